What follows belongs to an exercise in optimizing a design on an open flow for small area and a short achievable clock period; a production flow would make more cautious choices. RTL that was checked went through simulation tests only; none was proved equivalent to the original. Order is by start time. A run may have started before the one above it ended, and the first run may already hold edits. The series may have gaps, and a smaller design here may also do less where the tests do not look. No functional check of the RTL was part of runs 4 to 8, 11, 18, 21 to 23, 25 and 31. Power is estimated from default activity; no workload was simulated.

### flow/design.v
module alu_top(CLK, OP1, OP2, OPRN, OUT, ZERO);
	input CLK;
	input [31:0] OP1;
	input [31:0] OP2;
	input [5:0] OPRN;
	output [31:0] OUT;
	output ZERO;
	reg [31:0] op1_q, op2_q;
	reg [5:0] oprn_q;
	reg [31:0] out_q;
	reg zero_q;
	wire [31:0] alu_out;
	wire alu_zero;
	ALU alu_inst(alu_out, alu_zero, op1_q, op2_q, oprn_q);
	always @(posedge CLK) begin
		op1_q <= OP1;
		op2_q <= OP2;
		oprn_q <= OPRN;
		out_q <= alu_out;
		zero_q <= alu_zero;
	end
	assign OUT = out_q;
	assign ZERO = zero_q;
endmodule

`timescale 1ns/10ps
module mux(result, operand1, operand2, control);
	input operand1, operand2, control;
	output result;
	wire notwire, and1wire, and2wire;
	not not1(notwire, control);
	and and1(and1wire, operand1, notwire);
	and and2(and2wire, operand2, control);
	or or1(result, and1wire, and2wire);
endmodule
module mux26_2x1(result, operand1, operand2, control);
	input [25:0] operand1, operand2;
	input control;
	output [25:0] result;
	genvar i; generate
		for (i=0; i<26; i=i+1)begin : mux5_2x1_gen_loop
			mux m(result[i], operand1[i], operand2[i], control);
		end
	endgenerate
endmodule
module mux5_2x1(result, operand1, operand2, control);
	input [4:0] operand1, operand2;
	input control;
	output [4:0] result;
	genvar i; generate
		for (i=0; i<5; i=i+1)begin : mux5_2x1_gen_loop
			mux m(result[i], operand1[i], operand2[i], control);
		end
	endgenerate
endmodule
module mux32_2x1(result, operand1, operand2, control);
	input [31:0] operand1, operand2;
	input control;
	output [31:0] result;
	genvar i; generate
		for (i=0; i<32; i=i+1)begin : mux_gen_loop
			mux m(result[i], operand1[i], operand2[i], control);
		end
	endgenerate
endmodule
module mux64_2x1(result, operand1, operand2, control);
	input [63:0] operand1, operand2;
	input control;
	output [63:0] result;
	genvar i;
	generate
		for (i=0; i<64; i=i+1)
		begin : mux_gen_loop
			mux m(result[i], operand1[i], operand2[i], control);
		end
	endgenerate
endmodule
module mux32_4x1(result, operand1, operand2, operand3, operand4, control);
	input [31:0] operand1, operand2, operand3, operand4;
	input [1:0] control;
	output [31:0] result;
	wire [31:0] mux1Wire, mux2Wire;
	mux32_2x1 m1(.result(mux1Wire), .operand1(operand1), .operand2(operand2), .control(control[0]));
	mux32_2x1 m2(.result(mux2Wire), .operand1(operand3), .operand2(operand4), .control(control[0]));
	mux32_2x1 m3(.result(result), .operand1(mux1Wire), .operand2(mux2Wire), .control(control[1]));
endmodule
module mux32_8x1(result, operand1, operand2, operand3, operand4, 
	operand5, operand6, operand7, operand8, control);
	input [31:0] operand1, operand2, operand3, operand4, operand5, operand6, operand7, operand8;
	input [2:0] control;
	output [31:0] result;
	wire [31:0] mux1Wire, mux2Wire;
	mux32_4x1 m1(mux1Wire, operand1, operand2, operand3, operand4, control[1:0]);
	mux32_4x1 m2(mux2Wire, operand5, operand6, operand7, operand8, control[1:0]);
	mux32_2x1 m3(result, mux1Wire, mux2Wire, control[2]);
endmodule
module mux32_16x1(result, operand1, operand2, operand3, operand4, 
	operand5, operand6, operand7, operand8,
	operand9, operand10, operand11, operand12, 
	operand13, operand14, operand15, operand16, control);
	input [31:0] operand1, operand2, operand3, operand4, 
	operand5, operand6, operand7, operand8, 
	operand9, operand10, operand11, operand12, 
	operand13, operand14, operand15, operand16;
	input [3:0] control;
	output [31:0] result;
	wire [31:0] mux1Wire, mux2Wire;
	mux32_8x1 m1(.result(mux1Wire), .operand1(operand1), .operand2(operand2), .operand3(operand3), 
		.operand4(operand4), .operand5(operand5), .operand6(operand6), .operand7(operand7), 
		.operand8(operand8), .control(control[2:0]));
	mux32_8x1 m2(.result(mux2Wire), .operand1(operand9), .operand2(operand10), .operand3(operand11), 
		.operand4(operand12), .operand5(operand13), .operand6(operand14), .operand7(operand15), 
		.operand8(operand16), .control(control[2:0]));
	mux32_2x1 m3(.result(result), .operand1(mux1Wire), .operand2(mux2Wire), .control(control[3]));
endmodule
module mux32_32x1(result, d0, d1, d2, d3, d4, d5, d6, d7, d8, d9, d10, d11, d12, d13, d14, d15, 
	d16, d17, d18, d19, d20, d21, d22, d23, d24, d25, d26, d27, d28, d29, d30, d31, control);
	input [31:0] d0, d1, d2, d3, d4, d5, d6, d7, d8, d9, d10, d11, d12, d13, d14, d15, 
	d16, d17, d18, d19, d20, d21, d22, d23, d24, d25, d26, d27, d28, d29, d30, d31;
	input [4:0] control;
	output [31:0] result;
	wire [31:0] mux1Wire, mux2Wire;
	mux32_16x1 m1(mux1Wire, d0, d1, d2, d3, d4, d5, d6, d7, 
		d8, d9, d10, d11, d12, d13, d14, d15, control[3:0]);
	mux32_16x1 m2(mux2Wire, d16, d17, d18, d19, d20, d21, d22, d23, 
		d24, d25, d26, d27, d28, d29, d30, d31, control[3:0]);
	mux32_2x1 m3(result, mux1Wire, mux2Wire, control[4]);
endmodule
module twosComplement(result, operand);
	input [31:0] operand;
	output [31:0] result;
	wire [31:0] notwire;
	wire notNeeded;
	wire add = 1'b0;
	wire [31:0] uno = 32'b1;
	genvar i;
	for (i=0; i<32; i=i+1) begin : logic_loop
		not not1(notwire[i], operand[i]);
	end
	rc_add_sub_32 rc(result, notNeeded, notwire, uno, add);
endmodule
module twosComplement64(result, operand);
	input [63:0] operand;
	output [63:0] result;
	wire [63:0] notwire;
	wire notNeeded;
	wire add = 1'b0;
	wire [63:0] uno = 64'b1;
	genvar i;
	for (i=0; i<64; i=i+1) begin : logic_loop
		not not1(notwire[i], operand[i]);
	end
	rc_add_sub_64 rc(result, notNeeded, notwire, uno, add);
endmodule
module buf32(result, operand);
	input [31:0] operand;
	output [31:0] result;
	genvar i;
	for (i=0; i<32; i=i+1) begin : logic_loop
		buf nb(result[i], operand[i]);
	end
endmodule
module lineDecoder2to4(d, b);
	input [1:0] b;
	output [3:0] d;
	wire [1:0] bundle;
	not n0(bundle[0], b[0]);
	not n1(bundle[1], b[1]);
	and a0(d[0], bundle[0], bundle[1]);
	and a1(d[1], bundle[1], b[0]);
	and a2(d[2], b[1], bundle[0]);
	and a3(d[3], b[1], b[0]);
endmodule
module lineDecoder3to8(d, b);
	input [2:0] b;
	output [7:0] d;
	wire [4:0] bundle;
	lineDecoder2to4 l(bundle[3:0], b[1:0]);
	not n0(bundle[4], b[2]);
	genvar i;
	for (i=0; i<4; i=i+1) begin : logic_loop
		and a1(d[i], bundle[i], bundle[4]);
		and a2(d[i+4], bundle[i], b[2]);
	end
endmodule
module lineDecoder4to16(d, b);
	input [3:0] b;
	output [15:0] d;
	wire [8:0] bundle;
	lineDecoder3to8 l(bundle[7:0], b[2:0]);
	not n0(bundle[8], b[3]);
	genvar i;
	for (i=0; i<8; i=i+1) begin : logic_loop
		and a1(d[i], bundle[i], bundle[8]);
		and a2(d[i+8], bundle[i], b[3]);
	end
endmodule
module lineDecoder5to32(d, b);
	input [4:0] b;
	output [31:0] d;
	wire [16:0] bundle;
	lineDecoder4to16 l(bundle[15:0], b[3:0]);
	not n0(bundle[16], b[4]);
	genvar i;
	for (i=0; i<16; i=i+1) begin : logic_loop
		and a1(d[i], bundle[i], bundle[16]);
		and a2(d[i+16], bundle[i], b[4]);
	end
endmodule
module nor32(result, operand1, operand2);
	input [31:0] operand1, operand2;
	output [31:0] result;
	genvar i;
	generate
		for (i=0; i<32; i=i+1)
		begin : nor32_loop
			nor nor1(result[i], operand1[i], operand2[i]);
		end
	endgenerate
endmodule
module and32(result, operand1, operand2);
	input [31:0] operand1, operand2;
	output [31:0] result;
	genvar i;
	generate
		for (i=0; i<32; i=i+1)
		begin : and32_loop
			and a1(result[i], operand1[i], operand2[i]);
		end
	endgenerate
endmodule
module inv32(result, operand);
	input [31:0] operand;
	output [31:0] result;
	genvar i;
	generate
		for (i=0; i<32; i=i+1)
		begin : inv32_loop
			not not1(result[i], operand[i]);
		end
	endgenerate
endmodule
module or31x1(result, operand);
	input [31:0] operand;
	wire [29:0] orWire; 
	output result;
	or o0(orWire[0], operand[0], operand[1]);
	or o1(orWire[1], orWire[0], operand[2]);
	or o2(orWire[2], orWire[1], operand[3]);
	or o3(orWire[3], orWire[2], operand[4]);
	or o4(orWire[4], orWire[3], operand[5]);
	or o5(orWire[5], orWire[4], operand[6]);
	or o6(orWire[6], orWire[5], operand[7]);
	or o7(orWire[7], orWire[6], operand[8]);
	or o8(orWire[8], orWire[7], operand[9]);
	or o9(orWire[9], orWire[8], operand[10]);
	or o10(orWire[10], orWire[9], operand[11]);
	or o11(orWire[11], orWire[10], operand[12]);
	or o12(orWire[12], orWire[11], operand[13]);
	or o13(orWire[13], orWire[12], operand[14]);
	or o14(orWire[14], orWire[13], operand[15]);
	or o15(orWire[15], orWire[14], operand[16]);
	or o16(orWire[16], orWire[15], operand[17]);
	or o17(orWire[17], orWire[16], operand[18]);
	or o18(orWire[18], orWire[17], operand[19]);
	or o19(orWire[19], orWire[18], operand[20]);
	or o20(orWire[20], orWire[19], operand[21]);
	or o21(orWire[21], orWire[20], operand[22]);
	or o22(orWire[22], orWire[21], operand[23]);
	or o23(orWire[23], orWire[22], operand[24]);
	or o24(orWire[24], orWire[23], operand[25]);
	or o25(orWire[25], orWire[24], operand[26]);
	or o26(orWire[26], orWire[25], operand[27]);
	or o27(orWire[27], orWire[26], operand[28]);
	or o28(orWire[28], orWire[27], operand[29]);
	or o29(orWire[29], orWire[28], operand[30]);
	or o30(result, orWire[29], operand[31]);
endmodule
module or32(result, operand1, operand2);
	input [31:0] operand1, operand2;
	output [31:0] result;
	wire [31:0] norWire;
	nor32 n1(norWire, operand1, operand2);
	inv32 i1(result, norWire);
endmodule
module rc_add_sub_32(result, carryOut, operand1, operand2, subtractNotAdd);
	input [31:0] operand1, operand2;
	input subtractNotAdd;
	output [31:0] result;
	output carryOut;
	wire [31:0] xorProduct;
	wire [31:0] wireNext;
	genvar i;
	generate
		for (i=0; i<32; i=i+1) begin : rc_add_sub_32_loop
			xor xor_inst(xorProduct[i], subtractNotAdd, operand2[i]);
			if(i!=0 && i!=31) begin
				full_adder fa(result[i], wireNext[i],
					operand1[i], xorProduct[i], wireNext[i-1]);
			end else if(i==0) begin
				full_adder fa(result[i], wireNext[i],
					operand1[i], xorProduct[i], subtractNotAdd);
			end else if(i==31) begin
				full_adder fa(result[i], carryOut,
					operand1[i], xorProduct[i], wireNext[i-1]);
			end
		end
	endgenerate
endmodule
module rc_add_sub_64(r, c, o, p, sNa);
	input [63:0] o, p;
	input sNa;
	output [63:0] r;
	output c;
	wire [63:0] xorProduct, wireNext;
	genvar i;
	generate
		for (i=0; i<64; i=i+1) begin : rc_add_sub_64_loop
			xor xor_inst(xorProduct[i], sNa, p[i]);
			if(i!=0 && i!=63) begin
				full_adder fa(r[i], wireNext[i], o[i], xorProduct[i], wireNext[i-1]);
			end else if(i==0) begin
				full_adder fa(r[i], wireNext[i], o[i], xorProduct[i], sNa);
			end else if(i==63) begin
				full_adder fa(r[i], c, o[i], xorProduct[i], wireNext[i-1]);
			end
		end
	endgenerate
endmodule
module full_adder(s, co, o, p, ci);
	input o, p, ci;
	output s, co;
	wire HA1sum, HA1carry, HA2carry;
	half_adder h1(HA1sum, HA1carry, o, p);
	half_adder h2(s, HA2carry, HA1sum, ci);
	or orI(co, HA1carry, HA2carry);
endmodule
module half_adder(s, c, o, p);
	input o, p;
	output s, c;
	xor i(s, o, p);
	and j(c, o, p);
endmodule
`timescale 1ns/10ps
module barrel_shifter(result, operand, shift, leftNotRight);
	input [31:0] operand;
	input [31:0] shift;
	input leftNotRight;
	output [31:0] result;
	wire [31:0] shiftOut0, shiftOut1, muxOut;
	wire orResult;
	right_shifter rs(.result(shiftOut0), .operand(operand), .shift(shift[4:0]));
	left_shifter ls(.result(shiftOut1), .operand(operand), .shift(shift[4:0]));
	mux32_2x1 m(.result(muxOut), .operand1(shiftOut0), 
		.operand2(shiftOut1), .control(leftNotRight));
	or31x1 or1(orResult, {5'b0,{shift[31:5]}});
	mux32_2x1 m1(.result(result), .operand1(muxOut), 
		.operand2(0), .control(orResult));
endmodule
module left_shifter(result, operand, shift);
	input [31:0] operand;
	input [4:0] shift;
	output [31:0] result;
	wire mOut [3:0][31:0];
	genvar i, m, j, k;
	generate
		for (i=0; i<=31; i=i+1)
		begin : input_mux_gen_loop_
			if(i>0) begin
				mux m1(.result(mOut[0][i]), .operand1(operand[i]), .operand2(operand[i-1]), .control(shift[0]));
			end else begin
				mux m2(.result(mOut[0][i]), .operand1(operand[i]), .operand2(1'b0), .control(shift[0]));
			end
		end
		for (m=0; m<3; m=m+1)
		begin : inner_col_mux_gen_loop_
			for (k=0; k<=31; k=k+1)
			begin : inner_mux_gen_loop_
				if(k>=2**(m+1)) begin
					mux m3(.result(mOut[m+1][k]), .operand1(mOut[m][k]), .operand2(mOut[m][k-2**(m+1)]), .control(shift[m+1]));
				end else begin
					mux m4(.result(mOut[m+1][k]), .operand1(mOut[m][k]), .operand2(1'b0), .control(shift[m+1]));
				end
			end
		end
		for (j=0; j<=31; j=j+1)
		begin : result_mux_gen_loop_
			if(j>=16) begin
				mux m5(.result(result[j]), .operand1(mOut[3][j]), .operand2(mOut[3][j-16]), .control(shift[4]));
			end else begin
				mux m6(.result(result[j]), .operand1(mOut[3][j]), .operand2(1'b0), .control(shift[4]));
			end
		end
	endgenerate
endmodule
module right_shifter(result, operand, shift);
	input [31:0] operand;
	input [4:0] shift;
	output [31:0] result;
	wire mOut [3:0][31:0];
	genvar i, m, j, k;
	generate
		for (i=0; i<=31; i=i+1)
		begin : input_mux_gen_loop_
			if(i<31) begin
				mux m1(.result(mOut[0][i]), .operand1(operand[i]), .operand2(operand[i+1]), .control(shift[0]));
			end else begin
				mux m2(.result(mOut[0][i]), .operand1(operand[i]), .operand2(1'b0), .control(shift[0]));
			end
		end
		for (m=0; m<3; m=m+1)
		begin : inner_col_mux_gen_loop_
			for (k=0; k<=31; k=k+1)
			begin : inner_mux_gen_loop_
				if(k<32-2**(m+1)) begin
					mux m3(.result(mOut[m+1][k]), .operand1(mOut[m][k]), .operand2(mOut[m][k+2**(m+1)]), .control(shift[m+1]));
				end else begin
					mux m4(.result(mOut[m+1][k]), .operand1(mOut[m][k]), .operand2(1'b0), .control(shift[m+1]));
				end
			end
		end
		for (j=0; j<=31; j=j+1)
		begin : result_mux_gen_loop_
			if(j<16) begin
				mux m5(.result(result[j]), .operand1(mOut[3][j]), .operand2(mOut[3][j+16]), .control(shift[4]));
			end else begin
				mux m6(.result(result[j]), .operand1(mOut[3][j]), .operand2(1'b0), .control(shift[4]));
			end
		end
	endgenerate
endmodule
module mult_32Bit_Unsigned(resultHigh, resultLow, multiplicand, multiplier);
	input [31:0] multiplicand, multiplier;
	output [31:0] resultHigh, resultLow;
	wire cOut [31:0];
	wire [31:0] op2Wire [31:0];
	and32 an(op2Wire[0], multiplicand, {32{multiplier[0]}});
	buf b2(cOut[0], 1'b0);
	buf b(resultLow[0], op2Wire[0][0]);
	genvar j;
	generate
		for (j=1; j<32; j=j+1) begin : loop_
			wire [31:0] op1Wire;
			and32 an(op1Wire, multiplicand, {32{multiplier[j]}});
			rc_add_sub_32 ad(op2Wire[j], cOut[j], op1Wire, {cOut[j-1],{op2Wire[j-1][31:1]}}, 1'b0);
			buf b(resultLow[j], op2Wire[j][0]);
		end
	endgenerate
	buf32 b4(resultHigh, {cOut[31],{op2Wire[31][31:1]}});
endmodule
module mult(resultHigh, resultLow, multiplicand, multiplier);
	input [31:0] multiplicand, multiplier;
	output [31:0] resultHigh, resultLow;
	wire [31:0] bundle [3:0];
	wire [63:0] unsignedWire, twosOutm, muxOut;
	wire xorGate;
	xor o(xorGate, multiplicand[31], multiplier[31]);
	twosComplement t1(bundle[0], multiplicand);
	mux32_2x1 m1(bundle[1], multiplicand, bundle[0], multiplicand[31]);
	twosComplement t2(bundle[2], multiplier);
	mux32_2x1 m2(bundle[3], multiplier, bundle[2], multiplier[31]);
	mult_32Bit_Unsigned mul(unsignedWire[63:32], unsignedWire[31:0], bundle[1], bundle[3]);
	twosComplement64 t3(twosOutm, unsignedWire);
	mux64_2x1 m3(muxOut, unsignedWire, twosOutm, xorGate);
	buf32 b1(resultLow, muxOut[31:0]);
	buf32 b2(resultHigh, muxOut[63:32]);
endmodule
`timescale 1ns/10ps
module ALU(OUT, ZERO, OP1, OP2, OPRN);
	input [(32 -1):0] OP1;  
	input [(32 -1):0] OP2;  
	input [(6 -1):0] OPRN;  
	output [(32 -1):0] OUT;  
	output ZERO;
	wire [31:0] addSubWire;
	wire [31:0] shftWire;
	wire [31:0] mulWire;
	wire [31:0] andWire;
	wire [31:0] orWire;
	wire [31:0] norWire;
	wire [31:0] nullWire;
	wire carryWire;
	wire nonZero;
	wire [31:0] muxWire;
	wire lnr;
	wire andADDWire;
	wire orADDWire;
	and andADD(andADDWire, OPRN[0], OPRN[3]);
	rc_add_sub_32 addSub(.result(addSubWire), .carryOut(carryWire), .operand1(OP1), .operand2(OP2), .subtractNotAdd(OPRN[1])); 
	mult mult_32Bit_Signed(.resultHigh(nullWire), .resultLow(mulWire), .multiplicand(OP1), .multiplier(OP2));
	not lnrNOT(lnr, OPRN[0]);
	barrel_shifter b1(shftWire, OP1, OP2, lnr);
	nor32 n1(.result(norWire), .operand1(OP1), .operand2(OP2));
	or32 o1(.result(orWire), .operand1(OP1), .operand2(OP2));
	and32 a1(.result(andWire), .operand1(OP1), .operand2(OP2));
	mux32_16x1 m1(muxWire, addSubWire, addSubWire, addSubWire, mulWire, 
		shftWire, shftWire, andWire, orWire, 
		norWire, addSubWire, addSubWire, addSubWire, 
		addSubWire, addSubWire, addSubWire, 
		addSubWire, OPRN[3:0]);
	or31x1 or1(nonZero, muxWire);
	not zeroNOT(ZERO, nonZero);
	buf32 bbb(OUT, muxWire);
endmodule
### flow/run.sh
#!/bin/bash
# synth_recipe.tcl (not shown) runs the flow's synth.tcl, then flattens the netlist and writes it again
# the make line also repeats each setting of config.mk as NAME=value (left out here)
make -C /OpenROAD-flow-scripts/flow DESIGN_CONFIG=/design/flow/config.mk WORK_HOME=/design/flow/orfs CLKGATE_MAP_FILE= SYNTH_SCRIPT=/design/flow/synth_recipe.tcl finish
### flow/config.mk
export PLATFORM = sky130hd
export DESIGN_NAME = alu_top
export DESIGN_NICKNAME = alu_top
export VERILOG_FILES = /design/flow/design.v
export SDC_FILE = /design/flow/constraint.sdc
export NUM_CORES = 4
export LEC_CHECK = 0
export CAP_MARGIN = 20
export CORE_MARGIN = 2
export CORE_UTILIZATION = 40
export SLEW_MARGIN = 20
### flow/constraint.sdc
create_clock -name core_clock -period 29.5 [get_ports {CLK}]
set_input_delay 5.9000 -clock core_clock [delete_from_list [all_inputs] [get_ports {CLK}]]
set_output_delay 5.9000 -clock core_clock [all_outputs]
set_load 0.01 [all_outputs]
==> results of run 1 <==
-- metal layers --
layer,track usage (%),up-vias,wire (um)
li1,-,8566,-
met3,6.199,154,8990
met2,44.55,973,38140
met1,42.68,10357,38270
met5,0,-,0
met4,9.554,0,3165
-- area by class of cell --
type / count / share of cell area, %
multi-input combinational: 2109 / 78.41
clock inverter: 7 / 0.3324
clock buffer: 9 / 0.8548
timing repair buffer: 196 / 6.544
sequential: 101 / 7.736
inverter: 174 / 2.479
tap: 765 / 3.633
antenna: 1 / 0.009498
-- logic make-up (layout without fill, tap and decap cells) --
logic type	Yosys count	in the layout	share of synthesized area, %
DFF	101	101	8.672
muxes	166	166	8.281
xor gates and xnor gates	93	93	3.612
buffers and inverters	378	386	6.316
other	0	1	0
adders and majority gates	591	591	46.68
and+or+nand+nor	828	828	14.42
AOI/OAI and AO/OA	431	431	12.02
-- repair_timing --
item                                    in CTS  in global routing
endpoints found under the setup margin       3                  3
pin swaps                                   42                229
hold buffers                                 0                  0
resized for setup                           60                297
buffers inserted                             0                  2
gates cloned                                 0                  0
-- path summary, 6_finish.rpt --
path / from / depth (start not counted) / end
max reg2reg: op1_q[0] / 78 / zero_q
min reg2reg: op2_q[22] / 3 / out_q[22]
max: op1_q[0] / 78 / zero_q
min: op2_q[22] / 3 / out_q[22]
-- per-stage QoR --
stage          util [%]  instance area [um2]  hold slack [ns]  setup TNS [ns]  std cells
2_1_floorplan         -                23320           0.6618               0       2588
5_1_grt           45.66                26340           0.8897         -0.1244       3361
3_3_place_gp      43.66                25190           0.7796         -0.5438       3343
6_report          45.66                26350           0.8199               0       3362
4_1_cts           44.49                25670           0.7931               0       3359
3_5_place_dp      43.66                25190           0.7658          -1.090       3343
-- flip-flops by register name, summed over array words and instances (netlist names) --
| name | count |
|---|---|
| op1_q | 32 |
| op2_q | 32 |
| oprn_q | 4 |
| out_q | 32 |
| zero_q | 1 |
-- worst min-delay path, cell delays in order, from the launching register on --
cell	delay [ns]
dfxtp_1	0.47
nor3_1	0.10
a21oi_1	0.12
o21ai_0	0.08
-- cells in the mapped netlist (10+ instances only) --
library cell | n | area (um2)
xnor2_1 | 54 | 473.0
a22oi_1 | 12 | 90.09
o21ai_0 | 136 | 680.7
clkbuf_1 | 145 | 544.3
a21oi_1 | 68 | 340.3
a221oi_1 | 12 | 105.1
dfxtp_1 | 101 | 2022
fa_1 | 465 | 9309
nor3_1 | 22 | 110.1
ha_1 | 125 | 1564
mux4_2 | 13 | 292.8
a211oi_1 | 19 | 142.6
inv_1 | 172 | 645.6
nor2_1 | 125 | 469.2
o221ai_1 | 11 | 96.34
xor2_1 | 37 | 324.1
mux2_2 | 77 | 867.1
buf_2 | 15 | 75.07
o22ai_1 | 39 | 244.0
nand3_1 | 21 | 105.1
and2_1 | 30 | 187.7
mux2i_1 | 74 | 740.7
o311ai_0 | 14 | 122.6
nor4_1 | 10 | 62.56
nand2_1 | 587 | 2203
o211ai_1 | 24 | 180.2
buf_1 | 38 | 142.6
o31ai_1 | 10 | 75.07
==> impl.org, run 1 <==
** Critical path
- The worst setup path is captured at a flop.
- The kind of cell with the highest combined delay along the critical path is adder cells.
- Crit path launch type :: flop
- Category of the critical setup timing path :: reg -> reg
- Crit-path most repeated cell :: fa_2
- Data on the critical path is required at its endpoint by 29.80 ns.
- Register-to-Register Setup Slack :: 0.64 ns
- Largest fanout of any net on the critical path :: 17
- Arrival time at the worst endpoint :: 29.16 ns
- Buffers & Inverters on Critical Path :: 9
- For this run, the slowest stage of the critical path takes 0.60 ns.
- Crit-path slowest cell :: fa_2

** Timing
- In this run the tightest slew margin relative to its limit is 18.58%.
- Setup violations remaining at the end of the flow were counted as 0.
- Endpoints failing hold :: 0
- Setup slack of the critical path after layout :: 0.6389 ns
- After layout, the minimum clock period comes to 28.86 ns.
- The clock arrives with 0.01250 ns of skew.
- Derived from the worst setup path, the maximum achievable clock frequency is 34.65 MHz.
- Final-report max-slew violation count :: 0
- For the pin with the worst max-slew slack, the measured transition is 1.211 ns.
- After layout, the worst path uses 97.83% of the clock period.

** Final layout
- Multi-input logic area :: 20660 um2
- Nets :: 3252
- Summing all flip-flop and latch instances after layout gives 2038 um2.
- The library cell used most frequently in the layout, excluding fill and tap cells, is nand2_1.
- Cells with a size suffix above 1 make up 22.07% of the layout.
- In the layout the commonest cells are nand2_1 (584), fa_2 (283), fa_1 (182), o21ai_0 (134).
- The filler cells instantiated in the layout total 5631.
- Synth-to-Final Area Change :: 13.00%

** Global route
- Global routing finished with a remaining overflow of 0.
- The via count of the first global-routing pass is 20722.
- Largest net degree at the start of global routing :: 63
- Aggregate global-route resource usage :: 29.68%
- Global-route wire length before repair :: 132500 um
- Initial antenna violation count :: 3

** Synthesis
- Counting flops with a built-in enable in the synthesized netlist gives 0.
- The average instance in the mapped netlist occupies 9.009 um2.
- Among all flip-flop cells after synthesis, the most frequent one is dfxtp_1.
- Counting flops with an async set or reset pin after synthesis yields a share of 0%.
- Post-synthesis instance area :: 23310 um2
- Syn. warnings :: 5
- Sequential fraction of the synthesis area :: 8.672%
- Synthesis handed over a netlist of 2588 instances.
- Yosys mapped the design onto 78 distinct sky130hd cell types.
- In this run, synthesis produced a sequential element count of 101.

** Floorplan
- In this run the core area contains 88 standard-cell rows.
- Total core area :: 57700 um2
- Pin placement for this block handled 104 I/O pins.
- X dimension of the die :: 245.4 um
- For this configuration, the core starts out at a cell density of 40.41%.
- The die covers 60230 um2.
- Measured along the y axis, the die boundary spans 245.4 um.

** Routing
- Routed wirelength normalized by instance count :: 26.34 um
- Number of iterations in the first detailed-routing pass :: 7
- Using the TritonRoute via totals, the vias-per-cell ratio works out to 5.964.
- 1st-iter DRT viols :: 2197
- Routed WL :: 88570 um
- Drt drc :: 0
- Total vias in the final route :: 20050
- DRT antenna net count :: 0

** Place
- Minimum setup slack after placement :: -0.7433 ns
- The HPWL after detailed placement is 69950 um.
- Final estimated routing congestion in global placement :: 1.010
- Number of buffers inserted by port buffering :: 101

** Clock tree
- The later pin in the worst-skew pair is clocked with a latency of 0.39 ns.
- In this run the clock root is driven by a clkbuf_16.
- No sink is reached through more buffers than the 2 on the longest clock path.
- In this run the number of H-tree levels came out at 3.
- Sinks on the clock net :: 101
- CTS tree :: yes
- Clock buffer count from CTS :: 9
- Clock transition at the register clock pins on the worst setup and hold paths after CTS :: 0.08 ns

** Run status
- Status :: complete, no violations

** Min path
- In this run the worst hold path is classified as reg -> reg.

** Run
- Max_cap viols :: 0
Power of run 1 is left out: the tool's default activity adds up to more than one toggle a clock period on the data nets, which glitch-free logic cannot reach.
==> run 2, diff against run 1 <==
==> flow/design.v (replaced) <==
module alu_top(CLK, OP1, OP2, OPRN, OUT, ZERO);
	input CLK;
	input [31:0] OP1;
	input [31:0] OP2;
	input [5:0] OPRN;
	output [31:0] OUT;
	output ZERO;
	reg [31:0] op1_q, op2_q;
	reg [5:0] oprn_q;
	reg [31:0] out_q;
	reg zero_q;
	wire [31:0] alu_out;
	wire alu_zero;
	ALU alu_inst(alu_out, alu_zero, op1_q, op2_q, oprn_q);
	always @(posedge CLK) begin
		op1_q <= OP1;
		op2_q <= OP2;
		oprn_q <= OPRN;
		out_q <= alu_out;
		zero_q <= alu_zero;
	end
	assign OUT = out_q;
	assign ZERO = zero_q;
endmodule

`timescale 1ns/10ps
`timescale 1ns/10ps
module ALU(OUT, ZERO, OP1, OP2, OPRN);
	input [(32 -1):0] OP1;
	input [(32 -1):0] OP2;
	input [(6 -1):0] OPRN;
	output [(32 -1):0] OUT;
	output ZERO;
	wire [3:0] op = OPRN[3:0];
	wire is_mul = (op == 4'h3);
	wire is_shl = (op == 4'h4);
	wire is_shr = (op == 4'h5);
	wire is_and = (op == 4'h6);
	wire is_or  = (op == 4'h7);
	wire is_nor = (op == 4'h8);
	wire is_sh  = is_shl | is_shr;
	wire is_log = is_and | is_or | is_nor;
	wire is_sub = (op == 4'h2) | (op == 4'ha) | (op == 4'hb) | (op == 4'he) | (op == 4'hf);
	wire is_ari = ~(is_mul | is_sh | is_log);
	wire [31:0] arev;
	genvar gi;
	generate for (gi = 0; gi < 32; gi = gi + 1) begin : rev_a
		assign arev[gi] = OP1[31-gi];
	end endgenerate
	wire [31:0] x = is_shr ? arev : OP1;
	wire [32:0] yb = {OP2, 1'b0};
	wire sh_ok = ~|OP2[31:5];
	wire [15:0] one, two, neg;
	generate for (gi = 0; gi < 16; gi = gi + 1) begin : enc
		wire y0 = yb[2*gi], y1 = yb[2*gi+1], y2 = yb[2*gi+2];
		wire hit = sh_ok & (OP2[4:1] == gi);
		assign one[gi] = is_sh ? (hit & ~OP2[0]) : (y0 ^ y1);
		assign two[gi] = is_sh ? (hit & OP2[0]) : ((y2 & ~y1 & ~y0) | (~y2 & y1 & y0));
		assign neg[gi] = ~is_sh & y2;
	end endgenerate
	wire pp0_0 = ((x[0] & one[0]) | (1'b0 & two[0])) ^ neg[0];
	wire pp0_1 = ((x[1] & one[0]) | (x[0] & two[0])) ^ neg[0];
	wire pp0_2 = ((x[2] & one[0]) | (x[1] & two[0])) ^ neg[0];
	wire pp0_3 = ((x[3] & one[0]) | (x[2] & two[0])) ^ neg[0];
	wire pp0_4 = ((x[4] & one[0]) | (x[3] & two[0])) ^ neg[0];
	wire pp0_5 = ((x[5] & one[0]) | (x[4] & two[0])) ^ neg[0];
	wire pp0_6 = ((x[6] & one[0]) | (x[5] & two[0])) ^ neg[0];
	wire pp0_7 = ((x[7] & one[0]) | (x[6] & two[0])) ^ neg[0];
	wire pp0_8 = ((x[8] & one[0]) | (x[7] & two[0])) ^ neg[0];
	wire pp0_9 = ((x[9] & one[0]) | (x[8] & two[0])) ^ neg[0];
	wire pp0_10 = ((x[10] & one[0]) | (x[9] & two[0])) ^ neg[0];
	wire pp0_11 = ((x[11] & one[0]) | (x[10] & two[0])) ^ neg[0];
	wire pp0_12 = ((x[12] & one[0]) | (x[11] & two[0])) ^ neg[0];
	wire pp0_13 = ((x[13] & one[0]) | (x[12] & two[0])) ^ neg[0];
	wire pp0_14 = ((x[14] & one[0]) | (x[13] & two[0])) ^ neg[0];
	wire pp0_15 = ((x[15] & one[0]) | (x[14] & two[0])) ^ neg[0];
	wire pp0_16 = ((x[16] & one[0]) | (x[15] & two[0])) ^ neg[0];
	wire pp0_17 = ((x[17] & one[0]) | (x[16] & two[0])) ^ neg[0];
	wire pp0_18 = ((x[18] & one[0]) | (x[17] & two[0])) ^ neg[0];
	wire pp0_19 = ((x[19] & one[0]) | (x[18] & two[0])) ^ neg[0];
	wire pp0_20 = ((x[20] & one[0]) | (x[19] & two[0])) ^ neg[0];
	wire pp0_21 = ((x[21] & one[0]) | (x[20] & two[0])) ^ neg[0];
	wire pp0_22 = ((x[22] & one[0]) | (x[21] & two[0])) ^ neg[0];
	wire pp0_23 = ((x[23] & one[0]) | (x[22] & two[0])) ^ neg[0];
	wire pp0_24 = ((x[24] & one[0]) | (x[23] & two[0])) ^ neg[0];
	wire pp0_25 = ((x[25] & one[0]) | (x[24] & two[0])) ^ neg[0];
	wire pp0_26 = ((x[26] & one[0]) | (x[25] & two[0])) ^ neg[0];
	wire pp0_27 = ((x[27] & one[0]) | (x[26] & two[0])) ^ neg[0];
	wire pp0_28 = ((x[28] & one[0]) | (x[27] & two[0])) ^ neg[0];
	wire pp0_29 = ((x[29] & one[0]) | (x[28] & two[0])) ^ neg[0];
	wire pp0_30 = ((x[30] & one[0]) | (x[29] & two[0])) ^ neg[0];
	wire pp0_31 = ((x[31] & one[0]) | (x[30] & two[0])) ^ neg[0];
	wire pp1_0 = ((x[0] & one[1]) | (1'b0 & two[1])) ^ neg[1];
	wire pp1_1 = ((x[1] & one[1]) | (x[0] & two[1])) ^ neg[1];
	wire pp1_2 = ((x[2] & one[1]) | (x[1] & two[1])) ^ neg[1];
	wire pp1_3 = ((x[3] & one[1]) | (x[2] & two[1])) ^ neg[1];
	wire pp1_4 = ((x[4] & one[1]) | (x[3] & two[1])) ^ neg[1];
	wire pp1_5 = ((x[5] & one[1]) | (x[4] & two[1])) ^ neg[1];
	wire pp1_6 = ((x[6] & one[1]) | (x[5] & two[1])) ^ neg[1];
	wire pp1_7 = ((x[7] & one[1]) | (x[6] & two[1])) ^ neg[1];
	wire pp1_8 = ((x[8] & one[1]) | (x[7] & two[1])) ^ neg[1];
	wire pp1_9 = ((x[9] & one[1]) | (x[8] & two[1])) ^ neg[1];
	wire pp1_10 = ((x[10] & one[1]) | (x[9] & two[1])) ^ neg[1];
	wire pp1_11 = ((x[11] & one[1]) | (x[10] & two[1])) ^ neg[1];
	wire pp1_12 = ((x[12] & one[1]) | (x[11] & two[1])) ^ neg[1];
	wire pp1_13 = ((x[13] & one[1]) | (x[12] & two[1])) ^ neg[1];
	wire pp1_14 = ((x[14] & one[1]) | (x[13] & two[1])) ^ neg[1];
	wire pp1_15 = ((x[15] & one[1]) | (x[14] & two[1])) ^ neg[1];
	wire pp1_16 = ((x[16] & one[1]) | (x[15] & two[1])) ^ neg[1];
	wire pp1_17 = ((x[17] & one[1]) | (x[16] & two[1])) ^ neg[1];
	wire pp1_18 = ((x[18] & one[1]) | (x[17] & two[1])) ^ neg[1];
	wire pp1_19 = ((x[19] & one[1]) | (x[18] & two[1])) ^ neg[1];
	wire pp1_20 = ((x[20] & one[1]) | (x[19] & two[1])) ^ neg[1];
	wire pp1_21 = ((x[21] & one[1]) | (x[20] & two[1])) ^ neg[1];
	wire pp1_22 = ((x[22] & one[1]) | (x[21] & two[1])) ^ neg[1];
	wire pp1_23 = ((x[23] & one[1]) | (x[22] & two[1])) ^ neg[1];
	wire pp1_24 = ((x[24] & one[1]) | (x[23] & two[1])) ^ neg[1];
	wire pp1_25 = ((x[25] & one[1]) | (x[24] & two[1])) ^ neg[1];
	wire pp1_26 = ((x[26] & one[1]) | (x[25] & two[1])) ^ neg[1];
	wire pp1_27 = ((x[27] & one[1]) | (x[26] & two[1])) ^ neg[1];
	wire pp1_28 = ((x[28] & one[1]) | (x[27] & two[1])) ^ neg[1];
	wire pp1_29 = ((x[29] & one[1]) | (x[28] & two[1])) ^ neg[1];
	wire pp2_0 = ((x[0] & one[2]) | (1'b0 & two[2])) ^ neg[2];
	wire pp2_1 = ((x[1] & one[2]) | (x[0] & two[2])) ^ neg[2];
	wire pp2_2 = ((x[2] & one[2]) | (x[1] & two[2])) ^ neg[2];
	wire pp2_3 = ((x[3] & one[2]) | (x[2] & two[2])) ^ neg[2];
	wire pp2_4 = ((x[4] & one[2]) | (x[3] & two[2])) ^ neg[2];
	wire pp2_5 = ((x[5] & one[2]) | (x[4] & two[2])) ^ neg[2];
	wire pp2_6 = ((x[6] & one[2]) | (x[5] & two[2])) ^ neg[2];
	wire pp2_7 = ((x[7] & one[2]) | (x[6] & two[2])) ^ neg[2];
	wire pp2_8 = ((x[8] & one[2]) | (x[7] & two[2])) ^ neg[2];
	wire pp2_9 = ((x[9] & one[2]) | (x[8] & two[2])) ^ neg[2];
	wire pp2_10 = ((x[10] & one[2]) | (x[9] & two[2])) ^ neg[2];
	wire pp2_11 = ((x[11] & one[2]) | (x[10] & two[2])) ^ neg[2];
	wire pp2_12 = ((x[12] & one[2]) | (x[11] & two[2])) ^ neg[2];
	wire pp2_13 = ((x[13] & one[2]) | (x[12] & two[2])) ^ neg[2];
	wire pp2_14 = ((x[14] & one[2]) | (x[13] & two[2])) ^ neg[2];
	wire pp2_15 = ((x[15] & one[2]) | (x[14] & two[2])) ^ neg[2];
	wire pp2_16 = ((x[16] & one[2]) | (x[15] & two[2])) ^ neg[2];
	wire pp2_17 = ((x[17] & one[2]) | (x[16] & two[2])) ^ neg[2];
	wire pp2_18 = ((x[18] & one[2]) | (x[17] & two[2])) ^ neg[2];
	wire pp2_19 = ((x[19] & one[2]) | (x[18] & two[2])) ^ neg[2];
	wire pp2_20 = ((x[20] & one[2]) | (x[19] & two[2])) ^ neg[2];
	wire pp2_21 = ((x[21] & one[2]) | (x[20] & two[2])) ^ neg[2];
	wire pp2_22 = ((x[22] & one[2]) | (x[21] & two[2])) ^ neg[2];
	wire pp2_23 = ((x[23] & one[2]) | (x[22] & two[2])) ^ neg[2];
	wire pp2_24 = ((x[24] & one[2]) | (x[23] & two[2])) ^ neg[2];
	wire pp2_25 = ((x[25] & one[2]) | (x[24] & two[2])) ^ neg[2];
	wire pp2_26 = ((x[26] & one[2]) | (x[25] & two[2])) ^ neg[2];
	wire pp2_27 = ((x[27] & one[2]) | (x[26] & two[2])) ^ neg[2];
	wire pp3_0 = ((x[0] & one[3]) | (1'b0 & two[3])) ^ neg[3];
	wire pp3_1 = ((x[1] & one[3]) | (x[0] & two[3])) ^ neg[3];
	wire pp3_2 = ((x[2] & one[3]) | (x[1] & two[3])) ^ neg[3];
	wire pp3_3 = ((x[3] & one[3]) | (x[2] & two[3])) ^ neg[3];
	wire pp3_4 = ((x[4] & one[3]) | (x[3] & two[3])) ^ neg[3];
	wire pp3_5 = ((x[5] & one[3]) | (x[4] & two[3])) ^ neg[3];
	wire pp3_6 = ((x[6] & one[3]) | (x[5] & two[3])) ^ neg[3];
	wire pp3_7 = ((x[7] & one[3]) | (x[6] & two[3])) ^ neg[3];
	wire pp3_8 = ((x[8] & one[3]) | (x[7] & two[3])) ^ neg[3];
	wire pp3_9 = ((x[9] & one[3]) | (x[8] & two[3])) ^ neg[3];
	wire pp3_10 = ((x[10] & one[3]) | (x[9] & two[3])) ^ neg[3];
	wire pp3_11 = ((x[11] & one[3]) | (x[10] & two[3])) ^ neg[3];
	wire pp3_12 = ((x[12] & one[3]) | (x[11] & two[3])) ^ neg[3];
	wire pp3_13 = ((x[13] & one[3]) | (x[12] & two[3])) ^ neg[3];
	wire pp3_14 = ((x[14] & one[3]) | (x[13] & two[3])) ^ neg[3];
	wire pp3_15 = ((x[15] & one[3]) | (x[14] & two[3])) ^ neg[3];
	wire pp3_16 = ((x[16] & one[3]) | (x[15] & two[3])) ^ neg[3];
	wire pp3_17 = ((x[17] & one[3]) | (x[16] & two[3])) ^ neg[3];
	wire pp3_18 = ((x[18] & one[3]) | (x[17] & two[3])) ^ neg[3];
	wire pp3_19 = ((x[19] & one[3]) | (x[18] & two[3])) ^ neg[3];
	wire pp3_20 = ((x[20] & one[3]) | (x[19] & two[3])) ^ neg[3];
	wire pp3_21 = ((x[21] & one[3]) | (x[20] & two[3])) ^ neg[3];
	wire pp3_22 = ((x[22] & one[3]) | (x[21] & two[3])) ^ neg[3];
	wire pp3_23 = ((x[23] & one[3]) | (x[22] & two[3])) ^ neg[3];
	wire pp3_24 = ((x[24] & one[3]) | (x[23] & two[3])) ^ neg[3];
	wire pp3_25 = ((x[25] & one[3]) | (x[24] & two[3])) ^ neg[3];
	wire pp4_0 = ((x[0] & one[4]) | (1'b0 & two[4])) ^ neg[4];
	wire pp4_1 = ((x[1] & one[4]) | (x[0] & two[4])) ^ neg[4];
	wire pp4_2 = ((x[2] & one[4]) | (x[1] & two[4])) ^ neg[4];
	wire pp4_3 = ((x[3] & one[4]) | (x[2] & two[4])) ^ neg[4];
	wire pp4_4 = ((x[4] & one[4]) | (x[3] & two[4])) ^ neg[4];
	wire pp4_5 = ((x[5] & one[4]) | (x[4] & two[4])) ^ neg[4];
	wire pp4_6 = ((x[6] & one[4]) | (x[5] & two[4])) ^ neg[4];
	wire pp4_7 = ((x[7] & one[4]) | (x[6] & two[4])) ^ neg[4];
	wire pp4_8 = ((x[8] & one[4]) | (x[7] & two[4])) ^ neg[4];
	wire pp4_9 = ((x[9] & one[4]) | (x[8] & two[4])) ^ neg[4];
	wire pp4_10 = ((x[10] & one[4]) | (x[9] & two[4])) ^ neg[4];
	wire pp4_11 = ((x[11] & one[4]) | (x[10] & two[4])) ^ neg[4];
	wire pp4_12 = ((x[12] & one[4]) | (x[11] & two[4])) ^ neg[4];
	wire pp4_13 = ((x[13] & one[4]) | (x[12] & two[4])) ^ neg[4];
	wire pp4_14 = ((x[14] & one[4]) | (x[13] & two[4])) ^ neg[4];
	wire pp4_15 = ((x[15] & one[4]) | (x[14] & two[4])) ^ neg[4];
	wire pp4_16 = ((x[16] & one[4]) | (x[15] & two[4])) ^ neg[4];
	wire pp4_17 = ((x[17] & one[4]) | (x[16] & two[4])) ^ neg[4];
	wire pp4_18 = ((x[18] & one[4]) | (x[17] & two[4])) ^ neg[4];
	wire pp4_19 = ((x[19] & one[4]) | (x[18] & two[4])) ^ neg[4];
	wire pp4_20 = ((x[20] & one[4]) | (x[19] & two[4])) ^ neg[4];
	wire pp4_21 = ((x[21] & one[4]) | (x[20] & two[4])) ^ neg[4];
	wire pp4_22 = ((x[22] & one[4]) | (x[21] & two[4])) ^ neg[4];
	wire pp4_23 = ((x[23] & one[4]) | (x[22] & two[4])) ^ neg[4];
	wire pp5_0 = ((x[0] & one[5]) | (1'b0 & two[5])) ^ neg[5];
	wire pp5_1 = ((x[1] & one[5]) | (x[0] & two[5])) ^ neg[5];
	wire pp5_2 = ((x[2] & one[5]) | (x[1] & two[5])) ^ neg[5];
	wire pp5_3 = ((x[3] & one[5]) | (x[2] & two[5])) ^ neg[5];
	wire pp5_4 = ((x[4] & one[5]) | (x[3] & two[5])) ^ neg[5];
	wire pp5_5 = ((x[5] & one[5]) | (x[4] & two[5])) ^ neg[5];
	wire pp5_6 = ((x[6] & one[5]) | (x[5] & two[5])) ^ neg[5];
	wire pp5_7 = ((x[7] & one[5]) | (x[6] & two[5])) ^ neg[5];
	wire pp5_8 = ((x[8] & one[5]) | (x[7] & two[5])) ^ neg[5];
	wire pp5_9 = ((x[9] & one[5]) | (x[8] & two[5])) ^ neg[5];
	wire pp5_10 = ((x[10] & one[5]) | (x[9] & two[5])) ^ neg[5];
	wire pp5_11 = ((x[11] & one[5]) | (x[10] & two[5])) ^ neg[5];
	wire pp5_12 = ((x[12] & one[5]) | (x[11] & two[5])) ^ neg[5];
	wire pp5_13 = ((x[13] & one[5]) | (x[12] & two[5])) ^ neg[5];
	wire pp5_14 = ((x[14] & one[5]) | (x[13] & two[5])) ^ neg[5];
	wire pp5_15 = ((x[15] & one[5]) | (x[14] & two[5])) ^ neg[5];
	wire pp5_16 = ((x[16] & one[5]) | (x[15] & two[5])) ^ neg[5];
	wire pp5_17 = ((x[17] & one[5]) | (x[16] & two[5])) ^ neg[5];
	wire pp5_18 = ((x[18] & one[5]) | (x[17] & two[5])) ^ neg[5];
	wire pp5_19 = ((x[19] & one[5]) | (x[18] & two[5])) ^ neg[5];
	wire pp5_20 = ((x[20] & one[5]) | (x[19] & two[5])) ^ neg[5];
	wire pp5_21 = ((x[21] & one[5]) | (x[20] & two[5])) ^ neg[5];
	wire pp6_0 = ((x[0] & one[6]) | (1'b0 & two[6])) ^ neg[6];
	wire pp6_1 = ((x[1] & one[6]) | (x[0] & two[6])) ^ neg[6];
	wire pp6_2 = ((x[2] & one[6]) | (x[1] & two[6])) ^ neg[6];
	wire pp6_3 = ((x[3] & one[6]) | (x[2] & two[6])) ^ neg[6];
	wire pp6_4 = ((x[4] & one[6]) | (x[3] & two[6])) ^ neg[6];
	wire pp6_5 = ((x[5] & one[6]) | (x[4] & two[6])) ^ neg[6];
	wire pp6_6 = ((x[6] & one[6]) | (x[5] & two[6])) ^ neg[6];
	wire pp6_7 = ((x[7] & one[6]) | (x[6] & two[6])) ^ neg[6];
	wire pp6_8 = ((x[8] & one[6]) | (x[7] & two[6])) ^ neg[6];
	wire pp6_9 = ((x[9] & one[6]) | (x[8] & two[6])) ^ neg[6];
	wire pp6_10 = ((x[10] & one[6]) | (x[9] & two[6])) ^ neg[6];
	wire pp6_11 = ((x[11] & one[6]) | (x[10] & two[6])) ^ neg[6];
	wire pp6_12 = ((x[12] & one[6]) | (x[11] & two[6])) ^ neg[6];
	wire pp6_13 = ((x[13] & one[6]) | (x[12] & two[6])) ^ neg[6];
	wire pp6_14 = ((x[14] & one[6]) | (x[13] & two[6])) ^ neg[6];
	wire pp6_15 = ((x[15] & one[6]) | (x[14] & two[6])) ^ neg[6];
	wire pp6_16 = ((x[16] & one[6]) | (x[15] & two[6])) ^ neg[6];
	wire pp6_17 = ((x[17] & one[6]) | (x[16] & two[6])) ^ neg[6];
	wire pp6_18 = ((x[18] & one[6]) | (x[17] & two[6])) ^ neg[6];
	wire pp6_19 = ((x[19] & one[6]) | (x[18] & two[6])) ^ neg[6];
	wire pp7_0 = ((x[0] & one[7]) | (1'b0 & two[7])) ^ neg[7];
	wire pp7_1 = ((x[1] & one[7]) | (x[0] & two[7])) ^ neg[7];
	wire pp7_2 = ((x[2] & one[7]) | (x[1] & two[7])) ^ neg[7];
	wire pp7_3 = ((x[3] & one[7]) | (x[2] & two[7])) ^ neg[7];
	wire pp7_4 = ((x[4] & one[7]) | (x[3] & two[7])) ^ neg[7];
	wire pp7_5 = ((x[5] & one[7]) | (x[4] & two[7])) ^ neg[7];
	wire pp7_6 = ((x[6] & one[7]) | (x[5] & two[7])) ^ neg[7];
	wire pp7_7 = ((x[7] & one[7]) | (x[6] & two[7])) ^ neg[7];
	wire pp7_8 = ((x[8] & one[7]) | (x[7] & two[7])) ^ neg[7];
	wire pp7_9 = ((x[9] & one[7]) | (x[8] & two[7])) ^ neg[7];
	wire pp7_10 = ((x[10] & one[7]) | (x[9] & two[7])) ^ neg[7];
	wire pp7_11 = ((x[11] & one[7]) | (x[10] & two[7])) ^ neg[7];
	wire pp7_12 = ((x[12] & one[7]) | (x[11] & two[7])) ^ neg[7];
	wire pp7_13 = ((x[13] & one[7]) | (x[12] & two[7])) ^ neg[7];
	wire pp7_14 = ((x[14] & one[7]) | (x[13] & two[7])) ^ neg[7];
	wire pp7_15 = ((x[15] & one[7]) | (x[14] & two[7])) ^ neg[7];
	wire pp7_16 = ((x[16] & one[7]) | (x[15] & two[7])) ^ neg[7];
	wire pp7_17 = ((x[17] & one[7]) | (x[16] & two[7])) ^ neg[7];
	wire pp8_0 = ((x[0] & one[8]) | (1'b0 & two[8])) ^ neg[8];
	wire pp8_1 = ((x[1] & one[8]) | (x[0] & two[8])) ^ neg[8];
	wire pp8_2 = ((x[2] & one[8]) | (x[1] & two[8])) ^ neg[8];
	wire pp8_3 = ((x[3] & one[8]) | (x[2] & two[8])) ^ neg[8];
	wire pp8_4 = ((x[4] & one[8]) | (x[3] & two[8])) ^ neg[8];
	wire pp8_5 = ((x[5] & one[8]) | (x[4] & two[8])) ^ neg[8];
	wire pp8_6 = ((x[6] & one[8]) | (x[5] & two[8])) ^ neg[8];
	wire pp8_7 = ((x[7] & one[8]) | (x[6] & two[8])) ^ neg[8];
	wire pp8_8 = ((x[8] & one[8]) | (x[7] & two[8])) ^ neg[8];
	wire pp8_9 = ((x[9] & one[8]) | (x[8] & two[8])) ^ neg[8];
	wire pp8_10 = ((x[10] & one[8]) | (x[9] & two[8])) ^ neg[8];
	wire pp8_11 = ((x[11] & one[8]) | (x[10] & two[8])) ^ neg[8];
	wire pp8_12 = ((x[12] & one[8]) | (x[11] & two[8])) ^ neg[8];
	wire pp8_13 = ((x[13] & one[8]) | (x[12] & two[8])) ^ neg[8];
	wire pp8_14 = ((x[14] & one[8]) | (x[13] & two[8])) ^ neg[8];
	wire pp8_15 = ((x[15] & one[8]) | (x[14] & two[8])) ^ neg[8];
	wire pp9_0 = ((x[0] & one[9]) | (1'b0 & two[9])) ^ neg[9];
	wire pp9_1 = ((x[1] & one[9]) | (x[0] & two[9])) ^ neg[9];
	wire pp9_2 = ((x[2] & one[9]) | (x[1] & two[9])) ^ neg[9];
	wire pp9_3 = ((x[3] & one[9]) | (x[2] & two[9])) ^ neg[9];
	wire pp9_4 = ((x[4] & one[9]) | (x[3] & two[9])) ^ neg[9];
	wire pp9_5 = ((x[5] & one[9]) | (x[4] & two[9])) ^ neg[9];
	wire pp9_6 = ((x[6] & one[9]) | (x[5] & two[9])) ^ neg[9];
	wire pp9_7 = ((x[7] & one[9]) | (x[6] & two[9])) ^ neg[9];
	wire pp9_8 = ((x[8] & one[9]) | (x[7] & two[9])) ^ neg[9];
	wire pp9_9 = ((x[9] & one[9]) | (x[8] & two[9])) ^ neg[9];
	wire pp9_10 = ((x[10] & one[9]) | (x[9] & two[9])) ^ neg[9];
	wire pp9_11 = ((x[11] & one[9]) | (x[10] & two[9])) ^ neg[9];
	wire pp9_12 = ((x[12] & one[9]) | (x[11] & two[9])) ^ neg[9];
	wire pp9_13 = ((x[13] & one[9]) | (x[12] & two[9])) ^ neg[9];
	wire pp10_0 = ((x[0] & one[10]) | (1'b0 & two[10])) ^ neg[10];
	wire pp10_1 = ((x[1] & one[10]) | (x[0] & two[10])) ^ neg[10];
	wire pp10_2 = ((x[2] & one[10]) | (x[1] & two[10])) ^ neg[10];
	wire pp10_3 = ((x[3] & one[10]) | (x[2] & two[10])) ^ neg[10];
	wire pp10_4 = ((x[4] & one[10]) | (x[3] & two[10])) ^ neg[10];
	wire pp10_5 = ((x[5] & one[10]) | (x[4] & two[10])) ^ neg[10];
	wire pp10_6 = ((x[6] & one[10]) | (x[5] & two[10])) ^ neg[10];
	wire pp10_7 = ((x[7] & one[10]) | (x[6] & two[10])) ^ neg[10];
	wire pp10_8 = ((x[8] & one[10]) | (x[7] & two[10])) ^ neg[10];
	wire pp10_9 = ((x[9] & one[10]) | (x[8] & two[10])) ^ neg[10];
	wire pp10_10 = ((x[10] & one[10]) | (x[9] & two[10])) ^ neg[10];
	wire pp10_11 = ((x[11] & one[10]) | (x[10] & two[10])) ^ neg[10];
	wire pp11_0 = ((x[0] & one[11]) | (1'b0 & two[11])) ^ neg[11];
	wire pp11_1 = ((x[1] & one[11]) | (x[0] & two[11])) ^ neg[11];
	wire pp11_2 = ((x[2] & one[11]) | (x[1] & two[11])) ^ neg[11];
	wire pp11_3 = ((x[3] & one[11]) | (x[2] & two[11])) ^ neg[11];
	wire pp11_4 = ((x[4] & one[11]) | (x[3] & two[11])) ^ neg[11];
	wire pp11_5 = ((x[5] & one[11]) | (x[4] & two[11])) ^ neg[11];
	wire pp11_6 = ((x[6] & one[11]) | (x[5] & two[11])) ^ neg[11];
	wire pp11_7 = ((x[7] & one[11]) | (x[6] & two[11])) ^ neg[11];
	wire pp11_8 = ((x[8] & one[11]) | (x[7] & two[11])) ^ neg[11];
	wire pp11_9 = ((x[9] & one[11]) | (x[8] & two[11])) ^ neg[11];
	wire pp12_0 = ((x[0] & one[12]) | (1'b0 & two[12])) ^ neg[12];
	wire pp12_1 = ((x[1] & one[12]) | (x[0] & two[12])) ^ neg[12];
	wire pp12_2 = ((x[2] & one[12]) | (x[1] & two[12])) ^ neg[12];
	wire pp12_3 = ((x[3] & one[12]) | (x[2] & two[12])) ^ neg[12];
	wire pp12_4 = ((x[4] & one[12]) | (x[3] & two[12])) ^ neg[12];
	wire pp12_5 = ((x[5] & one[12]) | (x[4] & two[12])) ^ neg[12];
	wire pp12_6 = ((x[6] & one[12]) | (x[5] & two[12])) ^ neg[12];
	wire pp12_7 = ((x[7] & one[12]) | (x[6] & two[12])) ^ neg[12];
	wire pp13_0 = ((x[0] & one[13]) | (1'b0 & two[13])) ^ neg[13];
	wire pp13_1 = ((x[1] & one[13]) | (x[0] & two[13])) ^ neg[13];
	wire pp13_2 = ((x[2] & one[13]) | (x[1] & two[13])) ^ neg[13];
	wire pp13_3 = ((x[3] & one[13]) | (x[2] & two[13])) ^ neg[13];
	wire pp13_4 = ((x[4] & one[13]) | (x[3] & two[13])) ^ neg[13];
	wire pp13_5 = ((x[5] & one[13]) | (x[4] & two[13])) ^ neg[13];
	wire pp14_0 = ((x[0] & one[14]) | (1'b0 & two[14])) ^ neg[14];
	wire pp14_1 = ((x[1] & one[14]) | (x[0] & two[14])) ^ neg[14];
	wire pp14_2 = ((x[2] & one[14]) | (x[1] & two[14])) ^ neg[14];
	wire pp14_3 = ((x[3] & one[14]) | (x[2] & two[14])) ^ neg[14];
	wire pp15_0 = ((x[0] & one[15]) | (1'b0 & two[15])) ^ neg[15];
	wire pp15_1 = ((x[1] & one[15]) | (x[0] & two[15])) ^ neg[15];
	wire s0, c0;
	fa u_fa0(s0, c0, neg[1], pp0_2, pp1_0);
	wire hs0, hc0;
	ha u_ha0(hs0, hc0, pp0_3, pp1_1);
	wire s1, c1;
	fa u_fa1(s1, c1, neg[2], pp0_4, pp1_2);
	wire s2, c2;
	fa u_fa2(s2, c2, pp2_0, hc0, s1);
	wire s3, c3;
	fa u_fa3(s3, c3, pp0_5, pp1_3, pp2_1);
	wire hs1, hc1;
	ha u_ha1(hs1, hc1, c1, s3);
	wire s4, c4;
	fa u_fa4(s4, c4, neg[3], pp0_6, pp1_4);
	wire s5, c5;
	fa u_fa5(s5, c5, pp2_2, pp3_0, c3);
	wire s6, c6;
	fa u_fa6(s6, c6, s4, hc1, s5);
	wire s7, c7;
	fa u_fa7(s7, c7, pp0_7, pp1_5, pp2_3);
	wire s8, c8;
	fa u_fa8(s8, c8, pp3_1, c4, s7);
	wire hs2, hc2;
	ha u_ha2(hs2, hc2, c5, s8);
	wire s9, c9;
	fa u_fa9(s9, c9, neg[4], pp0_8, pp1_6);
	wire s10, c10;
	fa u_fa10(s10, c10, pp2_4, pp3_2, pp4_0);
	wire s11, c11;
	fa u_fa11(s11, c11, c7, s9, s10);
	wire hs3, hc3;
	ha u_ha3(hs3, hc3, c8, s11);
	wire s12, c12;
	fa u_fa12(s12, c12, pp0_9, pp1_7, pp2_5);
	wire s13, c13;
	fa u_fa13(s13, c13, pp3_3, pp4_1, c9);
	wire s14, c14;
	fa u_fa14(s14, c14, c10, s12, s13);
	wire s15, c15;
	fa u_fa15(s15, c15, c11, hc3, s14);
	wire s16, c16;
	fa u_fa16(s16, c16, neg[5], pp0_10, pp1_8);
	wire s17, c17;
	fa u_fa17(s17, c17, pp2_6, pp3_4, pp4_2);
	wire s18, c18;
	fa u_fa18(s18, c18, pp5_0, c12, s16);
	wire s19, c19;
	fa u_fa19(s19, c19, s17, c13, s18);
	wire hs4, hc4;
	ha u_ha4(hs4, hc4, c14, s19);
	wire s20, c20;
	fa u_fa20(s20, c20, pp0_11, pp1_9, pp2_7);
	wire s21, c21;
	fa u_fa21(s21, c21, pp3_5, pp4_3, pp5_1);
	wire s22, c22;
	fa u_fa22(s22, c22, c16, c17, s20);
	wire s23, c23;
	fa u_fa23(s23, c23, s21, c18, s22);
	wire hs5, hc5;
	ha u_ha5(hs5, hc5, c19, s23);
	wire s24, c24;
	fa u_fa24(s24, c24, neg[6], pp0_12, pp1_10);
	wire s25, c25;
	fa u_fa25(s25, c25, pp2_8, pp3_6, pp4_4);
	wire s26, c26;
	fa u_fa26(s26, c26, pp5_2, pp6_0, c20);
	wire s27, c27;
	fa u_fa27(s27, c27, c21, s24, s25);
	wire s28, c28;
	fa u_fa28(s28, c28, s26, c22, s27);
	wire hs6, hc6;
	ha u_ha6(hs6, hc6, c23, s28);
	wire s29, c29;
	fa u_fa29(s29, c29, pp0_13, pp1_11, pp2_9);
	wire s30, c30;
	fa u_fa30(s30, c30, pp3_7, pp4_5, pp5_3);
	wire s31, c31;
	fa u_fa31(s31, c31, pp6_1, c24, c25);
	wire s32, c32;
	fa u_fa32(s32, c32, s29, s30, c26);
	wire s33, c33;
	fa u_fa33(s33, c33, s31, c27, s32);
	wire s34, c34;
	fa u_fa34(s34, c34, c28, hc6, s33);
	wire s35, c35;
	fa u_fa35(s35, c35, neg[7], pp0_14, pp1_12);
	wire s36, c36;
	fa u_fa36(s36, c36, pp2_10, pp3_8, pp4_6);
	wire s37, c37;
	fa u_fa37(s37, c37, pp5_4, pp6_2, pp7_0);
	wire s38, c38;
	fa u_fa38(s38, c38, c29, c30, s35);
	wire s39, c39;
	fa u_fa39(s39, c39, s36, s37, c31);
	wire s40, c40;
	fa u_fa40(s40, c40, s38, c32, s39);
	wire hs7, hc7;
	ha u_ha7(hs7, hc7, c33, s40);
	wire s41, c41;
	fa u_fa41(s41, c41, pp0_15, pp1_13, pp2_11);
	wire s42, c42;
	fa u_fa42(s42, c42, pp3_9, pp4_7, pp5_5);
	wire s43, c43;
	fa u_fa43(s43, c43, pp6_3, pp7_1, c35);
	wire s44, c44;
	fa u_fa44(s44, c44, c36, c37, s41);
	wire s45, c45;
	fa u_fa45(s45, c45, s42, s43, c38);
	wire s46, c46;
	fa u_fa46(s46, c46, s44, c39, s45);
	wire s47, c47;
	fa u_fa47(s47, c47, c40, s46, hc7);
	wire s48, c48;
	fa u_fa48(s48, c48, neg[8], pp0_16, pp1_14);
	wire s49, c49;
	fa u_fa49(s49, c49, pp2_12, pp3_10, pp4_8);
	wire s50, c50;
	fa u_fa50(s50, c50, pp5_6, pp6_4, pp7_2);
	wire s51, c51;
	fa u_fa51(s51, c51, pp8_0, c41, c42);
	wire s52, c52;
	fa u_fa52(s52, c52, s48, s49, s50);
	wire s53, c53;
	fa u_fa53(s53, c53, c43, s51, c44);
	wire s54, c54;
	fa u_fa54(s54, c54, s52, c45, s53);
	wire hs8, hc8;
	ha u_ha8(hs8, hc8, c46, s54);
	wire s55, c55;
	fa u_fa55(s55, c55, pp0_17, pp1_15, pp2_13);
	wire s56, c56;
	fa u_fa56(s56, c56, pp3_11, pp4_9, pp5_7);
	wire s57, c57;
	fa u_fa57(s57, c57, pp6_5, pp7_3, pp8_1);
	wire s58, c58;
	fa u_fa58(s58, c58, c48, c49, c50);
	wire s59, c59;
	fa u_fa59(s59, c59, s55, s56, s57);
	wire s60, c60;
	fa u_fa60(s60, c60, c51, s58, c52);
	wire s61, c61;
	fa u_fa61(s61, c61, s59, c53, s60);
	wire hs9, hc9;
	ha u_ha9(hs9, hc9, c54, s61);
	wire s62, c62;
	fa u_fa62(s62, c62, neg[9], pp0_18, pp1_16);
	wire s63, c63;
	fa u_fa63(s63, c63, pp2_14, pp3_12, pp4_10);
	wire s64, c64;
	fa u_fa64(s64, c64, pp5_8, pp6_6, pp7_4);
	wire s65, c65;
	fa u_fa65(s65, c65, pp8_2, pp9_0, c55);
	wire s66, c66;
	fa u_fa66(s66, c66, c56, c57, s62);
	wire s67, c67;
	fa u_fa67(s67, c67, s63, s64, c58);
	wire s68, c68;
	fa u_fa68(s68, c68, s65, c59, s66);
	wire s69, c69;
	fa u_fa69(s69, c69, c60, s67, s68);
	wire s70, c70;
	fa u_fa70(s70, c70, c61, s69, hc9);
	wire s71, c71;
	fa u_fa71(s71, c71, pp0_19, pp1_17, pp2_15);
	wire s72, c72;
	fa u_fa72(s72, c72, pp3_13, pp4_11, pp5_9);
	wire s73, c73;
	fa u_fa73(s73, c73, pp6_7, pp7_5, pp8_3);
	wire s74, c74;
	fa u_fa74(s74, c74, pp9_1, c62, c63);
	wire s75, c75;
	fa u_fa75(s75, c75, c64, s71, s72);
	wire s76, c76;
	fa u_fa76(s76, c76, s73, c65, s74);
	wire s77, c77;
	fa u_fa77(s77, c77, c66, s75, c67);
	wire s78, c78;
	fa u_fa78(s78, c78, c68, s76, s77);
	wire hs10, hc10;
	ha u_ha10(hs10, hc10, c69, s78);
	wire s79, c79;
	fa u_fa79(s79, c79, neg[10], pp0_20, pp1_18);
	wire s80, c80;
	fa u_fa80(s80, c80, pp2_16, pp3_14, pp4_12);
	wire s81, c81;
	fa u_fa81(s81, c81, pp5_10, pp6_8, pp7_6);
	wire s82, c82;
	fa u_fa82(s82, c82, pp8_4, pp9_2, pp10_0);
	wire s83, c83;
	fa u_fa83(s83, c83, c71, c72, c73);
	wire s84, c84;
	fa u_fa84(s84, c84, s79, s80, s81);
	wire s85, c85;
	fa u_fa85(s85, c85, s82, c74, s83);
	wire s86, c86;
	fa u_fa86(s86, c86, c75, s84, c76);
	wire s87, c87;
	fa u_fa87(s87, c87, s85, c77, s86);
	wire s88, c88;
	fa u_fa88(s88, c88, c78, s87, hc10);
	wire s89, c89;
	fa u_fa89(s89, c89, pp0_21, pp1_19, pp2_17);
	wire s90, c90;
	fa u_fa90(s90, c90, pp3_15, pp4_13, pp5_11);
	wire s91, c91;
	fa u_fa91(s91, c91, pp6_9, pp7_7, pp8_5);
	wire s92, c92;
	fa u_fa92(s92, c92, pp9_3, pp10_1, c79);
	wire s93, c93;
	fa u_fa93(s93, c93, c80, c81, c82);
	wire s94, c94;
	fa u_fa94(s94, c94, s89, s90, s91);
	wire s95, c95;
	fa u_fa95(s95, c95, c83, s92, s93);
	wire s96, c96;
	fa u_fa96(s96, c96, c84, s94, c85);
	wire s97, c97;
	fa u_fa97(s97, c97, s95, c86, s96);
	wire hs11, hc11;
	ha u_ha11(hs11, hc11, c87, s97);
	wire s98, c98;
	fa u_fa98(s98, c98, neg[11], pp0_22, pp1_20);
	wire s99, c99;
	fa u_fa99(s99, c99, pp2_18, pp3_16, pp4_14);
	wire s100, c100;
	fa u_fa100(s100, c100, pp5_12, pp6_10, pp7_8);
	wire s101, c101;
	fa u_fa101(s101, c101, pp8_6, pp9_4, pp10_2);
	wire s102, c102;
	fa u_fa102(s102, c102, pp11_0, c89, c90);
	wire s103, c103;
	fa u_fa103(s103, c103, c91, s98, s99);
	wire s104, c104;
	fa u_fa104(s104, c104, s100, s101, c92);
	wire s105, c105;
	fa u_fa105(s105, c105, c93, s102, c94);
	wire s106, c106;
	fa u_fa106(s106, c106, s103, c95, s104);
	wire s107, c107;
	fa u_fa107(s107, c107, s105, c96, s106);
	wire hs12, hc12;
	ha u_ha12(hs12, hc12, c97, s107);
	wire s108, c108;
	fa u_fa108(s108, c108, pp0_23, pp1_21, pp2_19);
	wire s109, c109;
	fa u_fa109(s109, c109, pp3_17, pp4_15, pp5_13);
	wire s110, c110;
	fa u_fa110(s110, c110, pp6_11, pp7_9, pp8_7);
	wire s111, c111;
	fa u_fa111(s111, c111, pp9_5, pp10_3, pp11_1);
	wire s112, c112;
	fa u_fa112(s112, c112, c98, c99, c100);
	wire s113, c113;
	fa u_fa113(s113, c113, c101, s108, s109);
	wire s114, c114;
	fa u_fa114(s114, c114, s110, s111, c102);
	wire s115, c115;
	fa u_fa115(s115, c115, s112, c103, s113);
	wire s116, c116;
	fa u_fa116(s116, c116, c104, c105, s114);
	wire s117, c117;
	fa u_fa117(s117, c117, s115, c106, s116);
	wire hs13, hc13;
	ha u_ha13(hs13, hc13, c107, s117);
	wire s118, c118;
	fa u_fa118(s118, c118, neg[12], pp0_24, pp1_22);
	wire s119, c119;
	fa u_fa119(s119, c119, pp2_20, pp3_18, pp4_16);
	wire s120, c120;
	fa u_fa120(s120, c120, pp5_14, pp6_12, pp7_10);
	wire s121, c121;
	fa u_fa121(s121, c121, pp8_8, pp9_6, pp10_4);
	wire s122, c122;
	fa u_fa122(s122, c122, pp11_2, pp12_0, c108);
	wire s123, c123;
	fa u_fa123(s123, c123, c109, c110, c111);
	wire s124, c124;
	fa u_fa124(s124, c124, s118, s119, s120);
	wire s125, c125;
	fa u_fa125(s125, c125, s121, c112, s122);
	wire s126, c126;
	fa u_fa126(s126, c126, s123, c113, s124);
	wire s127, c127;
	fa u_fa127(s127, c127, c114, c115, s125);
	wire s128, c128;
	fa u_fa128(s128, c128, s126, c116, s127);
	wire s129, c129;
	fa u_fa129(s129, c129, c117, s128, hc13);
	wire s130, c130;
	fa u_fa130(s130, c130, pp0_25, pp1_23, pp2_21);
	wire s131, c131;
	fa u_fa131(s131, c131, pp3_19, pp4_17, pp5_15);
	wire s132, c132;
	fa u_fa132(s132, c132, pp6_13, pp7_11, pp8_9);
	wire s133, c133;
	fa u_fa133(s133, c133, pp9_7, pp10_5, pp11_3);
	wire s134, c134;
	fa u_fa134(s134, c134, pp12_1, c118, c119);
	wire s135, c135;
	fa u_fa135(s135, c135, c120, c121, s130);
	wire s136, c136;
	fa u_fa136(s136, c136, s131, s132, s133);
	wire s137, c137;
	fa u_fa137(s137, c137, c122, c123, s134);
	wire s138, c138;
	fa u_fa138(s138, c138, c124, s135, s136);
	wire s139, c139;
	fa u_fa139(s139, c139, c125, c126, s137);
	wire s140, c140;
	fa u_fa140(s140, c140, s138, c127, s139);
	wire hs14, hc14;
	ha u_ha14(hs14, hc14, c128, s140);
	wire s141, c141;
	fa u_fa141(s141, c141, neg[13], pp0_26, pp1_24);
	wire s142, c142;
	fa u_fa142(s142, c142, pp2_22, pp3_20, pp4_18);
	wire s143, c143;
	fa u_fa143(s143, c143, pp5_16, pp6_14, pp7_12);
	wire s144, c144;
	fa u_fa144(s144, c144, pp8_10, pp9_8, pp10_6);
	wire s145, c145;
	fa u_fa145(s145, c145, pp11_4, pp12_2, pp13_0);
	wire s146, c146;
	fa u_fa146(s146, c146, c130, c131, c132);
	wire s147, c147;
	fa u_fa147(s147, c147, c133, s141, s142);
	wire s148, c148;
	fa u_fa148(s148, c148, s143, s144, s145);
	wire s149, c149;
	fa u_fa149(s149, c149, c134, s146, c135);
	wire s150, c150;
	fa u_fa150(s150, c150, c136, s147, s148);
	wire s151, c151;
	fa u_fa151(s151, c151, c137, c138, s149);
	wire s152, c152;
	fa u_fa152(s152, c152, s150, c139, s151);
	wire s153, c153;
	fa u_fa153(s153, c153, c140, s152, hc14);
	wire s154, c154;
	fa u_fa154(s154, c154, pp0_27, pp1_25, pp2_23);
	wire s155, c155;
	fa u_fa155(s155, c155, pp3_21, pp4_19, pp5_17);
	wire s156, c156;
	fa u_fa156(s156, c156, pp6_15, pp7_13, pp8_11);
	wire s157, c157;
	fa u_fa157(s157, c157, pp9_9, pp10_7, pp11_5);
	wire s158, c158;
	fa u_fa158(s158, c158, pp12_3, pp13_1, c141);
	wire s159, c159;
	fa u_fa159(s159, c159, c142, c143, c144);
	wire s160, c160;
	fa u_fa160(s160, c160, c145, s154, s155);
	wire s161, c161;
	fa u_fa161(s161, c161, s156, s157, c146);
	wire s162, c162;
	fa u_fa162(s162, c162, s158, s159, c147);
	wire s163, c163;
	fa u_fa163(s163, c163, c148, s160, c149);
	wire s164, c164;
	fa u_fa164(s164, c164, s161, c150, s162);
	wire s165, c165;
	fa u_fa165(s165, c165, c151, s163, s164);
	wire hs15, hc15;
	ha u_ha15(hs15, hc15, c152, s165);
	wire s166, c166;
	fa u_fa166(s166, c166, neg[14], pp0_28, pp1_26);
	wire s167, c167;
	fa u_fa167(s167, c167, pp2_24, pp3_22, pp4_20);
	wire s168, c168;
	fa u_fa168(s168, c168, pp5_18, pp6_16, pp7_14);
	wire s169, c169;
	fa u_fa169(s169, c169, pp8_12, pp9_10, pp10_8);
	wire s170, c170;
	fa u_fa170(s170, c170, pp11_6, pp12_4, pp13_2);
	wire s171, c171;
	fa u_fa171(s171, c171, pp14_0, c154, c155);
	wire s172, c172;
	fa u_fa172(s172, c172, c156, c157, s166);
	wire s173, c173;
	fa u_fa173(s173, c173, s167, s168, s169);
	wire s174, c174;
	fa u_fa174(s174, c174, s170, c158, c159);
	wire s175, c175;
	fa u_fa175(s175, c175, s171, c160, s172);
	wire s176, c176;
	fa u_fa176(s176, c176, s173, c161, c162);
	wire s177, c177;
	fa u_fa177(s177, c177, s174, s175, c163);
	wire s178, c178;
	fa u_fa178(s178, c178, c164, s176, s177);
	wire s179, c179;
	fa u_fa179(s179, c179, c165, hc15, s178);
	wire s180, c180;
	fa u_fa180(s180, c180, pp0_29, pp1_27, pp2_25);
	wire s181, c181;
	fa u_fa181(s181, c181, pp3_23, pp4_21, pp5_19);
	wire s182, c182;
	fa u_fa182(s182, c182, pp6_17, pp7_15, pp8_13);
	wire s183, c183;
	fa u_fa183(s183, c183, pp9_11, pp10_9, pp11_7);
	wire s184, c184;
	fa u_fa184(s184, c184, pp12_5, pp13_3, pp14_1);
	wire s185, c185;
	fa u_fa185(s185, c185, c166, c167, c168);
	wire s186, c186;
	fa u_fa186(s186, c186, c169, c170, s180);
	wire s187, c187;
	fa u_fa187(s187, c187, s181, s182, s183);
	wire s188, c188;
	fa u_fa188(s188, c188, s184, c171, s185);
	wire s189, c189;
	fa u_fa189(s189, c189, c172, c173, s186);
	wire s190, c190;
	fa u_fa190(s190, c190, s187, c174, c175);
	wire s191, c191;
	fa u_fa191(s191, c191, s188, s189, c176);
	wire s192, c192;
	fa u_fa192(s192, c192, s190, c177, s191);
	wire hs16, hc16;
	ha u_ha16(hs16, hc16, c178, s192);
	wire s193, c193;
	fa u_fa193(s193, c193, neg[15], pp0_30, pp1_28);
	wire s194, c194;
	fa u_fa194(s194, c194, pp2_26, pp3_24, pp4_22);
	wire s195, c195;
	fa u_fa195(s195, c195, pp5_20, pp6_18, pp7_16);
	wire s196, c196;
	fa u_fa196(s196, c196, pp8_14, pp9_12, pp10_10);
	wire s197, c197;
	fa u_fa197(s197, c197, pp11_8, pp12_6, pp13_4);
	wire s198, c198;
	fa u_fa198(s198, c198, pp14_2, pp15_0, c180);
	wire s199, c199;
	fa u_fa199(s199, c199, c181, c182, c183);
	wire s200, c200;
	fa u_fa200(s200, c200, c184, s193, s194);
	wire s201, c201;
	fa u_fa201(s201, c201, s195, s196, s197);
	wire s202, c202;
	fa u_fa202(s202, c202, c185, s198, s199);
	wire s203, c203;
	fa u_fa203(s203, c203, c186, c187, s200);
	wire s204, c204;
	fa u_fa204(s204, c204, s201, c188, c189);
	wire s205, c205;
	fa u_fa205(s205, c205, s202, s203, c190);
	wire s206, c206;
	fa u_fa206(s206, c206, s204, c191, s205);
	wire s207, c207;
	fa u_fa207(s207, c207, c192, s206, hc16);
	wire s208, c208;
	fa u_fa208(s208, c208, pp0_31, pp1_29, pp2_27);
	wire s209, c209;
	fa u_fa209(s209, c209, pp3_25, pp4_23, pp5_21);
	wire s210, c210;
	fa u_fa210(s210, c210, pp6_19, pp7_17, pp8_15);
	wire s211, c211;
	fa u_fa211(s211, c211, pp9_13, pp10_11, pp11_9);
	wire s212, c212;
	fa u_fa212(s212, c212, pp12_7, pp13_5, pp14_3);
	wire s213, c213;
	fa u_fa213(s213, c213, pp15_1, c193, c194);
	wire s214, c214;
	fa u_fa214(s214, c214, c195, c196, c197);
	wire s215, c215;
	fa u_fa215(s215, c215, s208, s209, s210);
	wire s216, c216;
	fa u_fa216(s216, c216, s211, s212, c198);
	wire s217, c217;
	fa u_fa217(s217, c217, c199, s213, s214);
	wire s218, c218;
	fa u_fa218(s218, c218, c200, c201, s215);
	wire s219, c219;
	fa u_fa219(s219, c219, c202, s216, c203);
	wire s220, c220;
	fa u_fa220(s220, c220, s217, s218, c204);
	wire s221, c221;
	fa u_fa221(s221, c221, s219, c205, s220);
	wire hs17, hc17;
	ha u_ha17(hs17, hc17, c206, s221);
	wire [31:0] ms = {c207, s207, c179, s179, c153, s153, c129, s129, hc12, hc11, c88, s88, c70, s70, hc8, c47, s47, c34, s34, hc5, hc4, c15, s15, hc2, c6, s6, c2, s2, c0, s0, pp0_1, pp0_0};
	wire [31:0] mc = {hs17, 1'b0, hs16, 1'b0, hs15, 1'b0, hs14, 1'b0, hs13, hs12, hs11, 1'b0, hs10, 1'b0, hs9, hs8, 1'b0, hs7, 1'b0, hs6, hs5, hs4, 1'b0, hs3, hs2, 1'b0, hs1, 1'b0, hs0, 1'b0, 1'b0, neg[0]};
	wire [31:0] fx = is_ari ? OP1 : ms;
	wire [31:0] fy = is_ari ? (OP2 ^ {32{is_sub}}) : mc;
	wire fci = is_ari & is_sub;
	wire [31:0] sum = fx + fy + fci;
	wire [31:0] srev;
	generate for (gi = 0; gi < 32; gi = gi + 1) begin : rev_s
		assign srev[gi] = sum[31-gi];
	end endgenerate
	wire [31:0] lg = ({32{is_and}} & (OP1 & OP2)) | ({32{is_or}} & (OP1 | OP2)) | ({32{is_nor}} & ~(OP1 | OP2));
	assign OUT = ({32{~is_shr & ~is_log}} & sum) | ({32{is_shr}} & srev) | lg;
	wire [31:0] zq = {fx[30:0] | fy[30:0], 1'b0} | {32{fci}};
	wire zs = &(~(fx ^ fy ^ zq));
	assign ZERO = is_log ? ~|lg : zs;
endmodule
module ha(s, co, a, b);
	input a, b;
	output s, co;
	assign s = a ^ b;
	assign co = a & b;
endmodule
module fa(s, co, a, b, c);
	input a, b, c;
	output s, co;
	assign s = a ^ b ^ c;
	assign co = (a & b) | (a & c) | (b & c);
endmodule
==> run 2 against run 1 <==
Against the previous run:
- still clean on timing, DRC and antenna
- sequential share of layout area rose by 2.2 points
- worst hold slack got worse by 0.0020 ns
- critical path depth fell by 50
- count of clock-buffer cells in the layout rose by 1
- register-to-register slack improved by 19 ns
- synthesized area fell by 22%
- cell area fell by 23%
- die area fell by 21%
- synthesized cell count fell by 16%
- highest routed layer unchanged
==> impl.org, run 2 <==
** Run status
- The flow ran to the end and the layout has no timing, DRC or antenna violations.

** Routing
- Number of vias per cell :: 6.110
- Total vias in the final route :: 17041
- Drt drc :: 0
- In the final routed layout, each cell accounts on average for 25.19 um.
- The first TritonRoute pass finished after 5 iterations.
- 1st-iter DRT viols :: 2138
- DRT antenna net count :: 0
- Routed WL :: 70250 um

** Global route
- Vias in the first global route :: 17146
- The initial antenna violation count was 0.
- GRT Residual Overflow :: 0
- Entering global routing, the biggest net connects 67 pins.
- Across every metal layer, demand over resource in global routing totals 29.66%.
- Global-route wire length before repair :: 105700 um

** Critical path
- The worst setup path is launched from a flop.
- The setup path with the least slack is of type reg -> reg.
- For the worst setup path, the data arrival time is 9.68 ns.
- Tracing the worst setup path back leads to its startpoint at oprn_q[2].
- The worst register-to-register path has a depth of 28.
- Required arrival time at the worst endpoint :: 29.76 ns
- Largest fanout of any net on the critical path :: 54
- The largest single stage delay on the critical path is 0.90 ns.
- Crit-path slowest cell :: a2bb2oi_2
- Worst setup EP type :: flop
- Worst R2R Start :: oprn_q[2]
- Register-to-Register Setup Slack :: 20.09 ns
- In this run the critical register-to-register path is captured at out_q[0].
- Crit-path most repeated cell :: fa_1
- The critical path ends at out_q[0].

** Place
- The congestion estimate from routability-driven global placement came to 0.9456.
- Number of placed cells counting well taps :: 2773
- Total half-perimeter wirelength after legalization and detailed placement :: 51860 um
- The count of buffers added on input and output ports is 101.

** Clock tree
- Buffers added to address setup during post-CTS repair amount to 0.
- Clock latency at the later pin of the worst-skew pair :: 0.39 ns
- Library cell used as clock root buffer :: clkbuf_16
- Clock buffer count from CTS :: 9
- Gates resized during post-CTS repair numbered 0.
- TritonCTS built the clock tree.
- Clock transition at the register clock pins on the worst setup and hold paths after CTS :: 0.08 ns
- Sinks on the clock net :: 101
- Number of hold buffers added after CTS :: 0
- H-Tree Level Count :: 3
- Maximum number of buffers from clock root to sink :: 2

** Final layout
- Top library cells by usage in the layout, fill and taps aside :: inv_1 (274), o22ai_1 (263), xnor2_1 (249), fa_1 (208), nand2_1 (157)
- Nets :: 2564
- Count of non-filler cells in the finished layout :: 2789
- Synth-to-Final Area Change :: 11.09%
- Leading registers by flop count :: op1_q: 32 flops, op2_q: 32 flops, out_q: 32 flops
- The library cell used most frequently in the layout, excluding fill and tap cells, is inv_1.
- Ratio of cells with drive above 1 in the final layout :: 6.122%
- Inserted Diodes :: 0
- After filler insertion, the fill cell instance count of the layout stands at 4542.

** Synthesis
- Dominant register cell in the synthesized netlist :: dfxtp_1
- The netlist uses 76 different library cells.
- Syn. warnings :: 1
- Top-count cell post-synth :: inv_1
- Number of synthesized register bits :: 101
- Sequential fraction of the synthesis area :: 11.07%
- Counting every instance in the synthesized netlist gives 2178.
- Post-synthesis instance area :: 18270 um2
- Number of synthesized flops with an enable pin :: 0
- Top post-synthesis cells by count :: inv_1 (275), o22ai_1 (263), xnor2_1 (249)
- Of the post-synthesis cell area, the dominant cell type holds 22.79%.
- After synthesis, the share of flip-flops with an asynchronous set or reset is 0%.
- By area the synthesized netlist is led by fa_1 (23%), xnor2_1 (12%), dfxtp_1 (11%).
- Largest area contributor in the netlist :: fa_1
- Avg Inst Size Synth :: 8.390 um2

** Timing
- Setup violations remaining at the end of the flow were counted as 0.
- Actual slew at the worst max-slew pin :: 1.193 ns
- Based on the critical path, the design can be clocked at up to 106.2 MHz.
- Worst max-slew margin expressed relative to the limit :: 19.76%
- Part of the cycle the worst path needs :: 31.91%
- RSZ-0062 raised after global routing :: false
- For the final database, setup skew stands at 0.01431 ns.
- Post-layout min period :: 9.415 ns
- Endpoints failing hold :: 0
- Final-report max-slew violation count :: 0
- Tightest hold margin :: 0.8180 ns
- After routing, the total negative slack on setup checks comes to 0 ns.

** Floorplan
- The initial utilization of the core area, before any placement, comes to 40.44%.
- The floorplan step defined a core boundary enclosing 45190 um2.
- Die ar. :: 47410 um2
- Die extent in y :: 217.7 um
- The die is 217.7 um wide.
- In this run the core area contains 78 standard-cell rows.
- Pin placement for this block handled 104 I/O pins.

** Min path
- Worst hold path stage count :: 3
- Path type of the worst min-delay path :: reg -> reg

** Run
- Max_cap viols :: 0
[run 2: changes by cell type in the layout (fill, tap and decap cells not counted), moves of 75 or more]
cell / previous run / this run
o22ai_1: 39 / 263
xnor2_1: 53 / 249
mux2_2: 76 / 1
o21ai_0: 134 / 46
xor2_1: 37 / 112
nand2_1: 584 / 157
fa_2: 283 / 0
inv_1: 124 / 274
[run 2: how the worst min path moves through the flow]
stage               startpoint         to  slack (ns)
CTS                  op1_q[17]  out_q[17]        0.80
global route          op1_q[5]   out_q[5]        0.84
global placement     op1_q[31]  out_q[31]        0.78
detailed placement   op1_q[17]  out_q[17]        0.77
floorplan            op1_q[25]  out_q[25]        0.62
finish               op1_q[17]  out_q[17]        0.82
[run 2: final cells by class]
class                      count  area, um2  area share, %
clock buffer                  10      239.0          1.177
multi-input combinational   1629      14710          72.46
sequential                   101       2022          9.961
inverter                     281       1055          5.196
clock inverter                 6      51.30         0.2527
tap                          600      750.7          3.698
timing repair buffer         162       1473          7.255
[run 2: cells by family (layout without fill, tap and decap cells)]
family / count (synthesis) / in the layout / share of synthesized area (%)
compound gates: 530 / 530 / 18.60
buf+inv: 448 / 459 / 9.251
xor+xnor: 366 / 366 / 17.92
simple gates: 353 / 353 / 9.566
fa+ha+maj: 341 / 341 / 31.46
flops: 101 / 101 / 11.07
mux: 39 / 39 / 2.143
[run 2: worst max-delay path, delay by kind of cell (launching register included)]
family / cells / cell delay (ns)
buf+inv: 4 / 1.33
fa+ha+maj: 7 / 2.80
flops: 1 / 0.44
compound gates: 11 / 3.50
simple gates: 4 / 0.79
xor+xnor: 2 / 0.39
[run 2: stage by stage]
stage / util, % / setup WS, ns / instance area (um2)
6_report: 44.92 / 20.09 / 20300
2_1_floorplan: - / 21.77 / 18270
4_1_cts: 44.92 / 20.22 / 20300
3_3_place_gp: 44.26 / 20.24 / 20000
5_1_grt: 44.92 / 19.75 / 20300
3_5_place_dp: 44.28 / 20.23 / 20010
[run 2: metal layers]
layer / track usage (%) / up-vias / part of all wire (%)
met2: 48.81 / 1053 / 47
li1: - / 7373 / -
met4: 11.34 / 0 / 4.2
met5: 0 / - / 0
met1: 39.16 / 8407 / 40
met3: 4.644 / 208 / 9.6
Power of run 2 is left out for the same reason.
==> run 3, diff against run 2 <==
--- a/flow/design.v
+++ b/flow/design.v
@@ -54,5 +54,5 @@
 	generate for (gi = 0; gi < 16; gi = gi + 1) begin : enc
 		wire y0 = yb[2*gi], y1 = yb[2*gi+1], y2 = yb[2*gi+2];
-		wire hit = sh_ok & (OP2[4:1] == gi);
+		wire hit = (OP2[4:1] == gi);
 		assign one[gi] = is_sh ? (hit & ~OP2[0]) : (y0 ^ y1);
 		assign two[gi] = is_sh ? (hit & OP2[0]) : ((y2 & ~y1 & ~y0) | (~y2 & y1 & y0));
@@ -816,5 +816,138 @@
 	wire [31:0] fy = is_ari ? (OP2 ^ {32{is_sub}}) : mc;
 	wire fci = is_ari & is_sub;
-	wire [31:0] sum = fx + fy + fci;
+	wire [31:0] pg_p = fx ^ fy;
+	wire [31:0] pg_g = fx & fy;
+	wire G0_0 = pg_g[0] | (pg_p[0] & fci);
+	wire G1_0 = pg_g[1] | (pg_p[1] & G0_0);
+	wire G3_2 = pg_g[3] | (pg_p[3] & pg_g[2]);
+	wire P3_2 = pg_p[3] & pg_p[2];
+	wire G5_4 = pg_g[5] | (pg_p[5] & pg_g[4]);
+	wire P5_4 = pg_p[5] & pg_p[4];
+	wire G7_6 = pg_g[7] | (pg_p[7] & pg_g[6]);
+	wire P7_6 = pg_p[7] & pg_p[6];
+	wire G9_8 = pg_g[9] | (pg_p[9] & pg_g[8]);
+	wire P9_8 = pg_p[9] & pg_p[8];
+	wire G11_10 = pg_g[11] | (pg_p[11] & pg_g[10]);
+	wire P11_10 = pg_p[11] & pg_p[10];
+	wire G13_12 = pg_g[13] | (pg_p[13] & pg_g[12]);
+	wire P13_12 = pg_p[13] & pg_p[12];
+	wire G15_14 = pg_g[15] | (pg_p[15] & pg_g[14]);
+	wire P15_14 = pg_p[15] & pg_p[14];
+	wire G17_16 = pg_g[17] | (pg_p[17] & pg_g[16]);
+	wire P17_16 = pg_p[17] & pg_p[16];
+	wire G19_18 = pg_g[19] | (pg_p[19] & pg_g[18]);
+	wire P19_18 = pg_p[19] & pg_p[18];
+	wire G21_20 = pg_g[21] | (pg_p[21] & pg_g[20]);
+	wire P21_20 = pg_p[21] & pg_p[20];
+	wire G23_22 = pg_g[23] | (pg_p[23] & pg_g[22]);
+	wire P23_22 = pg_p[23] & pg_p[22];
+	wire G25_24 = pg_g[25] | (pg_p[25] & pg_g[24]);
+	wire P25_24 = pg_p[25] & pg_p[24];
+	wire G27_26 = pg_g[27] | (pg_p[27] & pg_g[26]);
+	wire P27_26 = pg_p[27] & pg_p[26];
+	wire G29_28 = pg_g[29] | (pg_p[29] & pg_g[28]);
+	wire P29_28 = pg_p[29] & pg_p[28];
+	wire G31_30 = pg_g[31] | (pg_p[31] & pg_g[30]);
+	wire P31_30 = pg_p[31] & pg_p[30];
+	wire G2_0 = pg_g[2] | (pg_p[2] & G1_0);
+	wire G3_0 = G3_2 | (P3_2 & G1_0);
+	wire G6_4 = pg_g[6] | (pg_p[6] & G5_4);
+	wire P6_4 = pg_p[6] & P5_4;
+	wire G7_4 = G7_6 | (P7_6 & G5_4);
+	wire P7_4 = P7_6 & P5_4;
+	wire G10_8 = pg_g[10] | (pg_p[10] & G9_8);
+	wire P10_8 = pg_p[10] & P9_8;
+	wire G11_8 = G11_10 | (P11_10 & G9_8);
+	wire P11_8 = P11_10 & P9_8;
+	wire G14_12 = pg_g[14] | (pg_p[14] & G13_12);
+	wire P14_12 = pg_p[14] & P13_12;
+	wire G15_12 = G15_14 | (P15_14 & G13_12);
+	wire P15_12 = P15_14 & P13_12;
+	wire G18_16 = pg_g[18] | (pg_p[18] & G17_16);
+	wire P18_16 = pg_p[18] & P17_16;
+	wire G19_16 = G19_18 | (P19_18 & G17_16);
+	wire P19_16 = P19_18 & P17_16;
+	wire G22_20 = pg_g[22] | (pg_p[22] & G21_20);
+	wire P22_20 = pg_p[22] & P21_20;
+	wire G23_20 = G23_22 | (P23_22 & G21_20);
+	wire P23_20 = P23_22 & P21_20;
+	wire G26_24 = pg_g[26] | (pg_p[26] & G25_24);
+	wire P26_24 = pg_p[26] & P25_24;
+	wire G27_24 = G27_26 | (P27_26 & G25_24);
+	wire P27_24 = P27_26 & P25_24;
+	wire G30_28 = pg_g[30] | (pg_p[30] & G29_28);
+	wire P30_28 = pg_p[30] & P29_28;
+	wire G31_28 = G31_30 | (P31_30 & G29_28);
+	wire P31_28 = P31_30 & P29_28;
+	wire G4_0 = pg_g[4] | (pg_p[4] & G3_0);
+	wire G5_0 = G5_4 | (P5_4 & G3_0);
+	wire G6_0 = G6_4 | (P6_4 & G3_0);
+	wire G7_0 = G7_4 | (P7_4 & G3_0);
+	wire G12_8 = pg_g[12] | (pg_p[12] & G11_8);
+	wire P12_8 = pg_p[12] & P11_8;
+	wire G13_8 = G13_12 | (P13_12 & G11_8);
+	wire P13_8 = P13_12 & P11_8;
+	wire G14_8 = G14_12 | (P14_12 & G11_8);
+	wire P14_8 = P14_12 & P11_8;
+	wire G15_8 = G15_12 | (P15_12 & G11_8);
+	wire P15_8 = P15_12 & P11_8;
+	wire G20_16 = pg_g[20] | (pg_p[20] & G19_16);
+	wire P20_16 = pg_p[20] & P19_16;
+	wire G21_16 = G21_20 | (P21_20 & G19_16);
+	wire P21_16 = P21_20 & P19_16;
+	wire G22_16 = G22_20 | (P22_20 & G19_16);
+	wire P22_16 = P22_20 & P19_16;
+	wire G23_16 = G23_20 | (P23_20 & G19_16);
+	wire P23_16 = P23_20 & P19_16;
+	wire G28_24 = pg_g[28] | (pg_p[28] & G27_24);
+	wire P28_24 = pg_p[28] & P27_24;
+	wire G29_24 = G29_28 | (P29_28 & G27_24);
+	wire P29_24 = P29_28 & P27_24;
+	wire G30_24 = G30_28 | (P30_28 & G27_24);
+	wire P30_24 = P30_28 & P27_24;
+	wire G31_24 = G31_28 | (P31_28 & G27_24);
+	wire P31_24 = P31_28 & P27_24;
+	wire G8_0 = pg_g[8] | (pg_p[8] & G7_0);
+	wire G9_0 = G9_8 | (P9_8 & G7_0);
+	wire G10_0 = G10_8 | (P10_8 & G7_0);
+	wire G11_0 = G11_8 | (P11_8 & G7_0);
+	wire G12_0 = G12_8 | (P12_8 & G7_0);
+	wire G13_0 = G13_8 | (P13_8 & G7_0);
+	wire G14_0 = G14_8 | (P14_8 & G7_0);
+	wire G15_0 = G15_8 | (P15_8 & G7_0);
+	wire G24_16 = pg_g[24] | (pg_p[24] & G23_16);
+	wire P24_16 = pg_p[24] & P23_16;
+	wire G25_16 = G25_24 | (P25_24 & G23_16);
+	wire P25_16 = P25_24 & P23_16;
+	wire G26_16 = G26_24 | (P26_24 & G23_16);
+	wire P26_16 = P26_24 & P23_16;
+	wire G27_16 = G27_24 | (P27_24 & G23_16);
+	wire P27_16 = P27_24 & P23_16;
+	wire G28_16 = G28_24 | (P28_24 & G23_16);
+	wire P28_16 = P28_24 & P23_16;
+	wire G29_16 = G29_24 | (P29_24 & G23_16);
+	wire P29_16 = P29_24 & P23_16;
+	wire G30_16 = G30_24 | (P30_24 & G23_16);
+	wire P30_16 = P30_24 & P23_16;
+	wire G31_16 = G31_24 | (P31_24 & G23_16);
+	wire P31_16 = P31_24 & P23_16;
+	wire G16_0 = pg_g[16] | (pg_p[16] & G15_0);
+	wire G17_0 = G17_16 | (P17_16 & G15_0);
+	wire G18_0 = G18_16 | (P18_16 & G15_0);
+	wire G19_0 = G19_16 | (P19_16 & G15_0);
+	wire G20_0 = G20_16 | (P20_16 & G15_0);
+	wire G21_0 = G21_16 | (P21_16 & G15_0);
+	wire G22_0 = G22_16 | (P22_16 & G15_0);
+	wire G23_0 = G23_16 | (P23_16 & G15_0);
+	wire G24_0 = G24_16 | (P24_16 & G15_0);
+	wire G25_0 = G25_16 | (P25_16 & G15_0);
+	wire G26_0 = G26_16 | (P26_16 & G15_0);
+	wire G27_0 = G27_16 | (P27_16 & G15_0);
+	wire G28_0 = G28_16 | (P28_16 & G15_0);
+	wire G29_0 = G29_16 | (P29_16 & G15_0);
+	wire G30_0 = G30_16 | (P30_16 & G15_0);
+	wire G31_0 = G31_16 | (P31_16 & G15_0);
+	wire [31:0] cy = {G30_0, G29_0, G28_0, G27_0, G26_0, G25_0, G24_0, G23_0, G22_0, G21_0, G20_0, G19_0, G18_0, G17_0, G16_0, G15_0, G14_0, G13_0, G12_0, G11_0, G10_0, G9_0, G8_0, G7_0, G6_0, G5_0, G4_0, G3_0, G2_0, G1_0, G0_0, fci};
+	wire [31:0] sum = pg_p ^ cy;
 	wire [31:0] srev;
 	generate for (gi = 0; gi < 32; gi = gi + 1) begin : rev_s
@@ -822,8 +955,9 @@
 	end endgenerate
 	wire [31:0] lg = ({32{is_and}} & (OP1 & OP2)) | ({32{is_or}} & (OP1 | OP2)) | ({32{is_nor}} & ~(OP1 | OP2));
-	assign OUT = ({32{~is_shr & ~is_log}} & sum) | ({32{is_shr}} & srev) | lg;
+	wire sh_zero = is_sh & ~sh_ok;   
+	assign OUT = ({32{~is_shr & ~is_log & ~sh_zero}} & sum) | ({32{is_shr & sh_ok}} & srev) | lg;
 	wire [31:0] zq = {fx[30:0] | fy[30:0], 1'b0} | {32{fci}};
 	wire zs = &(~(fx ^ fy ^ zq));
-	assign ZERO = is_log ? ~|lg : zs;
+	assign ZERO = is_log ? ~|lg : (sh_zero | zs);
 endmodule
 module ha(s, co, a, b);
--- a/flow/config.mk
+++ b/flow/config.mk
@@ -10,2 +10,4 @@
 export CORE_UTILIZATION = 40
 export SLEW_MARGIN = 20
+export SYNTH_HIERARCHICAL = 1
+export SYNTH_MINIMUM_KEEP_SIZE = 0
==> run 3 against run 2 <==
Against the previous run:
- flip-flop and latch count unchanged
- critical path type unchanged
- routed wire length shrank 3.9%
- die area is 2.5% lower
- count of clock-buffer cells in the layout fell by 1
- cell count decreased by 11%
- via count shrank 9.7%
- critical path depth shrank 4
- utilization decreased by 1.1 points
- non-clock buffer count fell by 42
- synthesized cell count fell by 12%
- fmax grew 7.7%
- highest routed layer unchanged
==> impl.org, run 3 <==
** Floorplan
- Measured along the x axis, the die boundary spans 215.0 um.
- 104 I/O pins were placed.
- The initial utilization of the core area, before any placement, comes to 40.36%.
- Cell Rows :: 77
- Total core area :: 44120 um2
- The floorplan step defined a die boundary enclosing 46230 um2.
- Die extent in y :: 215.0 um

** Timing
- Setup repair after global routing left no endpoint under its margin.
- For the pin with the worst max-slew slack, the measured transition is 1.129 ns.
- Endpoints failing hold :: 0
- Measured against its own limit, the worst slew margin works out to 24.03%.
- The number of pins exceeding their max-slew limit in the final report was 0.
- The clock arrives with 0.006318 ns of skew.
- Total Negative Setup Slacks :: 0 ns
- The routed design could run at a clock period as short as 8.740 ns.
- Setup violations remaining at the end of the flow were counted as 0.
- The worst path uses 29.63% of the clock period.
- FMAX :: 114.4 MHz

** Critical path
- Crit-path most repeated cell :: fa_1
- The kind of cell with the highest combined delay along the critical path is adder cells.
- Category of the critical setup timing path :: reg -> reg
- Arrival time at the worst endpoint :: 9.02 ns
- Series of cell instances along the critical path :: nor3b_2 -> buf_4 -> and2_2 -> buf_4 -> mux2i_1 -> o22ai_1 -> xnor2_1 -> fa_1 -> fa_1 -> fa_1 -> fa_1 -> fa_1 -> ha_1 -> fa_1 -> mux2i_1 -> inv_1 -> ha_1 -> a22o_1 -> a221oi_1 -> nand4_1 -> nor4b_1 -> a21oi_1 -> or3_1 -> o31ai_1
- Counting cells, the worst reg-to-reg path comes to 24.
- Worst R2R Start :: oprn_q[2]
- Among all stages on the critical path, the largest delay is contributed by mux2i_1.
- At the worst endpoint, the required time is 29.78 ns.
- The worst register-to-register path ends at zero_q.
- Buffers & Inverters on Critical Path :: 3
- Crit path launch type :: flop
- Maximum cell stage delay along the critical path :: 0.93 ns
- Worst setup EP type :: flop
- Largest fanout of any net on the critical path :: 51
- For flop-to-flop paths, the worst setup slack is 20.76 ns.

** Final layout
- With fillers left out, the area of the finished cells amounts to 19320 um2.
- Cells with a size suffix above 1 make up 4.359% of the layout.
- Leaving out fill and tap cells, the most frequent cells in the layout are xnor2_1 (314), fa_1 (228), a22oi_1 (207), nand2_1 (126).
- Nets :: 2297
- Compared with the post-synthesis result, the final layout area differs by 8.494%.
- Total of fill cells in the finished design :: 4386
- Leading registers by flop count :: op1_q: 32 flops, op2_q: 32 flops, out_q: 32 flops
- Across the whole layout, storage elements account for 2022 um2.
- Most common cell after layout, fill and taps aside :: xnor2_1
- Inserted Diodes :: 0
- Multi-input logic area :: 14670 um2
- Count of non-filler cells in the finished layout :: 2496

** Min path
- Counting instances, the worst hold path has a depth of 3.
- Path type of the worst min-delay path :: reg -> reg
- Hold Crit Endpoint :: out_q[2]
- Startpoint of the tightest hold check path :: op1_q[2]

** Synthesis
- Avg Inst Size Synth :: 9.271 um2
- Post-synthesis instance area :: 17810 um2
- Cell count after synthesis :: 1921
- The Yosys step of the flow raised 7 warnings.

** Place
- Counting tap cells, the placed design contains a total of 2480 instances.
- After legalization and detailed placement, the total HPWL measured 51250 um.
- Dpl cell area :: 19010 um2
- Final estimated routing congestion in global placement :: 0.9642
- Number of buffers inserted by port buffering :: 101

** Global route
- For this run, the total global-route usage over all layers was measured as 29.00%.
- Entering global routing, the biggest net connects 52 pins.
- Vias in the first global route :: 15580
- GRT Residual Overflow :: 0
- The initial antenna violation count is 0.
- The first global-routing pass estimated 100300 um of wire.

** Routing
- DRT antenna net count :: 0
- Summing over every cut layer, the via total after detailed routing is 15380.
- Number of vias per cell :: 6.162
- After detailed routing, the number of remaining DRC violations is 0.
- Wires add up to 67500 um.
- Number of iterations in the first detailed-routing pass :: 8
- For this block, the initial DRC count from the detailed router was 1663.
- Dividing the detail-routed wire length by the instance count gives 27.04 um.

** Clock tree
- Sinks on the clock net :: 101
- The tree is rooted in a clkbuf_16.
- Counting along the longest clock path gives a buffer depth of 2.
- Gates resized during post-CTS repair numbered 0.
- CTS tree :: yes
- Number of hold buffers added after CTS :: 0
- The number of setup buffers added after CTS is 0.
- After clock tree synthesis, the clock-pin slew on the worst setup and hold paths is 0.08 ns.
- Clock buffer count from CTS :: 9
- The H-tree was split into 3 levels.
- Clock latency at the later pin of the worst-skew pair :: 0.37 ns

** Run
- Max_cap viols :: 0

** Run status
- Status :: complete, no violations
-- run 3: final cells by class --
type                       count  area share, %
inverter                     112          2.176
sequential                   101          10.46
tap                          592          3.833
timing repair buffer         120          5.970
multi-input combinational   1555          75.92
clock buffer                   9          1.166
clock inverter                 7         0.4727
-- run 3: per-stage QoR --
| stage | hold WS, ns | utilization (%) | worst slack, ns |
|---|---|---|---|
| 2_1_floorplan | 0.5822 | - | 22.46 |
| 3_3_place_gp | 0.7123 | 43.07 | 21.12 |
| 3_5_place_dp | 0.7183 | 43.07 | 21.00 |
| 4_1_cts | 0.7341 | 43.79 | 20.96 |
| 5_1_grt | 0.7615 | 43.79 | 20.34 |
| 6_report | 0.7440 | 43.79 | 20.76 |
-- run 3: per-layer routing --
layer / up-vias / share of wire (%) / GRT usage [%]
li1: 6654 / - / -
met1: 7794 / 42 / 39.25
met2: 798 / 45 / 45.62
met3: 134 / 9.0 / 5.761
met4: 0 / 4.0 / 11.33
met5: - / 0 / 0
-- run 3: worst reg2reg max path: cells and delay by family (launching register included) --
family	cells	cell delay [ns]
compound gates	5	1.07
mux	2	1.21
xor+xnor	1	0.31
simple gates	5	1.20
flops	1	0.46
fa+ha+maj	8	3.44
buf+inv	3	0.94
-- run 3: worst max path at each step --
stage	startpoint	to	slack [ns]	cells after the start
finish	oprn_q[2]	zero_q	20.76	24
global route	oprn_q[2]	zero_q	20.34	24
global placement	oprn_q[2]	zero_q	21.12	24
CTS	oprn_q[2]	zero_q	20.96	24
floorplan	oprn_q[2]	zero_q	22.46	23
detailed placement	oprn_q[2]	zero_q	21.00	23
Power of run 3 is left out for the same reason.
==> run 4, diff against run 3 <==
--- a/flow/design.v
+++ b/flow/design.v
@@ -55,7 +55,7 @@
 		wire y0 = yb[2*gi], y1 = yb[2*gi+1], y2 = yb[2*gi+2];
 		wire hit = (OP2[4:1] == gi);
-		assign one[gi] = is_sh ? (hit & ~OP2[0]) : (y0 ^ y1);
-		assign two[gi] = is_sh ? (hit & OP2[0]) : ((y2 & ~y1 & ~y0) | (~y2 & y1 & y0));
-		assign neg[gi] = ~is_sh & y2;
+		assign one[gi] = (is_sh & hit & ~OP2[0]) | (is_mul & (y0 ^ y1)) | (is_ari & (gi == 0));
+		assign two[gi] = (is_sh & hit & OP2[0]) | (is_mul & ((y2 & ~y1 & ~y0) | (~y2 & y1 & y0)));
+		assign neg[gi] = is_mul & y2;
 	end endgenerate
 	wire pp0_0 = ((x[0] & one[0]) | (1'b0 & two[0])) ^ neg[0];
@@ -811,8 +811,8 @@
 	wire hs17, hc17;
 	ha u_ha17(hs17, hc17, c206, s221);
-	wire [31:0] ms = {c207, s207, c179, s179, c153, s153, c129, s129, hc12, hc11, c88, s88, c70, s70, hc8, c47, s47, c34, s34, hc5, hc4, c15, s15, hc2, c6, s6, c2, s2, c0, s0, pp0_1, pp0_0};
-	wire [31:0] mc = {hs17, 1'b0, hs16, 1'b0, hs15, 1'b0, hs14, 1'b0, hs13, hs12, hs11, 1'b0, hs10, 1'b0, hs9, hs8, 1'b0, hs7, 1'b0, hs6, hs5, hs4, 1'b0, hs3, hs2, 1'b0, hs1, 1'b0, hs0, 1'b0, 1'b0, neg[0]};
-	wire [31:0] fx = is_ari ? OP1 : ms;
-	wire [31:0] fy = is_ari ? (OP2 ^ {32{is_sub}}) : mc;
+	wire [31:0] ms = {hs17, s207, hs16, s179, hs15, s153, hs14, s129, hs13, hs12, hs11, s88, hs10, s70, hs9, hs8, s47, hs7, s34, hs6, hs5, hs4, s15, hs3, hs2, s6, hs1, s2, hs0, s0, pp0_1, pp0_0};
+	wire [31:0] mc = {c207, 1'b0, c179, 1'b0, c153, 1'b0, c129, 1'b0, hc12, hc11, c88, 1'b0, c70, 1'b0, hc8, c47, 1'b0, c34, 1'b0, hc5, hc4, c15, 1'b0, hc2, c6, 1'b0, c2, 1'b0, c0, 1'b0, 1'b0, neg[0]};
+	wire [31:0] fx = ms;
+	wire [31:0] fy = mc | ({32{is_ari}} & (OP2 ^ {32{is_sub}}));
 	wire fci = is_ari & is_sub;
 	wire [31:0] pg_p = fx ^ fy;
--- a/flow/config.mk
+++ b/flow/config.mk
@@ -6,8 +6,8 @@
 export NUM_CORES = 4
 export LEC_CHECK = 0
-export CAP_MARGIN = 20
+export CAP_MARGIN = 50
 export CORE_MARGIN = 2
 export CORE_UTILIZATION = 40
-export SLEW_MARGIN = 20
+export SLEW_MARGIN = 70
 export SYNTH_HIERARCHICAL = 1
 export SYNTH_MINIMUM_KEEP_SIZE = 0
==> run 4 against run 3 <==
Against the previous run:
- count of clock-buffer cells in the layout is 1 higher
- global-route usage increased by 1.0 points
- critical endpoint is now out_q[31]
- cell count increased by 0.20%
==> impl.org, run 4 <==
** Run status
- Status :: complete, no violations

** Routing
- Once detail routing completed, the nets flagged for antenna violations numbered 0.
- For this block, the initial DRC count from the detailed router was 1917.
- After detailed routing, the average wire length per cell comes to 26.86 um.
- Summed over all layers, the routed wires come to 67180 um.
- Number of vias per cell :: 6.282
- The pre-antenna-repair detailed-routing pass consisted of 6 iterations.
- Total vias in the final route :: 15712
- After detailed routing, the number of remaining DRC violations is 0.

** Place
- Routability-driven placement finished with a final weighted congestion of 0.9483.
- In this run the tool buffered the top-level ports with 101 buffer cells.
- At the placement stage, the worst setup path has a slack of 20.32 ns.
- Number of placed cells counting well taps :: 2481
- Detailed placement finished with a half-perimeter wire length of 51310 um.

** Floorplan
- The floorplan has 76 rows.
- The floorplan step defined a die boundary enclosing 45150 um2.
- Count of pins on the block boundary :: 104
- The die is 212.5 um tall.
- Effective utilization at floorplan :: 40.45%
- X dimension of the die :: 212.5 um
- Total core area :: 42980 um2

** Final layout
- Total of fill cells in the finished design :: 4153
- Storage element area :: 2059 um2
- Most common cell after layout, fill and taps aside :: xnor2_1
- Synth-to-Final Area Change :: 15.46%
- The finished layout holds 2501 standard cells, fillers aside.
- The top cell types in the final layout, fill and taps aside, are xnor2_1 (316), fa_1 (228), o22ai_1 (148), a22oi_1 (120), inv_1 (105).
- In the final layout, the multi-input gates occupy 14850 um2.
- In the final design database the tool counted 2309 nets.
- Leading registers by flop count :: op1_q: 32 flops, op2_q: 32 flops, out_q: 32 flops
- The repair_antennas step left the layout with diodes totalling 0.
- Ratio of cells with drive above 1 in the final layout :: 13.00%

** Clock tree
- Total setup buffers inserted after CTS :: 0
- CTS tree :: yes
- Sinks on the clock net :: 101
- Number of hold buffers added after CTS :: 0
- CTS built an H-tree with a depth of 3.
- Library cell used as clock root buffer :: clkbuf_16
- Maximum number of buffers from clock root to sink :: 2
- Post-cts sizing count :: 0
- Clock latency at the later pin of the worst-skew pair :: 0.36 ns
- After clock tree synthesis, the clock-pin slew on the worst setup and hold paths is 0.07 ns.
- Clock buffer count from CTS :: 9

** Timing
- Endpoints failing hold :: 0
- FMAX :: 109.1 MHz
- Total Negative Setup Slacks :: 0 ns
- Setup slack of the critical path after layout :: 20.34 ns
- Across the routed clock network, the largest skew measured is 0.01624 ns.
- At the pin with the least slew margin, the transition time is 0.4839 ns.
- Headroom to the max-slew limit came out at 67.68%.
- Hold is met by 0.7499 ns.
- Counting I/O delays and the setup requirement, the final critical path takes 9.162 ns.
- Part of the cycle the worst path needs :: 31.06%
- Final-report max-slew violation count :: 0
- Setup repair after global routing left no endpoint under its margin.
- Final setup vio count :: 0

** Critical path
- Arrival time at the worst endpoint :: 9.40 ns
- Broken down by cell family, the worst path's largest delay share belongs to adder cells.
- The number of buffers and inverters on the critical path is 4.
- Data on the critical path is required at its endpoint by 29.73 ns.
- Maximum cell stage delay along the critical path :: 0.61 ns
- The slowest stage of the critical path belongs to the cell dfxtp_1.
- Crit-path most repeated cell :: fa_1
- The worst setup path is launched from a flop.
- The critical path is of the reg -> reg type.
- Worst setup EP type :: flop
- Of all nets on the critical path, the largest fanout is 37.

** Pwr
- Summed over all nets, the switching power comes to 0.5980 mW.
- Clock share of power :: 9.7%
- Of the total power, the share spent switching nets is 50.29%.
- In this run, the combinational gates consume 74.4% of the power.
- Across the VDD grid, the largest voltage drop is 0.00004671 V.
- In this run the static leakage power is 8.018 nW.
- Seq pwr share :: 15.9%
- PwrDens :: 59.23 nW/um2
- Internal power component :: 0.5911 mW

** Synthesis
- Yosys printed 7 warnings.
- Post-synthesis instance area :: 17390 um2
- In the synthesized netlist, the number of instances is 1870.
- Avg Inst Size Synth :: 9.298 um2

** Global route
- GRT Residual Overflow :: 0
- Aggregate global-route resource usage :: 30.04%
- Vias in the first global route :: 15856
- The initial antenna violation count was 1.
- Entering global routing, the biggest net connects 44 pins.
- The first global-routing pass estimated 100500 um of wire.

** Min path
- Path type of the worst min-delay path :: reg -> reg

** Run
- Max_cap viols :: 0
-- run 4: layer usage --
layer / global-route usage (%) / up-vias / part of all wire [%]
met4: 11.12 / 2 / 4.5
met1: 40.97 / 7947 / 41
met5: 0 / - / 0.019
met3: 6.027 / 162 / 9.7
met2: 47.05 / 899 / 45
li1: - / 6702 / -
-- run 4: metrics by stage --
stage	utilization [%]	total power, mW	cell area (um2)
floorplan	-	0.7391	17390
global placement	44.19	1.039	18990
detailed placement	45.68	1.058	19640
CTS	46.37	1.177	19930
global route	46.71	1.266	20080
finish	46.71	1.189	20080
-- run 4: cell type report --
class | instances | area share [%]
Clock buffer | 10 | 1.141
Clock inverter | 6 | 0.3241
Inverter | 113 | 2.169
Multi-Input combinational cell | 1505 | 73.98
Sequential cell | 101 | 10.26
Tap cell | 585 | 3.646
Timing Repair Buffer | 181 | 8.482
-- run 4: final timing paths --
kind                   from   endpoint  slack, ns  depth (start not counted)
hold reg to reg   op2_q[26]  out_q[26]       0.75                          2
setup reg to reg  oprn_q[2]  out_q[31]      20.34                         27
setup / recovery  oprn_q[2]  out_q[31]      20.34                         27
hold / removal    op2_q[26]  out_q[26]       0.75                          2
-- run 4: worst reg2reg max path, cell delays in order (launching register included) --
cell      delay, ns
dfxtp_1        0.61
nor2b_2        0.22
buf_4          0.37
nor2b_4        0.40
and2_2         0.21
buf_8          0.27
buf_12         0.30
mux2_4         0.48
a22oi_1        0.27
xnor2_1        0.12
fa_1           0.45
fa_1           0.40
fa_1           0.40
fa_1           0.51
fa_1           0.41
ha_1           0.20
fa_1           0.62
inv_1          0.07
ha_1           0.42
nand3_1        0.11
o211ai_1       0.19
a221oi_1       0.43
nor2_1         0.09
nor3_2         0.36
a21oi_2        0.13
o21a_1         0.21
or3_1          0.39
a311o_1        0.39
-- run 4: power by group through the flow --
stage / clock [mW] / combinational, mW / sequential [mW]
2_1_floorplan: 0 / 0.549 / 0.190
3_3_place_gp: 0 / 0.850 / 0.189
3_5_place_dp: 0 / 0.866 / 0.192
4_1_cts: 0.118 / 0.871 / 0.188
5_1_grt: 0.123 / 0.952 / 0.191
6_report: 0.116 / 0.884 / 0.189
==> run 5, diff against run 4 <==
==> flow/flow/run.sh (new file) <==
#!/bin/bash
set -euo pipefail
bash standard.sh SETUP_SLACK_MARGIN=22 finish > standard_flow.log 2>&1
==> flow/standard.sh (new file) <==
#!/bin/bash
# synth_recipe.tcl (not shown) runs the flow's synth.tcl, then flattens the netlist and writes it again
# the make line also repeats each setting of config.mk as NAME=value (left out here)
make -C /OpenROAD-flow-scripts/flow DESIGN_CONFIG=/design/flow/config.mk WORK_HOME=/design/flow/orfs CLKGATE_MAP_FILE= SYNTH_SCRIPT=/design/flow/synth_recipe.tcl "${@:-finish}"
--- a/flow/config.mk
+++ b/flow/config.mk
@@ -6,8 +6,8 @@
 export NUM_CORES = 4
 export LEC_CHECK = 0
-export CAP_MARGIN = 50
+export CAP_MARGIN = 20
 export CORE_MARGIN = 2
 export CORE_UTILIZATION = 40
-export SLEW_MARGIN = 70
+export SLEW_MARGIN = 20
 export SYNTH_HIERARCHICAL = 1
 export SYNTH_MINIMUM_KEEP_SIZE = 0
removed: flow/run.sh
==> run 5 against run 4 <==
Against the previous run:
- routed wire length grew 8.3%
- critical path type unchanged
- still clean
- highest routed layer unchanged
- clock skew is 0.0045 ns lower
- die area did not move
==> impl.org, run 5 <==
** Final layout
- Leaving out fill and tap cells, the most frequent cell in the layout is xnor2_1.
- Top library cells by usage in the layout, fill and taps aside :: xnor2_1 (313), fa_1 (196), o22ai_1 (139), buf_4 (118), a22oi_1 (111)
- 0 antenna diodes ended up in the layout.
- Count of non-filler cells in the finished layout :: 2600
- Cells with a size suffix above 1 make up 19.95% of the layout.
- Nets :: 2408
- Synth-to-Final Area Change :: 25.58%
- Leading registers by flop count :: op1_q: 32 flops, op2_q: 32 flops, out_q: 32 flops
- Fill cells in the final layout number 3945.

** Routing
- DRT antenna net count :: 0
- The first detailed-routing pass took 7 iterations.
- Dividing the detail-routed via count by the number of cells gives 6.315.
- In the routed design, unresolved DRC markers number 0.
- Total vias in the final route :: 16420
- Routed wirelength normalized by instance count :: 27.99 um
- Routed WL :: 72780 um
- 1st-iter DRT viols :: 2137

** Critical path
- The worst register-to-register path begins at oprn_q[2].
- Arrival time at the worst endpoint :: 7.84 ns
- The critical path is of the reg -> reg type.
- The number of cells on the worst reg-to-reg path is 27.
- For flop-to-flop paths, the worst setup slack is 21.90 ns.
- Required arrival time at the worst endpoint :: 29.74 ns
- Worst setup EP type :: flop
- The worst setup path is launched from a flop.
- Worst reg2reg endpoint :: out_q[31]
- Of all nets on the critical path, the largest fanout is 9.

** Run
- Max_cap viols :: 0

** Place
- Number of placed cells counting well taps :: 2452
- Final estimated routing congestion in global placement :: 0.9639
- Total half-perimeter wirelength after legalization and detailed placement :: 51010 um
- Number of buffers inserted by port buffering :: 101

** Synthesis
- Yosys printed 7 warnings.
- Cell count after synthesis :: 1870
- After synthesis, the mean cell area works out to 9.298 um2.
- Post-synthesis instance area :: 17390 um2

** Run status
- The flow ran to the end and the layout has no timing, DRC or antenna violations.

** Floorplan
- Effective utilization at floorplan :: 40.45%
- X dimension of the die :: 212.5 um
- The die is 212.5 um tall.
- In this run the core area contains 76 standard-cell rows.
- Count of pins on the block boundary :: 104
- Total core area :: 42980 um2
- The floorplan step defined a die boundary enclosing 45150 um2.

** Pwr
- Seq pwr share :: 14.4%
- Clock share of power :: 9.1%
- PwrDens :: 60.72 nW/um2
- Of the total power, the share spent switching nets is 49.96%.
- IR analysis of the VDD net gives a maximum drop of 0.00005477 V.
- The internal power of the cells totals 0.6634 mW.
- P_sw :: 0.6624 mW
- Leakage power :: 8.727 nW
- Logic pwr share :: 76.4%

** Clock tree
- Clock latency at the later pin of the worst-skew pair :: 0.37 ns
- CTS built an H-tree with a depth of 3.
- Clock transition at the register clock pins on the worst setup and hold paths after CTS :: 0.08 ns
- No sink is reached through more buffers than the 2 on the longest clock path.
- The clock drives 101 sinks.
- CTS tree :: yes
- The tree is rooted in a clkbuf_16.
- Clock buffer count from CTS :: 9

** Min path
- The worst hold path terminates at out_q[26].
- In this run the most critical hold path is launched from op2_q[26].
- Path type of the worst min-delay path :: reg -> reg
- Worst hold path stage count :: 2

** Timing
- The clock arrives with 0.01178 ns of skew.
- The number of pins exceeding their max-slew limit in the final report came to 0.
- FMAX :: 131.6 MHz
- Part of the cycle the worst path needs :: 25.75%
- Setup violations remaining at the end of the flow were counted as 0.
- Hold timing on the final database bottoms out at a slack of 0.7351 ns.
- Setup repair after global routing could not meet its margin everywhere.
- Worst max-slew margin expressed relative to the limit :: 14.96%
- The smallest clock period supported by the final layout is computed as 7.598 ns.
- For the final routed database, the setup TNS stands at 0 ns.
- Actual slew at the worst max-slew pin :: 1.260 ns
- Endpoints failing hold :: 0

** Global route
- Entering global routing, the biggest net connects 42 pins.
- The first global-routing pass estimated 105900 um of wire.
- The via count of the first global-routing pass was 16403.
- After global routing the overflow that remains totals 0.
- Aggregate global-route resource usage :: 31.94%
- Initial antenna violation count :: 5
==> run 5: cell count changes in the layout (fill, tap and decap cells not counted), sizes merged <==
cell and delta:
clkinv +1, buf +90, clkbuf -2, mux2 +3, clkdlybuf4s15 -3, bufbuf +10
==> run 5: worst max-delay path by stage <==
stage	start	end	slack [ns]	cells past startpoint
floorplan	oprn_q[3]	out_q[0]	22.00	30
global placement	oprn_q[2]	out_q[0]	19.71	25
detailed placement	oprn_q[2]	out_q[0]	19.59	25
CTS	oprn_q[2]	out_q[0]	22.00	29
global route	oprn_q[2]	out_q[0]	21.74	29
finish	oprn_q[2]	out_q[31]	21.90	27
==> run 5: critical path: stages (launching register included) <==
cell and delay [ns]:
dfxtp_4 0.36, nor2b_4 0.17, buf_12 0.11, nor2b_4 0.18, and2_4 0.22, buf_12 0.11
buf_12 0.11, buf_16 0.15, mux2_4 0.42, buf_6 0.21, a22oi_1 0.21, xnor2_1 0.17
fa_1 0.46, fa_1 0.46, fa_1 0.40, fa_1 0.55, fa_1 0.47, fa_2 0.68
inv_1 0.11, ha_4 0.30, nand3_1 0.12, a211oi_2 0.30, nor3_4 0.09, a21oi_2 0.23
o21a_1 0.18, buf_4 0.11, o21ai_0 0.13, a311o_1 0.42
==> run 5: repair_timing <==
item	CTS	global route
cloned	16	3
hold endpoints to repair	0	0
resized for setup	154	71
pin swaps	21	50
hold buffers	0	0
setup buffers	85	28
endpoints found under the setup margin	33	20
==> run 5: power groups by stage <==
stage          Sequential (mW)  Clock, mW  Combinational, mW
3_5_place_dp             0.191          0              0.868
3_3_place_gp             0.191          0              0.858
4_1_cts                  0.189      0.123              0.955
6_report                 0.191      0.121               1.01
2_1_floorplan            0.191          0              0.550
5_1_grt                  0.192      0.128               1.07
==> run 5: final cells by class <==
cell class,instances,area [um2],share of cell area (%)
Clock inverter,7,87.58,0.4011
Multi-Input combinational cell,1508,15260,69.88
Tap cell,585,732.0,3.352
Timing Repair Buffer,277,3057,14.00
Clock buffer,9,225.2,1.031
Sequential cell,101,2044,9.363
Inverter,113,431.7,1.977
==> run 5: per-layer routing <==
layer  share of wire (%)  wire length [um]  vias to the layer above  GRT usage, %
met4                 5.8              4242                        4         13.53
met3                  12              8649                      254         8.626
li1                    -                 -                     6922             -
met2                  44             32180                     1111         50.39
met5               0.037                27                        -             0
met1                  38             27680                     8129         41.22
==> run 5: through the flow <==
step | setup slack, ns | total power [mW] | cell area [um2] | utilization, %
6_report | 21.90 | 1.326 | 21830 | 50.80
5_1_grt | 21.74 | 1.394 | 21830 | 50.80
4_1_cts | 22.00 | 1.267 | 21230 | 49.39
3_5_place_dp | 19.59 | 1.059 | 19020 | 44.25
3_3_place_gp | 19.71 | 1.049 | 19010 | 44.24
2_1_floorplan | 22.00 | 0.7408 | 17500 | -
==> run 6, diff against run 5 <==
==> flow/run.sh (new file) <==
#!/bin/bash
# synth_recipe.tcl (not shown) runs the flow's synth.tcl, then flattens the netlist and writes it again
# the make line also repeats each setting of config.mk as NAME=value (left out here)
make -C /OpenROAD-flow-scripts/flow DESIGN_CONFIG=/design/flow/config.mk WORK_HOME=/design/flow/orfs CLKGATE_MAP_FILE= SYNTH_SCRIPT=/design/flow/synth_recipe.tcl finish
removed: flow/flow/run.sh
removed: flow/standard.sh
==> run 6 against run 5 <==
Against the previous run:
- worst hold slack better by 0.0059 ns
- critical endpoint is now out_q[0]
- synthesized area unchanged
- synthesized cell count did not move
- power shrank 11%
- sequential power decreased by 2%
- via count fell by 5.0%
- still clean
- critical path depth decreased by 1
- cell count down 4.7%
- global-route usage down 2.1 points
- non-clock buffer count fell by 120
==> impl.org, run 6 <==
** Synthesis
- Syn. warnings :: 7
- Cell count after synthesis :: 1870
- The cell area that synthesis handed to floorplanning was 17390 um2.
- Dividing the synthesized area by the synthesized cell count gives 9.298 um2.

** Global route
- Initial antenna violation count :: 1
- Vias in the first global route :: 15603
- The first global-routing pass estimated 99240 um of wire.
- In the global route stage, overall resource usage came out at 29.79%.
- Entering global routing, the biggest net connects 53 pins.
- GRT Residual Overflow :: 0

** Final layout
- Top library cells by usage in the layout, fill and taps aside :: xnor2_1 (318), fa_1 (228), o22ai_1 (150), a22oi_1 (120), inv_1 (106)
- The post-route netlist has 7.774% of its cells at a drive strength greater than 1.
- The filler cells instantiated in the layout total 4263.
- Synth-to-Final Area Change :: 11.10%
- In the final layout, the registers with the most flip-flops are op1_q: 32 flops, op2_q: 32 flops, out_q: 32 flops.
- The library cell used most frequently in the layout, excluding fill and tap cells, is xnor2_1.
- Count of non-filler cells in the finished layout :: 2477
- Nets :: 2285

** Timing
- Static timing analysis puts the maximum clock frequency at 99.10 MHz.
- Part of the cycle the worst path needs :: 34.21%
- Post-layout min period :: 10.09 ns
- Between clock sinks in the finished design, the worst skew comes to 0.01397 ns.
- Final setup vio count :: 0
- RSZ-0062 raised after global routing :: false
- The number of hold violations in the final report came to 0.
- The number of pins exceeding their max-slew limit in the final report is 0.
- Setup total negative slack on the finished layout was measured at 0 ns.
- At the pin with the least slew margin, the transition time is 1.189 ns.
- Headroom to the max-slew limit came out at 19.72%.

** Clock tree
- Counting the buffers created by CTS gives 9.
- After clock tree synthesis, the flow added hold-fix buffers numbering 0.
- Sinks on the clock net :: 101
- CTS tree :: yes
- The tree is rooted in a clkbuf_16.
- Clock latency on the worst-skew pair, taken at its later pin, is 0.36 ns.
- The longest clock path from root to sink contains 2 buffers.
- The clock tree synthesis step divided the H-tree into 3 levels.
- Clock transition at the register clock pins on the worst setup and hold paths after CTS :: 0.07 ns
- Total setup buffers inserted after CTS :: 0
- Post-cts sizing count :: 0

** Critical path
- Category of the critical setup timing path :: reg -> reg
- Arrival time at the worst endpoint :: 10.32 ns
- Largest delay share family, worst path :: adder cells
- Buffers & Inverters on Critical Path :: 3
- STA classifies the critical path startpoint as a flop.
- Worst setup EP type :: flop
- Crit-path most repeated cell :: fa_1
- Of all nets on the critical path, the largest fanout is 52.
- Maximum cell stage delay along the critical path :: 0.91 ns
- Among all stages on the critical path, the largest delay is contributed by mux2i_1.
- Required arrival time at the worst endpoint :: 29.73 ns

** Floorplan
- Count of pins on the block boundary :: 104
- Die ar. :: 45150 um2
- Cell Rows :: 76
- The region available for standard cell placement spans 42980 um2.
- Measured along the y axis, the die boundary spans 212.5 um.
- X dimension of the die :: 212.5 um
- Once the floorplan was initialized, standard cells occupied 40.45% of the core.

** Place
- After legalization and detailed placement, the total HPWL measured 50770 um.
- Number of buffers inserted by port buffering :: 101
- Final estimated routing congestion in global placement :: 0.9483
- The number of placed instances, taps included, is 2461.

** Routing
- Routed wirelength normalized by instance count :: 26.93 um
- Summed over all layers, the routed wires come to 66710 um.
- 1st-iter DRT viols :: 1876
- After detailed routing, the number of vias per cell comes to 6.300.
- Number of iterations in the first detailed-routing pass :: 6
- Total vias in the final route :: 15605
- The detail route stage leaves a number of antenna-violating nets equal to 0.
- Drt drc :: 0

** Run status
- Status :: complete, no violations

** Run
- Max_cap viols :: 0

** Pwr
- PwrDens :: 60.94 nW/um2
- IR analysis of the VDD net gives a maximum drop of 0.00004899 V.
- Leakage power :: 7.711 nW

** Min path
- Path type of the worst min-delay path :: reg -> reg
run 6: metal layers:
metal  global-route usage (%)  up-vias  part of all wire, %
li1                         -     6653                    -
met1                    39.52     7814                   40
met2                    46.87      986                   45
met3                    7.991      150                   11
met4                    10.18        2                  3.9
met5                        0        -                0.018
run 6: final cells by class:
| type | instances | area (um2) | share of cell area, % |
|---|---|---|---|
| Multi-Input combinational cell | 1505 | 14400 | 74.54 |
| Sequential cell | 101 | 2022 | 10.47 |
| Timing Repair Buffer | 157 | 1431 | 7.410 |
| Tap cell | 585 | 732.0 | 3.789 |
| Inverter | 113 | 424.2 | 2.196 |
| Clock buffer | 9 | 225.2 | 1.166 |
| Clock inverter | 6 | 80.08 | 0.4146 |
| Antenna cell | 1 | 2.502 | 0.01296 |
run 6: worst paths after layout:
| check | from | to | slack, ns | depth (start not counted) |
|---|---|---|---|---|
| max reg2reg | oprn_q[2] | out_q[0] | 19.41 | 26 |
| min | op2_q[26] | out_q[26] | 0.74 | 2 |
| min reg2reg | op2_q[26] | out_q[26] | 0.74 | 2 |
| max | oprn_q[2] | out_q[0] | 19.41 | 26 |
run 6: where the power goes:
group / switching [mW] / internal (mW) / total (mW)
combinational: 0.511 / 0.358 / 0.869
clock: 0.0534 / 0.0670 / 0.120
sequential: 0.0215 / 0.166 / 0.187
run 6: tightest hold or removal path: stages (launching register included):
cell	delay (ns)
dfxtp_1	0.45
o2111ai_1	0.14
nand3_1	0.08
run 6: per-stage QoR:
step / power (mW) / area (um2) / util (%) / hold slack, ns / setup slack (ns)
final: 1.177 / 19320 / 44.94 / 0.7410 / 19.41
after global routing: 1.263 / 19310 / 44.93 / 0.7644 / 19.11
after CTS: 1.173 / 19300 / 44.91 / 0.7123 / 19.58
after detailed placement: 1.047 / 19000 / 44.20 / 0.6953 / 19.64
after global placement: 1.039 / 18990 / 44.19 / 0.6949 / 19.70
after floorplan: 0.7391 / 17390 / - / 0.5226 / 21.85
==> run 7, diff against run 6 <==
==> flow/flow/run.sh (new file) <==
#!/bin/bash
set -euo pipefail
bash standard.sh SETUP_SLACK_MARGIN=23 finish > standard_flow.log 2>&1
==> flow/standard.sh (new file) <==
#!/bin/bash
# synth_recipe.tcl (not shown) runs the flow's synth.tcl, then flattens the netlist and writes it again
# the make line also repeats each setting of config.mk as NAME=value (left out here)
make -C /OpenROAD-flow-scripts/flow DESIGN_CONFIG=/design/flow/config.mk WORK_HOME=/design/flow/orfs CLKGATE_MAP_FILE= SYNTH_SCRIPT=/design/flow/synth_recipe.tcl "${@:-finish}"
removed: flow/run.sh
==> run 7 against run 6 <==
Against the previous run:
- non-clock buffer count grew 201
- global-route usage grew 4.0 points
- critical path depth grew 2
- count of clock-buffer cells in the layout is the same
- via count grew 11%
- setup slack gained 2.7 ns
- largest power group unchanged
==> impl.org, run 7 <==
** Routing
- The detailed router finished its first iteration with 2260 violations.
- Dividing the detail-routed wire length by the instance count gives 29.12 um.
- Number of vias per cell :: 6.461
- In this run the remaining antenna-violating nets after routing total 0.
- For this block, the via count after detailed routing is 17334.
- The final layout contains routed wiring with a total length of 78130 um.
- Before antenna repair, the detailed router went through 6 iterations.
- Drt drc :: 0

** Place
- Minimum setup slack after placement :: 19.83 ns
- At the end of routability-driven placement, the weighted congestion stood at 0.9312.
- Number of placed cells counting well taps :: 2448
- Total half-perimeter wirelength after legalization and detailed placement :: 51920 um
- Number of buffers inserted by port buffering :: 101

** Global route
- Largest net degree at the start of global routing :: 41
- For this run the aggregate overflow at the end of global routing stands at 0.
- The via count of the first global-routing pass was 17007.
- Initial antenna violation count :: 2
- The first global-routing pass estimated 111400 um of wire.
- Aggregate global-route resource usage :: 33.75%

** Timing
- The number of pins exceeding their max-slew limit in the final report is 0.
- Actual slew at the worst max-slew pin :: 1.263 ns
- In the final timing run, aggregate negative setup slack is 0 ns.
- Setup violations remaining at the end of the flow were counted as 0.
- Worst clock skew on the final layout :: 0.009025 ns
- FMAX :: 134.7 MHz
- RSZ-0062 raised after global routing :: true
- The number of hold violations in the final report came to 0.
- Worst max-slew margin expressed relative to the limit :: 14.73%
- Post-layout min period :: 7.423 ns
- The final critical path takes up 25.16% of the cycle.
- Setup slack on the critical path of the routed design comes to 22.08 ns.

** Final layout
- In the final layout, the registers with the most flip-flops are op1_q: 32 flops, op2_q: 32 flops, out_q: 32 flops.
- Top library cells by usage in the layout, fill and taps aside :: xnor2_1 (296), buf_4 (170), fa_1 (144), o22ai_1 (124), inv_1 (96)
- Ratio of cells with drive above 1 in the final layout :: 33.08%
- At the end of the flow, the number of nets in the layout was 2491.
- Multi-input logic area :: 16250 um2
- Most common cell after layout, fill and taps aside :: xnor2_1
- Inserted Diodes :: 0
- Once layout is complete, the cells apart from fillers number 2683.
- Utilization of the core after routing :: 55.12%
- Storage element area :: 2069 um2
- Counting the fill cells in the layout gives 3752.
- Compared with the post-synthesis result, the final layout area differs by 36.27%.

** Pwr
- Cell internal power was estimated by the tool at 0.8235 mW.
- The share of total power dissipated in sequential elements is 12.4%.
- Leakage power :: 9.417 nW
- Logic pwr share :: 80.0%
- Tot Pwr :: 1.587 mW
- Fraction of power spent switching nets :: 48.09%
- Max IR drop VDD :: 0.00006921 V
- P_sw :: 0.7630 mW
- PwrDens :: 66.96 nW/um2
- Clock share of power :: 7.6%

** Floorplan
- The die covers 45150 um2.
- Measured along the y axis, the die boundary spans 212.5 um.
- The floorplan step defined a core boundary enclosing 42980 um2.
- X dimension of the die :: 212.5 um
- For this design the top-level I/O count stands at 104.
- Effective utilization at floorplan :: 40.45%
- Cell Rows :: 76

** Synthesis
- The synthesized netlist occupies a cell area of 17390 um2.
- Syn. warnings :: 7
- After technology mapping, the gate count stands at 1870.
- A synthesized cell averages 9.298 um2.

** Clock tree
- Clock latency at the later pin of the worst-skew pair :: 0.36 ns
- Maximum number of buffers from clock root to sink :: 2
- H-Tree Level Count :: 3
- Counting the buffers created by CTS gives 9.
- TritonCTS built the clock tree.
- Clock transition at the register clock pins on the worst setup and hold paths after CTS :: 0.08 ns
- Clock tree synthesis selected as its root buffer the cell clkbuf_16.
- Sinks on the clock net :: 101

** Run status
- Status :: complete, no violations

** Critical path
- Crit-path most repeated cell :: fa_2
- By startpoint and endpoint, the worst setup path is classified as reg -> reg.
- Of all nets on the critical path, the largest fanout is 6.
- Worst setup EP type :: flop
- At the worst endpoint, the required time is 29.74 ns.
- Arrival time at the worst endpoint :: 7.66 ns
- Maximum cell stage delay along the critical path :: 0.57 ns
- Crit-path slowest cell :: fa_2
- STA classifies the critical path startpoint as a flop.

** Min path
- The tightest min-delay check is of the reg -> reg type.

** Run
- Max-cap violations in this run came to 0.
[run 7: path summary, 6_finish.rpt]
check	from	endpoint	slack (ns)	cells past startpoint
max	oprn_q[2]	out_q[31]	22.08	28
min	op2_q[26]	out_q[26]	0.75	2
max reg2reg	oprn_q[2]	out_q[31]	22.08	28
min reg2reg	op2_q[26]	out_q[26]	0.75	2
[run 7: cell type report]
cell class              instances  area share (%)
flip-flops and latches        101           8.735
well taps                     585           3.089
multi-input cells            1510           68.60
repair buffers                358           16.42
clock inverters                 7          0.3802
clock buffers                   9          0.9506
inverters                     113           1.827
[run 7: worst max-delay path: cells and delay by family, from the launching register on]
family	cells	cell delay (ns)
compound gates	6	1.13
xor+xnor	1	0.17
fa+ha+maj	7	3.01
buf+inv	7	0.81
flops	1	0.37
mux	1	0.31
simple gates	6	1.48
[run 7: layer usage]
layer / vias up / share of wire, % / GRT usage [%]
met5: - / 0.015 / 0
met4: 2 / 7.3 / 17.46
met3: 330 / 12 / 8.582
met2: 1268 / 43 / 51.94
met1: 8614 / 37 / 43.76
li1: 7120 / - / -
[run 7: metrics by stage]
step | cell area [um2] | hold WS (ns)
global placement | 19300 | 0.6992
CTS | 22250 | 0.7276
finish | 23690 | 0.7516
detailed placement | 19300 | 0.7230
global route | 23690 | 0.7700
floorplan | 17980 | 0.5226
[run 7: power by group through the flow]
stage,logic (mW),clock network [mW],registers [mW]
global route,1.33,0.127,0.198
detailed placement,0.896,0,0.192
CTS,1.11,0.121,0.193
finish,1.27,0.120,0.197
global placement,0.889,0,0.191
floorplan,0.574,0,0.191
[run 7: timing repair]
action | 4_1_cts | 5_1_grt
endpoints found under the hold margin | 0 | 0
pin swaps | 81 | 112
cloned | 21 | 2
hold buffers | 0 | 0
resized for setup | 388 | 176
setup endpoints to repair | 66 | 66
setup buffers | 129 | 67
==> run 8, diff against run 7 <==
==> flow/flow/run.sh (replaced) <==
#!/bin/bash
set -euo pipefail
bash standard.sh SETUP_SLACK_MARGIN=21 finish > standard_flow.log 2>&1
==> run 8 against run 7 <==
Against the previous run:
- still clean on timing, DRC and antenna
- first-iteration DRC count fell by 15%
- sequential power fell by 5%
- register-to-register slack got worse by 0.84 ns
- combinational power fell by about 30%
- power fell by 25%
- die area did not move
==> impl.org, run 8 <==
** Run status
- Status :: complete, no violations

** Global route
- Largest net degree at the start of global routing :: 53
- Initial antenna violation count :: 3
- The via count of the first global-routing pass came to 15680.
- Global-route wire length before repair :: 99830 um
- Global routing used 29.94% of the available tracks.
- GRT Residual Overflow :: 0

** Timing
- Setup repair after global routing left no endpoint under its margin.
- Setup total negative slack on the finished layout was measured at 0 ns.
- Once routing completed, OpenROAD measured the worst setup slack at 21.24 ns.
- Endpoints failing hold :: 0
- Worst clock skew on the final layout :: 0.01461 ns
- FMAX :: 121.1 MHz
- Headroom to the max-slew limit came out at 22.19%.
- Final setup vio count :: 0
- At the pin with the least slew margin, the transition time is 1.153 ns.
- Post-layout min period :: 8.261 ns
- Final-report max-slew violation count :: 0
- Dividing the final minimum period by the clock period gives 28.00%.

** Routing
- Total vias in the final route :: 15637
- DRT antenna net count :: 0
- In the routed design, unresolved DRC markers number 0.
- Number of iterations in the first detailed-routing pass :: 6
- For this block, the routed nets add up to 67570 um of wire.
- In this run, the number of DRC markers left after iteration 0 of detailed routing was 1922.
- Number of vias per cell :: 6.270
- Routed wirelength normalized by instance count :: 27.09 um

** Min path
- The startpoint identified for the worst hold timing path is op2_q[26].
- Path type of the worst min-delay path :: reg -> reg

** Pwr
- Leakage power :: 7.905 nW
- Cell internal power was estimated by the tool at 0.5995 mW.
- Clock share of power :: 10.1%
- PwrDens :: 60.30 nW/um2
- IR analysis of the VDD net gives a maximum drop of 0.00004968 V.
- Tot Pwr :: 1.193 mW
- In this run, the combinational gates consume 74.1% of the power.
- P_sw :: 0.5935 mW
- The share of total power dissipated in sequential elements is 15.8%.
- Fraction of power spent switching nets :: 49.75%

** Clock tree
- Clock latency on the worst-skew pair, taken at its later pin, is 0.36 ns.
- Maximum number of buffers from clock root to sink :: 2
- In this run, CTS created clock tree buffers numbering 9.
- The cell sitting at the root of the clock tree is a clkbuf_16.
- CTS tree :: yes
- The clock tree synthesis step divided the H-tree into 3 levels.
- Clock transition at the register clock pins on the worst setup and hold paths after CTS :: 0.07 ns
- Hold repair after CTS inserted 0 buffers.
- Sinks on the clock net :: 101

** Final layout
- Top library cells by usage in the layout, fill and taps aside :: xnor2_1 (318), fa_1 (227), o22ai_1 (148), a22oi_1 (120), inv_1 (106)
- Utilization of the core after routing :: 46.03%
- Cells with a size suffix above 1 make up 9.591% of the layout.
- Most common cell after layout, fill and taps aside :: xnor2_1
- Leading registers by flop count :: op1_q: 32 flops, op2_q: 32 flops, out_q: 32 flops
- The net count of the finished layout is 2302.
- The area growth from synthesis to layout is 13.79%.
- The layout has 4220 filler cells.

** Place
- At the end of routability-driven placement, the weighted congestion stood at 0.9483.
- Number of buffers inserted by port buffering :: 101
- Before CTS, the worst setup slack after placement is 19.64 ns.
- The wire-length estimate of the detail-placed layout is 50770 um.

** Floorplan
- The floorplan has 76 rows.
- Die ar. :: 45150 um2
- X dimension of the die :: 212.5 um
- The region available for standard cell placement spans 42980 um2.
- In this run the count of I/O pins placed on the die edge is 104.
- Effective utilization at floorplan :: 40.45%
- From bottom edge to top edge, the die measures 212.5 um.

** Critical path
- Arrival time at the worst endpoint :: 8.55 ns
- The slowest stage of the critical path belongs to the cell fa_1.
- The worst setup path is launched from a flop.
- In this run the worst setup path begins at oprn_q[2].
- Worst setup EP type :: flop
- Largest fanout of any net on the critical path :: 37
- The cell that appears most often on the critical path is fa_1.
- The critical path is of the reg -> reg type.
- On the worst path, the slowest cell contributes a delay of 0.65 ns.
- Required arrival time at the worst endpoint :: 29.79 ns
- The worst register-to-register path begins at oprn_q[2].

** Synthesis
- The mapped netlist covers 17390 um2.
- Synthesis produced a netlist whose cell count is 1870.
- Syn. warnings :: 7
- Avg Inst Size Synth :: 9.298 um2

** Run
- Max_cap viols :: 0
[run 8: changes by cell type in the layout (fill, tap and decap cells not counted), moves of 30 or more]
| cell | previous run | this run |
|---|---|---|
| fa_2 | 84 | 1 |
| fa_1 | 144 | 227 |
| buf_6 | 55 | 2 |
| clkdlybuf4s50_1 | 68 | 101 |
| buf_4 | 170 | 62 |
| buf_12 | 33 | 3 |
[run 8: metrics by stage]
step	cell area, um2	instances	hold slack [ns]
after floorplan	17390	1870	0.5226
after global placement	18990	2461	0.6949
after detailed placement	19000	2461	0.6953
after CTS	19490	2480	0.7105
after global routing	19780	2494	0.7626
final	19780	2494	0.7311
[run 8: layout make-up]
class	count	area [um2]	share of cell area (%)
Tap cell	585	732.0	3.700
Antenna cell	1	2.502	0.01265
Inverter	113	424.2	2.144
Clock buffer	9	225.2	1.138
Multi-Input combinational cell	1505	14610	73.82
Sequential cell	101	2023	10.23
Timing Repair Buffer	174	1692	8.550
Clock inverter	6	80.08	0.4048
[run 8: what timing repair did]
item                       CTS  global route
resized for setup           35            34
setup endpoints to repair   30             7
buffers inserted             4            10
pin swaps                    0             3
gates cloned                 0             3
[run 8: worst max-delay path, delay by kind of cell, from the launching register on]
family	cells	cell delay, ns
muxes	1	0.49
buffers and inverters	4	0.67
DFF	1	0.48
xor gates and xnor gates	1	0.13
AOI/OAI and AO/OA	4	0.83
adders and majority gates	8	3.76
and+or+nand+nor	8	1.79
[run 8: final timing paths]
path,slack (ns),end,cells after the start
worst max-delay path,21.24,zero_q,26
worst min-delay path,0.73,out_q[26],2
worst max register to register,21.24,zero_q,26
worst min register to register,0.73,out_q[26],2
[run 8: metal layers]
| metal | track usage (%) | part of all wire [%] |
|---|---|---|
| met1 | 39.88 | 40 |
| met2 | 46.60 | 45 |
| met3 | 8.021 | 11 |
| met4 | 10.90 | 4.2 |
| met5 | 0 | 0.018 |
[run 8: power by group through the flow]
stage               combinational (mW)  clock [mW]  sequential (mW)
floorplan                        0.549           0            0.190
global placement                 0.850           0            0.189
detailed placement               0.857           0            0.190
CTS                              0.865       0.123            0.187
global route                     0.956       0.130            0.190
finish                           0.884       0.121            0.188
==> run 9, diff against run 8 <==
--- a/flow/design.v
+++ b/flow/design.v
@@ -48,5 +48,9 @@
 		assign arev[gi] = OP1[31-gi];
 	end endgenerate
-	wire [31:0] x = is_shr ? arev : OP1;
+	wire m_rev = ~op[3] & op[2] & op[0];            
+	wire m_sh  = ~op[3] & op[2];                    
+	wire m_mul = ~op[3] & ~op[2] & op[1] & op[0];   
+	wire m_ari = op[3] | (~op[2] & ~(op[1] & op[0]));
+	wire [31:0] x = m_rev ? arev : OP1;
 	wire [32:0] yb = {OP2, 1'b0};
 	wire sh_ok = ~|OP2[31:5];
@@ -55,7 +59,7 @@
 		wire y0 = yb[2*gi], y1 = yb[2*gi+1], y2 = yb[2*gi+2];
 		wire hit = (OP2[4:1] == gi);
-		assign one[gi] = (is_sh & hit & ~OP2[0]) | (is_mul & (y0 ^ y1)) | (is_ari & (gi == 0));
-		assign two[gi] = (is_sh & hit & OP2[0]) | (is_mul & ((y2 & ~y1 & ~y0) | (~y2 & y1 & y0)));
-		assign neg[gi] = is_mul & y2;
+		assign one[gi] = (m_sh & hit & ~OP2[0]) | (m_mul & (y0 ^ y1)) | (m_ari & (gi == 0));
+		assign two[gi] = (m_sh & hit & OP2[0]) | (m_mul & ((y2 & ~y1 & ~y0) | (~y2 & y1 & y0)));
+		assign neg[gi] = m_mul & y2;
 	end endgenerate
 	wire pp0_0 = ((x[0] & one[0]) | (1'b0 & two[0])) ^ neg[0];
==> run 9 against run 8 <==
Against the previous run:
- utilization about the same
- cell area about the same
- setup slack better by 0.0059 ns
- flip-flop and latch count unchanged
- via count up 3.4%
- clock power about the same
- worst hold slack better by 0.22 ns
- power up 8.5%
- sequential share of layout area about the same
- cell count up 1.3%
- non-clock buffer count up 4
- critical path type unchanged
- critical endpoint unchanged
- largest power group unchanged
- highest routed layer unchanged
==> impl.org, run 9 <==
** Pwr
- The analysis attributes to net switching a power of 0.6708 mW.
- The internal power of the cells totals 0.6231 mW.
- Power spread over the standard cell area amounts to 65.45 nW/um2.
- Tot Pwr :: 1.294 mW
- Seq pwr share :: 14.5%
- The clock network burns 9.3% of the power.
- The analysis attributes to cell leakage a power of 8.104 nW.
- The worst-case IR drop observed on VDD is 0.00005594 V.
- Logic pwr share :: 76.2%
- Fraction of power spent switching nets :: 51.84%

** Final layout
- Top library cells by usage in the layout, fill and taps aside :: xnor2_1 (310), o22ai_1 (251), fa_1 (227), inv_1 (111), clkdlybuf4s50_1 (101)
- Inserted Diodes :: 0
- At the end of the flow, the number of nets in the layout was 2335.
- The multi-input combinational cells in the finished layout cover a total of 14560 um2.
- Total of fill cells in the finished design :: 4213
- Compared with the post-synthesis result, the final layout area differs by 13.72%.
- Count of non-filler cells in the finished layout :: 2527
- Utilization of the core after routing :: 45.99%
- The largest registers in the layout are op1_q: 32 flops, op2_q: 32 flops, out_q: 32 flops.
- Most common cell after layout, fill and taps aside :: xnor2_1
- Ratio of cells with drive above 1 in the final layout :: 9.063%
- Across the whole layout, storage elements account for 2024 um2.
- After routing the design area is 19770 um2.

** Global route
- Global routing consumed, on the met2 layer, 47.55% of the routing resources.
- The first global-routing pass estimated 101900 um of wire.
- Entering global routing, the biggest net connects 48 pins.
- Global-route track usage on met1 :: 41.63%
- GRT Residual Overflow :: 0
- Vias in the first global route :: 16108
- The global routing stage identified its most utilized layer as met2.
- Aggregate global-route resource usage :: 30.64%
- Initial antenna violation count :: 1
- For this run, global-route usage on met3 was measured as 6.233%.

** Critical path
- In this run the critical register-to-register path is captured at zero_q.
- Worst setup EP type :: flop
- For the worst flop-to-flop path, the logic depth is 26.
- Data on the critical path is required at its endpoint by 29.79 ns.
- STA puts the critical path data arrival time at 8.55 ns.
- Crit path launch type :: flop
- Largest fanout of any net on the critical path :: 47
- Register-to-Register Setup Slack :: 21.25 ns
- Category of the critical setup timing path :: reg -> reg
- Worst R2R Start :: oprn_q[1]

** Routing
- Number of iterations in the first detailed-routing pass :: 5
- Wires add up to 69250 um.
- Routed wirelength normalized by instance count :: 27.40 um
- Number of vias per cell :: 6.395
- Drt drc :: 0
- 1st-iter DRT viols :: 2532
- Detailed routing inserted a total of 16161 vias.
- DRT antenna net count :: 0

** Synthesis
- The average instance in the mapped netlist occupies 9.078 um2.
- Post-synthesis instance area :: 17380 um2
- Syn. warnings :: 7
- Cell count after synthesis :: 1915

** Timing
- Endpoints failing hold :: 0
- FMAX :: 121.1 MHz
- Post-layout min period :: 8.255 ns
- Part of the cycle the worst path needs :: 27.98%
- Once routing completed, OpenROAD measured the worst setup slack at 21.25 ns.
- The number of pins exceeding their max-slew limit in the final report came to 0.
- Measured against its own limit, the worst slew margin works out to 21.49%.
- Final setup vio count :: 0
- Actual slew at the worst max-slew pin :: 1.163 ns
- Total Negative Setup Slacks :: 0 ns
- Worst clock skew on the final layout :: 0.01467 ns
- Setup repair after global routing left no endpoint under its margin.
- Tightest hold margin :: 0.9526 ns

** Clock tree
- Library cell used as clock root buffer :: clkbuf_16
- The later pin in the worst-skew pair is clocked with a latency of 0.36 ns.
- CTS tree :: yes
- Number of hold buffers added after CTS :: 0
- Sinks on the clock net :: 101
- Counting the buffers created by CTS gives 9.
- The clock tree synthesis step divided the H-tree into 3 levels.
- The clock passes through at most 2 buffers.
- Clock transition at the register clock pins on the worst setup and hold paths after CTS :: 0.07 ns

** Floorplan
- Die ar. :: 45140 um2
- Once the floorplan was initialized, standard cells occupied 40.45% of the core.
- Cell Rows :: 76
- X dimension of the die :: 212.5 um
- From bottom edge to top edge, the die measures 212.5 um.
- Count of pins on the block boundary :: 104
- The region available for standard cell placement spans 42980 um2.

** Run status
- Status :: complete, no violations

** Place
- The number of placed instances, taps included, is 2495.
- Minimum setup slack after placement :: 20.33 ns
- Number of buffers inserted by port buffering :: 101
- Final estimated routing congestion in global placement :: 0.9712
- The wire-length estimate of the detail-placed layout is 49290 um.
- The placed instances occupy a cell area of 19110 um2.

** Min path
- For hold timing, the worst endpoint is zero_q.
- Startpoint of the tightest hold check path :: oprn_q[1]
- Counting instances, the worst hold path has a depth of 3.
- Path type of the worst min-delay path :: reg -> reg

** Run
- The tool flagged a number of max-cap violations equal to 0.
run 9: worst max path at each step:
stage,slack (ns),cells after the start,from,end
floorplan,22.19,24,oprn_q[2],zero_q
detailed placement,20.33,28,oprn_q[1],out_q[30]
CTS,20.99,22,oprn_q[3],out_q[30]
global placement,20.46,28,oprn_q[1],out_q[30]
global route,21.01,23,op2_q[3],zero_q
finish,21.25,26,oprn_q[1],zero_q
run 9: worst max-delay path, cell delays in order (launching register included):
cell and delay [ns]:
dfxtp_1 0.36, buf_12 0.23, nand2_1 0.14, nor3_4 0.25, buf_12 0.22, nand2_2 0.07
clkbuf_8 0.28, nor2_2 0.22, a31oi_4 0.07, buf_4 0.24, o22ai_1 0.23, xnor2_1 0.13
fa_1 0.48, fa_1 0.53, fa_1 0.44, fa_1 0.41, fa_1 0.51, fa_1 0.46
fa_1 0.45, or2_2 0.36, inv_1 0.07, ha_1 0.29, and3_1 0.20, or4_1 0.43
or4_1 0.54, nor4b_4 0.35, a211o_1 0.22
run 9: routing by layer:
metal | vias up | wire length, um
li1 | 6846 | -
met1 | 7991 | 27400
met2 | 1079 | 30710
met3 | 243 | 7677
met4 | 2 | 3458
met5 | - | 12
run 9: repair_timing:
item	CTS	global route
cloned	4	1
gates resized for setup	6	26
setup endpoints to repair	27	27
setup buffers	7	4
pin swaps	1	1
run 9: cell type report:
class,instances,share of cell area [%]
Inverter,114,2.165
Multi-Input combinational cell,1533,73.63
Clock inverter,7,0.4367
Timing Repair Buffer,178,8.684
Clock buffer,9,1.139
Sequential cell,101,10.24
Tap cell,585,3.703
run 9: power groups by stage:
stage	logic (mW)	clock network [mW]	registers (mW)
3_3_place_gp	0.942	0	0.189
5_1_grt	1.06	0.128	0.189
3_5_place_dp	0.954	0	0.190
4_1_cts	0.961	0.121	0.187
2_1_floorplan	0.610	0	0.190
6_report	0.986	0.120	0.188
==> run 10, diff against run 9 <==
==> flow/flow/run.sh (replaced) <==
#!/bin/bash
set -euo pipefail
bash standard.sh SETUP_SLACK_MARGIN=22 finish > standard_flow.log 2>&1
==> run 10 against run 9 <==
Against the previous run:
- non-clock buffer count increased by 105
- setup slack gained 0.83 ns
- cell count increased by 4.2%
- combinational power up 8%
- sequential share of layout area fell by 0.92 points
- sequential power about the same
==> impl.org, run 10 <==
** Run status
- Status :: complete, no violations

** Global route
- GRT Residual Overflow :: 0
- Global-route wire length before repair :: 107100 um
- The initial antenna violation count was 1.
- Aggregate global-route resource usage :: 32.37%
- Largest net degree at the start of global routing :: 40
- Vias in the first global route :: 16915

** Timing
- The worst path meets setup with 22.08 ns of slack.
- Actual slew at the worst max-slew pin :: 1.185 ns
- Setup total negative slack on the finished layout was measured at 0 ns.
- The number of pins exceeding their max-slew limit in the final report was 0.
- The routed design could run at a clock period as short as 7.421 ns.
- Part of the cycle the worst path needs :: 25.15%
- Worst clock skew on the final layout :: 0.01267 ns
- The number of hold violations in the final report came to 0.
- FMAX :: 134.8 MHz
- Setup violations remaining at the end of the flow were counted as 0.
- RSZ-0062 raised after global routing :: false
- The worst pin sits at a relative slew slack of 19.99%.

** Critical path
- By instance count, the cell type seen most on the critical path is fa_1.
- Worst setup EP type :: flop
- On the critical path the largest part of the delay comes from adder cells.
- The setup path with the least slack is of type reg -> reg.
- In this run the worst path has a maximum fanout of 11.
- Arrival time at the worst endpoint :: 7.72 ns
- Crit-path slowest cell :: or4b_2
- Buffers & Inverters on Critical Path :: 6
- Required arrival time at the worst endpoint :: 29.80 ns
- In this design, the stage delay of the slowest critical-path cell is 0.65 ns.
- The worst setup path is launched from a flop.

** Final layout
- Ratio of cells with drive above 1 in the final layout :: 19.05%
- For this run, the number of standard cells in the final layout without fillers is 2632.
- Most common cell after layout, fill and taps aside :: xnor2_1
- Top library cells by usage in the layout, fill and taps aside :: xnor2_1 (303), o22ai_1 (230), fa_1 (197), inv_1 (110), clkdlybuf4s50_1 (101)
- Inserted Diodes :: 0
- The finished cells cover 22050 um2.
- Synth-to-Final Area Change :: 26.83%
- Total of fill cells in the finished design :: 3925
- The largest registers in the layout are op1_q: 32 flops, op2_q: 32 flops, out_q: 32 flops.
- Nets :: 2440

** Synthesis
- Avg Inst Size Synth :: 9.078 um2
- Cell count after synthesis :: 1915
- During synthesis, Yosys emitted a total of 7 warnings.
- The synthesized netlist occupies a cell area of 17380 um2.

** Floorplan
- Die extent in y :: 212.5 um
- In this run the core area contains 76 standard-cell rows.
- 104 I/O pins were placed.
- Effective utilization at floorplan :: 40.45%
- Total core area :: 42980 um2
- In this run the horizontal extent of the chip is 212.5 um.
- Die ar. :: 45140 um2

** Place
- The congestion estimate from routability-driven global placement came to 0.9712.
- Detailed placement finished with a half-perimeter wire length of 49290 um.
- Minimum setup slack after placement :: 20.33 ns
- In this run the cell area measured after placement is 19110 um2.
- After detailed placement, the design holds a cell count of 2495.
- Number of buffers inserted by port buffering :: 101

** Clock tree
- H-Tree Level Count :: 3
- CTS tree :: yes
- The clock net in this run drives a total of 101 sinks.
- Clock latency at the later pin of the worst-skew pair :: 0.36 ns
- TritonCTS created 9 clock buffers.
- Clock transition at the register clock pins on the worst setup and hold paths after CTS :: 0.08 ns
- The cell sitting at the root of the clock tree is a clkbuf_16.
- Number of hold buffers added after CTS :: 0
- Counting along the longest clock path gives a buffer depth of 2.

** Pwr
- PwrDens :: 62.07 nW/um2
- Leakage power :: 9.030 nW
- Max IR drop VDD :: 0.00005820 V

** Routing
- In this run the top signal layer used is met5.
- Drt drc :: 0
- Routed WL :: 76650 um
- The detail route stage leaves a number of antenna-violating nets equal to 0.
- Summed over all nets, wire length on met3 after detailed routing comes to 10290 um.
- Total vias in the final route :: 17333
- The first TritonRoute pass finished after 10 iterations.
- Met1 routed wirelength after detailed routing :: 27990 um
- Number of vias per cell :: 6.585
- Routed wirelength normalized by instance count :: 29.12 um
- Detailed routing placed a total of 32590 um of wire on met2.
- In this run, the number of DRC markers left after iteration 0 of detailed routing was 2671.

** Min path
- The path class of the tightest hold or removal check is reg -> reg.

** Run
- Max-cap violations in this run came to 0.
## run 10: power by group
part | switching (mW) | internal [mW] | total [mW]
clock | 0.0596 | 0.0611 | 0.121
sequential | 0.0220 | 0.166 | 0.188
combinational | 0.617 | 0.443 | 1.06
total | 0.699 | 0.670 | 1.37
## run 10: final timing paths
check	startpoint	to	slack (ns)	depth (start not counted)
worst max-delay path	oprn_q[0]	zero_q	22.08	25
worst min-delay path	op2_q[4]	out_q[4]	0.90	4
worst max register to register	oprn_q[0]	zero_q	22.08	25
worst min register to register	op2_q[4]	out_q[4]	0.90	4
## run 10: metrics by stage
step | power [mW] | hold WS, ns | util, %
floorplan | 0.8001 | 0.6204 | -
global placement | 1.131 | 0.8883 | 44.45
detailed placement | 1.144 | 0.8976 | 44.45
CTS | 1.310 | 0.8611 | 48.95
global route | 1.449 | 0.9529 | 51.30
finish | 1.369 | 0.9001 | 51.30
## run 10: area by class of cell
cell class | instances | area [um2] | share of cell area, %
clock buffers | 9 | 225.2 | 1.021
clock inverters | 7 | 86.33 | 0.3916
inverters | 114 | 434.2 | 1.969
multi-input cells | 1533 | 15230 | 69.08
flip-flops and latches | 101 | 2054 | 9.318
well taps | 585 | 732.0 | 3.320
repair buffers | 283 | 3286 | 14.90
## run 10: what timing repair did
action	4_1_cts	5_1_grt
gates resized for setup	155	120
buffers inserted	54	38
pin swaps	15	46
cloned	19	10
setup endpoints to repair	33	19
## run 10: worst reg2reg max path: cells and delay by family (launching register included)
kind | cells | cell delay [ns]
AO/OA/AOI/OAI | 5 | 1.25
AND/OR/NAND/NOR | 6 | 1.75
buffers and inverters | 6 | 1.03
adder cells (fa/ha/maj) | 7 | 2.83
flip-flops | 1 | 0.37
XOR/XNOR | 1 | 0.11
## run 10: per-layer routing
| metal | global-route usage (%) | up-vias |
|---|---|---|
| met2 | 48.86 | 1369 |
| met3 | 9.394 | 442 |
| met4 | 17.24 | 2 |
| met5 | 0 | - |
| li1 | - | 7068 |
| met1 | 41.82 | 8452 |
==> run 11, diff against run 10 <==
--- a/flow/design.v
+++ b/flow/design.v
@@ -33,14 +33,16 @@
 	output ZERO;
 	wire [3:0] op = OPRN[3:0];
-	wire is_mul = (op == 4'h3);
-	wire is_shl = (op == 4'h4);
 	wire is_shr = (op == 4'h5);
 	wire is_and = (op == 4'h6);
 	wire is_or  = (op == 4'h7);
 	wire is_nor = (op == 4'h8);
-	wire is_sh  = is_shl | is_shr;
+	wire is_sh  = (op == 4'h4) | is_shr;
 	wire is_log = is_and | is_or | is_nor;
 	wire is_sub = (op == 4'h2) | (op == 4'ha) | (op == 4'hb) | (op == 4'he) | (op == 4'hf);
-	wire is_ari = ~(is_mul | is_sh | is_log);
+	wire is_ari = ~((op == 4'h3) | is_sh | is_log);
+	wire m_rev = ~op[3] & op[2] & op[0];            
+	wire m_sh  = ~op[3] & op[2];                    
+	wire m_mul = ~op[3] & ~op[2] & op[1] & op[0];   
+	wire m_ari = op[3] | (~op[2] & ~(op[1] & op[0]));   
 	wire [31:0] arev;
 	genvar gi;
@@ -48,8 +50,4 @@
 		assign arev[gi] = OP1[31-gi];
 	end endgenerate
-	wire m_rev = ~op[3] & op[2] & op[0];            
-	wire m_sh  = ~op[3] & op[2];                    
-	wire m_mul = ~op[3] & ~op[2] & op[1] & op[0];   
-	wire m_ari = op[3] | (~op[2] & ~(op[1] & op[0]));
 	wire [31:0] x = m_rev ? arev : OP1;
 	wire [32:0] yb = {OP2, 1'b0};
@@ -817,7 +815,21 @@
 	wire [31:0] ms = {hs17, s207, hs16, s179, hs15, s153, hs14, s129, hs13, hs12, hs11, s88, hs10, s70, hs9, hs8, s47, hs7, s34, hs6, hs5, hs4, s15, hs3, hs2, s6, hs1, s2, hs0, s0, pp0_1, pp0_0};
 	wire [31:0] mc = {c207, 1'b0, c179, 1'b0, c153, 1'b0, c129, 1'b0, hc12, hc11, c88, 1'b0, c70, 1'b0, hc8, c47, 1'b0, c34, 1'b0, hc5, hc4, c15, 1'b0, hc2, c6, 1'b0, c2, 1'b0, c0, 1'b0, 1'b0, neg[0]};
-	wire [31:0] fx = ms;
-	wire [31:0] fy = mc | ({32{is_ari}} & (OP2 ^ {32{is_sub}}));
+	wire [31:0] by = {32{is_ari}} & (OP2 ^ {32{is_sub}});
 	wire fci = is_ari & is_sub;
+	wire [31:0] lg = ({32{is_and}} & (OP1 & OP2)) | ({32{is_or}} & (OP1 | OP2)) | ({32{is_nor}} & ~(OP1 | OP2));
+	wire sh_zero = is_sh & ~sh_ok;   
+	wire sel_s = ~is_shr & ~is_log & ~sh_zero;
+	wire sel_r = is_shr & sh_ok;
+	wire zfix = is_log ? ~|lg : sh_zero;   
+	wire zuse = ~is_log;                  
+	alu_fin u_fin(OUT, ZERO, ms, mc, by, fci, sel_s, sel_r, lg, zfix, zuse);
+endmodule
+module alu_fin(OUT, ZERO, ms, mc, by, fci, sel_s, sel_r, lg, zfix, zuse);
+	output [31:0] OUT;
+	output ZERO;
+	input [31:0] ms, mc, by, lg;
+	input fci, sel_s, sel_r, zfix, zuse;
+	wire [31:0] fx = ms;
+	wire [31:0] fy = mc | by;
 	wire [31:0] pg_p = fx ^ fy;
 	wire [31:0] pg_g = fx & fy;
@@ -955,13 +967,12 @@
 	wire [31:0] sum = pg_p ^ cy;
 	wire [31:0] srev;
+	genvar gi;
 	generate for (gi = 0; gi < 32; gi = gi + 1) begin : rev_s
 		assign srev[gi] = sum[31-gi];
 	end endgenerate
-	wire [31:0] lg = ({32{is_and}} & (OP1 & OP2)) | ({32{is_or}} & (OP1 | OP2)) | ({32{is_nor}} & ~(OP1 | OP2));
-	wire sh_zero = is_sh & ~sh_ok;   
-	assign OUT = ({32{~is_shr & ~is_log & ~sh_zero}} & sum) | ({32{is_shr & sh_ok}} & srev) | lg;
+	assign OUT = ({32{sel_s}} & sum) | ({32{sel_r}} & srev) | lg;
 	wire [31:0] zq = {fx[30:0] | fy[30:0], 1'b0} | {32{fci}};
-	wire zs = &(~(fx ^ fy ^ zq));
-	assign ZERO = is_log ? ~|lg : (sh_zero | zs);
+	wire zs = ~|(fx ^ fy ^ zq);
+	assign ZERO = zfix | (zuse & zs);
 endmodule
 module ha(s, co, a, b);
==> flow/flow/run.sh (replaced) <==
#!/bin/bash
set -euo pipefail
bash standard.sh SETUP_SLACK_MARGIN=21.5 finish > standard_flow.log 2>&1
==> run 11 against run 10 <==
Against the previous run:
- still clean on timing, DRC and antenna
- clock power about the same
- non-clock buffer count down 98
- synthesized cell count down 1.8%
- sequential power about the same
- cell count down 4.1%
- die area up 2.9%
- utilization down 5.9 points
- flip-flop and latch count unchanged
- register-to-register slack worse by 0.39 ns
- fmax down 5.0%
- clock skew down 0.00066 ns
- critical path depth down 2
- largest cell class unchanged
- highest routed layer is now met4
==> impl.org, run 11 <==
** Global route
- The initial antenna violation count came to 1.
- Global routing consumed, over all layers together, 28.86% of the routing resources.
- GRT Residual Overflow :: 0
- Largest net degree at the start of global routing :: 48
- Global-route wire length before repair :: 100700 um
- The via count of the first global-routing pass was 16029.

** Floorplan
- Die extent in y :: 215.5 um
- Count of pins on the block boundary :: 104
- The core region is 44220 um2.
- The floorplan has 77 rows.
- In this run the horizontal extent of the chip is 215.5 um.
- The die covers 46460 um2.
- For this configuration, the core starts out at a cell density of 40.48%.

** Timing
- Part of the cycle the worst path needs :: 26.47%
- Setup repair after global routing left no endpoint under its margin.
- Final setup vio count :: 0
- Worst max-slew margin expressed relative to the limit :: 22.73%
- Between clock sinks in the finished design, the worst skew comes to 0.01202 ns.
- Final-report max-slew violation count :: 0
- Endpoints failing hold :: 0
- FMAX :: 128.0 MHz
- At the pin with the least slew margin, the transition time is 1.137 ns.
- For the final routed database, the setup TNS stands at 0 ns.
- Counting I/O delays and the setup requirement, the final critical path takes 7.810 ns.

** Run
- The tool flagged a number of max-cap violations equal to 0.

** Clock tree
- Maximum number of buffers from clock root to sink :: 2
- Library cell used as clock root buffer :: clkbuf_16
- CTS saw 101 sinks.
- CTS tree :: yes
- In this run the number of H-tree levels came out at 3.
- At the later pin of the worst-skew pair, clock insertion delay measures 0.35 ns.
- The number of clock buffers added by TritonCTS is 9.
- After clock tree synthesis, the flow added hold-fix buffers numbering 0.
- After clock tree synthesis, the clock-pin slew on the worst setup and hold paths is 0.07 ns.

** Synthesis
- During synthesis, Yosys emitted a total of 7 warnings.
- Post-synthesis instance area :: 17900 um2
- Avg Inst Size Synth :: 9.517 um2
- Synthesis handed over a netlist of 1881 instances.

** Pwr
- Per report_power, the sequential group accounts for 13.7% of the total.
- P_sw :: 0.6882 mW
- Logic pwr share :: 77.2%
- Internal power component :: 0.6689 mW
- Fraction of power spent switching nets :: 50.71%
- Max IR drop VDD :: 0.00004694 V
- Clock share of power :: 9.1%
- Leakage power :: 8.401 nW
- For this design the ratio of total power to cell area is 67.65 nW/um2.

** Routing
- Number of iterations in the first detailed-routing pass :: 6
- Number of vias per cell :: 6.161
- For this block, the routed nets add up to 67800 um of wire.
- Dividing the detail-routed wire length by the instance count gives 26.86 um.
- Total vias in the final route :: 15550
- DRT antenna net count :: 0
- Drt drc :: 0
- After the first detailed-routing iteration, the DRC count stood at 1751.

** Run status
- The flow ran to the end and the layout has no timing, DRC or antenna violations.

** Critical path
- Arrival time at the worst endpoint :: 8.09 ns
- The worst setup path is launched from a flop.
- STA classifies the critical path endpoint as a flop.
- Required arrival time at the worst endpoint :: 29.78 ns
- By startpoint and endpoint, the worst setup path is classified as reg -> reg.
- Largest fanout of any net on the critical path :: 21

** Final layout
- In the layout the commonest cells are xnor2_1 (321), o22ai_1 (261), fa_1 (228), inv_1 (119), nor2_1 (114).
- Ratio of cells with drive above 1 in the final layout :: 11.34%
- Most common cell after layout, fill and taps aside :: xnor2_1
- In the final design database the tool counted 2324 nets.
- Leading registers by flop count :: op1_q: 32 flops, op2_q: 32 flops, out_q: 32 flops
- Synth-to-Final Area Change :: 12.06%
- Count of non-filler cells in the finished layout :: 2524
- The layout has 4213 filler cells.

** Place
- Input and output buffers added on the ports amount to 101.
- The congestion estimate from routability-driven global placement came to 0.9502.
- Once detailed placement completed, the half-perimeter wirelength came to 49380 um.
- In this run, placement finished with an instance count of 2471.

** Min path
- The path class of the tightest hold or removal check is reg -> reg.
[run 11: what timing repair did]
action                     4_1_cts  5_1_grt
cloned                           2        1
resized for setup               10       19
setup buffers                   18       15
setup endpoints to repair       19       15
pin swaps                        3        4
[run 11: final cells by class]
type / instances / area [um2] / share of cell area (%)
Tap cell: 592 / 740.7 / 3.692
Clock inverter: 7 / 81.33 / 0.4054
Inverter: 121 / 454.2 / 2.264
Timing Repair Buffer: 185 / 1762 / 8.782
Sequential cell: 101 / 2024 / 10.09
Multi-Input combinational cell: 1508 / 14770 / 73.63
Clock buffer: 9 / 225.2 / 1.123
Antenna cell: 1 / 2.502 / 0.01247
[run 11: final timing paths]
path                            startpoint         to  slack (ns)  cells after the start
worst min-delay path             op1_q[12]  out_q[12]        0.87                      3
worst max-delay path             oprn_q[2]  out_q[31]       21.69                     23
worst min register to register   op1_q[12]  out_q[12]        0.87                      3
worst max register to register   oprn_q[2]  out_q[31]       21.69                     23
[run 11: worst max-delay path, stage by stage, from the launching register on]
cell	delay (ns)
dfxtp_1	0.56
nor2b_4	0.24
buf_12	0.15
nand2_8	0.24
mux2i_2	0.99
o22ai_1	0.18
xnor2_1	0.20
fa_1	0.42
fa_1	0.46
fa_1	0.46
fa_1	0.56
fa_1	0.43
ha_1	0.20
fa_1	0.40
or2_2	0.33
inv_1	0.07
ha_1	0.31
a21oi_1	0.18
nand2_1	0.06
a21oi_1	0.17
o21ai_2	0.11
a211o_2	0.37
or4b_1	0.51
nand3_1	0.11
[run 11: metrics by stage]
step	util, %	power, mW	hold slack (ns)	setup slack, ns	area, um2
finish	45.36	1.357	0.8707	21.69	20060
global route	45.36	1.444	0.8916	21.51	20060
CTS	44.78	1.344	0.8609	21.45	19800
detailed placement	43.53	1.213	0.8461	20.77	19250
global placement	43.53	1.196	0.8415	20.82	19250
floorplan	-	0.8667	0.6471	22.49	17950
[run 11: power groups by stage]
| stage | sequential [mW] | clock [mW] | combinational [mW] |
|---|---|---|---|
| after floorplan | 0.192 | 0 | 0.675 |
| after global placement | 0.188 | 0 | 1.01 |
| after detailed placement | 0.189 | 0 | 1.02 |
| after CTS | 0.186 | 0.125 | 1.03 |
| after global routing | 0.188 | 0.131 | 1.12 |
| final | 0.186 | 0.124 | 1.05 |
[run 11: metal layers]
| layer | GRT usage [%] | routed length (um) | vias up | share of wire (%) |
|---|---|---|---|---|
| met2 | 45.04 | 30320 | 1003 | 45 |
| met3 | 6.357 | 6854 | 213 | 10 |
| met1 | 39.28 | 27720 | 7689 | 41 |
| li1 | - | - | 6645 | - |
| met4 | 10.48 | 2898 | 0 | 4.3 |
| met5 | 0 | 0 | - | 0 |
==> run 12, diff against run 11 <==
==> flow/design.v: back to that of run 9 <==
==> run 12 against run 11 <==
Against the previous run:
- cell count rose by 0.32%
- utilization up 1.4 points
- via count rose by 5.3%
- largest power group unchanged
- highest routed layer is now met5
- critical path depth is the same
- routed wire length rose by 3.8%
==> impl.org, run 12 <==
** Final layout
- Leading registers by flop count :: op1_q: 32 flops, op2_q: 32 flops, out_q: 32 flops
- Utilization of the core after routing :: 46.79%
- Leaving out fill and tap cells, the most frequent cell in the layout is xnor2_1.
- Synth-to-Final Area Change :: 15.69%
- Nets :: 2340
- Leaving out filler cells and counting taps, the final layout contains 2532.
- Non-Filler Cell Area, Final :: 20110 um2
- Ratio of cells with drive above 1 in the final layout :: 10.43%
- Top library cells by usage in the layout, fill and taps aside :: xnor2_1 (310), o22ai_1 (250), fa_1 (222), inv_1 (111), clkdlybuf4s50_1 (101)
- The repair_antennas step left the layout with diodes totalling 0.

** Clock tree
- Sinks on the clock net :: 101
- The root buffer cell chosen for the clock tree is clkbuf_16.
- Hold repair after CTS inserted 0 buffers.
- The clock tree synthesis step divided the H-tree into 3 levels.
- After clock tree synthesis, the clock-pin slew on the worst setup and hold paths is 0.08 ns.
- Counting along the longest clock path gives a buffer depth of 2.
- Clock tree synthesis inserted a total of 9 buffers.
- TritonCTS built the clock tree.
- Clock latency at the later pin of the worst-skew pair :: 0.36 ns

** Synthesis
- Cell count after synthesis :: 1915
- Syn. warnings :: 7
- Post-synthesis instance area :: 17380 um2
- After synthesis, the mean cell area works out to 9.078 um2.

** Routing
- The detail route stage leaves a number of antenna-violating nets equal to 0.
- The detailed router placed 16367 vias in this run.
- The first detailed-routing pass took 5 iterations.
- Routed WL :: 70340 um
- Drt drc :: 0
- 1st-iter DRT viols :: 2236
- Routed wirelength normalized by instance count :: 27.78 um
- Number of vias per cell :: 6.464

** Timing
- Across the routed clock network, the largest skew measured is 0.01453 ns.
- Actual slew at the worst max-slew pin :: 1.208 ns
- Final-report max-slew violation count :: 0
- Post-layout min period :: 7.840 ns
- The worst path uses 26.57% of the clock period.
- Endpoints failing hold :: 0
- Adding up every negative setup slack in the final design gives 0 ns.
- Final hold analysis gives a worst-case slack of 0.8995 ns.
- Headroom to the max-slew limit came out at 18.48%.
- RSZ-0062 raised after global routing :: true
- Setup violations remaining at the end of the flow were counted as 0.
- Based on the critical path, the design can be clocked at up to 127.6 MHz.

** Global route
- Aggregate global-route resource usage :: 30.84%
- Initial antenna violation count :: 1
- Largest net degree at the start of global routing :: 45
- After global routing the overflow that remains totals 0.
- Global-route wire length before repair :: 102700 um
- The via count of the first global-routing pass came to 16160.

** Pwr
- Leakage power :: 8.207 nW
- IR analysis of the VDD net gives a maximum drop of 0.00005614 V.
- PwrDens :: 65.48 nW/um2

** Critical path
- Worst R2R Start :: oprn_q[2]
- The kind of cell with the highest combined delay along the critical path is adder cells.
- Required arrival time at the worst endpoint :: 29.80 ns
- The critical path goes through nor2b_2 -> buf_12 -> nand2_2 -> buf_16 -> mux2i_1 -> buf_4 -> o22ai_1 -> xnor2_1 -> fa_1 -> fa_1 -> fa_1 -> fa_1 -> fa_1 -> fa_1 -> fa_2 -> or2_2 -> inv_1 -> ha_2 -> and3_1 -> or4_1 -> or4_4 -> nor4b_4 -> a211o_1.
- The setup path with the least slack is of type reg -> reg.
- Register-to-Register Setup Slack :: 21.66 ns
- Crit-path most repeated cell :: fa_1
- Maximum cell stage delay along the critical path :: 0.51 ns
- The slowest stage of the critical path belongs to the cell fa_1.
- Worst setup EP type :: flop
- In this run the number of cells on the critical path is 23.
- Buffers & Inverters on Critical Path :: 4
- Arrival time at the worst endpoint :: 8.14 ns
- Crit path launch type :: flop
- The worst register-to-register path ends at zero_q.
- For the worst flop-to-flop path, the logic depth is 23.
- Largest fanout of any net on the critical path :: 38
- In this run the worst setup path begins at oprn_q[2].

** Floorplan
- Once the floorplan was initialized, standard cells occupied 40.45% of the core.
- The core region is 42980 um2.
- The floorplan step defined a die boundary enclosing 45140 um2.
- In this run the count of I/O pins placed on the die edge is 104.
- Die extent in y :: 212.5 um
- Cell Rows :: 76
- The die is 212.5 um wide.

** Run
- Max-cap violations in this run came to 0.

** Place
- Once detailed placement completed, the half-perimeter wirelength came to 49290 um.
- At the end of routability-driven placement, the weighted congestion stood at 0.9712.
- Dpl cell area :: 19110 um2
- Number of placed cells counting well taps :: 2495
- Number of buffers inserted by port buffering :: 101

** Min path
- Startpoint of the tightest hold check path :: op2_q[1]
- Worst hold path stage count :: 4
- Hold Crit Endpoint :: out_q[1]
- Path type of the worst min-delay path :: reg -> reg

** Run status
- The flow ran to the end and the layout has no timing, DRC or antenna violations.
[run 12: worst max path at each step]
stage                      to
finish                 zero_q
floorplan              zero_q
global route        out_q[30]
CTS                    zero_q
global placement    out_q[30]
detailed placement  out_q[30]
[run 12: metrics by stage]
stage / power (mW) / setup slack [ns]
3_5_place_dp: 1.144 / 20.33
4_1_cts: 1.277 / 21.51
3_3_place_gp: 1.131 / 20.46
2_1_floorplan: 0.8001 / 22.19
6_report: 1.317 / 21.66
5_1_grt: 1.400 / 21.48
[run 12: tightest hold or removal path, cell delays in order (launching register included)]
cell and delay [ns]:
dfxtp_2 0.44, nand2_1 0.06, o311ai_0 0.21, nor2_1 0.10
o31ai_1 0.05
[run 12: routing by layer]
metal	vias up	GRT usage (%)	wire, um
li1	6847	-	-
met1	8123	41.79	27710
met2	1141	47.94	31230
met3	254	6.470	7813
met4	2	12.56	3578
met5	-	0	12
[run 12: power breakdown]
part / internal (mW) / switching [mW]
combinational: 0.410 / 0.598
sequential: 0.166 / 0.0221
clock: 0.0611 / 0.0596
total: 0.638 / 0.679
[run 12: cell type report]
| type | count | area (um2) |
|---|---|---|
| inverters | 114 | 427.9 |
| fillers | 4173 | 22870 |
| repair buffers | 183 | 1949 |
| well taps | 585 | 732.0 |
| multi-input cells | 1533 | 14660 |
| clock inverters | 7 | 86.33 |
| clock buffers | 9 | 225.2 |
| flip-flops and latches | 101 | 2034 |
[run 12: repair_timing]
action,in CTS,in global routing
setup buffers,11,1
pin swaps,2,4
gates resized for setup,43,39
gates cloned,6,3
setup endpoints to repair,31,19
==> run 13, diff against run 12 <==
==> flow/flow/run.sh (replaced) <==
#!/bin/bash
set -euo pipefail
bash standard.sh "BUFFER_PORTS_ARGS=-buffer_cell sky130_fd_sc_hd__buf_1" SETUP_SLACK_MARGIN=21.5 finish > standard_flow.log 2>&1
==> run 13 against run 12 <==
Against the previous run:
- die area unchanged
- still clean on timing, DRC and antenna
- routed wire length shrank 2.9%
- global-route usage down 0.61 points
- non-clock buffer count is 4 lower
- highest routed layer unchanged
- clock power increased by 4%
- synthesized area did not move
==> impl.org, run 13 <==
** Pwr
- Per report_power, the sequential group accounts for 14.7% of the total.
- IR analysis of the VDD net gives a maximum drop of 0.00004601 V.
- Overall power consumption after layout is estimated at 1.275 mW.
- Internal power component :: 0.5979 mW
- Logic pwr share :: 75.4%
- Leakage power :: 7.895 nW
- Summed over all nets, the switching power comes to 0.6771 mW.
- In this run the power density over the cells is 66.22 nW/um2.
- Per report_power, the clock group accounts for 9.9% of the total.
- Fraction of power spent switching nets :: 53.10%

** Critical path
- At the worst endpoint, the required time is 29.79 ns.
- Largest fanout of any net on the critical path :: 42
- Register-to-Register Setup Slack :: 21.55 ns
- Among all stages on the critical path, the largest delay is contributed by or4_1.
- Maximum cell stage delay along the critical path :: 0.55 ns
- Crit path launch type :: flop
- Crit-path most repeated cell :: fa_1
- The endpoint identified for the worst register-to-register timing path is zero_q.
- Series of cell instances along the critical path :: nor2b_2 -> buf_8 -> nand2_2 -> buf_16 -> mux2i_1 -> buf_6 -> o22ai_1 -> xnor2_1 -> fa_1 -> fa_1 -> fa_1 -> fa_1 -> fa_1 -> fa_1 -> fa_1 -> or2_2 -> inv_1 -> ha_1 -> and3_1 -> or4_1 -> or4_1 -> nor4b_4 -> a211o_1
- Worst R2R Start :: oprn_q[2]
- Category of the critical setup timing path :: reg -> reg
- Worst setup EP type :: flop
- Beginning of the critical path :: oprn_q[2]
- Reg2Reg Depth :: 23
- Arrival time at the worst endpoint :: 8.24 ns

** Timing
- Worst clock skew on the final layout :: 0.01202 ns
- Endpoints failing hold :: 0
- Final-report max-slew violation count :: 0
- FMAX :: 125.8 MHz
- After routing, the total negative slack on setup checks comes to 0 ns.
- Of the available clock period, the critical path in the final layout requires 26.94%.
- Setup violations remaining at the end of the flow were counted as 0.
- At the pin with the least slew margin, the transition time is 1.189 ns.
- Subtracting the final worst setup slack from the clock period gives 7.947 ns.
- Worst max-slew margin expressed relative to the limit :: 19.74%
- Setup repair after global routing could not meet its margin everywhere.

** Min path
- Startpoint of the tightest hold check path :: op2_q[1]
- For hold timing, the worst endpoint is out_q[1].
- Path type of the worst min-delay path :: reg -> reg
- Counting instances, the worst hold path has a depth of 4.

** Floorplan
- Total core area :: 42980 um2
- The die covers 45140 um2.
- The die is 212.5 um wide.
- In this run the core area contains 76 standard-cell rows.
- Effective utilization at floorplan :: 40.45%
- In this run the vertical extent of the chip is 212.5 um.
- Pin placement for this block handled 104 I/O pins.

** Place
- After legalization and detailed placement, the total HPWL measured 48990 um.
- At the end of routability-driven placement, the weighted congestion stood at 1.003.
- Once placement finished, the instance area stood at 18470 um2.
- Buffers placed on the I/O ports in this run total 101.

** Routing
- DRT antenna net count :: 0
- 1st-iter DRT viols :: 1806
- Routed WL :: 68320 um
- The first detailed-routing pass ran for 5 iterations.
- Total vias in the final route :: 16197
- Routed wirelength normalized by instance count :: 27.05 um
- Number of vias per cell :: 6.412
- For this run, design rule violations remaining after detail routing come to 0.

** Clock tree
- TritonCTS created 9 clock buffers.
- Number of hold buffers added after CTS :: 0
- Clock-pin slew was measured on the worst setup and hold paths at 0.08 ns.
- The clock net in this run drives a total of 101 sinks.
- TritonCTS built the clock tree.
- The H-tree was split into 3 levels.
- Clock latency at the later pin of the worst-skew pair :: 0.37 ns
- The root buffer cell chosen for the clock tree is clkbuf_16.
- Maximum number of buffers from clock root to sink :: 2

** Final layout
- Most common cell after layout, fill and taps aside :: xnor2_1
- The finished cells cover 19260 um2.
- From synthesis to final layout, the design area changed by 10.77%.
- The net count of the finished layout is 2334.
- Inserted Diodes :: 0
- The top cell types in the final layout, fill and taps aside, are xnor2_1 (310), o22ai_1 (251), fa_1 (227), inv_1 (111), buf_1 (101).
- Leading registers by flop count :: op1_q: 32 flops, op2_q: 32 flops, out_q: 32 flops
- In the final layout, the share of cells above drive strength 1 is 9.789%.

** Global route
- Global routing finished with a remaining overflow of 0.
- Vias in the first global route :: 16000
- Aggregate global-route resource usage :: 30.23%
- Initial antenna violation count :: 1
- Entering global routing, the biggest net connects 48 pins.
- The first global-routing pass estimated 101100 um of wire.

** Synthesis
- Avg Inst Size Synth :: 9.078 um2
- For this run, the number of Yosys warnings is 7.
- Cell count after synthesis :: 1915
- Post-synthesis instance area :: 17380 um2

** Run status
- Status :: complete, no violations

** Run
- Max-cap violations in this run came to 0.
run 13: repair_timing:
item	4_1_cts	5_1_grt
resized for setup	23	40
cloned	2	0
hold endpoints to repair	0	0
buffers inserted	15	0
pin swaps	2	0
setup endpoints to repair	31	21
run 13: metrics by stage:
| step | setup WS (ns) | cells | hold WS [ns] | util, % |
|---|---|---|---|---|
| after floorplan | 22.19 | 1915 | 0.6204 | - |
| after global placement | 20.62 | 2490 | 0.8737 | 42.89 |
| after detailed placement | 20.64 | 2493 | 0.8794 | 42.98 |
| after CTS | 21.51 | 2526 | 0.9032 | 44.43 |
| after global routing | 21.44 | 2526 | 0.9307 | 44.80 |
| final | 21.55 | 2526 | 0.9015 | 44.80 |
run 13: area by class of cell:
cell class                 count  area (um2)
fill                        4180       23730
clock buffer                   9       225.2
sequential                   101        2034
multi-input combinational   1531       14580
timing repair buffer         179        1162
tap                          585       732.0
clock inverter                 7       98.84
inverter                     114       427.9
run 13: worst max-delay path by stage:
| stage | slack, ns | cells after the start | end |
|---|---|---|---|
| floorplan | 22.19 | 24 | zero_q |
| global placement | 20.62 | 23 | zero_q |
| detailed placement | 20.64 | 24 | out_q[30] |
| CTS | 21.51 | 22 | zero_q |
| global route | 21.44 | 25 | zero_q |
| finish | 21.55 | 23 | zero_q |
run 13: per-layer routing:
layer / global-route usage (%) / routed length, um / vias up
met1: 39.93 / 26830 / 8014
met2: 46.69 / 30320 / 1069
li1: - / - / 6856
met3: 7.607 / 7416 / 254
met4: 13.17 / 3657 / 4
met5: 1.557 / 105 / -
run 13: critical path: cells and delay by family (launching register included):
family / cells / cell delay (ns)
XOR/XNOR: 1 / 0.17
AND/OR/NAND/NOR: 7 / 2.21
flip-flops: 1 / 0.45
buffers and inverters: 4 / 0.86
multiplexers: 1 / 0.25
adder cells (fa/ha/maj): 8 / 3.55
AO/OA/AOI/OAI: 2 / 0.36
run 13: power by group through the flow:
| stage | clock network (mW) | registers, mW | logic (mW) |
|---|---|---|---|
| 2_1_floorplan | 0 | 0.190 | 0.610 |
| 3_3_place_gp | 0 | 0.189 | 0.905 |
| 3_5_place_dp | 0 | 0.189 | 0.919 |
| 4_1_cts | 0.128 | 0.187 | 0.931 |
| 5_1_grt | 0.134 | 0.189 | 1.04 |
| 6_report | 0.126 | 0.188 | 0.962 |
==> run 14, diff against run 13 <==
--- a/flow/config.mk
+++ b/flow/config.mk
@@ -9,4 +9,5 @@
 export CORE_MARGIN = 2
 export CORE_UTILIZATION = 40
+export CTS_BUF_LIST = sky130_fd_sc_hd__clkbuf_4 sky130_fd_sc_hd__clkbuf_8
 export SLEW_MARGIN = 20
 export SYNTH_HIERARCHICAL = 1
==> run 14 against run 13 <==
Against the previous run:
- fmax grew 0.22%
- sequential share of layout area is essentially flat
- global-route usage about the same
- critical endpoint unchanged
- still clean on timing, DRC and antenna
- setup slack improved by 0.018 ns
- highest routed layer unchanged
==> impl.org, run 14 <==
** Run status
- The run finished with no timing, DRC or antenna violations.

** Clock tree
- CTS tree :: yes
- CTS built an H-tree with a depth of 3.
- Number of hold buffers added after CTS :: 0
- The longest clock path from root to sink contains 2 buffers.
- Library cell used as clock root buffer :: clkbuf_8
- The tree built by TritonCTS fans out to 101 sinks.
- Clock latency at the later pin of the worst-skew pair :: 0.41 ns
- Clock buffer count from CTS :: 9
- Clock-pin slew was measured on the worst setup and hold paths at 0.11 ns.

** Routing
- DRT antenna net count :: 0
- Summing over every cut layer, the via total after detailed routing is 16152.
- Drt drc :: 0
- Routed WL :: 68310 um
- Routed wirelength normalized by instance count :: 27.03 um
- 1st-iter DRT viols :: 2013
- The first TritonRoute pass finished after 6 iterations.
- Number of vias per cell :: 6.392

** Global route
- The initial antenna violation count is 1.
- Aggregate global-route resource usage :: 30.24%
- Entering global routing, the biggest net connects 48 pins.
- The via count of the first global-routing pass was 15969.
- Global-route wire length before repair :: 101200 um
- GRT Residual Overflow :: 0

** Pwr
- Per report_power, the sequential group accounts for 15.0% of the total.
- Summed over all nets, the switching power comes to 0.6746 mW.
- In this run the static leakage power is 7.856 nW.
- Tot Pwr :: 1.246 mW
- Dividing total power by cell area gives a power density of 65.01 nW/um2.
- Cell internal power was estimated by the tool at 0.5715 mW.
- Across the VDD grid, the largest voltage drop is 0.00004562 V.
- Clock share of power :: 7.8%
- Fraction of power spent switching nets :: 54.14%
- Logic pwr share :: 77.2%

** Place
- The placed instances occupy a cell area of 18470 um2.
- Number of buffers inserted by port buffering :: 101
- Final estimated routing congestion in global placement :: 1.003
- The wire-length estimate of the detail-placed layout is 48990 um.
- Once placement completed, the tool counted placed cells totaling 2493.

** Critical path
- The setup path with the least slack is of type reg -> reg.
- STA puts the critical path data required time at 29.84 ns.
- The worst register-to-register path has a depth of 23.
- Largest fanout of any net on the critical path :: 42
- Arrival time at the worst endpoint :: 8.26 ns
- STA classifies the critical path endpoint as a flop.
- STA classifies the critical path startpoint as a flop.

** Min path
- The min-delay analysis places its worst path in the category reg -> reg.
- Worst hold path stage count :: 4

** Synthesis
- Synthesis produced 1915 cells.
- The Yosys step of the flow raised 7 warnings.
- Avg Inst Size Synth :: 9.078 um2
- After synthesis the cells add up to 17380 um2.

** Final layout
- From synthesis to final layout, the design area changed by 10.26%.
- Ratio of cells with drive above 1 in the final layout :: 9.835%
- After filler insertion, the fill cell instance count of the layout stands at 4191.
- Once layout is done, the placed cells without fillers occupy 19170 um2.
- Once layout is complete, the cells apart from fillers number 2527.
- Top library cells by usage in the layout, fill and taps aside :: xnor2_1 (310), o22ai_1 (251), fa_1 (227), inv_1 (111), buf_1 (101)
- Leading registers by flop count :: op1_q: 32 flops, op2_q: 32 flops, out_q: 32 flops
- 0 antenna diodes ended up in the layout.
- Nets :: 2335
- Most common cell after layout, fill and taps aside :: xnor2_1

** Timing
- After layout, the worst path uses 26.88% of the clock period.
- Total Negative Setup Slacks :: 0 ns
- Timing would allow up to 126.1 MHz.
- Hold timing on the final database bottoms out at a slack of 0.9074 ns.
- In this run the tightest slew margin relative to its limit is 14.20%.
- Endpoints failing hold :: 0
- Worst clock skew on the final layout :: 0.02110 ns
- The routed design could run at a clock period as short as 7.929 ns.
- Final setup vio count :: 0
- For the pin with the worst max-slew slack, the measured transition is 1.271 ns.
- RSZ-0062 raised after global routing :: true
- The number of pins exceeding their max-slew limit in the final report was 0.

** Floorplan
- X dimension of the die :: 212.5 um
- Total core area :: 42980 um2
- The die is 212.5 um tall.
- The floorplan has 76 rows.
- Effective utilization at floorplan :: 40.45%
- The die covers 45140 um2.
- Count of pins on the block boundary :: 104

** Run
- Max-cap violations in this run came to 0.
## run 14: layout make-up
type / instances / area (um2) / share of cell area [%]
multi-input combinational: 1531 / 14580 / 76.04
sequential: 101 / 2034 / 10.61
timing repair buffer: 180 / 1176 / 6.136
tap: 585 / 732.0 / 3.819
inverter: 114 / 427.9 / 2.232
clock buffer: 9 / 123.9 / 0.6462
clock inverter: 7 / 98.84 / 0.5157
## run 14: critical path: stages (launching register included)
cell and delay [ns]:
dfxtp_4 0.46, nor2b_2 0.20, buf_8 0.25, nand2_2 0.12, buf_16 0.23, mux2i_1 0.25, clkbuf_8 0.30, o22ai_1 0.13
xnor2_1 0.17, fa_1 0.51, fa_1 0.48, fa_1 0.45, fa_1 0.40, fa_1 0.51, fa_1 0.45, fa_1 0.46
or2_2 0.36, inv_1 0.08, ha_1 0.29, and3_1 0.19, or4_1 0.45, or4_1 0.55, nor4b_4 0.33, a211o_1 0.20
## run 14: what timing repair did
item | 4_1_cts | 5_1_grt
resized for setup | 25 | 43
pin swaps | 2 | 0
setup buffers | 15 | 1
endpoints found under the setup margin | 31 | 20
cloned | 2 | 0
endpoints found under the hold margin | 0 | 0
## run 14: worst paths after layout
path | slack, ns | end | start
worst max-delay path | 21.57 | zero_q | oprn_q[2]
worst min-delay path | 0.91 | out_q[1] | op2_q[1]
worst min register to register | 0.91 | out_q[1] | op2_q[1]
worst max register to register | 21.57 | zero_q | oprn_q[2]
## run 14: stage by stage
step                utilization (%)  worst slack [ns]
floorplan                         -             22.19
global placement              42.89             20.62
detailed placement            42.98             20.64
CTS                           44.18             21.51
global route                  44.60             21.41
finish                        44.60             21.57
## run 14: per-layer routing
metal  global-route usage, %  share of wire [%]  vias up
met5                   1.557               0.15        -
met2                   46.78                 44     1089
met4                   13.19                5.4        4
li1                        -                  -     6838
met1                   40.40                 39     7957
met3                   6.780                 11      264
## run 14: power by group through the flow
stage,sequential (mW),clock (mW),combinational (mW)
after floorplan,0.190,0,0.610
after global placement,0.189,0,0.905
after detailed placement,0.189,0,0.919
after CTS,0.187,0.0978,0.931
after global routing,0.189,0.104,1.04
final,0.187,0.0967,0.962
==> run 15, diff against run 14 <==
--- a/flow/config.mk
+++ b/flow/config.mk
@@ -8,6 +8,5 @@
 export CAP_MARGIN = 20
 export CORE_MARGIN = 2
-export CORE_UTILIZATION = 40
-export CTS_BUF_LIST = sky130_fd_sc_hd__clkbuf_4 sky130_fd_sc_hd__clkbuf_8
+export CORE_UTILIZATION = 65
 export SLEW_MARGIN = 20
 export SYNTH_HIERARCHICAL = 1
==> run 15 against run 14 <==
Against the previous run:
- synthesized area unchanged
- utilization up 29 points
- routed wire length down 2.4%
- setup slack better by 0.068 ns
- fmax up 0.86%
- sequential share of layout area up 0.060 points
- critical path depth up 1
- register-to-register slack better by 0.07 ns
- via count up 3.4%
- critical endpoint unchanged
- highest routed layer is now met4
==> impl.org, run 15 <==
** Floorplan
- Die extent in y :: 167.5 um
- The region available for standard cell placement spans 26130 um2.
- Cell Rows :: 59
- Count of pins on the block boundary :: 104
- Effective utilization at floorplan :: 66.52%
- Die ar. :: 28070 um2
- From left edge to right edge, the die measures 167.5 um.

** Place
- Counting tap cells, the placed design contains a total of 2241 instances.
- Dpl cell area :: 18110 um2
- Final estimated routing congestion in global placement :: 0.9958
- Number of buffers inserted by port buffering :: 101
- Detailed placement ended at an HPWL of 45270 um.

** Clock tree
- Library cell used as clock root buffer :: clkbuf_16
- H-Tree Level Count :: 3
- Clock transition at the register clock pins on the worst setup and hold paths after CTS :: 0.07 ns
- The clock net in this run drives a total of 101 sinks.
- No sink is reached through more buffers than the 2 on the longest clock path.
- Number of hold buffers added after CTS :: 0
- TritonCTS built the clock tree.
- Clock buffer count from CTS :: 9
- Clock latency on the worst-skew pair, taken at its later pin, is 0.36 ns.

** Timing
- Setup repair after global routing left no endpoint under its margin.
- Endpoints failing hold :: 0
- Part of the cycle the worst path needs :: 26.65%
- Actual slew at the worst max-slew pin :: 1.332 ns
- FMAX :: 127.2 MHz
- Final setup vio count :: 0
- After layout, the minimum clock period comes to 7.861 ns.
- In this run the tightest slew margin relative to its limit is 10.08%.
- Worst clock skew on the final layout :: 0.01533 ns
- The number of pins exceeding their max-slew limit in the final report came to 0.
- Summed over all failing endpoints, the final setup total negative slack is 0 ns.

** Min path
- The path class of the tightest hold or removal check is reg -> reg.
- Hold Crit Endpoint :: zero_q
- The worst hold path passes through 3 cells.
- Startpoint of the tightest hold check path :: oprn_q[1]

** Synthesis
- Avg Inst Size Synth :: 9.078 um2
- The synthesized netlist occupies a cell area of 17380 um2.
- During synthesis, Yosys emitted a total of 7 warnings.
- Synthesis produced a netlist whose cell count is 1915.

** Critical path
- Data on the critical path arrives at its endpoint at 8.15 ns.
- Counting both buffers and inverters, the worst setup path holds a total of 4.
- Crit-path slowest cell :: or4b_2
- Maximum cell stage delay along the critical path :: 0.65 ns
- The setup path with the least slack is of type reg -> reg.
- Among cell families on the critical path, the largest total delay comes from adder cells.
- Crit path launch type :: flop
- Of all nets on the critical path, the largest fanout is 42.
- Register-to-Register Setup Slack :: 21.64 ns
- Required arrival time at the worst endpoint :: 29.79 ns
- Worst reg2reg endpoint :: zero_q
- Series of cell instances along the critical path :: nor2b_2 -> buf_8 -> nand2_2 -> buf_16 -> mux2i_4 -> buf_6 -> nor2_1 -> xnor2_1 -> fa_1 -> fa_1 -> fa_1 -> fa_1 -> fa_1 -> ha_1 -> fa_1 -> or2_2 -> inv_1 -> ha_1 -> a22oi_1 -> nand2_1 -> or4b_2 -> a211oi_2 -> nor4b_4 -> a211o_1
- Worst R2R Start :: oprn_q[2]
- Worst setup EP type :: flop
- Counting cells, the worst reg-to-reg path comes to 24.
- Crit-path most repeated cell :: fa_1

** Routing
- Total vias in the final route :: 16707
- After detailed routing, the total wire length is 66700 um.
- Routed wirelength normalized by instance count :: 29.28 um
- Number of vias per cell :: 7.334
- Number of iterations in the first detailed-routing pass :: 19
- In this run the remaining antenna-violating nets after routing total 0.
- In the routed design, unresolved DRC markers number 0.
- 1st-iter DRT viols :: 2774

** Global route
- Global routing used 46.49% of the available tracks.
- The total overflow left after global routing is 0.
- Global-route wire length before repair :: 98250 um
- Initial antenna violation count :: 0
- Largest net degree at the start of global routing :: 48
- The via count of the first global-routing pass is 16424.

** Final layout
- After routing the design area is 19110 um2.
- Most common cell after layout, fill and taps aside :: xnor2_1
- After the flow finishes, the layout carries non-filler instances totaling 2278.
- Utilization of the core after routing :: 73.12%
- Ratio of cells with drive above 1 in the final layout :: 10.04%
- Synth-to-Final Area Change :: 9.911%
- The number of antenna diodes in the final layout is 0.
- After the last flow step, the layout net total stands at 2336.
- The largest registers in the layout are op1_q: 32 flops, op2_q: 32 flops, out_q: 32 flops.
- Top library cells by usage in the layout, fill and taps aside :: xnor2_1 (310), o22ai_1 (250), fa_1 (226), inv_1 (111), buf_1 (101)

** Pwr
- The analysis attributes to cell leakage a power of 7.938 nW.
- Max IR drop VDD :: 0.00005119 V
- PwrDens :: 64.45 nW/um2

** Run
- Max_cap viols :: 0

** Run status
- Status :: complete, no violations
run 15: how the worst max path moves through the flow:
stage,startpoint,end,slack [ns],depth (start not counted)
finish,oprn_q[2],zero_q,21.64,24
global route,oprn_q[2],zero_q,21.47,23
global placement,oprn_q[3],zero_q,20.70,22
CTS,oprn_q[1],zero_q,21.50,26
detailed placement,oprn_q[3],zero_q,20.61,22
floorplan,oprn_q[2],zero_q,22.19,24
run 15: cell type report:
class | count | area [um2]
clock buffer | 9 | 225.2
clock inverter | 7 | 97.59
fill | 2035 | 7025
inverter | 114 | 427.9
multi-input combinational | 1531 | 14600
sequential | 101 | 2039
tap | 335 | 419.2
timing repair buffer | 181 | 1301
run 15: report_power, final:
group	leakage, nW	switching, mW	internal (mW)
Clock	0.159	0.0590	0.0692
Combinational	6.93	0.552	0.365
Sequential	0.853	0.0201	0.166
run 15: repair_timing:
action / 4_1_cts / 5_1_grt
pin swaps: 0 / 2
cloned: 2 / 6
setup buffers: 10 / 3
endpoints found under the setup margin: 31 / 27
resized for setup: 32 / 50
run 15: layer usage:
layer,global-route usage (%),vias up,share of wire [%]
met4,27.83,0,7.7
met5,0,-,0
li1,-,6847,-
met1,61.29,7939,35
met2,66.90,1544,41
met3,14.98,377,16
run 15: worst register-to-register path: cells and delay by family (launching register included):
kind,cells,cell delay [ns]
buffers and inverters,4,0.90
AOI/OAI and AO/OA,3,0.71
adders and majority gates,8,3.25
and+or+nand+nor,7,1.92
DFF,1,0.42
muxes,1,0.41
xor gates and xnor gates,1,0.20
run 15: stage by stage:
step | hold WS (ns) | total power, mW | setup WS [ns]
finish | 0.9392 | 1.231 | 21.64
global route | 0.9645 | 1.305 | 21.47
CTS | 0.8906 | 1.194 | 21.50
detailed placement | 0.8888 | 1.056 | 20.61
global placement | 0.8721 | 1.038 | 20.70
floorplan | 0.6204 | 0.8001 | 22.19
==> run 16, diff against run 15 <==
--- a/flow/design.v
+++ b/flow/design.v
@@ -33,14 +33,16 @@
 	output ZERO;
 	wire [3:0] op = OPRN[3:0];
-	wire is_mul = (op == 4'h3);
-	wire is_shl = (op == 4'h4);
 	wire is_shr = (op == 4'h5);
 	wire is_and = (op == 4'h6);
 	wire is_or  = (op == 4'h7);
 	wire is_nor = (op == 4'h8);
-	wire is_sh  = is_shl | is_shr;
+	wire is_sh  = (op == 4'h4) | is_shr;
 	wire is_log = is_and | is_or | is_nor;
 	wire is_sub = (op == 4'h2) | (op == 4'ha) | (op == 4'hb) | (op == 4'he) | (op == 4'hf);
-	wire is_ari = ~(is_mul | is_sh | is_log);
+	wire is_ari = ~((op == 4'h3) | is_sh | is_log);
+	wire m_rev = ~op[3] & op[2] & op[0];            
+	wire m_sh  = ~op[3] & op[2];                    
+	wire m_mul = ~op[3] & ~op[2] & op[1] & op[0];   
+	wire m_ari = op[3] | (~op[2] & ~(op[1] & op[0]));   
 	wire [31:0] arev;
 	genvar gi;
@@ -48,8 +50,4 @@
 		assign arev[gi] = OP1[31-gi];
 	end endgenerate
-	wire m_rev = ~op[3] & op[2] & op[0];            
-	wire m_sh  = ~op[3] & op[2];                    
-	wire m_mul = ~op[3] & ~op[2] & op[1] & op[0];   
-	wire m_ari = op[3] | (~op[2] & ~(op[1] & op[0]));
 	wire [31:0] x = m_rev ? arev : OP1;
 	wire [32:0] yb = {OP2, 1'b0};
@@ -63,4 +61,7 @@
 		assign neg[gi] = m_mul & y2;
 	end endgenerate
+	wire sub = op[1];   
+	wire [31:0] by = {32{m_ari}} & (OP2 ^ {32{sub}});
+	wire fci = m_ari & sub;
 	wire pp0_0 = ((x[0] & one[0]) | (1'b0 & two[0])) ^ neg[0];
 	wire pp0_1 = ((x[1] & one[0]) | (x[0] & two[0])) ^ neg[0];
@@ -95,34 +96,35 @@
 	wire pp0_30 = ((x[30] & one[0]) | (x[29] & two[0])) ^ neg[0];
 	wire pp0_31 = ((x[31] & one[0]) | (x[30] & two[0])) ^ neg[0];
-	wire pp1_0 = ((x[0] & one[1]) | (1'b0 & two[1])) ^ neg[1];
-	wire pp1_1 = ((x[1] & one[1]) | (x[0] & two[1])) ^ neg[1];
-	wire pp1_2 = ((x[2] & one[1]) | (x[1] & two[1])) ^ neg[1];
-	wire pp1_3 = ((x[3] & one[1]) | (x[2] & two[1])) ^ neg[1];
-	wire pp1_4 = ((x[4] & one[1]) | (x[3] & two[1])) ^ neg[1];
-	wire pp1_5 = ((x[5] & one[1]) | (x[4] & two[1])) ^ neg[1];
-	wire pp1_6 = ((x[6] & one[1]) | (x[5] & two[1])) ^ neg[1];
-	wire pp1_7 = ((x[7] & one[1]) | (x[6] & two[1])) ^ neg[1];
-	wire pp1_8 = ((x[8] & one[1]) | (x[7] & two[1])) ^ neg[1];
-	wire pp1_9 = ((x[9] & one[1]) | (x[8] & two[1])) ^ neg[1];
-	wire pp1_10 = ((x[10] & one[1]) | (x[9] & two[1])) ^ neg[1];
-	wire pp1_11 = ((x[11] & one[1]) | (x[10] & two[1])) ^ neg[1];
-	wire pp1_12 = ((x[12] & one[1]) | (x[11] & two[1])) ^ neg[1];
-	wire pp1_13 = ((x[13] & one[1]) | (x[12] & two[1])) ^ neg[1];
-	wire pp1_14 = ((x[14] & one[1]) | (x[13] & two[1])) ^ neg[1];
-	wire pp1_15 = ((x[15] & one[1]) | (x[14] & two[1])) ^ neg[1];
-	wire pp1_16 = ((x[16] & one[1]) | (x[15] & two[1])) ^ neg[1];
-	wire pp1_17 = ((x[17] & one[1]) | (x[16] & two[1])) ^ neg[1];
-	wire pp1_18 = ((x[18] & one[1]) | (x[17] & two[1])) ^ neg[1];
-	wire pp1_19 = ((x[19] & one[1]) | (x[18] & two[1])) ^ neg[1];
-	wire pp1_20 = ((x[20] & one[1]) | (x[19] & two[1])) ^ neg[1];
-	wire pp1_21 = ((x[21] & one[1]) | (x[20] & two[1])) ^ neg[1];
-	wire pp1_22 = ((x[22] & one[1]) | (x[21] & two[1])) ^ neg[1];
-	wire pp1_23 = ((x[23] & one[1]) | (x[22] & two[1])) ^ neg[1];
-	wire pp1_24 = ((x[24] & one[1]) | (x[23] & two[1])) ^ neg[1];
-	wire pp1_25 = ((x[25] & one[1]) | (x[24] & two[1])) ^ neg[1];
-	wire pp1_26 = ((x[26] & one[1]) | (x[25] & two[1])) ^ neg[1];
-	wire pp1_27 = ((x[27] & one[1]) | (x[26] & two[1])) ^ neg[1];
-	wire pp1_28 = ((x[28] & one[1]) | (x[27] & two[1])) ^ neg[1];
-	wire pp1_29 = ((x[29] & one[1]) | (x[28] & two[1])) ^ neg[1];
+	wire neg0b = neg[0] | by[0];
+	wire pp1_0 = ((x[0] & one[1]) | (1'b0 & two[1]) | by[2]) ^ neg[1];
+	wire pp1_1 = ((x[1] & one[1]) | (x[0] & two[1]) | by[3]) ^ neg[1];
+	wire pp1_2 = ((x[2] & one[1]) | (x[1] & two[1]) | by[4]) ^ neg[1];
+	wire pp1_3 = ((x[3] & one[1]) | (x[2] & two[1]) | by[5]) ^ neg[1];
+	wire pp1_4 = ((x[4] & one[1]) | (x[3] & two[1]) | by[6]) ^ neg[1];
+	wire pp1_5 = ((x[5] & one[1]) | (x[4] & two[1]) | by[7]) ^ neg[1];
+	wire pp1_6 = ((x[6] & one[1]) | (x[5] & two[1]) | by[8]) ^ neg[1];
+	wire pp1_7 = ((x[7] & one[1]) | (x[6] & two[1]) | by[9]) ^ neg[1];
+	wire pp1_8 = ((x[8] & one[1]) | (x[7] & two[1]) | by[10]) ^ neg[1];
+	wire pp1_9 = ((x[9] & one[1]) | (x[8] & two[1]) | by[11]) ^ neg[1];
+	wire pp1_10 = ((x[10] & one[1]) | (x[9] & two[1]) | by[12]) ^ neg[1];
+	wire pp1_11 = ((x[11] & one[1]) | (x[10] & two[1]) | by[13]) ^ neg[1];
+	wire pp1_12 = ((x[12] & one[1]) | (x[11] & two[1]) | by[14]) ^ neg[1];
+	wire pp1_13 = ((x[13] & one[1]) | (x[12] & two[1]) | by[15]) ^ neg[1];
+	wire pp1_14 = ((x[14] & one[1]) | (x[13] & two[1]) | by[16]) ^ neg[1];
+	wire pp1_15 = ((x[15] & one[1]) | (x[14] & two[1]) | by[17]) ^ neg[1];
+	wire pp1_16 = ((x[16] & one[1]) | (x[15] & two[1]) | by[18]) ^ neg[1];
+	wire pp1_17 = ((x[17] & one[1]) | (x[16] & two[1]) | by[19]) ^ neg[1];
+	wire pp1_18 = ((x[18] & one[1]) | (x[17] & two[1]) | by[20]) ^ neg[1];
+	wire pp1_19 = ((x[19] & one[1]) | (x[18] & two[1]) | by[21]) ^ neg[1];
+	wire pp1_20 = ((x[20] & one[1]) | (x[19] & two[1]) | by[22]) ^ neg[1];
+	wire pp1_21 = ((x[21] & one[1]) | (x[20] & two[1]) | by[23]) ^ neg[1];
+	wire pp1_22 = ((x[22] & one[1]) | (x[21] & two[1]) | by[24]) ^ neg[1];
+	wire pp1_23 = ((x[23] & one[1]) | (x[22] & two[1]) | by[25]) ^ neg[1];
+	wire pp1_24 = ((x[24] & one[1]) | (x[23] & two[1]) | by[26]) ^ neg[1];
+	wire pp1_25 = ((x[25] & one[1]) | (x[24] & two[1]) | by[27]) ^ neg[1];
+	wire pp1_26 = ((x[26] & one[1]) | (x[25] & two[1]) | by[28]) ^ neg[1];
+	wire pp1_27 = ((x[27] & one[1]) | (x[26] & two[1]) | by[29]) ^ neg[1];
+	wire pp1_28 = ((x[28] & one[1]) | (x[27] & two[1]) | by[30]) ^ neg[1];
+	wire pp1_29 = ((x[29] & one[1]) | (x[28] & two[1]) | by[31]) ^ neg[1];
 	wire pp2_0 = ((x[0] & one[2]) | (1'b0 & two[2])) ^ neg[2];
 	wire pp2_1 = ((x[1] & one[2]) | (x[0] & two[2])) ^ neg[2];
@@ -815,9 +817,21 @@
 	wire hs17, hc17;
 	ha u_ha17(hs17, hc17, c206, s221);
-	wire [31:0] ms = {hs17, s207, hs16, s179, hs15, s153, hs14, s129, hs13, hs12, hs11, s88, hs10, s70, hs9, hs8, s47, hs7, s34, hs6, hs5, hs4, s15, hs3, hs2, s6, hs1, s2, hs0, s0, pp0_1, pp0_0};
-	wire [31:0] mc = {c207, 1'b0, c179, 1'b0, c153, 1'b0, c129, 1'b0, hc12, hc11, c88, 1'b0, c70, 1'b0, hc8, c47, 1'b0, c34, 1'b0, hc5, hc4, c15, 1'b0, hc2, c6, 1'b0, c2, 1'b0, c0, 1'b0, 1'b0, neg[0]};
+	wire [31:0] ms = {c207, s207, c179, s179, c153, s153, c129, s129, hc12, hc11, c88, s88, c70, s70, hc8, c47, s47, c34, s34, hc5, hc4, c15, s15, hc2, c6, s6, c2, s2, c0, s0, pp0_1, pp0_0};
+	wire [31:0] mc = {hs17, 1'b0, hs16, 1'b0, hs15, 1'b0, hs14, 1'b0, hs13, hs12, hs11, 1'b0, hs10, 1'b0, hs9, hs8, 1'b0, hs7, 1'b0, hs6, hs5, hs4, 1'b0, hs3, hs2, 1'b0, hs1, 1'b0, hs0, 1'b0, by[1], neg0b};
+	wire [31:0] lg = ({32{is_and}} & (OP1 & OP2)) | ({32{is_or}} & (OP1 | OP2)) | ({32{is_nor}} & ~(OP1 | OP2));
+	wire sh_zero = is_sh & ~sh_ok;   
+	wire sel_s = ~is_shr & ~is_log & ~sh_zero;
+	wire sel_r = is_shr & sh_ok;
+	wire zfix = is_log ? ~|lg : sh_zero;   
+	wire zuse = ~is_log;                  
+	alu_fin u_fin(OUT, ZERO, ms, mc, fci, sel_s, sel_r, lg, zfix, zuse);
+endmodule
+module alu_fin(OUT, ZERO, ms, mc, fci, sel_s, sel_r, lg, zfix, zuse);
+	output [31:0] OUT;
+	output ZERO;
+	input [31:0] ms, mc, lg;
+	input fci, sel_s, sel_r, zfix, zuse;
 	wire [31:0] fx = ms;
-	wire [31:0] fy = mc | ({32{is_ari}} & (OP2 ^ {32{is_sub}}));
-	wire fci = is_ari & is_sub;
+	wire [31:0] fy = mc;
 	wire [31:0] pg_p = fx ^ fy;
 	wire [31:0] pg_g = fx & fy;
@@ -955,13 +969,12 @@
 	wire [31:0] sum = pg_p ^ cy;
 	wire [31:0] srev;
+	genvar gi;
 	generate for (gi = 0; gi < 32; gi = gi + 1) begin : rev_s
 		assign srev[gi] = sum[31-gi];
 	end endgenerate
-	wire [31:0] lg = ({32{is_and}} & (OP1 & OP2)) | ({32{is_or}} & (OP1 | OP2)) | ({32{is_nor}} & ~(OP1 | OP2));
-	wire sh_zero = is_sh & ~sh_ok;   
-	assign OUT = ({32{~is_shr & ~is_log & ~sh_zero}} & sum) | ({32{is_shr & sh_ok}} & srev) | lg;
+	assign OUT = ({32{sel_s}} & sum) | ({32{sel_r}} & srev) | lg;
 	wire [31:0] zq = {fx[30:0] | fy[30:0], 1'b0} | {32{fci}};
-	wire zs = &(~(fx ^ fy ^ zq));
-	assign ZERO = is_log ? ~|lg : (sh_zero | zs);
+	wire zs = ~|(fx ^ fy ^ zq);
+	assign ZERO = zfix | (zuse & zs);
 endmodule
 module ha(s, co, a, b);
--- a/flow/config.mk
+++ b/flow/config.mk
@@ -8,5 +8,5 @@
 export CAP_MARGIN = 20
 export CORE_MARGIN = 2
-export CORE_UTILIZATION = 65
+export CORE_UTILIZATION = 40
 export SLEW_MARGIN = 20
 export SYNTH_HIERARCHICAL = 1
==> run 16 against run 15 <==
Against the previous run:
- fmax about the same
- cell area up 1.3%
- synthesized area up 1.2%
- global-route usage down 17 points
- combinational power up 43%
- first-iteration DRC count down 33%
- die area up 63%
- utilization down 28 points
- via count down 6.7%
- non-clock buffer count down 4
- clock power down 12%
- critical path type unchanged
- critical endpoint unchanged
- largest cell class unchanged
- largest power group unchanged
==> impl.org, run 16 <==
** Timing
- RSZ-0062 raised after global routing :: false
- The number of hold violations in the final report was 0.
- Headroom to the max-slew limit came out at 22.83%.
- Setup total negative slack on the finished layout was measured at 0 ns.
- FMAX :: 127.1 MHz
- Final setup vio count :: 0
- Actual slew at the worst max-slew pin :: 1.147 ns
- Post-layout min period :: 7.866 ns
- On the final layout, the worst clock skew is 0.008547 ns.
- Final-report max-slew violation count :: 0
- The worst path uses 26.67% of the clock period.

** Global route
- Global-route wire length before repair :: 97470 um
- In the global route stage, overall resource usage came out at 29.00%.
- Largest net degree at the start of global routing :: 63
- The via count of the first global-routing pass was 15371.
- The initial antenna violation count is 0.
- GRT Residual Overflow :: 0

** Critical path
- The worst register-to-register path has a setup slack of 21.63 ns.
- The worst setup path is launched from a flop.
- The critical path in this run is classified as reg -> reg.
- The worst setup path is captured at a flop.
- The critical path goes through buf_12 -> and4bb_2 -> buf_12 -> nand2_8 -> mux2_4 -> o22ai_1 -> xnor2_1 -> fa_2 -> fa_1 -> fa_1 -> fa_1 -> fa_1 -> fa_1 -> fa_2 -> inv_1 -> ha_2 -> a21oi_1 -> or3b_2 -> or4_1 -> a2111oi_1 -> nand4_1 -> o41ai_2.
- Required arrival time at the worst endpoint :: 29.75 ns
- Largest fanout of any net on the critical path :: 38
- Crit-path most repeated cell :: fa_1
- Measured in cells, the most critical reg-to-reg path has a length of 22.
- Worst R2R Start :: oprn_q[0]
- The largest single stage delay on the critical path is 0.63 ns.
- The endpoint identified for the worst register-to-register timing path is zero_q.
- Arrival time at the worst endpoint :: 8.11 ns
- Largest delay share family, worst path :: adder cells
- Among all stages on the critical path, the largest delay is contributed by fa_2.
- The number of buffers and inverters on the critical path is 3.

** Clock tree
- The clock drives 101 sinks.
- Clock-pin slew was measured on the worst setup and hold paths at 0.07 ns.
- Maximum number of buffers from clock root to sink :: 2
- Library cell used as clock root buffer :: clkbuf_16
- Clock buffer count from CTS :: 9
- The clock tree synthesis step divided the H-tree into 3 levels.
- TritonCTS built the clock tree.
- Clock latency at the later pin of the worst-skew pair :: 0.36 ns

** Min path
- The worst hold path begins at op1_q[29].
- The worst hold path was traced through 4 stages.
- The worst hold path belongs to the class reg -> reg.
- The path with the worst hold slack has its endpoint at out_q[29].

** Final layout
- In the final layout, the registers with the most flip-flops are op1_q: 32 flops, op2_q: 32 flops, out_q: 32 flops.
- Ratio of cells with drive above 1 in the final layout :: 10.03%
- Nets :: 2317
- The finished cells cover 19350 um2.
- Relative to the synthesized area, the layout overhead comes to 9.992%.
- The repair_antennas step left the layout with diodes totalling 0.
- Most common cell after layout, fill and taps aside :: xnor2_1
- The library cells used most frequently in the layout, excluding fill and tap cells, are xnor2_1 (285), o22ai_1 (231), fa_1 (225), inv_1 (119), buf_1 (101).
- Utilization of the core after routing :: 44.73%

** Synthesis
- Post-synthesis instance area :: 17590 um2
- Cell count after synthesis :: 1865
- Syn. warnings :: 7
- Dividing the synthesized area by the synthesized cell count gives 9.433 um2.

** Floorplan
- For this design the top-level I/O count stands at 104.
- The total area inside the core boundary comes to 43270 um2.
- Cell Rows :: 76
- Die extent in y :: 213.7 um
- Die ar. :: 45680 um2
- The initial utilization of the core area, before any placement, comes to 40.66%.
- X dimension of the die :: 213.7 um

** Run status
- Status :: complete, no violations

** Routing
- The detail route stage leaves a number of antenna-violating nets equal to 0.
- The first detailed-routing pass took 12 iterations.
- After detailed routing, the number of remaining DRC violations is 0.
- In this run, the number of DRC markers left after iteration 0 of detailed routing was 1857.
- The detailed router placed 15586 vias in this run.
- The routed design has 65690 um of wire.
- Routed wirelength normalized by instance count :: 26.18 um
- After detailed routing, the number of vias per cell comes to 6.212.

** Place
- Total half-perimeter wirelength after legalization and detailed placement :: 48690 um
- At the end of routability-driven placement, the weighted congestion stood at 0.9703.
- After detailed placement, the total cell area comes to 18630 um2.
- Number of buffers inserted by port buffering :: 101

** Pwr
- The worst-case IR drop observed on VDD is 0.00008246 V.
- For this design the ratio of total power to cell area is 83.37 nW/um2.
- For this design the static power due to leakage is 8.027 nW.

** Run
- Max_cap viols :: 0
-- run 16: worst register-to-register path, stage by stage, from the launching register on --
cell and delay [ns]:
dfxtp_1 0.37, buf_12 0.22, and4bb_2 0.35, buf_12 0.24
nand2_8 0.18, mux2_4 0.37, o22ai_1 0.21, xnor2_1 0.13
fa_2 0.43, fa_1 0.51, fa_1 0.44, fa_1 0.40
fa_1 0.51, fa_1 0.46, fa_2 0.63, inv_1 0.07
ha_2 0.40, a21oi_1 0.07, or3b_2 0.49, or4_1 0.42
a2111oi_1 0.30, nand4_1 0.18, o41ai_2 0.36
-- run 16: stage by stage --
| step | setup slack, ns | cells | power (mW) | hold WS [ns] |
|---|---|---|---|---|
| global route | 21.49 | 2509 | 1.731 | 0.9138 |
| floorplan | 22.30 | 1889 | 1.039 | 0.6492 |
| finish | 21.63 | 2509 | 1.613 | 0.8554 |
| global placement | 19.88 | 2473 | 1.440 | 0.8293 |
| CTS | 21.50 | 2498 | 1.585 | 0.8442 |
| detailed placement | 19.86 | 2473 | 1.461 | 0.8291 |
-- run 16: worst max-delay path by stage --
stage / slack (ns) / cells past startpoint / startpoint / endpoint
2_1_floorplan: 22.30 / 24 / op2_q[3] / zero_q
3_3_place_gp: 19.88 / 22 / oprn_q[1] / zero_q
6_report: 21.63 / 22 / oprn_q[0] / zero_q
3_5_place_dp: 19.86 / 22 / oprn_q[1] / zero_q
4_1_cts: 21.50 / 20 / oprn_q[2] / zero_q
5_1_grt: 21.49 / 22 / oprn_q[0] / zero_q
-- run 16: per-layer routing --
| metal | GRT usage (%) | wire [um] | vias up | share of wire, % |
|---|---|---|---|---|
| met2 | 45.79 | 29950 | 925 | 46 |
| met1 | 38.89 | 26320 | 7782 | 40 |
| met4 | 11.95 | 3074 | 0 | 4.7 |
| met3 | 5.785 | 6352 | 170 | 9.7 |
| met5 | 0 | 0 | - | 0 |
| li1 | - | - | 6709 | - |
-- run 16: final cells by class --
cell class	instances	area [um2]
clock buffers	9	225.2
clock inverters	7	56.30
fillers	4239	23920
inverters	122	457.9
multi-input cells	1508	14760
flip-flops and latches	101	2041
well taps	585	732.0
repair buffers	177	1082
-- run 16: report_power, final --
part / total (mW) / internal [mW] / leakage, nW / switching, mW
logic: 1.31 / 0.502 / 7.03 / 0.807
clock network: 0.113 / 0.0583 / 0.142 / 0.0543
registers: 0.191 / 0.169 / 0.853 / 0.0224
total: 1.61 / 0.729 / 8.03 / 0.884
-- run 16: what timing repair did --
action,CTS,global route
resized for setup,31,26
gates cloned,3,4
buffers inserted,6,7
setup endpoints to repair,33,7
pin swaps,5,7
hold buffers,0,0
==> run 17, diff against run 16 <==
==> flow/design.v: back to that of run 9 <==
--- a/flow/config.mk
+++ b/flow/config.mk
@@ -6,4 +6,5 @@
 export NUM_CORES = 4
 export LEC_CHECK = 0
+export ABC_AREA = 1
 export CAP_MARGIN = 20
 export CORE_MARGIN = 2
==> run 17 against run 16 <==
Against the previous run:
- first-iteration DRC count is 1.9% lower
- highest routed layer unchanged
- combinational power decreased by 18%
- critical endpoint unchanged
- largest cell class unchanged
- clock power rose by 21%
- fmax grew 0.87%
- via count is 10% higher
==> impl.org, run 17 <==
** Critical path
- Arrival time at the worst endpoint :: 8.13 ns
- Reg2Reg Depth :: 28
- Largest fanout of any net on the critical path :: 28
- The worst register-to-register path ends at zero_q.
- Maximum cell stage delay along the critical path :: 0.68 ns
- The worst setup path is captured at a flop.
- The most numerous cell type found on the critical path is fa_1.
- The slowest stage of the critical path is the inv_2 cell.
- The worst setup path is launched from a flop.
- Required arrival time at the worst endpoint :: 29.83 ns
- By startpoint and endpoint, the worst setup path is classified as reg -> reg.
- Worst R2R Start :: oprn_q[0]
- Setup slack on the worst reg-to-reg path comes out at 21.70 ns.

** Routing
- Routed WL :: 70190 um
- 1st-iter DRT viols :: 1822
- Routed wirelength normalized by instance count :: 23.92 um
- Drt drc :: 0
- The first TritonRoute pass finished after 7 iterations.
- The detail route stage leaves a number of antenna-violating nets equal to 0.
- In the routed layout, each cell is associated on average with a via count of 5.853.
- Total vias in the final route :: 17179

** Synthesis
- Dividing the synthesized area by the synthesized cell count gives 8.090 um2.
- Syn. warnings :: 7
- Post-synthesis instance area :: 18620 um2
- Cell count after synthesis :: 2301

** Min path
- Hold Crit Endpoint :: out_q[31]
- In this run the worst hold path is classified as reg -> reg.
- The startpoint identified for the worst hold timing path is op1_q[31].
- Worst hold path stage count :: 5

** Final layout
- Inserted Diodes :: 0
- Most common cell after layout, fill and taps aside :: nand2_1
- Cells with a size suffix above 1 make up 10.61% of the layout.
- Total of fill cells in the finished design :: 4699
- The largest registers in the layout are op1_q: 32 flops, op2_q: 32 flops, out_q: 32 flops.
- For this run, the post-layout net count is 2721.
- Top library cells by usage in the layout, fill and taps aside :: nand2_1 (338), xor2_1 (274), inv_1 (267), fa_1 (228), o22ai_1 (175)
- From synthesis to final layout, the design area changed by 6.083%.
- Count of non-filler cells in the finished layout :: 2935

** Timing
- Actual slew at the worst max-slew pin :: 1.118 ns
- The clock arrives with 0.02136 ns of skew.
- The routed design could run at a clock period as short as 7.798 ns.
- Final setup vio count :: 0
- Endpoints failing hold :: 0
- Total Negative Setup Slacks :: 0 ns
- Part of the cycle the worst path needs :: 26.44%
- The worst pin sits at a relative slew slack of 25.46%.
- Static timing analysis puts the maximum clock frequency at 128.2 MHz.
- Final-report max-slew violation count :: 0
- RSZ-0062 raised after global routing :: false

** Global route
- The initial antenna violation count came to 0.
- Global-route wire length before repair :: 104200 um
- Aggregate global-route resource usage :: 29.12%
- Vias in the first global route :: 16919
- Largest net degree at the start of global routing :: 67
- For this run the aggregate overflow at the end of global routing stands at 0.

** Clock tree
- Number of hold buffers added after CTS :: 0
- The tree is rooted in a clkbuf_16.
- Clock buffer count from CTS :: 9
- CTS built an H-tree with a depth of 3.
- Clock transition at the register clock pins on the worst setup and hold paths after CTS :: 0.07 ns
- The clock passes through at most 2 buffers.
- TritonCTS built the clock tree.
- The later pin in the worst-skew pair is clocked with a latency of 0.41 ns.
- Sinks on the clock net :: 101

** Place
- Including well taps, the total number of placed cells is 2914.
- Buffers placed on the I/O ports in this run total 101.
- The congestion estimate from routability-driven global placement came to 0.9472.
- After legalization and detailed placement, the total HPWL measured 51900 um.

** Pwr
- For this design the static power due to leakage is 10.65 nW.
- Across the VDD grid, the largest voltage drop is 0.00005240 V.
- PwrDens :: 70.74 nW/um2

** Floorplan
- Total core area :: 46260 um2
- Count of pins on the block boundary :: 104
- For this configuration, the core starts out at a cell density of 40.24%.
- Measured along the x axis, the die boundary spans 219.7 um.
- The die covers 48280 um2.
- Die extent in y :: 219.7 um
- The initialized floorplan defines 79 standard-cell rows.

** Run status
- The flow ran to the end and the layout has no timing, DRC or antenna violations.

** Run
- Across the run, the number of max-cap violations was 0.
==> run 17: changes by cell type in the layout (fill, tap and decap cells not counted), moves of 30 or more <==
cell	change
xor2_1	+236
nor3_1	+38
nor2_1	+34
o22ai_1	-56
inv_1	+148
o22ai_2	+87
nand3_1	+150
a22o_1	-30
mux2_2	-30
xnor2_1	-280
nand2_1	+296
==> run 17: worst max path at each step <==
| stage | startpoint | end | slack (ns) | depth (start not counted) |
|---|---|---|---|---|
| 6_report | oprn_q[0] | zero_q | 21.70 | 28 |
| 5_1_grt | oprn_q[1] | out_q[30] | 21.51 | 30 |
| 4_1_cts | oprn_q[3] | zero_q | 21.57 | 29 |
| 3_5_place_dp | oprn_q[1] | out_q[31] | 21.40 | 26 |
| 3_3_place_gp | oprn_q[1] | out_q[31] | 21.30 | 26 |
| 2_1_floorplan | out_q[0] | OUT[0] | 23.27 | 0 |
==> run 17: critical path: cells and delay by family, from the launching register on <==
kind	cells	cell delay [ns]
xor+xnor	1	0.20
simple gates	11	1.59
fa+ha+maj	9	3.83
flops	1	0.38
buf+inv	5	1.38
compound gates	2	0.32
==> run 17: final cells by class <==
type	instances	area, um2	area share [%]
flip-flops and latches	101	2022	10.24
clock buffers	9	225.2	1.140
inverters	306	1170	5.924
repair buffers	144	701.9	3.554
multi-input cells	1761	14770	74.77
clock inverters	7	103.9	0.5259
well taps	607	759.5	3.846
==> run 17: stage by stage <==
step / area (um2) / setup slack, ns / util, % / power, mW / hold slack [ns]
after floorplan: 18620 / 23.27 / - / 0.9023 / 0.6055
after CTS: 19680 / 21.57 / 42.53 / 1.385 / 0.7864
after detailed placement: 19330 / 21.40 / 41.79 / 1.241 / 0.7556
final: 19750 / 21.70 / 42.69 / 1.397 / 0.7967
after global placement: 19330 / 21.30 / 41.78 / 1.235 / 0.7515
after global routing: 19750 / 21.51 / 42.69 / 1.524 / 0.8311
==> run 17: report_power, final <==
group | internal [mW] | switching (mW)
Combinational | 0.368 | 0.710
Sequential | 0.167 | 0.0145
Clock | 0.0754 | 0.0618
==> run 17: timing repair <==
item / 4_1_cts / 5_1_grt
gates cloned: 0 / 1
endpoints found under the hold margin: 0 / 0
buffers inserted: 0 / 4
pin swaps: 0 / 2
setup endpoints to repair: 9 / 19
resized for setup: 2 / 9
==> run 17: layer usage <==
metal  track usage, %  vias to the layer above  wire [um]
met5                0                        -          0
met4            12.93                        0       3376
met3            7.260                      213       7445
met2            45.27                      993      31050
met1            38.20                     8379      28320
li1                 -                     7594          -
==> run 18, diff against run 17 <==
--- a/flow/design.v
+++ b/flow/design.v
@@ -33,14 +33,16 @@
 	output ZERO;
 	wire [3:0] op = OPRN[3:0];
-	wire is_mul = (op == 4'h3);
-	wire is_shl = (op == 4'h4);
 	wire is_shr = (op == 4'h5);
 	wire is_and = (op == 4'h6);
 	wire is_or  = (op == 4'h7);
 	wire is_nor = (op == 4'h8);
-	wire is_sh  = is_shl | is_shr;
+	wire is_sh  = (op == 4'h4) | is_shr;
 	wire is_log = is_and | is_or | is_nor;
 	wire is_sub = (op == 4'h2) | (op == 4'ha) | (op == 4'hb) | (op == 4'he) | (op == 4'hf);
-	wire is_ari = ~(is_mul | is_sh | is_log);
+	wire is_ari = ~((op == 4'h3) | is_sh | is_log);
+	wire m_rev = ~op[3] & op[2] & op[0];            
+	wire m_sh  = ~op[3] & op[2];                    
+	wire m_mul = ~op[3] & ~op[2] & op[1] & op[0];   
+	wire m_ari = op[3] | (~op[2] & ~(op[1] & op[0]));   
 	wire [31:0] arev;
 	genvar gi;
@@ -48,8 +50,4 @@
 		assign arev[gi] = OP1[31-gi];
 	end endgenerate
-	wire m_rev = ~op[3] & op[2] & op[0];            
-	wire m_sh  = ~op[3] & op[2];                    
-	wire m_mul = ~op[3] & ~op[2] & op[1] & op[0];   
-	wire m_ari = op[3] | (~op[2] & ~(op[1] & op[0]));
 	wire [31:0] x = m_rev ? arev : OP1;
 	wire [32:0] yb = {OP2, 1'b0};
@@ -63,4 +61,7 @@
 		assign neg[gi] = m_mul & y2;
 	end endgenerate
+	wire sub = op[1];   
+	wire [31:0] by = {32{m_ari}} & (OP2 ^ {32{sub}});
+	wire fci = m_ari & sub;
 	wire pp0_0 = ((x[0] & one[0]) | (1'b0 & two[0])) ^ neg[0];
 	wire pp0_1 = ((x[1] & one[0]) | (x[0] & two[0])) ^ neg[0];
@@ -95,34 +96,35 @@
 	wire pp0_30 = ((x[30] & one[0]) | (x[29] & two[0])) ^ neg[0];
 	wire pp0_31 = ((x[31] & one[0]) | (x[30] & two[0])) ^ neg[0];
-	wire pp1_0 = ((x[0] & one[1]) | (1'b0 & two[1])) ^ neg[1];
-	wire pp1_1 = ((x[1] & one[1]) | (x[0] & two[1])) ^ neg[1];
-	wire pp1_2 = ((x[2] & one[1]) | (x[1] & two[1])) ^ neg[1];
-	wire pp1_3 = ((x[3] & one[1]) | (x[2] & two[1])) ^ neg[1];
-	wire pp1_4 = ((x[4] & one[1]) | (x[3] & two[1])) ^ neg[1];
-	wire pp1_5 = ((x[5] & one[1]) | (x[4] & two[1])) ^ neg[1];
-	wire pp1_6 = ((x[6] & one[1]) | (x[5] & two[1])) ^ neg[1];
-	wire pp1_7 = ((x[7] & one[1]) | (x[6] & two[1])) ^ neg[1];
-	wire pp1_8 = ((x[8] & one[1]) | (x[7] & two[1])) ^ neg[1];
-	wire pp1_9 = ((x[9] & one[1]) | (x[8] & two[1])) ^ neg[1];
-	wire pp1_10 = ((x[10] & one[1]) | (x[9] & two[1])) ^ neg[1];
-	wire pp1_11 = ((x[11] & one[1]) | (x[10] & two[1])) ^ neg[1];
-	wire pp1_12 = ((x[12] & one[1]) | (x[11] & two[1])) ^ neg[1];
-	wire pp1_13 = ((x[13] & one[1]) | (x[12] & two[1])) ^ neg[1];
-	wire pp1_14 = ((x[14] & one[1]) | (x[13] & two[1])) ^ neg[1];
-	wire pp1_15 = ((x[15] & one[1]) | (x[14] & two[1])) ^ neg[1];
-	wire pp1_16 = ((x[16] & one[1]) | (x[15] & two[1])) ^ neg[1];
-	wire pp1_17 = ((x[17] & one[1]) | (x[16] & two[1])) ^ neg[1];
-	wire pp1_18 = ((x[18] & one[1]) | (x[17] & two[1])) ^ neg[1];
-	wire pp1_19 = ((x[19] & one[1]) | (x[18] & two[1])) ^ neg[1];
-	wire pp1_20 = ((x[20] & one[1]) | (x[19] & two[1])) ^ neg[1];
-	wire pp1_21 = ((x[21] & one[1]) | (x[20] & two[1])) ^ neg[1];
-	wire pp1_22 = ((x[22] & one[1]) | (x[21] & two[1])) ^ neg[1];
-	wire pp1_23 = ((x[23] & one[1]) | (x[22] & two[1])) ^ neg[1];
-	wire pp1_24 = ((x[24] & one[1]) | (x[23] & two[1])) ^ neg[1];
-	wire pp1_25 = ((x[25] & one[1]) | (x[24] & two[1])) ^ neg[1];
-	wire pp1_26 = ((x[26] & one[1]) | (x[25] & two[1])) ^ neg[1];
-	wire pp1_27 = ((x[27] & one[1]) | (x[26] & two[1])) ^ neg[1];
-	wire pp1_28 = ((x[28] & one[1]) | (x[27] & two[1])) ^ neg[1];
-	wire pp1_29 = ((x[29] & one[1]) | (x[28] & two[1])) ^ neg[1];
+	wire neg0b = neg[0] | by[0];
+	wire pp1_0 = ((x[0] & one[1]) | (1'b0 & two[1]) | by[2]) ^ neg[1];
+	wire pp1_1 = ((x[1] & one[1]) | (x[0] & two[1]) | by[3]) ^ neg[1];
+	wire pp1_2 = ((x[2] & one[1]) | (x[1] & two[1]) | by[4]) ^ neg[1];
+	wire pp1_3 = ((x[3] & one[1]) | (x[2] & two[1]) | by[5]) ^ neg[1];
+	wire pp1_4 = ((x[4] & one[1]) | (x[3] & two[1]) | by[6]) ^ neg[1];
+	wire pp1_5 = ((x[5] & one[1]) | (x[4] & two[1]) | by[7]) ^ neg[1];
+	wire pp1_6 = ((x[6] & one[1]) | (x[5] & two[1]) | by[8]) ^ neg[1];
+	wire pp1_7 = ((x[7] & one[1]) | (x[6] & two[1]) | by[9]) ^ neg[1];
+	wire pp1_8 = ((x[8] & one[1]) | (x[7] & two[1]) | by[10]) ^ neg[1];
+	wire pp1_9 = ((x[9] & one[1]) | (x[8] & two[1]) | by[11]) ^ neg[1];
+	wire pp1_10 = ((x[10] & one[1]) | (x[9] & two[1]) | by[12]) ^ neg[1];
+	wire pp1_11 = ((x[11] & one[1]) | (x[10] & two[1]) | by[13]) ^ neg[1];
+	wire pp1_12 = ((x[12] & one[1]) | (x[11] & two[1]) | by[14]) ^ neg[1];
+	wire pp1_13 = ((x[13] & one[1]) | (x[12] & two[1]) | by[15]) ^ neg[1];
+	wire pp1_14 = ((x[14] & one[1]) | (x[13] & two[1]) | by[16]) ^ neg[1];
+	wire pp1_15 = ((x[15] & one[1]) | (x[14] & two[1]) | by[17]) ^ neg[1];
+	wire pp1_16 = ((x[16] & one[1]) | (x[15] & two[1]) | by[18]) ^ neg[1];
+	wire pp1_17 = ((x[17] & one[1]) | (x[16] & two[1]) | by[19]) ^ neg[1];
+	wire pp1_18 = ((x[18] & one[1]) | (x[17] & two[1]) | by[20]) ^ neg[1];
+	wire pp1_19 = ((x[19] & one[1]) | (x[18] & two[1]) | by[21]) ^ neg[1];
+	wire pp1_20 = ((x[20] & one[1]) | (x[19] & two[1]) | by[22]) ^ neg[1];
+	wire pp1_21 = ((x[21] & one[1]) | (x[20] & two[1]) | by[23]) ^ neg[1];
+	wire pp1_22 = ((x[22] & one[1]) | (x[21] & two[1]) | by[24]) ^ neg[1];
+	wire pp1_23 = ((x[23] & one[1]) | (x[22] & two[1]) | by[25]) ^ neg[1];
+	wire pp1_24 = ((x[24] & one[1]) | (x[23] & two[1]) | by[26]) ^ neg[1];
+	wire pp1_25 = ((x[25] & one[1]) | (x[24] & two[1]) | by[27]) ^ neg[1];
+	wire pp1_26 = ((x[26] & one[1]) | (x[25] & two[1]) | by[28]) ^ neg[1];
+	wire pp1_27 = ((x[27] & one[1]) | (x[26] & two[1]) | by[29]) ^ neg[1];
+	wire pp1_28 = ((x[28] & one[1]) | (x[27] & two[1]) | by[30]) ^ neg[1];
+	wire pp1_29 = ((x[29] & one[1]) | (x[28] & two[1]) | by[31]) ^ neg[1];
 	wire pp2_0 = ((x[0] & one[2]) | (1'b0 & two[2])) ^ neg[2];
 	wire pp2_1 = ((x[1] & one[2]) | (x[0] & two[2])) ^ neg[2];
@@ -815,9 +817,21 @@
 	wire hs17, hc17;
 	ha u_ha17(hs17, hc17, c206, s221);
-	wire [31:0] ms = {hs17, s207, hs16, s179, hs15, s153, hs14, s129, hs13, hs12, hs11, s88, hs10, s70, hs9, hs8, s47, hs7, s34, hs6, hs5, hs4, s15, hs3, hs2, s6, hs1, s2, hs0, s0, pp0_1, pp0_0};
-	wire [31:0] mc = {c207, 1'b0, c179, 1'b0, c153, 1'b0, c129, 1'b0, hc12, hc11, c88, 1'b0, c70, 1'b0, hc8, c47, 1'b0, c34, 1'b0, hc5, hc4, c15, 1'b0, hc2, c6, 1'b0, c2, 1'b0, c0, 1'b0, 1'b0, neg[0]};
+	wire [31:0] ms = {c207, s207, c179, s179, c153, s153, c129, s129, hc12, hc11, c88, s88, c70, s70, hc8, c47, s47, c34, s34, hc5, hc4, c15, s15, hc2, c6, s6, c2, s2, c0, s0, pp0_1, pp0_0};
+	wire [31:0] mc = {hs17, 1'b0, hs16, 1'b0, hs15, 1'b0, hs14, 1'b0, hs13, hs12, hs11, 1'b0, hs10, 1'b0, hs9, hs8, 1'b0, hs7, 1'b0, hs6, hs5, hs4, 1'b0, hs3, hs2, 1'b0, hs1, 1'b0, hs0, 1'b0, by[1], neg0b};
+	wire [31:0] lg = ({32{is_and}} & (OP1 & OP2)) | ({32{is_or}} & (OP1 | OP2)) | ({32{is_nor}} & ~(OP1 | OP2));
+	wire sh_zero = is_sh & ~sh_ok;   
+	wire sel_s = ~is_shr & ~is_log & ~sh_zero;
+	wire sel_r = is_shr & sh_ok;
+	wire zfix = is_log ? ~|lg : sh_zero;   
+	wire zuse = ~is_log;                  
+	alu_fin u_fin(OUT, ZERO, ms, mc, fci, sel_s, sel_r, lg, zfix, zuse);
+endmodule
+module alu_fin(OUT, ZERO, ms, mc, fci, sel_s, sel_r, lg, zfix, zuse);
+	output [31:0] OUT;
+	output ZERO;
+	input [31:0] ms, mc, lg;
+	input fci, sel_s, sel_r, zfix, zuse;
 	wire [31:0] fx = ms;
-	wire [31:0] fy = mc | ({32{is_ari}} & (OP2 ^ {32{is_sub}}));
-	wire fci = is_ari & is_sub;
+	wire [31:0] fy = mc;
 	wire [31:0] pg_p = fx ^ fy;
 	wire [31:0] pg_g = fx & fy;
@@ -955,13 +969,19 @@
 	wire [31:0] sum = pg_p ^ cy;
 	wire [31:0] srev;
+	genvar gi;
 	generate for (gi = 0; gi < 32; gi = gi + 1) begin : rev_s
 		assign srev[gi] = sum[31-gi];
 	end endgenerate
-	wire [31:0] lg = ({32{is_and}} & (OP1 & OP2)) | ({32{is_or}} & (OP1 | OP2)) | ({32{is_nor}} & ~(OP1 | OP2));
-	wire sh_zero = is_sh & ~sh_ok;   
-	assign OUT = ({32{~is_shr & ~is_log & ~sh_zero}} & sum) | ({32{is_shr & sh_ok}} & srev) | lg;
-	wire [31:0] zq = {fx[30:0] | fy[30:0], 1'b0} | {32{fci}};
-	wire zs = &(~(fx ^ fy ^ zq));
-	assign ZERO = is_log ? ~|lg : (sh_zero | zs);
+	assign OUT = ({32{sel_s}} & sum) | ({32{sel_r}} & srev) | lg;
+	wire zs;
+	alu_zd u_zd(zs, pg_p, pg_p | pg_g, fci);
+	assign ZERO = zfix | (zuse & zs);
+endmodule
+module alu_zd(zs, p, t, fci);
+	output zs;
+	input [31:0] p, t;
+	input fci;
+	wire [31:0] zq = {t[30:0], 1'b0} | {32{fci}};
+	assign zs = ~|(p ^ zq);
 endmodule
 module ha(s, co, a, b);
--- a/flow/config.mk
+++ b/flow/config.mk
@@ -6,5 +6,4 @@
 export NUM_CORES = 4
 export LEC_CHECK = 0
-export ABC_AREA = 1
 export CAP_MARGIN = 20
 export CORE_MARGIN = 2
==> run 18 against run 17 <==
Against the previous run:
- power rose by 18%
- utilization is 1.3 points higher
- cell count shrank 13%
- non-clock buffer count grew 17
- clock skew decreased by 0.010 ns
- fmax is 0.54% lower
- global-route usage shrank 1.3 points
- critical path depth shrank 6
- register-to-register slack got worse by 0.04 ns
- synthesized cell count decreased by 17%
- routed wire length down 7.6%
- sequential share of layout area rose by 0.27 points
==> impl.org, run 18 <==
** Timing
- Part of the cycle the worst path needs :: 26.58%
- The number of hold violations in the final report came to 0.
- Summed over all failing endpoints, the final setup total negative slack is 0 ns.
- On the final layout, the worst clock skew is 0.01134 ns.
- Post-layout min period :: 7.841 ns
- Hold is met by 0.8860 ns.
- At the pin with the least slew margin, the transition time is 1.034 ns.
- Setup repair after global routing could not meet its margin everywhere.
- Final setup vio count :: 0
- The worst pin sits at a relative slew slack of 30.46%.
- The number of pins exceeding their max-slew limit in the final report is 0.
- FMAX :: 127.5 MHz

** Clock tree
- After clock tree synthesis, the flow added hold-fix buffers numbering 0.
- Clock buffer count from CTS :: 9
- Counting every sink on the clock net gives 101.
- The clock tree synthesis step divided the H-tree into 3 levels.
- CTS tree :: yes
- Clock latency at the later pin of the worst-skew pair :: 0.36 ns
- The longest clock path from root to sink contains 2 buffers.
- After clock tree synthesis, the clock-pin slew on the worst setup and hold paths is 0.07 ns.
- The tree is rooted in a clkbuf_16.

** Floorplan
- After floorplanning, the core was sized to cover 44030 um2.
- The floorplan step defined a die boundary enclosing 46180 um2.
- Count of pins on the block boundary :: 104
- For this configuration, the core starts out at a cell density of 40.40%.
- In this run the horizontal extent of the chip is 214.9 um.
- Cell Rows :: 77
- Die extent in y :: 214.9 um

** Routing
- DRT antenna net count :: 0
- The detailed router finished its first iteration with 1573 violations.
- Routed WL :: 64880 um
- In the routed layout, each cell is associated on average with a via count of 6.151.
- For this run, design rule violations remaining after detail routing come to 0.
- Number of iterations in the first detailed-routing pass :: 6
- Total vias in the final route :: 15672
- Routed wirelength normalized by instance count :: 25.46 um

** Pwr
- Clock share of power :: 7.0%
- In this run switching power makes up 55.04% of total power.
- In this run the static leakage power is 8.085 nW.
- The internal power of the cells totals 0.7418 mW.
- Max IR drop VDD :: 0.00008783 V
- For this design the ratio of total power to cell area is 85.27 nW/um2.
- P_sw :: 0.9081 mW
- Seq pwr share :: 11.6%
- Per report_power, the combinational group accounts for 81.4% of the total.

** Final layout
- Leaving out fill and tap cells, the most frequent cell in the layout is xnor2_1.
- Inserted Diodes :: 0
- The post-route netlist has 8.282% of its cells at a drive strength greater than 1.
- From synthesis to final layout, the design area changed by 8.756%.
- Registers take 2033 um2.
- Nets :: 2350
- Summing all multi-input logic gate instances after layout gives 14800 um2.
- Leading registers by flop count :: op1_q: 32 flops, op2_q: 32 flops, out_q: 32 flops
- Top library cells by usage in the layout, fill and taps aside :: xnor2_1 (287), o22ai_1 (233), fa_1 (227), inv_1 (156), buf_1 (101)
- Total of fill cells in the finished design :: 4334

** Place
- The HPWL after detailed placement is 49120 um.
- At the end of routability-driven placement, the weighted congestion stood at 0.9380.
- In this run the tool buffered the top-level ports with 101 buffer cells.

** Run
- Across the run, the number of max-cap violations was 0.

** Critical path
- STA classifies the critical path endpoint as a flop.
- In this run the worst path has a maximum fanout of 29.
- For the worst setup path, the data arrival time is 8.15 ns.
- Required arrival time at the worst endpoint :: 29.81 ns
- Category of the critical setup timing path :: reg -> reg
- Crit path launch type :: flop

** Global route
- Global-route wire length before repair :: 97470 um
- Initial antenna violation count :: 0
- GRT Residual Overflow :: 0
- Largest net degree at the start of global routing :: 62
- The via count of the first global-routing pass was 15399.
- Global routing used 27.83% of the available tracks across all layers.

** Synthesis
- Syn. warnings :: 7
- Post-synthesis instance area :: 17790 um2
- Avg Inst Size Synth :: 9.314 um2
- After technology mapping, the gate count stands at 1910.

** Min path
- The tightest min-delay check is of the reg -> reg type.

** Run status
- Status :: complete, no violations
## run 18: power by group through the flow
stage / Clock, mW / Combinational [mW] / Sequential [mW]
3_3_place_gp: 0 / 1.29 / 0.193
6_report: 0.115 / 1.34 / 0.191
2_1_floorplan: 0 / 0.880 / 0.194
3_5_place_dp: 0 / 1.31 / 0.193
4_1_cts: 0.116 / 1.32 / 0.191
5_1_grt: 0.123 / 1.47 / 0.193
## run 18: worst max-delay path: stages, from the launching register on
cell      delay (ns)
dfxtp_4         0.44
inv_1           0.09
ha_1            0.21
and3b_1         0.28
a32o_1          0.31
buf_4           0.24
a222oi_1        0.49
xnor2_1         0.15
fa_1            0.49
fa_1            0.53
fa_1            0.45
fa_1            0.41
fa_1            0.50
fa_1            0.45
fa_1            0.60
inv_1           0.10
ha_1            0.31
or3_1           0.36
a211oi_2        0.18
a21oi_1         0.08
or4_4           0.56
nor4_4          0.37
a21o_1          0.17
## run 18: worst paths after layout
check	start	to	slack (ns)	cells after the start
hold reg to reg	op1_q[29]	out_q[29]	0.89	4
hold / removal	op1_q[29]	out_q[29]	0.89	4
setup / recovery	op2_q[3]	zero_q	21.66	22
setup reg to reg	op2_q[3]	zero_q	21.66	22
## run 18: area by class of cell
type,count,area share [%]
multi-input cells,1520,76.48
flip-flops and latches,101,10.51
repair buffers,161,4.605
well taps,592,3.828
inverters,158,3.065
clock buffers,10,1.235
clock inverters,6,0.2781
## run 18: what timing repair did
item	in CTS	in global routing
resized for setup	25	10
buffers inserted	3	1
endpoints found under the setup margin	33	15
pin swaps	2	3
gates cloned	1	1
## run 18: metrics by stage
| stage | power (mW) | cells | worst slack, ns | instance area (um2) | util (%) |
|---|---|---|---|---|---|
| detailed placement | 1.506 | 2526 | 19.91 | 18850 | 42.80 |
| global route | 1.784 | 2548 | 21.37 | 19350 | 43.94 |
| global placement | 1.483 | 2526 | 19.99 | 18850 | 42.80 |
| finish | 1.650 | 2548 | 21.66 | 19350 | 43.94 |
| CTS | 1.630 | 2546 | 21.50 | 19280 | 43.80 |
| floorplan | 1.073 | 1933 | 22.26 | 17880 | - |
## run 18: metal layers
| layer | up-vias | GRT usage [%] | share of wire, % |
|---|---|---|---|
| li1 | 6795 | - | - |
| met1 | 7831 | 37.65 | 41 |
| met2 | 892 | 44.70 | 46 |
| met3 | 154 | 4.713 | 9.0 |
| met4 | 0 | 10.21 | 4.3 |
| met5 | - | 0 | 0 |
==> run 19, diff against run 18 <==
--- a/flow/design.v
+++ b/flow/design.v
@@ -974,15 +974,8 @@
 	end endgenerate
 	assign OUT = ({32{sel_s}} & sum) | ({32{sel_r}} & srev) | lg;
-	wire zs;
-	alu_zd u_zd(zs, pg_p, pg_p | pg_g, fci);
+	wire [31:0] zq = {fx[30:0] | fy[30:0], 1'b0} | {32{fci}};
+	wire zs = ~|(fx ^ fy ^ zq);
 	assign ZERO = zfix | (zuse & zs);
 endmodule
-module alu_zd(zs, p, t, fci);
-	output zs;
-	input [31:0] p, t;
-	input fci;
-	wire [31:0] zq = {t[30:0], 1'b0} | {32{fci}};
-	assign zs = ~|(p ^ zq);
-endmodule
 module ha(s, co, a, b);
 	input a, b;
==> flow/flow/run.sh (replaced) <==
#!/bin/bash
set -euo pipefail
bash standard.sh "BUFFER_PORTS_ARGS=-buffer_cell sky130_fd_sc_hd__buf_1" SETUP_SLACK_MARGIN=22.5 finish > standard_flow.log 2>&1
==> run 19 against run 18 <==
Against the previous run:
- still clean
- utilization rose by 4.4 points
- critical path depth is the same
- via count is 4.2% higher
- register-to-register slack improved by 0.35 ns
- fmax increased by 4.6%
- setup slack better by 0.35 ns
- cell area up 8.2%
- worst hold slack worse by 0.037 ns
- die area decreased by 1.1%
- clock power is 9.6% higher
- largest cell class unchanged
- largest power group unchanged
==> impl.org, run 19 <==
** Floorplan
- Count of pins on the block boundary :: 104
- X dimension of the die :: 213.7 um
- Cell Rows :: 76
- For this configuration, the core starts out at a cell density of 40.66%.
- Total core area :: 43270 um2
- The floorplan step defined a die boundary enclosing 45680 um2.
- Die extent in y :: 213.7 um

** Global route
- Largest net degree at the start of global routing :: 35
- The first global-routing pass estimated 103100 um of wire.
- The via count of the first global-routing pass was 16262.
- GRT Residual Overflow :: 0
- Global routing used 30.66% of the available tracks across all layers.
- Initial antenna violation count :: 1

** Timing
- Setup repair after global routing could not meet its margin everywhere.
- On the final layout, the worst clock skew is 0.02121 ns.
- Total Negative Setup Slacks :: 0 ns
- Setup violations remaining at the end of the flow were counted as 0.
- Actual slew at the worst max-slew pin :: 0.8267 ns
- Post-layout min period :: 7.495 ns
- FMAX :: 133.4 MHz
- Tightest hold margin :: 0.8490 ns
- Endpoints failing hold :: 0
- Headroom to the max-slew limit came out at 44.76%.
- Part of the cycle the worst path needs :: 25.41%
- Final-report max-slew violation count :: 0

** Routing
- Using the TritonRoute via totals, the vias-per-cell ratio works out to 6.312.
- Total vias in the final route :: 16324
- In this run the remaining antenna-violating nets after routing total 0.
- After detailed routing, the number of remaining DRC violations is 0.
- 1st-iter DRT viols :: 1851
- Number of iterations in the first detailed-routing pass :: 12
- Dividing the detail-routed wire length by the instance count gives 26.68 um.
- Summed over all layers, the routed wires come to 69000 um.

** Place
- Final estimated routing congestion in global placement :: 0.9516
- Dpl cell area :: 18640 um2
- The HPWL after detailed placement is 49000 um.
- Port buffering added 101 buffers.
- Counting tap cells, the placed design contains a total of 2473 instances.

** Clock tree
- Clock buffer count from CTS :: 9
- Sinks on the clock net :: 101
- H-Tree Level Count :: 3
- In this run the deepest clock path goes through 2 buffers.
- Number of hold buffers added after CTS :: 0
- Clock transition at the register clock pins on the worst setup and hold paths after CTS :: 0.09 ns
- Clock latency at the later pin of the worst-skew pair :: 0.37 ns
- The cell sitting at the root of the clock tree is a clkbuf_16.
- TritonCTS built the clock tree.

** Pwr
- Max IR drop VDD :: 0.00006218 V
- The analysis attributes to cell leakage a power of 8.548 nW.
- PwrDens :: 86.53 nW/um2

** Synthesis
- Summing every instance area after synthesis gives 17590 um2.
- The average instance in the mapped netlist occupies 9.433 um2.
- Counting every instance in the synthesized netlist gives 1865.
- For this run, the number of Yosys warnings is 7.

** Final layout
- The largest registers in the layout are op1_q: 32 flops, op2_q: 32 flops, out_q: 32 flops.
- In the final layout, the multi-input gates occupy 15290 um2.
- Storage element area :: 2054 um2
- The finished cells cover 20940 um2.
- Most common cell after layout, fill and taps aside :: xnor2_1
- Total of fill cells in the finished design :: 4054
- In the layout the commonest cells are xnor2_1 (281), o22ai_1 (219), fa_1 (185), inv_1 (114), buf_1 (101).
- The area growth from synthesis to layout is 19.01%.
- Ratio of cells with drive above 1 in the final layout :: 19.25%
- Once layout is complete, the cells apart from fillers number 2586.
- Nets :: 2393

** Critical path
- Worst setup EP type :: flop
- For flop-to-flop paths, the worst setup slack is 22.01 ns.
- Series of cell instances along the critical path :: buf_12 -> and4bb_4 -> buf_12 -> a32o_2 -> buf_8 -> a222oi_1 -> xnor2_1 -> fa_2 -> fa_1 -> fa_2 -> fa_2 -> fa_1 -> fa_1 -> fa_2 -> inv_2 -> ha_4 -> a21oi_1 -> or3b_2 -> or4_4 -> a2111oi_4 -> nand4_1 -> o41ai_2
- Beginning of the critical path :: oprn_q[1]
- The most critical setup path has its endpoint at zero_q.
- Crit path launch type :: flop
- Measured in cells, the most critical reg-to-reg path has a length of 22.
- In this run the critical register-to-register path is launched from oprn_q[1].
- Category of the critical setup timing path :: reg -> reg
- At the worst endpoint, the required time is 29.77 ns.
- Arrival time at the worst endpoint :: 7.76 ns
- Among all stages on the critical path, the largest delay is contributed by fa_2.
- Largest fanout of any net on the critical path :: 29
- Crit-path most repeated cell :: fa_2
- Maximum cell stage delay along the critical path :: 0.65 ns
- In this run the critical register-to-register path is captured at zero_q.

** Run
- Across the run, the number of max-cap violations was 0.

** Run status
- The run finished with no timing, DRC or antenna violations.

** Min path
- In this run the worst hold path is classified as reg -> reg.
## run 19: metrics by stage
stage	total power, mW	utilization (%)	setup slack [ns]
after global placement	1.441	43.09	20.49
after global routing	1.931	48.39	21.81
final	1.812	48.39	22.01
after detailed placement	1.465	43.09	20.40
after floorplan	1.041	-	22.52
after CTS	1.703	46.76	22.01
## run 19: timing repair
| action | in CTS | in global routing |
|---|---|---|
| buffers inserted | 51 | 30 |
| gates cloned | 13 | 2 |
| pin swaps | 42 | 56 |
| setup endpoints to repair | 33 | 30 |
| gates resized for setup | 122 | 109 |
## run 19: final cells by class
type	count	share of cell area, %
diodes	1	0.01195
clock buffers	10	1.141
clock inverters	6	0.3705
inverters	122	2.187
multi-input cells	1507	73.05
flip-flops and latches	101	9.812
well taps	585	3.496
repair buffers	254	9.932
## run 19: power by group
group          internal (mW)  switching (mW)
combinational          0.615           0.881
clock                 0.0697          0.0564
sequential             0.169          0.0218
total                  0.853           0.959
## run 19: worst max-delay path: cells and delay by family, from the launching register on
family          cells  cell delay [ns]
compound gates      5             1.34
buf+inv             4             0.56
fa+ha+maj           8             3.53
simple gates        4             1.41
xor+xnor            1             0.19
flops               1             0.37
## run 19: worst min path at each step
stage,start,to,slack (ns),cells after the start
after floorplan,op1_q[6],out_q[6],0.65,4
after global placement,op1_q[29],out_q[29],0.83,4
after detailed placement,op1_q[1],out_q[1],0.83,4
after CTS,op1_q[1],out_q[1],0.83,4
after global routing,op1_q[1],out_q[1],0.93,4
final,op1_q[1],out_q[1],0.85,4
## run 19: per-layer routing
layer	up-vias	part of all wire (%)	GRT usage (%)
met2	1069	46	48.41
met5	-	0	0
met4	0	4.9	12.91
li1	6880	-	-
met1	8144	38	39.88
met3	231	11	7.909
==> run 20, diff against run 19 <==
==> flow/flow/run.sh (replaced) <==
#!/bin/bash
set -euo pipefail
bash standard.sh "BUFFER_PORTS_ARGS=-buffer_cell sky130_fd_sc_hd__buf_1" SETUP_SLACK_MARGIN=22 finish > standard_flow.log 2>&1
==> run 20 against run 19 <==
Against the previous run:
- via count fell by 3.4%
- utilization shrank 2.7 points
- cell area down 5.6%
- worst hold slack better by 0.010 ns
- critical path type unchanged
- power fell by 7.5%
- sequential share of layout area is 0.53 points higher
- die area unchanged
- global-route usage is 1.2 points lower
- register-to-register slack better by 0.11 ns
- largest cell class unchanged
==> impl.org, run 20 <==
** Run status
- Status :: complete, no violations

** Routing
- Routed wirelength normalized by instance count :: 26.49 um
- Number of iterations in the first detailed-routing pass :: 6
- The detailed router finished its first iteration with 1947 violations.
- After detailed routing, the met3 layer carries 6720 um of wire.
- Routed WL :: 66800 um
- After detailed routing, the number of remaining DRC violations is 0.
- Met2 Wirelength :: 30920 um
- Top routing layer in use :: met4
- Met1 routed wirelength after detailed routing :: 26480 um
- Using the TritonRoute via totals, the vias-per-cell ratio works out to 6.249.
- The routed layout has 15761 vias.
- DRT antenna net count :: 0

** Final layout
- The count of cells in the finished layout, fillers not included, comes to 2522.
- Inserted Diodes :: 0
- Non-Filler Cell Area, Final :: 19770 um2
- The library cell used most frequently in the layout, excluding fill and tap cells, is xnor2_1.
- Leading registers by flop count :: op1_q: 32 flops, op2_q: 32 flops, out_q: 32 flops
- The top cell types in the final layout, fill and taps aside, are xnor2_1 (284), o22ai_1 (231), fa_1 (218), inv_1 (118), buf_1 (101).
- After the last flow step, the layout net total stands at 2330.
- Cells with a size suffix above 1 make up 11.82% of the layout.
- Utilization of the core after routing :: 45.68%
- Synth-to-Final Area Change :: 12.35%

** Floorplan
- In this run the count of I/O pins placed on the die edge is 104.
- Effective utilization at floorplan :: 40.66%
- Measured along the x axis, the die boundary spans 213.7 um.
- Die extent in y :: 213.7 um
- The floorplan has 76 rows.
- The die covers 45680 um2.
- Total core area :: 43270 um2

** Clock tree
- Sinks on the clock net :: 101
- The cell sitting at the root of the clock tree is a clkbuf_16.
- Number of hold buffers added after CTS :: 0
- Clock latency at the later pin of the worst-skew pair :: 0.37 ns
- H-Tree Level Count :: 3
- TritonCTS built the clock tree.
- Clock buffer count from CTS :: 9
- Clock-pin slew was measured on the worst setup and hold paths at 0.07 ns.
- The clock passes through at most 2 buffers.

** Pwr
- Max IR drop VDD :: 0.00007455 V
- In this run the power density over the cells is 84.82 nW/um2.
- The analysis attributes to cell leakage a power of 8.167 nW.

** Timing
- Post-layout min period :: 7.386 ns
- FMAX :: 135.4 MHz
- Setup slack on the critical path of the routed design comes to 22.11 ns.
- The number of hold violations in the final report is 0.
- Final setup vio count :: 0
- Final-report max-slew violation count :: 0
- Worst max-slew margin expressed relative to the limit :: 20.88%
- The clock arrives with 0.007899 ns of skew.
- The worst path uses 25.04% of the clock period.
- Actual slew at the worst max-slew pin :: 1.176 ns
- Setup repair after global routing could not meet its margin everywhere.
- Total Negative Setup Slacks :: 0 ns

** Global route
- Largest net degree at the start of global routing :: 39
- Global routing used 29.48% of the available tracks across all layers.
- The first global-routing pass estimated 98990 um of wire.
- The initial antenna violation count was 0.
- Vias in the first global route :: 15518
- For this run the aggregate overflow at the end of global routing stands at 0.

** Synthesis
- Summing every instance area after synthesis gives 17590 um2.
- Syn. warnings :: 7
- After technology mapping, the gate count stands at 1865.
- Dividing the synthesized area by the synthesized cell count gives 9.433 um2.

** Critical path
- STA classifies the critical path endpoint as a flop.
- The critical path is of the reg -> reg type.
- Arrival time at the worst endpoint :: 7.64 ns
- Crit-path slowest cell :: fa_1
- Crit-path most repeated cell :: fa_1
- Series of cell instances along the critical path :: and2b_1 -> and2_1 -> a32oi_4 -> o22ai_1 -> xnor2_1 -> fa_1 -> fa_1 -> fa_1 -> fa_1 -> fa_1 -> ha_1 -> fa_2 -> inv_2 -> ha_4 -> a21oi_1 -> or3b_4 -> or4_4 -> a2111oi_4 -> nand4_1 -> o41ai_2
- Largest fanout of any net on the critical path :: 10
- Maximum cell stage delay along the critical path :: 0.64 ns
- The worst setup path is launched from a flop.
- Required arrival time at the worst endpoint :: 29.75 ns

** Min path
- Path type of the worst min-delay path :: reg -> reg

** Place
- Number of placed cells counting well taps :: 2473
- Dpl cell area :: 18630 um2
- Total half-perimeter wirelength after legalization and detailed placement :: 48690 um
- In this run the tool buffered the top-level ports with 101 buffer cells.
- Minimum setup slack after placement :: 19.86 ns
- The congestion estimate from routability-driven global placement came to 0.9703.

** Run
- Across the run, the number of max-cap violations was 0.
## run 20: final cells by class
type | instances | area [um2]
clock inverters | 7 | 56.30
clock buffers | 9 | 225.2
flip-flops and latches | 101 | 2043
repair buffers | 189 | 1336
inverters | 122 | 457.9
well taps | 585 | 732.0
fillers | 4189 | 23500
multi-input cells | 1509 | 14910
## run 20: what timing repair did
item	in CTS	in global routing
pin swaps	11	25
endpoints found under the setup margin	33	18
setup buffers	14	7
cloned	8	4
resized for setup	61	44
## run 20: metrics by stage
step | power, mW | hold WS, ns
after floorplan | 1.039 | 0.6492
after global placement | 1.440 | 0.8293
after detailed placement | 1.461 | 0.8291
after CTS | 1.605 | 0.8442
after global routing | 1.793 | 0.9074
final | 1.676 | 0.8595
## run 20: worst paths after layout
path,startpoint,endpoint,slack [ns],cells past startpoint
max,oprn_q[3],zero_q,22.11,20
min reg2reg,op1_q[29],out_q[29],0.86,4
min,op1_q[29],out_q[29],0.86,4
max reg2reg,oprn_q[3],zero_q,22.11,20
## run 20: layer usage
layer  GRT usage [%]  vias to the layer above
met4           11.28                        0
li1                -                     6736
met2           47.23                      923
met3           6.224                      151
met1           39.08                     7951
met5               0                        -
## run 20: worst max-delay path, delay by kind of cell, from the launching register on
| family | cells | cell delay [ns] |
|---|---|---|
| buffers and inverters | 1 | 0.07 |
| AND/OR/NAND/NOR | 5 | 1.70 |
| AO/OA/AOI/OAI | 5 | 1.29 |
| flip-flops | 1 | 0.46 |
| XOR/XNOR | 1 | 0.18 |
| adder cells (fa/ha/maj) | 8 | 3.57 |
## run 20: where the power goes
| group | switching [mW] | internal (mW) |
|---|---|---|
| sequential | 0.0223 | 0.169 |
| clock | 0.0549 | 0.0583 |
| combinational | 0.833 | 0.539 |
==> run 21, diff against run 20 <==
--- a/flow/design.v
+++ b/flow/design.v
@@ -974,8 +974,15 @@
 	end endgenerate
 	assign OUT = ({32{sel_s}} & sum) | ({32{sel_r}} & srev) | lg;
-	wire [31:0] zq = {fx[30:0] | fy[30:0], 1'b0} | {32{fci}};
-	wire zs = ~|(fx ^ fy ^ zq);
+	wire zs;
+	alu_zd u_zd(zs, pg_p, pg_p | pg_g, fci);
 	assign ZERO = zfix | (zuse & zs);
 endmodule
+module alu_zd(zs, p, t, fci);
+	output zs;
+	input [31:0] p, t;
+	input fci;
+	wire [31:0] zq = {t[30:0], 1'b0} | {32{fci}};
+	assign zs = ~|(p ^ zq);
+endmodule
 module ha(s, co, a, b);
 	input a, b;
==> run 21 against run 20 <==
Against the previous run:
- still clean on timing, DRC and antenna
- flip-flop and latch count unchanged
- utilization shrank 0.21 points
- worst hold slack gained 0.010 ns
- synthesized cell count is 2.4% higher
- power is 1.4% higher
- critical endpoint unchanged
==> impl.org, run 21 <==
** Run status
- Status :: complete, no violations

** Routing
- 1st-iter DRT viols :: 1702
- The count of nets left with antenna violations once routing finished came out at 0.
- Number of vias per cell :: 6.178
- The first detailed-routing pass ran for 7 iterations.
- Routed WL :: 67010 um
- Drt drc :: 0
- The routed layout has 15977 vias.
- Dividing the detail-routed wire length by the instance count gives 25.91 um.

** Global route
- Global-route wire length before repair :: 98150 um
- Vias in the first global route :: 15482
- Aggregate global-route resource usage :: 28.06%
- Largest net degree at the start of global routing :: 62
- GRT Residual Overflow :: 0
- Initial antenna violation count :: 0

** Pwr
- Power spread over the standard cell area amounts to 84.90 nW/um2.
- Max IR drop VDD :: 0.00008938 V
- In this run the static leakage power is 8.353 nW.

** Timing
- Actual slew at the worst max-slew pin :: 1.059 ns
- Post-layout min period :: 7.557 ns
- Setup slack of the critical path after layout :: 21.94 ns
- Worst max-slew margin expressed relative to the limit :: 28.76%
- The number of hold violations in the final report is 0.
- The number of pins exceeding their max-slew limit in the final report came to 0.
- Clock skew on the completed layout was measured at 0.01119 ns.
- Setup violations remaining at the end of the flow were counted as 0.
- Part of the cycle the worst path needs :: 25.62%
- Setup repair after global routing could not meet its margin everywhere.
- Total Negative Setup Slacks :: 0 ns
- FMAX :: 132.3 MHz

** Place
- Final estimated routing congestion in global placement :: 0.9380
- Total half-perimeter wirelength after legalization and detailed placement :: 49120 um
- Minimum setup slack after placement :: 19.91 ns
- In this run, placement finished with an instance count of 2526.
- Number of buffers inserted by port buffering :: 101

** Final layout
- Nets :: 2388
- Synth-to-Final Area Change :: 12.55%
- 0 antenna diodes ended up in the layout.
- Total of fill cells in the finished design :: 4270
- Most common cell after layout, fill and taps aside :: xnor2_1
- Leading registers by flop count :: op1_q: 32 flops, op2_q: 32 flops, out_q: 32 flops
- Summing all multi-input logic gate instances after layout gives 14960 um2.
- Ratio of cells with drive above 1 in the final layout :: 12.14%
- Count of non-filler cells in the finished layout :: 2586
- Storage element area :: 2052 um2
- Top library cells by usage in the layout, fill and taps aside :: xnor2_1 (285), o22ai_1 (232), fa_1 (215), inv_1 (155), buf_1 (101)

** Floorplan
- During I/O placement, the number of pins put on the boundary was 104.
- Total core area :: 44030 um2
- In this run the core area contains 77 standard-cell rows.
- Die ar. :: 46180 um2
- From left edge to right edge, the die measures 214.9 um.
- The initial utilization of the core area, before any placement, comes to 40.40%.
- From bottom edge to top edge, the die measures 214.9 um.

** Synthesis
- Post-synthesis instance area :: 17790 um2
- After synthesis, the mean cell area works out to 9.314 um2.
- Syn. warnings :: 7
- Cell count after synthesis :: 1910

** Clock tree
- Buffers inserted to repair hold after CTS numbered 0.
- In this run the clock root is driven by a clkbuf_16.
- Sinks on the clock net :: 101
- The longest clock path from root to sink contains 2 buffers.
- The H-tree generated during clock tree synthesis spans 3 levels.
- Clock latency at the later pin of the worst-skew pair :: 0.36 ns
- Clock transition at the register clock pins on the worst setup and hold paths after CTS :: 0.07 ns
- Clock buffer count from CTS :: 9
- CTS tree :: yes

** Critical path
- The worst setup path is captured at a flop.
- Largest fanout of any net on the critical path :: 19
- The worst setup path is launched from a flop.
- Arrival time at the worst endpoint :: 7.86 ns
- Category of the critical setup timing path :: reg -> reg
- Required arrival time at the worst endpoint :: 29.81 ns

** Run
- Max_cap viols :: 0

** Min path
- The tightest min-delay check is of the reg -> reg type.
## run 21: metrics by stage
stage          hold slack [ns]  util [%]  total power, mW  area (um2)
3_5_place_dp            0.8503     42.80            1.506       18850
5_1_grt                 0.9375     45.48            1.836       20020
6_report                0.8696     45.48            1.700       20020
3_3_place_gp            0.8650     42.80            1.483       18850
2_1_floorplan           0.6492         -            1.073       17880
4_1_cts                 0.8599     44.02            1.645       19380
## run 21: timing repair
item                                    in CTS  in global routing
hold endpoints to repair                     0                  0
endpoints found under the setup margin      33                 17
gates resized for setup                     36                 74
buffers inserted                             5                 28
pin swaps                                    6                 24
cloned                                       3                  8
## run 21: routing by layer
metal / routed length, um / GRT usage, %
met5: 0 / 0
met1: 26910 / 37.99
met3: 6265 / 4.926
met2: 30790 / 44.95
met4: 3049 / 10.23
## run 21: layout make-up
cell class	instances	share of cell area [%]
multi-input combinational	1521	74.73
sequential	101	10.25
timing repair buffer	198	6.899
tap	592	3.699
inverter	158	2.962
clock buffer	10	1.194
clock inverter	6	0.2687
## run 21: final timing paths
check	start	end	slack, ns	depth (start not counted)
min reg2reg	op1_q[29]	out_q[29]	0.87	4
max	oprn_q[0]	zero_q	21.94	22
max reg2reg	oprn_q[0]	zero_q	21.94	22
min	op1_q[29]	out_q[29]	0.87	4
## run 21: power breakdown
part           internal, mW  switching (mW)
Clock                0.0611          0.0535
Sequential            0.169          0.0223
Combinational         0.546           0.849
Total                 0.775           0.924
## run 21: worst max-delay path, cell delays in order (launching register included)
cell and delay (ns):
dfxtp_4 0.37, buf_12 0.16, nand3b_1 0.21, buf_6 0.17, buf_12 0.17, mux2_2 0.36
a222oi_1 0.41, xnor2_1 0.24, fa_1 0.65, fa_1 0.47, fa_2 0.35, fa_2 0.35
fa_1 0.49, fa_1 0.56, fa_2 0.53, inv_2 0.12, ha_4 0.22, or3_4 0.33
a211oi_2 0.22, o22ai_1 0.11, or4_4 0.45, nor4_4 0.37, a21o_1 0.18
==> run 22, diff against run 21 <==
--- a/flow/design.v
+++ b/flow/design.v
@@ -983,5 +983,78 @@
 	input fci;
 	wire [31:0] zq = {t[30:0], 1'b0} | {32{fci}};
-	assign zs = ~|(p ^ zq);
+	wire [31:0] e = ~(p ^ zq);   
+	wire z0_0;
+	z_nand2 u_z0_0(z0_0, e[0], e[1]);
+	wire z0_1;
+	z_nand2 u_z0_1(z0_1, e[2], e[3]);
+	wire z0_2;
+	z_nand2 u_z0_2(z0_2, e[4], e[5]);
+	wire z0_3;
+	z_nand2 u_z0_3(z0_3, e[6], e[7]);
+	wire z0_4;
+	z_nand2 u_z0_4(z0_4, e[8], e[9]);
+	wire z0_5;
+	z_nand2 u_z0_5(z0_5, e[10], e[11]);
+	wire z0_6;
+	z_nand2 u_z0_6(z0_6, e[12], e[13]);
+	wire z0_7;
+	z_nand2 u_z0_7(z0_7, e[14], e[15]);
+	wire z0_8;
+	z_nand2 u_z0_8(z0_8, e[16], e[17]);
+	wire z0_9;
+	z_nand2 u_z0_9(z0_9, e[18], e[19]);
+	wire z0_10;
+	z_nand2 u_z0_10(z0_10, e[20], e[21]);
+	wire z0_11;
+	z_nand2 u_z0_11(z0_11, e[22], e[23]);
+	wire z0_12;
+	z_nand2 u_z0_12(z0_12, e[24], e[25]);
+	wire z0_13;
+	z_nand2 u_z0_13(z0_13, e[26], e[27]);
+	wire z0_14;
+	z_nand2 u_z0_14(z0_14, e[28], e[29]);
+	wire z0_15;
+	z_nand2 u_z0_15(z0_15, e[30], e[31]);
+	wire z1_0;
+	z_nor2 u_z1_0(z1_0, z0_0, z0_1);
+	wire z1_1;
+	z_nor2 u_z1_1(z1_1, z0_2, z0_3);
+	wire z1_2;
+	z_nor2 u_z1_2(z1_2, z0_4, z0_5);
+	wire z1_3;
+	z_nor2 u_z1_3(z1_3, z0_6, z0_7);
+	wire z1_4;
+	z_nor2 u_z1_4(z1_4, z0_8, z0_9);
+	wire z1_5;
+	z_nor2 u_z1_5(z1_5, z0_10, z0_11);
+	wire z1_6;
+	z_nor2 u_z1_6(z1_6, z0_12, z0_13);
+	wire z1_7;
+	z_nor2 u_z1_7(z1_7, z0_14, z0_15);
+	wire z2_0;
+	z_nand2 u_z2_0(z2_0, z1_0, z1_1);
+	wire z2_1;
+	z_nand2 u_z2_1(z2_1, z1_2, z1_3);
+	wire z2_2;
+	z_nand2 u_z2_2(z2_2, z1_4, z1_5);
+	wire z2_3;
+	z_nand2 u_z2_3(z2_3, z1_6, z1_7);
+	wire z3_0;
+	z_nor2 u_z3_0(z3_0, z2_0, z2_1);
+	wire z3_1;
+	z_nor2 u_z3_1(z3_1, z2_2, z2_3);
+	wire z4_0;
+	z_nand2 u_z4_0(z4_0, z3_0, z3_1);
+	assign zs = ~z4_0;
+endmodule
+module z_nand2(y, a, b);
+	output y;
+	input a, b;
+	assign y = ~(a & b);
+endmodule
+module z_nor2(y, a, b);
+	output y;
+	input a, b;
+	assign y = ~(a | b);
 endmodule
 module ha(s, co, a, b);
==> run 22 against run 21 <==
Against the previous run:
- still clean
- cell count shrank 2.6%
- count of clock-buffer cells in the layout is the same
- global-route usage shrank 0.61 points
- synthesized cell count shrank 2.8%
- non-clock buffer count shrank 11
- sequential share of layout area grew 0.20 points
- first-iteration DRC count grew 4.0%
- routed wire length shrank 6.6%
- synthesized area shrank 1.8%
- register-to-register slack gained 0.23 ns
- via count shrank 5.5%
- combinational power shrank 7%
- largest cell class unchanged
==> impl.org, run 22 <==
** Timing
- Final-report max-slew violation count :: 0
- The number of hold violations in the final report was 0.
- In this run the tightest slew margin relative to its limit is 29.19%.
- Part of the cycle the worst path needs :: 24.83%
- RSZ-0062 raised after global routing :: false
- Post-layout min period :: 7.324 ns
- In the post-route analysis, the smallest setup slack over all paths is 22.18 ns.
- Based on the critical path, the design can be clocked at up to 136.5 MHz.
- Worst clock skew on the final layout :: 0.009243 ns
- Hold is met by 0.8226 ns.
- Setup violations remaining at the end of the flow were counted as 0.
- For the pin with the worst max-slew slack, the measured transition is 1.052 ns.
- For the final routed database, the setup TNS stands at 0 ns.

** Critical path
- Of all nets on the critical path, the largest fanout is 22.
- Data on the critical path is required at its endpoint by 29.72 ns.
- Walking the worst path, the cells encountered are and2b_1 -> and2_2 -> a22oi_1 -> buf_6 -> o22ai_1 -> xnor2_1 -> fa_1 -> fa_2 -> fa_2 -> fa_1 -> fa_1 -> ha_2 -> fa_1 -> inv_1 -> ha_4 -> nand3_4 -> nor3_4 -> o2111ai_4 -> a311o_1 -> o21ai_2 -> a21oi_2 -> xnor2_2 -> a221o_1.
- The critical path contains buffers and inverters numbering 2 combined.
- Arrival time at the worst endpoint :: 7.55 ns
- Crit-path slowest cell :: fa_1
- Largest delay share family, worst path :: adder cells
- Register-to-Register Setup Slack :: 22.18 ns
- The worst setup path is captured at a flop.
- For this run, the slowest stage of the critical path takes 0.60 ns.
- Crit-path most repeated cell :: fa_1
- Category of the critical setup timing path :: reg -> reg
- Crit path launch type :: flop

** Synthesis
- In this run the cell area of the synthesized design comes to 17460 um2.
- Cell count after synthesis :: 1856
- Dividing the synthesized area by the synthesized cell count gives 9.409 um2.
- During synthesis, Yosys emitted a total of 7 warnings.

** Place
- In this run the tool buffered the top-level ports with 101 buffer cells.
- Total half-perimeter wirelength after legalization and detailed placement :: 45220 um
- Including well taps, the total number of placed cells is 2473.
- At the placement stage, the worst setup path has a slack of 20.32 ns.
- Dpl cell area :: 18550 um2
- Final estimated routing congestion in global placement :: 0.9608

** Global route
- GRT Residual Overflow :: 0
- Entering global routing, the biggest net connects 44 pins.
- Global routing used 27.46% of the available tracks across all layers.
- Global-route wire length before repair :: 93000 um
- The via count of the first global-routing pass is 15280.
- The initial antenna violation count came to 0.

** Clock tree
- CTS tree :: yes
- Sinks on the clock net :: 101
- At the later pin of the worst-skew pair, clock insertion delay measures 0.35 ns.
- In this run the number of H-tree levels came out at 3.
- Library cell used as clock root buffer :: clkbuf_16
- Maximum number of buffers from clock root to sink :: 2
- Clock-pin slew was measured on the worst setup and hold paths at 0.07 ns.
- Clock tree synthesis inserted a total of 9 buffers.
- Number of hold buffers added after CTS :: 0

** Floorplan
- 104 I/O pins were placed.
- Total core area :: 43080 um2
- The die is 212.9 um wide.
- The floorplan step defined a die boundary enclosing 45350 um2.
- Effective utilization at floorplan :: 40.54%
- Cell Rows :: 76
- Die extent in y :: 212.9 um

** Pwr
- Combinational logic burns 80.4% of the power.
- Fraction of power spent switching nets :: 53.64%
- Leakage power :: 8.248 nW
- Tot Pwr :: 1.608 mW
- Max IR drop VDD :: 0.00009434 V
- Cell internal power was estimated by the tool at 0.7453 mW.
- Registers are responsible for 12.0% of the overall power.
- Dividing total power by cell area gives a power density of 82.23 nW/um2.
- Clock share of power :: 7.6%
- In this run the power spent charging and discharging nets is 0.8622 mW.

** Routing
- Routed WL :: 62590 um
- After detailed routing, the average wire length per cell comes to 24.85 um.
- Number of vias per cell :: 5.996
- The count of nets left with antenna violations once routing finished came out at 0.
- 1st-iter DRT viols :: 1770
- For this run, design rule violations remaining after detail routing come to 0.
- The final route contains 15105 vias.
- Before antenna repair, the detailed router went through 11 iterations.

** Final layout
- The finished layout holds 2519 standard cells, fillers aside.
- Leaving out fill and tap cells, the most frequent cell in the layout is xnor2_1.
- Non-Filler Cell Area, Final :: 19550 um2
- Leading registers by flop count :: op1_q: 32 flops, op2_q: 32 flops, out_q: 32 flops
- After filler insertion, the fill cell instance count of the layout stands at 4121.
- In the layout the commonest cells are xnor2_1 (289), o22ai_1 (230), fa_1 (221), inv_1 (154), buf_1 (101).
- Ratio of cells with drive above 1 in the final layout :: 11.63%
- Storage element area :: 2042 um2
- Inserted Diodes :: 0
- In the final design database the tool counted 2328 nets.
- Synth-to-Final Area Change :: 11.95%
- Once layout is complete, the utilization of the core stands at 45.38%.
- Multi-input logic area :: 14690 um2

** Run status
- Status :: complete, no violations

** Run
- Max-cap violations in this run came to 0.

** Min path
- The tightest min-delay check is of the reg -> reg type.
[run 22: what timing repair did]
action                                  4_1_cts  5_1_grt
resized for setup                            40       54
cloned                                        5        6
endpoints found under the setup margin       33       15
pin swaps                                     6       24
setup buffers                                 6       13
[run 22: final cells by class]
cell class,count,area share [%]
Inverter,156,2.995
Multi-Input combinational cell,1474,75.13
Tap cell,585,3.744
Clock buffer,10,1.222
Timing Repair Buffer,187,6.080
Sequential cell,101,10.44
Clock inverter,6,0.3840
[run 22: final timing paths]
path | from | end | depth (start not counted)
worst max register to register | oprn_q[3] | out_q[2] | 23
worst min-delay path | op1_q[1] | out_q[1] | 3
worst min register to register | op1_q[1] | out_q[1] | 3
worst max-delay path | oprn_q[3] | out_q[2] | 23
[run 22: power by group through the flow]
stage	Combinational [mW]	Sequential, mW	Clock (mW)
after floorplan	0.817	0.194	0
after global placement	1.21	0.194	0
after detailed placement	1.23	0.195	0
after CTS	1.26	0.192	0.125
after global routing	1.42	0.194	0.132
final	1.29	0.192	0.123
[run 22: routing by layer]
layer	global-route usage (%)	share of wire [%]
met1	34.78	38
met4	8.994	4.1
met3	8.104	11
met2	44.78	46
met5	0	0
[run 22: worst reg2reg max path: cells and delay by family (launching register included)]
family,cells,cell delay [ns]
buf+inv,2,0.40
compound gates,7,1.72
simple gates,4,1.06
flops,1,0.47
fa+ha+maj,8,3.20
xor+xnor,2,0.36
==> run 23, diff against run 22 <==
==> flow/flow/run.sh (replaced) <==
#!/bin/bash
set -euo pipefail
bash standard.sh "BUFFER_PORTS_ARGS=-buffer_cell sky130_fd_sc_hd__buf_1" SETUP_SLACK_MARGIN=22.5 finish > standard_flow.log 2>&1
==> run 23 against run 22 <==
Against the previous run:
- global-route usage is 1.3 points higher
- sequential power hardly changed
- clock skew about the same
- power increased by 9.2%
- die area did not move
- critical path depth rose by 3
- count of clock-buffer cells in the layout is 1 higher
- worst hold slack improved by 0.044 ns
==> impl.org, run 23 <==
** Place
- The congestion estimate from routability-driven global placement came to 0.9568.
- In this run the tool buffered the top-level ports with 101 buffer cells.
- Total half-perimeter wirelength after legalization and detailed placement :: 45520 um
- Summing all placed instances gives a cell area of 18550 um2.
- Prior to clock tree synthesis, the placed netlist has a worst setup slack of 20.61 ns.

** Routing
- In the final routed layout, each cell accounts on average for 25.23 um.
- In the routed design, unresolved DRC markers number 0.
- Total vias in the final route :: 15654
- 1st-iter DRT viols :: 1908
- Number of vias per cell :: 6.093
- Number of iterations in the first detailed-routing pass :: 6
- For this block, the routed nets add up to 64820 um of wire.
- Once detail routing completed, the nets flagged for antenna violations numbered 0.

** Global route
- The first global-routing pass estimated 97100 um of wire.
- Entering global routing, the biggest net connects 36 pins.
- The initial antenna violation count is 0.
- Global routing used 28.80% of the available tracks across all layers.
- The via count of the first global-routing pass came to 15808.
- The total overflow left after global routing is 0.

** Final layout
- Top library cells by usage in the layout, fill and taps aside :: xnor2_1 (286), o22ai_1 (230), fa_1 (208), inv_1 (150), buf_1 (101)
- Inserted Diodes :: 0
- Of the cells placed in the final design, the portion with a size suffix greater than 1 is 15.78%.
- The largest registers in the layout are op1_q: 32 flops, op2_q: 32 flops, out_q: 32 flops.
- Synth-to-Final Area Change :: 17.75%
- The final layout contains 2378 nets.
- The finished cells cover 20560 um2.
- Total of fill cells in the finished design :: 4004
- The library cell used most frequently in the layout, excluding fill and tap cells, is xnor2_1.

** Critical path
- The critical path is of the reg -> reg type.
- STA puts the critical path data required time at 29.73 ns.
- Largest fanout of any net on the critical path :: 24
- Crit path launch type :: flop
- Worst setup EP type :: flop
- Arrival time at the worst endpoint :: 7.34 ns

** Timing
- The number of hold violations in the final report came to 0.
- Worst clock skew on the final layout :: 0.009509 ns
- RSZ-0062 raised after global routing :: true
- In the post-route analysis, the smallest setup slack over all paths is 22.39 ns.
- Setup violations remaining at the end of the flow were counted as 0.
- Headroom to the max-slew limit came out at 24.92%.
- The tightest hold path in the finished design has a slack of 0.8669 ns.
- Based on the critical path, the design can be clocked at up to 140.6 MHz.
- Final-report max-slew violation count :: 0
- Part of the cycle the worst path needs :: 24.10%
- Post-layout min period :: 7.110 ns
- Summed over all failing endpoints, the final setup total negative slack is 0 ns.
- At the pin with the least slew margin, the transition time is 1.116 ns.

** Floorplan
- In this run the standard cell core region covers 43080 um2.
- Die ar. :: 45350 um2
- After floorplanning, the core was divided into 76 placement rows.
- The die is 212.9 um wide.
- Measured along the y axis, the die boundary spans 212.9 um.
- For this configuration, the core starts out at a cell density of 40.54%.
- Count of pins on the block boundary :: 104

** Min path
- Path type of the worst min-delay path :: reg -> reg

** Clock tree
- Sinks on the clock net :: 101
- Maximum number of buffers from clock root to sink :: 2
- Clock transition at the register clock pins on the worst setup and hold paths after CTS :: 0.07 ns
- Clock latency at the later pin of the worst-skew pair :: 0.36 ns
- Buffers inserted during clock tree synthesis total 9.
- The H-tree was split into 3 levels.
- The tree is rooted in a clkbuf_16.
- TritonCTS built the clock tree.
- Buffers inserted to repair hold after CTS numbered 0.

** Synthesis
- Syn. warnings :: 7
- Summing every instance area after synthesis gives 17460 um2.
- After synthesis, the mean cell area works out to 9.409 um2.
- Cell count after synthesis :: 1856

** Pwr
- PwrDens :: 85.37 nW/um2
- Tot Pwr :: 1.756 mW
- VDD sags by at most 0.0001199 V.
- Leakage power :: 8.675 nW

** Run
- Max_cap viols :: 0

** Run status
- The run finished with no timing, DRC or antenna violations.
[run 23: layout make-up]
class | instances | area [um2] | area share (%)
clock inverters | 5 | 43.79 | 0.2130
clock buffers | 11 | 252.7 | 1.229
inverters | 156 | 588.1 | 2.860
flip-flops and latches | 101 | 2054 | 9.991
repair buffers | 239 | 1942 | 9.443
multi-input cells | 1472 | 14950 | 72.70
well taps | 585 | 732.0 | 3.559
[run 23: report_power, final]
| group | switching [mW] | internal, mW |
|---|---|---|
| combinational | 0.859 | 0.589 |
| sequential | 0.0225 | 0.169 |
| clock | 0.0527 | 0.0626 |
| total | 0.934 | 0.821 |
[run 23: timing repair]
| item | in CTS | in global routing |
|---|---|---|
| setup endpoints to repair | 33 | 25 |
| cloned | 17 | 1 |
| gates resized for setup | 137 | 39 |
| buffers inserted | 51 | 14 |
| pin swaps | 38 | 50 |
[run 23: final timing paths]
check             cells past startpoint       from   endpoint  slack, ns
setup / recovery                     26  oprn_q[0]  out_q[29]      22.39
hold / removal                        3  op1_q[30]  out_q[30]       0.87
setup reg to reg                     26  oprn_q[0]  out_q[29]      22.39
hold reg to reg                       3  op1_q[30]  out_q[30]       0.87
[run 23: layer usage]
layer	global-route usage, %	vias up	share of wire (%)
li1	-	6675	-
met1	37.04	7823	38
met2	45.79	928	46
met3	7.619	228	11
met4	12.01	0	5.2
met5	0	-	0
[run 23: worst max-delay path, cell delays in order, from the launching register on]
cell	delay, ns
dfxtp_4	0.35
buf_12	0.12
nand3b_1	0.09
buf_6	0.15
buf_12	0.13
buf_4	0.11
mux2i_2	0.20
buf_4	0.43
o22ai_1	0.18
xnor2_1	0.18
fa_1	0.45
fa_2	0.41
fa_2	0.35
fa_1	0.51
fa_1	0.42
ha_2	0.19
fa_2	0.56
inv_2	0.05
ha_4	0.30
nand3_4	0.10
nor3_4	0.29
o2111ai_4	0.21
a311o_1	0.36
o21ai_2	0.18
a21oi_2	0.09
xnor2_2	0.19
a221o_1	0.35
[run 23: per-stage QoR]
stage,util [%],std cells
detailed placement,43.07,2470
finish,47.74,2569
floorplan,-,1879
global route,47.74,2569
CTS,47.01,2554
global placement,43.07,2470
==> run 24, diff against run 23 <==
--- a/flow/design.v
+++ b/flow/design.v
@@ -818,4 +818,5 @@
 	ha u_ha17(hs17, hc17, c206, s221);
 	wire [31:0] ms = {c207, s207, c179, s179, c153, s153, c129, s129, hc12, hc11, c88, s88, c70, s70, hc8, c47, s47, c34, s34, hc5, hc4, c15, s15, hc2, c6, s6, c2, s2, c0, s0, pp0_1, pp0_0};
+	wire [19:0] mcn = {hs17, hs16, hs15, hs14, hs13, hs12, hs11, hs10, hs9, hs8, hs7, hs6, hs5, hs4, hs3, hs2, hs1, hs0, by[1], neg0b};
 	wire [31:0] mc = {hs17, 1'b0, hs16, 1'b0, hs15, 1'b0, hs14, 1'b0, hs13, hs12, hs11, 1'b0, hs10, 1'b0, hs9, hs8, 1'b0, hs7, 1'b0, hs6, hs5, hs4, 1'b0, hs3, hs2, 1'b0, hs1, 1'b0, hs0, 1'b0, by[1], neg0b};
 	wire [31:0] lg = ({32{is_and}} & (OP1 & OP2)) | ({32{is_or}} & (OP1 | OP2)) | ({32{is_nor}} & ~(OP1 | OP2));
@@ -825,10 +826,12 @@
 	wire zfix = is_log ? ~|lg : sh_zero;   
 	wire zuse = ~is_log;                  
-	alu_fin u_fin(OUT, ZERO, ms, mc, fci, sel_s, sel_r, lg, zfix, zuse);
+	alu_fin u_fin(OUT, ZERO, ms, mcn, fci, sel_s, sel_r, lg, zfix, zuse);
 endmodule
-module alu_fin(OUT, ZERO, ms, mc, fci, sel_s, sel_r, lg, zfix, zuse);
+module alu_fin(OUT, ZERO, ms, mcn, fci, sel_s, sel_r, lg, zfix, zuse);
 	output [31:0] OUT;
 	output ZERO;
-	input [31:0] ms, mc, lg;
+	input [31:0] ms, lg;
+	input [19:0] mcn;
+	wire [31:0] mc = {mcn[19], 1'b0, mcn[18], 1'b0, mcn[17], 1'b0, mcn[16], 1'b0, mcn[15], mcn[14], mcn[13], 1'b0, mcn[12], 1'b0, mcn[11], mcn[10], 1'b0, mcn[9], 1'b0, mcn[8], mcn[7], mcn[6], 1'b0, mcn[5], mcn[4], 1'b0, mcn[3], 1'b0, mcn[2], 1'b0, mcn[1], mcn[0]};
 	input fci, sel_s, sel_r, zfix, zuse;
 	wire [31:0] fx = ms;
==> flow/flow/run.sh (replaced) <==
#!/bin/bash
set -euo pipefail
bash standard.sh "BUFFER_PORTS_ARGS=-buffer_cell sky130_fd_sc_hd__buf_1" SETUP_SLACK_MARGIN=22 finish > standard_flow.log 2>&1
==> run 24 against run 23 <==
Against the previous run:
- still clean
- flip-flop and latch count stayed put
- clock skew shrank 0.0031 ns
- via count shrank 6.5%
- critical path depth down 7
- utilization decreased by 3.6 points
- sequential share of layout area rose by 0.98 points
- global-route usage down 1.3 points
- sequential power barely moved
- largest power group unchanged
==> impl.org, run 24 <==
** Routing
- Total vias in the final route :: 14643
- In this run, the number of DRC markers left after iteration 0 of detailed routing was 2023.
- For this run, the detailed router's first-pass iteration total came to 8.
- Routed WL :: 61030 um
- After detailed routing, the number of remaining DRC violations is 0.
- In the final routed layout, each cell accounts on average for 25.77 um.
- The detail route stage leaves a number of antenna-violating nets equal to 0.
- Number of vias per cell :: 6.184

** Floorplan
- X dimension of the die :: 210.1 um
- Cell Rows :: 75
- The initial utilization of the core area, before any placement, comes to 40.52%.
- Die ar. :: 44150 um2
- Total core area :: 41950 um2
- Die extent in y :: 210.1 um
- During I/O placement, the number of pins put on the boundary was 104.

** Run
- Max_cap viols :: 0

** Timing
- FMAX :: 138.1 MHz
- Setup repair after global routing left no endpoint under its margin.
- Worst max-slew margin expressed relative to the limit :: 31.96%
- The number of pins exceeding their max-slew limit in the final report was 0.
- The number of hold violations in the final report came to 0.
- At the pin with the least slew margin, the transition time is 1.001 ns.
- Setup violations remaining at the end of the flow were counted as 0.
- Total Negative Setup Slacks :: 0 ns
- The worst path uses 24.55% of the clock period.
- The routed design could run at a clock period as short as 7.244 ns.
- Across the routed clock network, the largest skew measured is 0.006458 ns.

** Pwr
- PwrDens :: 72.73 nW/um2
- Net switching is 52.57% of the power.
- P_sw :: 0.7085 mW
- Internal power component :: 0.6393 mW
- Of the total power, registers draw 14.0%.
- Leakage power :: 7.680 nW
- The completed layout was analyzed and its total power is 1.348 mW.
- VDD sags by at most 0.00005807 V.
- Clock share of power :: 8.4%
- Logic pwr share :: 77.5%

** Final layout
- Non-Filler Cell Area, Final :: 18530 um2
- Leading registers by flop count :: op1_q: 32 flops, op2_q: 32 flops, out_q: 32 flops
- Top library cells by usage in the layout, fill and taps aside :: xnor2_1 (292), o22ai_1 (230), fa_1 (226), inv_1 (110), nor2_1 (102)
- Most common cell after layout, fill and taps aside :: xnor2_1
- Of the cells placed in the final design, the portion with a size suffix greater than 1 is 9.623%.
- Count of non-filler cells in the finished layout :: 2368
- Relative to the synthesized area, the layout overhead comes to 9.033%.
- Inserted Diodes :: 0
- Nets :: 2199

** Place
- Final estimated routing congestion in global placement :: 0.9431
- In this run the tool buffered the top-level ports with 101 buffer cells.
- Counting tap cells, the placed design contains a total of 2338 instances.
- Total half-perimeter wirelength after legalization and detailed placement :: 44500 um
- Dpl cell area :: 17920 um2

** Global route
- The first global-routing pass estimated 91420 um of wire.
- The via count of the first global-routing pass is 14738.
- Initial antenna violation count :: 0
- Largest net degree at the start of global routing :: 64
- Global routing finished with a remaining overflow of 0.
- Aggregate global-route resource usage :: 27.47%

** Synthesis
- Cell count after synthesis :: 1795
- Each instance of the synthesized netlist takes up on average 9.469 um2.
- Post-synthesis instance area :: 17000 um2
- The Yosys step of the flow raised 7 warnings.

** Clock tree
- Clock latency on the worst-skew pair, taken at its later pin, is 0.35 ns.
- CTS tree :: yes
- Maximum number of buffers from clock root to sink :: 2
- Clock buffer count from CTS :: 9
- After clock tree synthesis, the clock-pin slew on the worst setup and hold paths is 0.07 ns.
- The clock drives 101 sinks.
- CTS built an H-tree with a depth of 3.
- CTS placed an instance of clkbuf_16 at the clock tree root.

** Critical path
- Required arrival time at the worst endpoint :: 29.73 ns
- Worst setup EP type :: flop
- In this run the worst path has a maximum fanout of 12.
- Category of the critical setup timing path :: reg -> reg
- Crit path launch type :: flop
- Arrival time at the worst endpoint :: 7.47 ns

** Run status
- The flow ran to the end and the layout has no timing, DRC or antenna violations.

** Min path
- The tightest min-delay check is of the reg -> reg type.
==> run 24: metrics by stage <==
step	util, %	worst slack, ns	hold slack (ns)
3_3_place_gp	42.72	20.77	0.8211
2_1_floorplan	-	22.59	0.6506
6_report	44.18	22.26	0.8718
5_1_grt	44.18	22.05	0.9152
3_5_place_dp	42.72	20.75	0.8257
4_1_cts	43.81	22.01	0.8655
==> run 24: final timing paths <==
kind	endpoint	cells after the start	slack, ns	startpoint
max	out_q[2]	19	22.26	oprn_q[3]
min	out_q[1]	3	0.87	op1_q[1]
max reg2reg	out_q[2]	19	22.26	oprn_q[3]
min reg2reg	out_q[1]	3	0.87	op1_q[1]
==> run 24: routing by layer <==
| metal | global-route usage [%] | vias up | share of wire, % |
|---|---|---|---|
| met4 | 9.562 | 0 | 4.1 |
| met3 | 5.721 | 163 | 9.6 |
| li1 | - | 6345 | - |
| met1 | 37.19 | 7354 | 40 |
| met2 | 43.62 | 781 | 46 |
| met5 | 0 | - | 0 |
==> run 24: worst max-delay path: stages, from the launching register on <==
cell	delay (ns)
dfxtp_2	0.47
and2b_1	0.33
and2_1	0.35
a32oi_2	0.79
o22ai_1	0.21
xnor2_1	0.20
fa_1	0.67
fa_1	0.48
fa_1	0.41
fa_1	0.55
fa_1	0.42
ha_1	0.43
inv_1	0.07
ha_1	0.41
and4_1	0.24
nand2_1	0.06
a211oi_1	0.29
o21ai_1	0.14
xnor2_1	0.23
a221o_1	0.38
==> run 24: power by group through the flow <==
stage / registers [mW] / logic (mW) / clock network [mW]
finish: 0.189 / 1.04 / 0.114
global route: 0.191 / 1.14 / 0.122
CTS: 0.189 / 1.03 / 0.116
detailed placement: 0.191 / 1.02 / 0
global placement: 0.190 / 1.00 / 0
floorplan: 0.191 / 0.687 / 0
==> run 24: cell type report <==
type	count	area [um2]
clock inverter	6	53.80
tap	539	674.4
timing repair buffer	169	948.4
inverter	112	420.4
clock buffer	10	239.0
fill	4112	23420
sequential	101	2033
multi-input combinational	1431	14160
==> run 24: what timing repair did <==
item                       4_1_cts  5_1_grt
setup endpoints to repair       33       13
pin swaps                        1        3
gates cloned                     3        3
hold buffers                     0        0
gates resized for setup         22       23
setup buffers                    3        5
==> run 25, diff against run 24 <==
--- a/flow/design.v
+++ b/flow/design.v
@@ -839,4 +839,92 @@
 	wire [31:0] pg_p = fx ^ fy;
 	wire [31:0] pg_g = fx & fy;
+	wire [31:0] sum;
+	alu_add u_add(sum, pg_p, {pg_g[31], pg_g[29], pg_g[27], pg_g[25], pg_g[23], pg_g[22], pg_g[21], pg_g[19], pg_g[17], pg_g[16], pg_g[14], pg_g[12], pg_g[11], pg_g[10], pg_g[8], pg_g[7], pg_g[5], pg_g[3], pg_g[1], pg_g[0]}, fci);
+	wire [31:0] srev;
+	genvar gi;
+	generate for (gi = 0; gi < 32; gi = gi + 1) begin : rev_s
+		assign srev[gi] = sum[31-gi];
+	end endgenerate
+	assign OUT = ({32{sel_s}} & sum) | ({32{sel_r}} & srev) | lg;
+	wire zs;
+	alu_zd u_zd(zs, pg_p, pg_p | pg_g, fci);
+	assign ZERO = zfix | (zuse & zs);
+endmodule
+module alu_zd(zs, p, t, fci);
+	output zs;
+	input [31:0] p, t;
+	input fci;
+	wire [31:0] zq = {t[30:0], 1'b0} | {32{fci}};
+	wire [31:0] e = ~(p ^ zq);   
+	wire z0_0;
+	z_nand2 u_z0_0(z0_0, e[0], e[1]);
+	wire z0_1;
+	z_nand2 u_z0_1(z0_1, e[2], e[3]);
+	wire z0_2;
+	z_nand2 u_z0_2(z0_2, e[4], e[5]);
+	wire z0_3;
+	z_nand2 u_z0_3(z0_3, e[6], e[7]);
+	wire z0_4;
+	z_nand2 u_z0_4(z0_4, e[8], e[9]);
+	wire z0_5;
+	z_nand2 u_z0_5(z0_5, e[10], e[11]);
+	wire z0_6;
+	z_nand2 u_z0_6(z0_6, e[12], e[13]);
+	wire z0_7;
+	z_nand2 u_z0_7(z0_7, e[14], e[15]);
+	wire z0_8;
+	z_nand2 u_z0_8(z0_8, e[16], e[17]);
+	wire z0_9;
+	z_nand2 u_z0_9(z0_9, e[18], e[19]);
+	wire z0_10;
+	z_nand2 u_z0_10(z0_10, e[20], e[21]);
+	wire z0_11;
+	z_nand2 u_z0_11(z0_11, e[22], e[23]);
+	wire z0_12;
+	z_nand2 u_z0_12(z0_12, e[24], e[25]);
+	wire z0_13;
+	z_nand2 u_z0_13(z0_13, e[26], e[27]);
+	wire z0_14;
+	z_nand2 u_z0_14(z0_14, e[28], e[29]);
+	wire z0_15;
+	z_nand2 u_z0_15(z0_15, e[30], e[31]);
+	wire z1_0;
+	z_nor2 u_z1_0(z1_0, z0_0, z0_1);
+	wire z1_1;
+	z_nor2 u_z1_1(z1_1, z0_2, z0_3);
+	wire z1_2;
+	z_nor2 u_z1_2(z1_2, z0_4, z0_5);
+	wire z1_3;
+	z_nor2 u_z1_3(z1_3, z0_6, z0_7);
+	wire z1_4;
+	z_nor2 u_z1_4(z1_4, z0_8, z0_9);
+	wire z1_5;
+	z_nor2 u_z1_5(z1_5, z0_10, z0_11);
+	wire z1_6;
+	z_nor2 u_z1_6(z1_6, z0_12, z0_13);
+	wire z1_7;
+	z_nor2 u_z1_7(z1_7, z0_14, z0_15);
+	wire z2_0;
+	z_nand2 u_z2_0(z2_0, z1_0, z1_1);
+	wire z2_1;
+	z_nand2 u_z2_1(z2_1, z1_2, z1_3);
+	wire z2_2;
+	z_nand2 u_z2_2(z2_2, z1_4, z1_5);
+	wire z2_3;
+	z_nand2 u_z2_3(z2_3, z1_6, z1_7);
+	wire z3_0;
+	z_nor2 u_z3_0(z3_0, z2_0, z2_1);
+	wire z3_1;
+	z_nor2 u_z3_1(z3_1, z2_2, z2_3);
+	wire z4_0;
+	z_nand2 u_z4_0(z4_0, z3_0, z3_1);
+	assign zs = ~z4_0;
+endmodule
+module alu_add(sum, pg_p, gn, fci);
+	output [31:0] sum;
+	input [31:0] pg_p;
+	input [19:0] gn;
+	input fci;
+	wire [31:0] pg_g = {gn[19], 1'b0, gn[18], 1'b0, gn[17], 1'b0, gn[16], 1'b0, gn[15], gn[14], gn[13], 1'b0, gn[12], 1'b0, gn[11], gn[10], 1'b0, gn[9], 1'b0, gn[8], gn[7], gn[6], 1'b0, gn[5], gn[4], 1'b0, gn[3], 1'b0, gn[2], 1'b0, gn[1], gn[0]};
 	wire G0_0 = pg_g[0] | (pg_p[0] & fci);
 	wire G1_0 = pg_g[1] | (pg_p[1] & G0_0);
@@ -970,84 +1058,5 @@
 	wire G31_0 = G31_16 | (P31_16 & G15_0);
 	wire [31:0] cy = {G30_0, G29_0, G28_0, G27_0, G26_0, G25_0, G24_0, G23_0, G22_0, G21_0, G20_0, G19_0, G18_0, G17_0, G16_0, G15_0, G14_0, G13_0, G12_0, G11_0, G10_0, G9_0, G8_0, G7_0, G6_0, G5_0, G4_0, G3_0, G2_0, G1_0, G0_0, fci};
-	wire [31:0] sum = pg_p ^ cy;
-	wire [31:0] srev;
-	genvar gi;
-	generate for (gi = 0; gi < 32; gi = gi + 1) begin : rev_s
-		assign srev[gi] = sum[31-gi];
-	end endgenerate
-	assign OUT = ({32{sel_s}} & sum) | ({32{sel_r}} & srev) | lg;
-	wire zs;
-	alu_zd u_zd(zs, pg_p, pg_p | pg_g, fci);
-	assign ZERO = zfix | (zuse & zs);
-endmodule
-module alu_zd(zs, p, t, fci);
-	output zs;
-	input [31:0] p, t;
-	input fci;
-	wire [31:0] zq = {t[30:0], 1'b0} | {32{fci}};
-	wire [31:0] e = ~(p ^ zq);   
-	wire z0_0;
-	z_nand2 u_z0_0(z0_0, e[0], e[1]);
-	wire z0_1;
-	z_nand2 u_z0_1(z0_1, e[2], e[3]);
-	wire z0_2;
-	z_nand2 u_z0_2(z0_2, e[4], e[5]);
-	wire z0_3;
-	z_nand2 u_z0_3(z0_3, e[6], e[7]);
-	wire z0_4;
-	z_nand2 u_z0_4(z0_4, e[8], e[9]);
-	wire z0_5;
-	z_nand2 u_z0_5(z0_5, e[10], e[11]);
-	wire z0_6;
-	z_nand2 u_z0_6(z0_6, e[12], e[13]);
-	wire z0_7;
-	z_nand2 u_z0_7(z0_7, e[14], e[15]);
-	wire z0_8;
-	z_nand2 u_z0_8(z0_8, e[16], e[17]);
-	wire z0_9;
-	z_nand2 u_z0_9(z0_9, e[18], e[19]);
-	wire z0_10;
-	z_nand2 u_z0_10(z0_10, e[20], e[21]);
-	wire z0_11;
-	z_nand2 u_z0_11(z0_11, e[22], e[23]);
-	wire z0_12;
-	z_nand2 u_z0_12(z0_12, e[24], e[25]);
-	wire z0_13;
-	z_nand2 u_z0_13(z0_13, e[26], e[27]);
-	wire z0_14;
-	z_nand2 u_z0_14(z0_14, e[28], e[29]);
-	wire z0_15;
-	z_nand2 u_z0_15(z0_15, e[30], e[31]);
-	wire z1_0;
-	z_nor2 u_z1_0(z1_0, z0_0, z0_1);
-	wire z1_1;
-	z_nor2 u_z1_1(z1_1, z0_2, z0_3);
-	wire z1_2;
-	z_nor2 u_z1_2(z1_2, z0_4, z0_5);
-	wire z1_3;
-	z_nor2 u_z1_3(z1_3, z0_6, z0_7);
-	wire z1_4;
-	z_nor2 u_z1_4(z1_4, z0_8, z0_9);
-	wire z1_5;
-	z_nor2 u_z1_5(z1_5, z0_10, z0_11);
-	wire z1_6;
-	z_nor2 u_z1_6(z1_6, z0_12, z0_13);
-	wire z1_7;
-	z_nor2 u_z1_7(z1_7, z0_14, z0_15);
-	wire z2_0;
-	z_nand2 u_z2_0(z2_0, z1_0, z1_1);
-	wire z2_1;
-	z_nand2 u_z2_1(z2_1, z1_2, z1_3);
-	wire z2_2;
-	z_nand2 u_z2_2(z2_2, z1_4, z1_5);
-	wire z2_3;
-	z_nand2 u_z2_3(z2_3, z1_6, z1_7);
-	wire z3_0;
-	z_nor2 u_z3_0(z3_0, z2_0, z2_1);
-	wire z3_1;
-	z_nor2 u_z3_1(z3_1, z2_2, z2_3);
-	wire z4_0;
-	z_nand2 u_z4_0(z4_0, z3_0, z3_1);
-	assign zs = ~z4_0;
+	assign sum = pg_p ^ cy;
 endmodule
 module z_nand2(y, a, b);
==> run 25 against run 24 <==
Against the previous run:
- combinational power up 8%
- synthesized area is 0.45% higher
- cell count hardly changed
- register-to-register slack about the same
- utilization increased by 0.15 points
- first-iteration DRC count fell by 0.20%
- routed wire length shrank 0.25%
- flip-flop and latch count unchanged
- via count is 0.71% higher
- critical path depth rose by 4
- critical endpoint is now out_q[30]
- fmax about the same
- cell area grew 0.57%
==> impl.org, run 25 <==
** Run status
- The flow ran to the end and the layout has no timing, DRC or antenna violations.

** Timing
- FMAX :: 138.1 MHz
- Total Negative Setup Slacks :: 0 ns
- Setup violations remaining at the end of the flow were counted as 0.
- The number of pins exceeding their max-slew limit in the final report is 0.
- RSZ-0062 raised after global routing :: true
- Across the routed clock network, the largest skew measured is 0.01605 ns.
- The number of hold violations in the final report was 0.
- Part of the cycle the worst path needs :: 24.54%
- At the pin with the least slew margin, the transition time is 1.123 ns.
- Tightest hold margin :: 0.8669 ns
- Post-layout min period :: 7.240 ns
- Worst max-slew margin expressed relative to the limit :: 24.47%

** Pwr
- The design draws 1.420 mW.
- Dividing total power by cell area gives a power density of 76.20 nW/um2.
- Max IR drop VDD :: 0.00007551 V
- The analysis attributes to cell leakage a power of 7.718 nW.

** Floorplan
- Count of pins on the block boundary :: 104
- Row generation in the floorplan step produced 75 rows.
- Effective utilization at floorplan :: 40.61%
- In this run the horizontal extent of the chip is 210.6 um.
- Die extent in y :: 210.6 um
- Total core area :: 42040 um2
- The die covers 44350 um2.

** Global route
- The initial antenna violation count came to 0.
- Largest net degree at the start of global routing :: 63
- Vias in the first global route :: 14629
- After global routing the overflow that remains totals 0.
- Global-route wire length before repair :: 90180 um
- Aggregate global-route resource usage :: 27.05%

** Final layout
- From synthesis to final layout, the design area changed by 9.161%.
- Inserted Diodes :: 0
- Nets :: 2199
- Ratio of cells with drive above 1 in the final layout :: 9.962%
- In the final layout, the registers with the most flip-flops are op1_q: 32 flops, op2_q: 32 flops, out_q: 32 flops.
- Total of fill cells in the finished design :: 4003
- Leaving out fill and tap cells, the most frequent cell in the layout is xnor2_1.
- The top cell types in the final layout, fill and taps aside, are xnor2_1 (291), o22ai_1 (230), fa_1 (222), inv_1 (106), nor2_1 (104).
- Non-Filler Cell Area, Final :: 18640 um2
- Utilization of the core after routing :: 44.33%

** Synthesis
- The cell area that synthesis handed to floorplanning was 17070 um2.
- Syn. warnings :: 7
- Avg Inst Size Synth :: 9.532 um2
- Cell count after synthesis :: 1791

** Critical path
- Register-to-Register Setup Slack :: 22.26 ns
- STA classifies the critical path startpoint as a flop.
- In this run the critical register-to-register path is captured at out_q[30].
- Data on the critical path is required at its endpoint by 29.73 ns.
- Largest fanout of any net on the critical path :: 28
- The worst register-to-register path begins at op2_q[2].
- STA classifies the critical path endpoint as a flop.
- The setup path with the least slack is of type reg -> reg.
- STA puts the critical path data arrival time at 7.47 ns.
- The number of cells on the worst reg-to-reg path is 23.

** Routing
- In this run the remaining antenna-violating nets after routing total 0.
- Routed wirelength normalized by instance count :: 25.73 um
- Routed WL :: 60880 um
- Number of iterations in the first detailed-routing pass :: 8
- In the routed layout, each cell is associated on average with a via count of 6.233.
- 1st-iter DRT viols :: 2019
- Drt drc :: 0
- For this block, the via count after detailed routing is 14747.

** Clock tree
- At the later pin of the worst-skew pair, clock insertion delay measures 0.35 ns.
- Library cell used as clock root buffer :: clkbuf_16
- Number of hold buffers added after CTS :: 0
- After clock tree synthesis, the clock-pin slew on the worst setup and hold paths is 0.08 ns.
- The H-tree was split into 3 levels.
- Clock buffer count from CTS :: 9
- CTS saw 101 sinks.
- CTS tree :: yes
- In this run the deepest clock path goes through 2 buffers.

** Min path
- The worst hold path was traced through 3 stages.
- Hold Crit Endpoint :: out_q[1]
- Path type of the worst min-delay path :: reg -> reg
- The worst hold path begins at op1_q[1].

** Run
- Max_cap viols :: 0

** Place
- The HPWL after detailed placement is 44170 um.
- Dpl cell area :: 17960 um2
- In this run the tool buffered the top-level ports with 101 buffer cells.
- Final estimated routing congestion in global placement :: 0.9683
==> run 25: cell types whose count changed in the layout (fill, tap and decap cells not counted), moves of 4 or more <==
cell and delta:
fa_1 -4, mux2i_2 +4, nand2_1 -6, a21oi_1 -7, ha_1 +6, o21ai_0 -4, a221o_1 +5, inv_1 -4
==> run 25: critical path, cell delays in order, from the launching register on <==
cell      delay (ns)
dfxtp_2         0.46
inv_1           0.11
ha_2            0.27
nor2b_2         0.22
a22o_1          0.23
buf_4           0.23
a222oi_1        0.42
xnor2_1         0.20
fa_1            0.50
fa_1            0.51
fa_1            0.40
fa_1            0.53
fa_1            0.42
ha_1            0.21
fa_1            0.46
inv_1           0.09
ha_1            0.32
a31oi_4         0.23
nand2b_1        0.18
nor2_1          0.06
a311o_1         0.35
nor2_1          0.14
xnor2_1         0.17
a221o_1         0.42
==> run 25: power breakdown <==
part	leakage [nW]	total [mW]	switching, mW	internal (mW)
sequential	0.852	0.189	0.0225	0.167
clock	0.135	0.114	0.0517	0.0622
combinational	6.73	1.12	0.678	0.439
==> run 25: cell type report <==
class | count | area [um2] | area share (%)
flip-flops and latches | 101 | 2034 | 10.92
inverters | 108 | 405.4 | 2.175
clock inverters | 4 | 32.53 | 0.1746
well taps | 539 | 674.4 | 3.619
multi-input cells | 1432 | 14220 | 76.30
clock buffers | 12 | 256.5 | 1.376
repair buffers | 170 | 1013 | 5.438
==> run 25: what timing repair did <==
action	4_1_cts	5_1_grt
pin swaps	0	4
resized for setup	20	33
setup buffers	0	7
gates cloned	1	5
setup endpoints to repair	33	17
==> run 25: routing by layer <==
metal / up-vias / global-route usage [%] / share of wire [%]
met1: 7276 / 35.18 / 39
met3: 189 / 7.941 / 12
met2: 921 / 43.13 / 46
met5: - / 0 / 0
li1: 6361 / - / -
met4: 0 / 8.936 / 3.7
==> run 25: per-stage QoR <==
| step | std cells | setup WS (ns) |
|---|---|---|
| floorplan | 1791 | 22.51 |
| global placement | 2337 | 20.72 |
| detailed placement | 2337 | 20.57 |
| CTS | 2354 | 22.03 |
| global route | 2366 | 21.99 |
| finish | 2366 | 22.26 |
==> run 25: how the worst max path moves through the flow <==
| stage | startpoint | endpoint | slack, ns | cells after the start |
|---|---|---|---|---|
| 2_1_floorplan | op2_q[3] | out_q[1] | 22.51 | 25 |
| 3_3_place_gp | oprn_q[1] | out_q[3] | 20.72 | 21 |
| 3_5_place_dp | oprn_q[1] | out_q[28] | 20.57 | 21 |
| 4_1_cts | op2_q[2] | out_q[30] | 22.03 | 24 |
| 5_1_grt | op2_q[2] | out_q[28] | 21.99 | 21 |
| 6_report | op2_q[2] | out_q[30] | 22.26 | 23 |
==> run 26, diff against run 25 <==
==> flow/design.v: back to that of run 24 <==
==> flow/flow/run.sh (replaced) <==
#!/bin/bash
set -euo pipefail
bash standard.sh "BUFFER_PORTS_ARGS=-buffer_cell sky130_fd_sc_hd__buf_1" SETUP_SLACK_MARGIN=22.5 finish > standard_flow.log 2>&1
==> run 26 against run 25 <==
Against the previous run:
- still clean
- worst hold slack gained 0.015 ns
- cell area is 2.7% higher
- first-iteration DRC count is 7.0% lower
- register-to-register slack better by 0.41 ns
- critical endpoint is now out_q[31]
- largest power group unchanged
==> impl.org, run 26 <==
** Run status
- Status :: complete, no violations

** Timing
- Post-layout min period :: 6.830 ns
- In the final timing run, aggregate negative setup slack is 0 ns.
- Setup violations remaining at the end of the flow were counted as 0.
- Setup repair after global routing left no endpoint under its margin.
- The number of pins exceeding their max-slew limit in the final report is 0.
- Worst max-slew margin expressed relative to the limit :: 34.96%
- FMAX :: 146.4 MHz
- Part of the cycle the worst path needs :: 23.15%
- Actual slew at the worst max-slew pin :: 0.9667 ns
- Worst clock skew on the final layout :: 0.007069 ns
- The number of hold violations in the final report is 0.

** Routing
- Once detail routing completed, the nets flagged for antenna violations numbered 0.
- Number of vias per cell :: 6.206
- The first TritonRoute pass finished after 9 iterations.
- 1st-iter DRT viols :: 1877
- Total vias in the final route :: 14869
- In the final routed layout, each cell accounts on average for 26.01 um.
- After detailed routing, the total wire length is 62320 um.
- Drt drc :: 0

** Place
- Final estimated routing congestion in global placement :: 0.9431
- Number of buffers inserted by port buffering :: 101
- Total half-perimeter wirelength after legalization and detailed placement :: 44500 um

** Global route
- Global-route wire length before repair :: 92450 um
- GRT Residual Overflow :: 0
- The via count of the first global-routing pass is 14976.
- The initial antenna violation count came to 0.
- Largest net degree at the start of global routing :: 44
- Global routing used 27.83% of the available tracks across all layers.

** Critical path
- Category of the critical setup timing path :: reg -> reg
- In this run the critical register-to-register path is captured at out_q[31].
- Series of cell instances along the critical path :: buf_12 -> and4bb_4 -> buf_12 -> buf_4 -> a22oi_1 -> buf_4 -> o22ai_1 -> xnor2_1 -> fa_1 -> fa_1 -> fa_1 -> fa_1 -> fa_1 -> ha_4 -> fa_2 -> inv_1 -> ha_1 -> a21o_1 -> a31oi_2 -> a21oi_4 -> a22o_1 -> a21oi_2 -> xnor2_2 -> a221o_1
- By instance count, the cell type seen most on the critical path is fa_1.
- Crit-path slowest cell :: fa_1
- Worst setup EP type :: flop
- On the worst path, the slowest cell contributes a delay of 0.54 ns.
- Of all nets on the critical path, the largest fanout is 26.
- Tracing the worst setup path back leads to its startpoint at oprn_q[1].
- Arrival time at the worst endpoint :: 7.06 ns
- For the worst setup path, the data required time is 29.73 ns.
- Crit path launch type :: flop
- Across all register-to-register paths, the minimum setup slack is 22.67 ns.
- Worst R2R Start :: oprn_q[1]
- The number of cells on the worst reg-to-reg path is 24.

** Floorplan
- In this run the horizontal extent of the chip is 210.1 um.
- Effective utilization at floorplan :: 40.52%
- Die ar. :: 44150 um2
- Cell Rows :: 75
- Count of pins on the block boundary :: 104
- The total area inside the core boundary comes to 41950 um2.
- Die extent in y :: 210.1 um

** Clock tree
- Buffers inserted during clock tree synthesis total 9.
- The clock drives 101 sinks.
- CTS built an H-tree with a depth of 3.
- After clock tree synthesis, the clock-pin slew on the worst setup and hold paths is 0.07 ns.
- CTS tree :: yes
- Maximum number of buffers from clock root to sink :: 2
- Clock latency at the later pin of the worst-skew pair :: 0.35 ns
- The root buffer cell chosen for the clock tree is clkbuf_16.

** Pwr
- Max IR drop VDD :: 0.00006556 V
- Leakage power :: 7.888 nW
- Power comes to 1.413 mW.
- PwrDens :: 73.88 nW/um2

** Synthesis
- Cell count after synthesis :: 1795
- The Yosys step of the flow raised 7 warnings.
- Avg Inst Size Synth :: 9.469 um2
- Post-synthesis instance area :: 17000 um2

** Final layout
- Nets :: 2227
- Synth-to-Final Area Change :: 12.56%
- Top library cells by usage in the layout, fill and taps aside :: xnor2_1 (291), o22ai_1 (230), fa_1 (218), inv_1 (110)
- The filler cells instantiated in the layout total 4034.
- Most common cell after layout, fill and taps aside :: xnor2_1
- In the final layout, the registers with the most flip-flops are op1_q: 32 flops, op2_q: 32 flops, out_q: 32 flops.
- Ratio of cells with drive above 1 in the final layout :: 12.65%
- The repair_antennas step left the layout with diodes totalling 0.

** Min path
- The path with the worst hold slack has its endpoint at out_q[1].
- The path class of the tightest hold or removal check is reg -> reg.
- Worst hold path stage count :: 3
- Startpoint of the tightest hold check path :: op2_q[1]

** Run
- Max-cap violations in this run came to 0.
-- run 26: cell types whose count changed in the layout (fill, tap and decap cells not counted), moves of 5 or more --
cell,change
a221o_1,-5
ha_4,+5
buf_4,+12
nand2_1,+5
and2_1,-5
buf_12,+5
ha_1,-13
a21oi_1,+7
buf_6,+5
fa_2,+8
-- run 26: critical path, delay by kind of cell, from the launching register on --
family                     cells  cell delay, ns
AOI/OAI and AO/OA              8            1.62
xor gates and xnor gates       2            0.30
adders and majority gates      8            3.21
buffers and inverters          5            0.94
DFF                            1            0.36
and+or+nand+nor                1            0.23
-- run 26: layer usage --
metal	vias up	global-route usage (%)	share of wire (%)
met5	-	0	0
met4	0	10.30	4.6
met3	205	6.436	11
met2	908	43.97	45
met1	7348	37.20	39
li1	6408	-	-
-- run 26: timing repair --
item	in CTS	in global routing
hold endpoints to repair	0	0
gates resized for setup	52	56
cloned	7	4
setup endpoints to repair	33	19
pin swaps	6	14
setup buffers	9	22
hold buffers	0	0
-- run 26: per-stage QoR --
stage	hold slack, ns	cell area (um2)	std cells	utilization, %	setup WS, ns
6_report	0.8818	19130	2396	45.61	22.67
3_3_place_gp	0.8211	17920	2338	42.72	20.77
5_1_grt	0.9068	19130	2396	45.61	22.46
4_1_cts	0.8639	18650	2370	44.46	22.50
2_1_floorplan	0.6506	17000	1795	-	22.59
3_5_place_dp	0.8257	17920	2338	42.72	20.75
-- run 26: how the worst max path moves through the flow --
stage / end / slack, ns / depth (start not counted)
after floorplan: out_q[0] / 22.59 / 25
after global placement: out_q[1] / 20.77 / 20
after detailed placement: out_q[30] / 20.75 / 20
after CTS: out_q[28] / 22.50 / 23
after global routing: out_q[31] / 22.46 / 24
final: out_q[31] / 22.67 / 24
-- run 26: cell type report --
cell class	instances	area (um2)	area share, %
clock inverter	6	53.80	0.2812
tap	539	674.4	3.525
clock buffer	10	239.0	1.249
multi-input combinational	1432	14380	75.18
inverter	112	420.4	2.198
sequential	101	2043	10.68
timing repair buffer	196	1318	6.887
-- run 26: power breakdown --
group / switching [mW] / leakage, nW / internal, mW
Sequential: 0.0223 / 0.853 / 0.167
Clock: 0.0530 / 0.142 / 0.0609
Combinational: 0.651 / 6.89 / 0.459
Total: 0.726 / 7.89 / 0.687
==> run 27, diff against run 26 <==
--- a/flow/config.mk
+++ b/flow/config.mk
@@ -9,4 +9,5 @@
 export CORE_MARGIN = 2
 export CORE_UTILIZATION = 40
+export CTS_BUF_LIST = sky130_fd_sc_hd__clkbuf_8
 export SLEW_MARGIN = 20
 export SYNTH_HIERARCHICAL = 1
==> run 27 against run 26 <==
Against the previous run:
- routed wire length decreased by 0.96%
- first-iteration DRC count rose by 1.3%
- synthesized area unchanged
- worst hold slack got worse by 0.0029 ns
- cell area shrank 1.3%
- clock power fell by 27%
- sequential share of layout area increased by 0.12 points
- global-route usage barely moved
- register-to-register slack got worse by 0.13 ns
==> impl.org, run 27 <==
** Run status
- The run finished with no timing, DRC or antenna violations.

** Min path
- The tightest min-delay check is of the reg -> reg type.

** Global route
- Vias in the first global route :: 14919
- Entering global routing, the biggest net connects 44 pins.
- The initial antenna violation count came to 0.
- Global-route wire length before repair :: 92440 um
- Aggregate global-route resource usage :: 27.85%
- GRT Residual Overflow :: 0

** Clock tree
- H-Tree Level Count :: 3
- In this run the deepest clock path goes through 2 buffers.
- In this run, CTS created clock tree buffers numbering 9.
- For this design, the CTS-stage hold fixing added 0 buffers.
- CTS tree :: yes
- Sinks on the clock net :: 101
- The tree is rooted in a clkbuf_8.
- The clock reaches the later pin of the worst-skew pair after 0.38 ns.
- After clock tree synthesis, the clock-pin slew on the worst setup and hold paths is 0.10 ns.

** Pwr
- Tot Pwr :: 1.386 mW
- Max IR drop VDD :: 0.00006648 V
- PwrDens :: 73.36 nW/um2
- In this run the static leakage power is 7.765 nW.

** Final layout
- Nets :: 2215
- Leaving out fill and tap cells, the most frequent cell in the layout is xnor2_1.
- Top library cells by usage in the layout, fill and taps aside :: xnor2_1 (291), o22ai_1 (230), fa_1 (218), inv_1 (110)
- Ratio of cells with drive above 1 in the final layout :: 12.09%
- Utilization of the core after routing :: 45.03%
- Synth-to-Final Area Change :: 11.12%
- Count of non-filler cells in the finished layout :: 2385
- The largest registers in the layout are op1_q: 32 flops, op2_q: 32 flops, out_q: 32 flops.
- Non-Filler Cell Area, Final :: 18890 um2

** Routing
- The detailed router finished its first iteration with 1901 violations.
- Before antenna repair, the detailed router went through 8 iterations.
- Total vias in the final route :: 14844
- In this run the remaining antenna-violating nets after routing total 0.
- After detailed routing, the total wire length is 61720 um.
- Number of vias per cell :: 6.224
- Dividing the detail-routed wire length by the instance count gives 25.88 um.
- For this run, design rule violations remaining after detail routing come to 0.

** Synthesis
- Avg Inst Size Synth :: 9.469 um2
- In the synthesized netlist, the number of instances is 1795.
- Post-synthesis instance area :: 17000 um2
- Syn. warnings :: 7

** Place
- Once placement finished, the instance area stood at 17920 um2.
- Number of buffers inserted by port buffering :: 101
- The congestion estimate from routability-driven global placement came to 0.9431.
- Number of placed cells counting well taps :: 2338
- Minimum setup slack after placement :: 20.75 ns
- Total half-perimeter wirelength after legalization and detailed placement :: 44500 um

** Run
- Max_cap viols :: 0

** Timing
- The tightest hold path in the finished design has a slack of 0.8789 ns.
- For the final database, setup skew stands at 0.01305 ns.
- Part of the cycle the worst path needs :: 23.61%
- Actual slew at the worst max-slew pin :: 1.052 ns
- Final setup vio count :: 0
- Across all setup checks in the final design, the least slack found is 22.54 ns.
- Measured against its own limit, the worst slew margin works out to 28.47%.
- Final-report max-slew violation count :: 0
- FMAX :: 143.6 MHz
- Total Negative Setup Slacks :: 0 ns
- Post-layout min period :: 6.964 ns
- RSZ-0062 raised after global routing :: false
- The number of hold violations in the final report was 0.

** Floorplan
- The region available for standard cell placement spans 41950 um2.
- From left edge to right edge, the die measures 210.1 um.
- Cell Rows :: 75
- Die extent in y :: 210.1 um
- Count of pins on the block boundary :: 104
- For this configuration, the core starts out at a cell density of 40.52%.
- Die ar. :: 44150 um2

** Critical path
- Largest fanout of any net on the critical path :: 40
- Crit path launch type :: flop
- Worst setup EP type :: flop
- Category of the critical setup timing path :: reg -> reg
- Arrival time at the worst endpoint :: 7.24 ns
- Required arrival time at the worst endpoint :: 29.78 ns
run 27: critical path, cell delays in order, from the launching register on:
cell and delay (ns):
dfxtp_1 0.37, buf_12 0.23, nand3b_1 0.12, buf_6 0.17, buf_12 0.16, mux2i_2 0.84, o22ai_1 0.26, xnor2_1 0.22
fa_1 0.47, fa_1 0.45, fa_1 0.58, fa_1 0.41, ha_1 0.20, fa_1 0.41, inv_1 0.08, ha_1 0.30
a21oi_1 0.21, nor2_1 0.09, and3_2 0.24, a311oi_4 0.48, xnor2_1 0.19, a221o_1 0.37
run 27: layout make-up:
class                   count  area (um2)
diodes                      1       2.502
clock buffers              10       137.6
clock inverters             6       53.80
fillers                  4065       23060
inverters                 112       420.4
multi-input cells        1432       14370
flip-flops and latches    101        2041
well taps                 539       674.4
repair buffers            184        1187
run 27: metal layers:
layer	vias up	global-route usage (%)	part of all wire, %
met4	0	9.831	4.2
met1	7406	37.30	39
met5	-	0	0
met2	881	43.83	45
li1	6379	-	-
met3	178	6.838	11
run 27: what timing repair did:
item | 4_1_cts | 5_1_grt
gates resized for setup | 53 | 49
cloned | 7 | 3
endpoints found under the setup margin | 33 | 19
pin swaps | 6 | 17
buffers inserted | 9 | 11
run 27: where the power goes:
| part | leakage, nW | total (mW) | internal (mW) | switching [mW] |
|---|---|---|---|---|
| Sequential | 0.853 | 0.189 | 0.166 | 0.0225 |
| Combinational | 6.82 | 1.11 | 0.463 | 0.650 |
| Clock | 0.0954 | 0.0835 | 0.0344 | 0.0491 |
| Total | 7.77 | 1.39 | 0.664 | 0.722 |
run 27: final timing paths:
kind | start | end | slack, ns | cells after the start
max | oprn_q[0] | out_q[9] | 22.54 | 21
min | op2_q[1] | out_q[1] | 0.88 | 3
min reg2reg | op2_q[1] | out_q[1] | 0.88 | 3
max reg2reg | oprn_q[0] | out_q[9] | 22.54 | 21
==> run 28, diff against run 27 <==
--- a/flow/design.v
+++ b/flow/design.v
@@ -62,5 +62,6 @@
 	end endgenerate
 	wire sub = op[1];   
-	wire [31:0] by = {32{m_ari}} & (OP2 ^ {32{sub}});
+	wire [31:0] by = {{30{m_ari}} & OP2[31:2], {2{m_ari}} & (OP2[1:0] ^ {2{sub}})};
+	wire neg1s = neg[1] | (m_ari & sub);
 	wire fci = m_ari & sub;
 	wire pp0_0 = ((x[0] & one[0]) | (1'b0 & two[0])) ^ neg[0];
@@ -97,34 +98,34 @@
 	wire pp0_31 = ((x[31] & one[0]) | (x[30] & two[0])) ^ neg[0];
 	wire neg0b = neg[0] | by[0];
-	wire pp1_0 = ((x[0] & one[1]) | (1'b0 & two[1]) | by[2]) ^ neg[1];
-	wire pp1_1 = ((x[1] & one[1]) | (x[0] & two[1]) | by[3]) ^ neg[1];
-	wire pp1_2 = ((x[2] & one[1]) | (x[1] & two[1]) | by[4]) ^ neg[1];
-	wire pp1_3 = ((x[3] & one[1]) | (x[2] & two[1]) | by[5]) ^ neg[1];
-	wire pp1_4 = ((x[4] & one[1]) | (x[3] & two[1]) | by[6]) ^ neg[1];
-	wire pp1_5 = ((x[5] & one[1]) | (x[4] & two[1]) | by[7]) ^ neg[1];
-	wire pp1_6 = ((x[6] & one[1]) | (x[5] & two[1]) | by[8]) ^ neg[1];
-	wire pp1_7 = ((x[7] & one[1]) | (x[6] & two[1]) | by[9]) ^ neg[1];
-	wire pp1_8 = ((x[8] & one[1]) | (x[7] & two[1]) | by[10]) ^ neg[1];
-	wire pp1_9 = ((x[9] & one[1]) | (x[8] & two[1]) | by[11]) ^ neg[1];
-	wire pp1_10 = ((x[10] & one[1]) | (x[9] & two[1]) | by[12]) ^ neg[1];
-	wire pp1_11 = ((x[11] & one[1]) | (x[10] & two[1]) | by[13]) ^ neg[1];
-	wire pp1_12 = ((x[12] & one[1]) | (x[11] & two[1]) | by[14]) ^ neg[1];
-	wire pp1_13 = ((x[13] & one[1]) | (x[12] & two[1]) | by[15]) ^ neg[1];
-	wire pp1_14 = ((x[14] & one[1]) | (x[13] & two[1]) | by[16]) ^ neg[1];
-	wire pp1_15 = ((x[15] & one[1]) | (x[14] & two[1]) | by[17]) ^ neg[1];
-	wire pp1_16 = ((x[16] & one[1]) | (x[15] & two[1]) | by[18]) ^ neg[1];
-	wire pp1_17 = ((x[17] & one[1]) | (x[16] & two[1]) | by[19]) ^ neg[1];
-	wire pp1_18 = ((x[18] & one[1]) | (x[17] & two[1]) | by[20]) ^ neg[1];
-	wire pp1_19 = ((x[19] & one[1]) | (x[18] & two[1]) | by[21]) ^ neg[1];
-	wire pp1_20 = ((x[20] & one[1]) | (x[19] & two[1]) | by[22]) ^ neg[1];
-	wire pp1_21 = ((x[21] & one[1]) | (x[20] & two[1]) | by[23]) ^ neg[1];
-	wire pp1_22 = ((x[22] & one[1]) | (x[21] & two[1]) | by[24]) ^ neg[1];
-	wire pp1_23 = ((x[23] & one[1]) | (x[22] & two[1]) | by[25]) ^ neg[1];
-	wire pp1_24 = ((x[24] & one[1]) | (x[23] & two[1]) | by[26]) ^ neg[1];
-	wire pp1_25 = ((x[25] & one[1]) | (x[24] & two[1]) | by[27]) ^ neg[1];
-	wire pp1_26 = ((x[26] & one[1]) | (x[25] & two[1]) | by[28]) ^ neg[1];
-	wire pp1_27 = ((x[27] & one[1]) | (x[26] & two[1]) | by[29]) ^ neg[1];
-	wire pp1_28 = ((x[28] & one[1]) | (x[27] & two[1]) | by[30]) ^ neg[1];
-	wire pp1_29 = ((x[29] & one[1]) | (x[28] & two[1]) | by[31]) ^ neg[1];
+	wire pp1_0 = ((x[0] & one[1]) | (1'b0 & two[1]) | by[2]) ^ neg1s;
+	wire pp1_1 = ((x[1] & one[1]) | (x[0] & two[1]) | by[3]) ^ neg1s;
+	wire pp1_2 = ((x[2] & one[1]) | (x[1] & two[1]) | by[4]) ^ neg1s;
+	wire pp1_3 = ((x[3] & one[1]) | (x[2] & two[1]) | by[5]) ^ neg1s;
+	wire pp1_4 = ((x[4] & one[1]) | (x[3] & two[1]) | by[6]) ^ neg1s;
+	wire pp1_5 = ((x[5] & one[1]) | (x[4] & two[1]) | by[7]) ^ neg1s;
+	wire pp1_6 = ((x[6] & one[1]) | (x[5] & two[1]) | by[8]) ^ neg1s;
+	wire pp1_7 = ((x[7] & one[1]) | (x[6] & two[1]) | by[9]) ^ neg1s;
+	wire pp1_8 = ((x[8] & one[1]) | (x[7] & two[1]) | by[10]) ^ neg1s;
+	wire pp1_9 = ((x[9] & one[1]) | (x[8] & two[1]) | by[11]) ^ neg1s;
+	wire pp1_10 = ((x[10] & one[1]) | (x[9] & two[1]) | by[12]) ^ neg1s;
+	wire pp1_11 = ((x[11] & one[1]) | (x[10] & two[1]) | by[13]) ^ neg1s;
+	wire pp1_12 = ((x[12] & one[1]) | (x[11] & two[1]) | by[14]) ^ neg1s;
+	wire pp1_13 = ((x[13] & one[1]) | (x[12] & two[1]) | by[15]) ^ neg1s;
+	wire pp1_14 = ((x[14] & one[1]) | (x[13] & two[1]) | by[16]) ^ neg1s;
+	wire pp1_15 = ((x[15] & one[1]) | (x[14] & two[1]) | by[17]) ^ neg1s;
+	wire pp1_16 = ((x[16] & one[1]) | (x[15] & two[1]) | by[18]) ^ neg1s;
+	wire pp1_17 = ((x[17] & one[1]) | (x[16] & two[1]) | by[19]) ^ neg1s;
+	wire pp1_18 = ((x[18] & one[1]) | (x[17] & two[1]) | by[20]) ^ neg1s;
+	wire pp1_19 = ((x[19] & one[1]) | (x[18] & two[1]) | by[21]) ^ neg1s;
+	wire pp1_20 = ((x[20] & one[1]) | (x[19] & two[1]) | by[22]) ^ neg1s;
+	wire pp1_21 = ((x[21] & one[1]) | (x[20] & two[1]) | by[23]) ^ neg1s;
+	wire pp1_22 = ((x[22] & one[1]) | (x[21] & two[1]) | by[24]) ^ neg1s;
+	wire pp1_23 = ((x[23] & one[1]) | (x[22] & two[1]) | by[25]) ^ neg1s;
+	wire pp1_24 = ((x[24] & one[1]) | (x[23] & two[1]) | by[26]) ^ neg1s;
+	wire pp1_25 = ((x[25] & one[1]) | (x[24] & two[1]) | by[27]) ^ neg1s;
+	wire pp1_26 = ((x[26] & one[1]) | (x[25] & two[1]) | by[28]) ^ neg1s;
+	wire pp1_27 = ((x[27] & one[1]) | (x[26] & two[1]) | by[29]) ^ neg1s;
+	wire pp1_28 = ((x[28] & one[1]) | (x[27] & two[1]) | by[30]) ^ neg1s;
+	wire pp1_29 = ((x[29] & one[1]) | (x[28] & two[1]) | by[31]) ^ neg1s;
 	wire pp2_0 = ((x[0] & one[2]) | (1'b0 & two[2])) ^ neg[2];
 	wire pp2_1 = ((x[1] & one[2]) | (x[0] & two[2])) ^ neg[2];
--- a/flow/config.mk
+++ b/flow/config.mk
@@ -9,5 +9,4 @@
 export CORE_MARGIN = 2
 export CORE_UTILIZATION = 40
-export CTS_BUF_LIST = sky130_fd_sc_hd__clkbuf_8
 export SLEW_MARGIN = 20
 export SYNTH_HIERARCHICAL = 1
==> run 28 against run 27 <==
Against the previous run:
- combinational power rose by 11%
- clock power rose by 45%
- fmax rose by 0.76%
- routed wire length barely moved
- die area fell by 1.5%
- highest routed layer is now met5
- via count rose by 0.38%
- cell area fell by 0.33%
==> impl.org, run 28 <==
** Timing
- FMAX :: 144.7 MHz
- Worst max-slew margin expressed relative to the limit :: 31.22%
- Tightest hold margin :: 0.8986 ns
- Part of the cycle the worst path needs :: 23.43%
- Final-report max-slew violation count :: 0
- For the pin with the worst max-slew slack, the measured transition is 1.029 ns.
- Worst clock skew on the final layout :: 0.01461 ns
- Setup violations remaining at the end of the flow were counted as 0.
- Setup repair after global routing left no endpoint under its margin.
- Total Negative Setup Slacks :: 0 ns
- Post-layout min period :: 6.911 ns
- The number of hold violations in the final report was 0.
- Setup slack of the critical path after layout :: 22.59 ns

** Run
- Max_cap viols :: 0

** Critical path
- STA classifies the critical path endpoint as a flop.
- The critical path crosses 22 cells after its start point.
- Largest fanout of any net on the critical path :: 17
- Buffers & Inverters on Critical Path :: 4
- The number of cells on the worst reg-to-reg path is 22.
- At the worst endpoint, the required time is 29.73 ns.
- STA puts the critical path data arrival time at 7.14 ns.
- The critical path is of the reg -> reg type.
- Crit path launch type :: flop
- Crit-path most repeated cell :: fa_1
- Series of cell instances along the critical path :: and4bb_4 -> buf_12 -> nand2_2 -> buf_12 -> mux2_4 -> buf_12 -> o22ai_1 -> xnor2_1 -> fa_2 -> fa_1 -> fa_2 -> fa_1 -> fa_1 -> fa_1 -> fa_2 -> inv_1 -> ha_1 -> and3_4 -> a22o_1 -> a21oi_2 -> xnor2_2 -> a221o_1
- Maximum cell stage delay along the critical path :: 0.53 ns
- On the critical path, the stage with the largest delay is an instance of fa_1.
- Largest delay share family, worst path :: adder cells

** Floorplan
- The floorplan step defined a die boundary enclosing 43490 um2.
- Total core area :: 41020 um2
- In this run the horizontal extent of the chip is 208.5 um.
- From bottom edge to top edge, the die measures 208.5 um.
- Once the floorplan was initialized, standard cells occupied 40.80% of the core.
- Row generation in the floorplan step produced 74 rows.
- Count of pins on the block boundary :: 104

** Clock tree
- Buffers inserted during clock tree synthesis total 9.
- Clock transition at the register clock pins on the worst setup and hold paths after CTS :: 0.08 ns
- Sinks on the clock net :: 101
- Maximum number of buffers from clock root to sink :: 2
- The cell sitting at the root of the clock tree is a clkbuf_16.
- Number of hold buffers added after CTS :: 0
- CTS tree :: yes
- The H-tree was split into 3 levels.
- Clock latency on the worst-skew pair, taken at its later pin, is 0.36 ns.

** Final layout
- Inserted Diodes :: 0
- In the final layout, the registers with the most flip-flops are op1_q: 32 flops, op2_q: 32 flops, out_q: 32 flops.
- Leaving out fill and tap cells, the most frequent cell in the layout is xnor2_1.
- The finished layout holds 2361 standard cells, fillers aside.
- The library cells used most frequently in the layout, excluding fill and tap cells, are xnor2_1 (289), o22ai_1 (225), fa_1 (217), inv_1 (110).
- Synth-to-Final Area Change :: 12.49%
- Utilization of the core after routing :: 45.89%
- Ratio of cells with drive above 1 in the final layout :: 13.29%
- Nets :: 2199
- Summing all non-filler instances in the final layout gives an area of 18820 um2.
- The layout has 3862 filler cells.

** Min path
- The tightest min-delay check is of the reg -> reg type.
- Worst hold path stage count :: 4

** Synthesis
- Averaged over all synthesized cells, the footprint is 9.497 um2.
- Post-synthesis instance area :: 16730 um2
- Syn. warnings :: 7
- Synthesis produced 1762 cells.

** Routing
- After the first detailed-routing iteration, the DRC count stood at 2229.
- Top routing layer in use :: met5
- Number of vias per cell :: 6.311
- DRT antenna net count :: 0
- The final route contains 14901 vias.
- The routed design uses 27110 um of met2 wire.
- Wire segments on met3 add up to 7521 um in the final route.
- For this run, design rule violations remaining after detail routing come to 0.
- For this block, wires on met1 add up to 24270 um.
- Before antenna repair, the detailed router went through 13 iterations.
- After detailed routing, the total wire length is 61750 um.
- In the final routed layout, each cell accounts on average for 26.15 um.

** Global route
- Entering global routing, the biggest net connects 36 pins.
- The initial antenna violation count is 0.
- Global-route wire length before repair :: 91630 um
- After global routing the overflow that remains totals 0.
- The via count of the first global-routing pass is 14915.
- Aggregate global-route resource usage :: 27.68%

** Pwr
- Tot Pwr :: 1.534 mW
- For this design the ratio of total power to cell area is 81.49 nW/um2.
- Leakage power :: 7.688 nW
- Max IR drop VDD :: 0.00007514 V

** Place
- OpenSTA, run right after detailed placement, puts the worst setup slack at 20.94 ns.
- Input and output buffers added on the ports amount to 101.
- Final estimated routing congestion in global placement :: 0.9966
- In this run the cell area measured after placement is 17630 um2.
- Number of placed cells counting well taps :: 2300
- Detailed placement finished with a half-perimeter wire length of 43030 um.

** Run status
- Status :: complete, no violations
run 28: final cells by class:
class	instances	area [um2]	share of cell area (%)
clock inverter	4	55.05	0.2925
tap	532	665.6	3.536
clock buffer	12	246.5	1.309
multi-input combinational	1402	14100	74.91
sequential	101	2044	10.86
timing repair buffer	199	1295	6.879
inverter	111	416.7	2.213
run 28: repair_timing:
| item | 4_1_cts | 5_1_grt |
|---|---|---|
| setup endpoints to repair | 33 | 21 |
| pin swaps | 5 | 16 |
| cloned | 7 | 3 |
| setup buffers | 14 | 21 |
| gates resized for setup | 52 | 41 |
run 28: final timing paths:
path	startpoint	end	slack, ns
min reg2reg	op2_q[4]	out_q[4]	0.90
min	op2_q[4]	out_q[4]	0.90
max	oprn_q[1]	out_q[0]	22.59
max reg2reg	oprn_q[1]	out_q[0]	22.59
run 28: worst min-delay path, cell delays in order (launching register included):
cell     delay [ns]
dfxtp_4        0.37
nor2_1         0.11
a22o_1         0.25
a21oi_1        0.06
o21ai_0        0.07
run 28: report_power, final:
part / total, mW / internal [mW] / switching, mW
sequential: 0.188 / 0.168 / 0.0201
clock: 0.121 / 0.0686 / 0.0523
combinational: 1.23 / 0.511 / 0.714
total: 1.53 / 0.747 / 0.787
run 28: routing by layer:
metal	vias up	GRT usage, %
li1	6310	-
met1	7387	36.40
met2	1009	42.83
met3	193	8.649
met4	2	9.877
met5	-	0.8899
==> run 29, diff against run 28 <==
==> flow/flow/run.sh (replaced) <==
#!/bin/bash
set -euo pipefail
bash standard.sh "BUFFER_PORTS_ARGS=-buffer_cell sky130_fd_sc_hd__buf_1" SETUP_SLACK_MARGIN=22.7 finish > standard_flow.log 2>&1
--- a/flow/config.mk
+++ b/flow/config.mk
@@ -9,4 +9,5 @@
 export CORE_MARGIN = 2
 export CORE_UTILIZATION = 40
+export CTS_BUF_LIST = sky130_fd_sc_hd__clkbuf_8
 export SLEW_MARGIN = 20
 export SYNTH_HIERARCHICAL = 1
==> run 29 against run 28 <==
Against the previous run:
- register-to-register slack improved by 0.17 ns
- first-iteration DRC count shrank 1.8%
- global-route usage rose by 0.43 points
- via count is 1.2% higher
- synthesized area did not move
- utilization grew 0.90 points
- count of clock-buffer cells in the layout is 2 lower
- flip-flop and latch count did not move
==> impl.org, run 29 <==
** Pwr
- Leakage power :: 7.829 nW
- Max IR drop VDD :: 0.00007975 V
- The design draws 1.592 mW.
- PwrDens :: 82.96 nW/um2

** Routing
- Wires add up to 63010 um.
- After detailed routing, the number of remaining DRC violations is 0.
- For this block, the via count after detailed routing is 15084.
- After detailed routing, the average wire length per cell comes to 26.54 um.
- 1st-iter DRT viols :: 2188
- The pre-antenna-repair detailed-routing pass consisted of 10 iterations.
- Once detail routing completed, the nets flagged for antenna violations numbered 0.
- In the routed layout, each cell is associated on average with a via count of 6.354.

** Min path
- In this run the most critical hold path is launched from oprn_q[1].
- Worst hold path stage count :: 3
- The worst hold path terminates at zero_q.
- The worst hold path belongs to the class reg -> reg.

** Critical path
- Worst reg2reg endpoint :: out_q[0]
- Largest delay share family, worst path :: flip-flops
- For the worst setup path, the data required time is 23.60 ns.
- Crit-path slowest cell :: dfxtp_1
- Register-to-Register Setup Slack :: 22.76 ns
- Largest fanout of any net on the critical path :: 1
- On the worst path, the slowest cell contributes a delay of 0.35 ns.
- Together, buffers and inverters on the worst path number 1.
- The critical path in this run is classified as reg -> out.
- Crit path launch type :: flop
- Reg2Reg Depth :: 24
- Worst R2R Start :: oprn_q[0]
- Walking the worst path, the cells encountered are clkbuf_2.
- The worst setup path is captured at a primary output.
- Arrival time at the worst endpoint :: 0.89 ns

** Floorplan
- Effective utilization at floorplan :: 40.80%
- Total core area :: 41020 um2
- The die covers 43490 um2.
- 104 I/O pins were placed.
- Cell Rows :: 74
- Die extent in y :: 208.5 um
- X dimension of the die :: 208.5 um

** Timing
- Post-layout min period :: 6.788 ns
- The number of hold violations in the final report came to 0.
- FMAX :: 147.3 MHz
- Part of the cycle the worst path needs :: 23.01%
- Final setup vio count :: 0
- Total Negative Setup Slacks :: 0 ns
- Final-report max-slew violation count :: 0
- Worst clock skew on the final layout :: 0.02409 ns
- In this run the tightest slew margin relative to its limit is 37.85%.
- Actual slew at the worst max-slew pin :: 0.9243 ns
- Setup repair after global routing could not meet its margin everywhere.

** Global route
- Initial antenna violation count :: 0
- The first global-routing pass estimated 92850 um of wire.
- Largest net degree at the start of global routing :: 35
- GRT Residual Overflow :: 0
- The via count of the first global-routing pass was 15070.
- Aggregate global-route resource usage :: 28.12%

** Clock tree
- Clock buffer count from CTS :: 9
- The H-tree was split into 3 levels.
- TritonCTS built the clock tree.
- Sinks on the clock net :: 101
- In this run the clock root is driven by a clkbuf_8.
- Clock transition at the register clock pins on the worst setup and hold paths after CTS :: 0.12 ns
- Buffers inserted to repair hold after CTS numbered 0.
- Clock latency at the later pin of the worst-skew pair :: 0.40 ns
- The clock passes through at most 2 buffers.

** Place
- Final estimated routing congestion in global placement :: 0.9966
- Total half-perimeter wirelength after legalization and detailed placement :: 43030 um
- In this run the tool buffered the top-level ports with 101 buffer cells.

** Synthesis
- Cell count after synthesis :: 1762
- Post-synthesis instance area :: 16730 um2
- Each instance of the synthesized netlist takes up on average 9.497 um2.
- During synthesis, Yosys emitted a total of 7 warnings.

** Final layout
- Across the whole layout, storage elements account for 2053 um2.
- Summing all multi-input logic gate instances after layout gives 14340 um2.
- Leaving out fill and tap cells, the most frequent cell in the layout is xnor2_1.
- Nets :: 2212
- In the layout the commonest cells are xnor2_1 (286), o22ai_1 (222), fa_1 (205), inv_1 (111), nor2_1 (101).
- The largest registers in the layout are op1_q: 32 flops, op2_q: 32 flops, out_q: 32 flops.
- Of the cells placed in the final design, the portion with a size suffix greater than 1 is 16.72%.
- The number of antenna diodes in the final layout is 0.
- After filler insertion, the fill cell instance count of the layout stands at 3844.
- Cells fill 46.79% of the core in the end.
- Synth-to-Final Area Change :: 14.69%

** Run
- Max_cap viols :: 0

** Run status
- The run finished with no timing, DRC or antenna violations.
-- run 29: metal layers --
metal  global-route usage (%)  routed length [um]
met3                    8.830                8287
met1                    36.68               24010
met4                    10.20                3119
met5                   0.8899                  49
met2                    43.73               27540
-- run 29: per-stage QoR --
step                      hold slack (ns)  cells  cell area (um2)  setup WS (ns)
after floorplan                    0.6505   1762            16730          22.77
after global placement             0.8456   2299            17620          20.99
after detailed placement           0.8656   2300            17630          20.94
after CTS                          0.8780   2346            18530          22.70
after global routing               0.9052   2374            19190          22.62
final                              0.8936   2374            19190          22.71
-- run 29: worst max-delay path by stage --
stage | start | to | cells past startpoint
final | out_q[19] | OUT[19] | 1
after global routing | op2_q[4] | out_q[0] | 22
after CTS | out_q[17] | OUT[17] | 1
after detailed placement | oprn_q[2] | out_q[30] | 20
after global placement | oprn_q[2] | out_q[1] | 20
after floorplan | op2_q[3] | out_q[0] | 24
-- run 29: what timing repair did --
item / CTS / global route
resized for setup: 83 / 102
buffers inserted: 20 / 24
endpoints found under the setup margin: 35 / 40
pin swaps: 15 / 42
cloned: 10 / 4
-- run 29: power breakdown --
part | switching [mW] | internal, mW | total, mW
logic | 0.747 | 0.566 | 1.31
clock network | 0.0500 | 0.0414 | 0.0914
registers | 0.0204 | 0.168 | 0.188
-- run 29: area by class of cell --
class,count,area share (%)
timing repair buffer,210,7.895
multi-input combinational,1404,74.72
sequential,101,10.70
clock inverter,6,0.3260
tap,532,3.468
clock buffer,10,0.7171
inverter,111,2.171
==> run 30, diff against run 29 <==
==> flow/flow/run.sh (replaced) <==
#!/bin/bash
set -euo pipefail
bash standard.sh "BUFFER_PORTS_ARGS=-buffer_cell sky130_fd_sc_hd__buf_1" SETUP_SLACK_MARGIN=22.5 REMOVE_ABC_BUFFERS=1 finish > standard_flow.log 2>&1
==> run 30 against run 29 <==
Against the previous run:
- still clean
- setup slack got worse by 0.078 ns
- global-route usage rose by 0.093 points
- sequential share of layout area rose by 0.085 points
- clock skew rose by 0.0062 ns
- critical path depth rose by 23
- first-iteration DRC count fell by 12%
- critical endpoint is now zero_q
- largest power group unchanged
==> impl.org, run 30 <==
** Run status
- Status :: complete, no violations

** Pwr
- IR analysis of the VDD net gives a maximum drop of 0.00005411 V.
- Fraction of power spent switching nets :: 51.05%
- P_sw :: 0.7608 mW
- Seq pwr share :: 12.5%
- Leakage power :: 7.712 nW
- Internal power component :: 0.7294 mW
- PwrDens :: 78.69 nW/um2
- The share of total power dissipated in combinational logic is 80.1%.
- In this run, the clock network consumes 7.4% of the power.

** Floorplan
- X dimension of the die :: 208.5 um
- The total area inside the core boundary comes to 41020 um2.
- The die is 208.5 um tall.
- Cell Rows :: 74
- Die ar. :: 43490 um2
- In this run the count of I/O pins placed on the die edge is 104.
- Effective utilization at floorplan :: 40.80%

** Clock tree
- The clock reaches the later pin of the worst-skew pair after 0.46 ns.
- Counting every sink on the clock net gives 101.
- No sink is reached through more buffers than the 2 on the longest clock path.
- The H-tree generated during clock tree synthesis spans 3 levels.
- Number of hold buffers added after CTS :: 0
- TritonCTS built the clock tree.
- Library cell used as clock root buffer :: clkbuf_8
- Clock-pin slew was measured on the worst setup and hold paths at 0.10 ns.
- Clock buffer count from CTS :: 9

** Routing
- Detailed routing inserted a total of 14946 vias.
- Drt drc :: 0
- After detailed routing, the average wire length per cell comes to 26.16 um.
- DRT antenna net count :: 0
- The first detailed-routing pass ran for 9 iterations.
- Number of vias per cell :: 6.314
- Summed over all layers, the routed wires come to 61910 um.
- After the first detailed-routing iteration, the DRC count stood at 1931.

** Synthesis
- Syn. warnings :: 7
- A synthesized cell averages 9.497 um2.
- Cell count after synthesis :: 1762
- The synthesized netlist occupies a cell area of 16730 um2.

** Critical path
- Buffers & Inverters on Critical Path :: 3
- Largest fanout of any net on the critical path :: 12
- In this run the critical register-to-register path is launched from op2_q[1].
- The signal on the critical path passes through ha_1 -> nor2b_2 -> a22oi_1 -> buf_4 -> o22ai_1 -> xnor2_1 -> fa_1 -> fa_1 -> fa_1 -> fa_1 -> fa_1 -> fa_1 -> ha_1 -> fa_2 -> inv_1 -> ha_1 -> xor2_1 -> nand2_1 -> nor2_1 -> nand2_1 -> nor2_2 -> nand2_1 -> inv_1 -> a21o_1.
- Counting stages on the worst path, the most repeated cell is fa_1.
- Largest delay share family, worst path :: adder cells
- The worst setup path is launched from a flop.
- Worst setup EP type :: flop
- The slowest stage of the critical path belongs to the cell fa_1.
- Data on the critical path is required at its endpoint by 29.87 ns.
- In this run the worst setup path begins at op2_q[1].
- Register-to-Register Setup Slack :: 22.63 ns
- Maximum cell stage delay along the critical path :: 0.51 ns
- The worst setup path is of the reg -> reg kind.
- Arrival time at the worst endpoint :: 7.24 ns

** Final layout
- The final layout contains 2205 nets.
- The post-route netlist has 14.55% of its cells at a drive strength greater than 1.
- Leading registers by flop count :: op1_q: 32 flops, op2_q: 32 flops, out_q: 32 flops
- Synth-to-Final Area Change :: 13.17%
- The library cells used most frequently in the layout, excluding fill and tap cells, are xnor2_1 (287), o22ai_1 (228), fa_1 (216), inv_1 (110), buf_1 (101).
- Inserted Diodes :: 0
- Non-Filler Cell Area, Final :: 18940 um2
- The library cell used most frequently in the layout, excluding fill and tap cells, is xnor2_1.
- Utilization of the core after routing :: 46.17%

** Timing
- Actual slew at the worst max-slew pin :: 0.7829 ns
- Final setup vio count :: 0
- Post-layout min period :: 6.866 ns
- Measured against its own limit, the worst slew margin works out to 47.68%.
- Across the routed clock network, the largest skew measured is 0.03029 ns.
- Total Negative Setup Slacks :: 0 ns
- Part of the cycle the worst path needs :: 23.28%
- Final-report max-slew violation count :: 0
- For this run, the top clock speed supported by timing is 145.6 MHz.
- RSZ-0062 raised after global routing :: false
- The number of hold violations in the final report was 0.

** Place
- Dpl cell area :: 17660 um2
- Number of buffers inserted by port buffering :: 101
- Final estimated routing congestion in global placement :: 0.9344
- Once detailed placement completed, the half-perimeter wirelength came to 44000 um.

** Run
- Across the run, the number of max-cap violations was 0.

** Global route
- For this run, the total global-route usage over all layers was measured as 28.21%.
- The via count of the first global-routing pass was 15310.
- The first global-routing pass estimated 92340 um of wire.
- The initial antenna violation count came to 0.
- Largest net degree at the start of global routing :: 47
- Summed over all layers, the global routing overflow is 0.

** Min path
- Path type of the worst min-delay path :: reg -> reg
- Startpoint of the tightest hold check path :: op1_q[1]
-- run 30: routing by layer --
| layer | wire length (um) | GRT usage (%) | share of wire (%) | vias to the layer above |
|---|---|---|---|---|
| met5 | 0 | 0 | 0 | - |
| li1 | - | - | - | 6311 |
| met2 | 27830 | 44.09 | 45 | 1025 |
| met1 | 23770 | 36.97 | 38 | 7400 |
| met3 | 6970 | 5.992 | 11 | 210 |
| met4 | 3345 | 14.24 | 5.4 | 0 |
-- run 30: worst reg2reg max path: stages (launching register included) --
cell and delay [ns]:
dfxtp_4 0.43, ha_1 0.50, nor2b_2 0.42, a22oi_1 0.15, buf_4 0.23, o22ai_1 0.21, xnor2_1 0.11, fa_1 0.46
fa_1 0.51, fa_1 0.42, fa_1 0.43, fa_1 0.49, fa_1 0.41, ha_1 0.24, fa_2 0.34, inv_1 0.06
ha_1 0.32, xor2_1 0.24, nand2_1 0.08, nor2_1 0.19, nand2_1 0.10, nor2_2 0.14, nand2_1 0.06, inv_1 0.08
a21o_1 0.17
-- run 30: cell type report --
| type | count | area (um2) |
|---|---|---|
| sequential | 101 | 2042 |
| multi-input combinational | 1402 | 14220 |
| clock buffer | 11 | 151.4 |
| clock inverter | 5 | 88.84 |
| inverter | 111 | 416.7 |
| timing repair buffer | 205 | 1353 |
| fill | 3887 | 22080 |
| tap | 532 | 665.6 |
-- run 30: path summary, 6_finish.rpt --
path                                 end  depth (start not counted)
worst max register to register    zero_q                         24
worst max-delay path              zero_q                         24
worst min-delay path            out_q[1]                          3
worst min register to register  out_q[1]                          3
-- run 30: metrics by stage --
step | power (mW) | worst slack, ns | cells | hold WS [ns]
detailed placement | 1.242 | 20.92 | 2303 | 0.7782
CTS | 1.406 | 22.51 | 2342 | 0.8087
global route | 1.599 | 22.51 | 2367 | 0.8598
global placement | 1.227 | 21.04 | 2303 | 0.7794
floorplan | 0.9342 | 20.97 | 1609 | 0.6505
finish | 1.490 | 22.63 | 2367 | 0.8377
-- run 30: what timing repair did --
item	CTS	global route
resized for setup	69	55
buffers inserted	17	23
pin swaps	9	21
endpoints found under the setup margin	33	17
cloned	6	2
-- run 30: power by group through the flow --
stage / Sequential (mW) / Clock (mW) / Combinational, mW
final: 0.187 / 0.110 / 1.19
after CTS: 0.186 / 0.115 / 1.10
after global placement: 0.188 / 0 / 1.04
after floorplan: 0.194 / 0 / 0.740
after detailed placement: 0.189 / 0 / 1.05
after global routing: 0.189 / 0.119 / 1.29
==> run 31, diff against run 30 <==
--- a/flow/design.v
+++ b/flow/design.v
@@ -978,87 +978,5 @@
 	end endgenerate
 	assign OUT = ({32{sel_s}} & sum) | ({32{sel_r}} & srev) | lg;
-	wire zs;
-	alu_zd u_zd(zs, pg_p, pg_p | pg_g, fci);
-	assign ZERO = zfix | (zuse & zs);
-endmodule
-module alu_zd(zs, p, t, fci);
-	output zs;
-	input [31:0] p, t;
-	input fci;
-	wire [31:0] zq = {t[30:0], 1'b0} | {32{fci}};
-	wire [31:0] e = ~(p ^ zq);   
-	wire z0_0;
-	z_nand2 u_z0_0(z0_0, e[0], e[1]);
-	wire z0_1;
-	z_nand2 u_z0_1(z0_1, e[2], e[3]);
-	wire z0_2;
-	z_nand2 u_z0_2(z0_2, e[4], e[5]);
-	wire z0_3;
-	z_nand2 u_z0_3(z0_3, e[6], e[7]);
-	wire z0_4;
-	z_nand2 u_z0_4(z0_4, e[8], e[9]);
-	wire z0_5;
-	z_nand2 u_z0_5(z0_5, e[10], e[11]);
-	wire z0_6;
-	z_nand2 u_z0_6(z0_6, e[12], e[13]);
-	wire z0_7;
-	z_nand2 u_z0_7(z0_7, e[14], e[15]);
-	wire z0_8;
-	z_nand2 u_z0_8(z0_8, e[16], e[17]);
-	wire z0_9;
-	z_nand2 u_z0_9(z0_9, e[18], e[19]);
-	wire z0_10;
-	z_nand2 u_z0_10(z0_10, e[20], e[21]);
-	wire z0_11;
-	z_nand2 u_z0_11(z0_11, e[22], e[23]);
-	wire z0_12;
-	z_nand2 u_z0_12(z0_12, e[24], e[25]);
-	wire z0_13;
-	z_nand2 u_z0_13(z0_13, e[26], e[27]);
-	wire z0_14;
-	z_nand2 u_z0_14(z0_14, e[28], e[29]);
-	wire z0_15;
-	z_nand2 u_z0_15(z0_15, e[30], e[31]);
-	wire z1_0;
-	z_nor2 u_z1_0(z1_0, z0_0, z0_1);
-	wire z1_1;
-	z_nor2 u_z1_1(z1_1, z0_2, z0_3);
-	wire z1_2;
-	z_nor2 u_z1_2(z1_2, z0_4, z0_5);
-	wire z1_3;
-	z_nor2 u_z1_3(z1_3, z0_6, z0_7);
-	wire z1_4;
-	z_nor2 u_z1_4(z1_4, z0_8, z0_9);
-	wire z1_5;
-	z_nor2 u_z1_5(z1_5, z0_10, z0_11);
-	wire z1_6;
-	z_nor2 u_z1_6(z1_6, z0_12, z0_13);
-	wire z1_7;
-	z_nor2 u_z1_7(z1_7, z0_14, z0_15);
-	wire z2_0;
-	z_nand2 u_z2_0(z2_0, z1_0, z1_1);
-	wire z2_1;
-	z_nand2 u_z2_1(z2_1, z1_2, z1_3);
-	wire z2_2;
-	z_nand2 u_z2_2(z2_2, z1_4, z1_5);
-	wire z2_3;
-	z_nand2 u_z2_3(z2_3, z1_6, z1_7);
-	wire z3_0;
-	z_nor2 u_z3_0(z3_0, z2_0, z2_1);
-	wire z3_1;
-	z_nor2 u_z3_1(z3_1, z2_2, z2_3);
-	wire z4_0;
-	z_nand2 u_z4_0(z4_0, z3_0, z3_1);
-	assign zs = ~z4_0;
-endmodule
-module z_nand2(y, a, b);
-	output y;
-	input a, b;
-	assign y = ~(a & b);
-endmodule
-module z_nor2(y, a, b);
-	output y;
-	input a, b;
-	assign y = ~(a | b);
+	assign ZERO = zfix | (zuse & ~|sum);
 endmodule
 module ha(s, co, a, b);
==> flow/flow/run.sh (replaced) <==
#!/bin/bash
set -euo pipefail
bash standard.sh "BUFFER_PORTS_ARGS=-buffer_cell sky130_fd_sc_hd__buf_1" SETUP_SLACK_MARGIN=22.5 finish > standard_flow.log 2>&1
==> run 31 against run 30 <==
Against the previous run:
- synthesized cell count down 7.3%
- critical path depth fell by 1
- setup slack lost 0.40 ns
- cell count decreased by 5.5%
- global-route usage up 0.81 points
- critical path type unchanged
- utilization rose by 0.26 points
- combinational power about the same
- synthesized area shrank 4.2%
- fmax decreased by 5.5%
- largest cell class unchanged
- worst hold slack improved by 0.048 ns
- routed wire length shrank 2.5%
- flip-flop and latch count unchanged
- largest power group unchanged
==> impl.org, run 31 <==
** Run
- Max-cap violations in this run came to 0.

** Timing
- Endpoints failing hold :: 0
- Total Negative Setup Slacks :: 0 ns
- Final-report max-slew violation count :: 0
- For the pin with the worst max-slew slack, the measured transition is 1.056 ns.
- Setup repair after global routing could not meet its margin everywhere.
- Setup violations remaining at the end of the flow were counted as 0.
- Static timing analysis puts the maximum clock frequency at 137.6 MHz.
- Tightest hold margin :: 0.8855 ns
- Worst clock skew on the final layout :: 0.01595 ns
- Dividing the final minimum period by the clock period gives 24.63%.
- Measured against its own limit, the worst slew margin works out to 28.73%.
- The worst path meets setup with 22.24 ns of slack.
- Post-layout min period :: 7.265 ns

** Routing
- The first TritonRoute pass finished after 8 iterations.
- Routed wirelength normalized by instance count :: 26.98 um
- Number of vias per cell :: 6.505
- In this run the remaining antenna-violating nets after routing total 0.
- Total vias in the final route :: 14551
- For this run, design rule violations remaining after detail routing come to 0.
- Routed WL :: 60350 um
- The detailed router finished its first iteration with 2069 violations.

** Critical path
- In this run the worst path has a maximum fanout of 15.
- The worst setup path is launched from a flop.
- Crit-path most repeated cell :: fa_1
- On the worst path, the slowest cell contributes a delay of 0.63 ns.
- Crit-path slowest cell :: or4_2
- Category of the critical setup timing path :: reg -> reg
- Worst setup EP type :: flop
- Series of cell instances along the critical path :: nor2b_4 -> nand2_4 -> bufbuf_16 -> mux2i_4 -> buf_6 -> buf_2 -> o22ai_1 -> xnor2_1 -> fa_1 -> fa_1 -> fa_1 -> fa_1 -> fa_1 -> fa_2 -> ha_4 -> and3_1 -> nand2_1 -> o21a_1 -> nor2_1 -> or4_2 -> a222oi_1 -> nand4_1 -> o31ai_2
- For the worst setup path, the data required time is 29.78 ns.
- At the worst endpoint, the arrival time is 7.55 ns.

** Final layout
- Top library cells by usage in the layout, fill and taps aside :: xnor2_1 (281), o22ai_1 (224), fa_1 (205), buf_1 (101), dfxtp_1 (92)
- Most common cell after layout, fill and taps aside :: xnor2_1
- 0 antenna diodes ended up in the layout.
- At the end of the flow, the number of nets in the layout was 2062.
- Synth-to-Final Area Change :: 14.76%
- The largest registers in the layout are op1_q: 32 flops, op2_q: 32 flops, out_q: 32 flops.
- Utilization of the core after routing :: 46.43%
- Summing all non-filler instances in the final layout gives an area of 18400 um2.
- The post-route netlist has 16.53% of its cells at a drive strength greater than 1.
- Count of non-filler cells in the finished layout :: 2237

** Place
- Once placement completed, the tool counted placed cells totaling 2167.
- During placement, the flow inserted port buffers numbering 101.
- Detailed placement finished with a half-perimeter wire length of 42340 um.
- Routability-driven placement finished with a final weighted congestion of 0.9568.
- At the placement stage, the worst setup path has a slack of 20.81 ns.
- After detailed placement, the total cell area comes to 16980 um2.

** Pwr
- Summed over all cells, the static leakage comes to 7.237 nW.
- Tot Pwr :: 1.452 mW
- Across the VDD grid, the largest voltage drop is 0.00007067 V.
- For this design the ratio of total power to cell area is 78.91 nW/um2.

** Clock tree
- Library cell used as clock root buffer :: clkbuf_8
- Counting the buffers created by CTS gives 9.
- H-Tree Level Count :: 3
- The clock passes through at most 2 buffers.
- At the later pin of the worst-skew pair, clock insertion delay measures 0.38 ns.
- TritonCTS built the clock tree.
- CTS saw 101 sinks.
- The number of hold buffers added after CTS was 0.
- Clock transition at the register clock pins on the worst setup and hold paths after CTS :: 0.10 ns

** Global route
- Aggregate global-route resource usage :: 29.02%
- The via count of the first global-routing pass came to 14682.
- Largest net degree at the start of global routing :: 35
- The first global-routing pass estimated 90850 um of wire.
- The initial antenna violation count is 0.
- GRT Residual Overflow :: 0

** Floorplan
- For this configuration, the core starts out at a cell density of 40.46%.
- Count of pins on the block boundary :: 104
- The core region is 39640 um2.
- The floorplan has 73 rows.
- Die ar. :: 41710 um2
- X dimension of the die :: 204.2 um
- From bottom edge to top edge, the die measures 204.2 um.

** Synthesis
- In this run the cell area of the synthesized design comes to 16040 um2.
- Cell count after synthesis :: 1633
- The Yosys step of the flow raised 7 warnings.
- After synthesis, the mean cell area works out to 9.820 um2.

** Run status
- The run finished with no timing, DRC or antenna violations.

** Min path
- The worst hold path belongs to the class reg -> reg.
==> run 31: cell count changes in the layout (fill, tap and decap cells not counted), sizes merged, moves of 9 or more <==
cell   previous run  this run
and2              7        16
ha               78        58
inv             114        63
nand2            70        49
nor2            102        61
xnor2           291       282
xor2             36         6
==> run 31: final timing paths <==
check | endpoint | slack [ns] | depth (start not counted) | startpoint
setup / recovery | zero_q | 22.24 | 23 | oprn_q[2]
hold / removal | out_q[17] | 0.89 | 3 | op1_q[17]
setup reg to reg | zero_q | 22.24 | 23 | oprn_q[2]
hold reg to reg | out_q[17] | 0.89 | 3 | op1_q[17]
==> run 31: final cells by class <==
class	instances	area [um2]
clock buffers	10	137.6
clock inverters	6	92.59
fillers	3754	21240
inverters	59	221.5
multi-input cells	1327	13690
flip-flops and latches	101	2048
well taps	525	656.9
repair buffers	209	1554
==> run 31: critical path: cells and delay by family (launching register included) <==
family / cells / cell delay [ns]
adder cells (fa/ha/maj): 7 / 2.94
multiplexers: 1 / 0.27
XOR/XNOR: 1 / 0.18
flip-flops: 1 / 0.36
buffers and inverters: 3 / 0.75
AO/OA/AOI/OAI: 4 / 1.10
AND/OR/NAND/NOR: 7 / 1.54
==> run 31: report_power, final <==
part / internal (mW) / switching (mW)
Sequential: 0.167 / 0.0191
Combinational: 0.487 / 0.680
Clock: 0.0510 / 0.0482
Total: 0.705 / 0.748
==> run 31: timing repair <==
action	CTS	global route
endpoints found under the hold margin	0	0
pin swaps	43	11
gates cloned	11	0
buffers inserted	37	6
setup endpoints to repair	33	15
resized for setup	120	20
==> run 31: per-layer routing <==
layer,track usage (%),part of all wire (%),up-vias
met4,12.89,5.4,0
met5,0,0,-
met3,8.929,13,208
li1,-,-,6068
met2,44.75,44,1049
met1,37.42,38,7226
==> run 32, diff against run 31 <==
--- a/flow/design.v
+++ b/flow/design.v
@@ -978,5 +978,87 @@
 	end endgenerate
 	assign OUT = ({32{sel_s}} & sum) | ({32{sel_r}} & srev) | lg;
-	assign ZERO = zfix | (zuse & ~|sum);
+	wire zs;
+	alu_zd u_zd(zs, pg_p, pg_p | pg_g, fci);
+	assign ZERO = zfix | (zuse & zs);
+endmodule
+module alu_zd(zs, p, t, fci);
+	output zs;
+	input [31:0] p, t;
+	input fci;
+	wire [31:0] zq = {t[30:0], 1'b0} | {32{fci}};
+	wire [31:0] e = ~(p ^ zq);   
+	wire z0_0;
+	z_nand2 u_z0_0(z0_0, e[0], e[1]);
+	wire z0_1;
+	z_nand2 u_z0_1(z0_1, e[2], e[3]);
+	wire z0_2;
+	z_nand2 u_z0_2(z0_2, e[4], e[5]);
+	wire z0_3;
+	z_nand2 u_z0_3(z0_3, e[6], e[7]);
+	wire z0_4;
+	z_nand2 u_z0_4(z0_4, e[8], e[9]);
+	wire z0_5;
+	z_nand2 u_z0_5(z0_5, e[10], e[11]);
+	wire z0_6;
+	z_nand2 u_z0_6(z0_6, e[12], e[13]);
+	wire z0_7;
+	z_nand2 u_z0_7(z0_7, e[14], e[15]);
+	wire z0_8;
+	z_nand2 u_z0_8(z0_8, e[16], e[17]);
+	wire z0_9;
+	z_nand2 u_z0_9(z0_9, e[18], e[19]);
+	wire z0_10;
+	z_nand2 u_z0_10(z0_10, e[20], e[21]);
+	wire z0_11;
+	z_nand2 u_z0_11(z0_11, e[22], e[23]);
+	wire z0_12;
+	z_nand2 u_z0_12(z0_12, e[24], e[25]);
+	wire z0_13;
+	z_nand2 u_z0_13(z0_13, e[26], e[27]);
+	wire z0_14;
+	z_nand2 u_z0_14(z0_14, e[28], e[29]);
+	wire z0_15;
+	z_nand2 u_z0_15(z0_15, e[30], e[31]);
+	wire z1_0;
+	z_nor2 u_z1_0(z1_0, z0_0, z0_1);
+	wire z1_1;
+	z_nor2 u_z1_1(z1_1, z0_2, z0_3);
+	wire z1_2;
+	z_nor2 u_z1_2(z1_2, z0_4, z0_5);
+	wire z1_3;
+	z_nor2 u_z1_3(z1_3, z0_6, z0_7);
+	wire z1_4;
+	z_nor2 u_z1_4(z1_4, z0_8, z0_9);
+	wire z1_5;
+	z_nor2 u_z1_5(z1_5, z0_10, z0_11);
+	wire z1_6;
+	z_nor2 u_z1_6(z1_6, z0_12, z0_13);
+	wire z1_7;
+	z_nor2 u_z1_7(z1_7, z0_14, z0_15);
+	wire z2_0;
+	z_nand2 u_z2_0(z2_0, z1_0, z1_1);
+	wire z2_1;
+	z_nand2 u_z2_1(z2_1, z1_2, z1_3);
+	wire z2_2;
+	z_nand2 u_z2_2(z2_2, z1_4, z1_5);
+	wire z2_3;
+	z_nand2 u_z2_3(z2_3, z1_6, z1_7);
+	wire z3_0;
+	z_nor2 u_z3_0(z3_0, z2_0, z2_1);
+	wire z3_1;
+	z_nor2 u_z3_1(z3_1, z2_2, z2_3);
+	wire z4_0;
+	z_nand2 u_z4_0(z4_0, z3_0, z3_1);
+	assign zs = ~z4_0;
+endmodule
+module z_nand2(y, a, b);
+	output y;
+	input a, b;
+	assign y = ~(a & b);
+endmodule
+module z_nor2(y, a, b);
+	output y;
+	input a, b;
+	assign y = ~(a | b);
 endmodule
 module ha(s, co, a, b);
==> run 32 against run 31 <==
Against the previous run:
- global-route usage down 1.3 points
- die area up 4.3%
- via count up 2.6%
- power up 2.5%
- cell area up 1.6%
- combinational power up 3%
- sequential power about the same
- largest cell class unchanged
- highest routed layer is now met5
==> impl.org, run 32 <==
** Clock tree
- Clock buffer count from CTS :: 9
- Clock transition at the register clock pins on the worst setup and hold paths after CTS :: 0.11 ns
- The H-tree was split into 3 levels.
- CTS tree :: yes
- Sinks on the clock net :: 101
- At the later pin of the worst-skew pair, clock insertion delay measures 0.40 ns.
- The longest clock path from root to sink contains 2 buffers.
- Clock tree synthesis selected as its root buffer the cell clkbuf_8.

** Min path
- Counting instances, the worst hold path has a depth of 4.
- The path with the worst hold slack has its endpoint at out_q[4].
- Path type of the worst min-delay path :: reg -> reg
- The worst hold path begins at op2_q[4].

** Critical path
- At the worst endpoint, the arrival time is 7.18 ns.
- STA classifies the critical path endpoint as a flop.
- For flop-to-flop paths, the worst setup slack is 22.59 ns.
- Crit-path slowest cell :: fa_1
- Counting cells, the worst reg-to-reg path comes to 24.
- The worst register-to-register path begins at oprn_q[1].
- Maximum cell stage delay along the critical path :: 0.51 ns
- Crit path launch type :: flop
- Required arrival time at the worst endpoint :: 29.77 ns
- Worst reg2reg endpoint :: out_q[0]
- Crit-path most repeated cell :: fa_1
- Traced cell by cell, the critical path runs through and4bb_4 -> buf_12 -> nand2_2 -> buf_12 -> buf_4 -> mux2_2 -> o22ai_1 -> xnor2_1 -> fa_1 -> fa_1 -> fa_1 -> fa_1 -> fa_1 -> ha_4 -> fa_2 -> inv_1 -> ha_2 -> a21o_1 -> a31oi_2 -> a21oi_4 -> a22o_1 -> a21oi_2 -> xnor2_2 -> a221o_1.
- The setup path with the least slack is of type reg -> reg.
- In this run the worst path has a maximum fanout of 12.

** Place
- Total half-perimeter wirelength after legalization and detailed placement :: 43030 um
- Number of buffers inserted by port buffering :: 101
- In this run the cell area measured after placement is 17630 um2.
- Number of placed cells counting well taps :: 2300
- Minimum setup slack after placement :: 20.94 ns
- At the end of routability-driven placement, the weighted congestion stood at 0.9966.

** Floorplan
- The die covers 43490 um2.
- 104 I/O pins were placed.
- For this configuration, the core starts out at a cell density of 40.80%.
- The initialized floorplan defines 74 standard-cell rows.
- Measured along the x axis, the die boundary spans 208.5 um.
- Total core area :: 41020 um2
- The die is 208.5 um tall.

** Routing
- Drt drc :: 0
- After detailed routing, the average wire length per cell comes to 26.19 um.
- Number of vias per cell :: 6.333
- The detail route stage leaves a number of antenna-violating nets equal to 0.
- 1st-iter DRT viols :: 2319
- Total vias in the final route :: 14928
- The first detailed-routing pass ran for 7 iterations.
- Routed WL :: 61740 um

** Timing
- The clock arrives with 0.02344 ns of skew.
- Setup repair after global routing could not meet its margin everywhere.
- Part of the cycle the worst path needs :: 23.41%
- Actual slew at the worst max-slew pin :: 1.041 ns
- The number of pins exceeding their max-slew limit in the final report is 0.
- Measured against its own limit, the worst slew margin works out to 30.44%.
- Setup slack of the critical path after layout :: 22.59 ns
- Summed over all failing endpoints, the final setup total negative slack is 0 ns.
- The clock period could shrink to 6.906 ns.
- Endpoints failing hold :: 0
- Final setup vio count :: 0
- Derived from the worst setup path, the maximum achievable clock frequency is 144.8 MHz.

** Final layout
- Top library cells by usage in the layout, fill and taps aside :: xnor2_1 (289), o22ai_1 (226), fa_1 (217), inv_1 (112)
- Synth-to-Final Area Change :: 11.78%
- Leaving out filler cells and counting taps, the final layout contains 2357.
- The finished cells cover 18710 um2.
- Leading registers by flop count :: op1_q: 32 flops, op2_q: 32 flops, out_q: 32 flops
- Nets :: 2195
- The repair_antennas step left the layout with diodes totalling 0.
- Most common cell after layout, fill and taps aside :: xnor2_1
- Ratio of cells with drive above 1 in the final layout :: 13.15%

** Pwr
- Tot Pwr :: 1.489 mW
- The analysis attributes to cell leakage a power of 7.623 nW.
- Max IR drop VDD :: 0.00006187 V
- In this run the power density over the cells is 79.60 nW/um2.

** Global route
- Largest net degree at the start of global routing :: 36
- Aggregate global-route resource usage :: 27.77%
- Vias in the first global route :: 14958
- The first global-routing pass estimated 91830 um of wire.
- GRT Residual Overflow :: 0
- Initial antenna violation count :: 0

** Run
- Max_cap viols :: 0

** Synthesis
- Avg Inst Size Synth :: 9.497 um2
- Synthesis handed over a netlist of 1762 instances.
- Post-synthesis instance area :: 16730 um2
- Syn. warnings :: 7

** Run status
- Status :: complete, no violations
==> run 32: worst max-delay path by stage <==
stage | startpoint | end | slack, ns | depth (start not counted)
2_1_floorplan | op2_q[3] | out_q[0] | 22.77 | 24
3_3_place_gp | oprn_q[2] | out_q[1] | 20.99 | 20
3_5_place_dp | oprn_q[2] | out_q[30] | 20.94 | 20
4_1_cts | oprn_q[3] | out_q[0] | 22.50 | 22
5_1_grt | op2_q[2] | out_q[0] | 22.45 | 22
6_report | oprn_q[1] | out_q[0] | 22.59 | 24
==> run 32: metrics by stage <==
| step | hold WS, ns | utilization (%) |
|---|---|---|
| after floorplan | 0.6505 | - |
| after global placement | 0.8456 | 42.97 |
| after detailed placement | 0.8656 | 42.99 |
| after CTS | 0.8781 | 44.59 |
| after global routing | 0.9401 | 45.60 |
| final | 0.9041 | 45.60 |
==> run 32: critical path: cells and delay by family (launching register included) <==
family / cells / cell delay [ns]
AO/OA/AOI/OAI: 7 / 1.40
XOR/XNOR: 2 / 0.27
adder cells (fa/ha/maj): 8 / 3.17
buffers and inverters: 4 / 0.61
flip-flops: 1 / 0.49
multiplexers: 1 / 0.33
AND/OR/NAND/NOR: 2 / 0.48
==> run 32: routing by layer <==
layer / up-vias / wire length, um / track usage (%)
met2: 1055 / 27170 / 42.64
li1: 6304 / - / -
met4: 2 / 2754 / 10.79
met5: - / 49 / 0.8899
met1: 7354 / 23960 / 36.51
met3: 213 / 7809 / 8.574
==> run 32: timing repair <==
| action | 4_1_cts | 5_1_grt |
|---|---|---|
| setup endpoints to repair | 33 | 19 |
| setup buffers | 13 | 17 |
| hold buffers | 0 | 0 |
| gates cloned | 7 | 4 |
| resized for setup | 53 | 48 |
| pin swaps | 5 | 12 |
==> run 32: power by group <==
group | leakage, nW | internal (mW) | switching [mW] | total, mW
registers | 0.853 | 0.167 | 0.0202 | 0.188
logic | 6.66 | 0.498 | 0.712 | 1.21
clock network | 0.105 | 0.0414 | 0.0498 | 0.0912
total | 7.62 | 0.707 | 0.782 | 1.49
==> run 32: layout make-up <==
cell class                 count  area [um2]
fill                        3873       22310
multi-input combinational   1403       14130
sequential                   101        2043
timing repair buffer         194        1247
tap                          532       665.6
inverter                     111       416.7
clock buffer                  10       137.6
clock inverter                 6       62.56
==> run 33, diff against run 32 <==
--- a/flow/config.mk
+++ b/flow/config.mk
@@ -10,4 +10,5 @@
 export CORE_UTILIZATION = 40
 export CTS_BUF_LIST = sky130_fd_sc_hd__clkbuf_8
+export PLACE_DENSITY = 0.75
 export SLEW_MARGIN = 20
 export SYNTH_HIERARCHICAL = 1
==> run 33 against run 32 <==
Against the previous run:
- via count rose by 1.4%
- routed wire length fell by 2.8%
- fmax rose by 0.31%
- die area did not move
- combinational power barely moved
- sequential share of layout area fell by 0.083 points
- power rose by 1.4%
- synthesized area did not move
- critical endpoint is now zero_q
==> impl.org, run 33 <==
** Critical path
- At the worst endpoint, the arrival time is 7.21 ns.
- Crit path launch type :: flop
- For this run, the slowest stage of the critical path takes 0.52 ns.
- Among the stages of the critical path, the cell type that occurs most often is fa_1.
- Required arrival time at the worst endpoint :: 29.82 ns
- The worst setup path is captured at a flop.
- Crit-path slowest cell :: fa_1
- Largest fanout of any net on the critical path :: 31
- Category of the critical setup timing path :: reg -> reg

** Clock tree
- H-Tree Level Count :: 3
- Counting along the longest clock path gives a buffer depth of 2.
- Clock latency at the later pin of the worst-skew pair :: 0.39 ns
- Buffers inserted during clock tree synthesis total 9.
- Clock tree synthesis found a total of 101 sinks.
- Clock transition at the register clock pins on the worst setup and hold paths after CTS :: 0.11 ns
- CTS tree :: yes
- The tree is rooted in a clkbuf_8.
- Number of hold buffers added after CTS :: 0

** Place
- Once placement finished, the instance area stood at 17610 um2.
- The wire-length estimate of the detail-placed layout is 42120 um.
- Final estimated routing congestion in global placement :: 0.9881
- In this run the tool buffered the top-level ports with 101 buffer cells.

** Min path
- The tightest min-delay check is of the reg -> reg type.

** Floorplan
- Effective utilization at floorplan :: 40.80%
- Total core area :: 41020 um2
- The floorplan has 74 rows.
- Count of pins on the block boundary :: 104
- The die is 208.5 um tall.
- From left edge to right edge, the die measures 208.5 um.
- Die ar. :: 43490 um2

** Final layout
- Non-Filler Cell Area, Final :: 18800 um2
- The repair_antennas step left the layout with diodes totalling 0.
- Multi-input logic area :: 14200 um2
- Of the cells placed in the final design, the portion with a size suffix greater than 1 is 13.43%.
- Nets :: 2187
- Top library cells by usage in the layout, fill and taps aside :: xnor2_1 (287), o22ai_1 (223), fa_1 (215), inv_1 (110)
- After filler insertion, the fill cell instance count of the layout stands at 3803.
- Leading registers by flop count :: op1_q: 32 flops, op2_q: 32 flops, out_q: 32 flops
- Summing all flip-flop and latch instances after layout gives 2038 um2.
- Synth-to-Final Area Change :: 12.36%
- Most common cell after layout, fill and taps aside :: xnor2_1

** Timing
- For this run, the top clock speed supported by timing is 145.3 MHz.
- The number of pins exceeding their max-slew limit in the final report is 0.
- Actual slew at the worst max-slew pin :: 1.150 ns
- Adding up every negative setup slack in the final design gives 0 ns.
- The worst pin sits at a relative slew slack of 23.17%.
- Final setup vio count :: 0
- The number of hold violations in the final report was 0.
- In the finished design, the share of the clock period the worst path needs comes to 23.34%.
- The worst path needs 6.885 ns of the cycle, external delays included.
- RSZ-0062 raised after global routing :: true
- Clock skew on the completed layout was measured at 0.02112 ns.

** Pwr
- The worst-case IR drop observed on VDD is 0.00007421 V.
- Leakage power :: 7.637 nW
- For this design the ratio of total power to cell area is 80.30 nW/um2.

** Run status
- Status :: complete, no violations

** Routing
- Number of vias per cell :: 6.441
- DRT antenna net count :: 0
- Drt drc :: 0
- Total vias in the final route :: 15131
- The detailed router finished its first iteration with 2490 violations.
- Number of iterations in the first detailed-routing pass :: 9
- Routed wirelength normalized by instance count :: 25.55 um
- Routed WL :: 60030 um

** Global route
- The via count of the first global-routing pass came to 15294.
- Global routing used 27.00% of the available tracks across all layers.
- Largest net degree at the start of global routing :: 36
- For this run the aggregate overflow at the end of global routing stands at 0.
- The initial antenna violation count was 1.
- Global-route wire length before repair :: 90180 um

** Synthesis
- Syn. warnings :: 7
- The cell count after synthesis came out at 1762.
- The cell area that synthesis handed to floorplanning was 16730 um2.
- Avg Inst Size Synth :: 9.497 um2

** Run
- Max_cap viols :: 0
-- run 33: final cells by class --
class                      count  share of cell area [%]
clock buffer                   9                  0.6588
tap                          532                   3.540
multi-input combinational   1403                   75.55
timing repair buffer         186                   6.708
inverter                     111                   2.216
clock inverter                 7                  0.4858
sequential                   101                   10.84
-- run 33: per-stage QoR --
stage                     std cells  util, %  hold WS, ns  total power [mW]  setup slack (ns)
after floorplan                1762        -       0.6505            0.9404             22.77
after detailed placement       2298    42.93       0.8932             1.276             20.89
after CTS                      2334    44.88       0.9142             1.434             22.50
final                          2349    45.84       0.8779             1.510             22.62
after global routing           2349    45.84       0.8835             1.613             22.45
after global placement         2298    42.93       0.8746             1.246             21.09
-- run 33: worst max-delay path, delay by kind of cell (launching register included) --
kind | cells | cell delay, ns
DFF | 1 | 0.40
muxes | 1 | 0.28
xor gates and xnor gates | 2 | 0.33
adders and majority gates | 9 | 3.62
AOI/OAI and AO/OA | 2 | 0.30
buffers and inverters | 6 | 0.77
and+or+nand+nor | 7 | 1.09
-- run 33: power breakdown --
part | leakage, nW | internal (mW) | switching, mW
Sequential | 0.853 | 0.167 | 0.0196
Combinational | 6.68 | 0.510 | 0.720
Clock | 0.105 | 0.0412 | 0.0520
-- run 33: path summary, 6_finish.rpt --
check,startpoint,to,slack [ns],cells after the start
worst min register to register,oprn_q[1],zero_q,0.88,3
worst max register to register,oprn_q[0],zero_q,22.62,27
worst max-delay path,oprn_q[0],zero_q,22.62,27
worst min-delay path,oprn_q[1],zero_q,0.88,3
-- run 33: per-layer routing --
metal  GRT usage [%]  vias up  part of all wire, %  wire length [um]
li1                -     6281                    -                 -
met3           8.498      264                   14              8378
met1           34.83     7338                   37             22020
met5               0        -                    0                 0
met4           11.60        0                  5.1              3038
met2           41.70     1248                   44             26590
-- run 33: timing repair --
| item | CTS | global route |
|---|---|---|
| pin swaps | 5 | 9 |
| cloned | 8 | 4 |
| gates resized for setup | 65 | 57 |
| setup endpoints to repair | 33 | 19 |
| hold endpoints to repair | 0 | 0 |
| setup buffers | 12 | 11 |
==> run 34, diff against run 33 <==
--- a/flow/config.mk
+++ b/flow/config.mk
@@ -6,10 +6,9 @@
 export NUM_CORES = 4
 export LEC_CHECK = 0
-export CAP_MARGIN = 20
+export CAP_MARGIN = 0
 export CORE_MARGIN = 2
 export CORE_UTILIZATION = 40
 export CTS_BUF_LIST = sky130_fd_sc_hd__clkbuf_8
-export PLACE_DENSITY = 0.75
-export SLEW_MARGIN = 20
+export SLEW_MARGIN = 0
 export SYNTH_HIERARCHICAL = 1
 export SYNTH_MINIMUM_KEEP_SIZE = 0
==> run 34 against run 33 <==
Against the previous run:
- via count fell by 1.1%
- combinational power barely moved
- clock power fell by 2%
- largest power group unchanged
- clock skew rose by 0.0017 ns
- cell area fell by 1.2%
- highest routed layer unchanged
- still clean on timing, DRC and antenna
==> impl.org, run 34 <==
** Run status
- The run finished with no timing, DRC or antenna violations.

** Pwr
- Leakage power :: 7.587 nW
- Max IR drop VDD :: 0.00006249 V
- For this design the ratio of total power to cell area is 79.95 nW/um2.

** Routing
- Dividing the detail-routed wire length by the instance count gives 26.28 um.
- In the routed design, unresolved DRC markers number 0.
- The detailed router finished its first iteration with 2376 violations.
- After detailed routing, the number of vias per cell comes to 6.373.
- Number of iterations in the first detailed-routing pass :: 13
- Routed WL :: 61680 um
- Total vias in the final route :: 14958
- DRT antenna net count :: 0

** Critical path
- Crit-path slowest cell :: fa_1
- On the worst path, the slowest cell contributes a delay of 0.52 ns.
- The worst setup path is launched from a flop.
- Counting cells, the worst reg-to-reg path comes to 23.
- Register-to-Register Setup Slack :: 22.58 ns
- Worst R2R Start :: oprn_q[0]
- Crit-path most repeated cell :: fa_1
- STA classifies the critical path endpoint as a flop.
- Required arrival time at the worst endpoint :: 29.77 ns
- Data on the critical path arrives at its endpoint at 7.19 ns.
- Category of the critical setup timing path :: reg -> reg
- Worst reg2reg endpoint :: out_q[0]
- Largest fanout of any net on the critical path :: 18
- The number of buffers and inverters on the critical path is 5.
- Among cell families on the critical path, the largest total delay comes from adder cells.
- Series of cell instances along the critical path :: buf_12 -> and4bb_4 -> buf_12 -> nand2_4 -> buf_12 -> mux2_4 -> buf_4 -> o22ai_1 -> xnor2_1 -> fa_2 -> fa_1 -> fa_2 -> fa_1 -> fa_1 -> fa_1 -> fa_2 -> inv_1 -> ha_2 -> and3_1 -> a22o_1 -> a21oi_2 -> xnor2_2 -> a221o_1

** Clock tree
- In this run the deepest clock path goes through 2 buffers.
- In this run, CTS created clock tree buffers numbering 9.
- Number of hold buffers added after CTS :: 0
- H-Tree Level Count :: 3
- Library cell used as clock root buffer :: clkbuf_8
- The later pin in the worst-skew pair is clocked with a latency of 0.40 ns.
- Clock transition at the register clock pins on the worst setup and hold paths after CTS :: 0.10 ns
- Sinks on the clock net :: 101
- TritonCTS built the clock tree.

** Min path
- The worst hold path begins at op2_q[4].
- Path type of the worst min-delay path :: reg -> reg
- The path with the worst hold slack has its endpoint at out_q[4].
- Worst hold path stage count :: 4

** Global route
- Global routing consumed, over all layers together, 27.79% of the routing resources.
- Global-route wire length before repair :: 91630 um
- Initial antenna violation count :: 0
- Vias in the first global route :: 14830
- Largest net degree at the start of global routing :: 36
- Global routing finished with a remaining overflow of 0.

** Synthesis
- Synthesis produced a netlist whose cell count is 1762.
- Dividing the synthesized area by the synthesized cell count gives 9.497 um2.
- The mapped netlist covers 16730 um2.
- The Yosys step of the flow raised 7 warnings.

** Timing
- Counting I/O delays and the setup requirement, the final critical path takes 6.916 ns.
- Adding up every negative setup slack in the final design gives 0 ns.
- Based on the critical path, the design can be clocked at up to 144.6 MHz.
- Setup repair after global routing could not meet its margin everywhere.
- The worst path uses 23.44% of the clock period.
- The number of hold violations in the final report came to 0.
- Measured against its own limit, the worst slew margin works out to 28.61%.
- Worst clock skew on the final layout :: 0.02286 ns
- Final-report max-slew violation count :: 0
- For the pin with the worst max-slew slack, the measured transition is 1.050 ns.
- Final setup vio count :: 0

** Final layout
- Count of non-filler cells in the finished layout :: 2347
- Utilization of the core after routing :: 45.31%
- At the end of the flow, the number of nets in the layout was 2185.
- The largest registers in the layout are op1_q: 32 flops, op2_q: 32 flops, out_q: 32 flops.
- 0 antenna diodes ended up in the layout.
- In the layout the commonest cells are xnor2_1 (289), o22ai_1 (227), fa_1 (217), inv_1 (112).
- The area growth from synthesis to layout is 11.07%.
- The post-route netlist has 12.51% of its cells at a drive strength greater than 1.
- Leaving out fill and tap cells, the most frequent cell in the layout is xnor2_1.

** Floorplan
- Total core area :: 41020 um2
- Count of pins on the block boundary :: 104
- Cell Rows :: 74
- From left edge to right edge, the die measures 208.5 um.
- Effective utilization at floorplan :: 40.80%
- Die extent in y :: 208.5 um
- Die ar. :: 43490 um2

** Run
- Max-cap violations in this run came to 0.

** Place
- Total half-perimeter wirelength after legalization and detailed placement :: 42950 um
- Number of placed cells counting well taps :: 2299
- Port buffering added 101 buffers.
- Final estimated routing congestion in global placement :: 0.9966
## run 34: area by class of cell
cell class | instances | area [um2]
fillers | 3912 | 22430
clock buffers | 10 | 137.6
multi-input cells | 1403 | 14070
clock inverters | 6 | 62.56
well taps | 532 | 665.6
repair buffers | 184 | 1187
inverters | 111 | 416.7
flip-flops and latches | 101 | 2044
## run 34: how the worst max path moves through the flow
stage,start,to,slack [ns],cells past startpoint
2_1_floorplan,op2_q[3],out_q[0],22.77,24
3_3_place_gp,oprn_q[2],out_q[1],20.99,20
3_5_place_dp,oprn_q[2],out_q[30],20.92,20
4_1_cts,oprn_q[2],out_q[0],22.50,22
5_1_grt,oprn_q[0],out_q[0],22.46,23
6_report,oprn_q[0],out_q[0],22.58,23
## run 34: through the flow
stage | hold slack (ns) | cell area [um2] | setup WS (ns) | total power, mW
2_1_floorplan | 0.6505 | 16730 | 22.77 | 0.9404
3_3_place_gp | 0.8456 | 17620 | 20.99 | 1.271
3_5_place_dp | 0.8654 | 17620 | 20.92 | 1.287
4_1_cts | 0.8843 | 18270 | 22.50 | 1.426
5_1_grt | 0.9453 | 18590 | 22.46 | 1.602
6_report | 0.9220 | 18590 | 22.58 | 1.486
## run 34: repair_timing
| item | in CTS | in global routing |
|---|---|---|
| pin swaps | 6 | 14 |
| cloned | 7 | 4 |
| resized for setup | 55 | 44 |
| endpoints found under the hold margin | 0 | 0 |
| buffers inserted | 11 | 10 |
| setup endpoints to repair | 33 | 20 |
## run 34: routing by layer
metal  GRT usage [%]  wire length (um)  up-vias
met5               0                 0        -
met4           9.901              2843        0
li1                -                 -     6295
met3           8.408              7879      231
met1           37.06             23900     7386
met2           42.67             27060     1046
## run 34: report_power, final
group          leakage (nW)  total (mW)  internal (mW)  switching, mW
combinational          6.63        1.21          0.502          0.705
clock                 0.105      0.0913         0.0414         0.0499
sequential            0.853       0.188          0.167         0.0205
total                  7.59        1.49          0.710          0.776
## run 34: worst register-to-register path: cells and delay by family, from the launching register on
kind,cells,cell delay (ns)
buffers and inverters,5,0.77
AOI/OAI and AO/OA,4,0.91
muxes,1,0.36
adders and majority gates,8,3.44
DFF,1,0.40
and+or+nand+nor,3,0.61
xor gates and xnor gates,2,0.31
==> run 35, diff against run 34 <==
==> flow/flow/run.sh (replaced) <==
#!/bin/bash
set -euo pipefail
bash standard.sh "BUFFER_PORTS_ARGS=-buffer_cell sky130_fd_sc_hd__buf_1" SETUP_SLACK_MARGIN=22.6 finish > standard_flow.log 2>&1
==> run 35 against run 34 <==
Against the previous run:
- still clean on timing, DRC and antenna
- sequential share of layout area down 0.076 points
- utilization up 0.37 points
- power up 1.9%
- global-route usage up 0.22 points
- synthesized area unchanged
- cell area up 0.81%
- synthesized cell count unchanged
- routed wire length down 0.28%
- via count down 0.70%
- worst hold slack worse by 0.032 ns
- non-clock buffer count up 6
- critical path type unchanged
- largest cell class unchanged
==> impl.org, run 35 <==
** Global route
- GRT Residual Overflow :: 0
- The first global-routing pass estimated 92310 um of wire.
- Vias in the first global route :: 14892
- Largest net degree at the start of global routing :: 35
- Global routing consumed, over all layers together, 28.00% of the routing resources.
- The initial antenna violation count came to 0.

** Clock tree
- The tree is rooted in a clkbuf_8.
- In this run the number of H-tree levels came out at 3.
- Clock buffer count from CTS :: 9
- The clock net in this run drives a total of 101 sinks.
- TritonCTS built the clock tree.
- For the worst-skew pair, the clock arrives at the later sink with an insertion delay of 0.39 ns.
- Counting along the longest clock path gives a buffer depth of 2.
- After clock tree synthesis, the clock-pin slew on the worst setup and hold paths is 0.11 ns.

** Pwr
- P_sw :: 0.7877 mW
- Leakage power :: 7.614 nW
- Max IR drop VDD :: 0.00005935 V
- Of the total power, the clock network draws 6.0%.
- In this run the power density over the cells is 80.78 nW/um2.
- Combinational logic is responsible for 81.6% of the overall power.
- Sequential cells account for 12.4% of the total power.
- In this run switching power makes up 52.05% of total power.
- Internal power component :: 0.7257 mW

** Routing
- Routed wirelength normalized by instance count :: 26.15 um
- DRT antenna net count :: 0
- Routed WL :: 61510 um
- Across all layers, the routed design uses 14853 vias.
- In the routed design, unresolved DRC markers number 0.
- 1st-iter DRT viols :: 2364
- Using the TritonRoute via totals, the vias-per-cell ratio works out to 6.315.
- The first TritonRoute pass finished after 8 iterations.

** Floorplan
- The core region is 41020 um2.
- The initialized floorplan defines 74 standard-cell rows.
- The die is 208.5 um tall.
- Pin placement for this block handled 104 I/O pins.
- Die ar. :: 43490 um2
- In this run the horizontal extent of the chip is 208.5 um.
- Effective utilization at floorplan :: 40.80%

** Run status
- Status :: complete, no violations

** Critical path
- Required arrival time at the worst endpoint :: 29.77 ns
- Data on the critical path arrives at its endpoint at 7.09 ns.
- Register-to-Register Setup Slack :: 22.68 ns
- The critical path contains buffers and inverters numbering 5 combined.
- Largest delay share family, worst path :: adder cells
- Crit path launch type :: flop
- The worst setup path is captured at a flop.
- The slowest stage of the critical path is the fa_1 cell.
- Along the worst path, the maximum fanout reaches 12.
- The signal on the critical path passes through buf_12 -> and4bb_4 -> buf_12 -> nand2_2 -> buf_12 -> mux2_4 -> buf_4 -> o22ai_1 -> xnor2_1 -> fa_1 -> fa_1 -> fa_1 -> fa_1 -> fa_1 -> ha_1 -> inv_1 -> ha_2 -> a21o_1 -> a31oi_4 -> a21oi_4 -> a22o_1 -> a21oi_2 -> xnor2_2 -> a221o_1.
- The cell that appears most often on the critical path is fa_1.
- The critical path in this run is classified as reg -> reg.
- For this run, the slowest stage of the critical path takes 0.54 ns.

** Place
- Total half-perimeter wirelength after legalization and detailed placement :: 42950 um
- At the end of routability-driven placement, the weighted congestion stood at 0.9966.
- Minimum setup slack after placement :: 20.92 ns
- Input and output buffers added on the ports amount to 101.
- In this run the cell area measured after placement is 17620 um2.

** Timing
- Part of the cycle the worst path needs :: 23.12%
- Total Negative Setup Slacks :: 0 ns
- The number of hold violations in the final report was 0.
- Setup slack of the critical path after layout :: 22.68 ns
- Setup repair after global routing could not meet its margin everywhere.
- Setup violations remaining at the end of the flow were counted as 0.
- Based on the critical path, the design can be clocked at up to 146.6 MHz.
- Final-report max-slew violation count :: 0
- For the pin with the worst max-slew slack, the measured transition is 1.029 ns.
- Worst clock skew on the final layout :: 0.02312 ns
- In this run the tightest slew margin relative to its limit is 31.21%.
- The worst path needs 6.820 ns of the cycle, external delays included.

** Synthesis
- Summing every instance area after synthesis gives 16730 um2.
- Syn. warnings :: 7
- Cell count after synthesis :: 1762
- A synthesized cell averages 9.497 um2.

** Final layout
- Leading registers by flop count :: op1_q: 32 flops, op2_q: 32 flops, out_q: 32 flops
- Cells with a size suffix above 1 make up 13.52% of the layout.
- The repair_antennas step left the layout with diodes totalling 0.
- In the final layout, the multi-input gates occupy 14160 um2.
- Nets :: 2190
- The finished cells cover 18740 um2.
- Leaving out fill and tap cells, the most frequent cell in the layout is xnor2_1.
- Top library cells by usage in the layout, fill and taps aside :: xnor2_1 (288), o22ai_1 (225), fa_1 (212), inv_1 (112)
- Total of fill cells in the finished design :: 3900
- Synth-to-Final Area Change :: 11.97%
- Summing all flip-flop and latch instances after layout gives 2047 um2.

** Min path
- The min-delay analysis places its worst path in the category reg -> reg.

** Run
- Max_cap viols :: 0
-- run 35: power groups by stage --
stage	clock [mW]	combinational (mW)	sequential (mW)
floorplan	0	0.749	0.192
global placement	0	1.08	0.189
detailed placement	0	1.10	0.190
CTS	0.0921	1.17	0.187
global route	0.0986	1.34	0.189
finish	0.0910	1.23	0.188
-- run 35: what timing repair did --
action	CTS	global route
resized for setup	72	46
cloned	9	1
pin swaps	11	14
setup endpoints to repair	33	20
buffers inserted	12	15
hold buffers	0	0
-- run 35: area by class of cell --
type	count	share of cell area, %
multi-input combinational	1402	75.57
clock buffer	10	0.7346
sequential	101	10.92
tap	532	3.553
clock inverter	6	0.3339
inverter	111	2.224
timing repair buffer	190	6.658
-- run 35: worst reg2reg max path, delay by kind of cell, from the launching register on --
family          cells  cell delay (ns)
simple gates        2             0.43
flops               1             0.39
mux                 1             0.33
buf+inv             5             0.71
compound gates      7             1.40
fa+ha+maj           7             3.13
xor+xnor            2             0.32
-- run 35: per-stage QoR --
| stage | instances | hold slack, ns | total power [mW] | utilization [%] |
|---|---|---|---|---|
| after floorplan | 1762 | 0.6505 | 0.9404 | - |
| after global placement | 2299 | 0.8456 | 1.271 | 42.97 |
| after detailed placement | 2299 | 0.8654 | 1.287 | 42.97 |
| after CTS | 2336 | 0.8842 | 1.450 | 44.91 |
| after global routing | 2352 | 0.8980 | 1.626 | 45.68 |
| final | 2352 | 0.8903 | 1.513 | 45.68 |
-- run 35: layer usage --
metal  vias to the layer above  track usage, %  wire length [um]
met5                         -               0                 0
met4                         0           9.335              2504
met3                       209           8.483              7987
met2                      1051           43.29             27140
met1                      7297           37.35             23880
li1                       6296               -                 -
-- run 35: final timing paths --
path	from	to	cells past startpoint
setup / recovery	oprn_q[0]	out_q[0]	24
hold / removal	oprn_q[1]	zero_q	3
setup reg to reg	oprn_q[0]	out_q[0]	24
hold reg to reg	oprn_q[1]	zero_q	3
==> run 36, diff against run 35 <==
--- a/flow/config.mk
+++ b/flow/config.mk
@@ -6,4 +6,5 @@
 export NUM_CORES = 4
 export LEC_CHECK = 0
+export ABC_AREA = 1
 export CAP_MARGIN = 0
 export CORE_MARGIN = 2
==> run 36 against run 35 <==
Against the previous run:
- power is 2.2% higher
- utilization is 0.23 points higher
- sequential power is 4% lower
- clock skew is 0.0018 ns lower
- highest routed layer unchanged
- fmax is 0.93% higher
- still clean on timing, DRC and antenna
- global-route usage is 1.8 points higher
- die area is 9.4% higher
- first-iteration DRC count is 2.6% higher
- flip-flop and latch count stayed put
==> impl.org, run 36 <==
** Floorplan
- Effective utilization at floorplan :: 40.49%
- X dimension of the die :: 218.1 um
- The die covers 47570 um2.
- After floorplanning, the core was divided into 78 placement rows.
- Total core area :: 45280 um2
- In this run the vertical extent of the chip is 218.1 um.
- Count of pins on the block boundary :: 104

** Clock tree
- H-Tree Level Count :: 3
- Sinks on the clock net :: 101
- Clock buffer count from CTS :: 9
- At the later pin of the worst-skew pair, clock insertion delay measures 0.39 ns.
- Maximum number of buffers from clock root to sink :: 2
- Number of hold buffers added after CTS :: 0
- Clock-pin slew was measured on the worst setup and hold paths at 0.10 ns.
- TritonCTS built the clock tree.
- Library cell used as clock root buffer :: clkbuf_8

** Pwr
- The completed layout was analyzed and its total power is 1.546 mW.
- Summed over all cells, the static leakage comes to 10.84 nW.
- For this design the ratio of total power to cell area is 74.37 nW/um2.
- The worst-case IR drop observed on VDD is 0.00005657 V.

** Critical path
- Buffers & Inverters on Critical Path :: 1
- Crit-path slowest cell :: dfxtp_1
- On the worst path, the slowest cell contributes a delay of 0.33 ns.
- Largest delay share family, worst path :: flip-flops
- Crit path launch type :: flop
- Required arrival time at the worst endpoint :: 23.60 ns
- Along the worst path, the maximum fanout reaches 1.
- Series of cell instances along the critical path :: buf_1
- The critical path is of the reg -> out type.
- Arrival time at the worst endpoint :: 0.86 ns
- Worst setup EP type :: primary output

** Place
- Once detailed placement completed, the half-perimeter wirelength came to 52800 um.
- Routability-driven placement finished with a final weighted congestion of 0.9609.
- Port buffering added 101 buffers.

** Routing
- After detailed routing, the number of remaining DRC violations is 0.
- Number of vias per cell :: 5.538
- Number of iterations in the first detailed-routing pass :: 8
- 1st-iter DRT viols :: 2426
- The count of nets left with antenna violations once routing finished came out at 0.
- Total vias in the final route :: 18119
- Routed WL :: 71440 um
- In the final routed layout, each cell accounts on average for 21.83 um.

** Final layout
- The net count of the finished layout is 3042.
- Top library cells by usage in the layout, fill and taps aside :: nand2_1 (621), inv_1 (280), xor2_1 (261), fa_1 (217), o21ai_0 (215)
- The repair_antennas step left the layout with diodes totalling 0.
- The largest registers in the layout are op1_q: 32 flops, op2_q: 32 flops, out_q: 32 flops.
- Total of fill cells in the finished design :: 4611
- Most common cell after layout, fill and taps aside :: nand2_1
- Ratio of cells with drive above 1 in the final layout :: 11.60%
- Synth-to-Final Area Change :: 13.40%

** Run
- Max-cap violations in this run came to 0.

** Timing
- The number of hold violations in the final report is 0.
- Post-layout min period :: 6.757 ns
- The number of pins exceeding their max-slew limit in the final report came to 0.
- Worst max-slew margin expressed relative to the limit :: 43.08%
- Between clock sinks in the finished design, the worst skew comes to 0.02135 ns.
- Based on the critical path, the design can be clocked at up to 148.0 MHz.
- Setup violations remaining at the end of the flow were counted as 0.
- For the pin with the worst max-slew slack, the measured transition is 0.8518 ns.
- RSZ-0062 raised after global routing :: false
- In the final timing run, aggregate negative setup slack is 0 ns.
- Tightest hold margin :: 0.8293 ns
- Of the available clock period, the critical path in the final layout requires 22.91%.

** Synthesis
- Avg Inst Size Synth :: 7.210 um2
- Cell count after synthesis :: 2543
- The Yosys step of the flow raised 7 warnings.
- The cell area that synthesis handed to floorplanning was 18340 um2.

** Run status
- Status :: complete, no violations

** Global route
- Aggregate global-route resource usage :: 29.84%
- Vias in the first global route :: 17481
- The initial antenna violation count came to 0.
- The first global-routing pass estimated 106100 um of wire.
- GRT Residual Overflow :: 0
- Entering global routing, the biggest net connects 66 pins.

** Min path
- The min-delay analysis places its worst path in the category reg -> reg.
-- run 36: cell types whose count changed in the layout (fill, tap and decap cells not counted), moves of 29 or more --
cell | previous run | this run
o21ai_0 | 18 | 215
xor2_1 | 36 | 261
buf_4 | 71 | 106
nand3_1 | 3 | 133
nand2_1 | 66 | 621
o22ai_1 | 225 | 4
a222oi_1 | 29 | 0
maj3_1 | 29 | 0
a22o_1 | 31 | 0
xnor2_1 | 288 | 17
inv_1 | 112 | 280
mux2_2 | 31 | 0
o21ai_1 | 2 | 103
nor2_1 | 101 | 130
-- run 36: path summary, 6_finish.rpt --
path | start | end | slack (ns) | depth (start not counted)
setup / recovery | out_q[21] | OUT[21] | 22.74 | 1
setup reg to reg | op2_q[2] | out_q[31] | 22.86 | 24
hold / removal | op1_q[14] | out_q[14] | 0.83 | 5
hold reg to reg | op1_q[14] | out_q[14] | 0.83 | 5
-- run 36: through the flow --
stage | utilization [%] | instances | worst slack [ns] | area [um2]
finish | 45.91 | 3272 | 22.74 | 20790
CTS | 44.31 | 3232 | 22.60 | 20060
floorplan | - | 2543 | 23.27 | 18340
detailed placement | 42.44 | 3161 | 21.77 | 19220
global placement | 42.44 | 3161 | 21.86 | 19220
global route | 45.91 | 3272 | 22.54 | 20790
-- run 36: what timing repair did --
action                                  4_1_cts  5_1_grt
gates cloned                                  6        3
gates resized for setup                      51      111
buffers inserted                             49       37
endpoints found under the setup margin       33       28
pin swaps                                     7       15
-- run 36: metal layers --
metal,global-route usage [%],up-vias,share of wire (%)
li1,-,8203,-
met1,38.41,8586,39
met2,46.21,1096,44
met3,7.321,234,11
met4,15.85,0,6.1
met5,0,-,0
-- run 36: power breakdown --
| group | internal [mW] | switching, mW | total, mW |
|---|---|---|---|
| clock network | 0.0337 | 0.0526 | 0.0863 |
| logic | 0.461 | 0.818 | 1.28 |
| registers | 0.167 | 0.0141 | 0.181 |
-- run 36: area by class of cell --
class | count | area, um2 | area share (%)
Timing Repair Buffer | 236 | 1649 | 7.932
Clock buffer | 9 | 123.9 | 0.5958
Clock inverter | 7 | 75.07 | 0.3611
Multi-Input combinational cell | 1993 | 14830 | 71.33
Timing Repair inverter | 4 | 27.53 | 0.1324
Inverter | 322 | 1287 | 6.192
Tap cell | 600 | 750.7 | 3.611
Sequential cell | 101 | 2047 | 9.845

-- what the ideal ports hide --
In the flow no input, the clock included, has a driving cell. The finished layouts below were timed again as built, in two steps. Step 1: set_driving_cell puts a clkbuf_16 on CLK and a buf_2 on each other input, an assumption about the parent block. Step 2, shift: input delay + t, output delay - t, t = (earliest + latest rising clock arrival at the registers) / 2. This alone moves slack from input paths to output paths. Three values: ideal ports, drivers, drivers and shift; two values: the first two.
run	t, ns	setup slack, ns	hold WS [ns]	slew at the worst register clock pin (ns)	worst data-port slew with drivers (ns)
run 1	0.424	0.639 / 0.639 / 0.639	0.820 / 0.820 / 0.820	0.08 / 0.08	0.08
run 2	0.435	20.085 / 20.085 / 20.085	0.818 / 0.818 / 0.818	0.08 / 0.08	0.08
run 3	0.419	20.760 / 20.760 / 20.760	0.744 / 0.744 / 0.744	0.08 / 0.08	0.06
run 4	0.397	20.338 / 20.338 / 20.338	0.750 / 0.750 / 0.750	0.08 / 0.08	0.07
run 5	0.405	21.903 / 21.903 / 21.903	0.735 / 0.735 / 0.735	0.08 / 0.08	0.07
run 6	0.391	19.409 / 19.409 / 19.409	0.741 / 0.741 / 0.741	0.08 / 0.08	0.07
run 7	0.397	22.077 / 22.077 / 22.077	0.752 / 0.752 / 0.752	0.08 / 0.08	0.06
run 8	0.390	21.240 / 21.240 / 21.240	0.731 / 0.731 / 0.731	0.08 / 0.08	0.07
run 9	0.384	21.245 / 21.245 / 21.245	0.953 / 0.953 / 0.953	0.08 / 0.08	0.06
run 10	0.384	22.079 / 22.079 / 22.079	0.900 / 0.900 / 0.900	0.08 / 0.08	0.06
run 11	0.387	21.690 / 21.690 / 21.690	0.871 / 0.871 / 0.871	0.08 / 0.08	0.06
run 12	0.384	21.660 / 21.660 / 21.660	0.900 / 0.900 / 0.900	0.08 / 0.08	0.06
run 13	0.388	21.553 / 21.553 / 21.553	0.902 / 0.902 / 0.902	0.08 / 0.08	0.05
run 14	0.424	21.571 / 21.571 / 21.571	0.907 / 0.907 / 0.907	0.12 / 0.12	0.05
run 15	0.395	21.639 / 21.639 / 21.639	0.939 / 0.939 / 0.939	0.08 / 0.08	0.04
run 16	0.406	21.634 / 21.634 / 21.634	0.855 / 0.855 / 0.855	0.07 / 0.07	0.04
run 17	0.453	21.702 / 21.702 / 21.702	0.797 / 0.797 / 0.797	0.09 / 0.09	0.03
run 18	0.399	21.659 / 21.659 / 21.659	0.886 / 0.886 / 0.886	0.07 / 0.07	0.04
run 19	0.407	22.005 / 22.005 / 22.005	0.849 / 0.849 / 0.849	0.09 / 0.09	0.04
run 20	0.409	22.114 / 22.114 / 22.114	0.859 / 0.859 / 0.859	0.07 / 0.07	0.04
run 21	0.394	21.943 / 21.943 / 21.943	0.870 / 0.870 / 0.870	0.07 / 0.07	0.04
run 22	0.384	22.176 / 22.176 / 22.176	0.823 / 0.823 / 0.823	0.07 / 0.07	0.04
run 23	0.390	22.390 / 22.390 / 22.390	0.867 / 0.867 / 0.867	0.07 / 0.07	0.05
run 24	0.386	22.257 / 22.257 / 22.257	0.872 / 0.872 / 0.872	0.07 / 0.07	0.04
run 25	0.377	22.260 / 22.260 / 22.260	0.867 / 0.867 / 0.867	0.08 / 0.08	0.04
run 26	0.389	22.670 / 22.670 / 22.670	0.882 / 0.882 / 0.882	0.07 / 0.07	0.04
run 27	0.409	22.536 / 22.536 / 22.536	0.879 / 0.879 / 0.879	0.10 / 0.10	0.04
run 28	0.387	22.589 / 22.589 / 22.589	0.899 / 0.899 / 0.899	0.08 / 0.08	0.03
run 29	0.421	22.712 / 22.681 / 22.765	0.894 / 0.894 / 0.894	0.12 / 0.12	0.03
run 30	0.488	22.633 / 22.619 / 22.633	0.838 / 0.838 / 0.838	0.12 / 0.12	0.04
run 31	0.407	22.235 / 22.235 / 22.235	0.886 / 0.886 / 0.886	0.10 / 0.10	0.04
run 32	0.422	22.594 / 22.594 / 22.594	0.904 / 0.904 / 0.904	0.11 / 0.11	0.03
run 33	0.409	22.615 / 22.615 / 22.615	0.878 / 0.878 / 0.878	0.12 / 0.12	0.04
run 34	0.415	22.585 / 22.585 / 22.585	0.922 / 0.922 / 0.922	0.11 / 0.11	0.03
run 35	0.411	22.680 / 22.674 / 22.680	0.890 / 0.890 / 0.890	0.11 / 0.11	0.03
run 36	0.430	22.743 / 22.697 / 22.857	0.829 / 0.829 / 0.829	0.11 / 0.11	0.04
After both steps setup and hold are still met in every run listed.
